Background: an optimization exercise with open tools, aiming at small area. Do not read the settings as production practice.
At most, simulation tests tie the RTL to the original design; equivalence was not proved.
Runs are listed by start time; runs that overlapped did not see each other's results, and the first one shown may already differ from the original design.
The series may have gaps, and a smaller design here may also do less where the tests do not look.
No functional check of the RTL was part of runs 1, 10 to 13, 16, 17, 20, 21, 28 and 29.
In runs 9 to 29 the design's own scripts or RTL, not TritonCTS, make the clock network.
The clock port is modelled as an ideal driver, which makes a skipped or thinned clock tree look cheaper than it is; a real chip needs a root buffer or a tree.
Power and IR drop assume default switching activity.

$ cat flow/config.mk
export PLATFORM = sky130hd
export DESIGN_NAME = ALD_miami
export DESIGN_NICKNAME = ALD_miami
export VERILOG_FILES = /design/flow/design.v
export SDC_FILE = /design/flow/constraint.sdc
export NUM_CORES = 4
export LEC_CHECK = 0
export CAP_MARGIN = 20
export CORE_MARGIN = 2
export CORE_UTILIZATION = 40
export SLEW_MARGIN = 20
$ cat flow/constraint.sdc
create_clock -name core_clock -period 50.0 [get_ports {CLOCK_50}]
set_input_delay 10.0000 -clock core_clock [delete_from_list [all_inputs] [get_ports {CLOCK_50}]]
set_output_delay 10.0000 -clock core_clock [all_outputs]
set_load 0.01 [all_outputs]
$ cat flow/design.v
module DownClock(
    input clk, rst,
    output tick
);
parameter TICKS = 50;
reg [31:0]count;
assign tick = tick_reg;
reg tick_reg;
always @(posedge clk or negedge rst) begin
    if (rst == 1'b0) begin
        count <= 32'b0;
        tick_reg <= 1'b0;
    end
    else begin
        if (count >= TICKS / 2) begin
            tick_reg <= !tick_reg;
            count <= 32'b0;
        end
        else begin
            count <= count + 1;
        end
    end
end
endmodule
module Timer(
    clk,
    rst,
    tick,
    PRE,
    IN,
    DN,
	 TT,
	 EN,
	 ACC
);
input clk;
input rst;
input tick;
input [31:0]PRE;
input IN;
output reg DN;
output reg TT;
output reg EN;
output reg [31:0]ACC;
reg last_tick;
always @(posedge clk or negedge rst) begin
	if (rst == 1'b0) begin
		last_tick <= 1'b0;
		ACC <= 32'd0;
		DN <= 1'b0;
		TT <= 1'b0;
		EN <= 1'b0;
	end
	else begin
		last_tick <= tick;
		if (IN == 1'b0) begin
			ACC <= 32'd0;
			DN <= 1'b0;
			TT <= 1'b0;
			EN <= 1'b0;
		end
		else 
		begin
			DN <= (ACC >= PRE)? 1'b1 : 1'b0;
			TT <= (ACC < PRE)? 1'b1 : 1'b0;
			EN <= 1'b1;
			if (tick != last_tick && tick == 1'b1) begin
				ACC <= (ACC >= PRE)? ACC : ACC + 32'd1;
			end
		end
	end
end
endmodule
module Counter(
    clk,
    rst,
    PRE,
    IN,
	 RES,
    DN,
	 CU,
	 ACC
);
input clk;
input rst;
input [31:0]PRE;
input IN;
input RES;
output reg DN;
output reg CU;
output reg [31:0]ACC;
reg prev_IN;
always @(posedge clk or negedge rst) begin
	if (rst == 1'b0) begin
		prev_IN <= 1'b0;
		ACC <= 32'd0;
		DN <= 1'b0;
		CU <= 1'b0;
	end
	else begin
		prev_IN <= IN;
		if (RES == 1'b1) begin
			ACC <= 32'd0;
			DN <= 1'b0;
			CU <= 1'b0;
		end
		else begin 
			if (IN == 1'b1) begin
				CU <= 1'b1;
				DN <= (ACC >= PRE)? 1'b1 : 1'b0;
				if (prev_IN == 1'b0 && ACC < PRE) begin
					ACC <= ACC + 32'd1;
				end
			end
		end
	end
end
endmodule
module ALD_miami(
    SW,
    RST_N,
    CLOCK_50,
    LEDR
);
input [7:1]SW;
input RST_N;
input CLOCK_50;
output [6:0]LEDR;
wire clk = CLOCK_50;
wire rst = RST_N;
wire n_Start = !SW[1];
wire n_Stop = !SW[2];
wire n_TP1 = !SW[3];
wire n_TR = !SW[4];
wire n_Pressure_Switch = !SW[5];
wire n_Atmosphere = !SW[6];
wire n_heateron = !SW[7];
assign LEDR[0] = SV1;
assign LEDR[1] = SV4;
assign LEDR[2] = VV1;
assign LEDR[3] = VV2;
assign LEDR[4] = heaterson;
assign LEDR[5] = reactorheater;
assign LEDR[6] = mfcwater;
reg [7:0]step_counter;
reg [7:0]n_step_counter;
reg MFC;
reg SV1;
reg SV4;
reg Tok;
reg VV1;
reg VV2;
reg cycles_IN;
reg cycles_RES;
reg delay_start_IN;
reg done;
reg done1;
reg heaterson;
reg mfcwater;
reg mstart;
reg mstop;
reg prev_start_serial;
reg prev_tonp1_DN;
reg prev_tvac1_DN;
reg prev_tvacw_DN;
reg prev_twater_DN;
reg pulse_start_IN;
reg reactorheater;
reg start_section_IN;
reg start_serial;
reg startpos;
reg sv11;
reg sv1_start;
reg svac1;
reg svac2;
reg sw;
reg tonp1_IN;
reg tpstart_IN;
reg tpvac_IN;
reg trestarts_IN;
reg trig11;
reg trig21;
reg trig71;
reg trig81;
reg tvac1_IN;
reg tvacw_IN;
reg twait1_IN;
reg twaitw_IN;
reg twater_IN;
reg vacpumps;
reg [31:0]cycles_PRE;
reg [31:0]delay_start_PRE;
reg [31:0]precursor1;
reg [31:0]pulse_start_PRE;
reg [31:0]start_section_PRE;
reg [31:0]tonp1_PRE;
reg [31:0]tpstart_PRE;
reg [31:0]tpvac_PRE;
reg [31:0]trestarts_PRE;
reg [31:0]tvac1_PRE;
reg [31:0]tvacw_PRE;
reg [31:0]twait1_PRE;
reg [31:0]twaitw_PRE;
reg [31:0]twater_PRE;
reg n_MFC;
reg n_SV1;
reg n_SV4;
reg n_Tok;
reg n_VV1;
reg n_VV2;
reg n_cycles_IN;
reg n_cycles_RES;
reg n_delay_start_IN;
reg n_done;
reg n_done1;
reg n_heaterson;
reg n_mfcwater;
reg n_mstart;
reg n_mstop;
reg n_pulse_start_IN;
reg n_reactorheater;
reg n_start_section_IN;
reg n_start_serial;
reg n_startpos;
reg n_sv11;
reg n_sv1_start;
reg n_svac1;
reg n_svac2;
reg n_sw;
reg n_tonp1_IN;
reg n_tpstart_IN;
reg n_tpvac_IN;
reg n_trestarts_IN;
reg n_trig11;
reg n_trig21;
reg n_trig71;
reg n_trig81;
reg n_tvac1_IN;
reg n_tvacw_IN;
reg n_twait1_IN;
reg n_twaitw_IN;
reg n_twater_IN;
reg n_vacpumps;
reg [31:0]n_cycles_PRE;
reg [31:0]n_delay_start_PRE;
reg [31:0]n_precursor1;
reg [31:0]n_pulse_start_PRE;
reg [31:0]n_start_section_PRE;
reg [31:0]n_tonp1_PRE;
reg [31:0]n_tpstart_PRE;
reg [31:0]n_tpvac_PRE;
reg [31:0]n_trestarts_PRE;
reg [31:0]n_tvac1_PRE;
reg [31:0]n_tvacw_PRE;
reg [31:0]n_twait1_PRE;
reg [31:0]n_twaitw_PRE;
reg [31:0]n_twater_PRE;
wire tick;
DownClock #(.TICKS(1)) down(clk, rst, tick);
wire [31:0]n_tpvac_ACC;
wire n_tpvac_DN, n_tpvac_TT, n_tpvac_EN;
Timer t1(clk, rst, tick, n_tpvac_PRE, n_tpvac_IN, n_tpvac_DN, n_tpvac_TT, n_tpvac_EN, n_tpvac_ACC);
wire [31:0]n_pulse_start_ACC;
wire n_pulse_start_DN, n_pulse_start_TT, n_pulse_start_EN;
Timer t2(clk, rst, tick, n_pulse_start_PRE, n_pulse_start_IN, n_pulse_start_DN, n_pulse_start_TT, n_pulse_start_EN, n_pulse_start_ACC);
wire [31:0]n_start_section_ACC;
wire n_start_section_DN, n_start_section_TT, n_start_section_EN;
Timer t3(clk, rst, tick, n_start_section_PRE, n_start_section_IN, n_start_section_DN, n_start_section_TT, n_start_section_EN, n_start_section_ACC);
wire [31:0]n_delay_start_ACC;
wire n_delay_start_DN, n_delay_start_TT, n_delay_start_EN;
Timer t4(clk, rst, tick, n_delay_start_PRE, n_delay_start_IN, n_delay_start_DN, n_delay_start_TT, n_delay_start_EN, n_delay_start_ACC);
wire [31:0]n_tpstart_ACC;
wire n_tpstart_DN, n_tpstart_TT, n_tpstart_EN;
Timer t5(clk, rst, tick, n_tpstart_PRE, n_tpstart_IN, n_tpstart_DN, n_tpstart_TT, n_tpstart_EN, n_tpstart_ACC);
wire [31:0]n_tonp1_ACC;
wire n_tonp1_DN, n_tonp1_TT, n_tonp1_EN;
Timer t6(clk, rst, tick, n_tonp1_PRE, n_tonp1_IN, n_tonp1_DN, n_tonp1_TT, n_tonp1_EN, n_tonp1_ACC);
wire [31:0]n_twait1_ACC;
wire n_twait1_DN, n_twait1_TT, n_twait1_EN;
Timer t7(clk, rst, tick, n_twait1_PRE, n_twait1_IN, n_twait1_DN, n_twait1_TT, n_twait1_EN, n_twait1_ACC);
wire [31:0]n_tvac1_ACC;
wire n_tvac1_DN, n_tvac1_TT, n_tvac1_EN;
Timer t8(clk, rst, tick, n_tvac1_PRE, n_tvac1_IN, n_tvac1_DN, n_tvac1_TT, n_tvac1_EN, n_tvac1_ACC);
wire [31:0]n_twater_ACC;
wire n_twater_DN, n_twater_TT, n_twater_EN;
Timer t9(clk, rst, tick, n_twater_PRE, n_twater_IN, n_twater_DN, n_twater_TT, n_twater_EN, n_twater_ACC);
wire [31:0]n_twaitw_ACC;
wire n_twaitw_DN, n_twaitw_TT, n_twaitw_EN;
Timer t10(clk, rst, tick, n_twaitw_PRE, n_twaitw_IN, n_twaitw_DN, n_twaitw_TT, n_twaitw_EN, n_twaitw_ACC);
wire [31:0]n_tvacw_ACC;
wire n_tvacw_DN, n_tvacw_TT, n_tvacw_EN;
Timer t11(clk, rst, tick, n_tvacw_PRE, n_tvacw_IN, n_tvacw_DN, n_tvacw_TT, n_tvacw_EN, n_tvacw_ACC);
wire [31:0]n_trestarts_ACC;
wire n_trestarts_DN, n_trestarts_TT, n_trestarts_EN;
Timer t12(clk, rst, tick, n_trestarts_PRE, n_trestarts_IN, n_trestarts_DN, n_trestarts_TT, n_trestarts_EN, n_trestarts_ACC);
wire [31:0]n_cycles_ACC;
wire n_cycles_DN, n_cycles_CU;
Counter c1(clk, rst, n_cycles_PRE, n_cycles_IN, n_cycles_RES, n_cycles_DN, n_cycles_CU, n_cycles_ACC);
reg [63:0]rung_count;
always @(posedge clk or negedge rst) begin
    if (rst == 1'b0) begin
        rung_count <= 64'd0;
		MFC <= 1'b0;
		SV1 <= 1'b0;
		SV4 <= 1'b0;
		Tok <= 1'b0;
		VV1 <= 1'b0;
		VV2 <= 1'b0;
		cycles_IN <= 1'b0;
		cycles_RES <= 1'b0;
		delay_start_IN <= 1'b0;
		done <= 1'b0;
		done1 <= 1'b0;
		heaterson <= 1'b0;
		mfcwater <= 1'b0;
		mstart <= 1'b0;
		mstop <= 1'b0;
		prev_start_serial <= 1'b0;
		prev_tonp1_DN <= 1'b0;
		prev_tvac1_DN <= 1'b0;
		prev_tvacw_DN <= 1'b0;
		prev_twater_DN <= 1'b0;
		pulse_start_IN <= 1'b0;
		reactorheater <= 1'b0;
		start_section_IN <= 1'b0;
		start_serial <= 1'b0;
		startpos <= 1'b0;
		sv11 <= 1'b0;
		sv1_start <= 1'b0;
		svac1 <= 1'b0;
		svac2 <= 1'b0;
		sw <= 1'b0;
		tonp1_IN <= 1'b0;
		tpstart_IN <= 1'b0;
		tpvac_IN <= 1'b0;
		trestarts_IN <= 1'b0;
		trig11 <= 1'b0;
		trig21 <= 1'b0;
		trig71 <= 1'b0;
		trig81 <= 1'b0;
		tvac1_IN <= 1'b0;
		tvacw_IN <= 1'b0;
		twait1_IN <= 1'b0;
		twaitw_IN <= 1'b0;
		twater_IN <= 1'b0;
		vacpumps <= 1'b0;
		cycles_PRE <= 32'd10;
		delay_start_PRE <= 32'd10000;
		precursor1 <= 32'd0;
		pulse_start_PRE <= 32'd10010;
		start_section_PRE <= 32'd50000;
		tonp1_PRE <= 32'd20000;
		tpstart_PRE <= 32'd10000;
		tpvac_PRE <= 32'd200;
		trestarts_PRE <= 32'd90000;
		tvac1_PRE <= 32'd40000;
		tvacw_PRE <= 32'd80000;
		twait1_PRE <= 32'd1;
		twaitw_PRE <= 32'd1;
		twater_PRE <= 32'd20000;
		n_MFC <= 1'b0;
		n_SV1 <= 1'b0;
		n_SV4 <= 1'b0;
		n_Tok <= 1'b0;
		n_VV1 <= 1'b0;
		n_VV2 <= 1'b0;
		n_cycles_IN <= 1'b0;
		n_cycles_RES <= 1'b0;
		n_delay_start_IN <= 1'b0;
		n_done <= 1'b0;
		n_done1 <= 1'b0;
		n_heaterson <= 1'b0;
		n_mfcwater <= 1'b0;
		n_mstart <= 1'b0;
		n_mstop <= 1'b0;
		n_pulse_start_IN <= 1'b0;
		n_reactorheater <= 1'b0;
		n_start_section_IN <= 1'b0;
		n_start_serial <= 1'b0;
		n_startpos <= 1'b0;
		n_sv11 <= 1'b0;
		n_sv1_start <= 1'b0;
		n_svac1 <= 1'b0;
		n_svac2 <= 1'b0;
		n_sw <= 1'b0;
		n_tonp1_IN <= 1'b0;
		n_tpstart_IN <= 1'b0;
		n_tpvac_IN <= 1'b0;
		n_trestarts_IN <= 1'b0;
		n_trig11 <= 1'b0;
		n_trig21 <= 1'b0;
		n_trig71 <= 1'b0;
		n_trig81 <= 1'b0;
		n_tvac1_IN <= 1'b0;
		n_tvacw_IN <= 1'b0;
		n_twait1_IN <= 1'b0;
		n_twaitw_IN <= 1'b0;
		n_twater_IN <= 1'b0;
		n_vacpumps <= 1'b0;
		n_cycles_PRE <= 32'd10;
		n_delay_start_PRE <= 32'd10000;
		n_precursor1 <= 32'd0;
		n_pulse_start_PRE <= 32'd10010;
		n_start_section_PRE <= 32'd50000;
		n_tonp1_PRE <= 32'd20000;
		n_tpstart_PRE <= 32'd10000;
		n_tpvac_PRE <= 32'd200;
		n_trestarts_PRE <= 32'd90000;
		n_tvac1_PRE <= 32'd40000;
		n_tvacw_PRE <= 32'd80000;
		n_twait1_PRE <= 32'd1;
		n_twaitw_PRE <= 32'd1;
		n_twater_PRE <= 32'd20000;
    end
    else begin
        rung_count <= (rung_count + 64'b1) % 39;
        case (rung_count)
			0: begin
				n_mstop <= (!n_Stop || n_cycles_DN );
			end
			1: begin
				n_heaterson <= n_heateron;
			end
			2: begin
				n_mstart <= (n_Start && n_TP1 || n_mstart && n_Stop && !n_mstop );
			end
			3: begin
				n_tpvac_IN <= n_mstart;
			end
			4: begin
				n_reactorheater <= (n_mstart || n_reactorheater )&& !n_mstop;
			end
			5: begin
				n_vacpumps <= (n_tpvac_TT || n_mstart && n_vacpumps && !n_pulse_start_EN );
			end
			6: begin
				n_MFC <= n_mstart && (n_Pressure_Switch || !n_Atmosphere && n_MFC );
			end
			7: begin
				n_Tok <= (n_mstart && n_TR || n_mstart && n_Tok );
				n_pulse_start_IN <= (n_mstart && n_TR || n_mstart && n_Tok );
			end
			8: begin
				n_start_section_IN <= n_pulse_start_TT;
			end
			9: begin
				n_delay_start_IN <= n_start_section_TT;
			end
			10: begin
				if ((n_mstart) == 1'b1)
				begin
					n_tvacw_PRE <= 32'd80000;
					n_twaitw_PRE <= 32'd1;
					n_twater_PRE <= 32'd20000;
					n_cycles_PRE <= 32'd10;
					n_tvac1_PRE <= 32'd40000;
					n_twait1_PRE <= 32'd1;
					n_tonp1_PRE <= 32'd20000;
					n_precursor1 <= 32'd10000;
				end
			end
			11: begin
				n_start_serial <= n_delay_start_EN;
			end
			12: begin
				n_tpstart_IN <= n_start_serial;
			end
			13: begin
				n_startpos <= n_start_serial && (n_start_serial && !prev_start_serial);
				prev_start_serial <= n_start_serial;
			end
			14: begin
				n_sv1_start <= n_tonp1_DN && (n_tonp1_DN && !prev_tonp1_DN);
				prev_tonp1_DN <= n_tonp1_DN;
			end
			15: begin
				n_tonp1_IN <= (n_precursor1 >= 32'd2) && (n_trestarts_TT && !n_done1 || n_tpstart_EN || !n_tonp1_DN && n_tonp1_EN );
			end
			16: begin
				n_sv11 <= n_tonp1_TT;
			end
			17: begin
				n_trig11 <= (n_sv1_start || !n_startpos && n_trig11 && !n_trig81 );
			end
			18: begin
				n_twait1_IN <= n_trig11;
			end
			19: begin
				n_tvac1_IN <= n_twait1_DN;
			end
			20: begin
				n_svac1 <= n_tvac1_TT;
			end
			21: begin
				n_trig21 <= (n_tvac1_DN && (n_tvac1_DN && !prev_tvac1_DN) || n_trig21 && !n_startpos && !n_trig81 );
				prev_tvac1_DN <= n_tvac1_DN;
			end
			22: begin
				n_twater_IN <= n_trig21;
			end
			23: begin
				n_sw <= n_twater_TT;
			end
			24: begin
				n_trig71 <= (n_twater_DN && (n_twater_DN && !prev_twater_DN) || n_trig71 && !n_startpos && !n_trestarts_TT );
				prev_twater_DN <= n_twater_DN;
			end
			25: begin
				n_twaitw_IN <= n_trig71;
			end
			26: begin
				n_tvacw_IN <= n_twaitw_DN;
			end
			27: begin
				n_svac2 <= n_tvacw_TT;
			end
			28: begin
				n_trig81 <= (n_tvacw_DN && (n_tvacw_DN && !prev_tvacw_DN) || n_trig81 && !n_startpos && !n_trestarts_TT );
				prev_tvacw_DN <= n_tvacw_DN;
			end
			29: begin
				n_trestarts_IN <= n_trig81;
			end
			30: begin
				n_cycles_IN <= n_trestarts_TT;
			end
			31: begin
				n_cycles_RES <= n_startpos;
			end
			32: begin
				n_done1 <= n_cycles_DN;
				n_done <= n_cycles_DN;
			end
			33: begin
				n_SV1 <= n_sv11 && n_mstart;
			end
			34: begin
				n_SV4 <= n_sw && n_mstart;
			end
			35: begin
				n_VV1 <= (n_vacpumps || n_svac1 )&& n_mstart;
			end
			36: begin
				n_VV2 <= (n_vacpumps || n_svac2 )&& n_mstart;
			end
			37: begin
				n_mfcwater <= n_MFC;
			end
			38: begin
				MFC <= n_MFC;
				SV1 <= n_SV1;
				SV4 <= n_SV4;
				Tok <= n_Tok;
				VV1 <= n_VV1;
				VV2 <= n_VV2;
				cycles_IN <= n_cycles_IN;
				cycles_RES <= n_cycles_RES;
				delay_start_IN <= n_delay_start_IN;
				done <= n_done;
				done1 <= n_done1;
				heaterson <= n_heaterson;
				mfcwater <= n_mfcwater;
				mstart <= n_mstart;
				mstop <= n_mstop;
				pulse_start_IN <= n_pulse_start_IN;
				reactorheater <= n_reactorheater;
				start_section_IN <= n_start_section_IN;
				start_serial <= n_start_serial;
				startpos <= n_startpos;
				sv11 <= n_sv11;
				sv1_start <= n_sv1_start;
				svac1 <= n_svac1;
				svac2 <= n_svac2;
				sw <= n_sw;
				tonp1_IN <= n_tonp1_IN;
				tpstart_IN <= n_tpstart_IN;
				tpvac_IN <= n_tpvac_IN;
				trestarts_IN <= n_trestarts_IN;
				trig11 <= n_trig11;
				trig21 <= n_trig21;
				trig71 <= n_trig71;
				trig81 <= n_trig81;
				tvac1_IN <= n_tvac1_IN;
				tvacw_IN <= n_tvacw_IN;
				twait1_IN <= n_twait1_IN;
				twaitw_IN <= n_twaitw_IN;
				twater_IN <= n_twater_IN;
				vacpumps <= n_vacpumps;
				cycles_PRE <= n_cycles_PRE;
				delay_start_PRE <= n_delay_start_PRE;
				precursor1 <= n_precursor1;
				pulse_start_PRE <= n_pulse_start_PRE;
				start_section_PRE <= n_start_section_PRE;
				tonp1_PRE <= n_tonp1_PRE;
				tpstart_PRE <= n_tpstart_PRE;
				tpvac_PRE <= n_tpvac_PRE;
				trestarts_PRE <= n_trestarts_PRE;
				tvac1_PRE <= n_tvac1_PRE;
				tvacw_PRE <= n_tvacw_PRE;
				twait1_PRE <= n_twait1_PRE;
				twaitw_PRE <= n_twaitw_PRE;
				twater_PRE <= n_twater_PRE;
			end
        endcase
    end
end
endmodule
$ cat flow/run.sh
#!/bin/bash
# synth_recipe.tcl (not shown) runs the flow's synth.tcl, then flattens the netlist and writes it again
# the make line also repeats each setting of config.mk as NAME=value (left out here)
make -C /OpenROAD-flow-scripts/flow DESIGN_CONFIG=/design/flow/config.mk WORK_HOME=/design/flow/orfs CLKGATE_MAP_FILE= SYNTH_SCRIPT=/design/flow/synth_recipe.tcl finish
==> out/qor.tcl, run 1 <==
set qor(postRouteAntennaNets) 0
set qor(gr-total-overflow) 0
set qor(port-buffer-count) 15
set qor(worst_path_most_repeated_cell) {sky130_fd_sc_hd__o21ai_1}
set qor(timing.reg2reg.setup_slack_ns) 2.81
set qor(length_in_cells_of_the_worst_reg_to_reg_path) 164
set qor(grt_pass1_vias) 36000
set qor(min-delay-path-class) {reg2reg}
set qor(max_slew.worst_pin.slew_ns) 1.13
set qor(drive_above_1_share_pct) 18.3
set qor(ctsHoldBuffers) 0
set qor(synthCells) 4978
set qor(chip_height_um) 334
set qor(grt_pass1_wl_um) 184000
set qor(routedWlPerCell_um) 17.4
set qor(post-route-worst-setup-slack_ns) 2.81
set qor(viasPerCell) 6.04
set qor(reg2reg_from) {rung_count[0]}
set qor(maximum_number_of_pins_on_one_net_before_global_route_repair) 167
set qor(cts_made_buffers) 50
set qor(sequential_cell_area_mm2) 0.0122
set qor(insertion_delay_ns) 0.62
set qor(synth_enable_flop_cells) 0
set qor(worstSetupStartpointType) {flip-flop}
set qor(cts_tree) {built}
set qor(detail_route.first_pass.iterations) 6
set qor(detailedPlacementHpwl_um) 80500
set qor(clock-root-buffer) {sky130_fd_sc_hd__clkbuf_16}
set qor(yosysSeqAreaShare_pct) 28.0
set qor(clkSlewWorstSetupHoldPaths_ns) 0.06
set qor(grt_antenna_before_repair) 2
set qor(area_growth_pct) 8.17
set qor(max_transition_viols_final) 0
set qor(max_freq_ghz) 0.0212
set qor(status) {finished clean}
set qor(core.rowCount) 121
set qor(timing.hold.ws_ns) 0.369
set qor(synth.net_count) 5017
set qor(final_nets) 4964
set qor(drv.max_cap_violation_count) 0
set qor(die_width_um) 334
set qor(critical_path_fanout_max) 19
set qor(multi_input_area_mm2) 0.0299
set qor(worstPathRequired_ns) 50.48
set qor(synthesis.yosys.warnings) 4
set qor(synth.ff_latch_count) 488
set qor(number_of_flip_flops_in_the_largest_register) 64
set qor(path_class) {reg2reg}
set qor(timing.critical_path.slowest_stage_cell) {sky130_fd_sc_hd__or4_4}
set qor(layout_min_cycle_time_ns) 47.19
set qor(clock-sinks) 488
set qor(ys_dominant_reg_cell) {sky130_fd_sc_hd__dfrtp_1}
set qor(pre_cts_ws_ns) 0.184
set qor(worst_hold_path.num_cells) 0
set qor(setup-violations-final) 0
set qor(max_flop_register) {rung_count}
set qor(worstHoldStart) {n_delay_start_IN}
set qor(start_util_pct) 40.2
set qor(finalCritPeriodShare_pct) 94.4
set qor(final.fill_count) 10700
set qor(globalRouteTotalUtil_pct) 19.0
set qor(cts.path.max_buffers) 3
set qor(detailedRoute.firstIterationViolations) 3141
set qor(gpl.final_weighted_congestion) 0.899
set qor(design.portCount) 16
set qor(post_synth_num_cell_types) 199
set qor(core-area_mm2) 0.109
set qor(die_area_mm2) 0.112
set qor(detailroute.via_count) 38600
set qor(finalClockSkew_ns) 0.0356
set qor(holdPathEnd) {t4.EN}
set qor(syn_area_mm2) 0.0437
set qor(wirelength_um) 111000
set qor(timing.critical_path.slowest_cell_delay_ns) 0.69
set qor(critPathArrivalTime_ns) 47.67
set qor(number_of_endpoints_with_negative_hold_slack_in_the_final_report) 0
set qor(postSynth.asyncResetShare_pct) 100
set qor(critPathCaptureType) {flip-flop}
set qor(syn_area_per_cell_um2) 8.77
set qor(clock_tree.htree_level_count) 2
set qor(slew-limit-headroom_pct) 24.6
set qor(drc) 0
set qor(reg2reg_to) {rung_count[53]}
-- through the flow --
stage | utilization [%] | instances | setup TNS, ns | cell area, µm²
after floorplan | - | 4978 | 0 | 43700
after global placement | 40.8 | 6251 | 0 | 44300
after detailed placement | 40.8 | 6252 | 0 | 44300
after CTS | 42.7 | 6345 | 0 | 46300
after global routing | 43.5 | 6380 | -2.44 | 47200
final | 43.5 | 6382 | 0 | 47200
-- cell families after synthesis --
group	Yosys count	share of synthesized area [%]
simple gates	2054	25.7
compound gates	1594	29.0
flops	488	28.0
buf+inv	324	4.96
fa+ha+maj	46	1.25
xor+xnor	329	7.32
mux	143	3.81
-- worst max-delay path: cells and delay by family, from the launching register on --
kind	cells	cell delay (ns)
simple gates	39	11.92
fa+ha+maj	5	1.55
mux	11	3.43
compound gates	95	26.27
xor+xnor	8	2.27
flops	1	0.49
buf+inv	6	1.08
-- synthesized netlist by cell type (all sizes together), types with 47 or more instances --
cell,number,share of area [%]
nor4,119,2.0
o31ai,47,1.1
o21a,117,2.1
a21o,66,1.3
nand4,106,1.7
xnor2,220,5.0
inv,119,1.0
nor2,489,4.4
and2,154,2.3
clkbuf,90,1.3
o211ai,69,1.4
a21boi,50,0.96
nor3,124,1.6
mux2,59,1.6
nand2,416,3.7
and3,131,2.0
nor2b,91,1.3
mux2i,84,2.2
buf,101,2.3
dfrtp,488,28
nand3,192,2.3
a211oi,68,1.4
a21oi,299,3.9
or3,52,0.83
xor2,108,2.3
a31oi,107,1.7
o21ai,268,3.4
-- worst max path at each step --
stage	startpoint	endpoint	slack (ns)	cells after the start
final	rung_count[0]	rung_count[53]	2.81	164
after global routing	rung_count[0]	rung_count[53]	-0.16	165
after detailed placement	rung_count[0]	rung_count[53]	0.18	163
after CTS	rung_count[0]	rung_count[53]	0.17	163
after floorplan	rung_count[0]	rung_count[43]	7.22	178
after global placement	rung_count[0]	rung_count[15]	0.87	162
-- area by class of cell --
class,count,share of cell area (%)
inverters,121,0.996
diodes,2,0.0106
repair buffers,96,1.73
clock inverters,33,1.35
clock buffers,60,2.92
flip-flops and latches,488,25.9
well taps,1414,3.74
multi-input cells,4168,63.4
-- per-layer routing --
metal	vias up	GRT usage [%]	routed length (µm)
met5	-	0	13
met4	2	4.32	1980
met3	151	1.91	4740
met2	948	31.0	51300
met1	18600	27.1	52700
li1	18800	-	-
-- repair_timing --
action,in CTS,in global routing
buffers inserted,0,33
endpoints found under the setup margin,1,64
pin swaps,0,17
resized for setup,1,104
cloned,0,2
-- cell usage in the layout, fill, tap and decap left out, types with 31 or more instances in the layout --
cell	count
sky130_fd_sc_hd__nor2_1	457
sky130_fd_sc_hd__dfrtp_1	482
sky130_fd_sc_hd__a21oi_2	33
sky130_fd_sc_hd__nand4_1	97
sky130_fd_sc_hd__nor4_1	102
sky130_fd_sc_hd__o32ai_1	38
sky130_fd_sc_hd__a21oi_1	257
sky130_fd_sc_hd__a211oi_1	46
sky130_fd_sc_hd__mux2_2	39
sky130_fd_sc_hd__nor3_1	106
sky130_fd_sc_hd__o31ai_1	33
sky130_fd_sc_hd__xnor2_1	185
sky130_fd_sc_hd__a311oi_1	36
sky130_fd_sc_hd__o21a_1	100
sky130_fd_sc_hd__a21o_1	35
sky130_fd_sc_hd__and3_2	31
sky130_fd_sc_hd__or3_1	37
sky130_fd_sc_hd__nor2b_1	91
sky130_fd_sc_hd__o211ai_1	57
sky130_fd_sc_hd__mux2i_1	64
sky130_fd_sc_hd__buf_4	76
sky130_fd_sc_hd__o21ai_0	182
sky130_fd_sc_hd__and2_1	122
sky130_fd_sc_hd__nand3_1	183
sky130_fd_sc_hd__inv_1	115
sky130_fd_sc_hd__nand2_1	399
sky130_fd_sc_hd__xor2_1	98
sky130_fd_sc_hd__a31oi_1	96
sky130_fd_sc_hd__o21ai_1	52
sky130_fd_sc_hd__clkbuf_16	51
sky130_fd_sc_hd__and3_1	95
Power of run 1 is not shown: the default activity estimate is doubtful for this run.
==> run 2, diff against run 1 <==
==> flow/design.v (replaced) <==
module ALD_miami(
    SW,
    RST_N,
    CLOCK_50,
    LEDR
);
input [7:1]SW;
input RST_N;
input CLOCK_50;
output [6:0]LEDR;
wire clk = CLOCK_50;
wire rst = RST_N;
reg [5:0] rung;
wire r0  = (rung == 6'd0);
wire r1  = (rung == 6'd1);
wire r2  = (rung == 6'd2);
wire r6  = (rung == 6'd6);
wire r7  = (rung == 6'd7);
wire r19 = (rung == 6'd19);
wire r38 = (rung == 6'd38);
reg mstop, heat, mstart, precursor, vacpumps, mfc, tok;
reg ps0, ps1, ps2;           
reg tonp1_in, trig11, trig21, trig71, trig81;
reg svac1, svac2;
reg [3:0] cyc_acc;
reg cyc_dn, done1, cyc_res;
reg SV1, SV4, VV1, VV2, heaterson, reactorheater, mfcwater;
assign LEDR = {mfcwater, reactorheater, heaterson, VV2, VV1, SV4, SV1};
reg [3:0]  c_tpvac;       
reg [9:0]  c_pulse;       
reg [10:0] c_tonp1;       
reg [11:0] c_tvac1;       
reg [10:0] c_twater;      
reg [12:0] c_tvacw;       
wire tpvac_sat  = c_tpvac[3] & c_tpvac[1] & c_tpvac[0];
wire pulse_sat  = c_pulse[9] & c_pulse[1];
wire tonp1_ge   = c_tonp1[10] & c_tonp1[1];           
wire tonp1_sat  = tonp1_ge & c_tonp1[0];
wire tvac1_ge   = c_tvac1[11] & c_tvac1[2];           
wire tvac1_sat  = tvac1_ge & c_tvac1[1];
wire twater_ge  = c_twater[10] & c_twater[1];         
wire twater_sat = twater_ge & c_twater[0];
wire tvacw_ge   = c_tvacw[12] & c_tvacw[3];           
wire tvacw_sat  = tvacw_ge & c_tvacw[0];
wire tvacw_ge3  = c_tvacw[12] & (c_tvacw[3] | (c_tvacw[2] & c_tvacw[1] & c_tvacw[0]));  
wire startpos  = ps1 & ~ps2;
wire sv11      = tonp1_in & ~tonp1_ge;
wire sv1_start = tonp1_ge & ~c_tonp1[0];
wire prec_n    = precursor | mstart;
wire tonp1_n   = prec_n & ((trig81 & ~done1) | ps1 | sv11);
wire trig11_n  = sv1_start | (trig11 & ~startpos & ~trig81);
wire trig21_n  = (tvac1_ge & c_tvac1[0]) | (trig21 & ~startpos & ~trig81);
wire sw_tt     = trig21 & ~twater_ge;
wire trig71_n  = (trig21_n & twater_ge & ~c_twater[0]) | (trig71 & ~startpos & ~trig81);
wire trig81_n  = tvacw_ge & ~c_tvacw[0];
wire cyc_full  = cyc_acc[3] & cyc_acc[1];
wire cyc_inc   = trig81 & ~cyc_res & ~cyc_full;
wire [3:0] cyc_acc31 = cyc_acc + {3'd0, cyc_inc};
wire cyc_full31 = cyc_acc31[3] & cyc_acc31[1];
always @(posedge clk or negedge rst) begin
    if (rst == 1'b0) begin
        rung <= 6'd0;
        mstop <= 1'b0; heat <= 1'b0; mstart <= 1'b0; precursor <= 1'b0;
        vacpumps <= 1'b0; mfc <= 1'b0; tok <= 1'b0;
        ps0 <= 1'b0; ps1 <= 1'b0; ps2 <= 1'b0;
        tonp1_in <= 1'b0; trig11 <= 1'b0; trig21 <= 1'b0; trig71 <= 1'b0; trig81 <= 1'b0;
        svac1 <= 1'b0; svac2 <= 1'b0;
        cyc_acc <= 4'd0; cyc_dn <= 1'b0; done1 <= 1'b0; cyc_res <= 1'b0;
        SV1 <= 1'b0; SV4 <= 1'b0; VV1 <= 1'b0; VV2 <= 1'b0;
        heaterson <= 1'b0; reactorheater <= 1'b0; mfcwater <= 1'b0;
        c_tpvac <= 4'd0; c_pulse <= 10'd0; c_tonp1 <= 11'd0;
        c_tvac1 <= 12'd0; c_twater <= 11'd0; c_tvacw <= 13'd0;
    end
    else begin
        rung <= r38 ? 6'd0 : rung + 6'd1;
        if (r0) mstop <= SW[2] | cyc_dn;
        if (r1) heat <= ~SW[7];
        if (r2) mstart <= (~SW[1] & ~SW[3]) | (mstart & ~SW[2] & ~mstop);
        if (r6) mfc <= mstart & (~SW[5] | (SW[6] & mfc));
        if (r7) begin
            tok <= mstart & (~SW[4] | tok);
            ps0 <= tok & ~pulse_sat;
            vacpumps <= mstart & (~tpvac_sat | (vacpumps & ~tok));
        end
        if (r19) begin
            c_tonp1  <= tonp1_in ? c_tonp1 + {10'd0, ~tonp1_sat} : 11'd0;
            c_tvac1  <= trig11 ? c_tvac1 + {11'd0, ~tvac1_sat} : 12'd0;
            c_twater <= trig21 ? c_twater + {10'd0, ~twater_sat} : 11'd0;
            c_tvacw  <= trig71 ? c_tvacw + {12'd0, ~tvacw_sat} : 13'd0;
        end
        if (r38) begin
            c_tpvac <= mstart ? c_tpvac + {3'd0, ~tpvac_sat} : 4'd0;
            c_pulse <= tok ? c_pulse + {9'd0, ~pulse_sat} : 10'd0;
            ps1 <= ps0; ps2 <= ps1;
            precursor <= prec_n;
            tonp1_in <= tonp1_n;
            trig11 <= trig11_n;
            trig21 <= trig21_n;
            trig71 <= trig71_n;
            trig81 <= trig81_n;
            svac1 <= trig11 & ~tvac1_ge;
            svac2 <= trig71 & ~tvacw_ge3;
            done1 <= trig81 ? cyc_full : cyc_dn;
            cyc_acc <= startpos ? 4'd0 : cyc_acc31;
            cyc_dn <= ~startpos & (trig81 ? cyc_full31 : cyc_dn);
            cyc_res <= startpos;
            SV1 <= mstart & sv11;
            SV4 <= mstart & sw_tt;
            VV1 <= mstart & (vacpumps | svac1);
            VV2 <= mstart & (vacpumps | svac2);
            heaterson <= heat;
            reactorheater <= (mstart | reactorheater) & ~mstop;
            mfcwater <= mfc;
        end
    end
end
endmodule
==> run 2 against run 1 <==
Setup slack gained 36 ns. Via count decreased by 90%. Register-to-register slack better by 45 ns. Sequential share of layout area is 19 points higher. Final area fell by 88%. Critical path depth shrank 163. Global-route usage down 1.7 points. Utilization grew 2.2 points. Non-clock buffer count down 76. Maximum frequency increased to 4.2 times the previous value. Routed wire length fell by 90%. Synthesized area is 89% lower.
==> out/qor.tcl, run 2 <==
set qor(number_of_flip_flops_in_the_largest_register) 13
set qor(power_switching_share_pct) 21.4
set qor(comb_power_share_pct) 2.8
set qor(start_util_pct) 41.3
set qor(detailroute.via_count) 3966
set qor(ctsHoldBuffers) 0
set qor(worstPathBufferInverterCount) 1
set qor(unrepaired_setup_endpoints_after_global_routing) {no}
set qor(synth_top_area_cell) {sky130_fd_sc_hd__dfrtp_1}
set qor(share_seq_of_total_power_pct) 52.9
set qor(gpl.final_weighted_congestion) 0.808
set qor(clock-sinks) 98
set qor(synthMostInstantiatedCell) {sky130_fd_sc_hd__dfrtp_1}
set qor(slew-limit-headroom_pct) 35.6
set qor(setup_total_negative_slack_ns) 0
set qor(max_transition_viols_final) 0
set qor(num_antenna_cells) 0
set qor(cts_resized) 0
set qor(largestRegisters) {c_tvacw x13, c_tvac1 x12}
set qor(maximum_number_of_pins_on_one_net_before_global_route_repair) 79
set qor(worstPathRequired_ns) 40.00
set qor(chip_height_um) 116
set qor(cts_tree) {built}
set qor(final.fill_count) 1141
set qor(clock_power_share_pct) 44.3
set qor(detailedRoute.firstIterationViolations) 271
set qor(layout_min_cycle_time_ns) 11.23
set qor(synth_compound_area_share_pct) 18.7
set qor(leakagePower_nw) 2.40
set qor(syn_area_per_cell_um2) 9.19
set qor(drc) 0
set qor(finalCritPeriodShare_pct) 22.5
set qor(gr-total-overflow) 0
set qor(clock_tree.htree_level_count) 3
set qor(critPathTopFamily) {buffers and inverters}
set qor(yosys.area.top_type_share_pct) 49.2
set qor(synth_simple_gate_area_share_pct) 23.1
set qor(worstSetupStartpointType) {flip-flop}
set qor(cts.path.max_buffers) 2
set qor(power.density_cell_area_mw_per_mm2) 27.7
set qor(area_growth_pct) 10.6
set qor(synth.net_count) 565
set qor(synth.top_cells.by_area) {sky130_fd_sc_hd__dfrtp_1 (49%), sky130_fd_sc_hd__nand2_1 (6.6%), sky130_fd_sc_hd__o21ai_0 (6.4%)}
set qor(finalClockSkew_ns) 0.00594
set qor(design.portCount) 16
set qor(final_nets) 566
set qor(path_class) {reg2out}
set qor(cts_made_buffers) 9
set qor(placed_cells) 700
set qor(worstHoldStart) {svac2}
set qor(reg2reg_from) {rung[3]}
set qor(multi_input_area_mm2) 0.00231
set qor(layout_common_cells) {sky130_fd_sc_hd__dfrtp_1 (98), sky130_fd_sc_hd__nand2_1 (87), sky130_fd_sc_hd__o21ai_0 (64)}
set qor(status) {finished clean}
set qor(yosys.area_share.adder_pct) 3.52
set qor(viasPerCell) 5.55
set qor(clkSlewWorstSetupHoldPaths_ns) 0.07
set qor(synth_enable_flop_cells) 0
set qor(critical_path_cell_sequence) {clkdlybuf4s50_1}
set qor(max_flop_register) {c_tvacw}
set qor(synth_commonest_cells) {sky130_fd_sc_hd__dfrtp_1 (98), sky130_fd_sc_hd__nand2_1 (87), sky130_fd_sc_hd__o21ai_0 (64)}
set qor(insertion_delay_ns) 0.34
set qor(setup-violations-final) 0
set qor(core-area_mm2) 0.0121
set qor(routedWlPerCell_um) 15.0
set qor(sequential_cell_area_mm2) 0.00245
set qor(timing.reg2reg.setup_slack_ns) 47.49
set qor(wirelength_um) 10700
set qor(postSynth.asyncResetShare_pct) 100
set qor(post_synth_xor_area_fraction_pct) 1.05
set qor(length_in_cells_of_the_worst_reg_to_reg_path) 6
set qor(detailedPlacementHpwl_um) 7250
set qor(drive_above_1_share_pct) 4.57
set qor(globalRouteTotalUtil_pct) 17.3
set qor(max-vdd-ir-drop_v) 0.0000190
set qor(reg2reg_to) {c_tonp1[9]}
set qor(die_width_um) 116
set qor(min-delay-path-class) {reg2reg}
set qor(grt_pass1_vias) 3795
set qor(number_of_endpoints_with_negative_hold_slack_in_the_final_report) 0
set qor(worst_hold_path.num_cells) 2
set qor(drv.max_cap_violation_count) 0
set qor(grt_pass1_wl_um) 18400
set qor(port-buffer-count) 15
set qor(fin_cells) 715
set qor(timing.critical_path.slowest_stage_cell) {sky130_fd_sc_hd__clkdlybuf4s50_1}
set qor(die_area_mm2) 0.0134
set qor(timing.critical_path.slowest_cell_delay_ns) 0.54
set qor(switchingPower_mw) 0.0327
set qor(postCtsSetupRepairBufs) 0
set qor(synthesis.yosys.warnings) 1
set qor(max_freq_ghz) 0.0890
set qor(ys_dominant_reg_cell) {sky130_fd_sc_hd__dfrtp_1}
set qor(synthCells) 542
set qor(synth_top_family_by_area) {simple AND/OR/NAND/NOR gates}
set qor(critPathArrivalTime_ns) 1.23
set qor(post_synth_num_cell_types) 50
set qor(synth.ff_latch_count) 98
set qor(detail_route.first_pass.iterations) 4
set qor(critPathCaptureType) {primary output}
set qor(max_slew.worst_pin.slew_ns) 0.962
set qor(cellInternalPower_mw) 0.120
set qor(core.rowCount) 40
set qor(holdPathEnd) {svac2}
set qor(critical_path_fanout_max) 2
set qor(synth.mux.area_fraction_pct) 0
set qor(syn_area_mm2) 0.00498
set qor(postRouteAntennaNets) 0
set qor(grt_antenna_before_repair) 0
set qor(yosysSeqAreaShare_pct) 49.2
set qor(clock-root-buffer) {sky130_fd_sc_hd__clkbuf_16}
set qor(layout.cells.most_common) {sky130_fd_sc_hd__dfrtp_1}
## run 2: cell types whose count changed after synthesis, moves of 99 or more
cell                      previous run  this run
sky130_fd_sc_hd__a21oi_1           260        20
sky130_fd_sc_hd__and2_1            123        11
sky130_fd_sc_hd__dfrtp_1           488        98
sky130_fd_sc_hd__inv_1             115        16
sky130_fd_sc_hd__nand2_1           399        87
sky130_fd_sc_hd__nand3_1           185        49
sky130_fd_sc_hd__nor2_1            463        21
sky130_fd_sc_hd__nor3_1            108         5
sky130_fd_sc_hd__nor4_1            103         2
sky130_fd_sc_hd__o21ai_0           186        64
sky130_fd_sc_hd__xnor2_1           193         3
## run 2: area by class of cell
class / count / share of cell area [%]
clock buffers: 10 / 4.16
clock inverters: 5 / 1.02
inverters: 16 / 1.09
multi-input cells: 398 / 42.0
flip-flops and latches: 98 / 44.5
well taps: 168 / 3.81
repair buffers: 20 / 3.43
## run 2: stage by stage
step	cell area [µm²]	hold WS, ns	total power [mW]	setup slack (ns)	util (%)
6_report	5510	0.461	0.153	38.77	45.7
3_3_place_gp	5220	0.439	0.0867	38.75	43.3
2_1_floorplan	4980	0.429	0.0838	39.51	-
5_1_grt	5510	0.476	0.159	38.70	45.7
3_5_place_dp	5220	0.450	0.0868	38.74	43.3
4_1_cts	5510	0.464	0.156	38.75	45.7
## run 2: power by group through the flow
stage                     sequential [mW]  clock (mW)  combinational, mW
final                              0.0809      0.0677            0.00425
after global routing               0.0810      0.0733            0.00497
after CTS                          0.0809      0.0703            0.00440
after detailed placement           0.0824           0            0.00439
after global placement             0.0824           0            0.00430
after floorplan                    0.0820           0            0.00187
## run 2: cell families after synthesis
family | count (synthesis)
DFF | 98
buffers and inverters | 46
xor gates and xnor gates | 6
AOI/OAI and AO/OA | 150
adders and majority gates | 14
and+or+nand+nor | 228
## run 2: worst max-delay path by stage
stage	startpoint	end	slack (ns)	depth (start not counted)
final	mfcwater	LEDR[6]	38.77	1
after global routing	mfcwater	LEDR[6]	38.70	1
after CTS	mfcwater	LEDR[6]	38.75	1
after detailed placement	RST_N	c_tonp1[7]	38.74	2
after global placement	RST_N	c_tonp1[7]	38.75	2
after floorplan	SV1	LEDR[0]	39.51	1
## run 2: routing by layer
| metal | part of all wire [%] | track usage, % | vias up |
|---|---|---|---|
| met5 | 0 | 0 | - |
| met4 | 0.87 | 3.78 | 0 |
| met3 | 3.5 | 4.50 | 6 |
| met2 | 47 | 28.1 | 48 |
| met1 | 48 | 23.5 | 1953 |
| li1 | - | - | 1959 |
==> run 3, diff against run 2 <==
==> flow/design.v (replaced) <==
module ALD_miami(
    SW,
    RST_N,
    CLOCK_50,
    LEDR
);
input [7:1]SW;
input RST_N;
input CLOCK_50;
output [6:0]LEDR;
wire clk = CLOCK_50;
wire rst = RST_N;
reg [5:0] rung;
wire r0  = (rung == 6'd0);
wire r1  = (rung == 6'd1);
wire r2  = (rung == 6'd2);
wire r6  = (rung == 6'd6);
wire r7  = (rung == 6'd7);
wire r38 = (rung == 6'd38);
reg started;                 
reg mstop, heat, mstart, precursor, vacpumps, mfc, tok;
reg ps0, ps1, ps2;           
reg tonp1_in, trig11, trig21, trig71, trig81;
reg svac1, svac2;
reg [3:0] cyc_acc;
reg cyc_dn, done1, cyc_res;
reg SV1, SV4, VV1, VV2, heaterson, reactorheater, mfcwater;
assign LEDR = {mfcwater, reactorheater, heaterson, VV2, VV1, SV4, SV1};
reg [38:0] ring1;
reg [12:0] ring2;
reg [12:0] ring3;
reg cy1, cy2, cy3;
wire seg_tonp1  = (rung <= 6'd10);
wire seg_tvac1  = (rung >= 6'd11) & (rung <= 6'd22);
wire seg_twater = (rung >= 6'd23) & (rung <= 6'd33);
wire seg_tpvac  = (rung >= 6'd34) & (rung <= 6'd37);
wire first1     = r0 | (rung == 6'd11) | (rung == 6'd23) | (rung == 6'd34);
wire act1       = ~r38;
wire en1  = (seg_tonp1 & tonp1_in) | (seg_tvac1 & trig11) | (seg_twater & trig21) | (seg_tpvac & mstart);
wire sat1 = seg_tvac1 ? (ring1[11] & ring1[2] & ring1[1]) :
            seg_tpvac ? (ring1[3] & ring1[1] & ring1[0]) :
                        (ring1[10] & ring1[1] & ring1[0]);
wire old1 = ring1[0] & started;
wire cin1 = first1 ? ~(sat1 & started) : cy1;
wire nb1  = act1 ? (en1 & (old1 ^ cin1)) : ring1[0];
wire act2   = (rung >= 6'd13) & (rung <= 6'd25);
wire first2 = (rung == 6'd13);
wire sat2   = ring2[12] & ring2[3] & ring2[0];
wire cin2   = first2 ? ~sat2 : cy2;
wire nb2    = act2 ? (trig71 & (ring2[0] ^ cin2)) : ring2[0];
wire act3   = (rung >= 6'd13) & (rung <= 6'd22);
wire first3 = (rung == 6'd13);
wire sat3   = ring3[9] & ring3[1];
wire old3   = ring3[0] & started;
wire cin3   = first3 ? ~(sat3 & started) : cy3;
wire nb3    = act3 ? (tok & (old3 ^ cin3)) : ring3[0];
always @(posedge clk) begin
    ring1 <= {nb1, ring1[38:1]};
    ring2 <= {nb2, ring2[12:1]};
    ring3 <= {nb3, ring3[12:1]};
    cy1 <= old1 & cin1;
    cy2 <= ring2[0] & cin2;
    cy3 <= old3 & cin3;
end
wire tonp1_ge   = ring1[11] & ring1[2];      
wire tonp1_b0   = ring1[1];
wire tvac1_ge   = ring1[23] & ring1[14];     
wire tvac1_b0   = ring1[12];
wire twater_ge  = ring1[34] & ring1[25];     
wire twater_b0  = ring1[24];
wire tvacw_ge   = ring2[0] & ring2[4];       
wire tvacw_b0   = ring2[1];
wire tvacw_ge3  = ring2[0] & (ring2[4] | (ring2[3] & ring2[2] & ring2[1]));  
wire tpvac_sat  = ring1[30] & ring1[28] & ring1[27] & started;
wire pulse_sat  = ring3[2] & ring3[7];
wire startpos  = ps1 & ~ps2;
wire sv11      = tonp1_in & ~tonp1_ge;
wire sv1_start = tonp1_ge & ~tonp1_b0;
wire prec_n    = precursor | mstart;
wire tonp1_n   = prec_n & ((trig81 & ~done1) | ps1 | sv11);
wire trig11_n  = sv1_start | (trig11 & ~startpos & ~trig81);
wire trig21_n  = (tvac1_ge & tvac1_b0) | (trig21 & ~startpos & ~trig81);
wire sw_tt     = trig21 & ~twater_ge;
wire trig71_n  = (trig21_n & twater_ge & ~twater_b0) | (trig71 & ~startpos & ~trig81);
wire trig81_n  = tvacw_ge & ~tvacw_b0;
wire cyc_full  = cyc_acc[3] & cyc_acc[1];
wire cyc_inc   = trig81 & ~cyc_res & ~cyc_full;
wire [3:0] cyc_acc31 = cyc_acc + {3'd0, cyc_inc};
wire cyc_full31 = cyc_acc31[3] & cyc_acc31[1];
always @(posedge clk) begin
    if (r0) mstop <= SW[2] | cyc_dn;
    if (r1) heat <= ~SW[7];
    if (r7) ps0 <= tok & ~pulse_sat;
    if (r38) begin
        svac1 <= trig11 & ~tvac1_ge;
        svac2 <= trig71 & ~tvacw_ge3;
    end
end
always @(posedge clk or negedge rst) begin
    if (rst == 1'b0) begin
        rung <= 6'd0;
        started <= 1'b0;
        mstart <= 1'b0; precursor <= 1'b0;
        vacpumps <= 1'b0; mfc <= 1'b0; tok <= 1'b0;
        ps1 <= 1'b0; ps2 <= 1'b0;
        tonp1_in <= 1'b0; trig11 <= 1'b0; trig21 <= 1'b0; trig71 <= 1'b0; trig81 <= 1'b0;
        cyc_acc <= 4'd0; cyc_dn <= 1'b0; done1 <= 1'b0; cyc_res <= 1'b0;
        SV1 <= 1'b0; SV4 <= 1'b0; VV1 <= 1'b0; VV2 <= 1'b0;
        heaterson <= 1'b0; reactorheater <= 1'b0; mfcwater <= 1'b0;
    end
    else begin
        rung <= r38 ? 6'd0 : rung + 6'd1;
        if (r2) mstart <= (~SW[1] & ~SW[3]) | (mstart & ~SW[2] & ~mstop);
        if (r6) mfc <= mstart & (~SW[5] | (SW[6] & mfc));
        if (r7) begin
            tok <= mstart & (~SW[4] | tok);
            vacpumps <= mstart & (~tpvac_sat | (vacpumps & ~tok));
        end
        if (r38) begin
            started <= 1'b1;
            ps1 <= ps0; ps2 <= ps1;
            precursor <= prec_n;
            tonp1_in <= tonp1_n;
            trig11 <= trig11_n;
            trig21 <= trig21_n;
            trig71 <= trig71_n;
            trig81 <= trig81_n;
            done1 <= trig81 ? cyc_full : cyc_dn;
            cyc_acc <= startpos ? 4'd0 : cyc_acc31;
            cyc_dn <= ~startpos & (trig81 ? cyc_full31 : cyc_dn);
            cyc_res <= startpos;
            SV1 <= mstart & sv11;
            SV4 <= mstart & sw_tt;
            VV1 <= mstart & (vacpumps | svac1);
            VV2 <= mstart & (vacpumps | svac2);
            heaterson <= heat;
            reactorheater <= (mstart | reactorheater) & ~mstop;
            mfcwater <= mfc;
        end
    end
end
endmodule
==> run 3 against run 2 <==
Sequential power is 6.8% higher. Highest routed layer unchanged. Sequential share of layout area is 14 points higher. Total power is 4.7% lower. Via count is 48% lower. Critical endpoint is now LEDR[2]. Synthesized area is 29% lower.
==> out/qor.tcl, run 3 <==
set qor(max-vdd-ir-drop_v) 0.0000161
set qor(grt_pass1_wl_um) 10000
set qor(wirelength_um) 5860
set qor(core.rowCount) 34
set qor(power.density_cell_area_mw_per_mm2) 36.5
set qor(critPathArrivalTime_ns) 1.24
set qor(gr-total-overflow) 0
set qor(cts_resized) 0
set qor(final.fill_count) 786
set qor(share_of_the_core_filled_with_cells_in_the_final_layout_pct) 46.0
set qor(die_area_mm2) 0.00968
set qor(synth_enable_flop_cells) 5
set qor(grt_antenna_before_repair) 0
set qor(maximum_number_of_pins_on_one_net_before_global_route_repair) 34
set qor(finalClockSkew_ns) 0.00800
set qor(ctsHoldBuffers) 0
set qor(min-delay-path-class) {reg2reg}
set qor(post_synth_num_cell_types) 55
set qor(path_class) {reg2out}
set qor(insertion_delay_ns) 0.36
set qor(chip_height_um) 98.4
set qor(die_width_um) 98.4
set qor(worstPathRequired_ns) 40.00
set qor(critPathTopFamily) {buffers and inverters}
set qor(synth.net_count) 323
set qor(synth.ff_latch_count) 106
set qor(critical_path_cell_sequence) {clkdlybuf4s50_1}
set qor(yosys.area.top_type_share_pct) 38.2
set qor(timing.critical_path.slowest_cell_delay_ns) 0.53
set qor(final_nets) 334
set qor(unrepaired_setup_endpoints_after_global_routing) {no}
set qor(synthCells) 304
set qor(routedWlPerCell_um) 13.7
set qor(ys_dominant_reg_cell) {sky130_fd_sc_hd__dfxtp_1}
set qor(critPathCaptureType) {primary output}
set qor(max_transition_viols_final) 0
set qor(number_of_flip_flops_in_the_largest_register) 39
set qor(clock_tree.htree_level_count) 3
set qor(setup-violations-final) 0
set qor(area_growth_pct) 12.1
set qor(detailedPlacementHpwl_um) 3970
set qor(finalCritPeriodShare_pct) 22.5
set qor(synthMostInstantiatedCell) {sky130_fd_sc_hd__dfxtp_1}
set qor(cp.depth) 1
set qor(status) {finished clean}
set qor(gpl.final_weighted_congestion) 0.765
set qor(max_flop_register) {ring1}
set qor(globalRouteTotalUtil_pct) 13.2
set qor(core-area_mm2) 0.00868
set qor(max_slew.worst_pin.slew_ns) 0.512
set qor(clock-sinks) 106
set qor(slew-limit-headroom_pct) 65.9
set qor(detailedRoute.firstIterationViolations) 79
set qor(timing.reg2reg.setup_slack_ns) 47.53
set qor(postRouteAntennaNets) 0
set qor(setup_total_negative_slack_ns) 0
set qor(worstSetupStartpointType) {flip-flop}
set qor(drc) 0
set qor(cts.path.max_buffers) 2
set qor(largestRegisters) {ring1 x39, ring2 x13, ring3 x13}
set qor(detailroute.via_count) 2081
set qor(grt_pass1_vias) 1992
set qor(worstPathBufferInverterCount) 1
set qor(drv.max_cap_violation_count) 0
set qor(cts_made_buffers) 9
set qor(reg2reg_from) {rung[3]}
set qor(start_util_pct) 41.0
set qor(length_in_cells_of_the_worst_reg_to_reg_path) 7
set qor(cts_tree) {built}
set qor(max_freq_ghz) 0.0889
set qor(setup.worst_path.start) {VV1}
set qor(worst_hold_path.num_cells) 0
set qor(synth_commonest_cells) {sky130_fd_sc_hd__dfxtp_1 (68), sky130_fd_sc_hd__nand2_1 (38), sky130_fd_sc_hd__dfrtp_1 (33)}
set qor(drive_above_1_share_pct) 7.19
set qor(timing.critical_path.slowest_stage_cell) {sky130_fd_sc_hd__clkdlybuf4s50_1}
set qor(number_of_endpoints_with_negative_hold_slack_in_the_final_report) 0
set qor(power_switching_share_pct) 20.2
set qor(leakagePower_nw) 1.70
set qor(layout_min_cycle_time_ns) 11.24
set qor(share_seq_of_total_power_pct) 59.3
set qor(syn_area_mm2) 0.00356
set qor(syn_area_per_cell_um2) 11.7
set qor(synth.top_cells.by_area) {sky130_fd_sc_hd__dfxtp_1 (38%), sky130_fd_sc_hd__dfrtp_1 (23%), sky130_fd_sc_hd__edfxtp_1 (4.2%)}
set qor(cellInternalPower_mw) 0.116
set qor(critical_path_fanout_max) 2
set qor(port-buffer-count) 15
set qor(postCtsSetupRepairBufs) 0
set qor(synthesis.yosys.warnings) 1
set qor(postSynth.asyncResetShare_pct) 31.1
set qor(yosysSeqAreaShare_pct) 65.6
set qor(worstHoldStart) {ring1[13]}
set qor(clkSlewWorstSetupHoldPaths_ns) 0.09
set qor(comb_power_share_pct) 1.6
set qor(design.portCount) 16
set qor(viasPerCell) 4.86
set qor(holdPathEnd) {ring1[12]}
set qor(clock-root-buffer) {sky130_fd_sc_hd__clkbuf_8}
set qor(layout.cells.most_common) {sky130_fd_sc_hd__dfxtp_1}
set qor(switchingPower_mw) 0.0295
set qor(layout_common_cells) {sky130_fd_sc_hd__dfxtp_1 (68), sky130_fd_sc_hd__nand2_1 (38), sky130_fd_sc_hd__dfrtp_1 (33)}
set qor(reg2reg_to) {ring1[38]}
set qor(clock_power_share_pct) 39.1
set qor(num_antenna_cells) 0
set qor(detail_route.first_pass.iterations) 4
set qor(synth_top_area_cell) {sky130_fd_sc_hd__dfxtp_1}
==> run 3: changes by cell type after synthesis, sizes merged, moves of 17 or more <==
cell	before	now
o31ai	20	3
o21ai	64	17
nand2	87	38
dfxtp	0	68
dfrtp	98	33
nand3	49	10
==> run 3: worst register-to-register path: stages, from the launching register on <==
cell and delay [ns]:
sky130_fd_sc_hd__dfrtp_1 0.58, sky130_fd_sc_hd__or3b_4 0.49, sky130_fd_sc_hd__nor4_1 0.30, sky130_fd_sc_hd__nor3_1 0.11
sky130_fd_sc_hd__a22o_1 0.25, sky130_fd_sc_hd__ha_1 0.30, sky130_fd_sc_hd__a32oi_1 0.18, sky130_fd_sc_hd__o21ai_1 0.14
==> run 3: logic make-up after synthesis <==
group / Yosys count / synth area share, %
adders and majority gates: 10 / 3.51
AOI/OAI and AO/OA: 55 / 10.6
and+or+nand+nor: 96 / 14.0
DFF: 106 / 65.6
buffers and inverters: 29 / 4.21
muxes: 3 / 0.843
xor gates and xnor gates: 5 / 1.23
==> run 3: per-stage QoR <==
step	power, mW	std cells	hold WS (ns)	setup slack [ns]	area, µm²
after global placement	0.0907	412	0.310	39.05	3760
final	0.146	428	0.331	38.76	3990
after floorplan	0.0891	304	0.310	39.49	3560
after CTS	0.147	428	0.330	38.73	3990
after global routing	0.151	428	0.336	38.69	3990
after detailed placement	0.0907	412	0.312	39.04	3760
==> run 3: area by class of cell <==
| cell class | instances | area [µm²] | share of cell area, % |
|---|---|---|---|
| inverter | 12 | 45.0 | 1.13 |
| timing repair buffer | 17 | 165 | 4.14 |
| clock inverter | 2 | 20.0 | 0.501 |
| sequential | 106 | 2340 | 58.5 |
| tap | 108 | 135 | 3.38 |
| multi-input combinational | 169 | 1070 | 26.9 |
| clock buffer | 14 | 216 | 5.42 |
==> run 3: worst max path at each step <==
stage	slack, ns	endpoint
global route	38.69	LEDR[2]
floorplan	39.49	mstop
detailed placement	39.04	mstop
global placement	39.05	mstop
CTS	38.73	LEDR[2]
finish	38.76	LEDR[2]
==> run 3: layer usage <==
layer / up-vias / part of all wire [%] / track usage [%] / routed length [µm]
met1: 982 / 51 / 18.3 / 2980
li1: 1062 / - / - / -
met2: 28 / 43 / 19.5 / 2540
met3: 9 / 4.0 / 4.51 / 233
met5: - / 0 / 0 / 0
met4: 0 / 1.9 / 4.53 / 111
==> run 3: power groups by stage <==
stage | Clock (mW) | Sequential [mW] | Combinational, mW
5_1_grt | 0.0620 | 0.0865 | 0.00265
4_1_cts | 0.0586 | 0.0864 | 0.00241
6_report | 0.0570 | 0.0864 | 0.00231
3_3_place_gp | 0 | 0.0883 | 0.00238
3_5_place_dp | 0 | 0.0883 | 0.00241
2_1_floorplan | 0 | 0.0880 | 0.00105
==> run 4, diff against run 3 <==
--- a/flow/design.v
+++ b/flow/design.v
@@ -18,12 +18,11 @@
 wire r7  = (rung == 6'd7);
 wire r38 = (rung == 6'd38);
 reg started;                 
-reg mstop, heat, mstart, precursor, vacpumps, mfc, tok;
+reg mstart, vacpumps, mfc, tok;
 reg ps0, ps1, ps2;           
 reg tonp1_in, trig11, trig21, trig71, trig81;
-reg svac1, svac2;
-reg [3:0] cyc_acc;
-reg cyc_dn, done1, cyc_res;
+reg [3:0] cyc_acc;           
+reg cyc_ep;                  
 reg SV1, SV4, VV1, VV2, heaterson, reactorheater, mfcwater;
 assign LEDR = {mfcwater, reactorheater, heaterson, VV2, VV1, SV4, SV1};
 reg [38:0] ring1;
@@ -42,18 +41,21 @@
                         (ring1[10] & ring1[1] & ring1[0]);
 wire old1 = ring1[0] & started;
 wire cin1 = first1 ? ~(sat1 & started) : cy1;
-wire nb1  = act1 ? (en1 & (old1 ^ cin1)) : ring1[0];
+wire nb1  = act1 ? (en1 & (old1 ^ cin1)) : svac1_n;
 wire act2   = (rung >= 6'd13) & (rung <= 6'd25);
 wire first2 = (rung == 6'd13);
 wire sat2   = ring2[12] & ring2[3] & ring2[0];
 wire cin2   = first2 ? ~sat2 : cy2;
 wire nb2    = act2 ? (trig71 & (ring2[0] ^ cin2)) : ring2[0];
-wire act3   = (rung >= 6'd13) & (rung <= 6'd22);
-wire first3 = (rung == 6'd13);
+wire act3   = (rung >= 6'd15) & (rung <= 6'd24);
+wire first3 = (rung == 6'd15);
 wire sat3   = ring3[9] & ring3[1];
 wire old3   = ring3[0] & started;
 wire cin3   = first3 ? ~(sat3 & started) : cy3;
-wire nb3    = act3 ? (tok & (old3 ^ cin3)) : ring3[0];
+wire nb3    = act3 ? (tok & (old3 ^ cin3)) :
+              r0   ? (SW[2] | cyc_dn) :
+              r1   ? ~SW[7] :
+              r38  ? svac2_n : ring3[0];
 always @(posedge clk) begin
     ring1 <= {nb1, ring1[38:1]};
     ring2 <= {nb2, ring2[12:1]};
@@ -72,45 +74,47 @@
 wire tvacw_b0   = ring2[1];
 wire tvacw_ge3  = ring2[0] & (ring2[4] | (ring2[3] & ring2[2] & ring2[1]));  
 wire tpvac_sat  = ring1[30] & ring1[28] & ring1[27] & started;
-wire pulse_sat  = ring3[2] & ring3[7];
+wire pulse_sat  = ring3[4] & ring3[9];
+wire svac1      = ring1[0];
+wire mstop_r2   = ring3[11];
+wire mstop      = ring3[1];
+wire heat       = ring3[2];
+wire svac2      = ring3[0];
+wire svac1_n    = trig11 & ~tvac1_ge;
+wire svac2_n    = trig71 & ~tvacw_ge3;
 wire startpos  = ps1 & ~ps2;
 wire sv11      = tonp1_in & ~tonp1_ge;
 wire sv1_start = tonp1_ge & ~tonp1_b0;
-wire prec_n    = precursor | mstart;
-wire tonp1_n   = prec_n & ((trig81 & ~done1) | ps1 | sv11);
+wire tonp1_n   = (trig81 & ~cyc_ep) | ps1 | sv11;
 wire trig11_n  = sv1_start | (trig11 & ~startpos & ~trig81);
 wire trig21_n  = (tvac1_ge & tvac1_b0) | (trig21 & ~startpos & ~trig81);
 wire sw_tt     = trig21 & ~twater_ge;
 wire trig71_n  = (trig21_n & twater_ge & ~twater_b0) | (trig71 & ~startpos & ~trig81);
 wire trig81_n  = tvacw_ge & ~tvacw_b0;
-wire cyc_full  = cyc_acc[3] & cyc_acc[1];
-wire cyc_inc   = trig81 & ~cyc_res & ~cyc_full;
-wire [3:0] cyc_acc31 = cyc_acc + {3'd0, cyc_inc};
+wire cyc_res   = cyc_acc[3] & cyc_acc[1] & cyc_acc[0];
+wire cyc_full  = cyc_acc[3] & cyc_acc[1] & ~cyc_acc[0];
+wire cyc_dn    = cyc_ep & ~cyc_res;
+wire cyc_inc   = trig81 & ~cyc_full;
+wire [3:0] cyc_acc31 = cyc_res ? 4'd0 : cyc_acc + {3'd0, cyc_inc};
 wire cyc_full31 = cyc_acc31[3] & cyc_acc31[1];
 always @(posedge clk) begin
-    if (r0) mstop <= SW[2] | cyc_dn;
-    if (r1) heat <= ~SW[7];
     if (r7) ps0 <= tok & ~pulse_sat;
-    if (r38) begin
-        svac1 <= trig11 & ~tvac1_ge;
-        svac2 <= trig71 & ~tvacw_ge3;
-    end
 end
 always @(posedge clk or negedge rst) begin
     if (rst == 1'b0) begin
         rung <= 6'd0;
         started <= 1'b0;
-        mstart <= 1'b0; precursor <= 1'b0;
+        mstart <= 1'b0;
         vacpumps <= 1'b0; mfc <= 1'b0; tok <= 1'b0;
         ps1 <= 1'b0; ps2 <= 1'b0;
         tonp1_in <= 1'b0; trig11 <= 1'b0; trig21 <= 1'b0; trig71 <= 1'b0; trig81 <= 1'b0;
-        cyc_acc <= 4'd0; cyc_dn <= 1'b0; done1 <= 1'b0; cyc_res <= 1'b0;
+        cyc_acc <= 4'd0; cyc_ep <= 1'b0;
         SV1 <= 1'b0; SV4 <= 1'b0; VV1 <= 1'b0; VV2 <= 1'b0;
         heaterson <= 1'b0; reactorheater <= 1'b0; mfcwater <= 1'b0;
     end
     else begin
         rung <= r38 ? 6'd0 : rung + 6'd1;
-        if (r2) mstart <= (~SW[1] & ~SW[3]) | (mstart & ~SW[2] & ~mstop);
+        if (r2) mstart <= (~SW[1] & ~SW[3]) | (mstart & ~SW[2] & ~mstop_r2);
         if (r6) mfc <= mstart & (~SW[5] | (SW[6] & mfc));
         if (r7) begin
             tok <= mstart & (~SW[4] | tok);
@@ -119,16 +123,13 @@
         if (r38) begin
             started <= 1'b1;
             ps1 <= ps0; ps2 <= ps1;
-            precursor <= prec_n;
             tonp1_in <= tonp1_n;
             trig11 <= trig11_n;
             trig21 <= trig21_n;
             trig71 <= trig71_n;
             trig81 <= trig81_n;
-            done1 <= trig81 ? cyc_full : cyc_dn;
-            cyc_acc <= startpos ? 4'd0 : cyc_acc31;
-            cyc_dn <= ~startpos & (trig81 ? cyc_full31 : cyc_dn);
-            cyc_res <= startpos;
+            cyc_acc <= startpos ? 4'd11 : cyc_acc31;
+            cyc_ep <= trig81 ? cyc_full31 : cyc_dn;
             SV1 <= mstart & sv11;
             SV4 <= mstart & sw_tt;
             VV1 <= mstart & (vacpumps | svac1);
==> run 4 against run 3 <==
Critical path type unchanged. Combinational power up 8%. Global-route usage increased by 1.5 points. Largest cell class unchanged. Synthesized area shrank 6.2%.
==> out/qor.tcl, run 4 <==
set qor(status) {finished clean}
set qor(timing.critical_path.slowest_stage_cell) {sky130_fd_sc_hd__clkdlybuf4s50_1}
set qor(globalRouteTotalUtil_pct) 14.7
set qor(layout_min_cycle_time_ns) 11.26
set qor(core.rowCount) 33
set qor(yosysSeqAreaShare_pct) 64.1
set qor(clock_tree.htree_level_count) 3
set qor(layout_common_cells) {sky130_fd_sc_hd__dfxtp_1 (68), sky130_fd_sc_hd__nand2_1 (33), sky130_fd_sc_hd__dfrtp_1 (30)}
set qor(number_of_flip_flops_in_the_largest_register) 39
set qor(port-buffer-count) 15
set qor(postCtsSetupRepairBufs) 0
set qor(gpl.final_weighted_congestion) 0.804
set qor(critical_path_cell_sequence) {clkdlybuf4s50_1}
set qor(critPathArrivalTime_ns) 1.26
set qor(cts_tree) {built}
set qor(die_area_mm2) 0.00910
set qor(cellInternalPower_mw) 0.103
set qor(largestRegisters) {ring1 x39, ring2 x13, ring3 x13}
set qor(drive_above_1_share_pct) 7.40
set qor(synth.net_count) 314
set qor(wirelength_um) 5960
set qor(synthesis.yosys.warnings) 1
set qor(power_switching_share_pct) 22.2
set qor(leakagePower_nw) 1.55
set qor(critical_path_fanout_max) 2
set qor(placed_cells) 400
set qor(worstSetupStartpointType) {flip-flop}
set qor(gr-total-overflow) 0
set qor(postSynth.asyncResetShare_pct) 30.3
set qor(insertion_delay_ns) 0.36
set qor(worstPathRequired_ns) 40.00
set qor(worstHoldStart) {ring2[8]}
set qor(drc) 0
set qor(setup.worst_path.start) {SV4}
set qor(detail_route.first_pass.iterations) 4
set qor(clock-sinks) 99
set qor(grt_antenna_before_repair) 0
set qor(setup_total_negative_slack_ns) 0
set qor(detailedRoute.firstIterationViolations) 76
set qor(yosys.area.top_type_share_pct) 40.7
set qor(synth_enable_flop_cells) 1
set qor(number_of_endpoints_with_negative_hold_slack_in_the_final_report) 0
set qor(drv.max_cap_violation_count) 0
set qor(final_design_area_no_fill_mm2) 0.00372
set qor(routedWlPerCell_um) 14.3
set qor(postRouteAntennaNets) 0
set qor(finalClockSkew_ns) 0.0119
set qor(reg2reg_from) {rung[1]}
set qor(sequential_cell_area_mm2) 0.00214
set qor(share_of_the_core_filled_with_cells_in_the_final_layout_pct) 45.5
set qor(design_power_total_mw) 0.132
set qor(layout.cells.most_common) {sky130_fd_sc_hd__dfxtp_1}
set qor(syn_area_per_cell_um2) 11.3
set qor(critPathTopFamily) {buffers and inverters}
set qor(design.portCount) 16
set qor(worstPathBufferInverterCount) 1
set qor(comb_power_share_pct) 1.9
set qor(max_slew.worst_pin.slew_ns) 0.728
set qor(detailroute.via_count) 2052
set qor(detailedPlacementHpwl_um) 4090
set qor(critPathCaptureType) {primary output}
set qor(core-area_mm2) 0.00818
set qor(synth.top_cells.by_area) {sky130_fd_sc_hd__dfxtp_1 (41%), sky130_fd_sc_hd__dfrtp_1 (22%), sky130_fd_sc_hd__nand2_1 (3.7%)}
set qor(synthMostInstantiatedCell) {sky130_fd_sc_hd__dfxtp_1}
set qor(clkSlewWorstSetupHoldPaths_ns) 0.09
set qor(start_util_pct) 40.9
set qor(synthCells) 296
set qor(ctsHoldBuffers) 0
set qor(final_nets) 324
set qor(grt_pass1_wl_um) 9990
set qor(area_growth_pct) 11.3
set qor(unrepaired_setup_endpoints_after_global_routing) {no}
set qor(die_width_um) 95.4
set qor(grt_pass1_vias) 1987
set qor(synth_top_area_cell) {sky130_fd_sc_hd__dfxtp_1}
set qor(post_synth_num_cell_types) 50
set qor(placed_area_mm2) 0.00352
set qor(setup-violations-final) 0
set qor(final.fill_count) 753
set qor(synth.ff_latch_count) 99
set qor(clock_power_share_pct) 37.2
set qor(synth_commonest_cells) {sky130_fd_sc_hd__dfxtp_1 (68), sky130_fd_sc_hd__nand2_1 (33), sky130_fd_sc_hd__dfrtp_1 (30)}
set qor(ys_dominant_reg_cell) {sky130_fd_sc_hd__dfxtp_1}
set qor(cts.path.max_buffers) 2
set qor(timing.critical_path.slowest_cell_delay_ns) 0.54
set qor(max_freq_ghz) 0.0888
set qor(cts_resized) 0
set qor(chip_height_um) 95.4
set qor(maximum_number_of_pins_on_one_net_before_global_route_repair) 34
set qor(cts_made_buffers) 9
set qor(fin_cells) 416
set qor(num_antenna_cells) 0
set qor(syn_area_mm2) 0.00334
set qor(viasPerCell) 4.93
set qor(max-vdd-ir-drop_v) 0.0000160
set qor(power.density_cell_area_mw_per_mm2) 35.5
set qor(finalCritPeriodShare_pct) 22.5
set qor(max_flop_register) {ring1}
set qor(share_seq_of_total_power_pct) 60.9
set qor(slew-limit-headroom_pct) 51.4
set qor(switchingPower_mw) 0.0293
set qor(max_transition_viols_final) 0
set qor(multi_input_area_mm2) 0.00106
set qor(clock-root-buffer) {sky130_fd_sc_hd__clkbuf_8}
set qor(min-delay-path-class) {reg2reg}
set qor(path_class) {reg2out}
-- run 4: cell count changes after synthesis, sizes merged, moves of 4 or more --
cell / change
inv: -4
nand2: -5
a21oi: +4
edfxtp: -4
a21o: -4
nor2: +8
o21ai: +6
-- run 4: path summary, 6_finish.rpt --
kind / end / slack (ns) / cells past startpoint
setup / recovery: LEDR[1] / 38.74 / 1
max in group asynchronous: ps2 / 39.68 / 2
hold / removal: ring2[7] / 0.33 / 0
min in group asynchronous: trig21 / 10.02 / 2
hold reg to reg: ring2[7] / 0.33 / 0
setup reg to reg: ring1[38] / 47.31 / 10
-- run 4: power groups by stage --
stage	combinational [mW]	clock (mW)	sequential (mW)
final	0.00249	0.0491	0.0805
after global routing	0.00284	0.0533	0.0806
after CTS	0.00260	0.0502	0.0805
after detailed placement	0.00259	0	0.0823
after global placement	0.00256	0	0.0823
after floorplan	0.00117	0	0.0820
-- run 4: cells by family (layout without fill, tap and decap cells) --
logic type      Yosys count  count (layout)  synth area share [%]
buf+inv                  26              41                  4.27
xor+xnor                  5               5                  1.31
compound gates           63              63                  12.7
mux                       3               3                 0.899
fa+ha+maj                 9               9                  3.37
flops                    99              99                  64.1
simple gates             91              91                  13.3
-- run 4: cell type report --
type	count	share of cell area, %
Clock buffer	11	4.07
Clock inverter	5	1.14
Inverter	8	0.808
Multi-Input combinational cell	171	28.4
Sequential cell	99	57.6
Tap cell	105	3.53
Timing Repair Buffer	17	4.44
-- run 4: routing by layer --
layer / global-route usage [%] / part of all wire, %
met4: 4.40 / 1.4
met1: 20.0 / 50
met2: 22.5 / 44
met5: 0 / 0
met3: 4.90 / 4.1
-- run 4: metrics by stage --
stage                     hold WS (ns)  setup WS [ns]
after floorplan                  0.310          39.51
final                            0.328          38.74
after CTS                        0.325          38.72
after global placement           0.310          39.10
after global routing             0.325          38.69
after detailed placement         0.313          39.08
==> run 5, diff against run 4 <==
--- a/flow/config.mk
+++ b/flow/config.mk
@@ -8,4 +8,7 @@
 export CAP_MARGIN = 20
 export CORE_MARGIN = 2
 export CORE_UTILIZATION = 40
+export CTS_BUF_LIST = sky130_fd_sc_hd__clkbuf_8
+export CTS_CLUSTER_DIAMETER = 500
+export CTS_CLUSTER_SIZE = 100
 export SLEW_MARGIN = 20
==> run 5 against run 4 <==
Still clean on timing, DRC and antenna. Via count did not move. Final area did not move. Combinational power barely moved. Clock skew did not move. Largest cell class unchanged. Highest routed layer unchanged.
==> out/qor.tcl, run 5 <==
set qor(synthCells) 296
set qor(min-delay-path-class) {reg2reg}
set qor(drive_above_1_share_pct) 7.40
set qor(die_width_um) 95.4
set qor(die_area_mm2) 0.00910
set qor(yosys.area_share.adder_pct) 3.37
set qor(pre_cts_ws_ns) 39.08
set qor(cts_made_buffers) 9
set qor(wirelength_um) 5960
set qor(grt_pass1_vias) 1987
set qor(critPathArrivalTime_ns) 1.26
set qor(clkSlewWorstSetupHoldPaths_ns) 0.09
set qor(holdPathEnd) {ring2[7]}
set qor(viasPerCell) 4.93
set qor(placed_cells) 400
set qor(globalRouteTotalUtil_pct) 14.7
set qor(timing.critical_path.slowest_stage_cell) {sky130_fd_sc_hd__clkdlybuf4s50_1}
set qor(number_of_flip_flops_in_the_largest_register) 39
set qor(worstSetupStartpointType) {flip-flop}
set qor(detailroute.via_count) 2052
set qor(placed_area_mm2) 0.00352
set qor(clock-sinks) 99
set qor(final_nets) 324
set qor(clock-root-buffer) {sky130_fd_sc_hd__clkbuf_8}
set qor(synth.ff_latch_count) 99
set qor(worstHoldStart) {ring2[8]}
set qor(synth_top_family_by_area) {simple AND/OR/NAND/NOR gates}
set qor(synth_enable_flop_cells) 1
set qor(core.rowCount) 33
set qor(port-buffer-count) 15
set qor(max_slew.worst_pin.slew_ns) 0.728
set qor(power.density_cell_area_mw_per_mm2) 35.5
set qor(yosysSeqAreaShare_pct) 64.1
set qor(synth.mux.area_fraction_pct) 0.899
set qor(worst_hold_path.num_cells) 0
set qor(synth.net_count) 314
set qor(max_freq_ghz) 0.0888
set qor(ctsHoldBuffers) 0
set qor(worstPathRequired_ns) 40.00
set qor(post_synth_num_cell_types) 50
set qor(postRouteAntennaNets) 0
set qor(critPathTopFamily) {buffers and inverters}
set qor(cts_tree) {built}
set qor(max-vdd-ir-drop_v) 0.0000160
set qor(wl_met2_um) 2640
set qor(worstPathBufferInverterCount) 1
set qor(design.portCount) 16
set qor(layout_common_cells) {sky130_fd_sc_hd__dfxtp_1 (68), sky130_fd_sc_hd__nand2_1 (33), sky130_fd_sc_hd__dfrtp_1 (30)}
set qor(synthesis.yosys.warnings) 1
set qor(critical_path_cell_sequence) {clkdlybuf4s50_1}
set qor(grt_pass1_wl_um) 9990
set qor(synth_simple_gate_area_share_pct) 13.3
set qor(reg2reg_to) {ring1[38]}
set qor(number_of_endpoints_with_negative_hold_slack_in_the_final_report) 0
set qor(maximum_number_of_pins_on_one_net_before_global_route_repair) 34
set qor(start_util_pct) 40.9
set qor(length_in_cells_of_the_worst_reg_to_reg_path) 10
set qor(routedWlPerCell_um) 14.3
set qor(gr-total-overflow) 0
set qor(detailedRoute.firstIterationViolations) 76
set qor(slew-limit-headroom_pct) 51.4
set qor(core-area_mm2) 0.00818
set qor(timing.hold.ws_ns) 0.328
set qor(reg2reg_from) {rung[1]}
set qor(cts.path.max_buffers) 2
set qor(setup_total_negative_slack_ns) 0
set qor(finalCritPeriodShare_pct) 22.5
set qor(layout.cells.most_common) {sky130_fd_sc_hd__dfxtp_1}
set qor(detailedPlacementHpwl_um) 4090
set qor(design_power_total_mw) 0.132
set qor(leakagePower_nw) 1.55
set qor(postSynth.asyncResetShare_pct) 30.3
set qor(critPathCaptureType) {primary output}
set qor(area_growth_pct) 11.3
set qor(topRoutingLayerUsed) {met4}
set qor(max_flop_register) {ring1}
set qor(postCtsSetupRepairBufs) 0
set qor(grt_antenna_before_repair) 0
set qor(drt-met1-wl_um) 2990
set qor(num_antenna_cells) 0
set qor(syn_area_mm2) 0.00334
set qor(setup-violations-final) 0
set qor(unrepaired_setup_endpoints_after_global_routing) {no}
set qor(ys_dominant_reg_cell) {sky130_fd_sc_hd__dfxtp_1}
set qor(post-route-worst-setup-slack_ns) 38.74
set qor(drv.max_cap_violation_count) 0
set qor(post_synth_xor_area_fraction_pct) 1.31
set qor(largestRegisters) {ring1 x39, ring2 x13, ring3 x13}
set qor(syn_area_per_cell_um2) 11.3
set qor(detail_route.first_pass.iterations) 4
set qor(synthMostInstantiatedCell) {sky130_fd_sc_hd__dfxtp_1}
set qor(synth_top_area_cell) {sky130_fd_sc_hd__dfxtp_1}
set qor(insertion_delay_ns) 0.36
set qor(cts_resized) 0
set qor(synth.top_cells.by_area) {sky130_fd_sc_hd__dfxtp_1 (41%), sky130_fd_sc_hd__dfrtp_1 (22%), sky130_fd_sc_hd__nand2_1 (3.7%)}
set qor(status) {finished clean}
set qor(critical_path_fanout_max) 2
set qor(layout_min_cycle_time_ns) 11.26
set qor(fin_cells) 416
set qor(met3RoutedLength_um) 244
set qor(max_transition_viols_final) 0
set qor(drc) 0
set qor(share_of_the_core_filled_with_cells_in_the_final_layout_pct) 45.5
set qor(timing.critical_path.slowest_cell_delay_ns) 0.54
set qor(path_class) {reg2out}
set qor(yosys.area.top_type_share_pct) 40.7
set qor(finalClockSkew_ns) 0.0119
set qor(timing.reg2reg.setup_slack_ns) 47.31
set qor(final_design_area_no_fill_mm2) 0.00372
set qor(gpl.final_weighted_congestion) 0.804
set qor(synth_commonest_cells) {sky130_fd_sc_hd__dfxtp_1 (68), sky130_fd_sc_hd__nand2_1 (33), sky130_fd_sc_hd__dfrtp_1 (30)}
set qor(clock_tree.htree_level_count) 3
set qor(chip_height_um) 95.4
set qor(synth_compound_area_share_pct) 12.7
[run 5: cell counts in the layout (fill, tap and decap cells not counted)]
Identical to the previous run, type by type.
[run 5: final cells by class]
type | instances | area (µm²)
Fill cell | 753 | 4460
Sequential cell | 99 | 2140
Multi-Input combinational cell | 171 | 1060
Timing Repair Buffer | 17 | 165
Clock buffer | 11 | 151
Tap cell | 105 | 131
Clock inverter | 5 | 42.5
Inverter | 8 | 30.0
[run 5: cell families after synthesis]
logic type	Yosys count
AOI/OAI and AO/OA	63
xor gates and xnor gates	5
adders and majority gates	9
buffers and inverters	26
DFF	99
muxes	3
and+or+nand+nor	91
[run 5: worst max path at each step]
| stage | from | end | slack [ns] | cells past startpoint |
|---|---|---|---|---|
| floorplan | SV1 | LEDR[0] | 39.51 | 1 |
| global placement | SW[2] | ring3[12] | 39.10 | 4 |
| detailed placement | SW[2] | ring3[12] | 39.08 | 4 |
| CTS | SV4 | LEDR[1] | 38.72 | 1 |
| global route | mfcwater | LEDR[6] | 38.69 | 1 |
| finish | SV4 | LEDR[1] | 38.74 | 1 |
[run 5: per-layer routing]
metal	up-vias	global-route usage, %
met5	-	0
met4	0	4.40
met3	10	4.90
met2	25	22.5
met1	981	20.0
li1	1036	-
[run 5: where the power goes]
| group | switching [mW] | internal (mW) | leakage [nW] | total, mW |
|---|---|---|---|---|
| registers | 0.000580 | 0.0799 | 0.946 | 0.0805 |
| logic | 0.00114 | 0.00135 | 0.501 | 0.00249 |
| clock network | 0.0276 | 0.0215 | 0.102 | 0.0491 |
==> run 6, diff against run 5 <==
==> flow/flow/run.sh (new file) <==
#!/bin/bash
# Standard layout, run whole through standard.sh.
bash standard.sh > standard.log 2>&1
==> flow/standard.sh (new file) <==
#!/bin/bash
# synth_recipe.tcl (not shown) runs the flow's synth.tcl, then flattens the netlist and writes it again
# the make line also repeats each setting of config.mk as NAME=value (left out here)
make -C /OpenROAD-flow-scripts/flow DESIGN_CONFIG=/design/flow/config.mk WORK_HOME=/design/flow/orfs CLKGATE_MAP_FILE= SYNTH_SCRIPT=/design/flow/synth_recipe.tcl "${@:-finish}"
--- a/flow/config.mk
+++ b/flow/config.mk
@@ -8,7 +8,4 @@
 export CAP_MARGIN = 20
 export CORE_MARGIN = 2
 export CORE_UTILIZATION = 40
-export CTS_BUF_LIST = sky130_fd_sc_hd__clkbuf_8
-export CTS_CLUSTER_DIAMETER = 500
-export CTS_CLUSTER_SIZE = 100
 export SLEW_MARGIN = 20
removed: flow/run.sh
==> run 6 against run 5 <==
Sequential share of layout area is the same. Setup slack is the same. Total power is the same. Routed wire length is the same. Die area is the same. Cell count is the same. Global-route usage is the same. Via count is the same. Clock-buffer cell count is the same. Sequential power is essentially flat. Critical path depth is the same.
==> out/qor.tcl, run 6 <==
set qor(final.fill_count) 753
set qor(synth.ff_latch_count) 99
set qor(grt_pass1_wl_um) 9990
set qor(max_freq_ghz) 0.0888
set qor(cts.path.max_buffers) 2
set qor(wirelength_um) 5960
set qor(synthesis.yosys.warnings) 1
set qor(synthCells) 296
set qor(max_flop_register) {ring1}
set qor(die_width_um) 95.4
set qor(grt_pass1_vias) 1987
set qor(worstPathRequired_ns) 40.00
set qor(post-route-worst-setup-slack_ns) 38.74
set qor(postCtsSetupRepairBufs) 0
set qor(drive_above_1_share_pct) 7.40
set qor(max-vdd-ir-drop_v) 0.0000160
set qor(timing.hold.ws_ns) 0.328
set qor(number_of_endpoints_with_negative_hold_slack_in_the_final_report) 0
set qor(ys_dominant_reg_cell) {sky130_fd_sc_hd__dfxtp_1}
set qor(final_design_area_no_fill_mm2) 0.00372
set qor(max_transition_viols_final) 0
set qor(globalRouteTotalUtil_pct) 14.7
set qor(unrepaired_setup_endpoints_after_global_routing) {no}
set qor(grt_antenna_before_repair) 0
set qor(power.density_cell_area_mw_per_mm2) 35.5
set qor(fin_cells) 416
set qor(port-buffer-count) 15
set qor(start_util_pct) 40.9
set qor(yosysSeqAreaShare_pct) 64.1
set qor(worst_hold_path.num_cells) 0
set qor(detail_route.first_pass.iterations) 4
set qor(critical_path_cell_sequence) {clkdlybuf4s50_1}
set qor(syn_area_per_cell_um2) 11.3
set qor(timing.reg2reg.setup_slack_ns) 47.31
set qor(finalClockSkew_ns) 0.0119
set qor(status) {finished clean}
set qor(pre_cts_ws_ns) 39.08
set qor(synth_enable_flop_cells) 1
set qor(setup_total_negative_slack_ns) 0
set qor(critical_path_fanout_max) 2
set qor(critPathArrivalTime_ns) 1.26
set qor(reg2reg_to) {ring1[38]}
set qor(cts_made_buffers) 9
set qor(viasPerCell) 4.93
set qor(layout_common_cells) {sky130_fd_sc_hd__dfxtp_1 (68), sky130_fd_sc_hd__nand2_1 (33), sky130_fd_sc_hd__dfrtp_1 (30)}
set qor(yosys.area.top_type_share_pct) 40.7
set qor(syn_area_mm2) 0.00334
set qor(design_power_total_mw) 0.132
set qor(critPathTopFamily) {buffers and inverters}
set qor(timing.critical_path.slowest_cell_delay_ns) 0.54
set qor(cts_tree) {built}
set qor(max_slew.worst_pin.slew_ns) 0.728
set qor(finalCritPeriodShare_pct) 22.5
set qor(worstHoldStart) {ring2[8]}
set qor(clock-sinks) 99
set qor(post_synth_num_cell_types) 50
set qor(holdPathEnd) {ring2[7]}
set qor(design.portCount) 16
set qor(synth_commonest_cells) {sky130_fd_sc_hd__dfxtp_1 (68), sky130_fd_sc_hd__nand2_1 (33), sky130_fd_sc_hd__dfrtp_1 (30)}
set qor(core-area_mm2) 0.00818
set qor(cts_resized) 0
set qor(layout.cells.most_common) {sky130_fd_sc_hd__dfxtp_1}
set qor(detailedRoute.firstIterationViolations) 76
set qor(leakagePower_nw) 1.55
set qor(placed_area_mm2) 0.00352
set qor(detailedPlacementHpwl_um) 4090
set qor(final_nets) 324
set qor(postRouteAntennaNets) 0
set qor(num_antenna_cells) 0
set qor(synth.net_count) 314
set qor(path_class) {reg2out}
set qor(drc) 0
set qor(layout_min_cycle_time_ns) 11.26
set qor(share_of_the_core_filled_with_cells_in_the_final_layout_pct) 45.5
set qor(chip_height_um) 95.4
set qor(die_area_mm2) 0.00910
set qor(gpl.final_weighted_congestion) 0.804
set qor(largestRegisters) {ring1 x39, ring2 x13, ring3 x13}
set qor(clock_tree.htree_level_count) 3
set qor(area_growth_pct) 11.3
set qor(drv.max_cap_violation_count) 0
set qor(reg2reg_from) {rung[1]}
set qor(gr-total-overflow) 0
set qor(min-delay-path-class) {reg2reg}
set qor(placed_cells) 400
set qor(setup-violations-final) 0
set qor(slew-limit-headroom_pct) 51.4
set qor(maximum_number_of_pins_on_one_net_before_global_route_repair) 34
set qor(detailroute.via_count) 2052
set qor(worstPathBufferInverterCount) 1
set qor(clkSlewWorstSetupHoldPaths_ns) 0.09
set qor(worstSetupStartpointType) {flip-flop}
set qor(synth_top_area_cell) {sky130_fd_sc_hd__dfxtp_1}
set qor(core.rowCount) 33
set qor(ctsHoldBuffers) 0
set qor(number_of_flip_flops_in_the_largest_register) 39
set qor(clock-root-buffer) {sky130_fd_sc_hd__clkbuf_8}
set qor(critPathCaptureType) {primary output}
set qor(synth.top_cells.by_area) {sky130_fd_sc_hd__dfxtp_1 (41%), sky130_fd_sc_hd__dfrtp_1 (22%), sky130_fd_sc_hd__nand2_1 (3.7%)}
set qor(routedWlPerCell_um) 14.3
set qor(postSynth.asyncResetShare_pct) 30.3
set qor(insertion_delay_ns) 0.36
set qor(length_in_cells_of_the_worst_reg_to_reg_path) 10
set qor(timing.critical_path.slowest_stage_cell) {sky130_fd_sc_hd__clkdlybuf4s50_1}
set qor(synthMostInstantiatedCell) {sky130_fd_sc_hd__dfxtp_1}
==> run 6: cell counts after synthesis <==
No cell type changed its count.
==> run 6: worst max path at each step <==
stage	startpoint	end	slack, ns	cells after the start
6_report	SV4	LEDR[1]	38.74	1
5_1_grt	mfcwater	LEDR[6]	38.69	1
4_1_cts	SV4	LEDR[1]	38.72	1
3_5_place_dp	SW[2]	ring3[12]	39.08	4
3_3_place_gp	SW[2]	ring3[12]	39.10	4
2_1_floorplan	SV1	LEDR[0]	39.51	1
==> run 6: layout make-up <==
type	count	area [µm²]	share of cell area (%)
sequential	99	2140	57.6
multi-input combinational	171	1060	28.4
timing repair buffer	17	165	4.44
clock buffer	11	151	4.07
tap	105	131	3.53
clock inverter	5	42.5	1.14
inverter	8	30.0	0.808
==> run 6: layer usage <==
metal / vias up / GRT usage, % / routed length [µm]
met3: 10 / 4.90 / 244
met5: - / 0 / 0
met2: 25 / 22.5 / 2640
met4: 0 / 4.40 / 85
li1: 1036 / - / -
met1: 981 / 20.0 / 2990
==> run 6: power by group <==
part	total [mW]	internal [mW]	switching, mW
Clock	0.0491	0.0215	0.0276
Combinational	0.00249	0.00135	0.00114
Sequential	0.0805	0.0799	0.000580
==> run 6: cells by family (layout without fill, tap and decap cells) <==
group / after synthesis / after routing / share of synthesized area, %
multiplexers: 3 / 3 / 0.899
AND/OR/NAND/NOR: 91 / 91 / 13.3
flip-flops: 99 / 99 / 64.1
XOR/XNOR: 5 / 5 / 1.31
buffers and inverters: 26 / 41 / 4.27
AO/OA/AOI/OAI: 63 / 63 / 12.7
adder cells (fa/ha/maj): 9 / 9 / 3.37
==> run 7, diff against run 6 <==
==> flow/flow/run.sh (replaced) <==
#!/bin/bash
# The standard layout with two ORFS settings changed:
#  - the port buffers are the smallest buffer (buf_1) rather than the default
#  - clock tree synthesis inserts no dummy loads
set -euo pipefail
bash standard.sh \
  BUFFER_PORTS_ARGS="-buffer_cell sky130_fd_sc_hd__buf_1" \
  CTS_ARGS="-sink_clustering_enable -repair_clock_nets -dont_use_dummy_load" \
  finish > standard.log 2>&1
==> run 7 against run 6 <==
Still clean. Die area is the same. Combinational power fell by about 30%. Total power decreased by 8.7%. Setup slack better by 0.38 ns. Critical path depth unchanged.
==> out/qor.tcl, run 7 <==
set qor(grt_antenna_before_repair) 0
set qor(comb_power_share_pct) 1.4
set qor(grt_pass1_wl_um) 9910
set qor(finalCritPeriodShare_pct) 21.8
set qor(status) {finished clean}
set qor(share_seq_of_total_power_pct) 66.7
set qor(post_synth_num_cell_types) 50
set qor(syn_area_per_cell_um2) 11.3
set qor(viasPerCell) 5.00
set qor(setup_total_negative_slack_ns) 0
set qor(critical_path_cell_sequence) {buf_1}
set qor(layout.cells.most_common) {sky130_fd_sc_hd__dfxtp_1}
set qor(ctsHoldBuffers) 0
set qor(grt_pass1_vias) 1976
set qor(worstSetupStartpointType) {flip-flop}
set qor(switchingPower_mw) 0.0239
set qor(worstPathBufferInverterCount) 1
set qor(clock-sinks) 99
set qor(max_transition_viols_final) 0
set qor(timing.critical_path.slowest_stage_cell) {sky130_fd_sc_hd__dfrtp_1}
set qor(max_freq_ghz) 0.0919
set qor(number_of_endpoints_with_negative_hold_slack_in_the_final_report) 0
set qor(cellInternalPower_mw) 0.0967
set qor(min-delay-path-class) {reg2reg}
set qor(clock-root-buffer) {sky130_fd_sc_hd__clkbuf_8}
set qor(postCtsSetupRepairBufs) 0
set qor(drive_above_1_share_pct) 5.28
set qor(area_growth_pct) 6.22
set qor(finalClockSkew_ns) 0.0215
set qor(share_of_the_core_filled_with_cells_in_the_final_layout_pct) 43.4
set qor(synth.top_cells.by_area) {sky130_fd_sc_hd__dfxtp_1 (41%), sky130_fd_sc_hd__dfrtp_1 (22%), sky130_fd_sc_hd__nand2_1 (3.7%)}
set qor(synth.net_count) 314
set qor(synth_enable_flop_cells) 1
set qor(critical_path_fanout_max) 2
set qor(num_antenna_cells) 0
set qor(met3RoutedLength_um) 262
set qor(topRoutingLayerUsed) {met4}
set qor(drc) 0
set qor(largestRegisters) {ring1 x39, ring2 x13, ring3 x13}
set qor(syn_area_mm2) 0.00334
set qor(unrepaired_setup_endpoints_after_global_routing) {no}
set qor(yosysSeqAreaShare_pct) 64.1
set qor(worst_hold_path.num_cells) 0
set qor(critPathTopFamily) {flip-flops}
set qor(number_of_flip_flops_in_the_largest_register) 39
set qor(port-buffer-count) 15
set qor(layout_common_cells) {sky130_fd_sc_hd__dfxtp_1 (68), sky130_fd_sc_hd__nand2_1 (33), sky130_fd_sc_hd__dfrtp_1 (30)}
set qor(max_flop_register) {ring1}
set qor(worstPathRequired_ns) 40.00
set qor(die_area_mm2) 0.00910
set qor(clkSlewWorstSetupHoldPaths_ns) 0.08
set qor(layout_min_cycle_time_ns) 10.88
set qor(insertion_delay_ns) 0.35
set qor(wl_met2_um) 2570
set qor(detailedRoute.firstIterationViolations) 106
set qor(routedWlPerCell_um) 14.3
set qor(globalRouteTotalUtil_pct) 14.6
set qor(yosys.area.top_type_share_pct) 40.7
set qor(final_nets) 323
set qor(synthMostInstantiatedCell) {sky130_fd_sc_hd__dfxtp_1}
set qor(cts_made_buffers) 9
set qor(length_in_cells_of_the_worst_reg_to_reg_path) 10
set qor(drt-met1-wl_um) 2950
set qor(core-area_mm2) 0.00818
set qor(final.fill_count) 776
set qor(power.density_cell_area_mw_per_mm2) 34.0
set qor(max_slew.worst_pin.slew_ns) 0.800
set qor(timing.critical_path.slowest_cell_delay_ns) 0.39
set qor(clock_tree.htree_level_count) 3
set qor(timing.hold.ws_ns) 0.319
set qor(post-route-worst-setup-slack_ns) 39.12
set qor(drv.max_cap_violation_count) 0
set qor(synth_commonest_cells) {sky130_fd_sc_hd__dfxtp_1 (68), sky130_fd_sc_hd__nand2_1 (33), sky130_fd_sc_hd__dfrtp_1 (30)}
set qor(leakagePower_nw) 1.47
set qor(gr-total-overflow) 0
set qor(power_switching_share_pct) 19.8
set qor(die_width_um) 95.4
set qor(cts_tree) {built}
set qor(path_class) {reg2out}
set qor(cts.path.max_buffers) 2
set qor(detail_route.first_pass.iterations) 4
set qor(maximum_number_of_pins_on_one_net_before_global_route_repair) 34
set qor(pre_cts_ws_ns) 39.32
set qor(gpl.final_weighted_congestion) 0.779
set qor(wirelength_um) 5840
set qor(synth_top_area_cell) {sky130_fd_sc_hd__dfxtp_1}
set qor(final_design_area_no_fill_mm2) 0.00355
set qor(postRouteAntennaNets) 0
set qor(critPathArrivalTime_ns) 0.88
set qor(slew-limit-headroom_pct) 46.7
set qor(setup-violations-final) 0
set qor(start_util_pct) 40.9
set qor(postSynth.asyncResetShare_pct) 30.3
set qor(detailedPlacementHpwl_um) 3970
set qor(synthesis.yosys.warnings) 1
set qor(cts_resized) 0
set qor(critPathCaptureType) {primary output}
set qor(ys_dominant_reg_cell) {sky130_fd_sc_hd__dfxtp_1}
set qor(cp.depth) 1
set qor(chip_height_um) 95.4
set qor(detailroute.via_count) 2042
set qor(max-vdd-ir-drop_v) 0.0000205
set qor(core.rowCount) 33
set qor(clock_power_share_pct) 31.8
set qor(synthCells) 296
set qor(design.portCount) 16
set qor(placed_area_mm2) 0.00342
set qor(synth.ff_latch_count) 99
==> run 7: changes by cell type in the layout (fill, tap and decap cells not counted), moves of 2 or more <==
cell | previous run | this run
sky130_fd_sc_hd__buf_1 | 0 | 14
sky130_fd_sc_hd__clkdlybuf4s50_1 | 15 | 0
sky130_fd_sc_hd__inv_6 | 2 | 0
sky130_fd_sc_hd__clkbuf_8 | 11 | 9
==> run 7: final timing paths <==
path	startpoint	to	slack (ns)
min in group asynchronous	RST_N	reactorheater	9.72
max	SV4	LEDR[1]	39.12
max in group asynchronous	RST_N	tonp1_in	39.75
min reg2reg	ring1[31]	ring1[30]	0.32
max reg2reg	rung[1]	ring1[38]	47.22
min	ring1[31]	ring1[30]	0.32
==> run 7: metal layers <==
| layer | GRT usage, % | up-vias |
|---|---|---|
| met3 | 5.93 | 5 |
| met1 | 19.7 | 978 |
| met2 | 21.9 | 34 |
| met4 | 3.57 | 0 |
| met5 | 0 | - |
| li1 | - | 1025 |
==> run 7: cell type report <==
class / instances / area [µm²] / area share [%]
Tap cell: 105 / 131 / 3.70
Timing Repair Buffer: 16 / 65.1 / 1.83
Clock buffer: 9 / 124 / 3.49
Multi-Input combinational cell: 171 / 1060 / 29.8
Sequential cell: 99 / 2140 / 60.4
Inverter: 8 / 30.0 / 0.846
==> run 7: logic make-up (layout without fill, tap and decap cells) <==
logic type                 Yosys count  after routing  synth area share, %
buffers and inverters               26             33                 4.27
adders and majority gates            9              9                 3.37
and+or+nand+nor                     91             91                 13.3
DFF                                 99             99                 64.1
muxes                                3              3                0.899
AOI/OAI and AO/OA                   63             63                 12.7
xor gates and xnor gates             5              5                 1.31
==> run 7: power groups by stage <==
| stage | clock network (mW) | logic [mW] | registers [mW] |
|---|---|---|---|
| after floorplan | 0 | 0.00117 | 0.0820 |
| after global placement | 0 | 0.00177 | 0.0823 |
| after detailed placement | 0 | 0.00181 | 0.0823 |
| after CTS | 0.0397 | 0.00183 | 0.0805 |
| after global routing | 0.0434 | 0.00212 | 0.0807 |
| final | 0.0384 | 0.00175 | 0.0805 |
==> run 7: through the flow <==
stage,total power [mW],instances
after global placement,0.0840,399
after detailed placement,0.0841,399
after CTS,0.122,408
after floorplan,0.0832,296
final,0.121,408
after global routing,0.126,408
==> run 8, diff against run 7 <==
--- a/flow/flow/run.sh
+++ b/flow/flow/run.sh
@@ -5,5 +5,5 @@
 set -euo pipefail
 bash standard.sh \
   BUFFER_PORTS_ARGS="-buffer_cell sky130_fd_sc_hd__buf_1" \
-  CTS_ARGS="-sink_clustering_enable -repair_clock_nets -dont_use_dummy_load" \
+  CTS_ARGS="-sink_clustering_enable -repair_clock_nets -dont_use_dummy_load -root_buf sky130_fd_sc_hd__clkbuf_8 -buf_list sky130_fd_sc_hd__clkbuf_4" \
   finish > standard.log 2>&1
==> run 8 against run 7 <==
Register-to-register slack about the same. Setup slack unchanged. Utilization unchanged. Critical endpoint unchanged. Clock-buffer cell count unchanged. Total power unchanged. Non-clock buffer count unchanged. Via count unchanged.
==> out/qor.tcl, run 8 <==
set qor(clock-sinks) 99
set qor(synth.mux.area_fraction_pct) 0.899
set qor(leakagePower_nw) 1.47
set qor(area_growth_pct) 6.22
set qor(final_nets) 323
set qor(detailedPlacementHpwl_um) 3970
set qor(fin_cells) 408
set qor(timing.critical_path.slowest_stage_cell) {sky130_fd_sc_hd__dfrtp_1}
set qor(routedWlPerCell_um) 14.3
set qor(critPathCaptureType) {primary output}
set qor(placed_area_mm2) 0.00342
set qor(cts_made_buffers) 9
set qor(synth_compound_area_share_pct) 12.7
set qor(number_of_endpoints_with_negative_hold_slack_in_the_final_report) 0
set qor(num_antenna_cells) 0
set qor(grt_pass1_vias) 1976
set qor(holdPathEnd) {ring1[30]}
set qor(setup-violations-final) 0
set qor(setup_total_negative_slack_ns) 0
set qor(layout_min_cycle_time_ns) 10.88
set qor(grt_antenna_before_repair) 0
set qor(yosys.area.top_type_share_pct) 40.7
set qor(critical_path_cell_sequence) {buf_1}
set qor(max_slew.worst_pin.slew_ns) 0.800
set qor(max_freq_ghz) 0.0919
set qor(chip_height_um) 95.4
set qor(synthesis.yosys.warnings) 1
set qor(finalCritPeriodShare_pct) 21.8
set qor(timing.critical_path.slowest_cell_delay_ns) 0.39
set qor(synth_top_area_cell) {sky130_fd_sc_hd__dfxtp_1}
set qor(clock-root-buffer) {sky130_fd_sc_hd__clkbuf_8}
set qor(timing.hold.ws_ns) 0.319
set qor(critical_path_fanout_max) 2
set qor(layout_common_cells) {sky130_fd_sc_hd__dfxtp_1 (68), sky130_fd_sc_hd__nand2_1 (33), sky130_fd_sc_hd__dfrtp_1 (30)}
set qor(globalRouteTotalUtil_pct) 14.6
set qor(start_util_pct) 40.9
set qor(placed_cells) 399
set qor(status) {finished clean}
set qor(detail_route.first_pass.iterations) 4
set qor(reg2reg_to) {ring1[38]}
set qor(largestRegisters) {ring1 x39, ring2 x13, ring3 x13}
set qor(worst_hold_path.num_cells) 0
set qor(synth.net_count) 314
set qor(core.rowCount) 33
set qor(cts_tree) {built}
set qor(syn_area_per_cell_um2) 11.3
set qor(pre_cts_ws_ns) 39.32
set qor(power_switching_share_pct) 19.8
set qor(final_design_area_no_fill_mm2) 0.00355
set qor(max_flop_register) {ring1}
set qor(yosysSeqAreaShare_pct) 64.1
set qor(critPathTopFamily) {flip-flops}
set qor(synthCells) 296
set qor(number_of_flip_flops_in_the_largest_register) 39
set qor(clkSlewWorstSetupHoldPaths_ns) 0.08
set qor(worstSetupStartpointType) {flip-flop}
set qor(ctsHoldBuffers) 0
set qor(syn_area_mm2) 0.00334
set qor(worstPathBufferInverterCount) 1
set qor(switchingPower_mw) 0.0239
set qor(synth_simple_gate_area_share_pct) 13.3
set qor(comb_power_share_pct) 1.4
set qor(gpl.final_weighted_congestion) 0.779
set qor(share_of_the_core_filled_with_cells_in_the_final_layout_pct) 43.4
set qor(wirelength_um) 5840
set qor(timing.reg2reg.setup_slack_ns) 47.22
set qor(design_power_total_mw) 0.121
set qor(post_synth_xor_area_fraction_pct) 1.31
set qor(clock_tree.htree_level_count) 3
set qor(synth_enable_flop_cells) 1
set qor(grt_pass1_wl_um) 9910
set qor(final.fill_count) 776
set qor(path_class) {reg2out}
set qor(drv.max_cap_violation_count) 0
set qor(design.portCount) 16
set qor(reg2reg_from) {rung[1]}
set qor(viasPerCell) 5.00
set qor(slew-limit-headroom_pct) 46.7
set qor(detailedRoute.firstIterationViolations) 106
set qor(finalClockSkew_ns) 0.0215
set qor(postCtsSetupRepairBufs) 0
set qor(max_transition_viols_final) 0
set qor(synth.ff_latch_count) 99
set qor(synth_top_family_by_area) {simple AND/OR/NAND/NOR gates}
set qor(yosys.area_share.adder_pct) 3.37
set qor(ys_dominant_reg_cell) {sky130_fd_sc_hd__dfxtp_1}
set qor(core-area_mm2) 0.00818
set qor(max-vdd-ir-drop_v) 0.0000205
set qor(detailroute.via_count) 2042
set qor(drc) 0
set qor(unrepaired_setup_endpoints_after_global_routing) {no}
set qor(cellInternalPower_mw) 0.0967
set qor(length_in_cells_of_the_worst_reg_to_reg_path) 10
set qor(synth.top_cells.by_area) {sky130_fd_sc_hd__dfxtp_1 (41%), sky130_fd_sc_hd__dfrtp_1 (22%), sky130_fd_sc_hd__nand2_1 (3.7%)}
set qor(drive_above_1_share_pct) 5.28
set qor(power.density_cell_area_mw_per_mm2) 34.0
set qor(layout.cells.most_common) {sky130_fd_sc_hd__dfxtp_1}
set qor(clock_power_share_pct) 31.8
set qor(port-buffer-count) 15
set qor(die_width_um) 95.4
set qor(maximum_number_of_pins_on_one_net_before_global_route_repair) 34
set qor(min-delay-path-class) {reg2reg}
set qor(insertion_delay_ns) 0.35
set qor(worstHoldStart) {ring1[31]}
set qor(die_area_mm2) 0.00910
set qor(critPathArrivalTime_ns) 0.88
set qor(worstPathRequired_ns) 40.00
set qor(post_synth_num_cell_types) 50
set qor(cts.path.max_buffers) 2
set qor(synth_commonest_cells) {sky130_fd_sc_hd__dfxtp_1 (68), sky130_fd_sc_hd__nand2_1 (33), sky130_fd_sc_hd__dfrtp_1 (30)}
set qor(postRouteAntennaNets) 0
set qor(gr-total-overflow) 0
set qor(synthMostInstantiatedCell) {sky130_fd_sc_hd__dfxtp_1}
set qor(cts_resized) 0
set qor(share_seq_of_total_power_pct) 66.7
set qor(post-route-worst-setup-slack_ns) 39.12
set qor(postSynth.asyncResetShare_pct) 30.3
run 8: cells by family after synthesis:
kind of cell	count (synthesis)
AO/OA/AOI/OAI	63
AND/OR/NAND/NOR	91
flip-flops	99
XOR/XNOR	5
adder cells (fa/ha/maj)	9
buffers and inverters	26
multiplexers	3
run 8: per-layer routing:
metal | track usage [%] | part of all wire, % | vias to the layer above
li1 | - | - | 1025
met1 | 19.7 | 51 | 978
met2 | 21.9 | 44 | 34
met3 | 5.93 | 4.5 | 5
met4 | 3.57 | 0.98 | 0
met5 | 0 | 0 | -
run 8: how the worst max path moves through the flow:
stage	from	cells after the start	end
4_1_cts	VV2	1	LEDR[3]
6_report	SV4	1	LEDR[1]
5_1_grt	VV2	1	LEDR[3]
2_1_floorplan	SV1	1	LEDR[0]
3_5_place_dp	RST_N	1	cyc_acc[0]
3_3_place_gp	RST_N	1	cyc_acc[0]
run 8: final cells by class:
cell class                 instances  area (µm²)  share of cell area [%]
multi-input combinational        171        1060                    29.8
timing repair buffer              16        65.1                    1.83
clock buffer                       9         124                    3.49
sequential                        99        2140                    60.4
tap                              105         131                    3.70
inverter                           8        30.0                   0.846
run 8: power by group through the flow:
stage,clock (mW),combinational [mW],sequential [mW]
global placement,0,0.00177,0.0823
detailed placement,0,0.00181,0.0823
CTS,0.0397,0.00183,0.0805
floorplan,0,0.00117,0.0820
global route,0.0434,0.00212,0.0807
finish,0.0384,0.00175,0.0805
==> run 9, diff against run 8 <==
==> flow/flow/run.sh (replaced) <==
#!/bin/bash
# The standard layout, except:
#  - the port buffers are the smallest buffer (buf_1) rather than the default
#  - the clock tree is built by flow/mycts.tcl: the clock port drives four
#    clkbuf_16, each driving a quarter of the flip-flops, split by position
set -euo pipefail
P="BUFFER_PORTS_ARGS=-buffer_cell sky130_fd_sc_hd__buf_1"
bash standard.sh "$P" place > standard_place.log 2>&1
bash standard.sh "$P" run RUN_SCRIPT=$PWD/flow/mycts.tcl RUN_LOG_NAME_STEM=4_1_cts \
  MYCTS_NBUF=4 MYCTS_BUF=sky130_fd_sc_hd__clkbuf_16 MYCTS_CLKNET=CLOCK_50 > mycts.log 2>&1
bash standard.sh "$P" finish > standard_finish.log 2>&1
==> flow/flow/mycts.tcl (new file) <==
# Clock tree built by hand: the clock port drives NBUF clock buffers, each of
# which drives one group of flip-flops (groups split by position).
utl::set_metrics_stage "cts__{}"
source $::env(SCRIPTS_DIR)/load.tcl
erase_non_stage_variables cts
load_design 3_place.odb 3_place.sdc

set nbuf $::env(MYCTS_NBUF)
set bufm $::env(MYCTS_BUF)

set db [ord::get_db]
set block [ord::get_db_block]
set clk_port_net [$block findNet $::env(MYCTS_CLKNET)]
set master [$db findMaster $bufm]

# sinks with their positions
set sinks {}
foreach it [$clk_port_net getITerms] {
  set inst [$it getInst]
  set loc [$inst getLocation]
  set m [$inst getMaster]
  set x [expr {[lindex $loc 0] + [$m getWidth] / 2}]
  set y [expr {[lindex $loc 1] + [$m getHeight] / 2}]
  lappend sinks [list $it $x $y]
}
puts "mycts: [llength $sinks] sinks, $nbuf buffers of $bufm"

# recursive bisection into nbuf groups (nbuf a power of two)
proc split_groups { sinks n dir } {
  if { $n <= 1 } { return [list $sinks] }
  set idx [expr {$dir == 0 ? 1 : 2}]
  set s [lsort -integer -index $idx $sinks]
  set half [expr {[llength $s] / 2}]
  set a [lrange $s 0 [expr {$half - 1}]]
  set b [lrange $s $half end]
  set nd [expr {1 - $dir}]
  return [concat [split_groups $a [expr {$n / 2}] $nd] [split_groups $b [expr {$n / 2}] $nd]]
}
set groups [split_groups $sinks $nbuf 0]

set i 0
foreach g $groups {
  set sx 0; set sy 0
  foreach s $g { incr sx [lindex $s 1]; incr sy [lindex $s 2] }
  set cx [expr {$sx / [llength $g]}]
  set cy [expr {$sy / [llength $g]}]
  set inst [odb::dbInst_create $block $master "clkbuf_hand_$i"]
  set net [odb::dbNet_create $block "clknet_hand_$i"]
  $net setSigType CLOCK
  foreach s $g {
    set it [lindex $s 0]
    $it disconnect
    $it connect $net
  }
  [$inst findITerm A] connect $clk_port_net
  [$inst findITerm X] connect $net
  $inst setLocation [expr {$cx - [$master getWidth] / 2}] [expr {$cy - [$master getHeight] / 2}]
  $inst setPlacementStatus PLACED
  puts "mycts: buffer $i drives [llength $g] sinks at ($cx, $cy)"
  incr i
}

set_placement_padding -global \
  -left $::env(CELL_PAD_IN_SITES_DETAIL_PLACEMENT) \
  -right $::env(CELL_PAD_IN_SITES_DETAIL_PLACEMENT)
detailed_placement
set_propagated_clock [all_clocks]
estimate_parasitics -placement
report_clock_skew
report_check_types -max_slew -max_capacitance -violators
# slew at the flip-flop clock pins
for {set j 0} {$j < $i} {incr j} {
  set pins [get_pins -of_objects [get_nets clknet_hand_$j] -filter "direction==input"]
  set p [lindex $pins end]
  report_slews $p
}


if { !$::env(SKIP_CTS_REPAIR_TIMING) } {
  repair_timing_helper
  set result [catch { detailed_placement } msg]
  if { $result != 0 } {
    error "Detailed placement failed in CTS: $msg"
  }
  check_placement -verbose
}
report_metrics 4 "cts final"
orfs_write_db $::env(RESULTS_DIR)/4_1_cts.odb
orfs_write_sdc $::env(RESULTS_DIR)/4_cts.sdc
==> run 9 against run 8 <==
Still clean. Hold slack gained 0.014 ns. Final area is 0.67% lower. Die area is the same. Via count is 1.3% lower. Critical path type unchanged.
==> out/qor.tcl, run 9 <==
set qor(ys_dominant_reg_cell) {sky130_fd_sc_hd__dfxtp_1}
set qor(setup_total_negative_slack_ns) 0
set qor(cellInternalPower_mw) 0.0952
set qor(synth.net_count) 314
set qor(path_class) {reg2out}
set qor(switchingPower_mw) 0.0197
set qor(max_transition_viols_final) 0
set qor(grt_pass1_vias) 1905
set qor(layout_min_cycle_time_ns) 10.69
set qor(globalRouteTotalUtil_pct) 13.1
set qor(die_width_um) 95.4
set qor(post_synth_num_cell_types) 50
set qor(core-area_mm2) 0.00818
set qor(critical_path_cell_sequence) {buf_1}
set qor(fin_cells) 403
set qor(synth_commonest_cells) {sky130_fd_sc_hd__dfxtp_1 (68), sky130_fd_sc_hd__nand2_1 (33), sky130_fd_sc_hd__dfrtp_1 (30)}
set qor(setup-violations-final) 0
set qor(finalCritPeriodShare_pct) 21.4
set qor(detailroute.via_count) 2016
set qor(core.rowCount) 33
set qor(viasPerCell) 5.00
set qor(detail_route.first_pass.iterations) 4
set qor(unrepaired_setup_endpoints_after_global_routing) {no}
set qor(timing.critical_path.slowest_cell_delay_ns) 0.41
set qor(timing.critical_path.slowest_stage_cell) {sky130_fd_sc_hd__dfrtp_1}
set qor(wirelength_um) 5660
set qor(worstSetupStartpointType) {flip-flop}
set qor(synth.ff_latch_count) 99
set qor(layout.cells.most_common) {sky130_fd_sc_hd__dfxtp_1}
set qor(maximum_number_of_pins_on_one_net_before_global_route_repair) 34
set qor(ctsHoldBuffers) 0
set qor(critical_path_fanout_max) 2
set qor(critPathTopFamily) {flip-flops}
set qor(gr-total-overflow) 0
set qor(area_growth_pct) 5.51
set qor(grt_antenna_before_repair) 0
set qor(cts_resized) 0
set qor(critPathCaptureType) {primary output}
set qor(grt_pass1_wl_um) 9640
set qor(status) {finished clean}
set qor(routedWlPerCell_um) 14.0
set qor(largestRegisters) {ring1 x39, ring2 x13, ring3 x13}
set qor(drive_above_1_share_pct) 3.69
set qor(synthesis.yosys.warnings) 1
set qor(start_util_pct) 40.9
set qor(post-route-worst-setup-slack_ns) 39.31
set qor(number_of_endpoints_with_negative_hold_slack_in_the_final_report) 0
set qor(number_of_flip_flops_in_the_largest_register) 39
set qor(num_antenna_cells) 0
set qor(final.fill_count) 774
set qor(gpl.final_weighted_congestion) 0.779
set qor(max_flop_register) {ring1}
set qor(final_design_area_no_fill_mm2) 0.00352
set qor(design.portCount) 16
set qor(pre_cts_ws_ns) 39.32
set qor(synth_top_area_cell) {sky130_fd_sc_hd__dfxtp_1}
set qor(worstPathRequired_ns) 40.00
set qor(postCtsSetupRepairBufs) 0
set qor(chip_height_um) 95.4
set qor(syn_area_per_cell_um2) 11.3
set qor(port-buffer-count) 15
set qor(worstPathBufferInverterCount) 1
set qor(detailedRoute.firstIterationViolations) 80
set qor(detailedPlacementHpwl_um) 3970
set qor(finalClockSkew_ns) 0.00891
set qor(critPathArrivalTime_ns) 0.69
set qor(drc) 0
set qor(postSynth.asyncResetShare_pct) 30.3
set qor(synthCells) 296
set qor(power.density_cell_area_mw_per_mm2) 32.6
set qor(syn_area_mm2) 0.00334
set qor(final_nets) 318
set qor(synthMostInstantiatedCell) {sky130_fd_sc_hd__dfxtp_1}
set qor(leakagePower_nw) 1.46
set qor(clock_power_share_pct) 28.4
set qor(max-vdd-ir-drop_v) 0.0000180
set qor(timing.hold.ws_ns) 0.332
set qor(timing.reg2reg.setup_slack_ns) 47.25
set qor(die_area_mm2) 0.00910
set qor(share_of_the_core_filled_with_cells_in_the_final_layout_pct) 43.1
set qor(layout_common_cells) {sky130_fd_sc_hd__dfxtp_1 (68), sky130_fd_sc_hd__nand2_1 (33), sky130_fd_sc_hd__dfrtp_1 (30)}
set qor(slew-limit-headroom_pct) 48.9
set qor(design_power_total_mw) 0.115
set qor(synth.top_cells.by_area) {sky130_fd_sc_hd__dfxtp_1 (41%), sky130_fd_sc_hd__dfrtp_1 (22%), sky130_fd_sc_hd__nand2_1 (3.7%)}
set qor(clkSlewWorstSetupHoldPaths_ns) 0.09
set qor(placed_cells) 399
set qor(postRouteAntennaNets) 0
set qor(placed_area_mm2) 0.00342
set qor(share_seq_of_total_power_pct) 70.1
set qor(power_switching_share_pct) 17.2
set qor(comb_power_share_pct) 1.5
set qor(max_slew.worst_pin.slew_ns) 0.767
set qor(synth_enable_flop_cells) 1
set qor(yosysSeqAreaShare_pct) 64.1
set qor(drv.max_cap_violation_count) 0
set qor(yosys.area.top_type_share_pct) 40.7
set qor(insertion_delay_ns) 0.16
set qor(min-delay-path-class) {reg2reg}
set qor(max_freq_ghz) 0.0935
-- run 9: cell counts after synthesis --
No cell type changed its count.
-- run 9: path summary, 6_finish.rpt --
check | startpoint | to | cells after the start
max in group asynchronous | RST_N | trig71 | 1
worst max register to register | rung[1] | ring1[38] | 10
worst min register to register | ring1[36] | ring1[35] | 0
min in group asynchronous | RST_N | rung[2] | 1
worst min-delay path | ring1[36] | ring1[35] | 0
worst max-delay path | SV4 | LEDR[1] | 1
-- run 9: cell families (layout without fill, tap and decap cells) --
kind of cell / count (synthesis) / in the layout / share of synthesized area [%]
AND/OR/NAND/NOR: 91 / 91 / 13.3
XOR/XNOR: 5 / 5 / 1.31
flip-flops: 99 / 99 / 64.1
adder cells (fa/ha/maj): 9 / 9 / 3.37
buffers and inverters: 26 / 28 / 4.27
AO/OA/AOI/OAI: 63 / 63 / 12.7
multiplexers: 3 / 3 / 0.899
-- run 9: routing by layer --
| metal | track usage (%) | part of all wire (%) | wire [µm] | up-vias |
|---|---|---|---|---|
| li1 | - | - | - | 1020 |
| met1 | 19.9 | 50 | 2840 | 966 |
| met2 | 21.4 | 45 | 2540 | 27 |
| met3 | 1.19 | 4.1 | 233 | 3 |
| met4 | 1.07 | 0.90 | 51 | 0 |
| met5 | 0 | 0 | 0 | - |
-- run 9: layout make-up --
class | instances | area (µm²) | area share (%)
well taps | 105 | 131 | 3.73
inverters | 8 | 30.0 | 0.852
plain buffers | 4 | 100 | 2.84
multi-input cells | 171 | 1060 | 30.0
repair buffers | 16 | 65.1 | 1.85
flip-flops and latches | 99 | 2140 | 60.8
-- run 9: power groups by stage --
stage / combinational (mW) / clock, mW / sequential, mW
after floorplan: 0.00117 / 0 / 0.0820
after global placement: 0.00177 / 0 / 0.0823
after detailed placement: 0.00181 / 0 / 0.0823
after CTS: 0.00182 / 0.0339 / 0.0805
after global routing: 0.00212 / 0.0371 / 0.0807
final: 0.00173 / 0.0327 / 0.0805
==> run 10, diff against run 9 <==
--- a/flow/design.v
+++ b/flow/design.v
@@ -18,7 +18,8 @@
 wire r7  = (rung == 6'd7);
 wire r38 = (rung == 6'd38);
 reg started;                 
-reg mstart, vacpumps, mfc, tok;
+reg mstart, mfc, tok;
+reg vacpumps;                
 reg ps0, ps1, ps2;           
 reg tonp1_in, trig11, trig21, trig71, trig81;
 reg [3:0] cyc_acc;           
@@ -42,11 +43,10 @@
 wire old1 = ring1[0] & started;
 wire cin1 = first1 ? ~(sat1 & started) : cy1;
 wire nb1  = act1 ? (en1 & (old1 ^ cin1)) : svac1_n;
-wire act2   = (rung >= 6'd13) & (rung <= 6'd25);
 wire first2 = (rung == 6'd13);
 wire sat2   = ring2[12] & ring2[3] & ring2[0];
 wire cin2   = first2 ? ~sat2 : cy2;
-wire nb2    = act2 ? (trig71 & (ring2[0] ^ cin2)) : ring2[0];
+wire nb2    = trig71 & (ring2[0] ^ cin2);
 wire act3   = (rung >= 6'd15) & (rung <= 6'd24);
 wire first3 = (rung == 6'd15);
 wire sat3   = ring3[9] & ring3[1];
@@ -98,14 +98,17 @@
 wire [3:0] cyc_acc31 = cyc_res ? 4'd0 : cyc_acc + {3'd0, cyc_inc};
 wire cyc_full31 = cyc_acc31[3] & cyc_acc31[1];
 always @(posedge clk) begin
-    if (r7) ps0 <= tok & ~pulse_sat;
+    if (r7) begin
+        ps0 <= tok & ~pulse_sat;
+        vacpumps <= mstart & (~tpvac_sat | (vacpumps & ~tok));
+    end
 end
 always @(posedge clk or negedge rst) begin
     if (rst == 1'b0) begin
         rung <= 6'd0;
         started <= 1'b0;
         mstart <= 1'b0;
-        vacpumps <= 1'b0; mfc <= 1'b0; tok <= 1'b0;
+        mfc <= 1'b0; tok <= 1'b0;
         ps1 <= 1'b0; ps2 <= 1'b0;
         tonp1_in <= 1'b0; trig11 <= 1'b0; trig21 <= 1'b0; trig71 <= 1'b0; trig81 <= 1'b0;
         cyc_acc <= 4'd0; cyc_ep <= 1'b0;
@@ -118,7 +121,6 @@
         if (r6) mfc <= mstart & (~SW[5] | (SW[6] & mfc));
         if (r7) begin
             tok <= mstart & (~SW[4] | tok);
-            vacpumps <= mstart & (~tpvac_sat | (vacpumps & ~tok));
         end
         if (r38) begin
             started <= 1'b1;
==> run 10 against run 9 <==
Utilization up 0.17 points. Critical path depth did not move. Cell count grew 0.25%. Sequential power barely moved. Hold slack worse by 0.0068 ns. Clock skew rose by 0.0028 ns. First-iteration DRC count grew 79%. Synthesized cell count is 0.34% higher. Critical path type unchanged. Largest cell class unchanged.
==> out/qor.tcl, run 10 <==
set qor(fin_cells) 404
set qor(max_slew.worst_pin.slew_ns) 0.571
set qor(final.fill_count) 774
set qor(port-buffer-count) 15
set qor(layout_common_cells) {sky130_fd_sc_hd__dfxtp_1 (68), sky130_fd_sc_hd__nand2_1 (38), sky130_fd_sc_hd__dfrtp_1 (29)}
set qor(grt_pass1_vias) 1928
set qor(area_growth_pct) 5.95
set qor(yosysSeqAreaShare_pct) 64.6
set qor(insertion_delay_ns) 0.16
set qor(design.portCount) 16
set qor(routedWlPerCell_um) 14.5
set qor(sequential_cell_area_mm2) 0.00215
set qor(synth_top_area_cell) {sky130_fd_sc_hd__dfxtp_1}
set qor(max_freq_ghz) 0.0934
set qor(worstPathBufferInverterCount) 1
set qor(status) {finished clean}
set qor(wirelength_um) 5850
set qor(synth.top_cells.by_area) {sky130_fd_sc_hd__dfxtp_1 (41%), sky130_fd_sc_hd__dfrtp_1 (22%), sky130_fd_sc_hd__nand2_1 (4.3%)}
set qor(yosys.area_share.adder_pct) 3.39
set qor(viasPerCell) 5.00
set qor(critPathArrivalTime_ns) 0.70
set qor(finalClockSkew_ns) 0.0117
set qor(grt_antenna_before_repair) 0
set qor(ctsHoldBuffers) 0
set qor(gr-usage-met3_pct) 1.19
set qor(ys_dominant_reg_cell) {sky130_fd_sc_hd__dfxtp_1}
set qor(synthMostInstantiatedCell) {sky130_fd_sc_hd__dfxtp_1}
set qor(grt_pass1_wl_um) 9430
set qor(grtUsageMet1_pct) 18.9
set qor(layout_min_cycle_time_ns) 10.70
set qor(synth.net_count) 315
set qor(synth.ff_latch_count) 99
set qor(setup_total_negative_slack_ns) 0
set qor(die_area_mm2) 0.00905
set qor(postRouteAntennaNets) 0
set qor(detailroute.via_count) 2018
set qor(core.rowCount) 33
set qor(critPathCaptureType) {primary output}
set qor(power.density_cell_area_mw_per_mm2) 32.8
set qor(top_usage_layer) {met2}
set qor(setup-violations-final) 0
set qor(chip_height_um) 95.2
set qor(max-vdd-ir-drop_v) 0.0000186
set qor(multi_input_area_mm2) 0.00105
set qor(post_synth_xor_area_fraction_pct) 0.791
set qor(synth_simple_gate_area_share_pct) 15.4
set qor(min-delay-path-class) {reg2reg}
set qor(drive_above_1_share_pct) 4.35
set qor(placed_cells) 400
set qor(post_synth_num_cell_types) 49
set qor(yosys.area.top_type_share_pct) 41.0
set qor(synth_enable_flop_cells) 2
set qor(max_transition_viols_final) 0
set qor(syn_area_per_cell_um2) 11.2
set qor(layout.cells.most_common) {sky130_fd_sc_hd__dfxtp_1}
set qor(postSynth.asyncResetShare_pct) 29.3
set qor(largestRegisters) {ring1 x39, ring2 x13, ring3 x13}
set qor(start_util_pct) 40.9
set qor(drv.max_cap_violation_count) 0
set qor(clkSlewWorstSetupHoldPaths_ns) 0.09
set qor(drc) 0
set qor(synthesis.yosys.warnings) 1
set qor(detail_route.first_pass.iterations) 4
set qor(critPathTopFamily) {flip-flops}
set qor(synthCells) 297
set qor(syn_area_mm2) 0.00332
set qor(core-area_mm2) 0.00813
set qor(gr-total-overflow) 0
set qor(synth_commonest_cells) {sky130_fd_sc_hd__dfxtp_1 (68), sky130_fd_sc_hd__nand2_1 (38), sky130_fd_sc_hd__dfrtp_1 (29)}
set qor(detailedPlacementHpwl_um) 4110
set qor(final_nets) 319
set qor(globalRouteTotalUtil_pct) 12.9
set qor(critical_path_fanout_max) 2
set qor(max_flop_register) {ring1}
set qor(synth_top_family_by_area) {simple AND/OR/NAND/NOR gates}
set qor(timing.critical_path.slowest_stage_cell) {sky130_fd_sc_hd__dfrtp_1}
set qor(unrepaired_setup_endpoints_after_global_routing) {no}
set qor(leakagePower_nw) 1.40
set qor(synth.mux.area_fraction_pct) 0.678
set qor(finalCritPeriodShare_pct) 21.4
set qor(number_of_flip_flops_in_the_largest_register) 39
set qor(timing.critical_path.slowest_cell_delay_ns) 0.38
set qor(global_route.usage.met2_pct) 21.5
set qor(worstSetupStartpointType) {flip-flop}
set qor(postCtsSetupRepairBufs) 0
set qor(detailedRoute.firstIterationViolations) 143
set qor(maximum_number_of_pins_on_one_net_before_global_route_repair) 32
set qor(critical_path_cell_sequence) {buf_1}
set qor(num_antenna_cells) 0
set qor(gpl.final_weighted_congestion) 0.767
set qor(synth_compound_area_share_pct) 11.3
set qor(path_class) {reg2out}
set qor(number_of_endpoints_with_negative_hold_slack_in_the_final_report) 0
set qor(die_width_um) 95.2
set qor(worstPathRequired_ns) 40.00
set qor(cts_resized) 0
set qor(slew-limit-headroom_pct) 61.6
[run 10: cell types whose count changed after synthesis, moves of 3 or more]
cell                       previous run  this run
sky130_fd_sc_hd__and3_1               4         1
sky130_fd_sc_hd__mux2i_1              3         0
sky130_fd_sc_hd__nand2_1             33        38
sky130_fd_sc_hd__nand2b_1             6         3
sky130_fd_sc_hd__nand4b_1             0         3
sky130_fd_sc_hd__nor3b_1              1         4
sky130_fd_sc_hd__o21ai_0             17        20
sky130_fd_sc_hd__o21ai_1              6         1
sky130_fd_sc_hd__o31ai_1              3         6
[run 10: worst paths after layout]
check,slack (ns),to,startpoint,depth (start not counted)
worst min register to register,0.33,ring2[5],ring2[6],0
worst min-delay path,0.33,ring2[5],ring2[6],0
worst max register to register,47.14,ring1[38],rung[1],10
min in group asynchronous,9.70,cyc_acc[2],RST_N,1
max in group asynchronous,39.68,trig21,RST_N,2
worst max-delay path,39.30,LEDR[1],SV4,1
[run 10: per-layer routing]
metal  wire (µm)  up-vias
met4          19        0
met1        3070      973
met3         169        2
met2        2590       21
met5           0        -
li1            -     1022
[run 10: report_power, final]
| group | total, mW | internal, mW | switching (mW) |
|---|---|---|---|
| registers | 0.0805 | 0.0800 | 0.000525 |
| clock network | 0.0333 | 0.0147 | 0.0186 |
| logic | 0.00170 | 0.000654 | 0.00105 |
| total | 0.116 | 0.0953 | 0.0202 |
[run 10: area by class of cell]
type / count / area share [%]
buffer: 4 / 2.84
inverter: 6 / 0.640
multi-input combinational: 173 / 29.8
sequential: 99 / 61.0
tap: 105 / 3.73
timing repair buffer: 17 / 2.03
[run 10: kinds of logic after synthesis]
family	after synthesis
adder cells (fa/ha/maj)	9
multiplexers	2
XOR/XNOR	3
AND/OR/NAND/NOR	101
flip-flops	99
AO/OA/AOI/OAI	58
buffers and inverters	25
[run 10: per-stage QoR]
step                      power [mW]  cell area (µm²)  hold slack (ns)  util (%)  setup slack [ns]
after global routing           0.120             3520            0.337      43.3             39.25
after detailed placement      0.0841             3420            0.312      42.0             39.39
final                          0.116             3520            0.326      43.3             39.30
after global placement        0.0840             3420            0.311      42.0             39.42
after floorplan               0.0832             3320            0.310         -             39.51
==> run 11, diff against run 10 <==
==> flow/flow/run.sh (replaced) <==
#!/bin/bash
# The standard layout, except:
#  - the port buffers are the smallest buffer (buf_1) rather than the default
#  - the clock tree is built by flow/mycts.tcl: the clock port drives three
#    clkbuf_16, each driving a third of the flip-flops, split by position
set -euo pipefail
P="BUFFER_PORTS_ARGS=-buffer_cell sky130_fd_sc_hd__buf_1"
bash standard.sh "$P" place > standard_place.log 2>&1
bash standard.sh "$P" run RUN_SCRIPT=$PWD/flow/mycts.tcl RUN_LOG_NAME_STEM=4_1_cts \
  MYCTS_NBUF=3 MYCTS_BUF=sky130_fd_sc_hd__clkbuf_16 MYCTS_CLKNET=CLOCK_50 > mycts.log 2>&1
bash standard.sh "$P" finish > standard_finish.log 2>&1
--- a/flow/flow/mycts.tcl
+++ b/flow/flow/mycts.tcl
@@ -25,11 +25,22 @@
 }
 puts "mycts: [llength $sinks] sinks, $nbuf buffers of $bufm"
 
-# recursive bisection into nbuf groups (nbuf a power of two)
+# split into nbuf groups: recursive bisection for powers of two, else
+# strips along the longer side of the sink region
 proc split_groups { sinks n dir } {
   if { $n <= 1 } { return [list $sinks] }
   set idx [expr {$dir == 0 ? 1 : 2}]
   set s [lsort -integer -index $idx $sinks]
+  if { $n % 2 == 1 } {
+    set out {}
+    set len [llength $s]
+    for {set k 0} {$k < $n} {incr k} {
+      set lo [expr {$k * $len / $n}]
+      set hi [expr {($k + 1) * $len / $n - 1}]
+      lappend out [lrange $s $lo $hi]
+    }
+    return $out
+  }
   set half [expr {[llength $s] / 2}]
   set a [lrange $s 0 [expr {$half - 1}]]
   set b [lrange $s $half end]
==> run 11 against run 10 <==
Cell count shrank 0.25%. Total power down 3.2%. Critical path depth did not move. First-iteration DRC count is 7.0% higher. Clock power fell by 11%. Routed wire length shrank 0.85%. Utilization decreased by 0.31 points. Hold slack better by 0.0058 ns. Synthesized area unchanged. Final area down 0.71%. Synthesized cell count did not move. Largest cell class unchanged.
==> out/qor.tcl, run 11 <==
set qor(design.portCount) 16
set qor(placed_area_mm2) 0.00342
set qor(critPathArrivalTime_ns) 0.74
set qor(synthesis.yosys.warnings) 1
set qor(gr-total-overflow) 0
set qor(post_synth_num_cell_types) 49
set qor(synth_enable_flop_cells) 2
set qor(power.density_cell_area_mw_per_mm2) 32.0
set qor(path_class) {reg2out}
set qor(num_antenna_cells) 0
set qor(yosys.area.top_type_share_pct) 41.0
set qor(postCtsSetupRepairBufs) 0
set qor(drive_above_1_share_pct) 4.03
set qor(detail_route.first_pass.iterations) 4
set qor(finalCritPeriodShare_pct) 21.5
set qor(finalClockSkew_ns) 0.00947
set qor(largestRegisters) {ring1 x39, ring2 x13, ring3 x13}
set qor(final_nets) 318
set qor(grt_pass1_wl_um) 9430
set qor(timing.critical_path.slowest_cell_delay_ns) 0.40
set qor(max_transition_viols_final) 0
set qor(worstPathRequired_ns) 40.00
set qor(area_growth_pct) 5.20
set qor(critical_path_cell_sequence) {buf_1}
set qor(max_freq_ghz) 0.0932
set qor(start_util_pct) 40.9
set qor(postSynth.asyncResetShare_pct) 29.3
set qor(yosysSeqAreaShare_pct) 64.6
set qor(worstSetupStartpointType) {flip-flop}
set qor(final.fill_count) 774
set qor(syn_area_mm2) 0.00332
set qor(grt_pass1_vias) 1914
set qor(die_area_mm2) 0.00905
set qor(slew-limit-headroom_pct) 58.4
set qor(switchingPower_mw) 0.0200
set qor(maximum_number_of_pins_on_one_net_before_global_route_repair) 34
set qor(design_power_total_mw) 0.112
set qor(unrepaired_setup_endpoints_after_global_routing) {no}
set qor(clock_power_share_pct) 26.4
set qor(leakagePower_nw) 1.39
set qor(setup_total_negative_slack_ns) 0
set qor(ctsHoldBuffers) 0
set qor(post-route-worst-setup-slack_ns) 39.26
set qor(status) {finished clean}
set qor(synthMostInstantiatedCell) {sky130_fd_sc_hd__dfxtp_1}
set qor(max_slew.worst_pin.slew_ns) 0.618
set qor(routedWlPerCell_um) 14.4
set qor(layout_common_cells) {sky130_fd_sc_hd__dfxtp_1 (68), sky130_fd_sc_hd__nand2_1 (38), sky130_fd_sc_hd__dfrtp_1 (29)}
set qor(synth_top_area_cell) {sky130_fd_sc_hd__dfxtp_1}
set qor(ys_dominant_reg_cell) {sky130_fd_sc_hd__dfxtp_1}
set qor(viasPerCell) 5.01
set qor(core-area_mm2) 0.00813
set qor(grt_antenna_before_repair) 0
set qor(postRouteAntennaNets) 0
set qor(timing.critical_path.slowest_stage_cell) {sky130_fd_sc_hd__dfrtp_1}
set qor(number_of_flip_flops_in_the_largest_register) 39
set qor(insertion_delay_ns) 0.17
set qor(layout_min_cycle_time_ns) 10.74
set qor(detailroute.via_count) 2021
set qor(synth_commonest_cells) {sky130_fd_sc_hd__dfxtp_1 (68), sky130_fd_sc_hd__nand2_1 (38), sky130_fd_sc_hd__dfrtp_1 (29)}
set qor(worstPathBufferInverterCount) 1
set qor(clkSlewWorstSetupHoldPaths_ns) 0.11
set qor(pre_cts_ws_ns) 39.39
set qor(critical_path_fanout_max) 2
set qor(final_design_area_no_fill_mm2) 0.00350
set qor(power_switching_share_pct) 17.8
set qor(port-buffer-count) 15
set qor(detailedRoute.firstIterationViolations) 153
set qor(max-vdd-ir-drop_v) 0.0000302
set qor(comb_power_share_pct) 1.5
set qor(share_of_the_core_filled_with_cells_in_the_final_layout_pct) 43.0
set qor(max_flop_register) {ring1}
set qor(synth.top_cells.by_area) {sky130_fd_sc_hd__dfxtp_1 (41%), sky130_fd_sc_hd__dfrtp_1 (22%), sky130_fd_sc_hd__nand2_1 (4.3%)}
set qor(synth.ff_latch_count) 99
set qor(cellInternalPower_mw) 0.0919
set qor(layout.cells.most_common) {sky130_fd_sc_hd__dfxtp_1}
set qor(synthCells) 297
set qor(core.rowCount) 33
set qor(die_width_um) 95.2
set qor(gpl.final_weighted_congestion) 0.767
set qor(syn_area_per_cell_um2) 11.2
set qor(setup-violations-final) 0
set qor(cts_resized) 0
set qor(critPathTopFamily) {flip-flops}
set qor(critPathCaptureType) {primary output}
set qor(wirelength_um) 5800
set qor(share_seq_of_total_power_pct) 72.0
set qor(number_of_endpoints_with_negative_hold_slack_in_the_final_report) 0
set qor(drv.max_cap_violation_count) 0
set qor(chip_height_um) 95.2
set qor(drc) 0
set qor(min-delay-path-class) {reg2reg}
set qor(globalRouteTotalUtil_pct) 12.9
set qor(detailedPlacementHpwl_um) 4110
set qor(synth.net_count) 315
run 11: cell families after synthesis:
| logic type | Yosys count | share of synthesized area, % |
|---|---|---|
| multiplexers | 2 | 0.678 |
| adder cells (fa/ha/maj) | 9 | 3.39 |
| flip-flops | 99 | 64.6 |
| AO/OA/AOI/OAI | 58 | 11.3 |
| XOR/XNOR | 3 | 0.791 |
| AND/OR/NAND/NOR | 101 | 15.4 |
| buffers and inverters | 25 | 3.92 |
run 11: final timing paths:
path                            cells after the start  slack (ns)  startpoint         to
max in group asynchronous                           2       39.70       RST_N    rung[1]
min in group asynchronous                           1        9.68       RST_N        SV4
worst min-delay path                                0        0.33    ring2[9]   ring2[8]
worst max register to register                      8       47.10     rung[2]  ring1[38]
worst max-delay path                                1       39.26         SV4    LEDR[1]
worst min register to register                      0        0.33    ring2[9]   ring2[8]
run 11: final cells by class:
| class | count | area (µm²) | area share (%) |
|---|---|---|---|
| multi-input combinational | 173 | 1050 | 30.0 |
| inverter | 6 | 22.5 | 0.644 |
| tap | 105 | 131 | 3.76 |
| buffer | 3 | 75.1 | 2.15 |
| timing repair buffer | 17 | 71.3 | 2.04 |
| sequential | 99 | 2150 | 61.4 |
run 11: routing by layer:
layer,vias to the layer above,wire (µm),track usage (%)
met1,971,2900,18.8
met2,26,2650,22.1
met4,0,57,1.09
met3,4,186,0.791
met5,-,0,0
li1,1020,-,-
run 11: power groups by stage:
stage | clock, mW | sequential (mW) | combinational (mW)
finish | 0.0296 | 0.0806 | 0.00171
CTS | 0.0312 | 0.0806 | 0.00179
detailed placement | 0 | 0.0823 | 0.00177
global placement | 0 | 0.0823 | 0.00169
floorplan | 0 | 0.0820 | 0.00117
global route | 0.0336 | 0.0807 | 0.00196
run 11: stage by stage:
stage | hold WS (ns) | std cells
final | 0.331 | 403
after global routing | 0.346 | 403
after detailed placement | 0.312 | 400
after global placement | 0.311 | 400
after floorplan | 0.310 | 297
==> run 12, diff against run 11 <==
--- a/flow/config.mk
+++ b/flow/config.mk
@@ -7,5 +7,6 @@
 export LEC_CHECK = 0
 export CAP_MARGIN = 20
 export CORE_MARGIN = 2
-export CORE_UTILIZATION = 40
+export CORE_UTILIZATION = 65
+export PLACE_DENSITY = 0.75
 export SLEW_MARGIN = 20
==> run 12 against run 11 <==
Utilization up 26 points. Hold slack worse by 0.0097 ns. Critical path depth did not move.
==> out/qor.tcl, run 12 <==
set qor(status) {finished clean}
set qor(synth_commonest_cells) {sky130_fd_sc_hd__dfxtp_1 (68), sky130_fd_sc_hd__nand2_1 (38), sky130_fd_sc_hd__dfrtp_1 (29)}
set qor(slew-limit-headroom_pct) 60.9
set qor(post-route-worst-setup-slack_ns) 39.30
set qor(fin_cells) 368
set qor(core.rowCount) 26
set qor(cellInternalPower_mw) 0.0919
set qor(yosys.area.top_type_share_pct) 41.0
set qor(ctsHoldBuffers) 0
set qor(postRouteAntennaNets) 0
set qor(cts_resized) 0
set qor(wirelength_um) 5460
set qor(design_power_total_mw) 0.112
set qor(setup_total_negative_slack_ns) 0
set qor(pre_cts_ws_ns) 39.40
set qor(leakagePower_nw) 1.39
set qor(detailroute.via_count) 2008
set qor(start_util_pct) 66.3
set qor(critPathArrivalTime_ns) 0.70
set qor(postCtsSetupRepairBufs) 0
set qor(worstPathBufferInverterCount) 1
set qor(worstSetupStartpointType) {flip-flop}
set qor(share_seq_of_total_power_pct) 72.1
set qor(max-vdd-ir-drop_v) 0.0000388
set qor(drc) 0
set qor(grt_antenna_before_repair) 0
set qor(share_of_the_core_filled_with_cells_in_the_final_layout_pct) 68.9
set qor(critical_path_cell_sequence) {buf_1}
set qor(max_slew.worst_pin.slew_ns) 0.586
set qor(layout_common_cells) {sky130_fd_sc_hd__dfxtp_1 (68), sky130_fd_sc_hd__nand2_1 (38), sky130_fd_sc_hd__dfrtp_1 (29)}
set qor(number_of_flip_flops_in_the_largest_register) 39
set qor(placed_cells) 365
set qor(clock_power_share_pct) 26.4
set qor(insertion_delay_ns) 0.17
set qor(postSynth.asyncResetShare_pct) 29.3
set qor(finalClockSkew_ns) 0.0147
set qor(clkSlewWorstSetupHoldPaths_ns) 0.12
set qor(drv.max_cap_violation_count) 0
set qor(die_width_um) 75.5
set qor(gr-total-overflow) 0
set qor(power.density_cell_area_mw_per_mm2) 32.4
set qor(design.portCount) 16
set qor(synth_top_area_cell) {sky130_fd_sc_hd__dfxtp_1}
set qor(max_flop_register) {ring1}
set qor(detailedRoute.firstIterationViolations) 117
set qor(syn_area_per_cell_um2) 11.2
set qor(worstPathRequired_ns) 40.00
set qor(final_nets) 318
set qor(synth.top_cells.by_area) {sky130_fd_sc_hd__dfxtp_1 (41%), sky130_fd_sc_hd__dfrtp_1 (22%), sky130_fd_sc_hd__nand2_1 (4.3%)}
set qor(comb_power_share_pct) 1.5
set qor(grt_pass1_vias) 1777
set qor(num_antenna_cells) 0
set qor(timing.critical_path.slowest_cell_delay_ns) 0.40
set qor(min-delay-path-class) {reg2reg}
set qor(chip_height_um) 75.5
set qor(synthMostInstantiatedCell) {sky130_fd_sc_hd__dfxtp_1}
set qor(core-area_mm2) 0.00501
set qor(post_synth_num_cell_types) 49
set qor(unrepaired_setup_endpoints_after_global_routing) {no}
set qor(port-buffer-count) 15
set qor(setup-violations-final) 0
set qor(ys_dominant_reg_cell) {sky130_fd_sc_hd__dfxtp_1}
set qor(synthesis.yosys.warnings) 1
set qor(critical_path_fanout_max) 2
set qor(max_transition_viols_final) 0
set qor(viasPerCell) 5.46
set qor(drive_above_1_share_pct) 4.03
set qor(syn_area_mm2) 0.00332
set qor(area_growth_pct) 3.88
set qor(number_of_endpoints_with_negative_hold_slack_in_the_final_report) 0
set qor(grt_pass1_wl_um) 8520
set qor(gpl.final_weighted_congestion) 0.807
set qor(placed_area_mm2) 0.00337
set qor(globalRouteTotalUtil_pct) 19.0
set qor(largestRegisters) {ring1 x39, ring2 x13, ring3 x13}
set qor(power_switching_share_pct) 17.8
set qor(synth.net_count) 315
set qor(synth.ff_latch_count) 99
set qor(critPathTopFamily) {flip-flops}
set qor(synth_enable_flop_cells) 2
set qor(maximum_number_of_pins_on_one_net_before_global_route_repair) 34
set qor(timing.hold.ws_ns) 0.322
set qor(detailedPlacementHpwl_um) 3760
set qor(timing.critical_path.slowest_stage_cell) {sky130_fd_sc_hd__dfrtp_1}
set qor(layout.cells.most_common) {sky130_fd_sc_hd__dfxtp_1}
set qor(layout_min_cycle_time_ns) 10.70
set qor(finalCritPeriodShare_pct) 21.4
set qor(critPathCaptureType) {primary output}
set qor(routedWlPerCell_um) 14.8
set qor(die_area_mm2) 0.00570
set qor(max_freq_ghz) 0.0935
set qor(synthCells) 297
set qor(path_class) {reg2out}
set qor(final_design_area_no_fill_mm2) 0.00345
set qor(yosysSeqAreaShare_pct) 64.6
set qor(switchingPower_mw) 0.0199
set qor(detail_route.first_pass.iterations) 4
[run 12: cell counts in the layout (fill, tap and decap cells not counted)]
Identical to the previous run, type by type.
[run 12: power groups by stage]
stage	logic [mW]	clock network (mW)	registers [mW]
after floorplan	0.00117	0	0.0820
after global placement	0.00169	0	0.0823
after detailed placement	0.00174	0	0.0823
after CTS	0.00175	0.0298	0.0806
after global routing	0.00197	0.0324	0.0807
final	0.00169	0.0295	0.0806
[run 12: cell type report]
class / count / area [µm²]
Multi-Input combinational cell: 173 / 1050
Tap cell: 70 / 87.6
Sequential cell: 99 / 2150
Buffer: 3 / 75.1
Inverter: 6 / 22.5
Fill cell: 393 / 1560
Timing Repair Buffer: 17 / 71.3
[run 12: logic make-up after synthesis]
group / count (synthesis) / synth area share [%]
and+or+nand+nor: 101 / 15.4
AOI/OAI and AO/OA: 58 / 11.3
xor gates and xnor gates: 3 / 0.791
muxes: 2 / 0.678
buffers and inverters: 25 / 3.92
adders and majority gates: 9 / 3.39
DFF: 99 / 64.6
[run 12: worst register-to-register path, stage by stage (launching register included)]
cell,delay (ns)
sky130_fd_sc_hd__dfrtp_1,0.61
sky130_fd_sc_hd__nor4_1,0.55
sky130_fd_sc_hd__and2_1,0.26
sky130_fd_sc_hd__a31oi_1,0.07
sky130_fd_sc_hd__o21ai_2,0.08
sky130_fd_sc_hd__mux2_2,0.34
sky130_fd_sc_hd__ha_1,0.30
sky130_fd_sc_hd__a32o_1,0.26
sky130_fd_sc_hd__a32o_1,0.21
[run 12: worst paths after layout]
kind                                 from         end  slack [ns]  cells after the start
worst max-delay path                  SV4     LEDR[1]       39.30                      1
worst min-delay path            ring1[38]   ring1[37]        0.32                      0
worst max register to register    rung[2]   ring1[38]       47.22                      8
worst min register to register  ring1[38]   ring1[37]        0.32                      0
max in group asynchronous           RST_N      mstart       39.72                      2
min in group asynchronous           RST_N  cyc_acc[2]        9.67                      1
[run 12: layer usage]
layer,wire length (µm),global-route usage (%),up-vias
met5,0,0,-
met4,38,1.56,0
met3,116,1.06,2
met2,2570,31.8,30
met1,2740,28.9,957
li1,-,-,1019
==> run 13, diff against run 12 <==
==> flow/config.mk (replaced) <==
export PLATFORM = sky130hd
export DESIGN_NAME = ALD_miami
export DESIGN_NICKNAME = ALD_miami
export VERILOG_FILES = /design/flow/design.v
export SDC_FILE = /design/flow/constraint.sdc
export NUM_CORES = 4
export LEC_CHECK = 0
export CAP_MARGIN = 0
export CORE_MARGIN = 2
export CORE_UTILIZATION = 40
export SLEW_MARGIN = 0
==> run 13 against run 12 <==
Still clean. Clock power barely moved. Combinational power barely moved. Hold slack improved by 0.0079 ns. Via count decreased by 0.20%. Global-route usage is 6.1 points lower. Clock skew is 0.0049 ns lower. Maximum frequency is 0.25% lower. Synthesized area unchanged. Critical path depth did not move. Setup slack worse by 0.027 ns. Critical path type unchanged. Critical endpoint unchanged.
==> out/qor.tcl, run 13 <==
set qor(timing.hold.ws_ns) 0.330
set qor(final_design_area_no_fill_mm2) 0.00349
set qor(postRouteAntennaNets) 0
set qor(postSynth.asyncResetShare_pct) 29.3
set qor(worstSetupEndpoint) {LEDR[1]}
set qor(slew-limit-headroom_pct) 27.5
set qor(finalClockSkew_ns) 0.00980
set qor(globalRouteTotalUtil_pct) 12.9
set qor(critPathTopFamily) {flip-flops}
set qor(detailroute.via_count) 2004
set qor(largestRegisters) {ring1 x39, ring2 x13, ring3 x13}
set qor(fin_cells) 403
set qor(yosys.area.top_type_share_pct) 41.0
set qor(die_area_mm2) 0.00905
set qor(final_nets) 318
set qor(wirelength_um) 5830
set qor(chip_height_um) 95.2
set qor(synth.ff_latch_count) 99
set qor(detailedRoute.firstIterationViolations) 187
set qor(clkSlewWorstSetupHoldPaths_ns) 0.12
set qor(status) {finished clean}
set qor(insertion_delay_ns) 0.17
set qor(gpl.final_weighted_congestion) 0.767
set qor(finalCritPeriodShare_pct) 21.5
set qor(timing.critical_path.slowest_stage_cell) {sky130_fd_sc_hd__dfrtp_1}
set qor(synthMostInstantiatedCell) {sky130_fd_sc_hd__dfxtp_1}
set qor(critical_path_fanout_max) 2
set qor(max_freq_ghz) 0.0932
set qor(placed_area_mm2) 0.00342
set qor(worstSetupStartpointType) {flip-flop}
set qor(drv.max_cap_violation_count) 0
set qor(reg2reg_from) {rung[2]}
set qor(synth_commonest_cells) {sky130_fd_sc_hd__dfxtp_1 (68), sky130_fd_sc_hd__nand2_1 (38), sky130_fd_sc_hd__dfrtp_1 (29)}
set qor(maximum_number_of_pins_on_one_net_before_global_route_repair) 34
set qor(unrepaired_setup_endpoints_after_global_routing) {no}
set qor(cp.depth) 1
set qor(final.fill_count) 775
set qor(num_antenna_cells) 0
set qor(max-vdd-ir-drop_v) 0.0000302
set qor(post_synth_num_cell_types) 49
set qor(synth_top_area_cell) {sky130_fd_sc_hd__dfxtp_1}
set qor(setup-violations-final) 0
set qor(min-delay-path-class) {reg2reg}
set qor(grt_pass1_wl_um) 9430
set qor(ys_dominant_reg_cell) {sky130_fd_sc_hd__dfxtp_1}
set qor(max_flop_register) {ring1}
set qor(die_width_um) 95.2
set qor(critical_path_cell_sequence) {buf_1}
set qor(yosysSeqAreaShare_pct) 64.6
set qor(layout_min_cycle_time_ns) 10.73
set qor(synthesis.yosys.warnings) 1
set qor(design_power_total_mw) 0.112
set qor(timing.reg2reg.setup_slack_ns) 47.09
set qor(syn_area_per_cell_um2) 11.2
set qor(postCtsSetupRepairBufs) 0
set qor(critPathArrivalTime_ns) 0.73
set qor(critPathCaptureType) {primary output}
set qor(number_of_endpoints_with_negative_hold_slack_in_the_final_report) 0
set qor(worstPathBufferInverterCount) 1
set qor(start_util_pct) 40.9
set qor(ctsHoldBuffers) 0
set qor(length_in_cells_of_the_worst_reg_to_reg_path) 8
set qor(synthCells) 297
set qor(leakagePower_nw) 1.39
set qor(detailedPlacementHpwl_um) 4110
set qor(gr-total-overflow) 0
set qor(grt_pass1_vias) 1914
set qor(max_transition_viols_final) 0
set qor(design.portCount) 16
set qor(max_slew.worst_pin.slew_ns) 1.09
set qor(reg2reg_to) {ring1[38]}
set qor(setup_total_negative_slack_ns) 0
set qor(drive_above_1_share_pct) 3.69
set qor(layout_common_cells) {sky130_fd_sc_hd__dfxtp_1 (68), sky130_fd_sc_hd__nand2_1 (38), sky130_fd_sc_hd__dfrtp_1 (29)}
set qor(port-buffer-count) 15
set qor(core-area_mm2) 0.00813
set qor(synth_enable_flop_cells) 2
set qor(drc) 0
set qor(synth.top_cells.by_area) {sky130_fd_sc_hd__dfxtp_1 (41%), sky130_fd_sc_hd__dfrtp_1 (22%), sky130_fd_sc_hd__nand2_1 (4.3%)}
set qor(timing.critical_path.slowest_cell_delay_ns) 0.42
set qor(number_of_flip_flops_in_the_largest_register) 39
set qor(layout.cells.most_common) {sky130_fd_sc_hd__dfxtp_1}
set qor(placed_cells) 400
set qor(viasPerCell) 4.97
set qor(setup.worst_path.start) {SV4}
set qor(routedWlPerCell_um) 14.5
set qor(synth.net_count) 315
set qor(syn_area_mm2) 0.00332
set qor(detail_route.first_pass.iterations) 4
set qor(cts_resized) 0
set qor(area_growth_pct) 5.12
set qor(grt_antenna_before_repair) 0
set qor(power.density_cell_area_mw_per_mm2) 32.1
set qor(core.rowCount) 33
set qor(path_class) {reg2out}
set qor(worstPathRequired_ns) 40.00
==> run 13: changes by cell type in the layout (fill, tap and decap cells not counted) <==
cell and change:
sky130_fd_sc_hd__nand2b_1 +1, sky130_fd_sc_hd__nand2b_2 -1
==> run 13: worst register-to-register path: cells and delay by family, from the launching register on <==
kind	cells	cell delay (ns)
AO/OA/AOI/OAI	4	0.62
AND/OR/NAND/NOR	2	0.91
multiplexers	1	0.34
flip-flops	1	0.62
adder cells (fa/ha/maj)	1	0.31
==> run 13: cell families after synthesis <==
logic type      share of synthesized area (%)
compound gates                           11.3
xor+xnor                                0.791
fa+ha+maj                                3.39
buf+inv                                  3.92
flops                                    64.6
mux                                     0.678
simple gates                             15.4
==> run 13: stage by stage <==
stage	utilization [%]	worst slack, ns
after floorplan	-	39.51
after global placement	42.0	39.42
after detailed placement	42.0	39.39
after global routing	42.9	39.22
final	42.9	39.27
==> run 13: final cells by class <==
class / count / area, µm² / share of cell area [%]
buffer: 3 / 75.1 / 2.15
inverter: 6 / 22.5 / 0.645
multi-input combinational: 173 / 1050 / 29.9
sequential: 99 / 2150 / 61.5
tap: 105 / 131 / 3.76
timing repair buffer: 17 / 71.3 / 2.04
==> run 13: worst min path at each step <==
stage / from / endpoint / cells after the start
finish: ring2[9] / ring2[8] / 0
global route: ring2[5] / ring2[4] / 0
CTS: ring2[9] / ring2[8] / 0
detailed placement: ring3[3] / ring3[2] / 0
global placement: ring3[3] / ring3[2] / 0
floorplan: ring1[13] / ring1[12] / 0
==> run 13: routing by layer <==
metal,track usage [%],vias up,share of wire (%)
li1,-,1021,-
met1,18.8,956,51
met2,22.1,23,46
met3,0.791,4,2.5
met4,1.09,0,0.98
met5,0,-,0
==> run 13: power by group <==
group | internal [mW] | total [mW] | leakage, nW | switching, mW
logic | 0.000654 | 0.00170 | 0.411 | 0.00105
clock network | 0.0112 | 0.0298 | 0.0370 | 0.0186
registers | 0.0801 | 0.0806 | 0.938 | 0.000524
==> run 14, diff against run 13 <==
--- a/flow/design.v
+++ b/flow/design.v
@@ -19,7 +19,6 @@
 wire r38 = (rung == 6'd38);
 reg started;                 
 reg mstart, mfc, tok;
-reg vacpumps;                
 reg ps0, ps1, ps2;           
 reg tonp1_in, trig11, trig21, trig71, trig81;
 reg [3:0] cyc_acc;           
@@ -38,7 +37,7 @@
 wire act1       = ~r38;
 wire en1  = (seg_tonp1 & tonp1_in) | (seg_tvac1 & trig11) | (seg_twater & trig21) | (seg_tpvac & mstart);
 wire sat1 = seg_tvac1 ? (ring1[11] & ring1[2] & ring1[1]) :
-            seg_tpvac ? (ring1[3] & ring1[1] & ring1[0]) :
+            seg_tpvac ? (ring1[3] & ring1[2]) :
                         (ring1[10] & ring1[1] & ring1[0]);
 wire old1 = ring1[0] & started;
 wire cin1 = first1 ? ~(sat1 & started) : cy1;
@@ -73,8 +72,10 @@
 wire tvacw_ge   = ring2[0] & ring2[4];       
 wire tvacw_b0   = ring2[1];
 wire tvacw_ge3  = ring2[0] & (ring2[4] | (ring2[3] & ring2[2] & ring2[1]));  
-wire tpvac_sat  = ring1[30] & ring1[28] & ring1[27] & started;
 wire pulse_sat  = ring3[4] & ring3[9];
+wire tpvac_sat  = ring1[38] & ring1[37];     
+wire pulse_b9   = ring3[12];
+wire vacpumps   = mstart & (~tpvac_sat | ~(ps0 | pulse_b9));
 wire svac1      = ring1[0];
 wire mstop_r2   = ring3[11];
 wire mstop      = ring3[1];
@@ -100,7 +101,6 @@
 always @(posedge clk) begin
     if (r7) begin
         ps0 <= tok & ~pulse_sat;
-        vacpumps <= mstart & (~tpvac_sat | (vacpumps & ~tok));
     end
 end
 always @(posedge clk or negedge rst) begin
==> flow/flow/run.sh (replaced) <==
#!/bin/bash
# The standard layout, except:
#  - the port buffers are the smallest buffer (buf_1) rather than the default
#  - the clock tree is built by flow/mycts.tcl: the clock port drives four
#    clkbuf_16, each driving a quarter of the flip-flops, split by position
set -euo pipefail
P="BUFFER_PORTS_ARGS=-buffer_cell sky130_fd_sc_hd__buf_1"
bash standard.sh "$P" place > standard_place.log 2>&1
bash standard.sh "$P" run RUN_SCRIPT=$PWD/flow/mycts.tcl RUN_LOG_NAME_STEM=4_1_cts \
  MYCTS_NBUF=4 MYCTS_BUF=sky130_fd_sc_hd__clkbuf_16 MYCTS_CLKNET=CLOCK_50 > mycts.log 2>&1
bash standard.sh "$P" finish > standard_finish.log 2>&1
--- a/flow/config.mk
+++ b/flow/config.mk
@@ -5,7 +5,7 @@
 export SDC_FILE = /design/flow/constraint.sdc
 export NUM_CORES = 4
 export LEC_CHECK = 0
-export CAP_MARGIN = 0
+export CAP_MARGIN = 20
 export CORE_MARGIN = 2
 export CORE_UTILIZATION = 40
-export SLEW_MARGIN = 0
+export SLEW_MARGIN = 20
==> run 14 against run 13 <==
Sequential cell count down 1. Global-route usage fell by 0.17 points. Routed wire length is 3.9% lower. First-iteration DRC count fell by 22%. Synthesized cell count fell by 1.7%. Cell count is 1.5% lower. Total power is 2.2% higher. Setup slack improved by 0.047 ns. Final area shrank 0.25%. Highest routed layer unchanged.
==> out/qor.tcl, run 14 <==
set qor(wirelength_um) 5600
set qor(final.fill_count) 787
set qor(drv.max_cap_violation_count) 0
set qor(layout.cells.most_common) {sky130_fd_sc_hd__dfxtp_1}
set qor(core-area_mm2) 0.00813
set qor(timing.critical_path.slowest_cell_delay_ns) 0.39
set qor(post_synth_num_cell_types) 51
set qor(number_of_flip_flops_in_the_largest_register) 39
set qor(synth_top_area_cell) {sky130_fd_sc_hd__dfxtp_1}
set qor(routedWlPerCell_um) 14.1
set qor(number_of_endpoints_with_negative_hold_slack_in_the_final_report) 0
set qor(yosysSeqAreaShare_pct) 63.6
set qor(sequential_cell_area_mm2) 0.00212
set qor(die_width_um) 95.3
set qor(final_nets) 312
set qor(unrepaired_setup_endpoints_after_global_routing) {no}
set qor(max_flop_register) {ring1}
set qor(grt_antenna_before_repair) 0
set qor(globalRouteTotalUtil_pct) 12.7
set qor(postRouteAntennaNets) 0
set qor(min-delay-path-class) {reg2reg}
set qor(critPathTopFamily) {flip-flops}
set qor(layout_common_cells) {sky130_fd_sc_hd__dfxtp_1 (68), sky130_fd_sc_hd__nand2_1 (38), sky130_fd_sc_hd__dfrtp_1 (29)}
set qor(worstPathBufferInverterCount) 1
set qor(synth.ff_latch_count) 98
set qor(power.density_cell_area_mw_per_mm2) 32.9
set qor(slew-limit-headroom_pct) 49.4
set qor(detailedPlacementHpwl_um) 3900
set qor(switchingPower_mw) 0.0203
set qor(clkSlewWorstSetupHoldPaths_ns) 0.09
set qor(cellInternalPower_mw) 0.0942
set qor(path_class) {reg2out}
set qor(viasPerCell) 5.02
set qor(max_slew.worst_pin.slew_ns) 0.759
set qor(clock_power_share_pct) 29.3
set qor(critical_path_cell_sequence) {buf_1}
set qor(max_freq_ghz) 0.0936
set qor(die_area_mm2) 0.00907
set qor(multi_input_area_mm2) 0.00106
set qor(detailedRoute.firstIterationViolations) 146
set qor(gpl.final_weighted_congestion) 0.789
set qor(drive_above_1_share_pct) 5.14
set qor(setup-violations-final) 0
set qor(start_util_pct) 40.9
set qor(synthCells) 292
set qor(grt_pass1_vias) 1852
set qor(fin_cells) 397
set qor(share_seq_of_total_power_pct) 69.4
set qor(postSynth.asyncResetShare_pct) 29.6
set qor(detail_route.first_pass.iterations) 5
set qor(synth.net_count) 310
set qor(drc) 0
set qor(worstPathRequired_ns) 40.00
set qor(synth_enable_flop_cells) 1
set qor(syn_area_per_cell_um2) 11.4
set qor(detailroute.via_count) 1993
set qor(design.portCount) 16
set qor(worstSetupStartpointType) {flip-flop}
set qor(grt_pass1_wl_um) 9340
set qor(critical_path_fanout_max) 2
set qor(critPathCaptureType) {primary output}
set qor(max-vdd-ir-drop_v) 0.0000294
set qor(port-buffer-count) 15
set qor(design_power_total_mw) 0.115
set qor(num_antenna_cells) 0
set qor(finalCritPeriodShare_pct) 21.4
set qor(chip_height_um) 95.3
set qor(power_switching_share_pct) 17.8
set qor(synthMostInstantiatedCell) {sky130_fd_sc_hd__dfxtp_1}
set qor(syn_area_mm2) 0.00333
set qor(status) {finished clean}
set qor(postCtsSetupRepairBufs) 0
set qor(timing.critical_path.slowest_stage_cell) {sky130_fd_sc_hd__dfrtp_1}
set qor(comb_power_share_pct) 1.3
set qor(max_transition_viols_final) 0
set qor(maximum_number_of_pins_on_one_net_before_global_route_repair) 31
set qor(area_growth_pct) 4.62
set qor(synthesis.yosys.warnings) 1
set qor(critPathArrivalTime_ns) 0.68
set qor(synth_commonest_cells) {sky130_fd_sc_hd__dfxtp_1 (68), sky130_fd_sc_hd__nand2_1 (38), sky130_fd_sc_hd__dfrtp_1 (29)}
set qor(ctsHoldBuffers) 0
set qor(setup_total_negative_slack_ns) 0
set qor(largestRegisters) {ring1 x39, ring2 x13, ring3 x13}
set qor(gr-total-overflow) 0
set qor(core.rowCount) 33
set qor(cts_resized) 0
set qor(ys_dominant_reg_cell) {sky130_fd_sc_hd__dfxtp_1}
set qor(placed_cells) 393
set qor(leakagePower_nw) 1.41
set qor(synth.top_cells.by_area) {sky130_fd_sc_hd__dfxtp_1 (41%), sky130_fd_sc_hd__dfrtp_1 (22%), sky130_fd_sc_hd__nand2_1 (4.3%)}
set qor(finalClockSkew_ns) 0.0138
set qor(layout_min_cycle_time_ns) 10.68
set qor(insertion_delay_ns) 0.16
set qor(yosys.area.top_type_share_pct) 40.9
-- run 14: final timing paths --
check                               start   endpoint  slack [ns]  depth (start not counted)
worst max-delay path                  VV1    LEDR[2]       39.32                          1
worst min-delay path            ring1[26]  ring1[25]        0.32                          0
worst max register to register    rung[1]  ring1[38]       47.50                         11
worst min register to register  ring1[26]  ring1[25]        0.32                          0
max in group asynchronous           RST_N   tonp1_in       39.63                          1
min in group asynchronous           RST_N  heaterson        9.89                          1
-- run 14: layout make-up --
class / instances / share of cell area, %
inverters: 6 / 0.646
repair buffers: 15 / 1.65
multi-input cells: 169 / 30.3
plain buffers: 4 / 2.87
flip-flops and latches: 98 / 60.8
well taps: 105 / 3.77
-- run 14: metal layers --
| metal | up-vias | part of all wire, % | track usage, % | wire [µm] |
|---|---|---|---|---|
| met5 | - | 0 | 0 | 0 |
| met1 | 950 | 50 | 19.4 | 2790 |
| met4 | 0 | 1.6 | 1.69 | 87 |
| li1 | 998 | - | - | - |
| met3 | 6 | 3.3 | 0.632 | 185 |
| met2 | 39 | 45 | 20.6 | 2540 |
-- run 14: logic make-up after synthesis --
kind of cell               Yosys count  share of synthesized area, %
adders and majority gates            9                          3.38
buffers and inverters               25                          4.73
and+or+nand+nor                     94                          14.7
DFF                                 98                          63.6
xor gates and xnor gates             3                         0.789
AOI/OAI and AO/OA                   61                          12.2
muxes                                2                         0.639
-- run 14: power by group through the flow --
stage,Clock (mW),Combinational (mW),Sequential (mW)
after floorplan,0,0.00101,0.0810
after global placement,0,0.00156,0.0813
after detailed placement,0,0.00158,0.0813
after CTS,0.0345,0.00159,0.0795
after global routing,0.0373,0.00180,0.0796
final,0.0335,0.00152,0.0795
-- run 14: stage by stage --
stage	hold slack [ns]	cell area [µm²]	worst slack (ns)	utilization, %
2_1_floorplan	0.310	3330	39.51	-
3_3_place_gp	0.312	3380	39.36	41.6
3_5_place_dp	0.312	3380	39.36	41.6
5_1_grt	0.323	3480	39.26	42.8
6_report	0.317	3480	39.32	42.8
==> run 15, diff against run 14 <==
==> flow/flow/run.sh (replaced) <==
#!/bin/bash
# The standard layout, except:
#  - the port buffers are the smallest buffer (buf_1) rather than the default
#  - the clock tree is built by flow/mycts.tcl: the clock port drives four
#    buf_12, each driving a quarter of the flip-flops, split by position
set -euo pipefail
P="BUFFER_PORTS_ARGS=-buffer_cell sky130_fd_sc_hd__buf_1"
bash standard.sh "$P" place > standard_place.log 2>&1
bash standard.sh "$P" run RUN_SCRIPT=$PWD/flow/mycts.tcl RUN_LOG_NAME_STEM=4_1_cts \
  MYCTS_NBUF=4 MYCTS_BUF=sky130_fd_sc_hd__buf_12 MYCTS_CLKNET=CLOCK_50 > mycts.log 2>&1
bash standard.sh "$P" finish > standard_finish.log 2>&1
==> run 15 against run 14 <==
Maximum frequency is 0.22% higher. Via count is 0.90% lower. Sequential cell count stayed put. Register-to-register slack hardly changed. Die area stayed put. Combinational power hardly changed. Routed wire length is 0.37% lower. Critical path type unchanged.
==> out/qor.tcl, run 15 <==
set qor(setup-violations-final) 0
set qor(number_of_flip_flops_in_the_largest_register) 39
set qor(die_width_um) 95.3
set qor(min-delay-path-class) {reg2reg}
set qor(detailedPlacementHpwl_um) 3900
set qor(design_power_total_mw) 0.113
set qor(unrepaired_setup_endpoints_after_global_routing) {no}
set qor(grt_antenna_before_repair) 0
set qor(number_of_endpoints_with_negative_hold_slack_in_the_final_report) 0
set qor(wirelength_um) 5580
set qor(maximum_number_of_pins_on_one_net_before_global_route_repair) 31
set qor(worstPathBufferInverterCount) 1
set qor(timing.critical_path.slowest_stage_cell) {sky130_fd_sc_hd__dfrtp_1}
set qor(layout_min_cycle_time_ns) 10.66
set qor(setup_total_negative_slack_ns) 0
set qor(cts_resized) 0
set qor(core-area_mm2) 0.00813
set qor(worstSetupStartpointType) {flip-flop}
set qor(final_nets) 312
set qor(worstPathRequired_ns) 40.00
set qor(fin_cells) 397
set qor(finalClockSkew_ns) 0.0142
set qor(synth.mux.area_fraction_pct) 0.639
set qor(syn_area_per_cell_um2) 11.4
set qor(synthMostInstantiatedCell) {sky130_fd_sc_hd__dfxtp_1}
set qor(detail_route.first_pass.iterations) 4
set qor(gpl.final_weighted_congestion) 0.789
set qor(synthesis.yosys.warnings) 1
set qor(synth_commonest_cells) {sky130_fd_sc_hd__dfxtp_1 (68), sky130_fd_sc_hd__nand2_1 (38), sky130_fd_sc_hd__dfrtp_1 (29)}
set qor(power.density_cell_area_mw_per_mm2) 32.6
set qor(ctsHoldBuffers) 0
set qor(layout_common_cells) {sky130_fd_sc_hd__dfxtp_1 (68), sky130_fd_sc_hd__nand2_1 (38), sky130_fd_sc_hd__dfrtp_1 (29)}
set qor(postCtsSetupRepairBufs) 0
set qor(critPathCaptureType) {primary output}
set qor(synth_top_area_cell) {sky130_fd_sc_hd__dfxtp_1}
set qor(insertion_delay_ns) 0.13
set qor(chip_height_um) 95.3
set qor(synth_compound_area_share_pct) 12.2
set qor(critPathArrivalTime_ns) 0.66
set qor(critical_path_fanout_max) 2
set qor(detailedRoute.firstIterationViolations) 157
set qor(yosys.area_share.adder_pct) 3.38
set qor(drc) 0
set qor(max_transition_viols_final) 0
set qor(viasPerCell) 4.97
set qor(power_switching_share_pct) 18.0
set qor(postRouteAntennaNets) 0
set qor(area_growth_pct) 4.02
set qor(max_flop_register) {ring1}
set qor(path_class) {reg2out}
set qor(clkSlewWorstSetupHoldPaths_ns) 0.10
set qor(synth_top_family_by_area) {simple AND/OR/NAND/NOR gates}
set qor(critical_path_cell_sequence) {buf_1}
set qor(status) {finished clean}
set qor(num_antenna_cells) 0
set qor(finalCritPeriodShare_pct) 21.3
set qor(switchingPower_mw) 0.0203
set qor(cellInternalPower_mw) 0.0926
set qor(max_slew.worst_pin.slew_ns) 0.758
set qor(max-vdd-ir-drop_v) 0.0000224
set qor(post_synth_xor_area_fraction_pct) 0.789
set qor(gr-total-overflow) 0
set qor(syn_area_mm2) 0.00333
set qor(critPathTopFamily) {flip-flops}
set qor(max_freq_ghz) 0.0938
set qor(drive_above_1_share_pct) 5.14
set qor(layout.cells.most_common) {sky130_fd_sc_hd__dfxtp_1}
set qor(largestRegisters) {ring1 x39, ring2 x13, ring3 x13}
set qor(synth_simple_gate_area_share_pct) 14.7
set qor(globalRouteTotalUtil_pct) 12.7
set qor(synth.ff_latch_count) 98
set qor(yosys.area.top_type_share_pct) 40.9
set qor(grt_pass1_vias) 1844
set qor(comb_power_share_pct) 1.3
set qor(timing.critical_path.slowest_cell_delay_ns) 0.40
set qor(synth.top_cells.by_area) {sky130_fd_sc_hd__dfxtp_1 (41%), sky130_fd_sc_hd__dfrtp_1 (22%), sky130_fd_sc_hd__nand2_1 (4.3%)}
set qor(ys_dominant_reg_cell) {sky130_fd_sc_hd__dfxtp_1}
set qor(clock_power_share_pct) 28.2
set qor(post_synth_num_cell_types) 51
set qor(postSynth.asyncResetShare_pct) 29.6
set qor(die_area_mm2) 0.00907
set qor(slew-limit-headroom_pct) 49.5
set qor(share_seq_of_total_power_pct) 70.5
set qor(yosysSeqAreaShare_pct) 63.6
set qor(synthCells) 292
set qor(design.portCount) 16
set qor(detailroute.via_count) 1975
set qor(routedWlPerCell_um) 14.1
set qor(port-buffer-count) 15
set qor(synth.net_count) 310
set qor(start_util_pct) 40.9
set qor(placed_cells) 393
set qor(leakagePower_nw) 1.40
set qor(core.rowCount) 33
set qor(grt_pass1_wl_um) 9320
set qor(drv.max_cap_violation_count) 0
set qor(synth_enable_flop_cells) 1
==> run 15: cell counts after synthesis <==
Identical to the previous run, type by type.
==> run 15: logic make-up after synthesis <==
logic type      after synthesis
simple gates                 94
buf+inv                      25
compound gates               61
xor+xnor                      3
fa+ha+maj                     9
flops                        98
mux                           2
==> run 15: layout make-up <==
cell class              count  area, µm²
fillers                   791       4670
flip-flops and latches     98       2120
multi-input cells         169       1060
well taps                 105        131
plain buffers               4       80.1
repair buffers             15       57.6
inverters                   6       22.5
==> run 15: final timing paths <==
| check | slack, ns | from | end | depth (start not counted) |
|---|---|---|---|---|
| hold / removal | 0.32 | ring1[26] | ring1[25] | 0 |
| setup reg to reg | 47.50 | rung[1] | ring1[38] | 11 |
| min in group asynchronous | 9.91 | RST_N | mfcwater | 1 |
| hold reg to reg | 0.32 | ring1[26] | ring1[25] | 0 |
| max in group asynchronous | 39.61 | RST_N | tonp1_in | 1 |
| setup / recovery | 39.34 | VV1 | LEDR[2] | 1 |
==> run 15: worst reg2reg max path: cells and delay by family (launching register included) <==
kind / cells / cell delay [ns]
AO/OA/AOI/OAI: 4 / 0.85
adder cells (fa/ha/maj): 2 / 0.52
flip-flops: 1 / 0.48
AND/OR/NAND/NOR: 3 / 0.32
buffers and inverters: 1 / 0.15
multiplexers: 1 / 0.09
==> run 15: layer usage <==
layer	wire (µm)	GRT usage, %	part of all wire [%]	vias up
li1	-	-	-	996
met5	0	0	0	-
met4	91	1.81	1.6	0
met3	163	0.632	2.9	6
met2	2520	20.4	45	26
met1	2810	19.4	50	947
==> run 15: power groups by stage <==
stage	clock network (mW)	logic (mW)	registers, mW
after CTS	0.0328	0.00159	0.0796
after detailed placement	0	0.00158	0.0813
final	0.0318	0.00152	0.0795
after floorplan	0	0.00101	0.0810
after global routing	0.0356	0.00180	0.0796
after global placement	0	0.00156	0.0813
==> run 15: metrics by stage <==
step	hold WS (ns)	setup slack, ns	instance area [µm²]	util (%)
6_report	0.316	39.34	3460	42.6
5_1_grt	0.323	39.28	3460	42.6
3_5_place_dp	0.312	39.36	3380	41.6
3_3_place_gp	0.312	39.36	3380	41.6
2_1_floorplan	0.310	39.51	3330	-
==> run 16, diff against run 15 <==
--- a/flow/design.v
+++ b/flow/design.v
@@ -29,11 +29,11 @@
 reg [12:0] ring2;
 reg [12:0] ring3;
 reg cy1, cy2, cy3;
-wire seg_tonp1  = (rung <= 6'd10);
-wire seg_tvac1  = (rung >= 6'd11) & (rung <= 6'd22);
-wire seg_twater = (rung >= 6'd23) & (rung <= 6'd33);
-wire seg_tpvac  = (rung >= 6'd34) & (rung <= 6'd37);
-wire first1     = r0 | (rung == 6'd11) | (rung == 6'd23) | (rung == 6'd34);
+wire seg_tvac1  = (rung <= 6'd11);
+wire seg_tpvac  = (rung >= 6'd12) & (rung <= 6'd15);
+wire seg_tonp1  = (rung >= 6'd16) & (rung <= 6'd26);
+wire seg_twater = (rung >= 6'd27);
+wire first1     = r0 | (rung == 6'd12) | (rung == 6'd16) | (rung == 6'd27);
 wire act1       = ~r38;
 wire en1  = (seg_tonp1 & tonp1_in) | (seg_tvac1 & trig11) | (seg_twater & trig21) | (seg_tpvac & mstart);
 wire sat1 = seg_tvac1 ? (ring1[11] & ring1[2] & ring1[1]) :
@@ -63,17 +63,17 @@
     cy2 <= ring2[0] & cin2;
     cy3 <= old3 & cin3;
 end
-wire tonp1_ge   = ring1[11] & ring1[2];      
-wire tonp1_b0   = ring1[1];
-wire tvac1_ge   = ring1[23] & ring1[14];     
-wire tvac1_b0   = ring1[12];
-wire twater_ge  = ring1[34] & ring1[25];     
-wire twater_b0  = ring1[24];
+wire tvac1_ge   = ring1[12] & ring1[3];      
+wire tvac1_b0   = ring1[1];
+wire tonp1_ge   = ring1[27] & ring1[18];     
+wire tonp1_b0   = ring1[17];
+wire twater_ge  = ring1[38] & ring1[29];     
+wire twater_b0  = ring1[28];
 wire tvacw_ge   = ring2[0] & ring2[4];       
 wire tvacw_b0   = ring2[1];
 wire tvacw_ge3  = ring2[0] & (ring2[4] | (ring2[3] & ring2[2] & ring2[1]));  
 wire pulse_sat  = ring3[4] & ring3[9];
-wire tpvac_sat  = ring1[38] & ring1[37];     
+wire tpvac_sat  = ring1[16] & ring1[15];     
 wire pulse_b9   = ring3[12];
 wire vacpumps   = mstart & (~tpvac_sat | ~(ps0 | pulse_b9));
 wire svac1      = ring1[0];
==> run 16 against run 15 <==
Sequential power barely moved. Clock skew shrank 0.0060 ns. Critical path depth is the same. Global-route usage grew 0.14 points.
==> out/qor.tcl, run 16 <==
set qor(die_width_um) 93.6
set qor(max-vdd-ir-drop_v) 0.0000272
set qor(yosysSeqAreaShare_pct) 65.9
set qor(setup-violations-final) 0
set qor(ys_dominant_reg_cell) {sky130_fd_sc_hd__dfxtp_1}
set qor(layout_common_cells) {sky130_fd_sc_hd__dfxtp_1 (68), sky130_fd_sc_hd__nand2_1 (31), sky130_fd_sc_hd__dfrtp_1 (29)}
set qor(globalRouteTotalUtil_pct) 12.9
set qor(gpl.final_weighted_congestion) 0.799
set qor(length_in_cells_of_the_worst_reg_to_reg_path) 6
set qor(postRouteAntennaNets) 0
set qor(number_of_endpoints_with_negative_hold_slack_in_the_final_report) 0
set qor(die_area_mm2) 0.00876
set qor(drive_above_1_share_pct) 3.52
set qor(timing.reg2reg.setup_slack_ns) 47.80
set qor(worstHoldStart) {ring1[4]}
set qor(postSynth.asyncResetShare_pct) 29.6
set qor(reg2reg_from) {rung[0]}
set qor(grt_antenna_before_repair) 0
set qor(syn_area_mm2) 0.00321
set qor(synth.ff_latch_count) 98
set qor(detailedRoute.firstIterationViolations) 132
set qor(worst_hold_path.num_cells) 0
set qor(critical_path_fanout_max) 2
set qor(drv.max_cap_violation_count) 0
set qor(gr-total-overflow) 0
set qor(leakagePower_nw) 1.39
set qor(largestRegisters) {ring1 x39, ring2 x13, ring3 x13}
set qor(routedWlPerCell_um) 14.2
set qor(yosys.area.top_type_share_pct) 42.4
set qor(slew-limit-headroom_pct) 48.7
set qor(ctsHoldBuffers) 0
set qor(synthCells) 283
set qor(synth_enable_flop_cells) 1
set qor(synthMostInstantiatedCell) {sky130_fd_sc_hd__dfxtp_1}
set qor(post-route-worst-setup-slack_ns) 39.32
set qor(port-buffer-count) 15
set qor(timing.critical_path.slowest_cell_delay_ns) 0.39
set qor(synth_top_area_cell) {sky130_fd_sc_hd__dfxtp_1}
set qor(worstSetupStartpointType) {flip-flop}
set qor(pre_cts_ws_ns) 39.35
set qor(grt_pass1_vias) 1856
set qor(unrepaired_setup_endpoints_after_global_routing) {no}
set qor(core-area_mm2) 0.00777
set qor(layout.cells.most_common) {sky130_fd_sc_hd__dfxtp_1}
set qor(min-delay-path-class) {reg2reg}
set qor(finalClockSkew_ns) 0.00821
set qor(max_slew.worst_pin.slew_ns) 0.770
set qor(detail_route.first_pass.iterations) 4
set qor(core.rowCount) 32
set qor(placed_cells) 382
set qor(number_of_flip_flops_in_the_largest_register) 39
set qor(chip_height_um) 93.6
set qor(final_nets) 303
set qor(worstPathRequired_ns) 40.00
set qor(synth.net_count) 300
set qor(design.portCount) 16
set qor(postCtsSetupRepairBufs) 0
set qor(wirelength_um) 5460
set qor(setup_total_negative_slack_ns) 0
set qor(critPathArrivalTime_ns) 0.68
set qor(layout_min_cycle_time_ns) 10.68
set qor(grt_pass1_wl_um) 9140
set qor(holdPathEnd) {ring1[3]}
set qor(post_synth_num_cell_types) 46
set qor(finalCritPeriodShare_pct) 21.4
set qor(insertion_delay_ns) 0.13
set qor(status) {finished clean}
set qor(critPathCaptureType) {primary output}
set qor(num_antenna_cells) 0
set qor(max_transition_viols_final) 0
set qor(synthesis.yosys.warnings) 1
set qor(viasPerCell) 5.00
set qor(clkSlewWorstSetupHoldPaths_ns) 0.09
set qor(area_growth_pct) 5.14
set qor(critPathTopFamily) {flip-flops}
set qor(maximum_number_of_pins_on_one_net_before_global_route_repair) 35
set qor(synth.top_cells.by_area) {sky130_fd_sc_hd__dfxtp_1 (42%), sky130_fd_sc_hd__dfrtp_1 (23%), sky130_fd_sc_hd__nand2_1 (3.7%)}
set qor(reg2reg_to) {ring3[12]}
set qor(power.density_cell_area_mw_per_mm2) 33.3
set qor(worstPathBufferInverterCount) 1
set qor(share_of_the_core_filled_with_cells_in_the_final_layout_pct) 43.5
set qor(synth_commonest_cells) {sky130_fd_sc_hd__dfxtp_1 (68), sky130_fd_sc_hd__nand2_1 (32), sky130_fd_sc_hd__dfrtp_1 (29)}
set qor(detailroute.via_count) 1929
set qor(timing.critical_path.slowest_stage_cell) {sky130_fd_sc_hd__dfrtp_1}
set qor(path_class) {reg2out}
set qor(cts_resized) 0
set qor(fin_cells) 386
set qor(max_flop_register) {ring1}
set qor(syn_area_per_cell_um2) 11.3
set qor(drc) 0
set qor(detailedPlacementHpwl_um) 3760
set qor(design_power_total_mw) 0.112
set qor(max_freq_ghz) 0.0937
set qor(critical_path_cell_sequence) {buf_1}
set qor(start_util_pct) 41.3
==> run 16: cell types whose count changed after synthesis, sizes merged, moves of 3 or more <==
cell and delta:
buf -3, a21o -3, nand2 -6, nor3b -3, nand3 +5, and3 +3, nor2 -6
==> run 16: cells by family after synthesis <==
logic type               synth area share [%]
multiplexers                            0.974
AND/OR/NAND/NOR                          12.9
flip-flops                               65.9
buffers and inverters                    4.13
XOR/XNOR                                0.818
AO/OA/AOI/OAI                            12.1
adder cells (fa/ha/maj)                  3.12
==> run 16: worst max path at each step <==
stage	from	endpoint	slack (ns)	cells past startpoint
detailed placement	RST_N	heaterson	39.35	1
global route	reactorheater	LEDR[5]	39.31	1
global placement	RST_N	reactorheater	39.37	1
finish	reactorheater	LEDR[5]	39.32	1
floorplan	SV1	LEDR[0]	39.51	1
CTS	reactorheater	LEDR[5]	39.33	1
==> run 16: cell type report <==
class,count,area (µm²)
fill,766,4390
multi-input combinational,159,965
buffer,4,80.1
tap,102,128
timing repair buffer,15,57.6
sequential,98,2120
inverter,8,30.0
==> run 16: per-layer routing <==
metal,global-route usage [%],routed length [µm]
met2,19.5,2240
met5,0,0
met4,2.54,136
met3,2.58,339
met1,19.2,2750
==> run 16: stage by stage <==
stage	cell area, µm²	hold slack [ns]
global route	3380	0.340
global placement	3290	0.310
floorplan	3210	0.310
finish	3380	0.325
detailed placement	3290	0.313
==> run 16: report_power, final <==
part / switching, mW / total (mW) / internal (mW)
registers: 0.000487 / 0.0796 / 0.0791
logic: 0.00106 / 0.00157 / 0.000508
clock network: 0.0182 / 0.0312 / 0.0130
==> run 17, diff against run 16 <==
--- a/flow/design.v
+++ b/flow/design.v
@@ -42,12 +42,12 @@
 wire old1 = ring1[0] & started;
 wire cin1 = first1 ? ~(sat1 & started) : cy1;
 wire nb1  = act1 ? (en1 & (old1 ^ cin1)) : svac1_n;
-wire first2 = (rung == 6'd13);
+wire first2 = r0;
 wire sat2   = ring2[12] & ring2[3] & ring2[0];
 wire cin2   = first2 ? ~sat2 : cy2;
 wire nb2    = trig71 & (ring2[0] ^ cin2);
-wire act3   = (rung >= 6'd15) & (rung <= 6'd24);
-wire first3 = (rung == 6'd15);
+wire act3   = (rung >= 6'd28) & (rung <= 6'd37);
+wire first3 = (rung == 6'd28);
 wire sat3   = ring3[9] & ring3[1];
 wire old3   = ring3[0] & started;
 wire cin3   = first3 ? ~(sat3 & started) : cy3;
==> run 17 against run 16 <==
Still clean. Hold slack better by 0.0086 ns. Final area is 0.37% higher. Critical path depth stayed put. Clock power hardly changed. Total power is 0.16% higher. Synthesized area hardly changed. Highest routed layer unchanged.
==> out/qor.tcl, run 17 <==
set qor(gr-usage-met3_pct) 1.29
set qor(area_growth_pct) 5.49
set qor(share_seq_of_total_power_pct) 70.7
set qor(layout_common_cells) {sky130_fd_sc_hd__dfxtp_1 (68), sky130_fd_sc_hd__nand2_1 (35), sky130_fd_sc_hd__dfrtp_1 (29)}
set qor(synthMostInstantiatedCell) {sky130_fd_sc_hd__dfxtp_1}
set qor(grt_pass1_vias) 1852
set qor(postRouteAntennaNets) 0
set qor(max_flop_register) {ring1}
set qor(yosys.area.top_type_share_pct) 42.4
set qor(yosysSeqAreaShare_pct) 65.9
set qor(layout.cells.most_common) {sky130_fd_sc_hd__dfxtp_1}
set qor(design_power_total_mw) 0.113
set qor(critical_path_cell_sequence) {buf_1}
set qor(min-delay-path-class) {reg2reg}
set qor(synth_top_area_cell) {sky130_fd_sc_hd__dfxtp_1}
set qor(core-area_mm2) 0.00777
set qor(drv.max_cap_violation_count) 0
set qor(yosys.area_share.adder_pct) 3.50
set qor(max_freq_ghz) 0.0938
set qor(drc) 0
set qor(insertion_delay_ns) 0.13
set qor(synth_enable_flop_cells) 1
set qor(synth_compound_area_share_pct) 11.7
set qor(die_area_mm2) 0.00877
set qor(start_util_pct) 41.4
set qor(global_route.usage.met2_pct) 20.7
set qor(synth_top_family_by_area) {simple AND/OR/NAND/NOR gates}
set qor(design.portCount) 16
set qor(power.density_cell_area_mw_per_mm2) 33.2
set qor(switchingPower_mw) 0.0199
set qor(cts_resized) 0
set qor(clock_power_share_pct) 28.0
set qor(chip_height_um) 93.6
set qor(detail_route.first_pass.iterations) 4
set qor(worstSetupStartpointType) {flip-flop}
set qor(critPathCaptureType) {primary output}
set qor(critPathTopFamily) {flip-flops}
set qor(unrepaired_setup_endpoints_after_global_routing) {no}
set qor(synth.net_count) 297
set qor(final_nets) 302
set qor(grtUsageMet1_pct) 19.6
set qor(setup-violations-final) 0
set qor(wirelength_um) 5400
set qor(postSynth.asyncResetShare_pct) 29.6
set qor(ys_dominant_reg_cell) {sky130_fd_sc_hd__dfxtp_1}
set qor(top_usage_layer) {met2}
set qor(synth_commonest_cells) {sky130_fd_sc_hd__dfxtp_1 (68), sky130_fd_sc_hd__nand2_1 (35), sky130_fd_sc_hd__dfrtp_1 (29)}
set qor(grt_pass1_wl_um) 9320
set qor(core.rowCount) 32
set qor(timing.critical_path.slowest_cell_delay_ns) 0.39
set qor(synth.ff_latch_count) 98
set qor(cellInternalPower_mw) 0.0926
set qor(leakagePower_nw) 1.40
set qor(synth_simple_gate_area_share_pct) 12.4
set qor(grt_antenna_before_repair) 0
set qor(final.fill_count) 755
set qor(gpl.final_weighted_congestion) 0.797
set qor(slew-limit-headroom_pct) 49.1
set qor(comb_power_share_pct) 1.3
set qor(maximum_number_of_pins_on_one_net_before_global_route_repair) 30
set qor(drive_above_1_share_pct) 5.67
set qor(synthCells) 279
set qor(max-vdd-ir-drop_v) 0.0000244
set qor(finalCritPeriodShare_pct) 21.3
set qor(synth.top_cells.by_area) {sky130_fd_sc_hd__dfxtp_1 (42%), sky130_fd_sc_hd__dfrtp_1 (23%), sky130_fd_sc_hd__nand2_1 (4.1%)}
set qor(number_of_endpoints_with_negative_hold_slack_in_the_final_report) 0
set qor(viasPerCell) 4.89
set qor(num_antenna_cells) 0
set qor(detailedRoute.firstIterationViolations) 136
set qor(critical_path_fanout_max) 2
set qor(syn_area_mm2) 0.00321
set qor(gr-total-overflow) 0
set qor(synth.mux.area_fraction_pct) 1.32
set qor(worstPathBufferInverterCount) 1
set qor(finalClockSkew_ns) 0.0105
set qor(max_transition_viols_final) 0
set qor(post_synth_num_cell_types) 47
set qor(setup_total_negative_slack_ns) 0
set qor(detailedPlacementHpwl_um) 3720
set qor(path_class) {reg2out}
set qor(post_synth_xor_area_fraction_pct) 1.09
set qor(largestRegisters) {ring1 x39, ring2 x13, ring3 x13}
set qor(clkSlewWorstSetupHoldPaths_ns) 0.10
set qor(max_slew.worst_pin.slew_ns) 0.764
set qor(worstPathRequired_ns) 40.00
set qor(routedWlPerCell_um) 14.1
set qor(postCtsSetupRepairBufs) 0
set qor(number_of_flip_flops_in_the_largest_register) 39
set qor(syn_area_per_cell_um2) 11.5
set qor(status) {finished clean}
set qor(die_width_um) 93.6
set qor(globalRouteTotalUtil_pct) 12.9
set qor(timing.critical_path.slowest_stage_cell) {sky130_fd_sc_hd__dfrtp_1}
set qor(detailroute.via_count) 1876
set qor(port-buffer-count) 15
set qor(power_switching_share_pct) 17.7
set qor(synthesis.yosys.warnings) 1
set qor(critPathArrivalTime_ns) 0.66
set qor(ctsHoldBuffers) 0
set qor(layout_min_cycle_time_ns) 10.66
## run 17: cells by family after synthesis
group	Yosys count
flops	98
simple gates	84
compound gates	55
buf+inv	25
fa+ha+maj	9
xor+xnor	4
mux	4
## run 17: cell type report
cell class | instances | area (µm²) | area share [%]
Timing Repair Buffer | 17 | 72.6 | 2.14
Tap cell | 102 | 128 | 3.77
Multi-Input combinational cell | 156 | 966 | 28.5
Inverter | 7 | 26.3 | 0.775
Sequential cell | 98 | 2120 | 62.5
Buffer | 4 | 80.1 | 2.36
## run 17: per-stage QoR
stage          cells  setup slack (ns)  util, %  hold WS [ns]  instance area [µm²]
2_1_floorplan    279             39.51        -         0.310                 3210
3_3_place_gp     380             39.38     42.6         0.310                 3310
3_5_place_dp     380             39.35     42.6         0.312                 3310
5_1_grt          384             39.29     43.6         0.339                 3390
6_report         384             39.34     43.6         0.333                 3390
## run 17: path summary, 6_finish.rpt
kind | from | endpoint | slack [ns] | depth (start not counted)
max in group asynchronous | RST_N | rung[2] | 39.58 | 1
min | ring1[33] | ring1[32] | 0.33 | 0
min in group asynchronous | RST_N | mfc | 9.92 | 1
max reg2reg | rung[2] | ring1[38] | 47.81 | 7
max | VV2 | LEDR[3] | 39.34 | 1
min reg2reg | ring1[33] | ring1[32] | 0.33 | 0
## run 17: layer usage
layer / wire (µm) / vias to the layer above
met5: 0 / -
met4: 68 / 0
met3: 153 / 5
met2: 2360 / 19
met1: 2820 / 899
li1: - / 953
## run 17: power groups by stage
| stage | logic [mW] | registers, mW | clock network [mW] |
|---|---|---|---|
| final | 0.00151 | 0.0796 | 0.0315 |
| after global routing | 0.00180 | 0.0796 | 0.0352 |
| after detailed placement | 0.00158 | 0.0813 | 0 |
| after floorplan | 0.00101 | 0.0810 | 0 |
| after global placement | 0.00155 | 0.0812 | 0 |
| after CTS | 0.00159 | 0.0795 | 0.0322 |
==> run 18, diff against run 17 <==
--- a/flow/design.v
+++ b/flow/design.v
@@ -46,8 +46,8 @@
 wire sat2   = ring2[12] & ring2[3] & ring2[0];
 wire cin2   = first2 ? ~sat2 : cy2;
 wire nb2    = trig71 & (ring2[0] ^ cin2);
-wire act3   = (rung >= 6'd28) & (rung <= 6'd37);
-wire first3 = (rung == 6'd28);
+wire act3   = (rung >= 6'd15) & (rung <= 6'd24);
+wire first3 = (rung == 6'd15);
 wire sat3   = ring3[9] & ring3[1];
 wire old3   = ring3[0] & started;
 wire cin3   = first3 ? ~(sat3 & started) : cy3;
==> run 18 against run 17 <==
Clock power hardly changed. Synthesized area is 0.47% lower. Utilization hardly changed. Via count is 1.3% higher. Final area is 0.48% lower. Synthesized cell count is 0.36% higher. Total power hardly changed. Sequential power hardly changed. First-iteration DRC count is 28% lower. Hold slack hardly changed. Critical path type unchanged.
==> out/qor.tcl, run 18 <==
set qor(area_growth_pct) 5.48
set qor(grt_antenna_before_repair) 0
set qor(setup.worst_path.start) {VV2}
set qor(drv.max_cap_violation_count) 0
set qor(unrepaired_setup_endpoints_after_global_routing) {no}
set qor(synth.top_cells.by_area) {sky130_fd_sc_hd__dfxtp_1 (43%), sky130_fd_sc_hd__dfrtp_1 (23%), sky130_fd_sc_hd__nand2_1 (4.1%)}
set qor(die_area_mm2) 0.00873
set qor(globalRouteTotalUtil_pct) 13.1
set qor(critPathArrivalTime_ns) 0.66
set qor(num_antenna_cells) 0
set qor(yosys.area.top_type_share_pct) 42.6
set qor(detailroute.via_count) 1900
set qor(layout_common_cells) {sky130_fd_sc_hd__dfxtp_1 (68), sky130_fd_sc_hd__nand2_1 (35), sky130_fd_sc_hd__dfrtp_1 (29)}
set qor(largestRegisters) {ring1 x39, ring2 x13, ring3 x13}
set qor(postSynth.asyncResetShare_pct) 29.6
set qor(postCtsSetupRepairBufs) 0
set qor(ctsHoldBuffers) 0
set qor(timing.critical_path.slowest_stage_cell) {sky130_fd_sc_hd__dfrtp_1}
set qor(path_class) {reg2out}
set qor(ys_dominant_reg_cell) {sky130_fd_sc_hd__dfxtp_1}
set qor(critical_path_cell_sequence) {buf_1}
set qor(die_width_um) 93.4
set qor(post_synth_num_cell_types) 46
set qor(core-area_mm2) 0.00773
set qor(start_util_pct) 41.4
set qor(synth.ff_latch_count) 98
set qor(detail_route.first_pass.iterations) 4
set qor(synthesis.yosys.warnings) 1
set qor(finalClockSkew_ns) 0.00663
set qor(max-vdd-ir-drop_v) 0.0000237
set qor(cts_resized) 0
set qor(insertion_delay_ns) 0.13
set qor(port-buffer-count) 15
set qor(worstSetupStartpointType) {flip-flop}
set qor(gr-total-overflow) 0
set qor(routedWlPerCell_um) 14.2
set qor(placed_cells) 381
set qor(synth_commonest_cells) {sky130_fd_sc_hd__dfxtp_1 (68), sky130_fd_sc_hd__nand2_1 (35), sky130_fd_sc_hd__dfrtp_1 (29)}
set qor(layout_min_cycle_time_ns) 10.66
set qor(drive_above_1_share_pct) 3.53
set qor(critical_path_fanout_max) 2
set qor(status) {finished clean}
set qor(critPathCaptureType) {primary output}
set qor(synth_top_area_cell) {sky130_fd_sc_hd__dfxtp_1}
set qor(clkSlewWorstSetupHoldPaths_ns) 0.09
set qor(worstPathBufferInverterCount) 1
set qor(setup_total_negative_slack_ns) 0
set qor(postRouteAntennaNets) 0
set qor(max_transition_viols_final) 0
set qor(worst_hold_path.num_cells) 0
set qor(syn_area_per_cell_um2) 11.4
set qor(worstPathRequired_ns) 40.00
set qor(slew-limit-headroom_pct) 38.6
set qor(number_of_endpoints_with_negative_hold_slack_in_the_final_report) 0
set qor(syn_area_mm2) 0.00320
set qor(setup-violations-final) 0
set qor(detailedPlacementHpwl_um) 3750
set qor(timing.reg2reg.setup_slack_ns) 47.80
set qor(viasPerCell) 4.94
set qor(detailedRoute.firstIterationViolations) 98
set qor(yosysSeqAreaShare_pct) 66.2
set qor(max_slew.worst_pin.slew_ns) 0.922
set qor(layout.cells.most_common) {sky130_fd_sc_hd__dfxtp_1}
set qor(worstHoldStart) {ring1[20]}
set qor(synthCells) 280
set qor(leakagePower_nw) 1.41
set qor(synthMostInstantiatedCell) {sky130_fd_sc_hd__dfxtp_1}
set qor(cp.depth) 1
set qor(design.portCount) 16
set qor(max_flop_register) {ring1}
set qor(grt_pass1_wl_um) 9380
set qor(maximum_number_of_pins_on_one_net_before_global_route_repair) 30
set qor(finalCritPeriodShare_pct) 21.3
set qor(synth.net_count) 297
set qor(reg2reg_from) {rung[0]}
set qor(gpl.final_weighted_congestion) 0.804
set qor(synth_enable_flop_cells) 1
set qor(timing.critical_path.slowest_cell_delay_ns) 0.40
set qor(drc) 0
set qor(chip_height_um) 93.4
set qor(wirelength_um) 5460
set qor(core.rowCount) 32
set qor(max_freq_ghz) 0.0938
set qor(length_in_cells_of_the_worst_reg_to_reg_path) 9
set qor(min-delay-path-class) {reg2reg}
set qor(number_of_flip_flops_in_the_largest_register) 39
set qor(final_nets) 302
set qor(grt_pass1_vias) 1924
set qor(critPathTopFamily) {flip-flops}
set qor(fin_cells) 385
set qor(design_power_total_mw) 0.113
set qor(power.density_cell_area_mw_per_mm2) 33.4
run 18: final timing paths:
check                       endpoint
min in group asynchronous        mfc
max in group asynchronous        VV1
setup reg to reg           ring3[12]
hold / removal             ring1[19]
hold reg to reg            ring1[19]
setup / recovery             LEDR[3]
run 18: routing by layer:
layer	vias to the layer above	wire length, µm	track usage [%]
li1	959	-	-
met1	910	2850	19.8
met2	25	2280	20.6
met3	6	250	1.53
met4	0	81	1.72
met5	-	0	0
run 18: logic make-up (layout without fill, tap and decap cells):
kind of cell             Yosys count  in the layout  synth area share (%)
multiplexers                       3              3                 0.978
flip-flops                        98             98                  66.2
XOR/XNOR                           3              3                 0.822
AO/OA/AOI/OAI                     56             56                  11.6
adder cells (fa/ha/maj)            8              8                  3.13
AND/OR/NAND/NOR                   89             89                  13.5
buffers and inverters             23             26                  3.76
run 18: layout make-up:
| type | count | area, µm² |
|---|---|---|
| Fill cell | 733 | 4350 |
| Sequential cell | 98 | 2120 |
| Multi-Input combinational cell | 159 | 961 |
| Tap cell | 102 | 128 |
| Buffer | 4 | 80.1 |
| Timing Repair Buffer | 16 | 65.1 |
| Inverter | 6 | 22.5 |
run 18: power breakdown:
group / leakage, nW / internal [mW] / switching, mW / total [mW]
logic: 0.435 / 0.000485 / 0.000941 / 0.00143
registers: 0.934 / 0.0791 / 0.000509 / 0.0796
clock network: 0.0376 / 0.0130 / 0.0185 / 0.0316
run 18: metrics by stage:
stage | setup slack [ns] | area, µm² | utilization, % | hold WS, ns
final | 39.34 | 3370 | 43.7 | 0.333
after global routing | 39.29 | 3370 | 43.7 | 0.341
after detailed placement | 39.33 | 3290 | 42.6 | 0.312
after global placement | 39.37 | 3290 | 42.6 | 0.311
after floorplan | 39.51 | 3200 | - | 0.310
==> run 19, diff against run 18 <==
==> flow/flow/run.sh (replaced) <==
#!/bin/bash
# The standard layout, except:
#  - the port buffers are the smallest buffer (buf_1) rather than the default
#  - the clock tree is built by flow/mycts.tcl: the clock port drives four
#    buf_8, each driving a quarter of the flip-flops, split by position
set -euo pipefail
P="BUFFER_PORTS_ARGS=-buffer_cell sky130_fd_sc_hd__buf_1"
bash standard.sh "$P" place > standard_place.log 2>&1
bash standard.sh "$P" run RUN_SCRIPT=$PWD/flow/mycts.tcl RUN_LOG_NAME_STEM=4_1_cts \
  MYCTS_NBUF=4 MYCTS_BUF=sky130_fd_sc_hd__buf_8 MYCTS_CLKNET=CLOCK_50 > mycts.log 2>&1
bash standard.sh "$P" finish > standard_finish.log 2>&1
==> run 19 against run 18 <==
Hold slack improved by 0.0081 ns. Die area stayed put. Utilization fell by 0.26 points. Total power fell by 3.3%. Final area fell by 0.59%. Synthesized cell count stayed put. Routed wire length grew 0.57%. Clock skew grew 0.0017 ns. Sequential share of layout area rose by 0.37 points. Clock power is 12% lower. Maximum frequency is 0.30% lower. Cell count stayed put. Critical path type unchanged.
==> out/qor.tcl, run 19 <==
set qor(leakagePower_nw) 1.40
set qor(layout_min_cycle_time_ns) 10.69
set qor(number_of_flip_flops_in_the_largest_register) 39
set qor(critPathCaptureType) {primary output}
set qor(critical_path_cell_sequence) {buf_1}
set qor(chip_height_um) 93.4
set qor(core.rowCount) 32
set qor(drc) 0
set qor(critPathTopFamily) {flip-flops}
set qor(worstPathBufferInverterCount) 1
set qor(path_class) {reg2out}
set qor(worstSetupStartpointType) {flip-flop}
set qor(synth.net_count) 297
set qor(final.fill_count) 730
set qor(detail_route.first_pass.iterations) 4
set qor(final_nets) 302
set qor(final_design_area_no_fill_mm2) 0.00335
set qor(post_synth_num_cell_types) 46
set qor(synth_compound_area_share_pct) 11.6
set qor(synth_commonest_cells) {sky130_fd_sc_hd__dfxtp_1 (68), sky130_fd_sc_hd__nand2_1 (35), sky130_fd_sc_hd__dfrtp_1 (29)}
set qor(detailedPlacementHpwl_um) 3750
set qor(globalRouteTotalUtil_pct) 13.1
set qor(layout_common_cells) {sky130_fd_sc_hd__dfxtp_1 (68), sky130_fd_sc_hd__nand2_1 (35), sky130_fd_sc_hd__dfrtp_1 (29)}
set qor(clock_power_share_pct) 25.6
set qor(synth_top_family_by_area) {simple AND/OR/NAND/NOR gates}
set qor(grt_pass1_wl_um) 9380
set qor(grt_antenna_before_repair) 0
set qor(share_seq_of_total_power_pct) 73.1
set qor(routedWlPerCell_um) 14.3
set qor(synthMostInstantiatedCell) {sky130_fd_sc_hd__dfxtp_1}
set qor(status) {finished clean}
set qor(synth_enable_flop_cells) 1
set qor(setup-violations-final) 0
set qor(synth_simple_gate_area_share_pct) 13.5
set qor(max-vdd-ir-drop_v) 0.0000298
set qor(clkSlewWorstSetupHoldPaths_ns) 0.12
set qor(synth.top_cells.by_area) {sky130_fd_sc_hd__dfxtp_1 (43%), sky130_fd_sc_hd__dfrtp_1 (23%), sky130_fd_sc_hd__nand2_1 (4.1%)}
set qor(postRouteAntennaNets) 0
set qor(num_antenna_cells) 0
set qor(max_flop_register) {ring1}
set qor(switchingPower_mw) 0.0202
set qor(cts_resized) 0
set qor(min-delay-path-class) {reg2reg}
set qor(ys_dominant_reg_cell) {sky130_fd_sc_hd__dfxtp_1}
set qor(detailedRoute.firstIterationViolations) 80
set qor(detailroute.via_count) 1899
set qor(drv.max_cap_violation_count) 0
set qor(yosysSeqAreaShare_pct) 66.2
set qor(postSynth.asyncResetShare_pct) 29.6
set qor(finalClockSkew_ns) 0.00832
set qor(grt_pass1_vias) 1925
set qor(critical_path_fanout_max) 2
set qor(syn_area_per_cell_um2) 11.4
set qor(share_of_the_core_filled_with_cells_in_the_final_layout_pct) 43.4
set qor(design.portCount) 16
set qor(layout.cells.most_common) {sky130_fd_sc_hd__dfxtp_1}
set qor(postCtsSetupRepairBufs) 0
set qor(gpl.final_weighted_congestion) 0.804
set qor(max_slew.worst_pin.slew_ns) 0.953
set qor(number_of_endpoints_with_negative_hold_slack_in_the_final_report) 0
set qor(max_freq_ghz) 0.0935
set qor(synthesis.yosys.warnings) 1
set qor(finalCritPeriodShare_pct) 21.4
set qor(synth.mux.area_fraction_pct) 0.978
set qor(synthCells) 280
set qor(ctsHoldBuffers) 0
set qor(die_width_um) 93.4
set qor(synth.ff_latch_count) 98
set qor(timing.reg2reg.setup_slack_ns) 47.78
set qor(yosys.area_share.adder_pct) 3.13
set qor(critPathArrivalTime_ns) 0.69
set qor(power_switching_share_pct) 18.5
set qor(drive_above_1_share_pct) 3.53
set qor(power.density_cell_area_mw_per_mm2) 32.5
set qor(yosys.area.top_type_share_pct) 42.6
set qor(cellInternalPower_mw) 0.0887
set qor(max_transition_viols_final) 0
set qor(syn_area_mm2) 0.00320
set qor(design_power_total_mw) 0.109
set qor(area_growth_pct) 4.85
set qor(setup_total_negative_slack_ns) 0
set qor(wirelength_um) 5500
set qor(placed_area_mm2) 0.00329
set qor(insertion_delay_ns) 0.15
set qor(post_synth_xor_area_fraction_pct) 0.822
set qor(start_util_pct) 41.4
set qor(slew-limit-headroom_pct) 36.5
set qor(unrepaired_setup_endpoints_after_global_routing) {no}
set qor(timing.critical_path.slowest_stage_cell) {sky130_fd_sc_hd__dfrtp_1}
set qor(comb_power_share_pct) 1.3
set qor(gr-total-overflow) 0
set qor(maximum_number_of_pins_on_one_net_before_global_route_repair) 30
set qor(timing.critical_path.slowest_cell_delay_ns) 0.42
set qor(largestRegisters) {ring1 x39, ring2 x13, ring3 x13}
set qor(die_area_mm2) 0.00873
set qor(synth_top_area_cell) {sky130_fd_sc_hd__dfxtp_1}
set qor(port-buffer-count) 15
set qor(core-area_mm2) 0.00773
set qor(viasPerCell) 4.93
set qor(worstPathRequired_ns) 40.00
==> run 19: cell counts after synthesis <==
Identical to the previous run, type by type.
==> run 19: path summary, 6_finish.rpt <==
path                               start        end  cells past startpoint
max reg2reg                      rung[0]     trig71                      6
min in group asynchronous          RST_N        mfc                      1
min reg2reg                    ring1[20]  ring1[19]                      0
min                            ring1[20]  ring1[19]                      0
max                        reactorheater    LEDR[5]                      1
max in group asynchronous          RST_N        VV1                      1
==> run 19: area by class of cell <==
cell class | count | area, µm² | area share (%)
buffer | 4 | 60.1 | 1.79
inverter | 6 | 22.5 | 0.672
multi-input combinational | 159 | 961 | 28.7
sequential | 98 | 2120 | 63.1
tap | 102 | 128 | 3.81
timing repair buffer | 16 | 65.1 | 1.94
==> run 19: cells by family after synthesis <==
logic type      Yosys count
buf+inv                  23
simple gates             89
compound gates           56
mux                       3
xor+xnor                  3
flops                    98
fa+ha+maj                 8
==> run 19: power by group through the flow <==
stage / registers, mW / logic [mW] / clock network (mW)
after floorplan: 0.0810 / 0.000978 / 0
after global placement: 0.0813 / 0.00148 / 0
after detailed placement: 0.0813 / 0.00151 / 0
after CTS: 0.0796 / 0.00153 / 0.0284
after global routing: 0.0797 / 0.00173 / 0.0310
final: 0.0796 / 0.00143 / 0.0279
==> run 19: metrics by stage <==
step,cells,setup WS [ns],hold WS (ns)
finish,385,39.31,0.341
global route,385,39.26,0.347
detailed placement,381,39.33,0.312
global placement,381,39.37,0.311
floorplan,280,39.51,0.310
==> run 19: routing by layer <==
metal	vias to the layer above	wire length [µm]	track usage (%)
li1	958	-	-
met1	896	2870	19.9
met2	35	2270	20.5
met3	10	259	1.53
met4	0	89	1.72
met5	-	0	0
==> run 20, diff against run 19 <==
--- a/flow/design.v
+++ b/flow/design.v
@@ -21,8 +21,7 @@
 reg mstart, mfc, tok;
 reg ps0, ps1, ps2;           
 reg tonp1_in, trig11, trig21, trig71, trig81;
-reg [3:0] cyc_acc;           
-reg cyc_ep;                  
+reg [3:0] cyc_acc;
 reg SV1, SV4, VV1, VV2, heaterson, reactorheater, mfcwater;
 assign LEDR = {mfcwater, reactorheater, heaterson, VV2, VV1, SV4, SV1};
 reg [38:0] ring1;
@@ -92,9 +91,10 @@
 wire sw_tt     = trig21 & ~twater_ge;
 wire trig71_n  = (trig21_n & twater_ge & ~twater_b0) | (trig71 & ~startpos & ~trig81);
 wire trig81_n  = tvacw_ge & ~tvacw_b0;
-wire cyc_res   = cyc_acc[3] & cyc_acc[1] & cyc_acc[0];
-wire cyc_full  = cyc_acc[3] & cyc_acc[1] & ~cyc_acc[0];
-wire cyc_dn    = cyc_ep & ~cyc_res;
+wire cyc_res   = cyc_acc[3] & cyc_acc[1] & (cyc_acc[2] | cyc_acc[0]);    
+wire cyc_ep    = cyc_acc[3] & cyc_acc[1] & ~cyc_acc[0];                   
+wire cyc_full  = cyc_ep & ~cyc_acc[2];                                    
+wire cyc_dn    = cyc_full;
 wire cyc_inc   = trig81 & ~cyc_full;
 wire [3:0] cyc_acc31 = cyc_res ? 4'd0 : cyc_acc + {3'd0, cyc_inc};
 wire cyc_full31 = cyc_acc31[3] & cyc_acc31[1];
@@ -111,7 +111,7 @@
         mfc <= 1'b0; tok <= 1'b0;
         ps1 <= 1'b0; ps2 <= 1'b0;
         tonp1_in <= 1'b0; trig11 <= 1'b0; trig21 <= 1'b0; trig71 <= 1'b0; trig81 <= 1'b0;
-        cyc_acc <= 4'd0; cyc_ep <= 1'b0;
+        cyc_acc <= 4'd0;
         SV1 <= 1'b0; SV4 <= 1'b0; VV1 <= 1'b0; VV2 <= 1'b0;
         heaterson <= 1'b0; reactorheater <= 1'b0; mfcwater <= 1'b0;
     end
@@ -130,8 +130,7 @@
             trig21 <= trig21_n;
             trig71 <= trig71_n;
             trig81 <= trig81_n;
-            cyc_acc <= startpos ? 4'd11 : cyc_acc31;
-            cyc_ep <= trig81 ? cyc_full31 : cyc_dn;
+            cyc_acc <= startpos ? (cyc_full31 ? 4'd14 : 4'd11) : cyc_acc31;
             SV1 <= mstart & sv11;
             SV4 <= mstart & sw_tt;
             VV1 <= mstart & (vacpumps | svac1);
==> flow/flow/run.sh (replaced) <==
#!/bin/bash
# The standard layout, except:
#  - the port buffers are the smallest buffer (buf_1) rather than the default
#  - the clock tree is built by flow/mycts.tcl: the clock port drives four
#    buf_12, each driving a quarter of the flip-flops, split by position
set -euo pipefail
P="BUFFER_PORTS_ARGS=-buffer_cell sky130_fd_sc_hd__buf_1"
bash standard.sh "$P" place > standard_place.log 2>&1
bash standard.sh "$P" run RUN_SCRIPT=$PWD/flow/mycts.tcl RUN_LOG_NAME_STEM=4_1_cts \
  MYCTS_NBUF=4 MYCTS_BUF=sky130_fd_sc_hd__buf_12 MYCTS_CLKNET=CLOCK_50 > mycts.log 2>&1
bash standard.sh "$P" finish > standard_finish.log 2>&1
==> run 20 against run 19 <==
Clock skew is 0.0031 ns higher. Synthesized cell count is 0.71% lower. Cell count decreased by 0.26%. Combinational power grew 4%. Critical path depth unchanged. Setup slack better by 0.052 ns. Sequential power down 1%. First-iteration DRC count increased by 44%. Routed wire length fell by 6.4%. Critical path type unchanged. Largest cell class unchanged. Largest power group unchanged.
==> out/qor.tcl, run 20 <==
set qor(worst_hold_path.num_cells) 0
set qor(final_nets) 302
set qor(drive_above_1_share_pct) 3.19
set qor(grt_pass1_wl_um) 8960
set qor(drc) 0
set qor(start_util_pct) 41.2
set qor(max-vdd-ir-drop_v) 0.0000221
set qor(max_transition_viols_final) 0
set qor(timing.reg2reg.setup_slack_ns) 47.66
set qor(max_slew.worst_pin.slew_ns) 0.868
set qor(timing.critical_path.slowest_stage_cell) {sky130_fd_sc_hd__dfrtp_1}
set qor(yosys.area.top_type_share_pct) 43.0
set qor(detail_route.first_pass.iterations) 4
set qor(ys_dominant_reg_cell) {sky130_fd_sc_hd__dfxtp_1}
set qor(final_design_area_no_fill_mm2) 0.00334
set qor(drt-met1-wl_um) 2650
set qor(synthMostInstantiatedCell) {sky130_fd_sc_hd__dfxtp_1}
set qor(unrepaired_setup_endpoints_after_global_routing) {no}
set qor(design.portCount) 16
set qor(number_of_endpoints_with_negative_hold_slack_in_the_final_report) 0
set qor(synthesis.yosys.warnings) 1
set qor(critPathTopFamily) {flip-flops}
set qor(status) {finished clean}
set qor(postCtsSetupRepairBufs) 0
set qor(worstPathRequired_ns) 40.00
set qor(share_of_the_core_filled_with_cells_in_the_final_layout_pct) 43.4
set qor(max_freq_ghz) 0.0940
set qor(chip_height_um) 93.0
set qor(detailroute.via_count) 1875
set qor(synth.top_cells.by_area) {sky130_fd_sc_hd__dfxtp_1 (43%), sky130_fd_sc_hd__dfrtp_1 (22%), sky130_fd_sc_hd__nand2_1 (3.8%)}
set qor(postSynth.asyncResetShare_pct) 28.9
set qor(grt_antenna_before_repair) 0
set qor(core.rowCount) 32
set qor(met3RoutedLength_um) 150
set qor(core-area_mm2) 0.00769
set qor(finalClockSkew_ns) 0.0114
set qor(design_power_total_mw) 0.111
set qor(leakagePower_nw) 1.39
set qor(min-delay-path-class) {reg2reg}
set qor(synth_top_area_cell) {sky130_fd_sc_hd__dfxtp_1}
set qor(layout_min_cycle_time_ns) 10.64
set qor(path_class) {reg2out}
set qor(routedWlPerCell_um) 13.4
set qor(max_flop_register) {ring1}
set qor(gr-total-overflow) 0
set qor(wirelength_um) 5150
set qor(reg2reg_from) {rung[0]}
set qor(die_area_mm2) 0.00864
set qor(synth.ff_latch_count) 97
set qor(power.density_cell_area_mw_per_mm2) 33.4
set qor(synth.net_count) 296
set qor(layout.cells.most_common) {sky130_fd_sc_hd__dfxtp_1}
set qor(cts_resized) 0
set qor(synthCells) 278
set qor(syn_area_mm2) 0.00317
set qor(placed_area_mm2) 0.00326
set qor(finalCritPeriodShare_pct) 21.3
set qor(number_of_flip_flops_in_the_largest_register) 39
set qor(worstSetupStartpointType) {flip-flop}
set qor(globalRouteTotalUtil_pct) 12.5
set qor(reg2reg_to) {ring3[12]}
set qor(insertion_delay_ns) 0.13
set qor(critical_path_fanout_max) 2
set qor(num_antenna_cells) 0
set qor(pre_cts_ws_ns) 39.44
set qor(yosysSeqAreaShare_pct) 66.1
set qor(layout_common_cells) {sky130_fd_sc_hd__dfxtp_1 (68), sky130_fd_sc_hd__nand2_1 (32), sky130_fd_sc_hd__dfrtp_1 (28)}
set qor(critical_path_cell_sequence) {buf_1}
set qor(die_width_um) 93.0
set qor(viasPerCell) 4.88
set qor(largestRegisters) {ring1 x39, ring2 x13, ring3 x13}
set qor(port-buffer-count) 15
set qor(length_in_cells_of_the_worst_reg_to_reg_path) 7
set qor(gpl.final_weighted_congestion) 0.828
set qor(wl_met2_um) 2280
set qor(post_synth_num_cell_types) 48
set qor(postRouteAntennaNets) 0
set qor(area_growth_pct) 5.45
set qor(post-route-worst-setup-slack_ns) 39.36
set qor(setup-violations-final) 0
set qor(timing.critical_path.slowest_cell_delay_ns) 0.39
set qor(critPathArrivalTime_ns) 0.64
set qor(syn_area_per_cell_um2) 11.4
set qor(worstHoldStart) {ring1[13]}
set qor(worstPathBufferInverterCount) 1
set qor(detailedPlacementHpwl_um) 3540
set qor(setup_total_negative_slack_ns) 0
set qor(critPathCaptureType) {primary output}
set qor(synth_commonest_cells) {sky130_fd_sc_hd__dfxtp_1 (68), sky130_fd_sc_hd__nand2_1 (32), sky130_fd_sc_hd__dfrtp_1 (28)}
set qor(grt_pass1_vias) 1852
set qor(topRoutingLayerUsed) {met4}
set qor(holdPathEnd) {ring1[12]}
set qor(synth_enable_flop_cells) 1
set qor(drv.max_cap_violation_count) 0
set qor(maximum_number_of_pins_on_one_net_before_global_route_repair) 29
set qor(clkSlewWorstSetupHoldPaths_ns) 0.10
set qor(detailedRoute.firstIterationViolations) 115
set qor(ctsHoldBuffers) 0
set qor(slew-limit-headroom_pct) 42.1
## run 20: changes by cell type in the layout (fill, tap and decap cells not counted), sizes merged, moves of 2 or more
cell and delta:
a31oi +4, or3 +2, a21oi -2, o21ai +2, nand4 -5, o21a -2
nand2 -3, xor2 +2, buf +2, nand3 +2, a211oi +3, o31ai -2
## run 20: worst max path at each step
stage                        startpoint        end  cells past startpoint
after floorplan                     SV1    LEDR[0]                      1
after global placement            SW[2]  ring3[12]                      3
after detailed placement          SW[2]  ring3[12]                      3
after CTS                           VV2    LEDR[3]                      1
after global routing                SV1    LEDR[0]                      1
final                     reactorheater    LEDR[5]                      1
## run 20: layout make-up
type / instances / area, µm²
inverter: 7 / 26.3
sequential: 97 / 2090
multi-input combinational: 157 / 941
fill: 731 / 4350
timing repair buffer: 17 / 71.3
tap: 102 / 128
buffer: 4 / 80.1
## run 20: kinds of logic (layout without fill, tap and decap cells)
| logic type | Yosys count | count (layout) | synth area share [%] |
|---|---|---|---|
| flip-flops | 97 | 97 | 66.1 |
| XOR/XNOR | 4 | 4 | 1.11 |
| AND/OR/NAND/NOR | 82 | 82 | 12.2 |
| multiplexers | 2 | 2 | 0.672 |
| buffers and inverters | 24 | 28 | 4.19 |
| adder cells (fa/ha/maj) | 9 | 9 | 3.56 |
| AO/OA/AOI/OAI | 60 | 60 | 12.2 |
## run 20: power by group
| part | total [mW] | switching [mW] | internal (mW) | leakage [nW] |
|---|---|---|---|---|
| clock network | 0.0311 | 0.0181 | 0.0130 | 0.0376 |
| registers | 0.0787 | 0.000443 | 0.0783 | 0.920 |
| logic | 0.00149 | 0.000964 | 0.000530 | 0.433 |
## run 20: per-layer routing
| layer | GRT usage (%) | vias up |
|---|---|---|
| li1 | - | 958 |
| met1 | 18.9 | 883 |
| met2 | 20.6 | 29 |
| met3 | 0.651 | 5 |
| met4 | 1.23 | 0 |
| met5 | 0 | - |
## run 20: per-stage QoR
step	hold slack, ns	instances
5_1_grt	0.337	384
6_report	0.331	384
3_3_place_gp	0.310	380
2_1_floorplan	0.310	278
3_5_place_dp	0.312	380
==> run 21, diff against run 20 <==
--- a/flow/design.v
+++ b/flow/design.v
@@ -45,8 +45,8 @@
 wire sat2   = ring2[12] & ring2[3] & ring2[0];
 wire cin2   = first2 ? ~sat2 : cy2;
 wire nb2    = trig71 & (ring2[0] ^ cin2);
-wire act3   = (rung >= 6'd15) & (rung <= 6'd24);
-wire first3 = (rung == 6'd15);
+wire act3   = (rung >= 6'd28) & (rung <= 6'd37);
+wire first3 = (rung == 6'd28);
 wire sat3   = ring3[9] & ring3[1];
 wire old3   = ring3[0] & started;
 wire cin3   = first3 ? ~(sat3 & started) : cy3;
==> run 21 against run 20 <==
Synthesized cell count down 0.36%. Largest cell class unchanged. Cell count shrank 0.52%. Combinational power barely moved. Largest power group unchanged. Highest routed layer unchanged. Sequential power barely moved. Routed wire length up 5.5%. Critical endpoint is now LEDR[1].
==> out/qor.tcl, run 21 <==
set qor(status) {finished clean}
set qor(clkSlewWorstSetupHoldPaths_ns) 0.09
set qor(setup-violations-final) 0
set qor(finalClockSkew_ns) 0.0168
set qor(routedWlPerCell_um) 14.2
set qor(synth.top_cells.by_area) {sky130_fd_sc_hd__dfxtp_1 (43%), sky130_fd_sc_hd__dfrtp_1 (22%), sky130_fd_sc_hd__ha_1 (3.9%)}
set qor(synthesis.yosys.warnings) 1
set qor(max-vdd-ir-drop_v) 0.0000217
set qor(postCtsSetupRepairBufs) 0
set qor(power.density_cell_area_mw_per_mm2) 33.2
set qor(max_flop_register) {ring1}
set qor(syn_area_per_cell_um2) 11.5
set qor(max_slew.worst_pin.slew_ns) 0.989
set qor(number_of_endpoints_with_negative_hold_slack_in_the_final_report) 0
set qor(worstPathRequired_ns) 40.00
set qor(grt_antenna_before_repair) 0
set qor(core.rowCount) 32
set qor(synth_enable_flop_cells) 1
set qor(cts_resized) 0
set qor(max_freq_ghz) 0.0937
set qor(grt_pass1_wl_um) 9220
set qor(viasPerCell) 4.92
set qor(drive_above_1_share_pct) 4.29
set qor(postSynth.asyncResetShare_pct) 28.9
set qor(max_transition_viols_final) 0
set qor(min-delay-path-class) {reg2reg}
set qor(synthMostInstantiatedCell) {sky130_fd_sc_hd__dfxtp_1}
set qor(post-route-worst-setup-slack_ns) 39.33
set qor(port-buffer-count) 15
set qor(post_synth_num_cell_types) 46
set qor(core-area_mm2) 0.00773
set qor(timing.hold.ws_ns) 0.329
set qor(leakagePower_nw) 1.37
set qor(path_class) {reg2out}
set qor(globalRouteTotalUtil_pct) 12.9
set qor(die_width_um) 93.1
set qor(synth.net_count) 296
set qor(detailroute.via_count) 1881
set qor(slew-limit-headroom_pct) 34.1
set qor(largestRegisters) {ring1 x39, ring2 x13, ring3 x13}
set qor(drv.max_cap_violation_count) 0
set qor(pre_cts_ws_ns) 39.39
set qor(timing.critical_path.slowest_stage_cell) {sky130_fd_sc_hd__dfrtp_1}
set qor(start_util_pct) 41.1
set qor(detailedRoute.firstIterationViolations) 58
set qor(gr-total-overflow) 0
set qor(synthCells) 277
set qor(chip_height_um) 93.1
set qor(layout_min_cycle_time_ns) 10.67
set qor(critPathArrivalTime_ns) 0.67
set qor(layout_common_cells) {sky130_fd_sc_hd__dfxtp_1 (68), sky130_fd_sc_hd__nand2_1 (31), sky130_fd_sc_hd__dfrtp_1 (28)}
set qor(design.portCount) 16
set qor(area_growth_pct) 5.51
set qor(share_of_the_core_filled_with_cells_in_the_final_layout_pct) 43.4
set qor(critPathCaptureType) {primary output}
set qor(finalCritPeriodShare_pct) 21.3
set qor(final_nets) 301
set qor(die_area_mm2) 0.00867
set qor(design_power_total_mw) 0.111
set qor(gpl.final_weighted_congestion) 0.830
set qor(ctsHoldBuffers) 0
set qor(detailedPlacementHpwl_um) 3750
set qor(timing.critical_path.slowest_cell_delay_ns) 0.39
set qor(worstPathBufferInverterCount) 1
set qor(synth.ff_latch_count) 97
set qor(ys_dominant_reg_cell) {sky130_fd_sc_hd__dfxtp_1}
set qor(unrepaired_setup_endpoints_after_global_routing) {no}
set qor(number_of_flip_flops_in_the_largest_register) 39
set qor(detail_route.first_pass.iterations) 4
set qor(postRouteAntennaNets) 0
set qor(insertion_delay_ns) 0.13
set qor(synth_top_area_cell) {sky130_fd_sc_hd__dfxtp_1}
set qor(worstSetupStartpointType) {flip-flop}
set qor(maximum_number_of_pins_on_one_net_before_global_route_repair) 31
set qor(drc) 0
set qor(yosys.area.top_type_share_pct) 42.9
set qor(synth_commonest_cells) {sky130_fd_sc_hd__dfxtp_1 (68), sky130_fd_sc_hd__nand2_1 (31), sky130_fd_sc_hd__dfrtp_1 (28)}
set qor(syn_area_mm2) 0.00318
set qor(final.fill_count) 750
set qor(layout.cells.most_common) {sky130_fd_sc_hd__dfxtp_1}
set qor(critPathTopFamily) {flip-flops}
set qor(grt_pass1_vias) 1910
set qor(critical_path_cell_sequence) {buf_1}
set qor(setup_total_negative_slack_ns) 0
set qor(num_antenna_cells) 0
set qor(yosysSeqAreaShare_pct) 65.9
set qor(wirelength_um) 5430
set qor(critical_path_fanout_max) 2
-- run 21: changes by cell type after synthesis, moves of 2 or more --
cell | before | now
sky130_fd_sc_hd__nand4_1 | 2 | 0
sky130_fd_sc_hd__o21ai_1 | 1 | 6
sky130_fd_sc_hd__o21ai_0 | 22 | 14
sky130_fd_sc_hd__a31oi_1 | 6 | 4
sky130_fd_sc_hd__a211oi_1 | 3 | 1
sky130_fd_sc_hd__nand2b_1 | 3 | 5
sky130_fd_sc_hd__or3_1 | 2 | 0
sky130_fd_sc_hd__a21oi_1 | 6 | 11
-- run 21: cells by family (layout without fill, tap and decap cells) --
logic type | count (synthesis) | after routing | share of synthesized area [%]
compound gates | 59 | 59 | 12.4
simple gates | 81 | 81 | 12.1
buf+inv | 24 | 27 | 3.86
flops | 97 | 97 | 65.9
xor+xnor | 3 | 3 | 0.827
mux | 3 | 3 | 1.02
fa+ha+maj | 10 | 10 | 3.94
-- run 21: path summary, 6_finish.rpt --
| check | from | to | slack, ns | cells after the start |
|---|---|---|---|---|
| max in group asynchronous | RST_N | reactorheater | 39.62 | 1 |
| min in group asynchronous | RST_N | mstart | 9.90 | 1 |
| worst max-delay path | SV4 | LEDR[1] | 39.33 | 1 |
| worst min-delay path | ring1[6] | ring1[5] | 0.33 | 0 |
| worst max register to register | rung[0] | ring3[12] | 47.57 | 7 |
| worst min register to register | ring1[6] | ring1[5] | 0.33 | 0 |
-- run 21: layout make-up --
cell class              instances  area [µm²]  share of cell area, %
inverters                       8        30.0                  0.896
well taps                     102         128                   3.81
plain buffers                   4        80.1                   2.39
repair buffers                 15        57.6                   1.72
flip-flops and latches         97        2090                   62.4
multi-input cells             156         965                   28.8
-- run 21: stage by stage --
stage | instances | area (µm²)
3_5_place_dp | 378 | 3270
5_1_grt | 382 | 3350
6_report | 382 | 3350
2_1_floorplan | 277 | 3180
3_3_place_gp | 378 | 3270
-- run 21: report_power, final --
group | total, mW | leakage (nW) | internal, mW | switching (mW)
Sequential | 0.0787 | 0.920 | 0.0783 | 0.000458
Combinational | 0.00150 | 0.415 | 0.000512 | 0.000986
Clock | 0.0311 | 0.0376 | 0.0130 | 0.0181
Total | 0.111 | 1.37 | 0.0918 | 0.0196
-- run 21: routing by layer --
metal	global-route usage [%]	vias up	routed length, µm	part of all wire [%]
met5	0	-	0	0
met2	21.7	40	2370	44
li1	-	948	-	-
met4	2.21	0	107	2.0
met3	0.886	7	262	4.8
met1	18.7	886	2680	49
==> run 22, diff against run 21 <==
--- a/flow/design.v
+++ b/flow/design.v
@@ -30,8 +30,8 @@
 reg cy1, cy2, cy3;
 wire seg_tvac1  = (rung <= 6'd11);
 wire seg_tpvac  = (rung >= 6'd12) & (rung <= 6'd15);
-wire seg_tonp1  = (rung >= 6'd16) & (rung <= 6'd26);
-wire seg_twater = (rung >= 6'd27);
+wire seg_twater = (rung >= 6'd16) & (rung <= 6'd26);
+wire seg_tonp1  = (rung >= 6'd27);
 wire first1     = r0 | (rung == 6'd12) | (rung == 6'd16) | (rung == 6'd27);
 wire act1       = ~r38;
 wire en1  = (seg_tonp1 & tonp1_in) | (seg_tvac1 & trig11) | (seg_twater & trig21) | (seg_tpvac & mstart);
@@ -45,8 +45,8 @@
 wire sat2   = ring2[12] & ring2[3] & ring2[0];
 wire cin2   = first2 ? ~sat2 : cy2;
 wire nb2    = trig71 & (ring2[0] ^ cin2);
-wire act3   = (rung >= 6'd28) & (rung <= 6'd37);
-wire first3 = (rung == 6'd28);
+wire act3   = (rung >= 6'd15) & (rung <= 6'd24);
+wire first3 = (rung == 6'd15);
 wire sat3   = ring3[9] & ring3[1];
 wire old3   = ring3[0] & started;
 wire cin3   = first3 ? ~(sat3 & started) : cy3;
@@ -64,10 +64,10 @@
 end
 wire tvac1_ge   = ring1[12] & ring1[3];      
 wire tvac1_b0   = ring1[1];
-wire tonp1_ge   = ring1[27] & ring1[18];     
-wire tonp1_b0   = ring1[17];
-wire twater_ge  = ring1[38] & ring1[29];     
-wire twater_b0  = ring1[28];
+wire twater_ge  = ring1[27] & ring1[18];     
+wire twater_b0  = ring1[17];
+wire tonp1_ge   = ring1[38] & ring1[29];     
+wire tonp1_b0   = ring1[28];
 wire tvacw_ge   = ring2[0] & ring2[4];       
 wire tvacw_b0   = ring2[1];
 wire tvacw_ge3  = ring2[0] & (ring2[4] | (ring2[3] & ring2[2] & ring2[1]));  
==> run 22 against run 21 <==
Critical path depth did not move. Synthesized area fell by 0.55%. Utilization fell by 0.067 points. Combinational power barely moved. Clock power barely moved. Final area fell by 0.67%. Global-route usage fell by 0.95 points. Sequential cell count did not move. Maximum frequency rose by 0.15%. Critical endpoint is now LEDR[3].
==> out/qor.tcl, run 22 <==
set qor(ys_dominant_reg_cell) {sky130_fd_sc_hd__dfxtp_1}
set qor(timing.reg2reg.setup_slack_ns) 47.70
set qor(critPathArrivalTime_ns) 0.66
set qor(area_growth_pct) 5.39
set qor(gr-total-overflow) 0
set qor(grt_pass1_wl_um) 8500
set qor(viasPerCell) 4.82
set qor(number_of_endpoints_with_negative_hold_slack_in_the_final_report) 0
set qor(max_flop_register) {ring1}
set qor(switchingPower_mw) 0.0196
set qor(fin_cells) 383
set qor(max_slew.worst_pin.slew_ns) 0.862
set qor(status) {finished clean}
set qor(max-vdd-ir-drop_v) 0.0000296
set qor(unrepaired_setup_endpoints_after_global_routing) {no}
set qor(reg2reg_to) {ring3[12]}
set qor(grt_antenna_before_repair) 0
set qor(worstPathBufferInverterCount) 1
set qor(final_nets) 301
set qor(reg2reg_from) {rung[0]}
set qor(yosys.area.top_type_share_pct) 43.1
set qor(port-buffer-count) 15
set qor(maximum_number_of_pins_on_one_net_before_global_route_repair) 29
set qor(die_area_mm2) 0.00862
set qor(synth.ff_latch_count) 97
set qor(synth_top_area_cell) {sky130_fd_sc_hd__dfxtp_1}
set qor(layout.cells.most_common) {sky130_fd_sc_hd__dfxtp_1}
set qor(core.rowCount) 32
set qor(leakagePower_nw) 1.39
set qor(timing.critical_path.slowest_cell_delay_ns) 0.40
set qor(chip_height_um) 92.9
set qor(routedWlPerCell_um) 13.3
set qor(max_freq_ghz) 0.0938
set qor(syn_area_per_cell_um2) 11.4
set qor(synth_enable_flop_cells) 1
set qor(worstSetupEndpoint) {LEDR[3]}
set qor(setup-violations-final) 0
set qor(comb_power_share_pct) 1.3
set qor(layout_common_cells) {sky130_fd_sc_hd__dfxtp_1 (68), sky130_fd_sc_hd__nand2_1 (33), sky130_fd_sc_hd__dfrtp_1 (28)}
set qor(setup.worst_path.start) {VV2}
set qor(layout_min_cycle_time_ns) 10.66
set qor(start_util_pct) 41.1
set qor(power.density_cell_area_mw_per_mm2) 33.5
set qor(path_class) {reg2out}
set qor(length_in_cells_of_the_worst_reg_to_reg_path) 7
set qor(power_switching_share_pct) 17.6
set qor(detailroute.via_count) 1847
set qor(insertion_delay_ns) 0.13
set qor(synthesis.yosys.warnings) 1
set qor(detailedPlacementHpwl_um) 3540
set qor(clock_power_share_pct) 28.0
set qor(postCtsSetupRepairBufs) 0
set qor(post-route-worst-setup-slack_ns) 39.34
set qor(timing.critical_path.slowest_stage_cell) {sky130_fd_sc_hd__dfrtp_1}
set qor(critical_path_fanout_max) 2
set qor(critPathTopFamily) {flip-flops}
set qor(finalCritPeriodShare_pct) 21.3
set qor(synth.top_cells.by_area) {sky130_fd_sc_hd__dfxtp_1 (43%), sky130_fd_sc_hd__dfrtp_1 (22%), sky130_fd_sc_hd__nand2_1 (3.9%)}
set qor(detailedRoute.firstIterationViolations) 105
set qor(min-delay-path-class) {reg2reg}
set qor(critical_path_cell_sequence) {buf_1}
set qor(globalRouteTotalUtil_pct) 12.0
set qor(pre_cts_ws_ns) 39.47
set qor(placed_cells) 379
set qor(cellInternalPower_mw) 0.0918
set qor(synth.net_count) 295
set qor(drive_above_1_share_pct) 3.20
set qor(worstHoldStart) {ring3[7]}
set qor(postSynth.asyncResetShare_pct) 28.9
set qor(wirelength_um) 5080
set qor(worstPathRequired_ns) 40.00
set qor(design_power_total_mw) 0.111
set qor(yosysSeqAreaShare_pct) 66.2
set qor(design.portCount) 16
set qor(postRouteAntennaNets) 0
set qor(worstSetupStartpointType) {flip-flop}
set qor(cts_resized) 0
set qor(slew-limit-headroom_pct) 42.5
set qor(drc) 0
set qor(drv.max_cap_violation_count) 0
set qor(syn_area_mm2) 0.00316
set qor(ctsHoldBuffers) 0
set qor(die_width_um) 92.9
set qor(gpl.final_weighted_congestion) 0.745
set qor(detail_route.first_pass.iterations) 5
set qor(setup_total_negative_slack_ns) 0
set qor(max_transition_viols_final) 0
set qor(number_of_flip_flops_in_the_largest_register) 39
set qor(synthCells) 277
set qor(cp.depth) 1
set qor(grt_pass1_vias) 1686
set qor(finalClockSkew_ns) 0.0135
set qor(critPathCaptureType) {primary output}
set qor(share_seq_of_total_power_pct) 70.7
set qor(largestRegisters) {ring1 x39, ring2 x13, ring3 x13}
set qor(core-area_mm2) 0.00769
set qor(synth_commonest_cells) {sky130_fd_sc_hd__dfxtp_1 (68), sky130_fd_sc_hd__nand2_1 (33), sky130_fd_sc_hd__dfrtp_1 (28)}
set qor(synthMostInstantiatedCell) {sky130_fd_sc_hd__dfxtp_1}
set qor(clkSlewWorstSetupHoldPaths_ns) 0.10
set qor(post_synth_num_cell_types) 48
set qor(num_antenna_cells) 0
==> run 22: changes by cell type in the layout (fill, tap and decap cells not counted), moves of 2 or more <==
cell / delta
sky130_fd_sc_hd__o21ai_0: +7
sky130_fd_sc_hd__a21oi_1: -5
sky130_fd_sc_hd__o21ai_1: -5
sky130_fd_sc_hd__a31oi_1: +2
sky130_fd_sc_hd__a41oi_1: -2
sky130_fd_sc_hd__buf_4: +2
sky130_fd_sc_hd__inv_1: -2
sky130_fd_sc_hd__nand2_1: +2
sky130_fd_sc_hd__nand2b_1: -2
sky130_fd_sc_hd__nand4_1: +2
sky130_fd_sc_hd__or3_1: +2
==> run 22: power groups by stage <==
| stage | registers (mW) | logic [mW] | clock network [mW] |
|---|---|---|---|
| 6_report | 0.0787 | 0.00149 | 0.0312 |
| 5_1_grt | 0.0788 | 0.00177 | 0.0350 |
| 4_1_cts | 0.0787 | 0.00156 | 0.0321 |
| 3_5_place_dp | 0.0804 | 0.00156 | 0 |
| 3_3_place_gp | 0.0804 | 0.00155 | 0 |
| 2_1_floorplan | 0.0801 | 0.000996 | 0 |
==> run 22: worst reg2reg max path: stages (launching register included) <==
cell and delay (ns):
sky130_fd_sc_hd__dfrtp_1 0.47, sky130_fd_sc_hd__inv_1 0.11, sky130_fd_sc_hd__ha_1 0.18, sky130_fd_sc_hd__nand3b_1 0.14, sky130_fd_sc_hd__or3_1 0.71, sky130_fd_sc_hd__a22o_1 0.37, sky130_fd_sc_hd__o21ai_1 0.11, sky130_fd_sc_hd__a31oi_1 0.09
==> run 22: per-layer routing <==
metal | GRT usage [%] | routed length, µm | vias to the layer above | part of all wire [%]
met1 | 18.5 | 2700 | 872 | 53
met4 | 1.35 | 68 | 0 | 1.3
met2 | 18.9 | 2180 | 19 | 43
li1 | - | - | 950 | -
met3 | 0.976 | 137 | 6 | 2.7
met5 | 0 | 0 | - | 0
==> run 22: cell families (layout without fill, tap and decap cells) <==
| family | count (synthesis) | count (layout) | share of synthesized area, % |
|---|---|---|---|
| flops | 97 | 97 | 66.2 |
| simple gates | 84 | 84 | 12.6 |
| compound gates | 58 | 58 | 11.7 |
| buf+inv | 23 | 27 | 4.16 |
| fa+ha+maj | 9 | 9 | 3.56 |
| xor+xnor | 4 | 4 | 1.11 |
| mux | 2 | 2 | 0.673 |
==> run 22: worst min path at each step <==
stage           endpoint  slack [ns]  depth (start not counted)
2_1_floorplan  ring1[12]        0.31                          0
3_3_place_gp    ring3[4]        0.31                          0
3_5_place_dp   ring1[25]        0.31                          0
4_1_cts         ring3[6]        0.33                          0
5_1_grt         ring3[6]        0.33                          0
6_report        ring3[6]        0.32                          0
==> run 22: layout make-up <==
cell class                 instances  area [µm²]
tap                              102         128
sequential                        97        2090
fill                             738        4360
buffer                             4        80.1
inverter                           6        22.5
timing repair buffer              17        71.3
multi-input combinational        157         936
==> run 22: per-stage QoR <==
step                      utilization, %  hold slack [ns]  cell area, µm²
after global routing                43.3            0.333            3330
final                               43.3            0.323            3330
after global placement              42.3            0.310            3250
after detailed placement            42.3            0.312            3250
after floorplan                        -            0.310            3160
==> run 23, diff against run 22 <==
==> flow/flow/run.sh (replaced) <==
#!/bin/bash
# The standard layout (standard.sh), except:
#  - after floorplanning, flow/restructure.tcl re-maps the combinational logic
#    for area (OpenROAD restructure); the flip-flops stay as synthesized
#  - the port buffers are the smallest buffer (buf_1) rather than the default
#  - the clock tree is built by flow/mycts.tcl: the clock port drives four
#    buf_12, each driving a quarter of the flip-flops, split by position
set -euo pipefail
P="BUFFER_PORTS_ARGS=-buffer_cell sky130_fd_sc_hd__buf_1"
R="POST_FLOORPLAN_TCL=$PWD/flow/restructure.tcl"
bash standard.sh "$P" "$R" place > standard_place.log 2>&1
bash standard.sh "$P" "$R" run RUN_SCRIPT=$PWD/flow/mycts.tcl RUN_LOG_NAME_STEM=4_1_cts \
  MYCTS_NBUF=4 MYCTS_BUF=sky130_fd_sc_hd__buf_12 MYCTS_CLKNET=CLOCK_50 > mycts.log 2>&1
bash standard.sh "$P" "$R" finish > standard_finish.log 2>&1
==> flow/flow/restructure.tcl (new file) <==
# Sourced by ORFS floorplan.tcl as its POST_FLOORPLAN_TCL hook: area recovery
# on the synthesized netlist with OpenROAD's restructure (ABC re-mapping of
# the combinational logic for area).  Flip-flops are not touched.
set rmp_lib [lindex $::env(LIB_FILES) 0]
set rmp_dir $::env(RESULTS_DIR)/rmp
file mkdir $rmp_dir
log_cmd restructure -liberty_file $rmp_lib -target area \
  -tielo_port $::env(TIELO_CELL_AND_PORT) -tiehi_port $::env(TIEHI_CELL_AND_PORT) \
  -work_dir $rmp_dir -abc_logfile $::env(LOG_DIR)/2_1_restructure_abc.log
report_design_area
==> run 23 against run 22 <==
Hold slack better by 0.0087 ns. Maximum frequency barely moved. Combinational power grew 21%. Clock power is 2% lower. Clock skew is 0.0083 ns lower. Sequential share of layout area rose by 1.8 points. Final area is 2.7% lower. Largest power group unchanged. First-iteration DRC count shrank 16%. Via count up 2.6%. Utilization fell by 1.2 points.
==> out/qor.tcl, run 23 <==
set qor(status) {finished clean}
set qor(synth.net_count) 295
set qor(number_of_flip_flops_in_the_largest_register) 39
set qor(syn_area_mm2) 0.00316
set qor(slew-limit-headroom_pct) 46.2
set qor(wirelength_um) 5300
set qor(synth_enable_flop_cells) 1
set qor(min-delay-path-class) {reg2reg}
set qor(reg2reg_from) {rung[4]}
set qor(max_slew.worst_pin.slew_ns) 0.805
set qor(reg2reg_to) {ring3[12]}
set qor(post_synth_num_cell_types) 48
set qor(critPathCaptureType) {primary output}
set qor(chip_height_um) 92.9
set qor(detailedPlacementHpwl_um) 3750
set qor(leakagePower_nw) 1.22
set qor(critPathArrivalTime_ns) 0.65
set qor(switchingPower_mw) 0.0190
set qor(max_transition_viols_final) 0
set qor(worstPathBufferInverterCount) 1
set qor(ys_dominant_reg_cell) {sky130_fd_sc_hd__dfxtp_1}
set qor(synthCells) 277
set qor(layout.cells.most_common) {sky130_fd_sc_hd__dfxtp_1}
set qor(start_util_pct) 41.1
set qor(worstPathRequired_ns) 40.00
set qor(setup_total_negative_slack_ns) 0
set qor(yosysSeqAreaShare_pct) 66.2
set qor(unrepaired_setup_endpoints_after_global_routing) {no}
set qor(area_growth_pct) 2.50
set qor(length_in_cells_of_the_worst_reg_to_reg_path) 8
set qor(num_antenna_cells) 0
set qor(max-vdd-ir-drop_v) 0.0000206
set qor(insertion_delay_ns) 0.13
set qor(post-route-worst-setup-slack_ns) 39.35
set qor(detail_route.first_pass.iterations) 4
set qor(synthesis.yosys.warnings) 1
set qor(finalCritPeriodShare_pct) 21.3
set qor(worstHoldStart) {ring1[26]}
set qor(yosys.area.top_type_share_pct) 43.1
set qor(synth_top_area_cell) {sky130_fd_sc_hd__dfxtp_1}
set qor(detailroute.via_count) 1895
set qor(grt_pass1_vias) 1786
set qor(timing.critical_path.slowest_cell_delay_ns) 0.39
set qor(detailedRoute.firstIterationViolations) 88
set qor(holdPathEnd) {ring1[25]}
set qor(max_flop_register) {ring1}
set qor(synth.top_cells.by_area) {sky130_fd_sc_hd__dfxtp_1 (43%), sky130_fd_sc_hd__dfrtp_1 (22%), sky130_fd_sc_hd__nand2_1 (3.9%)}
set qor(max_freq_ghz) 0.0939
set qor(core-area_mm2) 0.00769
set qor(layout_min_cycle_time_ns) 10.65
set qor(core.rowCount) 32
set qor(power_switching_share_pct) 17.1
set qor(gpl.final_weighted_congestion) 0.841
set qor(grt_pass1_wl_um) 8750
set qor(path_class) {reg2out}
set qor(comb_power_share_pct) 1.6
set qor(drive_above_1_share_pct) 1.74
set qor(layout_common_cells) {sky130_fd_sc_hd__dfxtp_1 (68), sky130_fd_sc_hd__clkinv_1 (37), sky130_fd_sc_hd__nor2_1 (32)}
set qor(largestRegisters) {ring1 x39, ring2 x13, ring3 x13}
set qor(share_seq_of_total_power_pct) 70.9
set qor(worst_hold_path.num_cells) 0
set qor(drv.max_cap_violation_count) 0
set qor(viasPerCell) 4.87
set qor(number_of_endpoints_with_negative_hold_slack_in_the_final_report) 0
set qor(power.density_cell_area_mw_per_mm2) 34.3
set qor(clock_power_share_pct) 27.5
set qor(timing.reg2reg.setup_slack_ns) 46.93
set qor(design.portCount) 16
set qor(synth_commonest_cells) {sky130_fd_sc_hd__dfxtp_1 (68), sky130_fd_sc_hd__nand2_1 (33), sky130_fd_sc_hd__dfrtp_1 (28)}
set qor(syn_area_per_cell_um2) 11.4
set qor(finalClockSkew_ns) 0.00517
set qor(grt_antenna_before_repair) 0
set qor(critical_path_fanout_max) 2
set qor(port-buffer-count) 15
set qor(postSynth.asyncResetShare_pct) 28.9
set qor(postCtsSetupRepairBufs) 0
set qor(final_nets) 298
set qor(cts_resized) 0
set qor(maximum_number_of_pins_on_one_net_before_global_route_repair) 29
set qor(setup-violations-final) 0
set qor(die_area_mm2) 0.00862
set qor(synth.ff_latch_count) 97
set qor(drc) 0
set qor(gr-total-overflow) 0
set qor(globalRouteTotalUtil_pct) 12.5
set qor(ctsHoldBuffers) 0
set qor(timing.critical_path.slowest_stage_cell) {sky130_fd_sc_hd__dfrtp_1}
set qor(cellInternalPower_mw) 0.0920
set qor(postRouteAntennaNets) 0
set qor(die_width_um) 92.9
set qor(critPathTopFamily) {flip-flops}
set qor(routedWlPerCell_um) 13.6
set qor(pre_cts_ws_ns) 39.39
set qor(worstSetupStartpointType) {flip-flop}
set qor(critical_path_cell_sequence) {buf_1}
set qor(clkSlewWorstSetupHoldPaths_ns) 0.09
set qor(synthMostInstantiatedCell) {sky130_fd_sc_hd__dfxtp_1}
set qor(share_of_the_core_filled_with_cells_in_the_final_layout_pct) 42.1
run 23: power groups by stage:
stage               Combinational (mW)  Sequential (mW)  Clock (mW)
floorplan                     0.000996           0.0801           0
global placement               0.00184           0.0803           0
detailed placement             0.00185           0.0803           0
CTS                            0.00188           0.0787      0.0319
global route                   0.00209           0.0787      0.0348
finish                         0.00180           0.0787      0.0305
run 23: logic make-up after synthesis:
group / Yosys count / synth area share (%)
DFF: 97 / 66.2
and+or+nand+nor: 84 / 12.6
AOI/OAI and AO/OA: 58 / 11.7
buffers and inverters: 23 / 4.16
adders and majority gates: 9 / 3.56
xor gates and xnor gates: 4 / 1.11
muxes: 2 / 0.673
run 23: final cells by class:
type | instances | area [µm²]
Fill cell | 765 | 4450
Buffer | 4 | 80.1
Inverter | 37 | 139
Multi-Input combinational cell | 133 | 736
Tap cell | 102 | 128
Timing Repair Buffer | 16 | 63.8
Sequential cell | 97 | 2090
run 23: per-layer routing:
metal	GRT usage, %	wire length (µm)	vias up
met5	0	0	-
met4	1.96	104	0
met3	1.30	264	7
met2	19.7	2350	24
met1	18.9	2580	913
li1	-	-	951
run 23: worst max path at each step:
stage / startpoint / cells after the start / end / slack [ns]
floorplan: SV1 / 1 / LEDR[0] / 39.51
global placement: SW[7] / 4 / ring3[12] / 39.46
detailed placement: SW[7] / 4 / ring3[12] / 39.39
CTS: VV1 / 1 / LEDR[2] / 39.35
global route: reactorheater / 1 / LEDR[5] / 39.32
finish: VV1 / 1 / LEDR[2] / 39.35
run 23: metrics by stage:
stage / std cells / total power, mW / hold WS [ns] / cell area, µm²
after detailed placement: 385 / 0.0822 / 0.312 / 3160
after floorplan: 277 / 0.0811 / 0.310 / 3160
final: 389 / 0.111 / 0.331 / 3240
after global placement: 385 / 0.0822 / 0.312 / 3160
after global routing: 389 / 0.116 / 0.341 / 3240
==> run 24, diff against run 23 <==
==> flow/flow/run.sh (replaced) <==
#!/bin/bash
# The standard layout (standard.sh), except:
#  - after the standard synthesis, flow/remap.sh maps the combinational logic
#    again for area (Yosys + ABC); the flip-flops stay as synthesized
#  - the port buffers are the smallest buffer (buf_1) rather than the default
#  - the clock tree is built by flow/mycts.tcl: the clock port drives four
#    buf_12, each driving a quarter of the flip-flops, split by position
set -euo pipefail
P="BUFFER_PORTS_ARGS=-buffer_cell sky130_fd_sc_hd__buf_1"
RES=$PWD/orfs/results/$FLOW_PLATFORM/ALD_miami/base
bash standard.sh synth > standard_synth.log 2>&1
LIB=$(bash standard.sh print-LIB_FILES 2>/dev/null | sed -n 's/^LIB_FILES: *//p' | awk '{print $1}')
DU=$(bash standard.sh print-DONT_USE_CELLS 2>/dev/null | sed -n 's/^DONT_USE_CELLS: *//p')
echo "LIB=$LIB" > remap_inputs.log; echo "DONT_USE=$DU" >> remap_inputs.log
bash flow/remap.sh $RES/1_2_yosys.v "$LIB" "$DU" $PWD/remap.log
bash standard.sh do-1_synth > standard_synth_odb.log 2>&1
bash standard.sh "$P" place > standard_place.log 2>&1
bash standard.sh "$P" run RUN_SCRIPT=$PWD/flow/mycts.tcl RUN_LOG_NAME_STEM=4_1_cts \
  MYCTS_NBUF=4 MYCTS_BUF=sky130_fd_sc_hd__buf_12 MYCTS_CLKNET=CLOCK_50 > mycts.log 2>&1
bash standard.sh "$P" finish > standard_finish.log 2>&1
==> flow/flow/remap.sh (new file) <==
#!/bin/bash
# remap.sh NETLIST LIB "DONT_USE_CELLS" LOG
# Area re-mapping of a synthesized netlist's combinational logic: Yosys reads
# the cells as their liberty functions, keeps every flip-flop as the cell
# instance synthesis made (same name, same type), flattens the rest to gates
# and maps it again with ABC for area (deepsyn, then amap), then writes the
# netlist back in place.
set -euo pipefail
NET=$1; LIB=$2; DU=$3; LOG=$4
DUARGS=""
for c in $DU; do DUARGS="$DUARGS -dont_use $c"; done
cat > remap.ys <<YS
read_liberty -ignore_miss_func $LIB
read_verilog $NET.standard
hierarchy -top $FLOW_TOP
setattr -mod -set keep_hierarchy 1 sky130_fd_sc_hd__df* sky130_fd_sc_hd__edf* sky130_fd_sc_hd__sdf* sky130_fd_sc_hd__dl*
flatten
opt_clean
abc -liberty $LIB $DUARGS -script "+strash;&get -n;&deepsyn -T 10;&put;dch -f;amap;topo"
opt_clean
select $FLOW_TOP
write_verilog -noattr -selected $NET
YS
cp $NET $NET.standard
yosys -s remap.ys > $LOG 2>&1
removed: flow/flow/restructure.tcl
==> run 24 against run 23 <==
Register-to-register slack better by 0.40 ns. Setup slack got worse by 0.0089 ns. Largest power group unchanged. Global-route usage is 0.22 points higher. Synthesized cell count down 11%. Clock skew up 0.0022 ns. Via count fell by 7.3%.
==> out/qor.tcl, run 24 <==
set qor(status) {finished clean}
set qor(critical_path_cell_sequence) {buf_1}
set qor(finalCritPeriodShare_pct) 21.3
set qor(drv.max_cap_violation_count) 0
set qor(number_of_flip_flops_in_the_largest_register) 39
set qor(power_switching_share_pct) 17.4
set qor(clock_power_share_pct) 27.7
set qor(globalRouteTotalUtil_pct) 12.7
set qor(gr-total-overflow) 0
set qor(area_growth_pct) 9.45
set qor(setup-violations-final) 0
set qor(power.density_cell_area_mw_per_mm2) 35.5
set qor(die_width_um) 88.7
set qor(final.fill_count) 657
set qor(num_antenna_cells) 0
set qor(core.rowCount) 30
set qor(detailroute.via_count) 1757
set qor(leakagePower_nw) 1.22
set qor(critPathArrivalTime_ns) 0.66
set qor(post-route-worst-setup-slack_ns) 39.34
set qor(max_flop_register) {ring1}
set qor(drive_above_1_share_pct) 2.25
set qor(unrepaired_setup_endpoints_after_global_routing) {no}
set qor(max_transition_viols_final) 0
set qor(critPathCaptureType) {primary output}
set qor(timing.reg2reg.setup_slack_ns) 47.33
set qor(synthesis.yosys.warnings) 1
set qor(pre_cts_ws_ns) 39.42
set qor(finalClockSkew_ns) 0.00735
set qor(layout_min_cycle_time_ns) 10.66
set qor(final_nets) 278
set qor(die_area_mm2) 0.00788
set qor(clkSlewWorstSetupHoldPaths_ns) 0.09
set qor(slew-limit-headroom_pct) 61.5
set qor(worstPathBufferInverterCount) 1
set qor(min-delay-path-class) {reg2reg}
set qor(layout.cells.most_common) {sky130_fd_sc_hd__dfxtp_1}
set qor(grt_antenna_before_repair) 0
set qor(path_class) {reg2out}
set qor(critical_path_fanout_max) 2
set qor(comb_power_share_pct) 1.7
set qor(core-area_mm2) 0.00687
set qor(postCtsSetupRepairBufs) 0
set qor(insertion_delay_ns) 0.13
set qor(multi_input_area_um2) 683
set qor(worstPathRequired_ns) 40.00
set qor(postRouteAntennaNets) 0
set qor(sequential_cell_area_mm2) 0.00209
set qor(routedWlPerCell_um) 13.5
set qor(switchingPower_mw) 0.0194
set qor(max_slew.worst_pin.slew_ns) 0.576
set qor(viasPerCell) 4.84
set qor(syn_area_mm2) 0.00287
set qor(chip_height_um) 88.7
set qor(grt_pass1_wl_um) 7950
set qor(start_util_pct) 41.8
set qor(detail_route.first_pass.iterations) 4
set qor(ctsHoldBuffers) 0
set qor(cts_resized) 0
set qor(timing.critical_path.slowest_cell_delay_ns) 0.40
set qor(max_freq_ghz) 0.0938
set qor(synthCells) 246
set qor(detailedRoute.firstIterationViolations) 51
set qor(drc) 0
set qor(worstSetupStartpointType) {flip-flop}
set qor(gpl.final_weighted_congestion) 0.826
set qor(maximum_number_of_pins_on_one_net_before_global_route_repair) 29
set qor(timing.critical_path.slowest_stage_cell) {sky130_fd_sc_hd__dfrtp_1}
set qor(grt_pass1_vias) 1623
set qor(setup_total_negative_slack_ns) 0
set qor(share_seq_of_total_power_pct) 70.6
set qor(syn_area_per_cell_um2) 11.7
set qor(design.portCount) 16
set qor(detailedPlacementHpwl_um) 3500
set qor(largestRegisters) {ring1 x39, ring2 x13, ring3 x13}
set qor(critPathTopFamily) {flip-flops}
set qor(max-vdd-ir-drop_v) 0.0000254
set qor(cellInternalPower_mw) 0.0921
set qor(port-buffer-count) 15
set qor(layout_common_cells) {sky130_fd_sc_hd__dfxtp_1 (68), sky130_fd_sc_hd__dfrtp_1 (28), sky130_fd_sc_hd__nor2_1 (28)}
set qor(wirelength_um) 4890
set qor(number_of_endpoints_with_negative_hold_slack_in_the_final_report) 0
set qor(synth.net_count) 255
## run 24: cell types whose count changed in the layout (fill, tap and decap cells not counted), moves of 3 or more
cell	change
sky130_fd_sc_hd__o22ai_1	-4
sky130_fd_sc_hd__nor2_1	-4
sky130_fd_sc_hd__a22o_1	-3
sky130_fd_sc_hd__or2_0	+4
sky130_fd_sc_hd__o21ai_0	-13
sky130_fd_sc_hd__nand3_1	+4
sky130_fd_sc_hd__clkinv_1	-11
sky130_fd_sc_hd__nand2_1	+4
## run 24: worst paths after layout
path                          startpoint          to  depth (start not counted)
setup / recovery           reactorheater     LEDR[5]                          1
hold / removal                  ring2[5]    ring2[4]                          0
setup reg to reg                 rung[4]  cyc_acc[0]                          9
hold reg to reg                 ring2[5]    ring2[4]                          0
max in group asynchronous          RST_N      trig21                          2
min in group asynchronous          RST_N         mfc                          2
## run 24: metal layers
layer	global-route usage (%)	wire length, µm	vias up
met5	0	0	-
met4	2.62	109	0
met3	1.12	178	10
met2	20.7	2200	29
met1	18.5	2400	829
li1	-	-	889
## run 24: through the flow
| stage | util (%) | hold WS (ns) | instances | power (mW) | cell area, µm² |
|---|---|---|---|---|---|
| floorplan | - | 0.310 | 246 | 0.0812 | 2870 |
| global placement | 44.6 | 0.311 | 359 | 0.0823 | 3060 |
| detailed placement | 44.6 | 0.312 | 359 | 0.0824 | 3060 |
| global route | 45.8 | 0.340 | 363 | 0.116 | 3140 |
| finish | 45.8 | 0.332 | 363 | 0.112 | 3140 |
## run 24: final cells by class
| cell class | instances | area share [%] |
|---|---|---|
| sequential | 97 | 66.5 |
| multi-input combinational | 123 | 21.7 |
| tap | 96 | 3.82 |
| inverter | 26 | 3.10 |
| buffer | 4 | 2.55 |
| timing repair buffer | 17 | 2.27 |
## run 24: power groups by stage
| stage | logic, mW | clock network [mW] | registers, mW |
|---|---|---|---|
| 3_5_place_dp | 0.00197 | 0 | 0.0804 |
| 4_1_cts | 0.00199 | 0.0321 | 0.0787 |
| 2_1_floorplan | 0.000746 | 0 | 0.0804 |
| 5_1_grt | 0.00218 | 0.0347 | 0.0787 |
| 3_3_place_gp | 0.00196 | 0 | 0.0804 |
| 6_report | 0.00191 | 0.0309 | 0.0787 |
==> run 25, diff against run 24 <==
--- a/flow/flow/remap.sh
+++ b/flow/flow/remap.sh
@@ -16,7 +16,7 @@
 setattr -mod -set keep_hierarchy 1 sky130_fd_sc_hd__df* sky130_fd_sc_hd__edf* sky130_fd_sc_hd__sdf* sky130_fd_sc_hd__dl*
 flatten
 opt_clean
-abc -liberty $LIB $DUARGS -script "+strash;&get -n;&deepsyn -T 10;&put;dch -f;amap;topo"
+abc -liberty $LIB $DUARGS -script "+strash;&get -n;&deepsyn -T 10;&put;dch -f;amap -F 5 -A 10;topo"
 opt_clean
 select $FLOW_TOP
 write_verilog -noattr -selected $NET
==> run 25 against run 24 <==
Maximum frequency hardly changed. Final area increased by 0.16%. Combinational power shrank about 10%. Critical path depth unchanged. Setup slack gained 0.010 ns. Sequential power about the same. Total power is 0.43% lower. Synthesized cell count up 3.7%. Clock skew is 0.0019 ns lower. Still clean. Critical endpoint unchanged. Hold slack got worse by 0.0012 ns. Cell count is 2.5% higher. Highest routed layer unchanged. Register-to-register slack worse by 0.06 ns.
==> out/qor.tcl, run 25 <==
set qor(status) {finished clean}
set qor(synthesis.yosys.warnings) 1
set qor(wirelength_um) 4880
set qor(synth.net_count) 264
set qor(final_nets) 287
set qor(die_area_mm2) 0.00789
set qor(syn_area_per_cell_um2) 11.3
set qor(worstHoldStart) {ring1[20]}
set qor(critPathCaptureType) {primary output}
set qor(worstSetupStartpointType) {flip-flop}
set qor(worstPathRequired_ns) 40.00
set qor(area_growth_pct) 9.43
set qor(number_of_endpoints_with_negative_hold_slack_in_the_final_report) 0
set qor(layout_min_cycle_time_ns) 10.65
set qor(worst_hold_path.num_cells) 0
set qor(maximum_number_of_pins_on_one_net_before_global_route_repair) 29
set qor(max_freq_ghz) 0.0939
set qor(drv.max_cap_violation_count) 0
set qor(holdPathEnd) {ring1[19]}
set qor(critPathTopFamily) {flip-flops}
set qor(globalRouteTotalUtil_pct) 13.3
set qor(finalCritPeriodShare_pct) 21.3
set qor(clkSlewWorstSetupHoldPaths_ns) 0.09
set qor(detailedPlacementHpwl_um) 3570
set qor(core-area_mm2) 0.00687
set qor(unrepaired_setup_endpoints_after_global_routing) {no}
set qor(pre_cts_ws_ns) 39.46
set qor(design.portCount) 16
set qor(max-vdd-ir-drop_v) 0.0000187
set qor(critPathArrivalTime_ns) 0.65
set qor(max_slew.worst_pin.slew_ns) 0.507
set qor(ctsHoldBuffers) 0
set qor(grt_pass1_vias) 1689
set qor(routedWlPerCell_um) 13.1
set qor(syn_area_mm2) 0.00288
set qor(largestRegisters) {ring1 x39, ring2 x13, ring3 x13}
set qor(timing.critical_path.slowest_cell_delay_ns) 0.39
set qor(core.rowCount) 30
set qor(grt_pass1_wl_um) 8350
set qor(final.fill_count) 652
set qor(gpl.final_weighted_congestion) 0.878
set qor(leakagePower_nw) 1.19
set qor(timing.critical_path.slowest_stage_cell) {sky130_fd_sc_hd__dfrtp_1}
set qor(length_in_cells_of_the_worst_reg_to_reg_path) 10
set qor(final_design_area_no_fill_mm2) 0.00315
set qor(finalClockSkew_ns) 0.00550
set qor(critical_path_fanout_max) 2
set qor(max_flop_register) {ring1}
set qor(drive_above_1_share_pct) 2.17
set qor(grt_antenna_before_repair) 0
set qor(gr-total-overflow) 0
set qor(detailroute.via_count) 1771
set qor(die_width_um) 88.8
set qor(reg2reg_from) {rung[4]}
set qor(num_antenna_cells) 0
set qor(number_of_flip_flops_in_the_largest_register) 39
set qor(worstPathBufferInverterCount) 1
set qor(cts_resized) 0
set qor(setup-violations-final) 0
set qor(layout.cells.most_common) {sky130_fd_sc_hd__dfxtp_1}
set qor(max_transition_viols_final) 0
set qor(setup.worst_path.start) {reactorheater}
set qor(chip_height_um) 88.8
set qor(path_class) {reg2out}
set qor(viasPerCell) 4.76
set qor(post-route-worst-setup-slack_ns) 39.35
set qor(slew-limit-headroom_pct) 66.0
set qor(setup_total_negative_slack_ns) 0
set qor(layout_common_cells) {sky130_fd_sc_hd__dfxtp_1 (68), sky130_fd_sc_hd__clkinv_1 (30), sky130_fd_sc_hd__dfrtp_1 (28)}
set qor(timing.reg2reg.setup_slack_ns) 47.27
set qor(min-delay-path-class) {reg2reg}
set qor(postRouteAntennaNets) 0
set qor(start_util_pct) 41.9
set qor(drc) 0
set qor(power.density_cell_area_mw_per_mm2) 35.3
set qor(postCtsSetupRepairBufs) 0
set qor(synthCells) 255
set qor(insertion_delay_ns) 0.13
set qor(placed_area_mm2) 0.00307
set qor(reg2reg_to) {cyc_acc[2]}
set qor(detail_route.first_pass.iterations) 4
set qor(port-buffer-count) 15
set qor(detailedRoute.firstIterationViolations) 81
set qor(critical_path_cell_sequence) {buf_1}
## run 25: final cells by class
type,count,area [µm²],area share (%)
buffer,4,80.1,2.54
inverter,30,113,3.58
multi-input combinational,128,673,21.4
sequential,97,2090,66.4
tap,96,120,3.81
timing repair buffer,17,71.3,2.26
## run 25: power breakdown
| part | total (mW) | switching (mW) | internal, mW |
|---|---|---|---|
| combinational | 0.00171 | 0.00109 | 0.000611 |
| clock | 0.0306 | 0.0176 | 0.0130 |
| sequential | 0.0787 | 0.000340 | 0.0784 |
## run 25: metrics by stage
step	cells	utilization [%]	hold slack (ns)	power (mW)
global route	372	45.8	0.338	0.115
finish	372	45.8	0.331	0.111
detailed placement	368	44.7	0.312	0.0821
global placement	368	44.7	0.310	0.0821
floorplan	255	-	0.310	0.0810
## run 25: per-layer routing
layer,GRT usage [%],vias to the layer above,part of all wire [%],wire [µm]
met5,0,-,0,0
met1,20.2,839,53,2590
met2,21.4,19,43,2090
met3,1.03,6,2.6,129
li1,-,907,-,-
met4,1.65,0,1.5,74
## run 25: worst max path at each step
stage / endpoint / slack, ns / cells past startpoint
finish: LEDR[5] / 39.35 / 1
CTS: LEDR[5] / 39.34 / 1
detailed placement: ring3[12] / 39.46 / 4
floorplan: LEDR[5] / 39.62 / 0
global placement: ring3[12] / 39.48 / 4
global route: LEDR[1] / 39.30 / 1
==> run 26, diff against run 25 <==
--- a/flow/design.v
+++ b/flow/design.v
@@ -17,11 +17,11 @@
 wire r6  = (rung == 6'd6);
 wire r7  = (rung == 6'd7);
 wire r38 = (rung == 6'd38);
-reg started;                 
 reg mstart, mfc, tok;
 reg ps0, ps1, ps2;           
 reg tonp1_in, trig11, trig21, trig71, trig81;
 reg [3:0] cyc_acc;
+wire started = ~(cyc_acc[3] & cyc_acc[2] & ~cyc_acc[1]);    
 reg SV1, SV4, VV1, VV2, heaterson, reactorheater, mfcwater;
 assign LEDR = {mfcwater, reactorheater, heaterson, VV2, VV1, SV4, SV1};
 reg [38:0] ring1;
@@ -96,7 +96,7 @@
 wire cyc_full  = cyc_ep & ~cyc_acc[2];                                    
 wire cyc_dn    = cyc_full;
 wire cyc_inc   = trig81 & ~cyc_full;
-wire [3:0] cyc_acc31 = cyc_res ? 4'd0 : cyc_acc + {3'd0, cyc_inc};
+wire [3:0] cyc_acc31 = (cyc_res | ~started) ? 4'd0 : cyc_acc + {3'd0, cyc_inc};
 wire cyc_full31 = cyc_acc31[3] & cyc_acc31[1];
 always @(posedge clk) begin
     if (r7) begin
@@ -106,12 +106,11 @@
 always @(posedge clk or negedge rst) begin
     if (rst == 1'b0) begin
         rung <= 6'd0;
-        started <= 1'b0;
         mstart <= 1'b0;
         mfc <= 1'b0; tok <= 1'b0;
         ps1 <= 1'b0; ps2 <= 1'b0;
         tonp1_in <= 1'b0; trig11 <= 1'b0; trig21 <= 1'b0; trig71 <= 1'b0; trig81 <= 1'b0;
-        cyc_acc <= 4'd0;
+        cyc_acc <= 4'd12;
         SV1 <= 1'b0; SV4 <= 1'b0; VV1 <= 1'b0; VV2 <= 1'b0;
         heaterson <= 1'b0; reactorheater <= 1'b0; mfcwater <= 1'b0;
     end
@@ -123,7 +122,6 @@
             tok <= mstart & (~SW[4] | tok);
         end
         if (r38) begin
-            started <= 1'b1;
             ps1 <= ps0; ps2 <= ps1;
             tonp1_in <= tonp1_n;
             trig11 <= trig11_n;
--- a/flow/flow/remap.sh
+++ b/flow/flow/remap.sh
@@ -16,7 +16,7 @@
 setattr -mod -set keep_hierarchy 1 sky130_fd_sc_hd__df* sky130_fd_sc_hd__edf* sky130_fd_sc_hd__sdf* sky130_fd_sc_hd__dl*
 flatten
 opt_clean
-abc -liberty $LIB $DUARGS -script "+strash;&get -n;&deepsyn -T 10;&put;dch -f;amap -F 5 -A 10;topo"
+abc -liberty $LIB $DUARGS -script "+strash;&get -n;&deepsyn -T 10;&put;dch -f;amap;topo"
 opt_clean
 select $FLOW_TOP
 write_verilog -noattr -selected $NET
==> run 26 against run 25 <==
Clock skew up 0.0046 ns. First-iteration DRC count is 17% lower. Global-route usage down 0.25 points. Sequential share of layout area fell by 0.056 points. Critical path type unchanged.
==> out/qor.tcl, run 26 <==
set qor(min-delay-path-class) {reg2reg}
set qor(timing.hold.ws_ns) 0.323
set qor(port-buffer-count) 15
set qor(worstHoldStart) {ring1[14]}
set qor(clock_power_share_pct) 27.9
set qor(timing.reg2reg.setup_slack_ns) 47.37
set qor(wirelength_um) 4950
set qor(cts_resized) 0
set qor(max_transition_viols_final) 0
set qor(maximum_number_of_pins_on_one_net_before_global_route_repair) 28
set qor(power_switching_share_pct) 17.5
set qor(final_nets) 281
set qor(gr-total-overflow) 0
set qor(finalCritPeriodShare_pct) 21.3
set qor(gpl.final_weighted_congestion) 0.780
set qor(multi_input_area_um2) 668
set qor(critPathArrivalTime_ns) 0.67
set qor(timing.critical_path.slowest_stage_cell) {sky130_fd_sc_hd__dfrtp_1}
set qor(timing.critical_path.slowest_cell_delay_ns) 0.37
set qor(synthCells) 249
set qor(layout_min_cycle_time_ns) 10.67
set qor(detailedPlacementHpwl_um) 3620
set qor(grt_pass1_vias) 1671
set qor(largestRegisters) {ring1 x39, ring2 x13, ring3 x13}
set qor(num_antenna_cells) 0
set qor(grt_pass1_wl_um) 8150
set qor(worstSetupStartpointType) {flip-flop}
set qor(number_of_endpoints_with_negative_hold_slack_in_the_final_report) 0
set qor(synth.net_count) 258
set qor(detailedRoute.firstIterationViolations) 67
set qor(max_flop_register) {ring1}
set qor(chip_height_um) 88.4
set qor(viasPerCell) 4.71
set qor(grt_antenna_before_repair) 0
set qor(status) {finished clean}
set qor(setup_total_negative_slack_ns) 0
set qor(length_in_cells_of_the_worst_reg_to_reg_path) 10
set qor(drv.max_cap_violation_count) 0
set qor(area_growth_pct) 9.54
set qor(design.portCount) 16
set qor(synthesis.yosys.warnings) 1
set qor(worst_hold_path.num_cells) 0
set qor(drive_above_1_share_pct) 2.96
set qor(layout_common_cells) {sky130_fd_sc_hd__dfxtp_1 (68), sky130_fd_sc_hd__nor2_1 (32), sky130_fd_sc_hd__clkinv_1 (29)}
set qor(core-area_mm2) 0.00683
set qor(start_util_pct) 41.7
set qor(reg2reg_from) {rung[4]}
set qor(critPathCaptureType) {primary output}
set qor(clkSlewWorstSetupHoldPaths_ns) 0.09
set qor(path_class) {reg2out}
set qor(syn_area_per_cell_um2) 11.4
set qor(final.fill_count) 670
set qor(holdPathEnd) {ring1[13]}
set qor(number_of_flip_flops_in_the_largest_register) 39
set qor(unrepaired_setup_endpoints_after_global_routing) {no}
set qor(postCtsSetupRepairBufs) 0
set qor(critical_path_cell_sequence) {buf_1}
set qor(postRouteAntennaNets) 0
set qor(drc) 0
set qor(ctsHoldBuffers) 0
set qor(switchingPower_mw) 0.0193
set qor(share_seq_of_total_power_pct) 70.4
set qor(globalRouteTotalUtil_pct) 13.0
set qor(finalClockSkew_ns) 0.0101
set qor(die_area_mm2) 0.00781
set qor(routedWlPerCell_um) 13.5
set qor(insertion_delay_ns) 0.13
set qor(detail_route.first_pass.iterations) 4
set qor(worstPathRequired_ns) 40.00
set qor(die_width_um) 88.4
set qor(syn_area_mm2) 0.00285
set qor(reg2reg_to) {SV1}
set qor(power.density_cell_area_mw_per_mm2) 35.5
set qor(layout.cells.most_common) {sky130_fd_sc_hd__dfxtp_1}
set qor(max_slew.worst_pin.slew_ns) 0.595
set qor(critPathTopFamily) {flip-flops}
set qor(critical_path_fanout_max) 2
set qor(detailroute.via_count) 1725
set qor(worstPathBufferInverterCount) 1
set qor(setup-violations-final) 0
set qor(cellInternalPower_mw) 0.0912
set qor(core.rowCount) 30
set qor(max_freq_ghz) 0.0937
set qor(comb_power_share_pct) 1.6
set qor(sequential_cell_area_mm2) 0.00207
set qor(slew-limit-headroom_pct) 60.0
set qor(max-vdd-ir-drop_v) 0.0000261
set qor(leakagePower_nw) 1.18
-- run 26: changes by cell type in the layout (fill, tap and decap cells not counted), moves of 3 or more --
cell,previous run,this run
sky130_fd_sc_hd__a211oi_1,1,4
sky130_fd_sc_hd__o21ai_0,15,5
sky130_fd_sc_hd__nand3_1,8,2
sky130_fd_sc_hd__o22ai_1,2,5
sky130_fd_sc_hd__dfrtp_1,28,25
sky130_fd_sc_hd__a32o_1,0,3
sky130_fd_sc_hd__nor4_1,0,3
sky130_fd_sc_hd__nor2_1,27,32
sky130_fd_sc_hd__o21a_1,3,0
sky130_fd_sc_hd__o31ai_1,0,3
-- run 26: metal layers --
layer | part of all wire (%) | track usage (%) | up-vias
li1 | - | - | 887
met5 | 0 | 0 | -
met2 | 47 | 22.4 | 19
met1 | 49 | 18.6 | 812
met4 | 1.6 | 1.93 | 0
met3 | 2.7 | 0.933 | 7
-- run 26: per-stage QoR --
step / cells / util (%) / setup slack (ns) / area [µm²] / total power [mW]
detailed placement: 362 / 44.5 / 39.21 / 3040 / 0.0814
global placement: 362 / 44.5 / 39.25 / 3040 / 0.0814
global route: 366 / 45.6 / 39.29 / 3120 / 0.115
finish: 366 / 45.6 / 39.33 / 3120 / 0.111
floorplan: 249 / - / 39.37 / 2850 / 0.0802
-- run 26: area by class of cell --
class	instances	share of cell area (%)
flip-flops and latches	96	66.4
repair buffers	17	2.29
plain buffers	4	2.57
multi-input cells	124	21.4
inverters	29	3.49
well taps	96	3.85
-- run 26: worst max path at each step --
| stage | startpoint | end | slack (ns) | cells after the start |
|---|---|---|---|---|
| CTS | VV1 | LEDR[2] | 39.32 | 1 |
| detailed placement | SW[7] | ring3[12] | 39.21 | 5 |
| global route | VV1 | LEDR[2] | 39.29 | 1 |
| floorplan | SW[7] | ring3[12] | 39.37 | 4 |
| finish | VV1 | LEDR[2] | 39.33 | 1 |
| global placement | SW[7] | ring3[12] | 39.25 | 5 |
-- run 26: power groups by stage --
stage / sequential, mW / combinational [mW] / clock (mW)
after CTS: 0.0779 / 0.00189 / 0.0317
after floorplan: 0.0796 / 0.000622 / 0
after detailed placement: 0.0796 / 0.00188 / 0
after global placement: 0.0795 / 0.00183 / 0
final: 0.0779 / 0.00182 / 0.0309
after global routing: 0.0779 / 0.00207 / 0.0346
==> run 27, diff against run 26 <==
--- a/flow/flow/run.sh
+++ b/flow/flow/run.sh
@@ -4,7 +4,7 @@
 #    again for area (Yosys + ABC); the flip-flops stay as synthesized
 #  - the port buffers are the smallest buffer (buf_1) rather than the default
 #  - the clock tree is built by flow/mycts.tcl: the clock port drives four
-#    buf_12, each driving a quarter of the flip-flops, split by position
+#    buf_8, each driving a quarter of the flip-flops, split by position
 set -euo pipefail
 P="BUFFER_PORTS_ARGS=-buffer_cell sky130_fd_sc_hd__buf_1"
 RES=$PWD/orfs/results/$FLOW_PLATFORM/ALD_miami/base
@@ -16,5 +16,5 @@
 bash standard.sh do-1_synth > standard_synth_odb.log 2>&1
 bash standard.sh "$P" place > standard_place.log 2>&1
 bash standard.sh "$P" run RUN_SCRIPT=$PWD/flow/mycts.tcl RUN_LOG_NAME_STEM=4_1_cts \
-  MYCTS_NBUF=4 MYCTS_BUF=sky130_fd_sc_hd__buf_12 MYCTS_CLKNET=CLOCK_50 > mycts.log 2>&1
+  MYCTS_NBUF=4 MYCTS_BUF=sky130_fd_sc_hd__buf_8 MYCTS_CLKNET=CLOCK_50 > mycts.log 2>&1
 bash standard.sh "$P" finish > standard_finish.log 2>&1
==> run 27 against run 26 <==
Clock skew hardly changed. Maximum frequency is 0.22% lower. Critical path depth stayed put. Utilization is 0.20 points lower. Register-to-register slack worse by 0.25 ns. Sequential power hardly changed. Largest power group unchanged.
==> out/qor.tcl, run 27 <==
set qor(status) {finished clean}
set qor(path_class) {reg2out}
set qor(largestRegisters) {ring1 x39, ring2 x13, ring3 x13}
set qor(final.fill_count) 669
set qor(synthCells) 251
set qor(cts_resized) 0
set qor(max_transition_viols_final) 0
set qor(postRouteAntennaNets) 0
set qor(syn_area_per_cell_um2) 11.4
set qor(gr-total-overflow) 0
set qor(routedWlPerCell_um) 13.5
set qor(worstSetupStartpointType) {flip-flop}
set qor(leakagePower_nw) 1.16
set qor(critPathArrivalTime_ns) 0.69
set qor(die_area_mm2) 0.00782
set qor(timing.hold.ws_ns) 0.338
set qor(ctsHoldBuffers) 0
set qor(critPathTopFamily) {flip-flops}
set qor(grt_antenna_before_repair) 0
set qor(number_of_endpoints_with_negative_hold_slack_in_the_final_report) 0
set qor(core.rowCount) 30
set qor(timing.critical_path.slowest_stage_cell) {sky130_fd_sc_hd__dfrtp_1}
set qor(die_width_um) 88.5
set qor(max_flop_register) {ring1}
set qor(detailroute.via_count) 1767
set qor(layout.cells.most_common) {sky130_fd_sc_hd__dfxtp_1}
set qor(synth.net_count) 260
set qor(insertion_delay_ns) 0.15
set qor(max-vdd-ir-drop_v) 0.0000261
set qor(syn_area_mm2) 0.00285
set qor(postCtsSetupRepairBufs) 0
set qor(viasPerCell) 4.80
set qor(setup-violations-final) 0
set qor(slew-limit-headroom_pct) 62.9
set qor(timing.critical_path.slowest_cell_delay_ns) 0.38
set qor(critPathCaptureType) {primary output}
set qor(area_growth_pct) 8.82
set qor(worstPathBufferInverterCount) 1
set qor(grt_pass1_vias) 1704
set qor(start_util_pct) 41.8
set qor(maximum_number_of_pins_on_one_net_before_global_route_repair) 28
set qor(number_of_flip_flops_in_the_largest_register) 39
set qor(synthesis.yosys.warnings) 1
set qor(worstPathRequired_ns) 40.00
set qor(drv.max_cap_violation_count) 0
set qor(critical_path_cell_sequence) {buf_1}
set qor(unrepaired_setup_endpoints_after_global_routing) {no}
set qor(max_slew.worst_pin.slew_ns) 0.553
set qor(port-buffer-count) 15
set qor(chip_height_um) 88.5
set qor(layout_min_cycle_time_ns) 10.69
set qor(design.portCount) 16
set qor(wirelength_um) 4970
set qor(drc) 0
set qor(finalClockSkew_ns) 0.00982
set qor(finalCritPeriodShare_pct) 21.4
set qor(critical_path_fanout_max) 2
set qor(detail_route.first_pass.iterations) 5
set qor(min-delay-path-class) {reg2reg}
set qor(power.density_cell_area_mw_per_mm2) 34.4
set qor(core-area_mm2) 0.00683
set qor(grt_pass1_wl_um) 8270
set qor(num_antenna_cells) 0
set qor(gpl.final_weighted_congestion) 0.824
set qor(clkSlewWorstSetupHoldPaths_ns) 0.12
set qor(max_freq_ghz) 0.0935
set qor(final_nets) 283
set qor(detailedPlacementHpwl_um) 3540
set qor(setup_total_negative_slack_ns) 0
set qor(drive_above_1_share_pct) 2.94
set qor(globalRouteTotalUtil_pct) 13.1
set qor(layout_common_cells) {sky130_fd_sc_hd__dfxtp_1 (68), sky130_fd_sc_hd__nor2_1 (33), sky130_fd_sc_hd__clkinv_1 (27)}
set qor(detailedRoute.firstIterationViolations) 103
==> run 27: through the flow <==
| stage | std cells | total power [mW] | instance area [µm²] | setup slack, ns | util (%) |
|---|---|---|---|---|---|
| 2_1_floorplan | 251 | 0.0801 | 2850 | 39.52 | - |
| 3_3_place_gp | 364 | 0.0813 | 3040 | 39.43 | 44.6 |
| 3_5_place_dp | 364 | 0.0813 | 3040 | 39.39 | 44.6 |
| 5_1_grt | 368 | 0.110 | 3100 | 39.25 | 45.4 |
| 6_report | 368 | 0.107 | 3100 | 39.31 | 45.4 |
==> run 27: power breakdown <==
| group | total, mW | internal (mW) | switching (mW) |
|---|---|---|---|
| Sequential | 0.0778 | 0.0775 | 0.000356 |
| Clock | 0.0271 | 0.00920 | 0.0179 |
| Combinational | 0.00170 | 0.000610 | 0.00109 |
==> run 27: final cells by class <==
class	count	area (µm²)	share of cell area (%)
buffer	4	60.1	1.93
inverter	27	101	3.26
multi-input combinational	128	682	22.0
sequential	96	2070	66.7
tap	96	120	3.87
timing repair buffer	17	71.3	2.30
==> run 27: final timing paths <==
| kind | startpoint | slack (ns) | cells past startpoint | endpoint |
|---|---|---|---|---|
| worst max-delay path | SV1 | 39.31 | 1 | LEDR[0] |
| worst max register to register | rung[2] | 47.12 | 7 | cyc_acc[2] |
| worst min-delay path | ring2[11] | 0.34 | 0 | ring2[10] |
| worst min register to register | ring2[11] | 0.34 | 0 | ring2[10] |
| max in group asynchronous | RST_N | 39.86 | 2 | cyc_acc[2] |
| min in group asynchronous | RST_N | 9.83 | 2 | rung[4] |
==> run 27: layer usage <==
metal | routed length (µm) | share of wire [%] | global-route usage (%)
met1 | 2480 | 50 | 19.3
met2 | 2270 | 46 | 21.9
met3 | 167 | 3.4 | 1.49
met4 | 48 | 0.97 | 1.10
met5 | 0 | 0 | 0
==> run 28, diff against run 27 <==
--- a/flow/design.v
+++ b/flow/design.v
@@ -20,14 +20,39 @@
 reg mstart, mfc, tok;
 reg ps0, ps1, ps2;           
 reg tonp1_in, trig11, trig21, trig71, trig81;
-reg [3:0] cyc_acc;
-wire started = ~(cyc_acc[3] & cyc_acc[2] & ~cyc_acc[1]);    
 reg SV1, SV4, VV1, VV2, heaterson, reactorheater, mfcwater;
 assign LEDR = {mfcwater, reactorheater, heaterson, VV2, VV1, SV4, SV1};
+reg [3:0] cyc_acc;
+wire started   = ~(cyc_acc[3] & cyc_acc[2] & ~cyc_acc[1]);              
+wire cyc_res   = cyc_acc[3] & cyc_acc[1] & (cyc_acc[2] | cyc_acc[0]);    
+wire cyc_ep    = cyc_acc[3] & cyc_acc[1] & ~cyc_acc[0];                   
+wire cyc_full  = cyc_ep & ~cyc_acc[2];                                    
+wire cyc_inc   = trig81 & ~cyc_full;
+wire [3:0] cyc_acc31 = (cyc_res | ~started) ? 4'd0 : cyc_acc + {3'd0, cyc_inc};
+wire cyc_full31 = cyc_acc31[3] & cyc_acc31[1];
 reg [38:0] ring1;
 reg [12:0] ring2;
 reg [12:0] ring3;
 reg cy1, cy2, cy3;
+wire tvac1_ge   = ring1[12] & ring1[3];      
+wire tvac1_b0   = ring1[1];
+wire tpvac_sat  = ring1[16] & ring1[15];     
+wire twater_ge  = ring1[27] & ring1[18];     
+wire twater_b0  = ring1[17];
+wire tonp1_ge   = ring1[38] & ring1[29];     
+wire tonp1_b0   = ring1[28];
+wire svac1      = ring1[0];
+wire tvacw_ge   = ring2[0] & ring2[4];       
+wire tvacw_b0   = ring2[1];
+wire tvacw_ge3  = ring2[0] & (ring2[4] | (ring2[3] & ring2[2] & ring2[1]));  
+wire svac2      = ring3[0];
+wire mstop      = ring3[1];
+wire heat       = ring3[2];
+wire pulse_b9   = ring3[12];                 
+wire mstop_r2   = ring3[11];
+wire pulse_sat  = ring3[4] & ring3[9];       
+wire svac1_n    = trig11 & ~tvac1_ge;
+wire svac2_n    = trig71 & ~tvacw_ge3;
 wire seg_tvac1  = (rung <= 6'd11);
 wire seg_tpvac  = (rung >= 6'd12) & (rung <= 6'd15);
 wire seg_twater = (rung >= 6'd16) & (rung <= 6'd26);
@@ -51,7 +76,7 @@
 wire old3   = ring3[0] & started;
 wire cin3   = first3 ? ~(sat3 & started) : cy3;
 wire nb3    = act3 ? (tok & (old3 ^ cin3)) :
-              r0   ? (SW[2] | cyc_dn) :
+              r0   ? (SW[2] | cyc_full) :
               r1   ? ~SW[7] :
               r38  ? svac2_n : ring3[0];
 always @(posedge clk) begin
@@ -62,26 +87,7 @@
     cy2 <= ring2[0] & cin2;
     cy3 <= old3 & cin3;
 end
-wire tvac1_ge   = ring1[12] & ring1[3];      
-wire tvac1_b0   = ring1[1];
-wire twater_ge  = ring1[27] & ring1[18];     
-wire twater_b0  = ring1[17];
-wire tonp1_ge   = ring1[38] & ring1[29];     
-wire tonp1_b0   = ring1[28];
-wire tvacw_ge   = ring2[0] & ring2[4];       
-wire tvacw_b0   = ring2[1];
-wire tvacw_ge3  = ring2[0] & (ring2[4] | (ring2[3] & ring2[2] & ring2[1]));  
-wire pulse_sat  = ring3[4] & ring3[9];
-wire tpvac_sat  = ring1[16] & ring1[15];     
-wire pulse_b9   = ring3[12];
-wire vacpumps   = mstart & (~tpvac_sat | ~(ps0 | pulse_b9));
-wire svac1      = ring1[0];
-wire mstop_r2   = ring3[11];
-wire mstop      = ring3[1];
-wire heat       = ring3[2];
-wire svac2      = ring3[0];
-wire svac1_n    = trig11 & ~tvac1_ge;
-wire svac2_n    = trig71 & ~tvacw_ge3;
+wire vacpumps  = mstart & (~tpvac_sat | ~(ps0 | pulse_b9));
 wire startpos  = ps1 & ~ps2;
 wire sv11      = tonp1_in & ~tonp1_ge;
 wire sv1_start = tonp1_ge & ~tonp1_b0;
@@ -91,23 +97,13 @@
 wire sw_tt     = trig21 & ~twater_ge;
 wire trig71_n  = (trig21_n & twater_ge & ~twater_b0) | (trig71 & ~startpos & ~trig81);
 wire trig81_n  = tvacw_ge & ~tvacw_b0;
-wire cyc_res   = cyc_acc[3] & cyc_acc[1] & (cyc_acc[2] | cyc_acc[0]);    
-wire cyc_ep    = cyc_acc[3] & cyc_acc[1] & ~cyc_acc[0];                   
-wire cyc_full  = cyc_ep & ~cyc_acc[2];                                    
-wire cyc_dn    = cyc_full;
-wire cyc_inc   = trig81 & ~cyc_full;
-wire [3:0] cyc_acc31 = (cyc_res | ~started) ? 4'd0 : cyc_acc + {3'd0, cyc_inc};
-wire cyc_full31 = cyc_acc31[3] & cyc_acc31[1];
 always @(posedge clk) begin
-    if (r7) begin
-        ps0 <= tok & ~pulse_sat;
-    end
+    if (r7) ps0 <= tok & ~pulse_sat;
 end
 always @(posedge clk or negedge rst) begin
     if (rst == 1'b0) begin
         rung <= 6'd0;
-        mstart <= 1'b0;
-        mfc <= 1'b0; tok <= 1'b0;
+        mstart <= 1'b0; mfc <= 1'b0; tok <= 1'b0;
         ps1 <= 1'b0; ps2 <= 1'b0;
         tonp1_in <= 1'b0; trig11 <= 1'b0; trig21 <= 1'b0; trig71 <= 1'b0; trig81 <= 1'b0;
         cyc_acc <= 4'd12;
@@ -118,9 +114,7 @@
         rung <= r38 ? 6'd0 : rung + 6'd1;
         if (r2) mstart <= (~SW[1] & ~SW[3]) | (mstart & ~SW[2] & ~mstop_r2);
         if (r6) mfc <= mstart & (~SW[5] | (SW[6] & mfc));
-        if (r7) begin
-            tok <= mstart & (~SW[4] | tok);
-        end
+        if (r7) tok <= mstart & (~SW[4] | tok);
         if (r38) begin
             ps1 <= ps0; ps2 <= ps1;
             tonp1_in <= tonp1_n;
--- a/flow/flow/run.sh
+++ b/flow/flow/run.sh
@@ -4,7 +4,7 @@
 #    again for area (Yosys + ABC); the flip-flops stay as synthesized
 #  - the port buffers are the smallest buffer (buf_1) rather than the default
 #  - the clock tree is built by flow/mycts.tcl: the clock port drives four
-#    buf_8, each driving a quarter of the flip-flops, split by position
+#    buf_12, each driving a quarter of the flip-flops, split by position
 set -euo pipefail
 P="BUFFER_PORTS_ARGS=-buffer_cell sky130_fd_sc_hd__buf_1"
 RES=$PWD/orfs/results/$FLOW_PLATFORM/ALD_miami/base
@@ -16,5 +16,5 @@
 bash standard.sh do-1_synth > standard_synth_odb.log 2>&1
 bash standard.sh "$P" place > standard_place.log 2>&1
 bash standard.sh "$P" run RUN_SCRIPT=$PWD/flow/mycts.tcl RUN_LOG_NAME_STEM=4_1_cts \
-  MYCTS_NBUF=4 MYCTS_BUF=sky130_fd_sc_hd__buf_8 MYCTS_CLKNET=CLOCK_50 > mycts.log 2>&1
+  MYCTS_NBUF=4 MYCTS_BUF=sky130_fd_sc_hd__buf_12 MYCTS_CLKNET=CLOCK_50 > mycts.log 2>&1
 bash standard.sh "$P" finish > standard_finish.log 2>&1
--- a/flow/config.mk
+++ b/flow/config.mk
@@ -5,7 +5,7 @@
 export SDC_FILE = /design/flow/constraint.sdc
 export NUM_CORES = 4
 export LEC_CHECK = 0
-export CAP_MARGIN = 20
+export CAP_MARGIN = 0
 export CORE_MARGIN = 2
 export CORE_UTILIZATION = 40
-export SLEW_MARGIN = 20
+export SLEW_MARGIN = 0
==> run 28 against run 27 <==
Clock power rose by 14%. Sequential share of layout area decreased by 0.59 points. Register-to-register slack gained 0.03 ns. Maximum frequency up 0.40%. Setup slack improved by 0.043 ns. Cell count decreased by 0.27%. Routed wire length increased by 0.73%. Critical path depth did not move. Hold slack got worse by 0.011 ns. Clock skew shrank 0.0031 ns. Critical endpoint is now LEDR[1]. Largest power group unchanged.
==> out/qor.tcl, run 28 <==
set qor(final_design_area_no_fill_mm2) 0.00313
set qor(num_antenna_cells) 0
set qor(critical_path_cell_sequence) {buf_1}
set qor(area_growth_pct) 9.49
set qor(grt_pass1_wl_um) 8540
set qor(slew-limit-headroom_pct) 62.8
set qor(layout.cells.most_common) {sky130_fd_sc_hd__dfxtp_1}
set qor(start_util_pct) 41.6
set qor(setup_total_negative_slack_ns) 0
set qor(ctsHoldBuffers) 0
set qor(critical_path_fanout_max) 2
set qor(die_area_mm2) 0.00784
set qor(comb_power_share_pct) 1.6
set qor(min-delay-path-class) {reg2reg}
set qor(gpl.final_weighted_congestion) 0.948
set qor(setup-violations-final) 0
set qor(port-buffer-count) 15
set qor(core.rowCount) 30
set qor(number_of_flip_flops_in_the_largest_register) 39
set qor(drive_above_1_share_pct) 2.95
set qor(timing.critical_path.slowest_cell_delay_ns) 0.39
set qor(layout_common_cells) {sky130_fd_sc_hd__dfxtp_1 (68), sky130_fd_sc_hd__nor2_1 (33), sky130_fd_sc_hd__clkinv_1 (27)}
set qor(core-area_mm2) 0.00687
set qor(gr-total-overflow) 0
set qor(max_transition_viols_final) 0
set qor(worstPathRequired_ns) 40.00
set qor(final_nets) 282
set qor(insertion_delay_ns) 0.13
set qor(drv.max_cap_violation_count) 0
set qor(syn_area_per_cell_um2) 11.4
set qor(placed_area_mm2) 0.00305
set qor(number_of_endpoints_with_negative_hold_slack_in_the_final_report) 0
set qor(worstPathBufferInverterCount) 1
set qor(path_class) {reg2out}
set qor(max_freq_ghz) 0.0939
set qor(max_flop_register) {ring1}
set qor(clkSlewWorstSetupHoldPaths_ns) 0.09
set qor(max-vdd-ir-drop_v) 0.0000237
set qor(wirelength_um) 5000
set qor(maximum_number_of_pins_on_one_net_before_global_route_repair) 28
set qor(placed_cells) 363
set qor(drc) 0
set qor(clock_power_share_pct) 27.9
set qor(postRouteAntennaNets) 0
set qor(post-route-worst-setup-slack_ns) 39.35
set qor(postCtsSetupRepairBufs) 0
set qor(syn_area_mm2) 0.00286
set qor(fin_cells) 367
set qor(detailedPlacementHpwl_um) 3590
set qor(finalClockSkew_ns) 0.00674
set qor(critPathArrivalTime_ns) 0.65
set qor(unrepaired_setup_endpoints_after_global_routing) {no}
set qor(globalRouteTotalUtil_pct) 13.4
set qor(finalCritPeriodShare_pct) 21.3
set qor(synthCells) 250
set qor(synthesis.yosys.warnings) 1
set qor(share_seq_of_total_power_pct) 70.5
set qor(worstSetupStartpointType) {flip-flop}
set qor(synth.net_count) 259
set qor(sequential_cell_area_mm2) 0.00207
set qor(design.portCount) 16
set qor(final.fill_count) 649
set qor(critPathCaptureType) {primary output}
set qor(detail_route.first_pass.iterations) 4
set qor(multi_input_area_um2) 689
set qor(critPathTopFamily) {flip-flops}
set qor(layout_min_cycle_time_ns) 10.65
set qor(grt_pass1_vias) 1776
set qor(status) {finished clean}
set qor(grt_antenna_before_repair) 0
set qor(timing.critical_path.slowest_stage_cell) {sky130_fd_sc_hd__dfrtp_1}
set qor(switchingPower_mw) 0.0192
set qor(detailroute.via_count) 1787
set qor(chip_height_um) 88.6
set qor(cts_resized) 0
set qor(max_slew.worst_pin.slew_ns) 0.554
set qor(design_power_total_mw) 0.110
set qor(pre_cts_ws_ns) 39.31
set qor(die_width_um) 88.6
set qor(power_switching_share_pct) 17.4
set qor(detailedRoute.firstIterationViolations) 66
set qor(power.density_cell_area_mw_per_mm2) 35.3
set qor(routedWlPerCell_um) 13.6
set qor(cellInternalPower_mw) 0.0912
set qor(leakagePower_nw) 1.22
set qor(viasPerCell) 4.87
set qor(largestRegisters) {ring1 x39, ring2 x13, ring3 x13}
## run 28: cell types whose count changed in the layout (fill, tap and decap cells not counted), sizes merged, moves of 3 or more
cell / before / now
a211oi: 4 / 1
a32o: 1 / 4
nand4: 3 / 0
nand2: 13 / 17
o22ai: 2 / 5
o21ai: 13 / 7
## run 28: final timing paths
path                              end  depth (start not counted)      start  slack (ns)
min                         ring1[29]                          0  ring1[30]        0.33
max reg2reg                 ring3[12]                          9    rung[4]       47.15
min in group asynchronous         SV1                          2      RST_N        9.85
min reg2reg                 ring1[29]                          0  ring1[30]        0.33
max in group asynchronous  cyc_acc[2]                          2      RST_N       39.84
max                           LEDR[1]                          1        SV4       39.35
## run 28: area by class of cell
class	instances	share of cell area [%]
multi-input cells	127	22.0
plain buffers	4	2.56
well taps	96	3.84
inverters	27	3.24
flip-flops and latches	96	66.1
repair buffers	17	2.28
## run 28: stage by stage
stage	hold WS, ns	utilization (%)
2_1_floorplan	0.310	-
3_3_place_gp	0.310	44.4
3_5_place_dp	0.313	44.4
5_1_grt	0.336	45.6
6_report	0.327	45.6
## run 28: routing by layer
layer	GRT usage (%)	vias up	wire length [µm]
met2	21.8	25	2220
met1	19.7	858	2540
met5	0	-	0
li1	-	894	-
met3	1.40	10	153
met4	2.34	0	86
## run 28: power by group through the flow
stage          clock, mW  sequential (mW)  combinational, mW
4_1_cts           0.0318           0.0779            0.00179
2_1_floorplan          0           0.0796           0.000606
3_3_place_gp           0           0.0795            0.00174
6_report          0.0308           0.0779            0.00173
5_1_grt           0.0347           0.0779            0.00200
3_5_place_dp           0           0.0795            0.00179
==> run 29, diff against run 28 <==
--- a/flow/design.v
+++ b/flow/design.v
@@ -33,7 +33,8 @@
 reg [38:0] ring1;
 reg [12:0] ring2;
 reg [12:0] ring3;
-reg cy1, cy2, cy3;
+reg cy1;      
+reg cy23;     
 wire tvac1_ge   = ring1[12] & ring1[3];      
 wire tvac1_b0   = ring1[1];
 wire tpvac_sat  = ring1[16] & ring1[15];     
@@ -66,15 +67,16 @@
 wire old1 = ring1[0] & started;
 wire cin1 = first1 ? ~(sat1 & started) : cy1;
 wire nb1  = act1 ? (en1 & (old1 ^ cin1)) : svac1_n;
+wire act2   = (rung <= 6'd12);
 wire first2 = r0;
 wire sat2   = ring2[12] & ring2[3] & ring2[0];
-wire cin2   = first2 ? ~sat2 : cy2;
+wire cin2   = first2 ? ~sat2 : (act2 & cy23);
 wire nb2    = trig71 & (ring2[0] ^ cin2);
 wire act3   = (rung >= 6'd15) & (rung <= 6'd24);
 wire first3 = (rung == 6'd15);
 wire sat3   = ring3[9] & ring3[1];
 wire old3   = ring3[0] & started;
-wire cin3   = first3 ? ~(sat3 & started) : cy3;
+wire cin3   = first3 ? ~(sat3 & started) : cy23;
 wire nb3    = act3 ? (tok & (old3 ^ cin3)) :
               r0   ? (SW[2] | cyc_full) :
               r1   ? ~SW[7] :
@@ -84,8 +86,7 @@
     ring2 <= {nb2, ring2[12:1]};
     ring3 <= {nb3, ring3[12:1]};
     cy1 <= old1 & cin1;
-    cy2 <= ring2[0] & cin2;
-    cy3 <= old3 & cin3;
+    cy23 <= act2 ? (ring2[0] & cin2) : (old3 & cin3);
 end
 wire vacpumps  = mstart & (~tpvac_sat | ~(ps0 | pulse_b9));
 wire startpos  = ps1 & ~ps2;
--- a/flow/config.mk
+++ b/flow/config.mk
@@ -5,7 +5,7 @@
 export SDC_FILE = /design/flow/constraint.sdc
 export NUM_CORES = 4
 export LEC_CHECK = 0
-export CAP_MARGIN = 0
+export CAP_MARGIN = 20
 export CORE_MARGIN = 2
 export CORE_UTILIZATION = 40
-export SLEW_MARGIN = 0
+export SLEW_MARGIN = 20
==> run 29 against run 28 <==
Still clean on timing, DRC and antenna. Setup slack worse by 0.014 ns. Synthesized cell count rose by 2.4%. Register-to-register slack worse by 0.02 ns. Die area fell by 0.20%. Total power grew 0.46%. Critical endpoint unchanged.
==> out/qor.tcl, run 29 <==
set qor(status) {finished clean}
set qor(min-delay-path-class) {reg2reg}
set qor(detailedRoute.firstIterationViolations) 107
set qor(critical_path_cell_sequence) {buf_1}
set qor(max_flop_register) {ring1}
set qor(setup-violations-final) 0
set qor(critPathCaptureType) {primary output}
set qor(final_nets) 288
set qor(worstPathBufferInverterCount) 1
set qor(finalCritPeriodShare_pct) 21.3
set qor(synthesis.yosys.warnings) 1
set qor(core.rowCount) 30
set qor(gpl.final_weighted_congestion) 0.887
set qor(number_of_endpoints_with_negative_hold_slack_in_the_final_report) 0
set qor(core-area_mm2) 0.00683
set qor(detailroute.via_count) 1819
set qor(globalRouteTotalUtil_pct) 13.9
set qor(finalClockSkew_ns) 0.00760
set qor(postRouteAntennaNets) 0
set qor(maximum_number_of_pins_on_one_net_before_global_route_repair) 28
set qor(worstHoldStart) {ring3[10]}
set qor(area_growth_pct) 9.51
set qor(number_of_flip_flops_in_the_largest_register) 39
set qor(worstPathRequired_ns) 40.00
set qor(setup_total_negative_slack_ns) 0
set qor(length_in_cells_of_the_worst_reg_to_reg_path) 12
set qor(layout_common_cells) {sky130_fd_sc_hd__dfxtp_1 (67), sky130_fd_sc_hd__nor2_1 (38), sky130_fd_sc_hd__clkinv_1 (29)}
set qor(max-vdd-ir-drop_v) 0.0000207
set qor(syn_area_per_cell_um2) 11.1
set qor(largestRegisters) {ring1 x39, ring2 x13, ring3 x13}
set qor(start_util_pct) 41.8
set qor(slew-limit-headroom_pct) 47.9
set qor(synth.net_count) 265
set qor(detail_route.first_pass.iterations) 4
set qor(max_freq_ghz) 0.0938
set qor(ctsHoldBuffers) 0
set qor(critPathTopFamily) {flip-flops}
set qor(grt_antenna_before_repair) 0
set qor(leakagePower_nw) 1.21
set qor(final_design_area_no_fill_mm2) 0.00313
set qor(worst_hold_path.num_cells) 0
set qor(worstSetupStartpointType) {flip-flop}
set qor(synthCells) 256
set qor(holdPathEnd) {ring3[9]}
set qor(layout.cells.most_common) {sky130_fd_sc_hd__dfxtp_1}
set qor(max_transition_viols_final) 0
set qor(viasPerCell) 4.88
set qor(layout_min_cycle_time_ns) 10.67
set qor(max_slew.worst_pin.slew_ns) 0.775
set qor(num_antenna_cells) 0
set qor(wirelength_um) 5080
set qor(drive_above_1_share_pct) 2.89
set qor(unrepaired_setup_endpoints_after_global_routing) {no}
set qor(routedWlPerCell_um) 13.6
set qor(gr-total-overflow) 0
set qor(design.portCount) 16
set qor(die_width_um) 88.5
set qor(drv.max_cap_violation_count) 0
set qor(chip_height_um) 88.5
set qor(grt_pass1_wl_um) 8590
set qor(timing.reg2reg.setup_slack_ns) 47.13
set qor(power.density_cell_area_mw_per_mm2) 35.5
set qor(drc) 0
set qor(insertion_delay_ns) 0.13
set qor(timing.critical_path.slowest_stage_cell) {sky130_fd_sc_hd__dfrtp_1}
set qor(cts_resized) 0
set qor(critical_path_fanout_max) 2
set qor(critPathArrivalTime_ns) 0.67
set qor(postCtsSetupRepairBufs) 0
set qor(reg2reg_from) {rung[0]}
set qor(syn_area_mm2) 0.00285
set qor(grt_pass1_vias) 1815
set qor(detailedPlacementHpwl_um) 3730
set qor(timing.critical_path.slowest_cell_delay_ns) 0.38
set qor(clkSlewWorstSetupHoldPaths_ns) 0.09
set qor(path_class) {reg2out}
set qor(die_area_mm2) 0.00783
set qor(reg2reg_to) {cyc_acc[3]}
set qor(port-buffer-count) 15
set qor(placed_area_mm2) 0.00305
-- run 29: through the flow --
stage / hold WS [ns] / setup slack [ns] / total power, mW / utilization (%) / cells
global placement: 0.310 / 39.41 / 0.0815 / 44.6 / 369
floorplan: 0.310 / 39.54 / 0.0802 / - / 256
global route: 0.338 / 39.29 / 0.115 / 45.8 / 373
detailed placement: 0.312 / 39.39 / 0.0816 / 44.6 / 369
finish: 0.333 / 39.33 / 0.111 / 45.8 / 373
-- run 29: final cells by class --
type,count,area [µm²]
Fill cell,666,3710
Buffer,4,80.1
Sequential cell,95,2050
Multi-Input combinational cell,132,696
Inverter,29,109
Timing Repair Buffer,17,71.3
Tap cell,96,120
-- run 29: worst max path at each step --
stage               startpoint  cells past startpoint   endpoint
floorplan                SW[2]                      4  ring3[12]
global placement         SW[2]                      5  ring3[12]
detailed placement       SW[2]                      5  ring3[12]
CTS                        SV4                      1    LEDR[1]
global route               SV4                      1    LEDR[1]
finish                     SV4                      1    LEDR[1]
-- run 29: per-layer routing --
metal / GRT usage, % / up-vias / share of wire [%]
li1: - / 911 / -
met1: 20.3 / 870 / 50
met5: 0 / - / 0
met3: 1.12 / 9 / 3.3
met4: 2.89 / 0 / 2.5
met2: 22.7 / 29 / 44
-- run 29: power breakdown --
group	internal (mW)	total, mW	switching [mW]
registers	0.0772	0.0778	0.000606
logic	0.000767	0.00202	0.00125
clock network	0.0130	0.0311	0.0181

==> static timing again, ports no longer ideal <==
The results above use ideal ports. As a check the final layouts listed here were re-extracted and re-timed, cells and wires unchanged. Step 1 (the two cells are an assumption about what drives the block):
set clk [get_ports {CLOCK_50}]
set_driving_cell -lib_cell sky130_fd_sc_hd__clkbuf_16 $clk
set_driving_cell -lib_cell sky130_fd_sc_hd__buf_2 [delete_from_list [all_inputs] $clk]
Step 2, shift: input delay + t, output delay - t, t = (earliest + latest rising clock arrival at the registers) / 2. This alone moves slack from input paths to output paths. Three values: ideal, step 1, step 2; two values: the first two.
| run | shift t [ns] | setup WS [ns] | hold WS [ns] |
|---|---|---|---|
| run 1 | 0.672 | 2.807 / 2.807 / 2.807 | 0.369 / 0.369 / 0.369 |
| run 2 | 0.376 | 38.770 / 38.733 / 39.109 | 0.461 / 0.461 / 0.461 |
| run 3 | 0.386 | 38.756 / 38.724 / 39.035 | 0.331 / 0.331 / 0.331 |
| run 4 | 0.380 | 38.740 / 38.712 / 39.092 | 0.328 / 0.328 / 0.328 |
| run 5 | 0.380 | 38.740 / 38.712 / 39.092 | 0.328 / 0.328 / 0.328 |
| run 6 | 0.380 | 38.740 / 38.712 / 39.092 | 0.328 / 0.328 / 0.328 |
| run 7 | 0.369 | 39.117 / 39.088 / 39.388 | 0.319 / 0.319 / 0.319 |
| run 8 | 0.369 | 39.117 / 39.088 / 39.388 | 0.319 / 0.319 / 0.319 |
| run 9 | 0.224 | 39.310 / 39.237 / 39.428 | 0.332 / 0.332 / 0.332 |
| run 10 | 0.228 | 39.295 / 39.221 / 39.387 | 0.326 / 0.326 / 0.326 |
| run 11 | 0.230 | 39.265 / 39.203 / 39.394 | 0.331 / 0.332 / 0.332 |
| run 12 | 0.226 | 39.301 / 39.243 / 39.403 | 0.322 / 0.322 / 0.322 |
| run 13 | 0.231 | 39.274 / 39.212 / 39.394 | 0.330 / 0.330 / 0.330 |
| run 14 | 0.227 | 39.321 / 39.247 / 39.370 | 0.317 / 0.317 / 0.317 |
| run 15 | 0.208 | 39.344 / 39.264 / 39.368 | 0.316 / 0.316 / 0.316 |
| run 16 | 0.208 | 39.324 / 39.240 / 39.355 | 0.325 / 0.325 / 0.325 |
| run 17 | 0.209 | 39.343 / 39.263 / 39.375 | 0.333 / 0.333 / 0.333 |
| run 18 | 0.207 | 39.338 / 39.258 / 39.435 | 0.333 / 0.333 / 0.333 |
| run 19 | 0.214 | 39.306 / 39.236 / 39.448 | 0.341 / 0.341 / 0.341 |
| run 20 | 0.201 | 39.358 / 39.282 / 39.455 | 0.331 / 0.331 / 0.331 |
| run 21 | 0.209 | 39.325 / 39.243 / 39.431 | 0.329 / 0.329 / 0.329 |
| run 22 | 0.204 | 39.341 / 39.263 / 39.465 | 0.323 / 0.323 / 0.323 |
| run 23 | 0.206 | 39.352 / 39.270 / 39.391 | 0.331 / 0.331 / 0.331 |
| run 24 | 0.204 | 39.343 / 39.264 / 39.431 | 0.332 / 0.332 / 0.332 |
| run 25 | 0.201 | 39.353 / 39.275 / 39.455 | 0.331 / 0.331 / 0.331 |
| run 26 | 0.206 | 39.330 / 39.248 / 39.205 | 0.323 / 0.323 / 0.323 |
| run 27 | 0.212 | 39.306 / 39.233 / 39.401 | 0.338 / 0.338 / 0.338 |
| run 28 | 0.206 | 39.348 / 39.267 / 39.315 | 0.327 / 0.327 / 0.327 |
| run 29 | 0.203 | 39.334 / 39.256 / 39.412 | 0.333 / 0.333 / 0.333 |
After both steps setup and hold are still met in every run listed. For run 26, which loses most, drivers alone change the setup slack by -0.082 ns; drivers and shift together by -0.125 ns. Setup slack includes reset recovery checks.
